What follows belongs to an exercise in optimizing a design on an open flow for small area; a production flow would make more cautious choices. RTL that was checked went through simulation tests only; none was proved equivalent to the original. Order is by start time. A run may have started before the one above it ended, and the first run may already hold edits. The series may have gaps, and a smaller design here may also do less where the tests do not look. For runs 5, 17 and 18, only the layout was checked, not whether the RTL still works. The flow treats the clock pin as an ideal source, which a real chip does not have. Power is estimated from default activity; no workload was simulated.

==> flow/design.v <==
`timescale 1ns/100ps
module core_fsm(
    input                    clk,  
    input                    rst,
    input                    mode,
    input[4-1:0]     elec_idle_break,
    output[4-1:0]    rx_det_seq_req,
    input[4-1:0]     rx_det_seq_ack,
    input[4-1:0]     rx_det_valid,
    output[7:0]              ts_info,  
    output                   ts_update,
    input[3:0]               ts_update_ack,
    output                   ts_stop,
    output[5:0]              curr_speed,
    output                   linkup,
    input[4-1:0]     tsa_p2c,     
    input[4-1:0]     tsa_p_a2c,    
    input[4-1:0]     tsa_c_ws2wa,
    input[4-1:0]     tsa_c_wa2nw,
    input[4-1:0]     tsa_c_nw2na,
    input[4-1:0]     tsa_c_na2c,
    input[4-1:0]     tsa_c_c2i
);
reg[31:0]                    cnt;
reg[31:0]                    timeout_val_reg, timeout_val_nxt;
reg                          cnt_start_reg, cnt_start_nxt;
reg                          pulse_set_reg, pulse_set_nxt;
reg[3:0]                     state_nxt, state_reg;
reg[1:0]                     detect_subst_nxt, detect_subst_reg;
reg[1:0]                     poll_subst_nxt, poll_subst_reg;
reg[3:0]                     cfg_subst_nxt, cfg_subst_reg;
reg[31:0]                    lane0_info_reg, lane1_info_reg, lane2_info_reg, lane3_info_reg;
reg[31:0]                    lane0_info_nxt, lane1_info_nxt, lane2_info_nxt, lane3_info_nxt;
reg[4-1:0]           rx_det_seq_req_nxt, rx_det_seq_req_reg;
assign                       rx_det_seq_req = rx_det_seq_req_reg;
reg                          ts_update_nxt, ts_update_reg;
assign                       ts_update = ts_update_reg;
reg[7:0]                     ts_info_nxt, ts_info_reg;
assign                       ts_info = ts_info_reg;
always@(posedge clk) begin
    if(rst) begin
        state_reg <= 4'h0;
        detect_subst_reg <= 2'b00;
        poll_subst_reg <= 4'b0000;
        cfg_subst_reg <= 4'b0000;
    end else begin
        state_reg <= state_nxt;
        detect_subst_reg <= detect_subst_nxt;
        poll_subst_reg <= poll_subst_nxt;
        cfg_subst_reg <= cfg_subst_nxt;        
    end
end
always@(posedge clk) begin
    if(rst) begin
        pulse_set_reg <= 4'h0;
        cnt_start_reg <= 1'b0;
        timeout_val_reg <= 0;
        ts_info_reg <= 0;
        ts_update_reg <= 0;
        rx_det_seq_req_reg <= 0;
    end else begin
        pulse_set_reg <= pulse_set_nxt;
        cnt_start_reg <= cnt_start_nxt;
        timeout_val_reg <= timeout_val_nxt;
        ts_info_reg <= ts_info_nxt;
        ts_update_reg <= ts_update_nxt;
        rx_det_seq_req_reg <= rx_det_seq_req_nxt;
    end
end
always@(posedge clk) begin
    if(rst) begin
        cnt <= 32'hffffffff;
    end else begin
        if(cnt_start_reg) begin
            cnt <= timeout_val_reg;
        end 
  else begin
            cnt <= cnt - 1;
        end
    end
end
wire timeout = ~|cnt & ~cnt_start_reg ;
always@* begin
    default_val_init;
    case(state_reg)
        4'h0: begin
            case(detect_subst_reg)
                2'b00: begin
                    if(~pulse_set_reg) begin  
                        pulse_set_nxt = 1'b1;
                        cnt_start_nxt = 1'b1;
                        timeout_val_nxt = 'd12000000;  
                    end else begin
                        cnt_start_nxt = 1'b0;
                    end
                    if(|elec_idle_break || timeout) begin  
                        detect_subst_nxt = 2'b01;
                        pulse_set_nxt = 1'b0;
                        rx_det_seq_req_nxt = 4'hF;
                    end
                end
                2'b01: begin
                    if(~pulse_set_reg) begin  
                        pulse_set_nxt = 1'b1;
                        cnt_start_nxt = 1'b1;
                        timeout_val_nxt = 'd12000;  
                    end else begin
                        cnt_start_nxt = 1'b0;
                    end
                    rx_det_seq_req_nxt = &rx_det_seq_ack ?  4'h0: rx_det_seq_req_reg ;
                    if(&rx_det_valid) begin  
                        state_nxt = 4'h1;
                        detect_subst_nxt = 2'b00;  
                        pulse_set_nxt = 1'b0;
                        rx_det_seq_req_nxt = 1'b0;
                    end
                    if(timeout) begin
                        detect_subst_nxt = 2'b00;
                    end
                end
            endcase
        end
        4'h1: begin
            case(poll_subst_reg)
                4'b0000: begin
                    if(~pulse_set_reg) begin  
                        pulse_set_nxt = 1'b1;
                        cnt_start_nxt = 1'b1;
                        timeout_val_nxt = 'd24000;  
                        ts_info_nxt = {4'h1,4'b0000}; 
                        ts_update_nxt = 1'b1;
                    end else begin
                        cnt_start_nxt = 1'b0;
                        ts_update_nxt = &ts_update_ack? 1'b0 :ts_update_reg ;
                    end
                    if(&tsa_p_a2c) begin
                        poll_subst_nxt = 4'b0001;
                        pulse_set_nxt = 1'b0;                        
                    end
                    if(timeout) begin
                        state_nxt = 4'h0;
                    end                    
                end
                4'b0001: begin
                    if(~pulse_set_reg) begin  
                        pulse_set_nxt = 1'b1;
                        cnt_start_nxt = 1'b1;
                        timeout_val_nxt = 'd24000;  
                        ts_info_nxt = {4'h1,4'b0001};
                        ts_update_nxt = 1'b1;
                    end else begin
                        cnt_start_nxt = 1'b0;
                        ts_update_nxt = &ts_update_ack? 1'b0 :ts_update_reg ;
                    end
                    if(&tsa_p2c) begin
                        state_nxt = 4'h2;
                        poll_subst_nxt = 4'b0000;
                        pulse_set_nxt = 1'b0;
                    end
                    if(timeout) begin
                        state_nxt = 4'h0;
                    end
                end
            endcase
        end
        4'h2: begin
            case(cfg_subst_reg)
                4'b0000: begin
                    init_proc({4'h2,4'b0000},32'd24000);
                    if(&tsa_c_ws2wa) begin
                        cfg_subst_nxt = 4'b0001;
                        pulse_set_nxt = 1'b0;
                    end
                    if(timeout) begin 
                        state_nxt = 4'h0;
                    end
                end
                4'b0001: begin
                    init_proc({4'h2,4'b0001},32'd24000);
                    if(&tsa_c_wa2nw) begin
                        cfg_subst_nxt = 4'b0111;
                        pulse_set_nxt = 1'b0;
                    end
                    if(timeout) begin 
                        state_nxt = 4'h0;
                    end
                end
                4'b0111: begin
                    init_proc({4'h2,4'b0111},32'd24000);
                    if(&tsa_c_nw2na) begin
                        cfg_subst_nxt = 4'b0011;
                        pulse_set_nxt = 1'b0;
                    end
                    if(timeout) begin 
                        state_nxt = 4'h0;
                    end
                end
                4'b0011: begin
                    init_proc({4'h2,4'b0011},32'd24000);
                    if(&tsa_c_na2c) begin
                        cfg_subst_nxt = 4'b1110;
                        pulse_set_nxt = 1'b0;
                    end
                    if(timeout) begin 
                        state_nxt = 4'h0;
                    end
                end
                4'b1110: begin
                    init_proc({4'h2,4'b1110},32'd24000);
                    if(&tsa_c_c2i) begin
                        cfg_subst_nxt = 4'b1100;
                        pulse_set_nxt = 1'b0;
                    end
                    if(timeout) begin 
                        state_nxt = 4'h0;
                    end
                end
                4'b1100: begin
                    init_proc({4'h2,4'b1100},32'd24000);
                    if(timeout) begin 
                        state_nxt = 4'h0;
                    end
                end
            endcase
        end
    endcase
end
assign curr_speed = 6'h01;
assign ts_stop = 1'b0;
assign linkup = (state_reg == 4'h2) && (cfg_subst_reg == 4'b1100);
task init_proc;
input[7:0] ts_info;
input[31:0] timeout;
begin
    if(~pulse_set_reg) begin  
        pulse_set_nxt = 1'b1;
        cnt_start_nxt = 1'b1;
        timeout_val_nxt = timeout;  
        ts_info_nxt = ts_info;
        ts_update_nxt = 1'b1;
    end else begin
        cnt_start_nxt = 1'b0;
        ts_update_nxt = &ts_update_ack? 1'b0 :ts_update_reg ;
    end
end
endtask
task default_val_init;
begin
    state_nxt = state_reg;
    detect_subst_nxt = detect_subst_reg;
    poll_subst_nxt = poll_subst_reg;
    cfg_subst_nxt = cfg_subst_reg;
    cnt_start_nxt = cnt_start_reg;
    timeout_val_nxt = timeout_val_reg;
    pulse_set_nxt = pulse_set_reg;
    ts_update_nxt = ts_update_reg;
    ts_info_nxt = ts_info_reg;
    rx_det_seq_req_nxt = rx_det_seq_req_reg;
end   
endtask
endmodule                  
`timescale 1ns/100ps
module ts_gen(
    input                clk,  
    input                rst,
    input[7:0]           ts_info,  
    input                ts_update,
    output               ts_update_ack,
    input                ts_stop,    
    input                speed,
    input                mode,
    input[3:0]           lane_num,
    output               to_tsa_ts_sent_enough,
    input[7:0]           from_tsa_rcv_link_num,  
    input                from_tsa_rcv_link_num_vld,
    input[7:0]           from_tsa_rcv_lane_num,  
    input                from_tsa_rcv_lane_num_vld,
    output               to_tsa_update_ack,
    output               ts_valid,
    output[127:0]        ts,
    input                ts_tx_fifo_full
);
wire[3:0] curr_state = ts_info[7:4];
wire[3:0] curr_sub_st = ts_info[3:0];
reg[15:0] cnt_nxt, cnt_reg;
reg[15:0] target_nxt, target_reg;
integer i;
reg[1:0] state_nxt, state_reg;
reg[7:0] symbol_nxt[0:15];
reg[7:0] symbol_reg[0:15];
reg to_tsa_ts_sent_enough_nxt, to_tsa_ts_sent_enough_reg;
assign to_tsa_ts_sent_enough = to_tsa_ts_sent_enough_reg;
reg to_tsa_update_ack_nxt, to_tsa_update_ack_reg;
assign to_tsa_update_ack = to_tsa_update_ack_reg;
reg link_num_acquired_nxt, link_num_acquired_reg;
reg lane_num_acquired_nxt, lane_num_acquired_reg;
reg ts_valid_nxt, ts_valid_reg;
reg ts_update_ack_nxt, ts_update_ack_reg;
assign ts_update_ack = ts_update_ack_reg;
assign ts = ts_reg;
assign ts_valid = ts_valid_reg;
wire tsa_update = from_tsa_rcv_link_num_vld | from_tsa_rcv_lane_num_vld;
wire[127:0] ts_reg = {
        symbol_reg[0],
        symbol_reg[1],
        symbol_reg[2],
        symbol_reg[3],
        symbol_reg[4],
        symbol_reg[5],
        symbol_reg[6],
        symbol_reg[7],
        symbol_reg[8],
        symbol_reg[9],
        symbol_reg[10],
        symbol_reg[11],
        symbol_reg[12],
        symbol_reg[13],
        symbol_reg[14],
        symbol_reg[15]};
wire[5:0]   rate_support = 6'h3E;
wire[7:0]   w_lane_num = {4'h0,lane_num};
always@(posedge clk) begin
    if(rst) begin
        for(i=0;i<16;i=i+1) begin
            symbol_reg[i] <= 0;
        end
    end else begin
        for(i=0;i<16;i=i+1) begin
            symbol_reg[i] <= symbol_nxt[i]; 
        end
    end
end
always@(posedge clk) begin
    if(rst) begin
        state_reg <= 2'b00;
        cnt_reg <= 0;
        target_reg <= 0;
        to_tsa_update_ack_reg <= 0;
        to_tsa_ts_sent_enough_reg <= 0;        
        ts_valid_reg <= 1'b0;
        ts_update_ack_reg <= 1'b0;
        link_num_acquired_reg <= 0;
        lane_num_acquired_reg <= 0;           
    end else begin
        state_reg <= state_nxt;
        cnt_reg <= cnt_nxt;
        target_reg <= target_nxt;
        to_tsa_update_ack_reg <= to_tsa_update_ack_nxt;
        to_tsa_ts_sent_enough_reg <= to_tsa_ts_sent_enough_nxt;        
        ts_valid_reg <= ts_valid_nxt ;
        ts_update_ack_reg <= ts_update_ack_nxt;
        link_num_acquired_reg <= link_num_acquired_nxt;
        lane_num_acquired_reg <= lane_num_acquired_nxt;        
    end
end
always@* begin
    state_nxt = state_reg;
    target_nxt = target_reg;
    ts_valid_nxt = ts_valid_reg; 
    to_tsa_ts_sent_enough_nxt = to_tsa_ts_sent_enough_reg;
    to_tsa_update_ack_nxt = to_tsa_update_ack_reg;    
    ts_update_ack_nxt = ts_update_ack_reg;
    link_num_acquired_nxt = link_num_acquired_reg;
    lane_num_acquired_nxt = lane_num_acquired_reg;
    for(i=0;i<16;i=i+1) begin
        symbol_nxt[i] = symbol_reg[i]; 
    end
    cnt_nxt = cnt_reg;
    case(state_reg)
        2'b00: begin  
            if(ts_update || tsa_update) begin
                state_nxt = 2'b01;  
                ts_update_ack_nxt = ts_update;
                to_tsa_update_ack_nxt = tsa_update;  
                to_tsa_ts_sent_enough_nxt = 1'b0;
                if(curr_state == 4'h1 ) begin
                    symbol_nxt[0]  = 8'hBC;
                    symbol_nxt[1]  = 8'hF7;
                    symbol_nxt[2]  = 8'hF7;
                    symbol_nxt[3]  = 8'hFF;
                    symbol_nxt[4]  = {2'b00,rate_support};
                    symbol_nxt[5]  = 8'h00;
                    symbol_nxt[6]  = curr_sub_st == 4'b0000 ? 8'h4A : 8'h45;
                    symbol_nxt[7]  = curr_sub_st == 4'b0000 ? 8'h4A : 8'h45;
                    symbol_nxt[8]  = curr_sub_st == 4'b0000 ? 8'h4A : 8'h45;
                    symbol_nxt[9]  = curr_sub_st == 4'b0000 ? 8'h4A : 8'h45;
                    symbol_nxt[10] = curr_sub_st == 4'b0000 ? 8'h4A : 8'h45;
                    symbol_nxt[11] = curr_sub_st == 4'b0000 ? 8'h4A : 8'h45;
                    symbol_nxt[12] = curr_sub_st == 4'b0000 ? 8'h4A : 8'h45;
                    symbol_nxt[13] = curr_sub_st == 4'b0000 ? 8'h4A : 8'h45;
                    symbol_nxt[14] = curr_sub_st == 4'b0000 ? 8'h4A : 8'h45;
                    symbol_nxt[15] = curr_sub_st == 4'b0000 ? 8'h4A : 8'h45;
                    target_nxt     = curr_sub_st == 4'b0000 ? 16'd1024: 16'd16 ;
                end else if(curr_state == 4'h2 ) begin
                    symbol_nxt[0]  = 8'hBC;
                    symbol_nxt[3]  = 8'hFF;
                    symbol_nxt[4]  = {2'b00,rate_support};
                    symbol_nxt[5]  = 8'h00;
                    symbol_nxt[6]  = curr_sub_st == 4'b1110 ? 8'h45 : 8'h4A;
                    symbol_nxt[7]  = curr_sub_st == 4'b1110 ? 8'h45 : 8'h4A;
                    symbol_nxt[8]  = curr_sub_st == 4'b1110 ? 8'h45 : 8'h4A;
                    symbol_nxt[9]  = curr_sub_st == 4'b1110 ? 8'h45 : 8'h4A;
                    symbol_nxt[10] = curr_sub_st == 4'b1110 ? 8'h45 : 8'h4A;
                    symbol_nxt[11] = curr_sub_st == 4'b1110 ? 8'h45 : 8'h4A;
                    symbol_nxt[12] = curr_sub_st == 4'b1110 ? 8'h45 : 8'h4A;
                    symbol_nxt[13] = curr_sub_st == 4'b1110 ? 8'h45 : 8'h4A;
                    symbol_nxt[14] = curr_sub_st == 4'b1110 ? 8'h45 : 8'h4A;
                    symbol_nxt[15] = curr_sub_st == 4'b1110 ? 8'h45 : 8'h4A;
                    target_nxt     = curr_sub_st == 4'b1110 ? 16'd16 : 16'd2;
                    case(curr_sub_st)
                        4'b0000: begin
                            if(mode==1'b0) begin  
                                symbol_nxt[1]  = 8'h00;
                                symbol_nxt[2]  = 8'hF7;
                            end else begin  
                                symbol_nxt[1]  = 8'hF7;
                                symbol_nxt[2]  = 8'hF7;
                            end
                        end
                        4'b0001: begin
                            if(mode==1'b0) begin  
                                symbol_nxt[1]  = 8'h00;
                                symbol_nxt[2]  = w_lane_num;  
                            end else begin
                                symbol_nxt[1]  =  link_num_acquired_reg? from_tsa_rcv_link_num: 8'hF7;   
                                symbol_nxt[2]  =  lane_num_acquired_reg? from_tsa_rcv_lane_num: 8'hF7;   
                            end
                        end
                        4'b0111: begin
                            if(mode==1'b1) begin
                                symbol_nxt[1]  = 8'h00;                                
                                symbol_nxt[2]  = lane_num_acquired_reg? from_tsa_rcv_lane_num: 8'hF7;
                            end
                        end
                        4'b0011: begin
                            to_tsa_update_ack_nxt = 0;
                        end
                        4'b1110: begin
                            to_tsa_update_ack_nxt = 0;
                        end
                        4'b1100: begin
                        end
                    endcase
                end
            end
        end
        2'b01: begin  
            ts_update_ack_nxt = 1'b0;
            to_tsa_update_ack_nxt = 1'b0;
            if(cnt_reg >= target_reg) begin  
                to_tsa_ts_sent_enough_nxt = 1'b1;
            end
            if(~ts_tx_fifo_full) begin
                ts_valid_nxt = 1'b1;
                cnt_nxt = cnt_reg + 1;
            end else begin
                ts_valid_nxt = 1'b0;
            end
            if(ts_update & ~ts_update_ack_reg  ) begin  
                state_nxt = 2'b00;
                ts_update_ack_nxt = 1'b1;
                cnt_nxt = 0;
                to_tsa_ts_sent_enough_nxt = 1'b0;
            end
            if( tsa_update & ~to_tsa_update_ack_reg ) begin
                state_nxt = 2'b00;
                to_tsa_update_ack_nxt = 1'b1;  
                cnt_nxt = 0;
                to_tsa_ts_sent_enough_nxt = 1'b0;
                link_num_acquired_nxt = from_tsa_rcv_link_num_vld ? 1'b1: link_num_acquired_reg ;
                lane_num_acquired_nxt = from_tsa_rcv_lane_num_vld ? 1'b1: lane_num_acquired_reg ;
            end
        end
    endcase
end
endmodule
`timescale 1ns/100ps
module tsa(
    input                clk,  
    input                rst,
    input[7:0]           ts_info,  
    input                ts_update,
    output               ts_update_ack,
    input                ts_stop,    
    input                speed,
    input                mode,
    input[3:0]           lane_num,
    input                to_tsa_ts_sent_enough,  
    output[7:0]          to_tsg_rcv_link_num,  
    output               to_tsg_rcv_link_num_vld,
    output[7:0]          to_tsg_rcv_lane_num,  
    output               to_tsg_rcv_lane_num_vld,
    input                from_tsg_update_ack,
    input                remote_ts_valid,
    input[127:0]         remote_ts,
    output               tsa_p_a2c,
    output               tsa_p2c,
    output               tsa_c_ws2wa,
    output               tsa_c_wa2nw,
    output               tsa_c_nw2na,
    output               tsa_c_na2c,
    output               tsa_c_c2i
);
reg[7:0] symbol_nxt[0:15];
reg[7:0] symbol_reg[0:15];
wire[7:0] w_lane_num = {4'h0,lane_num};
reg[1:0] state_nxt, state_reg;
wire[3:0] curr_state = ts_info[7:4];
wire[3:0] curr_sub_st = ts_info[3:0];
reg[15:0] cnt_nxt, cnt_reg;
reg[15:0] target_nxt, target_reg;
reg[127:0] symbol_mask_nxt, symbol_mask_reg;
reg[127:0] ts2_symbol_mask_nxt, ts2_symbol_mask_reg;
reg tsa_p_a2c_nxt, tsa_p_a2c_reg;
assign tsa_p_a2c = tsa_p_a2c_reg;
reg tsa_p2c_nxt, tsa_p2c_reg;
assign tsa_p2c = tsa_p2c_reg;
reg tsa_c_ws2wa_nxt, tsa_c_ws2wa_reg;
assign tsa_c_ws2wa = tsa_c_ws2wa_reg;
reg tsa_c_wa2nw_nxt, tsa_c_wa2nw_reg;
assign tsa_c_wa2nw = tsa_c_wa2nw_reg;
reg tsa_c_nw2na_nxt, tsa_c_nw2na_reg;
assign tsa_c_nw2na = tsa_c_nw2na_reg;
reg tsa_c_na2c_nxt, tsa_c_na2c_reg;
assign tsa_c_na2c = tsa_c_na2c_reg;
reg tsa_c_c2i_nxt, tsa_c_c2i_reg;
assign tsa_c_c2i = tsa_c_c2i_reg;
reg [7:0] to_tsg_rcv_link_num_nxt, to_tsg_rcv_link_num_reg;
reg [7:0] to_tsg_rcv_lane_num_nxt, to_tsg_rcv_lane_num_reg;
reg to_tsg_rcv_link_num_vld_nxt, to_tsg_rcv_link_num_vld_reg;
reg to_tsg_rcv_lane_num_vld_nxt, to_tsg_rcv_lane_num_vld_reg;
reg link_num_acquired_nxt, link_num_acquired_reg;
reg lane_num_acquired_nxt, lane_num_acquired_reg;
wire [127:0] remote_ts_masked = remote_ts&symbol_mask_reg;
wire [127:0] ts_reg_masked = ts_reg&symbol_mask_reg;
reg ts_update_ack_nxt, ts_update_ack_reg;
assign ts_update_ack = ts_update_ack_reg;
integer i;
wire[5:0]   rate_support = 6'h3E;
wire [7:0] symbol0  = remote_ts[127:120];
wire [7:0] symbol1  = remote_ts[119:112];
wire [7:0] symbol2  = remote_ts[111:104];
wire [7:0] symbol3  = remote_ts[103:96];
wire [7:0] symbol4  = remote_ts[95:88];
wire [7:0] symbol5  = remote_ts[87:80];
wire [7:0] symbol6  = remote_ts[79:72];
wire [7:0] symbol7  = remote_ts[71:64];
wire [7:0] symbol8  = remote_ts[63:56];
wire [7:0] symbol9  = remote_ts[55:48];
wire [7:0] symbol10 = remote_ts[47:40];
wire [7:0] symbol11 = remote_ts[39:32];
wire [7:0] symbol12 = remote_ts[31:24];
wire [7:0] symbol13 = remote_ts[23:16];
wire [7:0] symbol14 = remote_ts[15:8];
wire [7:0] symbol15 = remote_ts[7:0];
wire[127:0] ts_reg = {
        symbol_reg[0],
        symbol_reg[1],
        symbol_reg[2],
        symbol_reg[3],
        symbol_reg[4],
        symbol_reg[5],
        symbol_reg[6],
        symbol_reg[7],
        symbol_reg[8],
        symbol_reg[9],
        symbol_reg[10],
        symbol_reg[11],
        symbol_reg[12],
        symbol_reg[13],
        symbol_reg[14],
        symbol_reg[15]};
always@(posedge clk) begin
    if(rst) begin
        state_reg <= 2'b00;
        cnt_reg <= 0;
        target_reg <= 0;
        ts_update_ack_reg <= 1'b0;     
        tsa_p_a2c_reg <= 0; 
        tsa_p2c_reg <= 0; 
        tsa_c_ws2wa_reg <= 0;
        tsa_c_wa2nw_reg <= 0;
        tsa_c_nw2na_reg <= 0;
        tsa_c_na2c_reg <= 0;
        tsa_c_c2i_reg <= 0;
        symbol_mask_reg <= 0;
        ts2_symbol_mask_reg <= 0;
        to_tsg_rcv_link_num_vld_reg <= 0;
        to_tsg_rcv_link_num_reg <= 0;
        to_tsg_rcv_lane_num_vld_reg <= 0;
        to_tsg_rcv_lane_num_reg <= 0;
        link_num_acquired_reg <= 0;
        lane_num_acquired_reg <= 0;      
    end else begin
        state_reg <= state_nxt;
        cnt_reg <= cnt_nxt;
        target_reg <= target_nxt;
        ts_update_ack_reg <= ts_update_ack_nxt;  
        tsa_p_a2c_reg <= tsa_p_a2c_nxt; 
        tsa_p2c_reg <= tsa_p2c_nxt; 
        tsa_c_ws2wa_reg <= tsa_c_ws2wa_nxt;
        tsa_c_wa2nw_reg <= tsa_c_wa2nw_nxt;
        tsa_c_nw2na_reg <= tsa_c_nw2na_nxt;
        tsa_c_na2c_reg <= tsa_c_na2c_nxt;
        tsa_c_c2i_reg <= tsa_c_c2i_nxt;
        symbol_mask_reg <= symbol_mask_nxt;
        ts2_symbol_mask_reg <= ts2_symbol_mask_nxt;
        to_tsg_rcv_link_num_vld_reg <= to_tsg_rcv_link_num_vld_nxt;
        to_tsg_rcv_link_num_reg <= to_tsg_rcv_link_num_nxt;
        to_tsg_rcv_lane_num_vld_reg <= to_tsg_rcv_lane_num_vld_nxt;
        to_tsg_rcv_lane_num_reg <= to_tsg_rcv_lane_num_nxt;      
        link_num_acquired_reg <= link_num_acquired_nxt;
        lane_num_acquired_reg <= lane_num_acquired_nxt;
    end
end
always@(posedge clk) begin
    if(rst) begin
        for(i=0;i<16;i=i+1) begin
            symbol_reg[i] <= 0;
        end
    end else begin
        for(i=0;i<16;i=i+1) begin
            symbol_reg[i] <= symbol_nxt[i]; 
        end
    end
end
always@* begin
    default_val_init;
    case(state_reg)
        2'b00: begin  
            if(ts_update) begin
                state_nxt = 2'b01;  
                ts_update_ack_nxt = 1'b1;
                cnt_nxt = 0;
                if(curr_state == 4'h1 ) begin
                    target_nxt     = curr_sub_st == 4'b0000 ? 16'd8: 16'd8 ;
                    symbol_nxt[0]  = 8'hBC;
                    symbol_nxt[1]  = 8'hF7;
                    symbol_nxt[2]  = 8'hF7;
                    symbol_nxt[3]  = 8'hFF;
                    symbol_nxt[4]  = {2'b00,rate_support};
                    symbol_nxt[5]  = 8'h00;
                    symbol_nxt[6]  = curr_sub_st == 4'b0000 ? 8'h4A : 8'h45;
                    symbol_nxt[7]  = curr_sub_st == 4'b0000 ? 8'h4A : 8'h45;
                    symbol_nxt[8]  = curr_sub_st == 4'b0000 ? 8'h4A : 8'h45;
                    symbol_nxt[9]  = curr_sub_st == 4'b0000 ? 8'h4A : 8'h45;
                    symbol_nxt[10] = curr_sub_st == 4'b0000 ? 8'h4A : 8'h45;
                    symbol_nxt[11] = curr_sub_st == 4'b0000 ? 8'h4A : 8'h45;
                    symbol_nxt[12] = curr_sub_st == 4'b0000 ? 8'h4A : 8'h45;
                    symbol_nxt[13] = curr_sub_st == 4'b0000 ? 8'h4A : 8'h45;
                    symbol_nxt[14] = curr_sub_st == 4'b0000 ? 8'h4A : 8'h45;
                    symbol_nxt[15] = curr_sub_st == 4'b0000 ? 8'h4A : 8'h45;
                    symbol_mask_nxt = 128'hFF_FF_FF_FF_FF_FF_FF_FF_FF_FF_FF_FF_FF_FF_FF_FF;
                end  else if(curr_state == 4'h2 ) begin  
                    symbol_nxt[0]  = 8'hBC;
                    symbol_nxt[3]  = 8'hFF;
                    symbol_nxt[4]  = {2'b00,rate_support};
                    symbol_nxt[5]  = 8'h00;
                    symbol_nxt[6]  = curr_sub_st == 4'b1110 ? 8'h45 : 8'h4A;
                    symbol_nxt[7]  = curr_sub_st == 4'b1110 ? 8'h45 : 8'h4A;
                    symbol_nxt[8]  = curr_sub_st == 4'b1110 ? 8'h45 : 8'h4A;
                    symbol_nxt[9]  = curr_sub_st == 4'b1110 ? 8'h45 : 8'h4A;
                    symbol_nxt[10] = curr_sub_st == 4'b1110 ? 8'h45 : 8'h4A;
                    symbol_nxt[11] = curr_sub_st == 4'b1110 ? 8'h45 : 8'h4A;
                    symbol_nxt[12] = curr_sub_st == 4'b1110 ? 8'h45 : 8'h4A;
                    symbol_nxt[13] = curr_sub_st == 4'b1110 ? 8'h45 : 8'h4A;
                    symbol_nxt[14] = curr_sub_st == 4'b1110 ? 8'h45 : 8'h4A;
                    symbol_nxt[15] = curr_sub_st == 4'b1110 ? 8'h45 : 8'h4A;
                    target_nxt     = curr_sub_st == 4'b0000 ? 16'd8: curr_sub_st == 4'b1110 ? 16'd8 : 16'd2;
                    case(curr_sub_st)
                        4'b0000: begin
                            symbol_mask_nxt = 128'hFF_00_FF_FF_FF_FF_FF_FF_FF_FF_FF_FF_FF_FF_FF_FF;  
                            symbol_nxt[2]  = 8'hF7;  
                        end
                        4'b0001: begin
                            symbol_nxt[1]  = to_tsg_rcv_link_num_reg;  
                            symbol_mask_nxt = 128'hFF_FF_00_FF_FF_FF_FF_FF_FF_FF_FF_FF_FF_FF_FF_FF;  
                        end
                        4'b0111: begin
                            symbol_mask_nxt = 128'hFF_FF_00_FF_FF_FF_FF_FF_FF_FF_FF_FF_FF_FF_FF_FF;  
                            ts2_symbol_mask_nxt = 128'hFF_FF_00_FF_FF_FF_00_00_00_00_00_00_00_00_00_00;
                        end
                        4'b1110: begin
                            if(mode==1'b1) begin
                                symbol_nxt[1]  = to_tsg_rcv_link_num_reg;  
                                symbol_nxt[2]  = to_tsg_rcv_lane_num_reg;
                            end else begin
                                symbol_nxt[1]  = 8'h00;  
                                symbol_nxt[2]  = w_lane_num;
                            end
                            symbol_mask_nxt = 128'hFF_FF_FF_FF_FF_FF_FF_FF_FF_FF_FF_FF_FF_FF_FF_FF;  
                        end
                    endcase
                end 
            end
        end
        2'b01: begin  
            ts_update_ack_nxt = 1'b0;            
            if(curr_state==4'h1) begin
                if(remote_ts_valid) begin
                    cnt_nxt = remote_ts == ts_reg ? cnt_reg + 1: cnt_reg;
                end
                if(ts_update & ~ts_update_ack_reg ) begin  
                    state_nxt = 2'b00;
                    ts_update_ack_nxt = 1'b1;  
                    cnt_nxt = 0;
                end else if(cnt_reg >= target_reg && to_tsa_ts_sent_enough || cnt_reg >= target_reg && target_reg <= 16'd2) begin 
                    tsa_p_a2c_nxt = {curr_state,curr_sub_st}=={4'h1,4'b0000} ;
                    tsa_p2c_nxt = {curr_state,curr_sub_st}=={4'h1,4'b0001} ;
                    cnt_nxt = 0;
                end
            end
            if(curr_state==4'h2) begin
                case(curr_sub_st)
                    4'b0000: begin
                        if(mode==1'b0) begin  
                            if(remote_ts_valid) begin  
                                if (ts_reg_masked == remote_ts_masked) begin
                                    cnt_nxt = symbol1 ==8'h00 ? cnt_reg + 1 : cnt_reg;  
                                end
                            end
                            if(cnt_reg >= target_reg) begin  
                                tsa_c_ws2wa_nxt = 1'b1;
                                cnt_nxt = 0;
                            end
                        end else begin  
                            if(~link_num_acquired_reg) begin 
                                if(remote_ts_valid) begin  
                                    if (ts_reg_masked == remote_ts_masked) begin 
                                        cnt_nxt = cnt_reg + 1;
                                        to_tsg_rcv_link_num_nxt = symbol1;
                                        to_tsg_rcv_link_num_vld_nxt = 1'b1;  
                                        link_num_acquired_nxt = 1'b1;
                                    end                                     
                                end
                            end else begin
                                to_tsg_rcv_link_num_vld_nxt = from_tsg_update_ack? 1'b0: to_tsg_rcv_link_num_vld_reg;  
                                if(remote_ts_valid) begin  
                                    if (ts_reg_masked == remote_ts_masked) begin 
                                        cnt_nxt = cnt_reg + 1;
                                    end                                     
                                end
                            end
                            if(cnt_reg >= target_reg) begin  
                                tsa_c_ws2wa_nxt = 1'b1;
                                cnt_nxt = 0;
                            end
                        end
                    end
                    4'b0001: begin
                        if(mode==1'b0) begin 
                            tsa_c_wa2nw_nxt = 1'b1;
                            cnt_nxt = 0;
                        end else begin  
                            if(~lane_num_acquired_reg) begin 
                                if(remote_ts_valid) begin
                                    if (ts_reg_masked == remote_ts_masked) begin
                                        cnt_nxt = symbol2==w_lane_num? cnt_reg + 1 : cnt_nxt;
                                        to_tsg_rcv_lane_num_nxt = symbol2;
                                        to_tsg_rcv_lane_num_vld_nxt = symbol2==w_lane_num? 1'b1 : 1'b0;  
                                        lane_num_acquired_nxt = symbol2==w_lane_num? 1'b1 : lane_num_acquired_reg;
                                    end
                                end
                            end else begin
                                to_tsg_rcv_lane_num_vld_nxt = from_tsg_update_ack? 1'b0: to_tsg_rcv_lane_num_vld_reg;  
                                if(remote_ts_valid) begin  
                                    if (ts_reg_masked == remote_ts_masked) begin 
                                        cnt_nxt = cnt_reg + 1;
                                    end                                     
                                end
                            end
                            if(cnt_reg >= target_reg) begin  
                                tsa_c_wa2nw_nxt = 1'b1;
                                cnt_nxt = 0;
                            end
                        end
                    end
                    4'b0111: begin
                        if(mode==1'b0) begin  
                            if(remote_ts_valid) begin  
                                if (ts_reg_masked == remote_ts_masked) begin
                                    cnt_nxt = symbol2 != 8'hF7 ? cnt_reg + 1 : cnt_reg;  
                                end
                            end
                            if(cnt_reg >= target_reg) begin  
                                tsa_c_nw2na_nxt = 1'b1;
                                cnt_nxt = 0;
                            end
                        end else begin  
                            if(remote_ts_valid) begin  
                                if (ts_reg_masked == remote_ts_masked) begin  
                                    if (symbol2 != to_tsg_rcv_lane_num_reg) begin
                                        cnt_nxt = cnt_reg + 1;  
                                    end 
                                end else begin  
                                    if (symbol2 == to_tsg_rcv_lane_num_reg) begin  
                                        if((ts2_symbol_mask_reg & remote_ts) == (ts2_symbol_mask_reg & ts_reg) && symbol6 == 8'h45 && symbol7 == 8'h45 &&
                                            symbol8 == 8'h45 &&symbol9 == 8'h45 &&symbol10 == 8'h45 &&symbol11 == 8'h45 && symbol12 == 8'h45 &&
                                            symbol13 == 8'h45 && symbol14 == 8'h45 && symbol15 == 8'h45) begin
                                            cnt_nxt = cnt_reg + 1;
                                        end
                                    end
                                end
                            end
                            if(cnt_reg >= target_reg) begin  
                                tsa_c_nw2na_nxt = 1'b1;
                                cnt_nxt = 0;
                            end
                        end
                    end  
                    4'b0011: begin
                        if(mode==1'b0) begin  
                            if(remote_ts_valid) begin 
                                if (ts_reg_masked == remote_ts_masked) begin
                                    cnt_nxt = symbol2 == w_lane_num ? cnt_reg + 1 : cnt_reg;  
                                end  
                            end
                            if(cnt_reg >= target_reg ) begin  
                                tsa_c_na2c_nxt = 1'b1;  
                                cnt_nxt = 0;
                            end
                        end else begin  
                            if(remote_ts_valid) begin 
                                if (ts_reg_masked == remote_ts_masked) begin  
                                       if (symbol2 != to_tsg_rcv_lane_num_reg) begin
                                           cnt_nxt = cnt_reg + 1;  
                                       end 
                                end else begin  
                                    if (symbol2 == to_tsg_rcv_lane_num_reg) begin  
                                        if((ts2_symbol_mask_reg & remote_ts) == (ts2_symbol_mask_reg & ts_reg) && symbol6 == 8'h45 && symbol7 == 8'h45 &&
                                            symbol8 == 8'h45 &&symbol9 == 8'h45 &&symbol10 == 8'h45 &&symbol11 == 8'h45 && symbol12 == 8'h45 &&
                                            symbol13 == 8'h45 && symbol14 == 8'h45 && symbol15 == 8'h45) begin
                                            cnt_nxt = cnt_reg + 1;
                                        end
                                    end
                                end
                            end
                            if(cnt_reg >= target_reg) begin  
                                tsa_c_na2c_nxt = 1'b1;
                                cnt_nxt = 0;
                            end
                        end
                    end  
                    4'b1110: begin
                        if(mode==1'b0) begin  
                            if(remote_ts_valid) begin 
                                if (ts_reg_masked == remote_ts_masked) begin
                                    cnt_nxt = cnt_reg + 1;  
                                end  
                            end
                            if(cnt_reg >= target_reg && to_tsa_ts_sent_enough) begin  
                                tsa_c_c2i_nxt = 1'b1;  
                                cnt_nxt = 0;
                            end
                        end else begin  
                            if(remote_ts_valid) begin 
                                if (ts_reg_masked == remote_ts_masked) begin
                                    cnt_nxt = cnt_reg + 1;  
                                end  
                            end
                            if(cnt_reg >= target_reg && to_tsa_ts_sent_enough ) begin  
                                tsa_c_c2i_nxt = 1'b1;  
                                cnt_nxt = 0;
                            end
                        end
                    end  
                endcase
                if(ts_update & ~ts_update_ack_reg ) begin  
                    state_nxt = 2'b00;
                    ts_update_ack_nxt = 1'b1;  
                    cnt_nxt = 0;
                end 
            end  
        end
    endcase
end
assign to_tsg_rcv_link_num_vld = to_tsg_rcv_link_num_vld_reg;
assign to_tsg_rcv_link_num = to_tsg_rcv_link_num_reg;
assign to_tsg_rcv_lane_num_vld = to_tsg_rcv_lane_num_vld_reg;
assign to_tsg_rcv_lane_num = to_tsg_rcv_lane_num_reg;
task default_val_init;
begin
    state_nxt = state_reg;
    target_nxt = target_reg;
    cnt_nxt = cnt_reg;
    ts_update_ack_nxt = ts_update_ack_reg;   
    tsa_p_a2c_nxt = tsa_p_a2c_reg;
    tsa_p2c_nxt = tsa_p2c_reg;
    tsa_c_ws2wa_nxt = tsa_c_ws2wa_reg;
    tsa_c_wa2nw_nxt = tsa_c_wa2nw_reg;
    tsa_c_nw2na_nxt = tsa_c_nw2na_reg;
    tsa_c_na2c_nxt = tsa_c_na2c_reg;   
    tsa_c_c2i_nxt = tsa_c_c2i_reg;   
    symbol_mask_nxt = symbol_mask_reg;
    ts2_symbol_mask_nxt = ts2_symbol_mask_reg;
    to_tsg_rcv_link_num_vld_nxt = to_tsg_rcv_link_num_vld_reg;
    to_tsg_rcv_link_num_nxt = to_tsg_rcv_link_num_reg;
    to_tsg_rcv_lane_num_vld_nxt = to_tsg_rcv_lane_num_vld_reg;
    to_tsg_rcv_lane_num_nxt = to_tsg_rcv_lane_num_reg;
    link_num_acquired_nxt = link_num_acquired_reg;
    lane_num_acquired_nxt = lane_num_acquired_reg;
    for(i=0;i<16;i=i+1) begin
        symbol_nxt[i] = symbol_reg[i]; 
    end
end
endtask
endmodule
`timescale 1ns/100ps
module LTSSM(
    input            clk,  
    input            rst,
    input            mode,  
    input            lane0_rx_det,
    input            lane1_rx_det,
    input            lane2_rx_det,
    input            lane3_rx_det,
    input            lane0_idle_break,
    input            lane1_idle_break,
    input            lane2_idle_break,
    input            lane3_idle_break,
    output           lane0_rx_det_seq_req,
    output           lane1_rx_det_seq_req,
    output           lane2_rx_det_seq_req,
    output           lane3_rx_det_seq_req,
    input            lane0_rx_det_seq_ack,
    input            lane1_rx_det_seq_ack,
    input            lane2_rx_det_seq_ack,
    input            lane3_rx_det_seq_ack,
    input[127:0]     lane0_ts_i,
    input            lane0_ts_i_vld,
    output[127:0]    lane0_ts_o,
    output           lane0_ts_o_vld,
    input[127:0]     lane1_ts_i,
    input            lane1_ts_i_vld,
    output[127:0]    lane1_ts_o,
    output           lane1_ts_o_vld,
    input[127:0]     lane2_ts_i,
    input            lane2_ts_i_vld,
    output[127:0]    lane2_ts_o,
    output           lane2_ts_o_vld,
    input[127:0]     lane3_ts_i,
    input            lane3_ts_i_vld,
    output[127:0]    lane3_ts_o,
    output           lane3_ts_o_vld,
    input            lane0_tx_fifo_full,
    input            lane1_tx_fifo_full,
    input            lane2_tx_fifo_full,
    input            lane3_tx_fifo_full,
    output[5:0]      curr_speed,
    output           linkup
);
wire        ts_stop;
wire        w_ts_stop;
wire        speed = 1'b0;
wire        w_linkup;
assign      ts_stop = w_ts_stop;
assign      linkup = w_linkup;
wire[3:0]   w_elec_idle_brk     =   {lane3_idle_break,lane2_idle_break,lane1_idle_break,lane0_idle_break};
wire[3:0]   w_rx_det_seq_ack    =   {lane3_rx_det_seq_ack,lane2_rx_det_seq_ack,lane1_rx_det_seq_ack,lane0_rx_det_seq_ack};
wire[3:0]   w_rx_det_seq_req;
assign      {lane3_rx_det_seq_req,lane2_rx_det_seq_req,lane1_rx_det_seq_req,lane0_rx_det_seq_req} = w_rx_det_seq_req;
wire[3:0]   w_lanes_rx_det; 
assign      w_lanes_rx_det = {lane3_rx_det, lane2_rx_det, lane1_rx_det, lane0_rx_det} ;
wire[7:0]   w_ts_info;
wire        w_ts_update;
wire[3:0]   w_ts_update_ack_tx;
wire[3:0]   w_ts_update_ack_rx;
wire    lane0_sent_enough;
wire    lane1_sent_enough;
wire    lane2_sent_enough;
wire    lane3_sent_enough;
wire    lane0_tsa_p_a2c;
wire    lane1_tsa_p_a2c;
wire    lane2_tsa_p_a2c;
wire    lane3_tsa_p_a2c;
wire    lane0_tsa_p2c;
wire    lane1_tsa_p2c;
wire    lane2_tsa_p2c;
wire    lane3_tsa_p2c;
wire    lane3_tsa_c_ws2wa;
wire    lane2_tsa_c_ws2wa;
wire    lane1_tsa_c_ws2wa;
wire    lane0_tsa_c_ws2wa;
wire    lane3_tsa_c_wa2nw;
wire    lane2_tsa_c_wa2nw;
wire    lane1_tsa_c_wa2nw;
wire    lane0_tsa_c_wa2nw;
wire    lane3_tsa_c_nw2na;
wire    lane2_tsa_c_nw2na;
wire    lane1_tsa_c_nw2na;
wire    lane0_tsa_c_nw2na;
wire    lane3_tsa_c_na2c;
wire    lane2_tsa_c_na2c;
wire    lane1_tsa_c_na2c;
wire    lane0_tsa_c_na2c;
wire    lane3_tsa_c_c2i;
wire    lane2_tsa_c_c2i;
wire    lane1_tsa_c_c2i;
wire    lane0_tsa_c_c2i;
wire [7:0] lane0_rcv_link_num;   
wire       lane0_rcv_link_num_vld;
wire [7:0] lane0_rcv_lane_num;    
wire       lane0_rcv_lane_num_vld;
wire [7:0] lane1_rcv_link_num;   
wire       lane1_rcv_link_num_vld;
wire [7:0] lane1_rcv_lane_num;    
wire       lane1_rcv_lane_num_vld;
wire [7:0] lane2_rcv_link_num;   
wire       lane2_rcv_link_num_vld;
wire [7:0] lane2_rcv_lane_num;    
wire       lane2_rcv_lane_num_vld;
wire [7:0] lane3_rcv_link_num;   
wire       lane3_rcv_link_num_vld;
wire [7:0] lane3_rcv_lane_num;    
wire       lane3_rcv_lane_num_vld;
wire       lane_0_update_ack;
wire       lane_1_update_ack;
wire       lane_2_update_ack;
wire       lane_3_update_ack;
ts_gen ts_gen_u0(
   .clk                             (clk),  
   .rst                             (rst),
   .ts_info                         (w_ts_info),  
   .ts_update                       (w_ts_update),
   .ts_update_ack                   (w_ts_update_ack_tx[0]),   
   .ts_stop                         (ts_stop),
   .lane_num                        (4'b0001),
   .mode                            (mode),
   .to_tsa_ts_sent_enough           (lane0_sent_enough),
   .from_tsa_rcv_link_num           (lane0_rcv_link_num),
   .from_tsa_rcv_link_num_vld       (lane0_rcv_link_num_vld),
   .from_tsa_rcv_lane_num           (lane0_rcv_lane_num),
   .from_tsa_rcv_lane_num_vld       (lane0_rcv_lane_num_vld),
   .to_tsa_update_ack               (lane0_update_ack),
   .ts_valid                        (lane0_ts_o_vld),
   .ts                              (lane0_ts_o),
   .ts_tx_fifo_full                 (lane0_tx_fifo_full)
);
tsa u_tsa_u0 (
    .clk                            (clk),                   
    .rst                            (rst),
    .ts_info                        (w_ts_info),               
    .ts_update                      (w_ts_update),
    .ts_update_ack                  (w_ts_update_ack_rx[0]),
    .ts_stop                        (ts_stop),
    .speed                          (speed),
    .lane_num                       (4'b0001),
    .mode                           (mode),
    .to_tsa_ts_sent_enough          (lane0_sent_enough),  
    .to_tsg_rcv_link_num            (lane0_rcv_link_num),
    .to_tsg_rcv_link_num_vld        (lane0_rcv_link_num_vld),
    .to_tsg_rcv_lane_num            (lane0_rcv_lane_num),
    .to_tsg_rcv_lane_num_vld        (lane0_rcv_lane_num_vld),
    .from_tsg_update_ack            (lane0_update_ack),
    .remote_ts_valid                (lane0_ts_i_vld), 
    .remote_ts                      (lane0_ts_i),             
    .tsa_p_a2c                      (lane0_tsa_p_a2c),
    .tsa_c_ws2wa                    (lane0_tsa_c_ws2wa),
    .tsa_c_nw2na                    (lane0_tsa_c_nw2na),    
    .tsa_c_wa2nw                    (lane0_tsa_c_wa2nw),
    .tsa_c_na2c                     (lane0_tsa_c_na2c),
    .tsa_c_c2i                      (lane0_tsa_c_c2i),        
    .tsa_p2c                        (lane0_tsa_p2c)
);
ts_gen ts_gen_u1(
   .clk                             (clk),  
   .rst                             (rst),
   .ts_info                         (w_ts_info),  
   .ts_update                       (w_ts_update),
   .ts_update_ack                   (w_ts_update_ack_tx[1]), 
   .ts_stop                         (ts_stop),    
   .lane_num                        (4'b0010), 
   .mode                            (mode),  
   .to_tsa_ts_sent_enough           (lane1_sent_enough),
   .from_tsa_rcv_link_num           (lane1_rcv_link_num),
   .from_tsa_rcv_link_num_vld       (lane1_rcv_link_num_vld),
   .from_tsa_rcv_lane_num           (lane1_rcv_lane_num),
   .from_tsa_rcv_lane_num_vld       (lane1_rcv_lane_num_vld),
   .to_tsa_update_ack               (lane1_update_ack),
   .ts_valid                        (lane1_ts_o_vld),
   .ts                              (lane1_ts_o),
   .ts_tx_fifo_full                 (lane1_tx_fifo_full)
);
tsa u_tsa_u1 (
    .clk                            (clk),                   
    .rst                            (rst),
    .ts_info                        (w_ts_info),               
    .ts_update                      (w_ts_update),
    .ts_update_ack                  (w_ts_update_ack_rx[1]),
    .ts_stop                        (ts_stop),
    .lane_num                       (4'b0010),
    .mode                           (mode),   
    .speed                          (speed),
    .to_tsa_ts_sent_enough          (lane1_sent_enough),  
    .to_tsg_rcv_link_num            (lane1_rcv_link_num),
    .to_tsg_rcv_link_num_vld        (lane1_rcv_link_num_vld),
    .to_tsg_rcv_lane_num            (lane1_rcv_lane_num),
    .to_tsg_rcv_lane_num_vld        (lane1_rcv_lane_num_vld),
    .from_tsg_update_ack            (lane1_update_ack),    
    .remote_ts_valid                (lane1_ts_i_vld),
    .remote_ts                      (lane1_ts_i),             
    .tsa_p_a2c                      (lane1_tsa_p_a2c),
    .tsa_c_ws2wa                    (lane1_tsa_c_ws2wa),
    .tsa_c_nw2na                    (lane1_tsa_c_nw2na),    
    .tsa_c_wa2nw                    (lane1_tsa_c_wa2nw),
    .tsa_c_na2c                     (lane1_tsa_c_na2c),   
    .tsa_c_c2i                      (lane1_tsa_c_c2i),        
    .tsa_p2c                        (lane1_tsa_p2c)
);
ts_gen ts_gen_u2(
   .clk                             (clk),  
   .rst                             (rst),
   .ts_info                         (w_ts_info),  
   .ts_update                       (w_ts_update),
   .ts_update_ack                   (w_ts_update_ack_tx[2]),
   .ts_stop                         (ts_stop),    
   .lane_num                        (4'b0100),   
   .mode                            (mode),
   .to_tsa_ts_sent_enough           (lane2_sent_enough),
   .from_tsa_rcv_link_num           (lane2_rcv_link_num),
   .from_tsa_rcv_link_num_vld       (lane2_rcv_link_num_vld),
   .from_tsa_rcv_lane_num           (lane2_rcv_lane_num),
   .from_tsa_rcv_lane_num_vld       (lane2_rcv_lane_num_vld),
   .to_tsa_update_ack               (lane2_update_ack),
   .ts_valid                        (lane2_ts_o_vld),
   .ts                              (lane2_ts_o),
   .ts_tx_fifo_full                 (lane2_tx_fifo_full)
);
tsa u_tsa_u2 (
    .clk                            (clk),                   
    .rst                            (rst),
    .ts_info                        (w_ts_info),               
    .ts_update                      (w_ts_update),
    .ts_update_ack                  (w_ts_update_ack_rx[2]),
    .ts_stop                        (ts_stop),
    .lane_num                       (4'b0100),
    .mode                           (mode),
    .speed                          (speed),
    .to_tsa_ts_sent_enough          (lane2_sent_enough),  
    .to_tsg_rcv_link_num            (lane2_rcv_link_num),
    .to_tsg_rcv_link_num_vld        (lane2_rcv_link_num_vld),
    .to_tsg_rcv_lane_num            (lane2_rcv_lane_num),
    .to_tsg_rcv_lane_num_vld        (lane2_rcv_lane_num_vld),
    .from_tsg_update_ack            (lane2_update_ack),    
    .remote_ts_valid                (lane2_ts_i_vld),
    .remote_ts                      (lane2_ts_i),             
    .tsa_p_a2c                      (lane2_tsa_p_a2c),
    .tsa_c_ws2wa                    (lane2_tsa_c_ws2wa),
    .tsa_c_nw2na                    (lane2_tsa_c_nw2na),    
    .tsa_c_wa2nw                    (lane2_tsa_c_wa2nw), 
    .tsa_c_na2c                     (lane2_tsa_c_na2c),  
    .tsa_c_c2i                      (lane2_tsa_c_c2i),        
    .tsa_p2c                        (lane2_tsa_p2c)
);
ts_gen ts_gen_u3(
   .clk                             (clk),  
   .rst                             (rst),
   .ts_info                         (w_ts_info),  
   .ts_update                       (w_ts_update),
   .ts_update_ack                   (w_ts_update_ack_tx[3]),
   .ts_stop                         (ts_stop),
   .lane_num                        (4'b1000),
   .mode                            (mode),
   .from_tsa_rcv_link_num           (lane3_rcv_link_num),
   .from_tsa_rcv_link_num_vld       (lane3_rcv_link_num_vld),
   .from_tsa_rcv_lane_num           (lane3_rcv_lane_num),
   .from_tsa_rcv_lane_num_vld       (lane3_rcv_lane_num_vld),
   .to_tsa_update_ack               (lane3_update_ack),
   .to_tsa_ts_sent_enough           (lane3_sent_enough),
   .ts_valid                        (lane3_ts_o_vld),
   .ts                              (lane3_ts_o),
   .ts_tx_fifo_full                 (lane3_tx_fifo_full)
);
tsa u_tsa_u3 (
    .clk                            (clk),                   
    .rst                            (rst),
    .ts_info                        (w_ts_info),               
    .ts_update                      (w_ts_update),
    .ts_update_ack                  (w_ts_update_ack_rx[3]),
    .ts_stop                        (ts_stop),
    .speed                          (speed),
    .lane_num                       (4'b1000),
    .mode                           (mode),
    .to_tsa_ts_sent_enough          (lane3_sent_enough),  
    .to_tsg_rcv_link_num            (lane3_rcv_link_num),
    .to_tsg_rcv_link_num_vld        (lane3_rcv_link_num_vld),
    .to_tsg_rcv_lane_num            (lane3_rcv_lane_num),
    .to_tsg_rcv_lane_num_vld        (lane3_rcv_lane_num_vld),
    .from_tsg_update_ack            (lane3_update_ack),    
    .remote_ts_valid                (lane3_ts_i_vld),
    .remote_ts                      (lane3_ts_i),             
    .tsa_p_a2c                      (lane3_tsa_p_a2c),
    .tsa_c_ws2wa                    (lane3_tsa_c_ws2wa),
    .tsa_c_nw2na                    (lane3_tsa_c_nw2na),
    .tsa_c_wa2nw                    (lane3_tsa_c_wa2nw),
    .tsa_c_na2c                     (lane3_tsa_c_na2c),
    .tsa_c_c2i                      (lane3_tsa_c_c2i),    
    .tsa_p2c                        (lane3_tsa_p2c)
);
core_fsm core_fsm_u(
    .clk                            (clk),  
    .rst                            (rst),
    .mode                           (mode),
    .elec_idle_break                (w_elec_idle_brk),
    .rx_det_seq_req                 (w_rx_det_seq_req),
    .rx_det_seq_ack                 (w_rx_det_seq_ack),
    .rx_det_valid                   (w_lanes_rx_det),
    .ts_info                        (w_ts_info),  
    .ts_update                      (w_ts_update),
    .ts_update_ack                  (w_ts_update_ack_tx&w_ts_update_ack_rx),  
    .ts_stop                        (w_ts_stop),
    .curr_speed                     (curr_speed),
    .linkup                         (w_linkup),
    .tsa_p2c                        ({lane3_tsa_p2c , lane2_tsa_p2c , lane1_tsa_p2c , lane0_tsa_p2c}),
    .tsa_c_nw2na                    ({lane3_tsa_c_nw2na , lane2_tsa_c_nw2na , lane1_tsa_c_nw2na , lane0_tsa_c_nw2na}),
    .tsa_c_ws2wa                    ({lane3_tsa_c_ws2wa , lane2_tsa_c_ws2wa , lane1_tsa_c_ws2wa , lane0_tsa_c_ws2wa}),
    .tsa_c_wa2nw                    ({lane3_tsa_c_wa2nw , lane2_tsa_c_wa2nw , lane1_tsa_c_wa2nw , lane0_tsa_c_wa2nw}),
    .tsa_c_na2c                     ({lane3_tsa_c_na2c , lane2_tsa_c_na2c , lane1_tsa_c_na2c , lane0_tsa_c_na2c}),
    .tsa_c_c2i                      ({lane3_tsa_c_c2i , lane2_tsa_c_c2i , lane1_tsa_c_c2i , lane0_tsa_c_c2i}),        
    .tsa_p_a2c                      ({lane3_tsa_p_a2c , lane2_tsa_p_a2c , lane1_tsa_p_a2c , lane0_tsa_p_a2c})
);
endmodule
==> flow/run.sh <==
#!/bin/bash
# synth_recipe.tcl (not shown) runs the flow's synth.tcl, then flattens the netlist and writes it again
# the make line also repeats each setting of config.mk as NAME=value (left out here)
make -C /OpenROAD-flow-scripts/flow DESIGN_CONFIG=/design/flow/config.mk WORK_HOME=/design/flow/orfs CLKGATE_MAP_FILE= SYNTH_SCRIPT=/design/flow/synth_recipe.tcl finish
==> flow/config.mk <==
export PLATFORM = sky130hd
export DESIGN_NAME = LTSSM
export DESIGN_NICKNAME = LTSSM
export VERILOG_FILES = /design/flow/design.v
export SDC_FILE = /design/flow/constraint.sdc
export NUM_CORES = 4
export LEC_CHECK = 0
export CAP_MARGIN = 20
export CORE_AREA = 10 10 390 390
export DIE_AREA = 0 0 400 400
export SLEW_MARGIN = 20
==> flow/constraint.sdc <==
create_clock -name core_clock -period 8.0 [get_ports {clk}]
set_input_delay 1.6000 -clock core_clock [delete_from_list [all_inputs] [get_ports {clk}]]
set_output_delay 1.6000 -clock core_clock [all_outputs]
set_load 0.01 [all_outputs]
==> summary.txt, run 1 <==
DRT
-----------------------------------------------------------------------------------------------------
Number of nets with antenna violations after detailed routing ..........................            0
Final routed wire length divided by cell count .........................................      21.3 um
DRT Wirelength .........................................................................   145,000 um
Via-per-instance ratio .................................................................         4.99
Pre-Repair DR Iteration Count ..........................................................            6
Number of DRC violations after detailed routing ........................................            0
Number of violations reported at the end of detailed-routing iteration 0 ...............        2,876
Number of vias after detailed routing ..................................................       34,000

SETUP PATH
-----------------------------------------------------------------------------------------------------
Stage delay of the slowest cell on the critical path ...................................       630 ps
Slowest library cell on the worst path ................................................. sky130_fd_sc_hd__o31ai_4
CP Data Required Time ..................................................................      8520 ps
Arrival time reported for the critical path endpoint ...................................      6100 ps
Category of the worst setup path launch point ..........................................   input port
Cells along the critical path .......................................................... clkdlybuf4s50_1 > or4_1 > o22a_1 > a211oi_1 > nand4_1 > o31ai_4 > and2_1 > a41oi_1 > nor2_1 > a21oi_1 > o31ai_1
Largest fanout on the critical path ....................................................           11
Kind of critical path .................................................................. input port to flop
Kind of capture point of the worst setup path ..........................................         flop

FLOORPLAN
-----------------------------------------------------------------------------------------------------
Cell row count .........................................................................          139
Die area ...............................................................................  160,000 um2
Die extent in y ........................................................................       400 um
# IOs ..................................................................................        1,062
Placeable core area ....................................................................  143,000 um2
Effective utilization at floorplan .....................................................        23.0%
Die W ..................................................................................       400 um

LAYOUT
-----------------------------------------------------------------------------------------------------
Ratio of cells with drive above 1 in the final layout ..................................        4.56%
Core Util, Final .......................................................................        30.1%
Final std cell area, no fill ...........................................................   43,200 um2
Number of filler cells placed in the layout ............................................       15,400
Syn-to-layout area delta ...............................................................        30.9%
Area occupied by multi-input gates .....................................................   18,900 um2
Number of flip-flops in the largest register ...........................................           32
Sequential cell area in the final layout ...............................................   10,400 um2
Non-filler cells in the finished layout ................................................        6,825
Final-stage net count ..................................................................        5,434

CLOCK TREE
-----------------------------------------------------------------------------------------------------
CTS tree ...............................................................................        built
CTS Sinks ..............................................................................          519
Clock-pin slew of the registers on the worst-case setup and hold paths .................        60 ps
Longest Clk Path Bufs ..................................................................            3
Htree depth ............................................................................            2
Number of buffers inserted during clock tree synthesis .................................           58
Count of hold buffers inserted by post-cts repair ......................................            0
Count of cells resized by post-cts repair ..............................................            0
Worst-Skew Late Latency ................................................................       660 ps
CTS root buffer ........................................................................ sky130_fd_sc_hd__clkbuf_16
# Post-CTS Setup Buffers ...............................................................            0

POWER
-----------------------------------------------------------------------------------------------------
Internal power consumption .............................................................      4800 uW
Pwr dens ...............................................................................   156 nW/um2
Switching share of power ...............................................................        28.7%
Static Leak ............................................................................    0.0145 uW
Sw Pwr .................................................................................      1930 uW
Clock share of power ...................................................................        42.7%
Gate power share .......................................................................        16.6%
VDD IR-drop max ........................................................................       184 uV
Relative contribution of sequential cells to total power ...............................        40.7%

STATUS
-----------------------------------------------------------------------------------------------------
Outcome ................................................................................  no timing/DRC/antenna violations

SYNTH
-----------------------------------------------------------------------------------------------------
Combinational family with the most area after synthesis ................................ simple AND/OR/NAND/NOR gates
Netlist Area Pre-Place .................................................................   33,000 um2
Post-synthesis simple-gate area fraction ...............................................        25.4%
Synth Register Bits ....................................................................          519
Top cell type by total area after synthesis ............................................ sky130_fd_sc_hd__dfxtp_1
XOR/XNOR Fraction of Synth Area ........................................................        5.04%
Cell types occupying the most area after synthesis ..................................... sky130_fd_sc_hd__dfxtp_1 31%, sky130_fd_sc_hd__buf_4 10%, sky130_fd_sc_hd__nor2_1 6.5%, sky130_fd_sc_hd__o21ai_0 4.8%, sky130_fd_sc_hd__a21oi_1 4.7%
Most frequently used flop master after synthesis ....................................... sky130_fd_sc_hd__dfxtp_1
Count leader, synth .................................................................... sky130_fd_sc_hd__nor2_1
Most common library cells after synthesis .............................................. 573 x sky130_fd_sc_hd__nor2_1, 519 x sky130_fd_sc_hd__dfxtp_1, 449 x sky130_fd_sc_hd__buf_4
Post-synthesis area per instance .......................................................     7.58 um2
Post-synth EDFFs .......................................................................            0
Post-Syn Instances .....................................................................        4,353
Async set-or-reset flop fraction in the synthesized netlist ............................           0%
Fraction of the mapped netlist area in compound gates ..................................        20.5%
Post-synthesis share of cell area spent on full adders, half adders and majority gates .        1.18%
Sequential cell area fraction in the yosys report ......................................        31.5%
Synth cell types .......................................................................           93
Area share of the leading cell type in the synthesized netlist .........................        31.5%
Number of warnings reported in the yosys synthesis log .................................           11
Multiplexer area fraction after synthesis ..............................................        2.81%

WORST HOLD PATH
-----------------------------------------------------------------------------------------------------
HP Class ............................................................................... flop to flop

TIMING
-----------------------------------------------------------------------------------------------------
FMAX ...................................................................................      179 MHz
Worst-case clock skew ..................................................................      61.8 ps
Final-report max-slew violation count ..................................................            0
Slack of the critical path .............................................................      2420 ps
Setup-violating endpoint count in the final report .....................................            0
Hold Fails Final Rpt ...................................................................            0
Post-route clock period utilization ....................................................        69.8%
Max-Slew Margin vs Limit ...............................................................        28.1%
Setup repair after global routing missed its margin ....................................        false
Setup TNS Final ........................................................................         0 ps
Worst Max-Slew Pin Slew ................................................................      1080 ps
Shortest period the worst path allows ..................................................      5580 ps

GLOBAL ROUTING
-----------------------------------------------------------------------------------------------------
Antenna violations before repair .......................................................           16
Fraction of met3 tracks used by global routing .........................................        3.63%
GR Overflow Total ......................................................................            0
Met2 Resource Use GR ...................................................................        28.7%
Most heavily used metal layer in global routing ........................................         met2
Largest net degree at the start of global routing ......................................          135
Vias in the first global route .........................................................       32,300
Total track usage ......................................................................        16.8%
Met1 Use GR ............................................................................        21.5%
Wire length of the first global-routing pass ...........................................   211,000 um

PLACEMENT
-----------------------------------------------------------------------------------------------------
Gpl congestion .........................................................................        0.904
Placed cell count ......................................................................        6,710
Setup Slack @ Placement ................................................................      1900 ps
Sum of net half-perimeters after detailed placement ....................................   115,000 um
Post-detailed-placement cell area ......................................................   41,100 um2
Quantity of I/O buffers inserted on ports ..............................................          879

RUN
-----------------------------------------------------------------------------------------------------
Number of maximum-capacitance violations ...............................................            0

==> layout by cell type (no fill, tap or decap), types with 30 or more instances in the layout <==
master / netlist / routed
sky130_fd_sc_hd__or4_1: 50 / 50
sky130_fd_sc_hd__xnor2_1: 93 / 93
sky130_fd_sc_hd__mux2i_1: 88 / 88
sky130_fd_sc_hd__a22oi_1: 38 / 38
sky130_fd_sc_hd__and3_1: 51 / 51
sky130_fd_sc_hd__nor3_1: 98 / 97
sky130_fd_sc_hd__o21ai_0: 318 / 317
sky130_fd_sc_hd__inv_1: 82 / 81
sky130_fd_sc_hd__nand2_1: 318 / 318
sky130_fd_sc_hd__nand3_1: 138 / 138
sky130_fd_sc_hd__clkbuf_16: 0 / 58
sky130_fd_sc_hd__conb_1: 2 / 182
sky130_fd_sc_hd__a21oi_1: 308 / 306
sky130_fd_sc_hd__ha_1: 31 / 30
sky130_fd_sc_hd__clkdlybuf4s50_1: 0 / 877
sky130_fd_sc_hd__nor2_1: 573 / 568
sky130_fd_sc_hd__nand2b_1: 32 / 32
sky130_fd_sc_hd__a211oi_1: 89 / 88
sky130_fd_sc_hd__nand4_1: 115 / 115
sky130_fd_sc_hd__nor4_1: 127 / 126
sky130_fd_sc_hd__and4_1: 33 / 33
sky130_fd_sc_hd__xor2_1: 97 / 97
sky130_fd_sc_hd__buf_4: 449 / 48
sky130_fd_sc_hd__a31oi_1: 92 / 91
sky130_fd_sc_hd__dfxtp_1: 519 / 518
==> metal layers <==
layer / wire, um / vias to the layer above
met1: 60300 / 16200
met3: 12300 / 203
met2: 69500 / 1476
met5: 102 / -
met4: 3090 / 14
li1: - / 16200
==> power groups by stage <==
stage	Combinational, uW	Clock (uW)	Sequential, uW
after detailed placement	1100	0	2790
after global placement	1100	0	2790
after global routing	1200	3030	2750
final	1120	2880	2740
after floorplan	584	0	2760
after CTS	1110	2920	2740
==> final timing paths <==
path                                               start  slack (ps)  cells past startpoint                               endpoint
hold / removal     ts_gen_u1.target_reg[10]$_SDFFE_PP0P_         450                      2  ts_gen_u1.target_reg[10]$_SDFFE_PP0P_
setup reg to reg  u_tsa_u1.symbol_reg[3][6]$_SDFFE_PP0P_        3570                     10       u_tsa_u1.cnt_reg[0]$_SDFFE_PP0P_
setup / recovery                           lane1_ts_i[1]        2420                     11       u_tsa_u1.cnt_reg[0]$_SDFFE_PP0P_
hold reg to reg    ts_gen_u1.target_reg[10]$_SDFFE_PP0P_         450                      2  ts_gen_u1.target_reg[10]$_SDFFE_PP0P_
==> stage by stage <==
stage | hold WS (ps) | total power [uW]
CTS | 457 | 6770
finish | 453 | 6740
detailed placement | 449 | 3900
global route | 486 | 6980
floorplan | 429 | 3340
global placement | 445 | 3890
==> layout make-up <==
cell class | count | share of cell area, %
Tap cell | 1903 | 5.51
Clock buffer | 83 | 3.88
Timing Repair Buffer | 929 | 21.3
Sequential cell | 519 | 24.1
Antenna cell | 6 | 0.0348
Inverter | 84 | 0.733
Clock inverter | 25 | 0.814
Multi-Input combinational cell | 3276 | 43.7
==> worst max-delay path, delay by kind of cell <==
| family | cells | cell delay [ps] |
|---|---|---|
| AO/OA/AOI/OAI | 6 | 1880 |
| buffers and inverters | 1 | 410 |
| AND/OR/NAND/NOR | 4 | 2190 |
==> logic make-up (layout without fill, tap and decap cells) <==
logic type,Yosys count,after routing
other,2,188
AOI/OAI and AO/OA,1095,1095
adders and majority gates,31,31
and+or+nand+nor,1686,1686
muxes,92,92
buffers and inverters,738,1121
DFF,519,519
xor gates and xnor gates,190,190
==> run 2: changes to the inputs <==
==> flow/design.v (replaced) <==
module core_fsm(
    input            clk,
    input            rst,
    input  [3:0]     elec_idle_break,
    output           rx_det_seq_req,    
    input  [3:0]     rx_det_seq_ack,
    input  [3:0]     rx_det_valid,
    output [3:0]     ts_info,
    output           ts_update,
    input            ts_update_ack,     
    output           linkup,
    input            tsa_p2c,           
    input            tsa_p_a2c,
    input            tsa_c_ws2wa,
    input            tsa_c_wa2nw,
    input            tsa_c_nw2na,
    input            tsa_c_na2c,
    input            tsa_c_c2i
);
localparam DQ = 2'd0, DA = 2'd1, POLL = 2'd2, CFG = 2'd3;
localparam LD_NONE = 2'd0, LD_12M = 2'd1, LD_12K = 2'd2, LD_24K = 2'd3;
reg [1:0]  st, st_n;
reg        ps, ps_n;
reg [2:0]  cs, cs_n;
reg        pulse, pulse_n;
reg [1:0]  ld, ld_n;
reg [31:0] cnt;
reg [3:0]  ti, ti_n;
reg        upd, upd_n;
reg        req, req_n;
assign rx_det_seq_req = req;
assign ts_info = ti;
assign ts_update = upd;
assign linkup = (st == CFG) && (cs == 3'd5);
wire timeout = ~|cnt & ~|ld;
always @(posedge clk) begin
    if (rst) begin
        st <= DQ; ps <= 1'b0; cs <= 3'd0; pulse <= 1'b0; ld <= LD_NONE;
        ti <= 4'd0; upd <= 1'b0; req <= 1'b0;
    end else begin
        st <= st_n; ps <= ps_n; cs <= cs_n; pulse <= pulse_n; ld <= ld_n;
        ti <= ti_n; upd <= upd_n; req <= req_n;
    end
end
always @(posedge clk) begin
    if (rst)
        cnt <= 32'hffffffff;
    else case (ld)
        LD_12M: cnt <= 32'd12000000;
        LD_12K: cnt <= 32'd12000;
        LD_24K: cnt <= 32'd24000;
        default: cnt <= cnt - 32'd1;
    endcase
end
always @* begin
    st_n = st; ps_n = ps; cs_n = cs; pulse_n = pulse; ti_n = ti; upd_n = upd; req_n = req;
    ld_n = LD_NONE;
    if (~pulse) begin
        pulse_n = 1'b1;
        ld_n = (st == DQ) ? LD_12M : (st == DA) ? LD_12K : LD_24K;
        if (st[1]) begin
            ti_n = st[0] ? {1'b1, cs} : {3'b001, ps};
            upd_n = 1'b1;
        end
    end else if (st[1]) begin
        upd_n = upd & ~ts_update_ack;
    end
    case (st)
        DQ: if (|elec_idle_break || timeout) begin
                st_n = DA; pulse_n = 1'b0; req_n = 1'b1;
            end
        DA: begin
                if (&rx_det_seq_ack) req_n = 1'b0;
                if (&rx_det_valid) begin
                    st_n = POLL; pulse_n = 1'b0; req_n = 1'b0;
                end else if (timeout) begin
                    st_n = DQ;
                end
            end
        POLL: begin
                if (~ps) begin
                    if (tsa_p_a2c) begin ps_n = 1'b1; pulse_n = 1'b0; end
                end else if (tsa_p2c) begin
                    st_n = CFG; ps_n = 1'b0; pulse_n = 1'b0;
                end
                if (timeout) st_n = DQ;
            end
        CFG: begin
                case (cs)
                    3'd0: if (tsa_c_ws2wa) begin cs_n = 3'd1;   pulse_n = 1'b0; end
                    3'd1:   if (tsa_c_wa2nw) begin cs_n = 3'd2;  pulse_n = 1'b0; end
                    3'd2:  if (tsa_c_nw2na) begin cs_n = 3'd3;   pulse_n = 1'b0; end
                    3'd3:   if (tsa_c_na2c)  begin cs_n = 3'd4; pulse_n = 1'b0; end
                    3'd4: if (tsa_c_c2i)   begin cs_n = 3'd5;     pulse_n = 1'b0; end
                    default: ;
                endcase
                if (timeout) st_n = DQ;
            end
    endcase
end
endmodule
module ts_gen #(parameter [7:0] LANE = 8'h01) (
    input                clk,
    input                rst,
    input  [3:0]         ts_info,
    input                ts_update,
    output               ts_update_ack,
    input                mode,
    output               to_tsa_ts_sent_enough,
    input  [7:0]         from_tsa_rcv_link_num,
    input                from_tsa_rcv_link_num_vld,
    input                from_tsa_rcv_lane_num_vld,
    output               to_tsa_update_ack,
    output               ts_valid,
    output [127:0]       ts,
    input                ts_tx_fifo_full
);
wire       is_poll = ~ts_info[3] & ts_info[1];
wire       is_cfg  = ts_info[3];
wire [2:0] sub     = ts_info[2:0];
wire       complete = (sub == 3'd4);
reg        gs, gs_n;
reg        tack, tack_n;
reg        uack, uack_n;
reg        se, se_n;
reg        vld, vld_n;
reg        lka, lka_n;
reg        lna, lna_n;
reg        t1, t1_n;           
reg        t2, t2_n;           
reg        p1, p1_n;           
reg        k1, k1_n;           
reg        p2, p2_n;           
reg        n2, n2_n;           
reg [10:0] cnt, cnt_n;
reg [1:0]  tg, tg_n;
assign ts_update_ack = tack;
assign to_tsa_update_ack = uack;
assign to_tsa_ts_sent_enough = se;
assign ts_valid = vld;
wire tsa_update = from_tsa_rcv_link_num_vld | from_tsa_rcv_lane_num_vld;
wire ge = (tg == 2'd0) | ((tg == 2'd1) & |cnt[10:1]) | ((tg == 2'd2) & |cnt[10:4]) | ((tg == 2'd3) & cnt[10]);
always @(posedge clk) begin
    if (rst) begin
        gs <= 1'b0; tack <= 1'b0; uack <= 1'b0; se <= 1'b0; vld <= 1'b0;
        lka <= 1'b0; lna <= 1'b0; t1 <= 1'b0; t2 <= 1'b0;
        p1 <= 1'b0; k1 <= 1'b0; p2 <= 1'b0; n2 <= 1'b0; cnt <= 11'd0; tg <= 2'd0;
    end else begin
        gs <= gs_n; tack <= tack_n; uack <= uack_n; se <= se_n; vld <= vld_n;
        lka <= lka_n; lna <= lna_n; t1 <= t1_n; t2 <= t2_n;
        p1 <= p1_n; k1 <= k1_n; p2 <= p2_n; n2 <= n2_n; cnt <= cnt_n; tg <= tg_n;
    end
end
always @* begin
    gs_n = gs; tack_n = tack; uack_n = uack; se_n = se; vld_n = vld;
    lka_n = lka; lna_n = lna; t1_n = t1; t2_n = t2;
    p1_n = p1; k1_n = k1; p2_n = p2; n2_n = n2; cnt_n = cnt; tg_n = tg;
    if (~gs) begin
        if (ts_update | tsa_update) begin
            gs_n = 1'b1;
            tack_n = ts_update;
            uack_n = tsa_update;
            se_n = 1'b0;
            if (is_poll) begin
                t1_n = ~ts_info[0]; t2_n = ts_info[0];
                p1_n = 1'b1; k1_n = 1'b0; p2_n = 1'b1; n2_n = 1'b0;
                tg_n = ts_info[0] ? 2'd2 : 2'd3;
            end else if (is_cfg) begin
                t1_n = ~complete; t2_n = complete;
                tg_n = complete ? 2'd2 : 2'd1;
                case (sub)
                    3'd0: begin
                        p1_n = mode; k1_n = 1'b0; p2_n = 1'b1; n2_n = 1'b0;
                    end
                    3'd1: begin
                        if (~mode) begin
                            p1_n = 1'b0; k1_n = 1'b0; p2_n = 1'b0; n2_n = 1'b1;
                        end else begin
                            p1_n = ~lka; k1_n = lka; p2_n = ~lna; n2_n = lna;
                        end
                    end
                    3'd2: begin
                        if (mode) begin
                            p1_n = 1'b0; k1_n = 1'b0; p2_n = ~lna; n2_n = lna;
                        end
                    end
                    3'd3, 3'd4: uack_n = 1'b0;
                    default: ;
                endcase
            end
        end
    end else begin
        tack_n = 1'b0;
        uack_n = 1'b0;
        if (ge) se_n = 1'b1;
        vld_n = ~ts_tx_fifo_full;
        if (~ts_tx_fifo_full) cnt_n = cnt + 11'd1;
        if (ts_update & ~tack) begin
            gs_n = 1'b0; tack_n = 1'b1; cnt_n = 11'd0; se_n = 1'b0;
        end
        if (tsa_update & ~uack) begin
            gs_n = 1'b0; uack_n = 1'b1; cnt_n = 11'd0; se_n = 1'b0;
            if (from_tsa_rcv_link_num_vld) lka_n = 1'b1;
            if (from_tsa_rcv_lane_num_vld) lna_n = 1'b1;
        end
    end
end
wire       L  = t1 | t2;
wire [7:0] s0 = {L, 1'b0, L, L, L, L, 1'b0, 1'b0};            
wire [7:0] s1 = ({8{p1}} & 8'hF7) | ({8{k1}} & from_tsa_rcv_link_num);
wire [7:0] s2 = ({8{p2}} & 8'hF7) | ({8{n2}} & LANE);
wire [7:0] s3 = {8{L}};                                       
wire [7:0] s4 = {2'b00, L, L, L, L, L, 1'b0};                 
wire [7:0] s5 = 8'h00;
wire [7:0] sid = {1'b0, L, 2'b00, t1, t2, t1, t2};           
assign ts = {s0, s1, s2, s3, s4, s5, {10{sid}}};
endmodule
module tsa_ctl(
    input        clk,
    input        rst,
    input  [3:0] ts_info,
    input        ts_update,
    output       ts_update_ack,
    output       active,      
    output       upd_new,     
    output       t8,          
    output       et2,         
    output       e1_link,     
    output       e2_num,      
    output       m1,          
    output       m2,          
    output       ts2m         
);
wire       is_poll = ~ts_info[3] & ts_info[1];
wire       is_cfg  = ts_info[3];
wire [2:0] sub     = ts_info[2:0];
reg as, tack, rt8, ret2, re1, re2, rm1, rm2, rts2m;
assign ts_update_ack = tack;
assign active = as;
assign upd_new = ts_update & ~tack;
assign t8 = rt8; assign et2 = ret2; assign e1_link = re1; assign e2_num = re2;
assign m1 = rm1; assign m2 = rm2; assign ts2m = rts2m;
always @(posedge clk) begin
    if (rst) begin
        as <= 1'b0; tack <= 1'b0; rt8 <= 1'b0; ret2 <= 1'b0; re1 <= 1'b0; re2 <= 1'b0;
        rm1 <= 1'b0; rm2 <= 1'b0; rts2m <= 1'b0;
    end else if (~as) begin
        if (ts_update) begin
            as <= 1'b1;
            tack <= 1'b1;
            if (is_poll) begin
                rt8 <= 1'b1; ret2 <= ts_info[0]; re1 <= 1'b0; re2 <= 1'b0;
                rm1 <= 1'b0; rm2 <= 1'b0;
            end else if (is_cfg) begin
                rt8 <= (sub == 3'd0) | (sub == 3'd4);
                ret2 <= (sub == 3'd4);
                case (sub)
                    3'd0: begin rm1 <= 1'b1; rm2 <= 1'b0; re2 <= 1'b0; end
                    3'd1:   begin rm1 <= 1'b0; rm2 <= 1'b1; re1 <= 1'b1; end
                    3'd2:  begin rm1 <= 1'b0; rm2 <= 1'b1; rts2m <= 1'b1; end
                    3'd4: begin rm1 <= 1'b0; rm2 <= 1'b0; re1 <= 1'b1; re2 <= 1'b1; end
                    default: ;
                endcase
            end
        end
    end else begin
        tack <= 1'b0;
        if (ts_update & ~tack) begin
            as <= 1'b0;
            tack <= 1'b1;
        end
    end
end
endmodule
module tsa #(parameter [7:0] LANE = 8'h01) (
    input                clk,
    input                rst,
    input  [3:0]         ts_info,
    input                mode,
    input                active,
    input                upd_new,
    input                t8,
    input                et2,
    input                e1_link,
    input                e2_num,
    input                m1,
    input                m2,
    input                ts2m,
    input                to_tsa_ts_sent_enough,
    output [7:0]         to_tsg_rcv_link_num,
    output               to_tsg_rcv_link_num_vld,
    output               to_tsg_rcv_lane_num_vld,
    input                from_tsg_update_ack,
    input                remote_ts_valid,
    input  [127:0]       remote_ts,
    output               tsa_p_a2c,
    output               tsa_p2c,
    output               tsa_c_ws2wa,
    output               tsa_c_wa2nw,
    output               tsa_c_nw2na,
    output               tsa_c_na2c,
    output               tsa_c_c2i
);
wire       is_poll = ~ts_info[3] & ts_info[1];
wire       is_cfg  = ts_info[3];
wire [2:0] sub     = ts_info[2:0];
reg [15:0] cnt;
reg        f_pa2c, f_p2c, f_ws2wa, f_wa2nw, f_nw2na, f_na2c, f_c2i;
reg [7:0]  link_num, lane_num;
reg        link_vld, lane_vld, link_acq, lane_acq;
assign tsa_p_a2c = f_pa2c;
assign tsa_p2c = f_p2c;
assign tsa_c_ws2wa = f_ws2wa;
assign tsa_c_wa2nw = f_wa2nw;
assign tsa_c_nw2na = f_nw2na;
assign tsa_c_na2c = f_na2c;
assign tsa_c_c2i = f_c2i;
assign to_tsg_rcv_link_num = link_num;
assign to_tsg_rcv_link_num_vld = link_vld;
assign to_tsg_rcv_lane_num_vld = lane_vld;
wire [7:0] r0 = remote_ts[127:120];
wire [7:0] r1 = remote_ts[119:112];
wire [7:0] r2 = remote_ts[111:104];
wire [7:0] r3 = remote_ts[103:96];
wire [7:0] r4 = remote_ts[95:88];
wire [7:0] r5 = remote_ts[87:80];
reg all_ts1, all_ts2;
integer i;
always @* begin
    all_ts1 = 1'b1; all_ts2 = 1'b1;
    for (i = 0; i < 10; i = i + 1) begin
        all_ts1 = all_ts1 & (remote_ts[8*i +: 8] == 8'h4A);
        all_ts2 = all_ts2 & (remote_ts[8*i +: 8] == 8'h45);
    end
end
wire       r1_link = (r1 == link_num);
wire       r2_lane = (r2 == lane_num);
wire       r2_wl   = (r2 == LANE);
wire       r2_pad  = (r2 == 8'hF7);
wire       eq_c    = (r0 == 8'hBC) & (r3 == 8'hFF) & (r4 == 8'h3E) & (r5 == 8'h00);
wire       eq1     = e1_link ? r1_link : (r1 == 8'hF7);
wire       eq2     = e2_num ? (mode ? r2_lane : r2_wl) : r2_pad;
wire       eq_id   = et2 ? all_ts2 : all_ts1;
wire       base    = eq_c & eq_id;
wire       full    = base & eq1 & eq2;
wire       mm      = base & (m1 | eq1) & (m2 | eq2);
wire       ts2ok   = (~ts2m | (eq_c & eq1)) & all_ts2;
wire       ge      = t8 ? |cnt[15:3] : |cnt[15:1];
wire       v       = remote_ts_valid;
wire       vm      = v & mm;
wire       usp_ln  = v & (mm ? ~r2_lane : (r2_lane & ts2ok));
reg inc, clr;
always @* begin
    inc = 1'b0; clr = 1'b0;
    if (is_poll) begin
        inc = v & full;
        if (upd_new) clr = 1'b1;
        else if (ge & (to_tsa_ts_sent_enough | ~t8)) clr = 1'b1;
    end
    if (is_cfg) begin
        case (sub)
            3'd0: begin
                inc = vm & (mode | (r1 == 8'h00));
                if (ge) clr = 1'b1;
            end
            3'd1: begin
                if (~mode) clr = 1'b1;
                else begin
                    inc = vm & (lane_acq | r2_wl);
                    if (ge) clr = 1'b1;
                end
            end
            3'd2, 3'd3: begin
                if (~mode) inc = vm & ((sub == 3'd2) ? ~r2_pad : r2_wl);
                else inc = usp_ln;
                if (ge) clr = 1'b1;
            end
            3'd4: begin
                inc = vm;
                if (ge & to_tsa_ts_sent_enough) clr = 1'b1;
            end
            default: ;
        endcase
        if (upd_new) clr = 1'b1;
    end
end
always @(posedge clk) begin
    if (active) begin
        if (clr) cnt <= 16'd0;
        else if (inc) cnt <= cnt + 16'd1;
    end else begin
        cnt <= 16'd0;
    end
end
always @(posedge clk) begin
    if (rst) begin
        f_pa2c <= 1'b0; f_p2c <= 1'b0; f_ws2wa <= 1'b0; f_wa2nw <= 1'b0;
        f_nw2na <= 1'b0; f_na2c <= 1'b0; f_c2i <= 1'b0;
        link_num <= 8'd0; lane_num <= 8'd0;
        link_vld <= 1'b0; lane_vld <= 1'b0; link_acq <= 1'b0; lane_acq <= 1'b0;
    end else if (active) begin
        if (is_poll & ~upd_new & ge & (to_tsa_ts_sent_enough | ~t8)) begin
            f_pa2c <= ~ts_info[0];
            f_p2c <= ts_info[0];
        end
        if (is_cfg) begin
            case (sub)
                3'd0: begin
                    if (ge) f_ws2wa <= 1'b1;
                    if (mode) begin
                        if (~link_acq) begin
                            if (vm) begin
                                link_num <= r1; link_vld <= 1'b1; link_acq <= 1'b1;
                            end
                        end else if (from_tsg_update_ack) begin
                            link_vld <= 1'b0;
                        end
                    end
                end
                3'd1: begin
                    if (~mode | ge) f_wa2nw <= 1'b1;
                    if (mode) begin
                        if (~lane_acq) begin
                            if (vm) begin
                                lane_num <= r2; lane_vld <= r2_wl; lane_acq <= r2_wl;
                            end
                        end else if (from_tsg_update_ack) begin
                            lane_vld <= 1'b0;
                        end
                    end
                end
                3'd2: if (ge) f_nw2na <= 1'b1;
                3'd3:  if (ge) f_na2c <= 1'b1;
                3'd4: if (ge & to_tsa_ts_sent_enough) f_c2i <= 1'b1;
                default: ;
            endcase
        end
    end
end
endmodule
module LTSSM(
    input            clk,  
    input            rst,
    input            mode,  
    input            lane0_rx_det,
    input            lane1_rx_det,
    input            lane2_rx_det,
    input            lane3_rx_det,
    input            lane0_idle_break,
    input            lane1_idle_break,
    input            lane2_idle_break,
    input            lane3_idle_break,
    output           lane0_rx_det_seq_req,
    output           lane1_rx_det_seq_req,
    output           lane2_rx_det_seq_req,
    output           lane3_rx_det_seq_req,
    input            lane0_rx_det_seq_ack,
    input            lane1_rx_det_seq_ack,
    input            lane2_rx_det_seq_ack,
    input            lane3_rx_det_seq_ack,
    input[127:0]     lane0_ts_i,
    input            lane0_ts_i_vld,
    output[127:0]    lane0_ts_o,
    output           lane0_ts_o_vld,
    input[127:0]     lane1_ts_i,
    input            lane1_ts_i_vld,
    output[127:0]    lane1_ts_o,
    output           lane1_ts_o_vld,
    input[127:0]     lane2_ts_i,
    input            lane2_ts_i_vld,
    output[127:0]    lane2_ts_o,
    output           lane2_ts_o_vld,
    input[127:0]     lane3_ts_i,
    input            lane3_ts_i_vld,
    output[127:0]    lane3_ts_o,
    output           lane3_ts_o_vld,
    input            lane0_tx_fifo_full,
    input            lane1_tx_fifo_full,
    input            lane2_tx_fifo_full,
    input            lane3_tx_fifo_full,
    output[5:0]      curr_speed,
    output           linkup
);
wire [3:0]  ts_info;
wire        ts_update;
wire        req;
wire [3:0]  gen_ack;
wire        rx_ack;
wire        active, upd_new, t8, et2, e1_link, e2_num, m1, m2, ts2m;
wire [3:0]  p_a2c, p2c, ws2wa, wa2nw, nw2na, na2c, c2i;
assign curr_speed = 6'h01;
assign {lane3_rx_det_seq_req, lane2_rx_det_seq_req, lane1_rx_det_seq_req, lane0_rx_det_seq_req} = {4{req}};
core_fsm core_fsm_u(
    .clk             (clk),
    .rst             (rst),
    .elec_idle_break ({lane3_idle_break, lane2_idle_break, lane1_idle_break, lane0_idle_break}),
    .rx_det_seq_req  (req),
    .rx_det_seq_ack  ({lane3_rx_det_seq_ack, lane2_rx_det_seq_ack, lane1_rx_det_seq_ack, lane0_rx_det_seq_ack}),
    .rx_det_valid    ({lane3_rx_det, lane2_rx_det, lane1_rx_det, lane0_rx_det}),
    .ts_info         (ts_info),
    .ts_update       (ts_update),
    .ts_update_ack   (&gen_ack & rx_ack),
    .linkup          (linkup),
    .tsa_p2c         (&p2c),
    .tsa_p_a2c       (&p_a2c),
    .tsa_c_ws2wa     (&ws2wa),
    .tsa_c_wa2nw     (&wa2nw),
    .tsa_c_nw2na     (&nw2na),
    .tsa_c_na2c      (&na2c),
    .tsa_c_c2i       (&c2i)
);
tsa_ctl tsa_ctl_u(
    .clk           (clk),
    .rst           (rst),
    .ts_info       (ts_info),
    .ts_update     (ts_update),
    .ts_update_ack (rx_ack),
    .active        (active),
    .upd_new       (upd_new),
    .t8            (t8),
    .et2           (et2),
    .e1_link       (e1_link),
    .e2_num        (e2_num),
    .m1            (m1),
    .m2            (m2),
    .ts2m          (ts2m)
);
wire [7:0] lane0_link_num;
wire       lane0_link_vld, lane0_lane_vld, lane0_sent_enough, lane0_uack;
ts_gen #(.LANE(8'h01)) ts_gen_u0(
    .clk                       (clk),
    .rst                       (rst),
    .ts_info                   (ts_info),
    .ts_update                 (ts_update),
    .ts_update_ack             (gen_ack[0]),
    .mode                      (mode),
    .to_tsa_ts_sent_enough     (lane0_sent_enough),
    .from_tsa_rcv_link_num     (lane0_link_num),
    .from_tsa_rcv_link_num_vld (lane0_link_vld),
    .from_tsa_rcv_lane_num_vld (lane0_lane_vld),
    .to_tsa_update_ack         (lane0_uack),
    .ts_valid                  (lane0_ts_o_vld),
    .ts                        (lane0_ts_o),
    .ts_tx_fifo_full           (lane0_tx_fifo_full)
);
tsa #(.LANE(8'h01)) u_tsa_u0(
    .clk                     (clk),
    .rst                     (rst),
    .ts_info                 (ts_info),
    .mode                    (mode),
    .active                  (active),
    .upd_new                 (upd_new),
    .t8                      (t8),
    .et2                     (et2),
    .e1_link                 (e1_link),
    .e2_num                  (e2_num),
    .m1                      (m1),
    .m2                      (m2),
    .ts2m                    (ts2m),
    .to_tsa_ts_sent_enough   (lane0_sent_enough),
    .to_tsg_rcv_link_num     (lane0_link_num),
    .to_tsg_rcv_link_num_vld (lane0_link_vld),
    .to_tsg_rcv_lane_num_vld (lane0_lane_vld),
    .from_tsg_update_ack     (lane0_uack),
    .remote_ts_valid         (lane0_ts_i_vld),
    .remote_ts               (lane0_ts_i),
    .tsa_p_a2c               (p_a2c[0]),
    .tsa_p2c                 (p2c[0]),
    .tsa_c_ws2wa             (ws2wa[0]),
    .tsa_c_wa2nw             (wa2nw[0]),
    .tsa_c_nw2na             (nw2na[0]),
    .tsa_c_na2c              (na2c[0]),
    .tsa_c_c2i               (c2i[0])
);
wire [7:0] lane1_link_num;
wire       lane1_link_vld, lane1_lane_vld, lane1_sent_enough, lane1_uack;
ts_gen #(.LANE(8'h02)) ts_gen_u1(
    .clk                       (clk),
    .rst                       (rst),
    .ts_info                   (ts_info),
    .ts_update                 (ts_update),
    .ts_update_ack             (gen_ack[1]),
    .mode                      (mode),
    .to_tsa_ts_sent_enough     (lane1_sent_enough),
    .from_tsa_rcv_link_num     (lane1_link_num),
    .from_tsa_rcv_link_num_vld (lane1_link_vld),
    .from_tsa_rcv_lane_num_vld (lane1_lane_vld),
    .to_tsa_update_ack         (lane1_uack),
    .ts_valid                  (lane1_ts_o_vld),
    .ts                        (lane1_ts_o),
    .ts_tx_fifo_full           (lane1_tx_fifo_full)
);
tsa #(.LANE(8'h02)) u_tsa_u1(
    .clk                     (clk),
    .rst                     (rst),
    .ts_info                 (ts_info),
    .mode                    (mode),
    .active                  (active),
    .upd_new                 (upd_new),
    .t8                      (t8),
    .et2                     (et2),
    .e1_link                 (e1_link),
    .e2_num                  (e2_num),
    .m1                      (m1),
    .m2                      (m2),
    .ts2m                    (ts2m),
    .to_tsa_ts_sent_enough   (lane1_sent_enough),
    .to_tsg_rcv_link_num     (lane1_link_num),
    .to_tsg_rcv_link_num_vld (lane1_link_vld),
    .to_tsg_rcv_lane_num_vld (lane1_lane_vld),
    .from_tsg_update_ack     (lane1_uack),
    .remote_ts_valid         (lane1_ts_i_vld),
    .remote_ts               (lane1_ts_i),
    .tsa_p_a2c               (p_a2c[1]),
    .tsa_p2c                 (p2c[1]),
    .tsa_c_ws2wa             (ws2wa[1]),
    .tsa_c_wa2nw             (wa2nw[1]),
    .tsa_c_nw2na             (nw2na[1]),
    .tsa_c_na2c              (na2c[1]),
    .tsa_c_c2i               (c2i[1])
);
wire [7:0] lane2_link_num;
wire       lane2_link_vld, lane2_lane_vld, lane2_sent_enough, lane2_uack;
ts_gen #(.LANE(8'h04)) ts_gen_u2(
    .clk                       (clk),
    .rst                       (rst),
    .ts_info                   (ts_info),
    .ts_update                 (ts_update),
    .ts_update_ack             (gen_ack[2]),
    .mode                      (mode),
    .to_tsa_ts_sent_enough     (lane2_sent_enough),
    .from_tsa_rcv_link_num     (lane2_link_num),
    .from_tsa_rcv_link_num_vld (lane2_link_vld),
    .from_tsa_rcv_lane_num_vld (lane2_lane_vld),
    .to_tsa_update_ack         (lane2_uack),
    .ts_valid                  (lane2_ts_o_vld),
    .ts                        (lane2_ts_o),
    .ts_tx_fifo_full           (lane2_tx_fifo_full)
);
tsa #(.LANE(8'h04)) u_tsa_u2(
    .clk                     (clk),
    .rst                     (rst),
    .ts_info                 (ts_info),
    .mode                    (mode),
    .active                  (active),
    .upd_new                 (upd_new),
    .t8                      (t8),
    .et2                     (et2),
    .e1_link                 (e1_link),
    .e2_num                  (e2_num),
    .m1                      (m1),
    .m2                      (m2),
    .ts2m                    (ts2m),
    .to_tsa_ts_sent_enough   (lane2_sent_enough),
    .to_tsg_rcv_link_num     (lane2_link_num),
    .to_tsg_rcv_link_num_vld (lane2_link_vld),
    .to_tsg_rcv_lane_num_vld (lane2_lane_vld),
    .from_tsg_update_ack     (lane2_uack),
    .remote_ts_valid         (lane2_ts_i_vld),
    .remote_ts               (lane2_ts_i),
    .tsa_p_a2c               (p_a2c[2]),
    .tsa_p2c                 (p2c[2]),
    .tsa_c_ws2wa             (ws2wa[2]),
    .tsa_c_wa2nw             (wa2nw[2]),
    .tsa_c_nw2na             (nw2na[2]),
    .tsa_c_na2c              (na2c[2]),
    .tsa_c_c2i               (c2i[2])
);
wire [7:0] lane3_link_num;
wire       lane3_link_vld, lane3_lane_vld, lane3_sent_enough, lane3_uack;
ts_gen #(.LANE(8'h08)) ts_gen_u3(
    .clk                       (clk),
    .rst                       (rst),
    .ts_info                   (ts_info),
    .ts_update                 (ts_update),
    .ts_update_ack             (gen_ack[3]),
    .mode                      (mode),
    .to_tsa_ts_sent_enough     (lane3_sent_enough),
    .from_tsa_rcv_link_num     (lane3_link_num),
    .from_tsa_rcv_link_num_vld (lane3_link_vld),
    .from_tsa_rcv_lane_num_vld (lane3_lane_vld),
    .to_tsa_update_ack         (lane3_uack),
    .ts_valid                  (lane3_ts_o_vld),
    .ts                        (lane3_ts_o),
    .ts_tx_fifo_full           (lane3_tx_fifo_full)
);
tsa #(.LANE(8'h08)) u_tsa_u3(
    .clk                     (clk),
    .rst                     (rst),
    .ts_info                 (ts_info),
    .mode                    (mode),
    .active                  (active),
    .upd_new                 (upd_new),
    .t8                      (t8),
    .et2                     (et2),
    .e1_link                 (e1_link),
    .e2_num                  (e2_num),
    .m1                      (m1),
    .m2                      (m2),
    .ts2m                    (ts2m),
    .to_tsa_ts_sent_enough   (lane3_sent_enough),
    .to_tsg_rcv_link_num     (lane3_link_num),
    .to_tsg_rcv_link_num_vld (lane3_link_vld),
    .to_tsg_rcv_lane_num_vld (lane3_lane_vld),
    .from_tsg_update_ack     (lane3_uack),
    .remote_ts_valid         (lane3_ts_i_vld),
    .remote_ts               (lane3_ts_i),
    .tsa_p_a2c               (p_a2c[3]),
    .tsa_p2c                 (p2c[3]),
    .tsa_c_ws2wa             (ws2wa[3]),
    .tsa_c_wa2nw             (wa2nw[3]),
    .tsa_c_nw2na             (nw2na[3]),
    .tsa_c_na2c              (na2c[3]),
    .tsa_c_c2i               (c2i[3])
);
endmodule
==> run 2 against run 1 <==
  * Setup slack improved by 150 ps
  * Sequential power is 38% lower
  * Highest routed layer unchanged
  * Die area did not move
  * Via count decreased by 37%
  * Synthesized area shrank 33%
  * Final cell count down 23%
  * Register-to-register slack got worse by 30 ps
  * Still clean
  * Maximum frequency up 2.8%
  * Clock-buffer cell count is 39 lower
  * Clock power is 42% lower
  * Non-clock buffer count decreased by 20
==> summary.txt, run 2 <==
STATUS
---------------------------------------------------------------------------------------
Outcome ..................................................................  no timing/DRC/antenna violations

SYNTH
---------------------------------------------------------------------------------------
Area share of the leading cell type in the synthesized netlist ...........        29.9%
Cell types occupying the most area after synthesis ....................... sky130_fd_sc_hd__dfxtp_1 30%, sky130_fd_sc_hd__buf_4 17%, sky130_fd_sc_hd__nor2_1 5.9%, sky130_fd_sc_hd__mux2i_1 3.7%, sky130_fd_sc_hd__a21oi_1 3.4%
Async set-or-reset flop fraction in the synthesized netlist ..............           0%
Post-synth EDFFs .........................................................            0
Netlist Area Pre-Place ...................................................   22,000 um2
Post-synthesis area per instance .........................................     7.98 um2
Post-Syn Instances .......................................................        2,752
Most frequently used flop master after synthesis ......................... sky130_fd_sc_hd__dfxtp_1
Number of warnings reported in the yosys synthesis log ...................           10
Top cell type by total area after synthesis .............................. sky130_fd_sc_hd__dfxtp_1
Sequential cell area fraction in the yosys report ........................        29.9%
Synth Register Bits ......................................................          328
Synth cell types .........................................................           82
Count leader, synth ...................................................... sky130_fd_sc_hd__buf_4
Most common library cells after synthesis ................................ 487 x sky130_fd_sc_hd__buf_4, 345 x sky130_fd_sc_hd__nor2_1, 328 x sky130_fd_sc_hd__dfxtp_1

GLOBAL ROUTING
---------------------------------------------------------------------------------------
Total track usage ........................................................        12.1%
Met2 Resource Use GR .....................................................        18.5%
Wire length of the first global-routing pass .............................   145,000 um
GR Overflow Total ........................................................            0
Met1 Use GR ..............................................................        17.2%
Antenna violations before repair .........................................           26
Fraction of met3 tracks used by global routing ...........................        3.44%
Largest net degree at the start of global routing ........................          150
Vias in the first global route ...........................................       20,500
Most heavily used metal layer in global routing ..........................         met2

DRT
---------------------------------------------------------------------------------------
Number of DRC violations after detailed routing ..........................            0
DRT Wirelength ...........................................................   106,000 um
Via-per-instance ratio ...................................................         4.12
Number of nets with antenna violations after detailed routing ............            0
Final routed wire length divided by cell count ...........................      20.3 um
Pre-Repair DR Iteration Count ............................................            8
Number of violations reported at the end of detailed-routing iteration 0 .        1,746
Number of vias after detailed routing ....................................       21,600

LAYOUT
---------------------------------------------------------------------------------------
Top library cells by usage in the layout, fill and taps aside ............ 875 x sky130_fd_sc_hd__clkdlybuf4s50_1, 345 x sky130_fd_sc_hd__nor2_1, 328 x sky130_fd_sc_hd__dfxtp_1
Number of filler cells placed in the layout ..............................       15,800
Ratio of cells with drive above 1 in the final layout ....................        4.47%
Syn-to-layout area delta .................................................        42.2%
Number of flip-flops in the largest register .............................           32
Top reg by flops ......................................................... core_fsm_u.cnt
Final-stage net count ....................................................        3,855
Leading cell type in the layout, fill and taps excluded .................. sky130_fd_sc_hd__clkdlybuf4s50_1

FLOORPLAN
---------------------------------------------------------------------------------------
Cell row count ...........................................................          139
Die area .................................................................  160,000 um2
Placeable core area ......................................................  143,000 um2
Die extent in y ..........................................................       400 um
# IOs ....................................................................        1,062
Effective utilization at floorplan .......................................        15.3%
Die W ....................................................................       400 um

POWER
---------------------------------------------------------------------------------------
Final total power ........................................................      3920 uW
VDD IR-drop max ..........................................................       115 uV
Pwr dens .................................................................   125 nW/um2
Static Leak ..............................................................    0.0106 uW

SETUP PATH
---------------------------------------------------------------------------------------
Arrival time reported for the critical path endpoint .....................      5850 ps
Cells along the critical path ............................................ clkdlybuf4s50_1 > nor4bb_1 > nand4_1 > nor4_1 > a22o_1 > o2111a_1 > nand2_1 > nor3_2 > mux2i_1 > nor2_1
CP Data Required Time ....................................................      8420 ps
Flop2flop setup slack ....................................................      3540 ps
Largest fanout on the critical path ......................................            8
Number of buffer and inverter instances along the worst setup path .......            1
Stage delay of the slowest cell on the critical path .....................       930 ps
Kind of capture point of the worst setup path ............................         flop
Slowest library cell on the worst path ................................... sky130_fd_sc_hd__nor3_2
Kind of critical path .................................................... input port to flop
Category of the worst setup path launch point ............................   input port
Family with the most delay on the worst path ............................. simple AND/OR/NAND/NOR gates

PLACEMENT
---------------------------------------------------------------------------------------
Sum of net half-perimeters after detailed placement ......................    90,100 um
Gpl congestion ...........................................................        0.935
Quantity of I/O buffers inserted on ports ................................          876

CLOCK TREE
---------------------------------------------------------------------------------------
CTS Sinks ................................................................          328
CTS tree .................................................................        built
Worst-Skew Late Latency ..................................................       570 ps
Number of buffers inserted during clock tree synthesis ...................           34
Clock-pin slew of the registers on the worst-case setup and hold paths ...        70 ps
CTS root buffer .......................................................... sky130_fd_sc_hd__clkbuf_16
Count of cells resized by post-cts repair ................................            0
# Post-CTS Setup Buffers .................................................            0
Htree depth ..............................................................            2
Longest Clk Path Bufs ....................................................            3
Count of hold buffers inserted by post-cts repair ........................            0

TIMING
---------------------------------------------------------------------------------------
Setup TNS Final ..........................................................         0 ps
Max-Slew Margin vs Limit .................................................        16.0%
Setup-violating endpoint count in the final report .......................            0
Final-report max-slew violation count ....................................            0
Shortest period the worst path allows ....................................      5430 ps
Setup repair after global routing missed its margin ......................        false
Post-route clock period utilization ......................................        67.9%
FMAX .....................................................................      184 MHz
Worst-case clock skew ....................................................      47.6 ps
Hold Fails Final Rpt .....................................................            0
Worst Max-Slew Pin Slew ..................................................      1250 ps

WORST HOLD PATH
---------------------------------------------------------------------------------------
HP Class ................................................................. flop to flop

RUN
---------------------------------------------------------------------------------------
Number of maximum-capacitance violations .................................            0

-- run 2: changes by cell type in the layout (fill, tap and decap cells not counted), sizes merged, moves of 61 or more --
cell    change
a211oi     -66
a21oi     -160
a31oi      -73
dfxtp     -191
nand2     -170
nand3      -76
nor2      -230
nor4       -65
nor4bb     +61
o21ai     -221
-- run 2: final cells by class --
class / count / area [um2] / share of cell area (%)
clock inverters: 16 / 174 / 0.557
multi-input cells: 1991 / 12000 / 38.3
flip-flops and latches: 328 / 6570 / 21.0
repair buffers: 909 / 9030 / 28.9
clock buffers: 44 / 960 / 3.07
diodes: 5 / 12.5 / 0.0400
well taps: 1903 / 2380 / 7.62
inverters: 42 / 158 / 0.505
-- run 2: metal layers --
metal / wire length, um / part of all wire, %
met5: 128 / 0.12
met3: 10100 / 9.5
met2: 46300 / 44
met4: 904 / 0.85
met1: 48800 / 46
-- run 2: worst paths after layout --
path                                       endpoint  cells past startpoint                     startpoint
setup / recovery  u_tsa_u1.link_num[2]$_SDFFE_PP0P_                     10                 lane1_ts_i[34]
hold reg to reg       u_tsa_u2.f_wa2nw$_SDFFE_PP0P_                      2  u_tsa_u2.f_wa2nw$_SDFFE_PP0P_
hold / removal        u_tsa_u2.f_wa2nw$_SDFFE_PP0P_                      2  u_tsa_u2.f_wa2nw$_SDFFE_PP0P_
setup reg to reg  u_tsa_u1.link_num[2]$_SDFFE_PP0P_                     10     tsa_ctl_u.re1$_SDFFE_PP0P_
-- run 2: report_power, final --
part | internal (uW) | switching, uW | leakage (uW)
registers | 1660 | 29.1 | 0.00265
logic | 315 | 253 | 0.00743
clock network | 922 | 742 | 0.000535
-- run 2: cell families (layout without fill, tap and decap cells) --
group,count (synthesis),after routing,share of synthesized area (%)
compound gates,459,459,13.1
xor+xnor,124,124,4.94
fa+ha+maj,14,14,0.797
buf+inv,616,1011,19.0
flops,328,328,29.9
mux,82,82,3.74
other cells,2,190,0.0342
simple gates,1127,1127,28.5
-- run 2: worst min-delay path, stage by stage, from the launching register on --
cell	delay, ps
sky130_fd_sc_hd__dfxtp_1	310
sky130_fd_sc_hd__inv_1	50
sky130_fd_sc_hd__a21oi_1	50
-- run 2: per-stage QoR --
stage / util, % / std cells / instance area (um2) / hold slack (ps) / setup WS, ps
2_1_floorplan: - / 2935 / 22700 / 426 / 4000
4_1_cts: 21.8 / 5233 / 31200 / 454 / 2780
3_3_place_gp: 20.9 / 5172 / 30100 / 433 / 1910
3_5_place_dp: 21.0 / 5173 / 30100 / 438 / 2190
5_1_grt: 21.8 / 5233 / 31200 / 485 / 2380
6_report: 21.8 / 5238 / 31200 / 451 / 2570
==> run 3: changes to the inputs <==
--- a/flow/config.mk
+++ b/flow/config.mk
@@ -7,2 +7,3 @@
 export LEC_CHECK = 0
+export ABC_AREA = 1
 export CAP_MARGIN = 20
==> run 3 against run 2 <==
  * Hold slack got worse by 1.2 ps
  * Maximum frequency increased by 9.7%
  * Die area did not move
  * Critical path depth up 2
  * Setup slack improved by 480 ps
  * First-iteration DRC count decreased by 7.9%
  * Core utilization is 1.0 points higher
  * Synthesized area up 5.9%
  * Sequential power barely moved
  * Via count up 13%
  * Clock skew shrank 0.86 ps
  * Clock power is 22% higher
  * Critical endpoint is now u_tsa_u2.lane_num[1]$_SDFFE_PP0P_
  * Largest cell class unchanged
==> summary.txt, run 3 <==
SYNTH
---------------------------------------------------------------------------------------
Cell types occupying the most area after synthesis ....................... sky130_fd_sc_hd__dfxtp_1 28%, sky130_fd_sc_hd__buf_4 16%, sky130_fd_sc_hd__nand2_1 8.9%, sky130_fd_sc_hd__nor2_1 7.7%, sky130_fd_sc_hd__inv_1 7.6%
Sequential cell area fraction in the yosys report ........................        28.2%
Count leader, synth ...................................................... sky130_fd_sc_hd__nand2_1
Post-Syn Instances .......................................................        3,563
Most common library cells after synthesis ................................ 551 x sky130_fd_sc_hd__nand2_1, 487 x sky130_fd_sc_hd__buf_4, 479 x sky130_fd_sc_hd__nor2_1
Number of warnings reported in the yosys synthesis log ...................           10
Area share of the leading cell type in the synthesized netlist ...........        28.2%
Post-synth EDFFs .........................................................            0
Synth cell types .........................................................           57
Netlist Area Pre-Place ...................................................   23,300 um2
Most frequently used flop master after synthesis ......................... sky130_fd_sc_hd__dfxtp_1
Top cell type by total area after synthesis .............................. sky130_fd_sc_hd__dfxtp_1
Post-synthesis area per instance .........................................     6.53 um2
Async set-or-reset flop fraction in the synthesized netlist ..............           0%
Synth Register Bits ......................................................          328

GLOBAL ROUTING
---------------------------------------------------------------------------------------
Antenna violations before repair .........................................           16
Vias in the first global route ...........................................       22,600
Largest net degree at the start of global routing ........................           89
GR Overflow Total ........................................................            0
Total track usage ........................................................        12.5%
Wire length of the first global-routing pass .............................   151,000 um

DRT
---------------------------------------------------------------------------------------
Via-per-instance ratio ...................................................         4.00
Number of vias after detailed routing ....................................       24,300
DRT Wirelength ...........................................................   109,000 um
Number of DRC violations after detailed routing ..........................            0
Number of nets with antenna violations after detailed routing ............            0
Number of violations reported at the end of detailed-routing iteration 0 .        1,608
Final routed wire length divided by cell count ...........................      18.0 um
Pre-Repair DR Iteration Count ............................................            6

CLOCK TREE
---------------------------------------------------------------------------------------
Number of buffers inserted during clock tree synthesis ...................           42
CTS Sinks ................................................................          328
Htree depth ..............................................................            2
CTS tree .................................................................        built
Count of cells resized by post-cts repair ................................            0
Longest Clk Path Bufs ....................................................            3
Clock-pin slew of the registers on the worst-case setup and hold paths ...        60 ps
Count of hold buffers inserted by post-cts repair ........................            0
Worst-Skew Late Latency ..................................................       610 ps
CTS root buffer .......................................................... sky130_fd_sc_hd__clkbuf_16
# Post-CTS Setup Buffers .................................................            0

WORST HOLD PATH
---------------------------------------------------------------------------------------
HP Class ................................................................. flop to flop

TIMING
---------------------------------------------------------------------------------------
FMAX .....................................................................      202 MHz
Setup repair after global routing missed its margin ......................        false
Worst Max-Slew Pin Slew ..................................................      1100 ps
Max-Slew Margin vs Limit .................................................        26.4%
Post-route clock period utilization ......................................        61.9%
Setup TNS Final ..........................................................         0 ps
Hold Fails Final Rpt .....................................................            0
Slack of the critical path ...............................................      3050 ps
Final-report max-slew violation count ....................................            0
Shortest period the worst path allows ....................................      4950 ps
Smallest hold slack ......................................................       450 ps
Worst-case clock skew ....................................................      46.7 ps
Setup-violating endpoint count in the final report .......................            0

POWER
---------------------------------------------------------------------------------------
Pwr dens .................................................................   131 nW/um2
Static Leak ..............................................................    0.0119 uW
Sw Pwr ...................................................................      1130 uW
Relative contribution of sequential cells to total power .................        39.4%
Internal power consumption ...............................................      3160 uW
Switching share of power .................................................        26.4%
Gate power share .........................................................        13.5%
VDD IR-drop max ..........................................................       139 uV
Clock share of power .....................................................        47.1%

PLACEMENT
---------------------------------------------------------------------------------------
Setup Slack @ Placement ..................................................      2430 ps
Gpl congestion ...........................................................        0.930
Quantity of I/O buffers inserted on ports ................................          876
Post-detailed-placement cell area ........................................   31,300 um2
Sum of net half-perimeters after detailed placement ......................    93,100 um

LAYOUT
---------------------------------------------------------------------------------------
Final std cell area, no fill .............................................   32,700 um2
Sequential cell area in the final layout .................................     6570 um2
Final-stage net count ....................................................        4,682
Number of flip-flops in the largest register .............................           32
Syn-to-layout area delta .................................................        40.7%
Area occupied by multi-input gates .......................................   11,700 um2
Top library cells by usage in the layout, fill and taps aside ............ 875 x sky130_fd_sc_hd__clkdlybuf4s50_1, 551 x sky130_fd_sc_hd__nand2_1, 479 x sky130_fd_sc_hd__nor2_1
Number of filler cells placed in the layout ..............................       16,000
Ratio of cells with drive above 1 in the final layout ....................        3.24%
Top reg by flops ......................................................... core_fsm_u.cnt
Leading cell type in the layout, fill and taps excluded .................. sky130_fd_sc_hd__clkdlybuf4s50_1

SETUP PATH
---------------------------------------------------------------------------------------
Kind of capture point of the worst setup path ............................         flop
Category of the worst setup path launch point ............................   input port
Largest fanout on the critical path ......................................           14
CP Data Required Time ....................................................      8470 ps
Kind of critical path .................................................... input port to flop
Arrival time reported for the critical path endpoint .....................      5420 ps

FLOORPLAN
---------------------------------------------------------------------------------------
# IOs ....................................................................        1,062
Die extent in y ..........................................................       400 um
Die W ....................................................................       400 um
Effective utilization at floorplan .......................................        16.2%
Die area .................................................................  160,000 um2
Placeable core area ......................................................  143,000 um2
Cell row count ...........................................................          139

STATUS
---------------------------------------------------------------------------------------
Outcome ..................................................................  no timing/DRC/antenna violations

RUN
---------------------------------------------------------------------------------------
Number of maximum-capacitance violations .................................            0

-- run 3: kinds of logic (layout without fill, tap and decap cells) --
logic type | after synthesis | count (layout) | share of synthesized area, %
adders and majority gates | 14 | 14 | 0.753
and+or+nand+nor | 1567 | 1567 | 30.0
other | 2 | 194 | 0.0323
DFF | 328 | 328 | 28.2
AOI/OAI and AO/OA | 532 | 532 | 12.6
xor gates and xnor gates | 97 | 97 | 3.65
buffers and inverters | 1023 | 1442 | 24.7
-- run 3: worst paths after layout --
kind	cells past startpoint	end	start	slack, ps
worst max register to register	11	u_tsa_u1.cnt[14]$_SDFFE_PP0P_	tsa_ctl_u.re1$_SDFFE_PP0P_	4070
worst min-delay path	2	u_tsa_u3.f_wa2nw$_SDFFE_PP0P_	u_tsa_u3.f_wa2nw$_SDFFE_PP0P_	450
worst max-delay path	12	u_tsa_u2.lane_num[1]$_SDFFE_PP0P_	mode	3050
worst min register to register	2	u_tsa_u3.f_wa2nw$_SDFFE_PP0P_	u_tsa_u3.f_wa2nw$_SDFFE_PP0P_	450
-- run 3: routing by layer --
layer  share of wire, %  up-vias  track usage (%)
li1                   -    12100                -
met1                 43    11200             16.6
met2                 46      941             20.6
met3                9.0       98             2.45
met4                2.0        4             3.02
met5              0.025        -                0
-- run 3: power by group through the flow --
stage               registers [uW]  clock network, uW  logic (uW)
CTS                           1690               2080         574
global placement              1720                  0         564
floorplan                     1720                  0         275
global route                  1690               2130         630
finish                        1690               2020         580
detailed placement            1720                  0         570
-- run 3: critical path, stage by stage --
cell and delay [ps]:
sky130_fd_sc_hd__clkdlybuf4s50_1 880, sky130_fd_sc_hd__clkinv_1 490, sky130_fd_sc_hd__nor2_1 260, sky130_fd_sc_hd__inv_1 160, sky130_fd_sc_hd__nor2_2 350, sky130_fd_sc_hd__inv_1 160
sky130_fd_sc_hd__nor2_1 180, sky130_fd_sc_hd__inv_1 70, sky130_fd_sc_hd__nor2_1 550, sky130_fd_sc_hd__inv_1 370, sky130_fd_sc_hd__o21ai_0 250, sky130_fd_sc_hd__a21oi_1 60
-- run 3: cell type report --
cell class                      instances  area share (%)
Inverter                              477            5.47
Antenna cell                            9          0.0688
Clock inverter                         18           0.837
Timing Repair Buffer                  889            27.1
Multi-Input combinational cell       2395            35.6
Tap cell                             1903            7.27
Clock buffer                           58            3.64
Sequential cell                       328            20.1
-- run 3: through the flow --
step                utilization (%)  std cells  total power [uW]
floorplan                         -       3746              1990
global placement               21.8       5992              2290
detailed placement             21.8       5992              2290
CTS                            22.8       6068              4340
finish                         22.8       6077              4290
global route                   22.8       6068              4460
==> run 4: changes to the inputs <==
==> flow/flow/run.sh (new file) <==
#!/bin/bash
# Standard layout, but the port buffers are the smallest buffer cell.
cp standard.sh standard_sh_copy.txt
export BUFFER_PORTS_ARGS="-buffer_cell sky130_fd_sc_hd__buf_1"
bash standard.sh > standard.log 2>&1
==> flow/standard.sh (new file) <==
#!/bin/bash
# synth_recipe.tcl (not shown) runs the flow's synth.tcl, then flattens the netlist and writes it again
# the make line also repeats each setting of config.mk as NAME=value (left out here)
make -C /OpenROAD-flow-scripts/flow DESIGN_CONFIG=/design/flow/config.mk WORK_HOME=/design/flow/orfs CLKGATE_MAP_FILE= SYNTH_SCRIPT=/design/flow/synth_recipe.tcl "${@:-finish}"
--- a/flow/config.mk
+++ b/flow/config.mk
@@ -7,3 +7,2 @@
 export LEC_CHECK = 0
-export ABC_AREA = 1
 export CAP_MARGIN = 20
removed: flow/run.sh
==> run 4 against run 3 <==
  * Still clean
  * Sequential power barely moved
  * Final cell count fell by 14%
  * Critical path type unchanged
  * Sequential share of layout area up 5.4 points
  * Clock skew shrank 20 ps
  * Die area unchanged
  * Setup slack got worse by 75 ps
  * Total power is 13% lower
  * Via count down 11%
  * Global-route usage is 0.90 points lower
==> summary.txt, run 4 <==
STATUS
---------------------------------------------------------------------------------------
Outcome ..................................................................  no timing/DRC/antenna violations

SYNTH
---------------------------------------------------------------------------------------
Post-Syn Instances .......................................................        2,752
Most frequently used flop master after synthesis ......................... sky130_fd_sc_hd__dfxtp_1
Synth Register Bits ......................................................          328
Top cell type by total area after synthesis .............................. sky130_fd_sc_hd__dfxtp_1
Post-synthesis area per instance .........................................     7.98 um2
Sequential cell area fraction in the yosys report ........................        29.9%
Post-synth EDFFs .........................................................            0
Async set-or-reset flop fraction in the synthesized netlist ..............           0%
Count leader, synth ...................................................... sky130_fd_sc_hd__buf_4
Netlist Area Pre-Place ...................................................   22,000 um2
Cell types occupying the most area after synthesis ....................... sky130_fd_sc_hd__dfxtp_1 30%, sky130_fd_sc_hd__buf_4 17%, sky130_fd_sc_hd__nor2_1 5.9%, sky130_fd_sc_hd__mux2i_1 3.7%, sky130_fd_sc_hd__a21oi_1 3.4%
Most common library cells after synthesis ................................ 487 x sky130_fd_sc_hd__buf_4, 345 x sky130_fd_sc_hd__nor2_1, 328 x sky130_fd_sc_hd__dfxtp_1
Area share of the leading cell type in the synthesized netlist ...........        29.9%
Number of warnings reported in the yosys synthesis log ...................           10
Synth cell types .........................................................           82

CLOCK TREE
---------------------------------------------------------------------------------------
Number of buffers inserted during clock tree synthesis ...................           36
Worst-Skew Late Latency ..................................................       550 ps
Htree depth ..............................................................            2
Clock-pin slew of the registers on the worst-case setup and hold paths ...        60 ps
CTS Sinks ................................................................          328
# Post-CTS Setup Buffers .................................................            0
Count of cells resized by post-cts repair ................................            0
CTS root buffer .......................................................... sky130_fd_sc_hd__clkbuf_16
CTS tree .................................................................        built
Longest Clk Path Bufs ....................................................            3
Count of hold buffers inserted by post-cts repair ........................            0

WORST HOLD PATH
---------------------------------------------------------------------------------------
HP Class ................................................................. flop to flop

TIMING
---------------------------------------------------------------------------------------
Worst-case clock skew ....................................................      26.7 ps
Final-report max-slew violation count ....................................            0
Smallest hold slack ......................................................       456 ps
Shortest period the worst path allows ....................................      5020 ps
Setup TNS Final ..........................................................         0 ps
FMAX .....................................................................      199 MHz
Setup-violating endpoint count in the final report .......................            0
Hold Fails Final Rpt .....................................................            0
Max-Slew Margin vs Limit .................................................        18.5%
Worst Max-Slew Pin Slew ..................................................      1210 ps
Setup repair after global routing missed its margin ......................        false
Post-route clock period utilization ......................................        62.8%

GLOBAL ROUTING
---------------------------------------------------------------------------------------
Total track usage ........................................................        11.6%
Antenna violations before repair .........................................           26
Vias in the first global route ...........................................       20,000
GR Overflow Total ........................................................            0
Wire length of the first global-routing pass .............................   139,000 um
Largest net degree at the start of global routing ........................          183

LAYOUT
---------------------------------------------------------------------------------------
Sequential cell area in the final layout .................................     6570 um2
Final-stage net count ....................................................        3,856
Syn-to-layout area delta .................................................        17.3%
Top reg by flops ......................................................... core_fsm_u.cnt
Final std cell area, no fill .............................................   25,800 um2
Area occupied by multi-input gates .......................................   12,000 um2
Number of filler cells placed in the layout ..............................       16,200
Top library cells by usage in the layout, fill and taps aside ............ 875 x sky130_fd_sc_hd__buf_1, 345 x sky130_fd_sc_hd__nor2_1, 328 x sky130_fd_sc_hd__dfxtp_1
Leading cell type in the layout, fill and taps excluded .................. sky130_fd_sc_hd__buf_1
Ratio of cells with drive above 1 in the final layout ....................        4.47%
Number of flip-flops in the largest register .............................           32

PLACEMENT
---------------------------------------------------------------------------------------
Quantity of I/O buffers inserted on ports ................................          876
Sum of net half-perimeters after detailed placement ......................    87,100 um
Gpl congestion ...........................................................         1.01
Post-detailed-placement cell area ........................................   24,600 um2

SETUP PATH
---------------------------------------------------------------------------------------
Kind of critical path .................................................... input port to flop
CP Data Required Time ....................................................      8400 ps
Category of the worst setup path launch point ............................   input port
Largest fanout on the critical path ......................................            8
Kind of capture point of the worst setup path ............................         flop
Arrival time reported for the critical path endpoint .....................      5420 ps

FLOORPLAN
---------------------------------------------------------------------------------------
# IOs ....................................................................        1,062
Placeable core area ......................................................  143,000 um2
Die W ....................................................................       400 um
Cell row count ...........................................................          139
Die area .................................................................  160,000 um2
Die extent in y ..........................................................       400 um
Effective utilization at floorplan .......................................        15.3%

RUN
---------------------------------------------------------------------------------------
Number of maximum-capacitance violations .................................            0

DRT
---------------------------------------------------------------------------------------
Final routed wire length divided by cell count ...........................      19.5 um
Pre-Repair DR Iteration Count ............................................            5
DRT Wirelength ...........................................................   102,000 um
Number of vias after detailed routing ....................................       21,700
Number of DRC violations after detailed routing ..........................            0
Number of violations reported at the end of detailed-routing iteration 0 .        1,816
Number of nets with antenna violations after detailed routing ............            0
Via-per-instance ratio ...................................................         4.14

POWER
---------------------------------------------------------------------------------------
Final total power ........................................................      3720 uW
Static Leak ..............................................................   0.00841 uW
VDD IR-drop max ..........................................................       114 uV
Pwr dens .................................................................   144 nW/um2

run 4: metal layers:
| layer | part of all wire, % | GRT usage (%) | wire length, um | vias up |
|---|---|---|---|---|
| li1 | - | - | - | 10300 |
| met1 | 46 | 17.0 | 47500 | 10300 |
| met2 | 43 | 17.0 | 43400 | 993 |
| met3 | 9.9 | 3.19 | 10100 | 81 |
| met4 | 1.0 | 1.42 | 1050 | 12 |
| met5 | 0.074 | 0 | 76 | - |
run 4: per-stage QoR:
stage                     setup WS, ps  cells  utilization, %
after floorplan                   4000   2935               -
after global placement            1960   5171            17.1
after detailed placement          2590   5172            17.1
after CTS                         3170   5235            17.9
after global routing              2880   5236            17.9
final                             2980   5244            18.0
run 4: kinds of logic after synthesis:
logic type	synth area share, %
other cells	0.0342
mux	3.74
flops	29.9
xor+xnor	4.94
simple gates	28.5
buf+inv	19.0
fa+ha+maj	0.797
compound gates	13.1
run 4: final cells by class:
class	count	share of cell area (%)
inverters	42	0.612
flip-flops and latches	328	25.5
clock inverters	16	0.563
multi-input cells	1991	46.4
diodes	9	0.0874
well taps	1903	9.24
repair buffers	908	13.8
clock buffers	47	3.81
run 4: worst max-delay path: stages:
cell	delay (ps)
sky130_fd_sc_hd__buf_1	100
sky130_fd_sc_hd__nor4bb_1	800
sky130_fd_sc_hd__nand4_1	380
sky130_fd_sc_hd__or4_1	610
sky130_fd_sc_hd__a21boi_0	550
sky130_fd_sc_hd__nand3_1	410
sky130_fd_sc_hd__or3_1	670
sky130_fd_sc_hd__mux2i_1	240
sky130_fd_sc_hd__nor2_1	60
run 4: worst paths after layout:
check | start | end | slack, ps | cells after the start
min reg2reg | ts_gen_u1.n2$_SDFFE_PP0P_ | ts_gen_u1.n2$_SDFFE_PP0P_ | 460 | 2
max | lane2_ts_i[3] | u_tsa_u2.lane_num[3]$_SDFFE_PP0P_ | 2980 | 9
max reg2reg | tsa_ctl_u.re1$_SDFFE_PP0P_ | u_tsa_u1.link_num[0]$_SDFFE_PP0P_ | 3900 | 10
min | ts_gen_u1.n2$_SDFFE_PP0P_ | ts_gen_u1.n2$_SDFFE_PP0P_ | 460 | 2
run 4: report_power, final:
part	total [uW]	internal [uW]	switching [uW]
Combinational	389	138	251
Clock	1640	910	735
Sequential	1690	1660	30.0
Total	3720	2700	1020
==> run 5: changes to the inputs <==
--- a/flow/design.v
+++ b/flow/design.v
@@ -141,3 +141,3 @@
 wire tsa_update = from_tsa_rcv_link_num_vld | from_tsa_rcv_lane_num_vld;
-wire ge = (tg == 2'd0) | ((tg == 2'd1) & |cnt[10:1]) | ((tg == 2'd2) & |cnt[10:4]) | ((tg == 2'd3) & cnt[10]);
+wire ge = (tg == 2'd0) | ((tg == 2'd1) & |cnt[10:1]) | ((tg == 2'd2) & |cnt[10:4]) | ((tg == 2'd3) & (cnt >= 11'd1024));
 always @(posedge clk) begin
--- a/flow/config.mk
+++ b/flow/config.mk
@@ -9,2 +9,4 @@
 export CORE_AREA = 10 10 390 390
+export CTS_BUF_LIST = sky130_fd_sc_hd__clkbuf_4
+export CTS_CLUSTER_SIZE = 30
 export DIE_AREA = 0 0 400 400
==> run 5 against run 4 <==
  * Global-route usage is 0.39 points lower
  * Combinational power hardly changed
  * Sequential power hardly changed
  * Setup slack better by 340 ps
  * Non-clock buffer count is 4 lower
  * Hold slack worse by 7.1 ps
  * Total power is 1.8% lower
  * Largest power group unchanged
==> summary.txt, run 5 <==
CLOCK TREE
---------------------------------------------------------------------------------------
Number of buffers inserted during clock tree synthesis ...................           87
# Post-CTS Setup Buffers .................................................            0
CTS tree .................................................................        built
Count of hold buffers inserted by post-cts repair ........................            0
Worst-Skew Late Latency ..................................................       900 ps
CTS Sinks ................................................................          328
Count of cells resized by post-cts repair ................................            0
Clock-pin slew of the registers on the worst-case setup and hold paths ...        60 ps
CTS root buffer .......................................................... sky130_fd_sc_hd__clkbuf_4
Htree depth ..............................................................            3
Longest Clk Path Bufs ....................................................            3

SYNTH
---------------------------------------------------------------------------------------
Netlist Area Pre-Place ...................................................   22,400 um2
Cell types occupying the most area after synthesis ....................... sky130_fd_sc_hd__dfxtp_1 29%, sky130_fd_sc_hd__buf_4 16%, sky130_fd_sc_hd__nor2_1 5.3%, sky130_fd_sc_hd__mux2i_1 3.8%, sky130_fd_sc_hd__nor4bb_1 3.8%
Number of warnings reported in the yosys synthesis log ...................           10
Top cell type by total area after synthesis .............................. sky130_fd_sc_hd__dfxtp_1
Synth cell types .........................................................           85
Post-Syn Instances .......................................................        2,822
Post-synth EDFFs .........................................................            0
Sequential cell area fraction in the yosys report ........................        29.3%
Most common library cells after synthesis ................................ 488 x sky130_fd_sc_hd__buf_4, 328 x sky130_fd_sc_hd__dfxtp_1, 318 x sky130_fd_sc_hd__nor2_1
Most frequently used flop master after synthesis ......................... sky130_fd_sc_hd__dfxtp_1
Async set-or-reset flop fraction in the synthesized netlist ..............           0%
Count leader, synth ...................................................... sky130_fd_sc_hd__buf_4
Post-synthesis area per instance .........................................     7.95 um2
Area share of the leading cell type in the synthesized netlist ...........        29.3%
Synth Register Bits ......................................................          328

DRT
---------------------------------------------------------------------------------------
Number of nets with antenna violations after detailed routing ............            0
Pre-Repair DR Iteration Count ............................................            5
Number of DRC violations after detailed routing ..........................            0
Via-per-instance ratio ...................................................         4.14
Number of vias after detailed routing ....................................       22,400
Number of violations reported at the end of detailed-routing iteration 0 .        1,523
DRT Wirelength ...........................................................    99,100 um
Final routed wire length divided by cell count ...........................      18.3 um

WORST HOLD PATH
---------------------------------------------------------------------------------------
HP Class ................................................................. flop to flop
Worst Hold Endpoint ...................................................... u_tsa_u3.f_wa2nw$_SDFFE_PP0P_
Start point of the worst min-delay path .................................. u_tsa_u3.f_wa2nw$_SDFFE_PP0P_
Hold path cells ..........................................................            2

SETUP PATH
---------------------------------------------------------------------------------------
Stage delay of the slowest cell on the critical path .....................       740 ps
Largest fanout on the critical path ......................................           19
Flop2flop setup slack ....................................................      3570 ps
Cells along the critical path ............................................ buf_1 > inv_1 > nor3_1 > nand3_1 > a2111o_1 > and2_1 > nor4_1 > mux2_2
CP Data Required Time ....................................................      8760 ps
Kind of capture point of the worst setup path ............................         flop
Arrival time reported for the critical path endpoint .....................      5440 ps
Kind of critical path .................................................... input port to flop
Reg-to-reg critical path endpoint ........................................ u_tsa_u3.lane_num[1]$_SDFFE_PP0P_
Reg2reg path depth .......................................................            8
Reg2Reg Launch Point ..................................................... tsa_ctl_u.ret2$_SDFFE_PP0P_
Slowest library cell on the worst path ................................... sky130_fd_sc_hd__nor3_1
Category of the worst setup path launch point ............................   input port

LAYOUT
---------------------------------------------------------------------------------------
Top library cells by usage in the layout, fill and taps aside ............ 875 x sky130_fd_sc_hd__buf_1, 328 x sky130_fd_sc_hd__dfxtp_1, 318 x sky130_fd_sc_hd__nor2_1
Leading cell type in the layout, fill and taps excluded .................. sky130_fd_sc_hd__buf_1
Core Util, Final .........................................................        18.3%
Area occupied by multi-input gates .......................................   12,400 um2
Syn-to-layout area delta .................................................        16.9%
Non-filler cells in the finished layout ..................................        5,404
Number of filler cells placed in the layout ..............................       16,300
Ratio of cells with drive above 1 in the final layout ....................        6.42%
Sequential cell area in the final layout .................................     6570 um2
Number of flip-flops in the largest register .............................           32
Final-stage net count ....................................................        3,977
Top reg by flops ......................................................... core_fsm_u.cnt

GLOBAL ROUTING
---------------------------------------------------------------------------------------
Antenna violations before repair .........................................           34
Wire length of the first global-routing pass .............................   136,000 um
Vias in the first global route ...........................................       21,500
Total track usage ........................................................        11.2%
GR Overflow Total ........................................................            0
Largest net degree at the start of global routing ........................           94

POWER
---------------------------------------------------------------------------------------
Static Leak ..............................................................   0.00881 uW
Gate power share .........................................................        10.7%
Sw Pwr ...................................................................      1050 uW
Relative contribution of sequential cells to total power .................        46.4%
Clock share of power .....................................................        42.9%
Final total power ........................................................      3650 uW
VDD IR-drop max ..........................................................      96.0 uV
Switching share of power .................................................        28.7%
Pwr dens .................................................................   139 nW/um2
Internal power consumption ...............................................      2600 uW

TIMING
---------------------------------------------------------------------------------------
Shortest period the worst path allows ....................................      4680 ps
Hold Fails Final Rpt .....................................................            0
Worst Max-Slew Pin Slew ..................................................      1060 ps
FMAX .....................................................................      214 MHz
Setup-violating endpoint count in the final report .......................            0
Max-Slew Margin vs Limit .................................................        29.0%
Setup repair after global routing missed its margin ......................        false
Worst-case clock skew ....................................................      92.6 ps
Post-route clock period utilization ......................................        58.5%
Setup TNS Final ..........................................................         0 ps
Slack of the critical path ...............................................      3320 ps
Final-report max-slew violation count ....................................            0

PLACEMENT
---------------------------------------------------------------------------------------
Sum of net half-perimeters after detailed placement ......................    83,000 um
Placed cell count ........................................................        5,238
Quantity of I/O buffers inserted on ports ................................          876
Setup Slack @ Placement ..................................................      2540 ps
Gpl congestion ...........................................................        0.890

FLOORPLAN
---------------------------------------------------------------------------------------
Die extent in y ..........................................................       400 um
Cell row count ...........................................................          139
Effective utilization at floorplan .......................................        15.6%
# IOs ....................................................................        1,062
Die area .................................................................  160,000 um2
Die W ....................................................................       400 um
Placeable core area ......................................................  143,000 um2

STATUS
---------------------------------------------------------------------------------------
Outcome ..................................................................  no timing/DRC/antenna violations

RUN
---------------------------------------------------------------------------------------
Number of maximum-capacitance violations .................................            0

-- run 5: changes by cell type in the layout (fill, tap and decap cells not counted), moves of 17 or more --
| cell | before | now |
|---|---|---|
| sky130_fd_sc_hd__nor2_1 | 345 | 318 |
| sky130_fd_sc_hd__inv_1 | 41 | 58 |
| sky130_fd_sc_hd__nor4bb_1 | 63 | 86 |
| sky130_fd_sc_hd__clkbuf_16 | 36 | 0 |
| sky130_fd_sc_hd__clkbuf_4 | 1 | 122 |
| sky130_fd_sc_hd__clkinv_1 | 0 | 20 |
| sky130_fd_sc_hd__nand2_1 | 149 | 178 |
-- run 5: cell type report --
class,count,area share (%)
Antenna cell,13,0.124
Clock buffer,121,3.46
Clock inverter,32,0.835
Inverter,59,0.844
Multi-Input combinational cell,2044,47.3
Sequential cell,328,25.0
Tap cell,1903,9.08
Timing Repair Buffer,904,13.3
-- run 5: layer usage --
metal / global-route usage [%] / up-vias / routed length (um) / part of all wire (%)
met2: 21.3 / 954 / 53000 / 53
met4: 4.88 / 18 / 3370 / 3.4
met5: 0 / - / 126 / 0.13
met3: 2.71 / 176 / 8070 / 8.1
li1: - / 10800 / - / -
met1: 11.5 / 10500 / 34500 / 35
-- run 5: through the flow --
stage | hold slack [ps] | area, um2
4_1_cts | 451 | 26200
5_1_grt | 487 | 26200
3_3_place_gp | 436 | 25000
3_5_place_dp | 440 | 25100
6_report | 449 | 26200
2_1_floorplan | 425 | 23100
-- run 5: cells by family after synthesis --
logic type / share of synthesized area (%)
adders and majority gates: 1.00
DFF: 29.3
and+or+nand+nor: 28.8
xor gates and xnor gates: 4.53
buffers and inverters: 18.9
other: 0.0335
muxes: 3.89
AOI/OAI and AO/OA: 13.6
-- run 5: power groups by stage --
| stage | registers, uW | clock network, uW | logic [uW] |
|---|---|---|---|
| after floorplan | 1720 | 0 | 273 |
| after global placement | 1730 | 0 | 379 |
| after detailed placement | 1730 | 0 | 385 |
| after CTS | 1690 | 1640 | 388 |
| after global routing | 1700 | 1710 | 434 |
| final | 1700 | 1570 | 392 |
-- run 5: worst max-delay path, delay by kind of cell --
family | cells | cell delay, ps
mux | 1 | 370
compound gates | 1 | 510
buf+inv | 2 | 1100
simple gates | 4 | 1850
-- run 5: worst max-delay path by stage --
stage	startpoint	slack, ps	end
3_5_place_dp	mode	2540	u_tsa_u3.cnt[15]$_SDFFE_PP0P_
3_3_place_gp	lane3_ts_i[56]	2140	u_tsa_u3.cnt[15]$_SDFFE_PP0P_
6_report	mode	3320	u_tsa_u3.cnt[15]$_SDFFE_PP0P_
2_1_floorplan	lane3_ts_i[88]	3810	u_tsa_u3.cnt[15]$_SDFFE_PP0P_
4_1_cts	tsa_ctl_u.ret2$_SDFFE_PP0P_	3330	u_tsa_u3.lane_num[1]$_SDFFE_PP0P_
5_1_grt	mode	3280	u_tsa_u3.cnt[15]$_SDFFE_PP0P_
==> run 6: changes to the inputs <==
--- a/flow/design.v
+++ b/flow/design.v
@@ -13,10 +13,6 @@
     input            tsa_p_a2c,
-    input            tsa_c_ws2wa,
-    input            tsa_c_wa2nw,
-    input            tsa_c_nw2na,
-    input            tsa_c_na2c,
-    input            tsa_c_c2i
+    output           cfg_new,           
+    input            tsa_cfg            
 );
 localparam DQ = 2'd0, DA = 2'd1, POLL = 2'd2, CFG = 2'd3;
-localparam LD_NONE = 2'd0, LD_12M = 2'd1, LD_12K = 2'd2, LD_24K = 2'd3;
 reg [1:0]  st, st_n;
@@ -25,4 +21,2 @@
 reg        pulse, pulse_n;
-reg [1:0]  ld, ld_n;
-reg [31:0] cnt;
 reg [3:0]  ti, ti_n;
@@ -30,2 +24,8 @@
 reg        req, req_n;
+reg [2:0]  lcfg;                      
+assign cfg_new = ts_info[3] & (ts_info[2:0] != lcfg);
+always @(posedge clk) begin
+    if (rst) lcfg <= 3'd0;
+    else if (ts_info[3]) lcfg <= ts_info[2:0];
+end
 assign rx_det_seq_req = req;
@@ -34,9 +34,25 @@
 assign linkup = (st == CFG) && (cs == 3'd5);
-wire timeout = ~|cnt & ~|ld;
+reg  [31:0] q;
+wire [32:0] c;
+assign c[0] = 1'b1;
+genvar gi;
+generate for (gi = 0; gi < 32; gi = gi + 1) begin : g_inc
+    assign c[gi+1] = c[gi] & q[gi];
+end endgenerate
+wire timeout = c[32];
+wire [31:0] load_val = (st == DQ) ? ~(32'd12000000 + 32'd1) : (st == DA) ? ~(32'd12000 + 32'd1) : ~(32'd24000 + 32'd1);
+always @(posedge clk) begin
+    if (rst)
+        q <= 32'd0;
+    else if (~pulse)
+        q <= load_val;
+    else
+        q <= q ^ c[31:0];
+end
 always @(posedge clk) begin
     if (rst) begin
-        st <= DQ; ps <= 1'b0; cs <= 3'd0; pulse <= 1'b0; ld <= LD_NONE;
+        st <= DQ; ps <= 1'b0; cs <= 3'd0; pulse <= 1'b0;
         ti <= 4'd0; upd <= 1'b0; req <= 1'b0;
     end else begin
-        st <= st_n; ps <= ps_n; cs <= cs_n; pulse <= pulse_n; ld <= ld_n;
+        st <= st_n; ps <= ps_n; cs <= cs_n; pulse <= pulse_n;
         ti <= ti_n; upd <= upd_n; req <= req_n;
@@ -44,18 +60,6 @@
 end
-always @(posedge clk) begin
-    if (rst)
-        cnt <= 32'hffffffff;
-    else case (ld)
-        LD_12M: cnt <= 32'd12000000;
-        LD_12K: cnt <= 32'd12000;
-        LD_24K: cnt <= 32'd24000;
-        default: cnt <= cnt - 32'd1;
-    endcase
-end
 always @* begin
     st_n = st; ps_n = ps; cs_n = cs; pulse_n = pulse; ti_n = ti; upd_n = upd; req_n = req;
-    ld_n = LD_NONE;
     if (~pulse) begin
         pulse_n = 1'b1;
-        ld_n = (st == DQ) ? LD_12M : (st == DA) ? LD_12K : LD_24K;
         if (st[1]) begin
@@ -88,10 +92,5 @@
         CFG: begin
-                case (cs)
-                    3'd0: if (tsa_c_ws2wa) begin cs_n = 3'd1;   pulse_n = 1'b0; end
-                    3'd1:   if (tsa_c_wa2nw) begin cs_n = 3'd2;  pulse_n = 1'b0; end
-                    3'd2:  if (tsa_c_nw2na) begin cs_n = 3'd3;   pulse_n = 1'b0; end
-                    3'd3:   if (tsa_c_na2c)  begin cs_n = 3'd4; pulse_n = 1'b0; end
-                    3'd4: if (tsa_c_c2i)   begin cs_n = 3'd5;     pulse_n = 1'b0; end
-                    default: ;
-                endcase
+                if (tsa_cfg && cs == lcfg && cs != 3'd5) begin
+                    cs_n = cs + 3'd1; pulse_n = 1'b0;
+                end
                 if (timeout) st_n = DQ;
@@ -134,4 +133,2 @@
 reg        n2, n2_n;           
-reg [10:0] cnt, cnt_n;
-reg [1:0]  tg, tg_n;
 assign ts_update_ack = tack;
@@ -141,3 +138,15 @@
 wire tsa_update = from_tsa_rcv_link_num_vld | from_tsa_rcv_lane_num_vld;
-wire ge = (tg == 2'd0) | ((tg == 2'd1) & |cnt[10:1]) | ((tg == 2'd2) & |cnt[10:4]) | ((tg == 2'd3) & (cnt >= 11'd1024));
+reg  [10:0] left;
+wire [11:0] b;
+assign b[0] = ~ts_tx_fifo_full;
+genvar gi;
+generate for (gi = 0; gi < 11; gi = gi + 1) begin : g_dec
+    assign b[gi+1] = b[gi] & ~left[gi];
+end endgenerate
+wire [10:0] target = is_poll ? (ts_info[0] ? 11'd16 : 11'd1024) : (complete ? 11'd16 : 11'd2);
+wire ge = ~|left;
+always @(posedge clk) begin
+    if (~gs) left <= target;
+    else     left <= left ^ b[10:0];
+end
 always @(posedge clk) begin
@@ -146,3 +155,3 @@
         lka <= 1'b0; lna <= 1'b0; t1 <= 1'b0; t2 <= 1'b0;
-        p1 <= 1'b0; k1 <= 1'b0; p2 <= 1'b0; n2 <= 1'b0; cnt <= 11'd0; tg <= 2'd0;
+        p1 <= 1'b0; k1 <= 1'b0; p2 <= 1'b0; n2 <= 1'b0;
     end else begin
@@ -150,3 +159,3 @@
         lka <= lka_n; lna <= lna_n; t1 <= t1_n; t2 <= t2_n;
-        p1 <= p1_n; k1 <= k1_n; p2 <= p2_n; n2 <= n2_n; cnt <= cnt_n; tg <= tg_n;
+        p1 <= p1_n; k1 <= k1_n; p2 <= p2_n; n2 <= n2_n;
     end
@@ -156,3 +165,3 @@
     lka_n = lka; lna_n = lna; t1_n = t1; t2_n = t2;
-    p1_n = p1; k1_n = k1; p2_n = p2; n2_n = n2; cnt_n = cnt; tg_n = tg;
+    p1_n = p1; k1_n = k1; p2_n = p2; n2_n = n2;
     if (~gs) begin
@@ -166,6 +175,4 @@
                 p1_n = 1'b1; k1_n = 1'b0; p2_n = 1'b1; n2_n = 1'b0;
-                tg_n = ts_info[0] ? 2'd2 : 2'd3;
             end else if (is_cfg) begin
                 t1_n = ~complete; t2_n = complete;
-                tg_n = complete ? 2'd2 : 2'd1;
                 case (sub)
@@ -196,8 +203,7 @@
         vld_n = ~ts_tx_fifo_full;
-        if (~ts_tx_fifo_full) cnt_n = cnt + 11'd1;
         if (ts_update & ~tack) begin
-            gs_n = 1'b0; tack_n = 1'b1; cnt_n = 11'd0; se_n = 1'b0;
+            gs_n = 1'b0; tack_n = 1'b1; se_n = 1'b0;
         end
         if (tsa_update & ~uack) begin
-            gs_n = 1'b0; uack_n = 1'b1; cnt_n = 11'd0; se_n = 1'b0;
+            gs_n = 1'b0; uack_n = 1'b1; se_n = 1'b0;
             if (from_tsa_rcv_link_num_vld) lka_n = 1'b1;
@@ -297,7 +303,4 @@
     output               tsa_p2c,
-    output               tsa_c_ws2wa,
-    output               tsa_c_wa2nw,
-    output               tsa_c_nw2na,
-    output               tsa_c_na2c,
-    output               tsa_c_c2i
+    input                cfg_new,           
+    output               tsa_cfg            
 );
@@ -307,3 +310,4 @@
 reg [15:0] cnt;
-reg        f_pa2c, f_p2c, f_ws2wa, f_wa2nw, f_nw2na, f_na2c, f_c2i;
+reg        f_pa2c, f_p2c;
+reg        f_cfg;
 reg [7:0]  link_num, lane_num;
@@ -312,7 +316,3 @@
 assign tsa_p2c = f_p2c;
-assign tsa_c_ws2wa = f_ws2wa;
-assign tsa_c_wa2nw = f_wa2nw;
-assign tsa_c_nw2na = f_nw2na;
-assign tsa_c_na2c = f_na2c;
-assign tsa_c_c2i = f_c2i;
+assign tsa_cfg = f_cfg;
 assign to_tsg_rcv_link_num = link_num;
@@ -386,9 +386,10 @@
 end
+wire [16:0] cc;
+assign cc[0] = inc;
+genvar gi;
+generate for (gi = 0; gi < 16; gi = gi + 1) begin : g_inc
+    assign cc[gi+1] = cc[gi] & cnt[gi];
+end endgenerate
 always @(posedge clk) begin
-    if (active) begin
-        if (clr) cnt <= 16'd0;
-        else if (inc) cnt <= cnt + 16'd1;
-    end else begin
-        cnt <= 16'd0;
-    end
+    cnt <= (cnt ^ cc[15:0]) & {16{active & ~clr}};
 end
@@ -396,7 +397,8 @@
     if (rst) begin
-        f_pa2c <= 1'b0; f_p2c <= 1'b0; f_ws2wa <= 1'b0; f_wa2nw <= 1'b0;
-        f_nw2na <= 1'b0; f_na2c <= 1'b0; f_c2i <= 1'b0;
+        f_pa2c <= 1'b0; f_p2c <= 1'b0; f_cfg <= 1'b0;
         link_num <= 8'd0; lane_num <= 8'd0;
         link_vld <= 1'b0; lane_vld <= 1'b0; link_acq <= 1'b0; lane_acq <= 1'b0;
-    end else if (active) begin
+    end else begin
+        if (cfg_new) f_cfg <= 1'b0;
+        if (active) begin
         if (is_poll & ~upd_new & ge & (to_tsa_ts_sent_enough | ~t8)) begin
@@ -408,3 +410,3 @@
                 3'd0: begin
-                    if (ge) f_ws2wa <= 1'b1;
+                    if (ge) f_cfg <= 1'b1;
                     if (mode) begin
@@ -420,3 +422,3 @@
                 3'd1: begin
-                    if (~mode | ge) f_wa2nw <= 1'b1;
+                    if (~mode | ge) f_cfg <= 1'b1;
                     if (mode) begin
@@ -431,5 +433,4 @@
                 end
-                3'd2: if (ge) f_nw2na <= 1'b1;
-                3'd3:  if (ge) f_na2c <= 1'b1;
-                3'd4: if (ge & to_tsa_ts_sent_enough) f_c2i <= 1'b1;
+                3'd2, 3'd3: if (ge) f_cfg <= 1'b1;
+                3'd4: if (ge & to_tsa_ts_sent_enough) f_cfg <= 1'b1;
                 default: ;
@@ -437,2 +438,3 @@
         end
+        end
     end
@@ -489,3 +491,4 @@
 wire        active, upd_new, t8, et2, e1_link, e2_num, m1, m2, ts2m;
-wire [3:0]  p_a2c, p2c, ws2wa, wa2nw, nw2na, na2c, c2i;
+wire [3:0]  p_a2c, p2c, fcfg;
+wire        cfg_new;
 assign curr_speed = 6'h01;
@@ -505,7 +508,4 @@
     .tsa_p_a2c       (&p_a2c),
-    .tsa_c_ws2wa     (&ws2wa),
-    .tsa_c_wa2nw     (&wa2nw),
-    .tsa_c_nw2na     (&nw2na),
-    .tsa_c_na2c      (&na2c),
-    .tsa_c_c2i       (&c2i)
+    .cfg_new         (cfg_new),
+    .tsa_cfg         (&fcfg)
 );
@@ -568,7 +568,4 @@
     .tsa_p2c                 (p2c[0]),
-    .tsa_c_ws2wa             (ws2wa[0]),
-    .tsa_c_wa2nw             (wa2nw[0]),
-    .tsa_c_nw2na             (nw2na[0]),
-    .tsa_c_na2c              (na2c[0]),
-    .tsa_c_c2i               (c2i[0])
+    .cfg_new                 (cfg_new),
+    .tsa_cfg                 (fcfg[0])
 );
@@ -615,7 +612,4 @@
     .tsa_p2c                 (p2c[1]),
-    .tsa_c_ws2wa             (ws2wa[1]),
-    .tsa_c_wa2nw             (wa2nw[1]),
-    .tsa_c_nw2na             (nw2na[1]),
-    .tsa_c_na2c              (na2c[1]),
-    .tsa_c_c2i               (c2i[1])
+    .cfg_new                 (cfg_new),
+    .tsa_cfg                 (fcfg[1])
 );
@@ -662,7 +656,4 @@
     .tsa_p2c                 (p2c[2]),
-    .tsa_c_ws2wa             (ws2wa[2]),
-    .tsa_c_wa2nw             (wa2nw[2]),
-    .tsa_c_nw2na             (nw2na[2]),
-    .tsa_c_na2c              (na2c[2]),
-    .tsa_c_c2i               (c2i[2])
+    .cfg_new                 (cfg_new),
+    .tsa_cfg                 (fcfg[2])
 );
@@ -709,7 +700,4 @@
     .tsa_p2c                 (p2c[3]),
-    .tsa_c_ws2wa             (ws2wa[3]),
-    .tsa_c_wa2nw             (wa2nw[3]),
-    .tsa_c_nw2na             (nw2na[3]),
-    .tsa_c_na2c              (na2c[3]),
-    .tsa_c_c2i               (c2i[3])
+    .cfg_new                 (cfg_new),
+    .tsa_cfg                 (fcfg[3])
 );
--- a/flow/config.mk
+++ b/flow/config.mk
@@ -9,4 +9,2 @@
 export CORE_AREA = 10 10 390 390
-export CTS_BUF_LIST = sky130_fd_sc_hd__clkbuf_4
-export CTS_CLUSTER_SIZE = 30
 export DIE_AREA = 0 0 400 400
==> run 6 against run 5 <==
  * Synthesized area decreased by 6.4%
  * First-iteration DRC count decreased by 27%
  * Clock power increased by 18%
  * Wire length decreased by 3.5%
  * Non-clock buffer count unchanged
  * Still clean
  * Via count decreased by 13%
  * Largest cell class unchanged
  * Design area decreased by 4.6%
  * Clock-buffer cell count decreased by 70
  * Flip-flop and latch count decreased by 19
  * Synthesized cell count decreased by 12%
  * Final cell count decreased by 7.9%
  * Core utilization decreased by 0.84 points
==> summary.txt, run 6 <==
TIMING
---------------------------------------------------------------------------------------
Setup repair after global routing missed its margin ......................        false
Max-Slew Margin vs Limit .................................................        32.3%
Hold Fails Final Rpt .....................................................            0
Setup-violating endpoint count in the final report .......................            0
Shortest period the worst path allows ....................................      6870 ps
FMAX .....................................................................      146 MHz
Setup TNS Final ..........................................................         0 ps
Worst Max-Slew Pin Slew ..................................................      1010 ps
Final-report max-slew violation count ....................................            0
Post-route clock period utilization ......................................        85.9%
Worst-case clock skew ....................................................      38.5 ps

GLOBAL ROUTING
---------------------------------------------------------------------------------------
Antenna violations before repair .........................................           33
GR Overflow Total ........................................................            0
Vias in the first global route ...........................................       18,800
Total track usage ........................................................        10.9%
Largest net degree at the start of global routing ........................          166
Wire length of the first global-routing pass .............................   128,000 um

DRT
---------------------------------------------------------------------------------------
Number of vias after detailed routing ....................................       19,400
DRT Wirelength ...........................................................    95,600 um
Number of DRC violations after detailed routing ..........................            0
Number of violations reported at the end of detailed-routing iteration 0 .        1,109
Via-per-instance ratio ...................................................         3.89
Pre-Repair DR Iteration Count ............................................            6
Final routed wire length divided by cell count ...........................      19.2 um
Number of nets with antenna violations after detailed routing ............            0

SETUP PATH
---------------------------------------------------------------------------------------
Kind of capture point of the worst setup path ............................         flop
Arrival time reported for the critical path endpoint .....................      7350 ps
CP Data Required Time ....................................................      8480 ps
Category of the worst setup path launch point ............................   input port
Flop2flop setup slack ....................................................      1230 ps
Reg2Reg Launch Point ..................................................... core_fsm_u.q[0]$_SDFF_PP0_
Largest fanout on the critical path ......................................            3
Reg2reg path depth .......................................................           35
Kind of critical path .................................................... input port to flop
Reg-to-reg critical path endpoint ........................................ core_fsm_u.req$_SDFFE_PP0P_

FLOORPLAN
---------------------------------------------------------------------------------------
Die area .................................................................  160,000 um2
Die extent in y ..........................................................       400 um
Placeable core area ......................................................  143,000 um2
Cell row count ...........................................................          139
Effective utilization at floorplan .......................................        14.6%
Die W ....................................................................       400 um
# IOs ....................................................................        1,062

WORST HOLD PATH
---------------------------------------------------------------------------------------
Hold path cells ..........................................................            1
HP Class ................................................................. flop to flop
Start point of the worst min-delay path .................................. core_fsm_u.q[0]$_SDFF_PP0_
Worst Hold Endpoint ...................................................... core_fsm_u.q[0]$_SDFF_PP0_

CLOCK TREE
---------------------------------------------------------------------------------------
CTS Sinks ................................................................          309
CTS root buffer .......................................................... sky130_fd_sc_hd__clkbuf_16
Count of cells resized by post-cts repair ................................            0
Worst-Skew Late Latency ..................................................       600 ps
# Post-CTS Setup Buffers .................................................            0
Htree depth ..............................................................            2
CTS tree .................................................................        built
Number of buffers inserted during clock tree synthesis ...................           41
Clock-pin slew of the registers on the worst-case setup and hold paths ...        60 ps
Count of hold buffers inserted by post-cts repair ........................            0
Longest Clk Path Bufs ....................................................            3

POWER
---------------------------------------------------------------------------------------
Final total power ........................................................      3780 uW
VDD IR-drop max ..........................................................       130 uV
Static Leak ..............................................................   0.00930 uW
Pwr dens .................................................................   151 nW/um2

SYNTH
---------------------------------------------------------------------------------------
Number of warnings reported in the yosys synthesis log ...................           10
Most common library cells after synthesis ................................ 488 x sky130_fd_sc_hd__buf_4, 309 x sky130_fd_sc_hd__dfxtp_1, 191 x sky130_fd_sc_hd__nor2_1
Async set-or-reset flop fraction in the synthesized netlist ..............           0%
Synth cell types .........................................................           78
Synth Register Bits ......................................................          309
Post-Syn Instances .......................................................        2,480
Post-synth EDFFs .........................................................            0
Count leader, synth ...................................................... sky130_fd_sc_hd__buf_4
Top cell type by total area after synthesis .............................. sky130_fd_sc_hd__dfxtp_1
Sequential cell area fraction in the yosys report ........................        29.4%
Most frequently used flop master after synthesis ......................... sky130_fd_sc_hd__dfxtp_1
Post-synthesis area per instance .........................................     8.47 um2
Netlist Area Pre-Place ...................................................   21,000 um2
Cell types occupying the most area after synthesis ....................... sky130_fd_sc_hd__dfxtp_1 29%, sky130_fd_sc_hd__buf_4 17%, sky130_fd_sc_hd__ha_1 7.9%, sky130_fd_sc_hd__nor4bb_1 3.6%, sky130_fd_sc_hd__nor2_1 3.4%
Area share of the leading cell type in the synthesized netlist ...........        29.4%

PLACEMENT
---------------------------------------------------------------------------------------
Post-detailed-placement cell area ........................................   23,700 um2
Sum of net half-perimeters after detailed placement ......................    81,400 um
Quantity of I/O buffers inserted on ports ................................          876
Gpl congestion ...........................................................        0.886

LAYOUT
---------------------------------------------------------------------------------------
Final-stage net count ....................................................        3,708
Number of flip-flops in the largest register .............................           32
Syn-to-layout area delta .................................................        19.1%
Final std cell area, no fill .............................................   25,000 um2
Ratio of cells with drive above 1 in the final layout ....................        4.72%
Top reg by flops ......................................................... core_fsm_u.q
Leading cell type in the layout, fill and taps excluded .................. sky130_fd_sc_hd__buf_1
Top library cells by usage in the layout, fill and taps aside ............ 875 x sky130_fd_sc_hd__buf_1, 308 x sky130_fd_sc_hd__dfxtp_1, 189 x sky130_fd_sc_hd__nor2_1

STATUS
---------------------------------------------------------------------------------------
Outcome ..................................................................  no timing/DRC/antenna violations

RUN
---------------------------------------------------------------------------------------
Number of maximum-capacitance violations .................................            0

[run 6: logic make-up (layout without fill, tap and decap cells)]
family          Yosys count  after routing  share of synthesized area, %
simple gates            895            895                          25.3
buf+inv                 665           1071                          20.7
compound gates          340            340                          10.5
flops                   309            309                          29.4
fa+ha+maj               133            133                          7.92
mux                      71             71                          3.42
xor+xnor                 65             65                          2.71
other cells               2            191                        0.0357
[run 6: worst max path at each step]
stage | end | slack, ps | start
after floorplan | u_tsa_u0.cnt[15]$_DFF_P_ | 1360 | lane0_ts_i[109]
after global placement | u_tsa_u2.cnt[15]$_DFF_P_ | 370 | lane2_ts_i[66]
after detailed placement | u_tsa_u2.cnt[15]$_DFF_P_ | 410 | lane2_ts_i[66]
after CTS | u_tsa_u2.cnt[15]$_DFF_P_ | 1050 | lane2_ts_i[66]
after global routing | u_tsa_u2.cnt[15]$_DFF_P_ | 800 | lane2_ts_i[66]
final | u_tsa_u2.cnt[15]$_DFF_P_ | 1130 | lane2_ts_i[66]
[run 6: cell type report]
| type | instances | area (um2) |
|---|---|---|
| clock buffers | 51 | 1120 |
| repair buffers | 904 | 3530 |
| flip-flops and latches | 309 | 6190 |
| fillers | 16200 | 118000 |
| multi-input cells | 1689 | 11200 |
| diodes | 6 | 15.0 |
| well taps | 1903 | 2380 |
| inverters | 95 | 357 |
| clock inverters | 21 | 229 |
[run 6: metrics by stage]
stage	hold slack, ps	cells	utilization (%)	setup slack (ps)
6_report	428	4978	17.4	1130
5_1_grt	462	4974	17.4	801
4_1_cts	430	4972	17.4	1050
3_5_place_dp	422	4900	16.5	407
3_3_place_gp	417	4900	16.5	375
2_1_floorplan	403	2663	-	1360
[run 6: metal layers]
metal	vias up	GRT usage, %	part of all wire [%]
met5	-	0	0.22
li1	9261	-	-
met3	150	4.03	11
met4	32	3.34	3.0
met2	936	20.1	51
met1	8986	11.4	35
[run 6: power breakdown]
group / internal [uW] / switching, uW
clock: 1070 / 791
combinational: 130 / 214
sequential: 1560 / 18.6
total: 2760 / 1020
[run 6: critical path, stage by stage]
cell and delay (ps):
sky130_fd_sc_hd__buf_1 130, sky130_fd_sc_hd__nor4bb_1 490, sky130_fd_sc_hd__nand4_1 190, sky130_fd_sc_hd__nor4_1 700
sky130_fd_sc_hd__o21ai_0 400, sky130_fd_sc_hd__nor3_1 210, sky130_fd_sc_hd__or3_1 130, sky130_fd_sc_hd__o311ai_0 140
sky130_fd_sc_hd__ha_1 250, sky130_fd_sc_hd__ha_1 190, sky130_fd_sc_hd__ha_1 190, sky130_fd_sc_hd__ha_1 200
sky130_fd_sc_hd__ha_1 210, sky130_fd_sc_hd__ha_1 200, sky130_fd_sc_hd__ha_1 200, sky130_fd_sc_hd__ha_1 200
sky130_fd_sc_hd__ha_1 200, sky130_fd_sc_hd__ha_1 200, sky130_fd_sc_hd__ha_1 200, sky130_fd_sc_hd__ha_1 200
sky130_fd_sc_hd__ha_1 210, sky130_fd_sc_hd__ha_1 200, sky130_fd_sc_hd__ha_1 200, sky130_fd_sc_hd__xor2_1 160
sky130_fd_sc_hd__and2_1 150
==> run 7: changes to the inputs <==
==> flow/flow/run.sh (replaced) <==
#!/bin/bash
# Standard layout with two changes: the port buffers are the smallest buffer
# cell, and after clock tree synthesis the cells on paths with timing slack
# are downsized (OpenROAD's power recovery), which also saves area.
cp standard.sh standard_sh_copy.txt
export BUFFER_PORTS_ARGS="-buffer_cell sky130_fd_sc_hd__buf_1"
export POST_CTS_TCL="$PWD/flow/post_cts.tcl"
bash standard.sh > standard.log 2>&1
==> flow/flow/post_cts.tcl (new file) <==
# downsize cells where the slack allows it
report_design_area
repair_timing -recover_power 100
report_design_area
--- a/flow/config.mk
+++ b/flow/config.mk
@@ -9,2 +9,4 @@
 export CORE_AREA = 10 10 390 390
+export CTS_BUF_LIST = sky130_fd_sc_hd__clkbuf_8
+export CTS_CLUSTER_SIZE = 40
 export DIE_AREA = 0 0 400 400
==> run 7 against run 6 <==
  * Largest cell class unchanged
  * Synthesized cell count stayed put
  * Hold slack better by 3.8 ps
  * First-iteration DRC count is 2.3% lower
  * Highest routed layer unchanged
  * Clock-buffer cell count is 25 higher
  * Register-to-register slack hardly changed
  * Sequential share of layout area is 0.052 points lower
  * Synthesized area stayed put
  * Flip-flop and latch count stayed put
  * Wire length is 0.16% higher
==> summary.txt, run 7 <==
CLOCK TREE
---------------------------------------------------------------------------------------
Worst-Skew Late Latency ..................................................       730 ps
CTS tree .................................................................        built
CTS Sinks ................................................................          309
Clock-pin slew of the registers on the worst-case setup and hold paths ...        60 ps

DRT
---------------------------------------------------------------------------------------
DRT Wirelength ...........................................................    95,700 um
Number of vias after detailed routing ....................................       19,500
Pre-Repair DR Iteration Count ............................................            5
Number of violations reported at the end of detailed-routing iteration 0 .        1,083
Number of DRC violations after detailed routing ..........................            0
Via-per-instance ratio ...................................................         3.89
Number of nets with antenna violations after detailed routing ............            0
Final routed wire length divided by cell count ...........................      19.1 um

WORST HOLD PATH
---------------------------------------------------------------------------------------
Hold path cells ..........................................................            1
Start point of the worst min-delay path .................................. core_fsm_u.q[0]$_SDFF_PP0_
HP Class ................................................................. flop to flop
Worst Hold Endpoint ...................................................... core_fsm_u.q[0]$_SDFF_PP0_

SETUP PATH
---------------------------------------------------------------------------------------
Arrival time reported for the critical path endpoint .....................      7790 ps
Flop2flop setup slack ....................................................      1220 ps
CP Data Required Time ....................................................      8650 ps
Kind of critical path .................................................... input port to flop
Reg2Reg Launch Point ..................................................... core_fsm_u.q[0]$_SDFF_PP0_
Kind of capture point of the worst setup path ............................         flop
Largest fanout on the critical path ......................................           20
Reg2reg path depth .......................................................           35
Category of the worst setup path launch point ............................   input port
Reg-to-reg critical path endpoint ........................................ core_fsm_u.req$_SDFFE_PP0P_

FLOORPLAN
---------------------------------------------------------------------------------------
Cell row count ...........................................................          139
Effective utilization at floorplan .......................................        14.6%
Placeable core area ......................................................  143,000 um2
Die extent in y ..........................................................       400 um
Die W ....................................................................       400 um
# IOs ....................................................................        1,062
Die area .................................................................  160,000 um2

SYNTH
---------------------------------------------------------------------------------------
Cell types occupying the most area after synthesis ....................... sky130_fd_sc_hd__dfxtp_1 29%, sky130_fd_sc_hd__buf_4 17%, sky130_fd_sc_hd__ha_1 7.9%, sky130_fd_sc_hd__nor4bb_1 3.6%, sky130_fd_sc_hd__nor2_1 3.4%
Number of warnings reported in the yosys synthesis log ...................           10
Synth Register Bits ......................................................          309
Netlist Area Pre-Place ...................................................   21,000 um2
Most frequently used flop master after synthesis ......................... sky130_fd_sc_hd__dfxtp_1
Top cell type by total area after synthesis .............................. sky130_fd_sc_hd__dfxtp_1
Async set-or-reset flop fraction in the synthesized netlist ..............           0%
Post-synthesis area per instance .........................................     8.47 um2
Most common library cells after synthesis ................................ 488 x sky130_fd_sc_hd__buf_4, 309 x sky130_fd_sc_hd__dfxtp_1, 191 x sky130_fd_sc_hd__nor2_1
Post-Syn Instances .......................................................        2,480
Post-synth EDFFs .........................................................            0
Count leader, synth ...................................................... sky130_fd_sc_hd__buf_4
Synth cell types .........................................................           78
Area share of the leading cell type in the synthesized netlist ...........        29.4%
Sequential cell area fraction in the yosys report ........................        29.4%

LAYOUT
---------------------------------------------------------------------------------------
Number of filler cells placed in the layout ..............................       16,300
Syn-to-layout area delta .................................................        19.4%
Top reg by flops ......................................................... core_fsm_u.q
Leading cell type in the layout, fill and taps excluded .................. sky130_fd_sc_hd__buf_1
Ratio of cells with drive above 1 in the final layout ....................        5.49%
Number of flip-flops in the largest register .............................           32
Core Util, Final .........................................................        17.5%
Top library cells by usage in the layout, fill and taps aside ............ 864 x sky130_fd_sc_hd__buf_1, 308 x sky130_fd_sc_hd__dfxtp_1, 189 x sky130_fd_sc_hd__nor2_1
Final-stage net count ....................................................        3,732
Final std cell area, no fill .............................................   25,100 um2

GLOBAL ROUTING
---------------------------------------------------------------------------------------
GR Overflow Total ........................................................            0
Wire length of the first global-routing pass .............................   129,000 um
Vias in the first global route ...........................................       19,000
Largest net degree at the start of global routing ........................          166
Total track usage ........................................................        10.9%
Antenna violations before repair .........................................           34

TIMING
---------------------------------------------------------------------------------------
Worst-case clock skew ....................................................      74.8 ps
Setup TNS Final ..........................................................         0 ps
Setup repair after global routing missed its margin ......................        false
Setup-violating endpoint count in the final report .......................            0
Post-route clock period utilization ......................................        89.2%
Hold Fails Final Rpt .....................................................            0
Shortest period the worst path allows ....................................      7140 ps
Final-report max-slew violation count ....................................            0
Max-Slew Margin vs Limit .................................................        26.5%
FMAX .....................................................................      140 MHz
Worst Max-Slew Pin Slew ..................................................      1090 ps

POWER
---------------------------------------------------------------------------------------
Static Leak ..............................................................   0.00936 uW
Internal power consumption ...............................................      2680 uW
Relative contribution of sequential cells to total power .................        42.7%
Gate power share .........................................................         9.4%
Clock share of power .....................................................        47.9%
VDD IR-drop max ..........................................................       119 uV
Switching share of power .................................................        27.4%
Pwr dens .................................................................   147 nW/um2
Sw Pwr ...................................................................      1010 uW

PLACEMENT
---------------------------------------------------------------------------------------
Post-detailed-placement cell area ........................................   23,700 um2
Gpl congestion ...........................................................        0.886
Quantity of I/O buffers inserted on ports ................................          876
Sum of net half-perimeters after detailed placement ......................    81,400 um

RUN
---------------------------------------------------------------------------------------
Number of maximum-capacitance violations .................................            0

STATUS
---------------------------------------------------------------------------------------
Outcome ..................................................................  no timing/DRC/antenna violations

==> run 7: cell counts after synthesis <==
Identical to the previous run, type by type.
==> run 7: kinds of logic (layout without fill, tap and decap cells) <==
logic type,Yosys count,after routing,synth area share [%]
muxes,71,71,3.42
and+or+nand+nor,895,895,25.3
other,2,193,0.0357
adders and majority gates,133,133,7.92
xor gates and xnor gates,65,65,2.71
buffers and inverters,665,1115,20.7
AOI/OAI and AO/OA,340,340,10.5
DFF,309,309,29.4
==> run 7: metal layers <==
| layer | share of wire [%] | vias to the layer above | track usage, % | wire length (um) |
|---|---|---|---|---|
| met5 | 0.24 | - | 0 | 230 |
| met4 | 2.9 | 34 | 3.27 | 2750 |
| met3 | 11 | 158 | 3.73 | 10400 |
| met2 | 51 | 916 | 20.1 | 48600 |
| met1 | 35 | 9112 | 11.6 | 33700 |
| li1 | - | 9314 | - | - |
==> run 7: cell type report <==
type	count	area [um2]	area share, %
clock inverters	34	300	1.20
multi-input cells	1689	11200	44.6
clock buffers	76	1050	4.17
repair buffers	910	3590	14.3
well taps	1903	2380	9.49
diodes	8	20.0	0.0798
flip-flops and latches	309	6190	24.7
inverters	95	357	1.42
==> run 7: worst max-delay path, cell delays in order <==
cell	delay, ps
sky130_fd_sc_hd__buf_1	100
sky130_fd_sc_hd__nor4b_1	570
sky130_fd_sc_hd__nand4_1	350
sky130_fd_sc_hd__nor4b_1	660
sky130_fd_sc_hd__o211ai_1	400
sky130_fd_sc_hd__nor3_2	250
sky130_fd_sc_hd__clkbuf_1	820
sky130_fd_sc_hd__o21ai_0	230
sky130_fd_sc_hd__o311ai_0	170
sky130_fd_sc_hd__ha_1	220
sky130_fd_sc_hd__ha_1	150
sky130_fd_sc_hd__ha_1	140
sky130_fd_sc_hd__ha_1	160
sky130_fd_sc_hd__ha_1	160
sky130_fd_sc_hd__ha_1	160
sky130_fd_sc_hd__ha_1	150
sky130_fd_sc_hd__ha_1	150
sky130_fd_sc_hd__ha_1	150
sky130_fd_sc_hd__ha_1	150
sky130_fd_sc_hd__ha_1	150
sky130_fd_sc_hd__ha_1	150
sky130_fd_sc_hd__ha_1	160
sky130_fd_sc_hd__ha_1	150
sky130_fd_sc_hd__ha_1	160
sky130_fd_sc_hd__xor2_1	130
sky130_fd_sc_hd__and2_1	130
==> run 7: metrics by stage <==
step | setup slack (ps) | hold slack (ps) | cells | total power [uW]
final | 862 | 432 | 5024 | 3690
after global routing | 413 | 463 | 5020 | 3880
after detailed placement | 407 | 422 | 4900 | 1950
after global placement | 375 | 417 | 4900 | 1940
after floorplan | 1360 | 403 | 2663 | 1840
==> run 7: worst max-delay path by stage <==
stage	cells past startpoint	start	slack [ps]	endpoint
2_1_floorplan	24	lane0_ts_i[109]	1360	u_tsa_u0.cnt[15]$_DFF_P_
3_3_place_gp	25	lane2_ts_i[66]	370	u_tsa_u2.cnt[15]$_DFF_P_
3_5_place_dp	25	lane2_ts_i[66]	410	u_tsa_u2.cnt[15]$_DFF_P_
5_1_grt	26	lane2_ts_i[29]	410	u_tsa_u2.cnt[15]$_DFF_P_
6_report	26	lane2_ts_i[29]	860	u_tsa_u2.cnt[15]$_DFF_P_
==> run 7: power by group through the flow <==
stage	Sequential (uW)	Combinational [uW]	Clock, uW
after floorplan	1600	237	0
after global placement	1610	332	0
after detailed placement	1610	338	0
after global routing	1580	384	1920
final	1580	347	1770
==> run 8: changes to the inputs <==
==> flow/flow/run.sh (replaced) <==
#!/bin/bash
# Standard layout with two changes:
#  - synthesis maps the logic with an area-oriented ABC script (flow/abc_area.script);
#    the registers and every other synthesis step are the standard ones;
#  - the port buffers are the smallest buffer cell.
set -euo pipefail
{ head -n 1 synth_recipe.tcl; cat flow/abc_wrap.tcl; tail -n +2 synth_recipe.tcl; } > area_synth.tcl
export FLOW_ABC_SCRIPT="$PWD/flow/abc_area.script"
export BUFFER_PORTS_ARGS="-buffer_cell sky130_fd_sc_hd__buf_1"
bash standard.sh SYNTH_SCRIPT="$PWD/area_synth.tcl" finish > standard.log 2>&1
==> flow/flow/abc_area.script (new file) <==
&get -n
&st
&syn2
&dch -f
&nf -a -R 1000
&st
&dch -f
&nf -a -R 1000
&put
topo
stime -c
dnsize -c
==> flow/flow/abc_wrap.tcl (new file) <==
# Run ABC with the area-oriented script given in FLOW_ABC_SCRIPT instead of
# the one the standard synthesis picks; everything else stays as it is.
proc abc {args} {
  set i [lsearch -exact $args -script]
  if { $i >= 0 } {
    lset args [expr { $i + 1 }] $::env(FLOW_ABC_SCRIPT)
  }
  puts "abc (area script): $args"
  yosys abc {*}$args
}
--- a/flow/config.mk
+++ b/flow/config.mk
@@ -9,4 +9,2 @@
 export CORE_AREA = 10 10 390 390
-export CTS_BUF_LIST = sky130_fd_sc_hd__clkbuf_8
-export CTS_CLUSTER_SIZE = 40
 export DIE_AREA = 0 0 400 400
removed: flow/flow/post_cts.tcl
==> run 8 against run 7 <==
  * Still clean on timing, DRC and antenna
  * First-iteration DRC count up 12%
  * Register-to-register slack got worse by 90 ps
  * Clock power about the same
  * Setup slack got worse by 140 ps
  * Sequential share of layout area increased by 1.2 points
  * Hold slack lost 5.0 ps
  * Combinational power shrank 4%
  * Flip-flop and latch count is the same
  * Critical path type unchanged
  * Critical endpoint is now u_tsa_u1.cnt[15]$_DFF_P_
  * Largest power group unchanged
==> summary.txt, run 8 <==
STATUS
-----------------------------------------------------------------------------------------------------
Outcome ................................................................................  no timing/DRC/antenna violations

LAYOUT
-----------------------------------------------------------------------------------------------------
Leading cell type in the layout, fill and taps excluded ................................ sky130_fd_sc_hd__buf_1
Final-stage net count ..................................................................        3,682
Syn-to-layout area delta ...............................................................        21.9%
Ratio of cells with drive above 1 in the final layout ..................................        3.46%
Number of flip-flops in the largest register ...........................................           32
Top reg by flops ....................................................................... core_fsm_u.q
Top library cells by usage in the layout, fill and taps aside .......................... 875 x sky130_fd_sc_hd__buf_1, 308 x sky130_fd_sc_hd__dfxtp_1, 287 x sky130_fd_sc_hd__nor2_1

SETUP PATH
-----------------------------------------------------------------------------------------------------
CP Data Required Time ..................................................................      8470 ps
Slowest library cell on the worst path ................................................. sky130_fd_sc_hd__nor3_1
Crit path to ........................................................................... u_tsa_u1.cnt[15]$_DFF_P_
Category of the worst setup path launch point ..........................................   input port
Arrival time reported for the critical path endpoint ...................................      7750 ps
Reg2Reg Launch Point ................................................................... core_fsm_u.q[0]$_SDFF_PP0_
Reg-to-reg critical path endpoint ...................................................... core_fsm_u.st[0]$_SDFFE_PP0P_
Flop2flop setup slack ..................................................................      1130 ps
Kind of critical path .................................................................. input port to flop
Largest fanout on the critical path ....................................................            2
Reg2reg path depth .....................................................................           35
Kind of capture point of the worst setup path ..........................................         flop
Most repeated library cell on the critical path ........................................ sky130_fd_sc_hd__ha_1
Stage delay of the slowest cell on the critical path ...................................       860 ps
Crit. Startpoint ....................................................................... lane1_ts_i[53]

TIMING
-----------------------------------------------------------------------------------------------------
Worst Max-Slew Pin Slew ................................................................      1050 ps
Setup repair after global routing missed its margin ....................................        false
Setup TNS Final ........................................................................         0 ps
Post-route clock period utilization ....................................................        91.0%
FMAX ...................................................................................      137 MHz
Slack of the critical path .............................................................       724 ps
Max-Slew Margin vs Limit ...............................................................        30.0%
Hold Fails Final Rpt ...................................................................            0
Worst-case clock skew ..................................................................      31.4 ps
Shortest period the worst path allows ..................................................      7280 ps
Final-report max-slew violation count ..................................................            0
Setup-violating endpoint count in the final report .....................................            0

SYNTH
-----------------------------------------------------------------------------------------------------
Top cell type by total area after synthesis ............................................ sky130_fd_sc_hd__dfxtp_1
Async set-or-reset flop fraction in the synthesized netlist ............................           0%
Post-synth EDFFs .......................................................................            0
Post-synthesis area per instance .......................................................     8.30 um2
Post-synthesis simple-gate area fraction ...............................................        25.0%
Sequential cell area fraction in the yosys report ......................................        31.5%
Combinational family with the most area after synthesis ................................ simple AND/OR/NAND/NOR gates
Most frequently used flop master after synthesis ....................................... sky130_fd_sc_hd__dfxtp_1
Post-synthesis share of cell area spent on full adders, half adders and majority gates .        8.48%
Synth Register Bits ....................................................................          309
Fraction of the mapped netlist area in compound gates ..................................        10.3%
XOR/XNOR Fraction of Synth Area ........................................................        2.28%
Count leader, synth .................................................................... sky130_fd_sc_hd__buf_4
Number of warnings reported in the yosys synthesis log .................................           10
Most common library cells after synthesis .............................................. 486 x sky130_fd_sc_hd__buf_4, 309 x sky130_fd_sc_hd__dfxtp_1, 287 x sky130_fd_sc_hd__nor2_1
Netlist Area Pre-Place .................................................................   19,600 um2
Multiplexer area fraction after synthesis ..............................................        2.09%
Post-Syn Instances .....................................................................        2,363
Cell types occupying the most area after synthesis ..................................... sky130_fd_sc_hd__dfxtp_1 32%, sky130_fd_sc_hd__buf_4 19%, sky130_fd_sc_hd__ha_1 8.5%, sky130_fd_sc_hd__nor2_1 5.5%, sky130_fd_sc_hd__a21oi_1 3.1%
Synth cell types .......................................................................           55
Area share of the leading cell type in the synthesized netlist .........................        31.5%

POWER
-----------------------------------------------------------------------------------------------------
Sw Pwr .................................................................................       961 uW
Relative contribution of sequential cells to total power ...............................        43.1%
Switching share of power ...............................................................        26.3%
Pwr dens ...............................................................................   153 nW/um2
Clock share of power ...................................................................        47.9%
VDD IR-drop max ........................................................................       129 uV
Internal power consumption .............................................................      2700 uW
Static Leak ............................................................................   0.00890 uW
Gate power share .......................................................................         9.1%

GLOBAL ROUTING
-----------------------------------------------------------------------------------------------------
Wire length of the first global-routing pass ...........................................   121,000 um
GR Overflow Total ......................................................................            0
Total track usage ......................................................................        10.1%
Antenna violations before repair .......................................................           25
Largest net degree at the start of global routing ......................................          190
Vias in the first global route .........................................................       17,700

CLOCK TREE
-----------------------------------------------------------------------------------------------------
Clock-pin slew of the registers on the worst-case setup and hold paths .................        60 ps
Worst-Skew Late Latency ................................................................       580 ps
Longest Clk Path Bufs ..................................................................            3
CTS root buffer ........................................................................ sky130_fd_sc_hd__clkbuf_16
CTS Sinks ..............................................................................          309
CTS tree ...............................................................................        built
Htree depth ............................................................................            2
Count of hold buffers inserted by post-cts repair ......................................            0
# Post-CTS Setup Buffers ...............................................................            0
Count of cells resized by post-cts repair ..............................................            0
Number of buffers inserted during clock tree synthesis .................................           36

DRT
-----------------------------------------------------------------------------------------------------
Number of DRC violations after detailed routing ........................................            0
Final routed wire length divided by cell count .........................................      17.9 um
DRT Wirelength .........................................................................    88,700 um
Via-per-instance ratio .................................................................         3.79
Pre-Repair DR Iteration Count ..........................................................            6
Number of vias after detailed routing ..................................................       18,700
Number of violations reported at the end of detailed-routing iteration 0 ...............        1,216
Number of nets with antenna violations after detailed routing ..........................            0

FLOORPLAN
-----------------------------------------------------------------------------------------------------
Die W ..................................................................................       400 um
Die extent in y ........................................................................       400 um
Cell row count .........................................................................          139
Placeable core area ....................................................................  143,000 um2
Die area ...............................................................................  160,000 um2
# IOs ..................................................................................        1,062
Effective utilization at floorplan .....................................................        13.7%

PLACEMENT
-----------------------------------------------------------------------------------------------------
Sum of net half-perimeters after detailed placement ....................................    76,200 um
Setup Slack @ Placement ................................................................       125 ps
Quantity of I/O buffers inserted on ports ..............................................          876
Gpl congestion .........................................................................        0.934

WORST HOLD PATH
-----------------------------------------------------------------------------------------------------
HP Class ............................................................................... flop to flop

RUN
-----------------------------------------------------------------------------------------------------
Number of maximum-capacitance violations ...............................................            0

-- run 8: cell count changes after synthesis, moves of 27 or more --
cell,previous run,this run
sky130_fd_sc_hd__and2_1,75,0
sky130_fd_sc_hd__and3_1,12,53
sky130_fd_sc_hd__clkbuf_1,72,0
sky130_fd_sc_hd__clkinv_1,2,87
sky130_fd_sc_hd__inv_1,92,0
sky130_fd_sc_hd__mux2i_1,68,41
sky130_fd_sc_hd__nor2_1,191,287
sky130_fd_sc_hd__nor2b_1,46,74
sky130_fd_sc_hd__nor3_1,52,107
sky130_fd_sc_hd__nor4bb_1,76,12
-- run 8: cell families (layout without fill, tap and decap cells) --
group / count (synthesis) / in the layout
compound gates: 315 / 315
xor+xnor: 51 / 51
fa+ha+maj: 133 / 133
buf+inv: 573 / 1066
flops: 309 / 309
mux: 41 / 41
other cells: 2 / 188
simple gates: 939 / 939
-- run 8: layer usage --
metal  part of all wire [%]  GRT usage (%)  up-vias
met5                  0.090              0        -
met4                    1.6           2.15       12
met3                    9.8           2.58      101
met2                     46           16.4      866
met1                     43           13.3     8786
li1                       -              -     8975
-- run 8: power groups by stage --
| stage | combinational [uW] | clock (uW) | sequential, uW |
|---|---|---|---|
| after global placement | 320 | 0 | 1610 |
| after global routing | 367 | 1880 | 1580 |
| after floorplan | 201 | 0 | 1610 |
| after detailed placement | 324 | 0 | 1610 |
| final | 332 | 1750 | 1580 |
| after CTS | 326 | 1810 | 1580 |
-- run 8: stage by stage --
step / power (uW) / utilization [%] / hold slack [ps] / cell area (um2) / std cells
detailed placement: 1930 / 15.8 / 418 / 22600 / 4879
finish: 3660 / 16.7 / 427 / 23900 / 4945
floorplan: 1810 / - / 398 / 20300 / 2546
CTS: 3710 / 16.6 / 426 / 23900 / 4942
global placement: 1930 / 15.8 / 410 / 22600 / 4879
global route: 3820 / 16.7 / 448 / 23900 / 4943
-- run 8: critical path, delay by kind of cell --
family / cells / cell delay (ps)
XOR/XNOR: 1 / 130
AO/OA/AOI/OAI: 2 / 240
adder cells (fa/ha/maj): 15 / 2700
buffers and inverters: 3 / 410
AND/OR/NAND/NOR: 10 / 2660
-- run 8: how the worst min path moves through the flow --
stage                                    start                    endpoint  slack (ps)  depth (start not counted)
finish              core_fsm_u.q[0]$_SDFF_PP0_  core_fsm_u.q[0]$_SDFF_PP0_         430                          1
detailed placement  core_fsm_u.q[0]$_SDFF_PP0_  core_fsm_u.q[0]$_SDFF_PP0_         420                          1
global placement    core_fsm_u.q[0]$_SDFF_PP0_  core_fsm_u.q[0]$_SDFF_PP0_         410                          1
global route        core_fsm_u.q[0]$_SDFF_PP0_  core_fsm_u.q[0]$_SDFF_PP0_         450                          1
CTS                 core_fsm_u.q[0]$_SDFF_PP0_  core_fsm_u.q[0]$_SDFF_PP0_         430                          1
floorplan           core_fsm_u.q[0]$_SDFF_PP0_  core_fsm_u.q[0]$_SDFF_PP0_         400                          1
-- run 8: final cells by class --
type | count | area, um2
diodes | 3 | 7.51
clock buffers | 47 | 1000
clock inverters | 16 | 233
fillers | 16300 | 120000
inverters | 87 | 327
multi-input cells | 1664 | 10200
flip-flops and latches | 309 | 6190
well taps | 1903 | 2380
repair buffers | 916 | 3600
==> run 9: changes to the inputs <==
--- a/flow/config.mk
+++ b/flow/config.mk
@@ -8,4 +8,4 @@
 export CAP_MARGIN = 20
-export CORE_AREA = 10 10 390 390
-export DIE_AREA = 0 0 400 400
+export CORE_AREA = 10 10 250 250
+export DIE_AREA = 0 0 260 260
 export SLEW_MARGIN = 20
==> run 9 against run 8 <==
  * The flow now stops in I/O pin placement (3_2_place_iop)
  * Synthesized area unchanged
  * Synthesized cell count unchanged
==> summary.txt, run 9 <==
SYNTH
-----------------------------------------------------------------------------
Most common library cells after synthesis ...................... 486 x sky130_fd_sc_hd__buf_4, 309 x sky130_fd_sc_hd__dfxtp_1, 287 x sky130_fd_sc_hd__nor2_1
Top cell type by total area after synthesis .................... sky130_fd_sc_hd__dfxtp_1
Post-Syn Instances .............................................        2,363
Sequential cell area fraction in the yosys report ..............        31.5%
Cell types occupying the most area after synthesis ............. sky130_fd_sc_hd__dfxtp_1 32%, sky130_fd_sc_hd__buf_4 19%, sky130_fd_sc_hd__ha_1 8.5%, sky130_fd_sc_hd__nor2_1 5.5%, sky130_fd_sc_hd__a21oi_1 3.1%
Netlist Area Pre-Place .........................................   19,600 um2
Count leader, synth ............................................ sky130_fd_sc_hd__buf_4
Async set-or-reset flop fraction in the synthesized netlist ....           0%
Synth cell types ...............................................           55
Synth Register Bits ............................................          309
Post-synthesis area per instance ...............................     8.30 um2
Area share of the leading cell type in the synthesized netlist .        31.5%
Number of warnings reported in the yosys synthesis log .........           10
Post-synth EDFFs ...............................................            0
Most frequently used flop master after synthesis ............... sky130_fd_sc_hd__dfxtp_1

STATUS
-----------------------------------------------------------------------------
Last stage ..................................................... I/O pin placement (3_2_place_iop)
Outcome ........................................................ aborted with a tool error
Error .......................................................... [ERROR PPL-0024] Number of IO pins (1062) exceeds maximum number of available positions (936). Increase the die perimeter from 1040.00um to 1444.32um.

FLOORPLAN
-----------------------------------------------------------------------------
Die W ..........................................................       260 um
Die extent in y ................................................       260 um
Effective utilization at floorplan .............................        34.6%
Cell row count .................................................           87

-- run 9: cell counts after synthesis --
Identical to the previous run, type by type.
-- run 9: cell families after synthesis --
group                    Yosys count  share of synthesized area, %
AO/OA/AOI/OAI                    315                          10.3
XOR/XNOR                          51                          2.28
AND/OR/NAND/NOR                  939                          25.0
flip-flops                       309                          31.5
multiplexers                      41                          2.09
adder cells (fa/ha/maj)          133                          8.48
buffers and inverters            573                          20.3
other                              2                        0.0383
==> run 10: changes to the inputs <==
--- a/flow/config.mk
+++ b/flow/config.mk
@@ -8,4 +8,6 @@
 export CAP_MARGIN = 20
-export CORE_AREA = 10 10 250 250
-export DIE_AREA = 0 0 260 260
+export CORE_AREA = 10 10 390 390
+export CTS_CLUSTER_DIAMETER = 60
+export CTS_CLUSTER_SIZE = 24
+export DIE_AREA = 0 0 400 400
 export SLEW_MARGIN = 20
==> run 10 against run 9 <==
  * Now clean on timing, DRC and antenna
  * Synthesized cell count stayed put
  * Synthesized area is the same
==> summary.txt, run 10 <==
LAYOUT
---------------------------------------------------------------------------------------
Number of flip-flops in the largest register .............................           32
Final-stage net count ....................................................        3,672
Final std cell area, no fill .............................................   23,600 um2
Top library cells by usage in the layout, fill and taps aside ............ 875 x sky130_fd_sc_hd__buf_1, 308 x sky130_fd_sc_hd__dfxtp_1, 287 x sky130_fd_sc_hd__nor2_1
Top reg by flops ......................................................... core_fsm_u.q
Non-filler cells in the finished layout ..................................        4,928
Syn-to-layout area delta .................................................        20.6%
Leading cell type in the layout, fill and taps excluded .................. sky130_fd_sc_hd__buf_1
Ratio of cells with drive above 1 in the final layout ....................        3.11%
Number of filler cells placed in the layout ..............................       16,300

SETUP PATH
---------------------------------------------------------------------------------------
Kind of critical path .................................................... input port to flop
Flop2flop setup slack ....................................................      1140 ps
Slowest library cell on the worst path ................................... sky130_fd_sc_hd__nor3_1
Kind of capture point of the worst setup path ............................         flop
Category of the worst setup path launch point ............................   input port
CP Data Required Time ....................................................      8500 ps
Most repeated library cell on the critical path .......................... sky130_fd_sc_hd__ha_1
Arrival time reported for the critical path endpoint .....................      7680 ps
Stage delay of the slowest cell on the critical path .....................       800 ps
Largest fanout on the critical path ......................................            2

SYNTH
---------------------------------------------------------------------------------------
Area share of the leading cell type in the synthesized netlist ...........        31.5%
Most common library cells after synthesis ................................ 486 x sky130_fd_sc_hd__buf_4, 309 x sky130_fd_sc_hd__dfxtp_1, 287 x sky130_fd_sc_hd__nor2_1
Number of warnings reported in the yosys synthesis log ...................           10
Count leader, synth ...................................................... sky130_fd_sc_hd__buf_4
Post-synthesis area per instance .........................................     8.30 um2
Netlist Area Pre-Place ...................................................   19,600 um2
Cell types occupying the most area after synthesis ....................... sky130_fd_sc_hd__dfxtp_1 32%, sky130_fd_sc_hd__buf_4 19%, sky130_fd_sc_hd__ha_1 8.5%, sky130_fd_sc_hd__nor2_1 5.5%, sky130_fd_sc_hd__a21oi_1 3.1%
Sequential cell area fraction in the yosys report ........................        31.5%
Post-Syn Instances .......................................................        2,363
Post-synth EDFFs .........................................................            0
Synth Register Bits ......................................................          309
Async set-or-reset flop fraction in the synthesized netlist ..............           0%
Synth cell types .........................................................           55
Top cell type by total area after synthesis .............................. sky130_fd_sc_hd__dfxtp_1
Most frequently used flop master after synthesis ......................... sky130_fd_sc_hd__dfxtp_1

TIMING
---------------------------------------------------------------------------------------
Worst Max-Slew Pin Slew ..................................................      1110 ps
Smallest hold slack ......................................................       431 ps
Hold Fails Final Rpt .....................................................            0
Final-report max-slew violation count ....................................            0
Shortest period the worst path allows ....................................      7180 ps
Post-route clock period utilization ......................................        89.8%
FMAX .....................................................................      139 MHz
Max-Slew Margin vs Limit .................................................        25.1%
Worst-case clock skew ....................................................      29.0 ps
Setup TNS Final ..........................................................         0 ps
Setup-violating endpoint count in the final report .......................            0
Setup repair after global routing missed its margin ......................        false

CLOCK TREE
---------------------------------------------------------------------------------------
Number of buffers inserted during clock tree synthesis ...................           26
Clock-pin slew of the registers on the worst-case setup and hold paths ...        90 ps
Longest Clk Path Bufs ....................................................            3
Count of hold buffers inserted by post-cts repair ........................            0
Worst-Skew Late Latency ..................................................       610 ps
CTS root buffer .......................................................... sky130_fd_sc_hd__clkbuf_16
CTS Sinks ................................................................          309
CTS tree .................................................................        built
Htree depth ..............................................................            1
# Post-CTS Setup Buffers .................................................            0
Count of cells resized by post-cts repair ................................            0

DRT
---------------------------------------------------------------------------------------
Number of vias after detailed routing ....................................       18,700
Pre-Repair DR Iteration Count ............................................            5
Via-per-instance ratio ...................................................         3.80
Number of DRC violations after detailed routing ..........................            0
DRT Wirelength ...........................................................    88,300 um
Number of violations reported at the end of detailed-routing iteration 0 .        1,344
Number of nets with antenna violations after detailed routing ............            0
Final routed wire length divided by cell count ...........................      17.9 um

FLOORPLAN
---------------------------------------------------------------------------------------
Cell row count ...........................................................          139
# IOs ....................................................................        1,062
Die extent in y ..........................................................       400 um
Die W ....................................................................       400 um
Effective utilization at floorplan .......................................        13.7%
Placeable core area ......................................................  143,000 um2
Die area .................................................................  160,000 um2

GLOBAL ROUTING
---------------------------------------------------------------------------------------
Wire length of the first global-routing pass .............................   120,000 um
Vias in the first global route ...........................................       17,600
Largest net degree at the start of global routing ........................          190
Antenna violations before repair .........................................           24
Total track usage ........................................................        9.99%
GR Overflow Total ........................................................            0

PLACEMENT
---------------------------------------------------------------------------------------
Placed cell count ........................................................        4,879
Post-detailed-placement cell area ........................................   22,600 um2
Sum of net half-perimeters after detailed placement ......................    76,200 um
Gpl congestion ...........................................................        0.934
Quantity of I/O buffers inserted on ports ................................          876

POWER
---------------------------------------------------------------------------------------
Static Leak ..............................................................   0.00877 uW
Final total power ........................................................      3360 uW
Pwr dens .................................................................   142 nW/um2
VDD IR-drop max ..........................................................       145 uV

WORST HOLD PATH
---------------------------------------------------------------------------------------
HP Class ................................................................. flop to flop

STATUS
---------------------------------------------------------------------------------------
Outcome ..................................................................  no timing/DRC/antenna violations

RUN
---------------------------------------------------------------------------------------
Number of maximum-capacitance violations .................................            0

-- run 10: cell counts after synthesis --
No cell type changed its count.
-- run 10: final cells by class --
type / count / area, um2 / area share, %
Clock inverter: 19 / 297 / 1.25
Inverter: 87 / 327 / 1.38
Sequential cell: 309 / 6190 / 26.2
Tap cell: 1903 / 2380 / 10.1
Antenna cell: 2 / 5.00 / 0.0212
Timing Repair Buffer: 916 / 3600 / 15.2
Multi-Input combinational cell: 1664 / 10200 / 43.0
Clock buffer: 28 / 678 / 2.87
-- run 10: critical path, delay by kind of cell --
family / cells / cell delay (ps)
AND/OR/NAND/NOR: 10 / 2600
adder cells (fa/ha/maj): 15 / 2700
XOR/XNOR: 1 / 130
AO/OA/AOI/OAI: 2 / 250
buffers and inverters: 3 / 400
-- run 10: logic make-up (layout without fill, tap and decap cells) --
| kind of cell | after synthesis | in the layout | synth area share, % |
|---|---|---|---|
| muxes | 41 | 41 | 2.09 |
| AOI/OAI and AO/OA | 315 | 315 | 10.3 |
| buffers and inverters | 573 | 1050 | 20.3 |
| adders and majority gates | 133 | 133 | 8.48 |
| and+or+nand+nor | 939 | 939 | 25.0 |
| DFF | 309 | 309 | 31.5 |
| xor gates and xnor gates | 51 | 51 | 2.28 |
| other | 2 | 187 | 0.0383 |
-- run 10: path summary, 6_finish.rpt --
check                             startpoint                             to  depth (start not counted)
setup / recovery              lane1_ts_i[52]       u_tsa_u1.cnt[15]$_DFF_P_                         31
hold / removal    core_fsm_u.q[0]$_SDFF_PP0_     core_fsm_u.q[0]$_SDFF_PP0_                          1
setup reg to reg  core_fsm_u.q[0]$_SDFF_PP0_  core_fsm_u.st[0]$_SDFFE_PP0P_                         35
hold reg to reg   core_fsm_u.q[0]$_SDFF_PP0_     core_fsm_u.q[0]$_SDFF_PP0_                          1
-- run 10: power by group --
part | internal (uW) | switching (uW) | total [uW] | leakage, uW
combinational | 118 | 214 | 332 | 0.00581
sequential | 1560 | 18.2 | 1570 | 0.00250
clock | 686 | 766 | 1450 | 0.000465
-- run 10: per-stage QoR --
stage	worst slack, ps	util, %
3_3_place_gp	-24.4	15.8
5_1_grt	420	16.5
3_5_place_dp	125	15.8
2_1_floorplan	1400	-
4_1_cts	779	16.5
6_report	819	16.5
-- run 10: metal layers --
layer	wire length [um]	track usage (%)
met1	37800	13.4
met2	40500	16.4
met3	8580	2.37
met4	1310	1.71
met5	80	0
==> run 11: changes to the inputs <==
--- a/flow/config.mk
+++ b/flow/config.mk
@@ -9,4 +9,4 @@
 export CORE_AREA = 10 10 390 390
-export CTS_CLUSTER_DIAMETER = 60
-export CTS_CLUSTER_SIZE = 24
+export CTS_CLUSTER_DIAMETER = 80
+export CTS_CLUSTER_SIZE = 28
 export DIE_AREA = 0 0 400 400
==> run 11 against run 10 <==
  * Register-to-register slack hardly changed
  * Synthesized cell count unchanged
  * Clock skew rose by 17 ps
  * Critical endpoint unchanged
  * Largest power group unchanged
==> summary.txt, run 11 <==
DRT
---------------------------------------------------------------------------------------
Final routed wire length divided by cell count ...........................      17.9 um
Number of nets with antenna violations after detailed routing ............            0
Number of violations reported at the end of detailed-routing iteration 0 .        1,349
Number of vias after detailed routing ....................................       18,700
DRT Wirelength ...........................................................    87,900 um
Pre-Repair DR Iteration Count ............................................            6
Number of DRC violations after detailed routing ..........................            0
Via-per-instance ratio ...................................................         3.80

SETUP PATH
---------------------------------------------------------------------------------------
CP Data Required Time ....................................................      8460 ps
Category of the worst setup path launch point ............................   input port
Flop2flop setup slack ....................................................      1130 ps
Largest fanout on the critical path ......................................            2
Most repeated library cell on the critical path .......................... sky130_fd_sc_hd__ha_1
Kind of capture point of the worst setup path ............................         flop
Arrival time reported for the critical path endpoint .....................      7750 ps
Slowest library cell on the worst path ................................... sky130_fd_sc_hd__nor3_1
Stage delay of the slowest cell on the critical path .....................       860 ps
Crit. Startpoint ......................................................... lane1_ts_i[53]
Reg2Reg Launch Point ..................................................... core_fsm_u.q[0]$_SDFF_PP0_
Kind of critical path .................................................... input port to flop

LAYOUT
---------------------------------------------------------------------------------------
Ratio of cells with drive above 1 in the final layout ....................        2.53%
Number of filler cells placed in the layout ..............................       16,400
Leading cell type in the layout, fill and taps excluded .................. sky130_fd_sc_hd__buf_1
Final-stage net count ....................................................        3,665
Number of flip-flops in the largest register .............................           32
Syn-to-layout area delta .................................................        18.9%
Top library cells by usage in the layout, fill and taps aside ............ 875 x sky130_fd_sc_hd__buf_1, 308 x sky130_fd_sc_hd__dfxtp_1, 287 x sky130_fd_sc_hd__nor2_1
Core Util, Final .........................................................        16.3%
Top reg by flops ......................................................... core_fsm_u.q

FLOORPLAN
---------------------------------------------------------------------------------------
Effective utilization at floorplan .......................................        13.7%
Die area .................................................................  160,000 um2
Die W ....................................................................       400 um
Die extent in y ..........................................................       400 um
# IOs ....................................................................        1,062
Cell row count ...........................................................          139
Placeable core area ......................................................  143,000 um2

SYNTH
---------------------------------------------------------------------------------------
Number of warnings reported in the yosys synthesis log ...................           10
Synth Register Bits ......................................................          309
Synth cell types .........................................................           55
Top cell type by total area after synthesis .............................. sky130_fd_sc_hd__dfxtp_1
Post-synth EDFFs .........................................................            0
Area share of the leading cell type in the synthesized netlist ...........        31.5%
Sequential cell area fraction in the yosys report ........................        31.5%
Count leader, synth ...................................................... sky130_fd_sc_hd__buf_4
Most common library cells after synthesis ................................ 486 x sky130_fd_sc_hd__buf_4, 309 x sky130_fd_sc_hd__dfxtp_1, 287 x sky130_fd_sc_hd__nor2_1
Netlist Area Pre-Place ...................................................   19,600 um2
Most frequently used flop master after synthesis ......................... sky130_fd_sc_hd__dfxtp_1
Cell types occupying the most area after synthesis ....................... sky130_fd_sc_hd__dfxtp_1 32%, sky130_fd_sc_hd__buf_4 19%, sky130_fd_sc_hd__ha_1 8.5%, sky130_fd_sc_hd__nor2_1 5.5%, sky130_fd_sc_hd__a21oi_1 3.1%
Post-synthesis area per instance .........................................     8.30 um2
Async set-or-reset flop fraction in the synthesized netlist ..............           0%
Post-Syn Instances .......................................................        2,363

CLOCK TREE
---------------------------------------------------------------------------------------
Htree depth ..............................................................            1
Clock-pin slew of the registers on the worst-case setup and hold paths ...       110 ps
Number of buffers inserted during clock tree synthesis ...................           19
# Post-CTS Setup Buffers .................................................            0
Count of cells resized by post-cts repair ................................            0
Count of hold buffers inserted by post-cts repair ........................            0
CTS Sinks ................................................................          309
CTS tree .................................................................        built
CTS root buffer .......................................................... sky130_fd_sc_hd__clkbuf_16
Worst-Skew Late Latency ..................................................       570 ps
Longest Clk Path Bufs ....................................................            3

GLOBAL ROUTING
---------------------------------------------------------------------------------------
Antenna violations before repair .........................................           25
Largest net degree at the start of global routing ........................          190
GR Overflow Total ........................................................            0
Total track usage ........................................................        9.96%
Wire length of the first global-routing pass .............................   120,000 um
Vias in the first global route ...........................................       17,500

PLACEMENT
---------------------------------------------------------------------------------------
Quantity of I/O buffers inserted on ports ................................          876
Gpl congestion ...........................................................        0.934
Sum of net half-perimeters after detailed placement ......................    76,200 um

RUN
---------------------------------------------------------------------------------------
Number of maximum-capacitance violations .................................            0

TIMING
---------------------------------------------------------------------------------------
Final-report max-slew violation count ....................................            0
Setup repair after global routing missed its margin ......................        false
Setup-violating endpoint count in the final report .......................            0
Shortest period the worst path allows ....................................      7290 ps
Max-Slew Margin vs Limit .................................................        25.5%
Hold Fails Final Rpt .....................................................            0
Post-route clock period utilization ......................................        91.2%
FMAX .....................................................................      137 MHz
Worst Max-Slew Pin Slew ..................................................      1110 ps
Worst-case clock skew ....................................................      46.2 ps

POWER
---------------------------------------------------------------------------------------
Static Leak ..............................................................   0.00861 uW
Final total power ........................................................      3020 uW
Pwr dens .................................................................   130 nW/um2
VDD IR-drop max ..........................................................       129 uV

STATUS
---------------------------------------------------------------------------------------
Outcome ..................................................................  no timing/DRC/antenna violations

WORST HOLD PATH
---------------------------------------------------------------------------------------
HP Class ................................................................. flop to flop
Start point of the worst min-delay path .................................. core_fsm_u.q[0]$_SDFF_PP0_

-- run 11: cell counts after synthesis --
No cell type changed its count.
-- run 11: worst max-delay path: cells and delay by family --
kind            cells  cell delay (ps)
fa+ha+maj          15             2700
xor+xnor            1              130
simple gates       10             2660
buf+inv             3              410
compound gates      2              240
-- run 11: cell type report --
class / count / area, um2 / area share [%]
tap: 1903 / 2380 / 10.2
timing repair buffer: 916 / 3600 / 15.5
antenna: 2 / 5.00 / 0.0215
sequential: 309 / 6190 / 26.5
clock inverter: 10 / 178 / 0.762
inverter: 87 / 327 / 1.40
multi-input combinational: 1664 / 10200 / 43.6
clock buffer: 19 / 475 / 2.04
-- run 11: path summary, 6_finish.rpt --
check | end | cells past startpoint
min reg2reg | core_fsm_u.q[0]$_SDFF_PP0_ | 1
max reg2reg | core_fsm_u.st[0]$_SDFFE_PP0P_ | 35
min | core_fsm_u.q[0]$_SDFF_PP0_ | 1
max | u_tsa_u1.cnt[15]$_DFF_P_ | 31
-- run 11: metrics by stage --
stage	cells	setup TNS [ps]	setup slack [ps]	cell area [um2]	hold WS (ps)
5_1_grt	4909	0	395	23300	456
6_report	4910	0	707	23300	434
3_3_place_gp	4879	-24.4	-24.4	22600	410
3_5_place_dp	4879	0	125	22600	418
2_1_floorplan	2546	0	1400	20300	398
4_1_cts	4908	0	737	23300	434
-- run 11: layer usage --
layer | GRT usage, % | vias to the layer above | routed length [um]
li1 | - | 8927 | -
met3 | 2.33 | 78 | 8430
met1 | 13.3 | 8773 | 37500
met2 | 16.4 | 883 | 40500
met4 | 1.66 | 12 | 1270
met5 | 0 | - | 87
-- run 11: cells by family (layout without fill, tap and decap cells) --
family                     Yosys count  after routing  share of synthesized area [%]
and+or+nand+nor                    939            939                           25.0
buffers and inverters              573           1032                           20.3
other                                2            187                         0.0383
DFF                                309            309                           31.5
muxes                               41             41                           2.09
AOI/OAI and AO/OA                  315            315                           10.3
xor gates and xnor gates            51             51                           2.28
adders and majority gates          133            133                           8.48
-- run 11: power breakdown --
group / total, uW / switching (uW) / internal, uW
clock: 1120 / 641 / 478
sequential: 1570 / 18.0 / 1560
combinational: 332 / 214 / 118
total: 3020 / 873 / 2150
==> run 12: changes to the inputs <==
--- a/flow/flow/run.sh
+++ b/flow/flow/run.sh
@@ -9,2 +9,3 @@
 export BUFFER_PORTS_ARGS="-buffer_cell sky130_fd_sc_hd__buf_1"
+export SKIP_REPAIR_TIE_FANOUT=1
 bash standard.sh SYNTH_SCRIPT="$PWD/area_synth.tcl" finish > standard.log 2>&1
--- a/flow/config.mk
+++ b/flow/config.mk
@@ -9,4 +9,4 @@
 export CORE_AREA = 10 10 390 390
-export CTS_CLUSTER_DIAMETER = 80
-export CTS_CLUSTER_SIZE = 28
+export CTS_CLUSTER_DIAMETER = 60
+export CTS_CLUSTER_SIZE = 24
 export DIE_AREA = 0 0 400 400
==> run 12 against run 11 <==
  * Highest routed layer unchanged
  * Critical path type unchanged
  * Clock skew shrank 3.1 ps
  * Total power grew 16%
  * Global-route usage about the same
==> summary.txt, run 12 <==
STATUS
---------------------------------------------------------------------------------------
Outcome ..................................................................  no timing/DRC/antenna violations

CLOCK TREE
---------------------------------------------------------------------------------------
Worst-Skew Late Latency ..................................................       640 ps
Count of cells resized by post-cts repair ................................            0
Htree depth ..............................................................            1
CTS tree .................................................................        built
Clock-pin slew of the registers on the worst-case setup and hold paths ...        90 ps
CTS root buffer .......................................................... sky130_fd_sc_hd__clkbuf_16
CTS Sinks ................................................................          309
# Post-CTS Setup Buffers .................................................            0
Count of hold buffers inserted by post-cts repair ........................            0
Number of buffers inserted during clock tree synthesis ...................           29
Longest Clk Path Bufs ....................................................            3

LAYOUT
---------------------------------------------------------------------------------------
Top library cells by usage in the layout, fill and taps aside ............ 875 x sky130_fd_sc_hd__buf_1, 309 x sky130_fd_sc_hd__dfxtp_1, 287 x sky130_fd_sc_hd__nor2_1
Number of flip-flops in the largest register .............................           32
Ratio of cells with drive above 1 in the final layout ....................        3.21%
Number of filler cells placed in the layout ..............................       16,400
Final-stage net count ....................................................        3,484
Top reg by flops ......................................................... core_fsm_u.q
Leading cell type in the layout, fill and taps excluded .................. sky130_fd_sc_hd__buf_1
Syn-to-layout area delta .................................................        17.8%
Core Util, Final .........................................................        16.1%

FLOORPLAN
---------------------------------------------------------------------------------------
Die area .................................................................  160,000 um2
# IOs ....................................................................        1,062
Die extent in y ..........................................................       400 um
Die W ....................................................................       400 um
Effective utilization at floorplan .......................................        13.7%
Cell row count ...........................................................          139
Placeable core area ......................................................  143,000 um2

TIMING
---------------------------------------------------------------------------------------
Max-Slew Margin vs Limit .................................................        23.2%
Setup TNS Final ..........................................................         0 ps
Hold Fails Final Rpt .....................................................            0
Post-route clock period utilization ......................................        89.9%
Worst-case clock skew ....................................................      43.1 ps
Worst Max-Slew Pin Slew ..................................................      1150 ps
Setup repair after global routing missed its margin ......................        false
Setup-violating endpoint count in the final report .......................            0
Shortest period the worst path allows ....................................      7190 ps
Final-report max-slew violation count ....................................            0
FMAX .....................................................................      139 MHz
Slack of the critical path ...............................................       810 ps

POWER
---------------------------------------------------------------------------------------
Pwr dens .................................................................   152 nW/um2
VDD IR-drop max ..........................................................       148 uV
Static Leak ..............................................................   0.00822 uW

DRT
---------------------------------------------------------------------------------------
Number of vias after detailed routing ....................................       17,900
DRT Wirelength ...........................................................    86,300 um
Number of DRC violations after detailed routing ..........................            0
Pre-Repair DR Iteration Count ............................................            5
Number of violations reported at the end of detailed-routing iteration 0 .        1,158
Final routed wire length divided by cell count ...........................      18.1 um
Via-per-instance ratio ...................................................         3.77
Number of nets with antenna violations after detailed routing ............            0

GLOBAL ROUTING
---------------------------------------------------------------------------------------
GR Overflow Total ........................................................            0
Vias in the first global route ...........................................       17,600
Antenna violations before repair .........................................           35
Total track usage ........................................................        9.94%
Largest net degree at the start of global routing ........................          185
Wire length of the first global-routing pass .............................   119,000 um

SETUP PATH
---------------------------------------------------------------------------------------
Reg-to-reg critical path endpoint ........................................ core_fsm_u.st[0]$_SDFFE_PP0P_
Arrival time reported for the critical path endpoint .....................      7690 ps
CP Data Required Time ....................................................      8500 ps
Reg2reg path depth .......................................................           35
Stage delay of the slowest cell on the critical path .....................       570 ps
Reg2Reg Launch Point ..................................................... core_fsm_u.q[0]$_SDFF_PP0_
Kind of critical path .................................................... input port to flop
Category of the worst setup path launch point ............................   input port
Slowest library cell on the worst path ................................... sky130_fd_sc_hd__nor4b_1
Largest fanout on the critical path ......................................            2
Flop2flop setup slack ....................................................      1120 ps
Kind of capture point of the worst setup path ............................         flop
Most repeated library cell on the critical path .......................... sky130_fd_sc_hd__ha_1

SYNTH
---------------------------------------------------------------------------------------
Synth cell types .........................................................           55
Netlist Area Pre-Place ...................................................   19,600 um2
Synth Register Bits ......................................................          309
Sequential cell area fraction in the yosys report ........................        31.5%
Top cell type by total area after synthesis .............................. sky130_fd_sc_hd__dfxtp_1
Cell types occupying the most area after synthesis ....................... sky130_fd_sc_hd__dfxtp_1 32%, sky130_fd_sc_hd__buf_4 19%, sky130_fd_sc_hd__ha_1 8.5%, sky130_fd_sc_hd__nor2_1 5.5%, sky130_fd_sc_hd__a21oi_1 3.1%
Area share of the leading cell type in the synthesized netlist ...........        31.5%
Most common library cells after synthesis ................................ 486 x sky130_fd_sc_hd__buf_4, 309 x sky130_fd_sc_hd__dfxtp_1, 287 x sky130_fd_sc_hd__nor2_1
Count leader, synth ...................................................... sky130_fd_sc_hd__buf_4
Post-synth EDFFs .........................................................            0
Number of warnings reported in the yosys synthesis log ...................           10
Async set-or-reset flop fraction in the synthesized netlist ..............           0%
Most frequently used flop master after synthesis ......................... sky130_fd_sc_hd__dfxtp_1
Post-synthesis area per instance .........................................     8.30 um2
Post-Syn Instances .......................................................        2,363

WORST HOLD PATH
---------------------------------------------------------------------------------------
Start point of the worst min-delay path .................................. core_fsm_u.q[0]$_SDFF_PP0_
HP Class ................................................................. flop to flop
Worst Hold Endpoint ...................................................... core_fsm_u.q[0]$_SDFF_PP0_
Hold path cells ..........................................................            1

PLACEMENT
---------------------------------------------------------------------------------------
Gpl congestion ...........................................................        0.949
Quantity of I/O buffers inserted on ports ................................          876
Setup Slack @ Placement ..................................................     -25.9 ps
Sum of net half-perimeters after detailed placement ......................    74,500 um

RUN
---------------------------------------------------------------------------------------
Number of maximum-capacitance violations .................................            0

run 12: cell types whose count changed in the layout (fill, tap and decap cells not counted), sizes merged:
cell and delta:
conb -183, diode +16, inv +12, clkbuf +10
buf -8, bufinv +1, clkinv +1
run 12: worst max path at each step:
stage,start,endpoint,slack (ps),depth (start not counted)
3_3_place_gp,lane1_ts_i[20],u_tsa_u1.cnt[15]$_DFF_P_,70,31
5_1_grt,lane1_ts_i[12],u_tsa_u1.cnt[15]$_DFF_P_,290,31
3_5_place_dp,lane1_ts_i[20],u_tsa_u1.cnt[15]$_DFF_P_,-30,31
6_report,lane1_ts_i[20],u_tsa_u1.cnt[15]$_DFF_P_,810,31
4_1_cts,lane1_ts_i[20],u_tsa_u1.cnt[15]$_DFF_P_,620,31
2_1_floorplan,lane3_ts_i[25],u_tsa_u3.cnt[15]$_DFF_P_,1400,30
run 12: cell type report:
cell class              count  area (um2)  area share [%]
diodes                     18        45.0           0.195
repair buffers            908        3540            15.3
well taps                1903        2380            10.3
clock inverters            24         419            1.81
inverters                  87         327            1.41
multi-input cells        1481        9490            41.0
flip-flops and latches    309        6190            26.8
clock buffers              29         726            3.14
run 12: cells by family after synthesis:
family / Yosys count / synth area share [%]
adders and majority gates: 133 / 8.48
DFF: 309 / 31.5
buffers and inverters: 573 / 20.3
xor gates and xnor gates: 51 / 2.28
and+or+nand+nor: 939 / 25.0
AOI/OAI and AO/OA: 315 / 10.3
muxes: 41 / 2.09
other: 2 / 0.0383
run 12: through the flow:
stage / total power, uW / instances / hold slack (ps) / cell area, um2
CTS: 3590 / 4741 / 437 / 23100
detailed placement: 1930 / 4688 / 417 / 21900
finish: 3520 / 4759 / 428 / 23100
floorplan: 1810 / 2363 / 398 / 19600
global placement: 1930 / 4688 / 409 / 21900
global route: 3680 / 4757 / 465 / 23100
run 12: worst max-delay path: cells and delay by family:
family	cells	cell delay, ps
simple gates	10	2380
xor+xnor	1	130
buf+inv	3	420
fa+ha+maj	15	2710
compound gates	2	430
run 12: layer usage:
metal  vias up  global-route usage, %  part of all wire [%]
met5         -                  0.696                  0.10
met4        16                   2.68                   1.8
met3        89                   2.97                   8.3
met2       686                   16.8                    48
met1      8343                   12.1                    42
li1       8802                      -                     -
run 12: power by group:
| group | internal [uW] | leakage, uW | switching (uW) |
|---|---|---|---|
| Combinational | 117 | 0.00517 | 208 |
| Clock | 794 | 0.000547 | 831 |
| Sequential | 1560 | 0.00250 | 17.7 |
| Total | 2470 | 0.00822 | 1060 |
==> run 13: changes to the inputs <==
--- a/flow/flow/run.sh
+++ b/flow/flow/run.sh
@@ -10,2 +10,3 @@
 export SKIP_REPAIR_TIE_FANOUT=1
+export CTS_ARGS="-sink_clustering_enable -repair_clock_nets -sink_clustering_size 24 -sink_clustering_max_diameter 60 -dont_use_dummy_load"
 bash standard.sh SYNTH_SCRIPT="$PWD/area_synth.tcl" finish > standard.log 2>&1
--- a/flow/config.mk
+++ b/flow/config.mk
@@ -9,4 +9,2 @@
 export CORE_AREA = 10 10 390 390
-export CTS_CLUSTER_DIAMETER = 60
-export CTS_CLUSTER_SIZE = 24
 export DIE_AREA = 0 0 400 400
==> run 13 against run 12 <==
  * Maximum frequency fell by 1.0%
  * Register-to-register slack got worse by 50 ps
  * Setup slack got worse by 74 ps
  * Core utilization decreased by 0.29 points
  * Combinational power barely moved
  * Critical path depth is the same
  * Sequential power about the same
  * Clock power fell by 26%
  * Largest power group is now sequential cells
  * Total power fell by 12%
==> summary.txt, run 13 <==
TIMING
---------------------------------------------------------------------------------------
Post-route clock period utilization ......................................        90.8%
Hold Fails Final Rpt .....................................................            0
FMAX .....................................................................      138 MHz
Max-Slew Margin vs Limit .................................................        19.1%
Setup repair after global routing missed its margin ......................        false
Setup-violating endpoint count in the final report .......................            0
Worst Max-Slew Pin Slew ..................................................      1210 ps
Final-report max-slew violation count ....................................            0
Setup TNS Final ..........................................................         0 ps
Shortest period the worst path allows ....................................      7260 ps
Worst-case clock skew ....................................................       104 ps

CLOCK TREE
---------------------------------------------------------------------------------------
Count of hold buffers inserted by post-cts repair ........................            0
Number of buffers inserted during clock tree synthesis ...................           29
Htree depth ..............................................................            1
CTS root buffer .......................................................... sky130_fd_sc_hd__clkbuf_16
Longest Clk Path Bufs ....................................................            3
Clock-pin slew of the registers on the worst-case setup and hold paths ...       100 ps
CTS tree .................................................................        built
# Post-CTS Setup Buffers .................................................            0
CTS Sinks ................................................................          309
Worst-Skew Late Latency ..................................................       630 ps
Count of cells resized by post-cts repair ................................            0

SYNTH
---------------------------------------------------------------------------------------
Top cell type by total area after synthesis .............................. sky130_fd_sc_hd__dfxtp_1
Count leader, synth ...................................................... sky130_fd_sc_hd__buf_4
Most common library cells after synthesis ................................ 486 x sky130_fd_sc_hd__buf_4, 309 x sky130_fd_sc_hd__dfxtp_1, 287 x sky130_fd_sc_hd__nor2_1
Post-synth EDFFs .........................................................            0
Async set-or-reset flop fraction in the synthesized netlist ..............           0%
Synth Register Bits ......................................................          309
Synth cell types .........................................................           55
Netlist Area Pre-Place ...................................................   19,600 um2
Cell types occupying the most area after synthesis ....................... sky130_fd_sc_hd__dfxtp_1 32%, sky130_fd_sc_hd__buf_4 19%, sky130_fd_sc_hd__ha_1 8.5%, sky130_fd_sc_hd__nor2_1 5.5%, sky130_fd_sc_hd__a21oi_1 3.1%
Post-synthesis area per instance .........................................     8.30 um2
Sequential cell area fraction in the yosys report ........................        31.5%
Area share of the leading cell type in the synthesized netlist ...........        31.5%
Most frequently used flop master after synthesis ......................... sky130_fd_sc_hd__dfxtp_1
Post-Syn Instances .......................................................        2,363
Number of warnings reported in the yosys synthesis log ...................           10

DRT
---------------------------------------------------------------------------------------
Number of violations reported at the end of detailed-routing iteration 0 .        1,150
Final routed wire length divided by cell count ...........................      18.2 um
Number of vias after detailed routing ....................................       17,900
Number of DRC violations after detailed routing ..........................            0
Pre-Repair DR Iteration Count ............................................            5
DRT Wirelength ...........................................................    86,300 um
Number of nets with antenna violations after detailed routing ............            0
Via-per-instance ratio ...................................................         3.79

SETUP PATH
---------------------------------------------------------------------------------------
Flop2flop setup slack ....................................................      1070 ps
Slowest library cell on the worst path ................................... sky130_fd_sc_hd__nor4b_1
Arrival time reported for the critical path endpoint .....................      7710 ps
Stage delay of the slowest cell on the critical path .....................       570 ps
CP Data Required Time ....................................................      8450 ps
Category of the worst setup path launch point ............................   input port
Kind of critical path .................................................... input port to flop
Most repeated library cell on the critical path .......................... sky130_fd_sc_hd__ha_1
Kind of capture point of the worst setup path ............................         flop
Largest fanout on the critical path ......................................            2

FLOORPLAN
---------------------------------------------------------------------------------------
Die W ....................................................................       400 um
Placeable core area ......................................................  143,000 um2
# IOs ....................................................................        1,062
Die area .................................................................  160,000 um2
Die extent in y ..........................................................       400 um
Effective utilization at floorplan .......................................        13.7%
Cell row count ...........................................................          139

LAYOUT
---------------------------------------------------------------------------------------
Top library cells by usage in the layout, fill and taps aside ............ 875 x sky130_fd_sc_hd__buf_1, 309 x sky130_fd_sc_hd__dfxtp_1, 287 x sky130_fd_sc_hd__nor2_1
Core Util, Final .........................................................        15.8%
Ratio of cells with drive above 1 in the final layout ....................        2.38%
Top reg by flops ......................................................... core_fsm_u.q
Final std cell area, no fill .............................................   22,700 um2
Number of flip-flops in the largest register .............................           32
Leading cell type in the layout, fill and taps excluded .................. sky130_fd_sc_hd__buf_1
Final-stage net count ....................................................        3,484
Syn-to-layout area delta .................................................        15.7%

PLACEMENT
---------------------------------------------------------------------------------------
Sum of net half-perimeters after detailed placement ......................    74,500 um
Post-detailed-placement cell area ........................................   21,900 um2
Quantity of I/O buffers inserted on ports ................................          876
Gpl congestion ...........................................................        0.949

RUN
---------------------------------------------------------------------------------------
Number of maximum-capacitance violations .................................            0

POWER
---------------------------------------------------------------------------------------
Final total power ........................................................      3110 uW
Pwr dens .................................................................   137 nW/um2
Static Leak ..............................................................   0.00803 uW
VDD IR-drop max ..........................................................       146 uV

WORST HOLD PATH
---------------------------------------------------------------------------------------
HP Class ................................................................. flop to flop

GLOBAL ROUTING
---------------------------------------------------------------------------------------
Largest net degree at the start of global routing ........................          185
Vias in the first global route ...........................................       17,600
Wire length of the first global-routing pass .............................   118,000 um
GR Overflow Total ........................................................            0
Total track usage ........................................................        9.93%
Antenna violations before repair .........................................           35

STATUS
---------------------------------------------------------------------------------------
Outcome ..................................................................  no timing/DRC/antenna violations

-- run 13: cell counts after synthesis --
Identical to the previous run, type by type.
-- run 13: routing by layer --
layer | share of wire (%) | wire [um] | global-route usage (%)
met5 | 0.10 | 90 | 0.696
met4 | 1.8 | 1530 | 2.66
met3 | 8.4 | 7210 | 2.97
met2 | 48 | 41500 | 16.8
met1 | 42 | 36000 | 12.1
-- run 13: kinds of logic (layout without fill, tap and decap cells) --
kind of cell | after synthesis | after routing | share of synthesized area [%]
simple gates | 939 | 939 | 25.0
buf+inv | 573 | 1024 | 20.3
compound gates | 315 | 315 | 10.3
flops | 309 | 309 | 31.5
fa+ha+maj | 133 | 133 | 8.48
xor+xnor | 51 | 51 | 2.28
mux | 41 | 41 | 2.09
other cells | 2 | 20 | 0.0383
-- run 13: final timing paths --
path,startpoint,endpoint,depth (start not counted)
setup reg to reg,core_fsm_u.q[0]$_SDFF_PP0_,core_fsm_u.st[0]$_SDFFE_PP0P_,35
hold reg to reg,core_fsm_u.q[0]$_SDFF_PP0_,core_fsm_u.q[0]$_SDFF_PP0_,1
setup / recovery,lane1_ts_i[20],u_tsa_u1.cnt[15]$_DFF_P_,31
hold / removal,core_fsm_u.q[0]$_SDFF_PP0_,core_fsm_u.q[0]$_SDFF_PP0_,1
-- run 13: cell type report --
class                      count  area (um2)
timing repair buffer         908        3540
sequential                   309        6190
inverter                      87         327
clock buffer                  29         726
antenna                       18        45.0
fill                       16400      121000
tap                         1903        2380
multi-input combinational   1481        9490
-- run 13: worst max-delay path, delay by kind of cell --
family	cells	cell delay, ps
and+or+nand+nor	10	2400
AOI/OAI and AO/OA	2	450
xor gates and xnor gates	1	130
buffers and inverters	3	420
adders and majority gates	15	2710
-- run 13: through the flow --
step	worst slack (ps)	hold WS [ps]	cells
after floorplan	1400	398	2363
after global placement	69.8	409	4688
after detailed placement	-25.9	417	4688
after CTS	563	432	4717
after global routing	232	462	4733
final	736	431	4735
-- run 13: power breakdown --
group / switching [uW] / internal [uW] / total, uW
clock network: 576 / 630 / 1210
logic: 208 / 117 / 325
registers: 17.7 / 1560 / 1580
total: 801 / 2300 / 3110
==> run 14: changes to the inputs <==
==> flow/flow/run.sh (replaced) <==
#!/bin/bash
# Standard layout (standard.sh) with these changes:
#  - synthesis maps the logic with an area-oriented ABC script (flow/abc_area.script);
#    the registers and every other synthesis step are the standard ones;
#  - the port buffers are the smallest buffer cell (every port still gets one);
#  - one tie cell drives all constant outputs instead of one tie cell each;
#  - clock tree: larger sink clusters and no dummy loads.
set -euo pipefail
{ head -n 1 synth_recipe.tcl; cat flow/abc_wrap.tcl; tail -n +2 synth_recipe.tcl; } > area_synth.tcl
export FLOW_ABC_SCRIPT="$PWD/flow/abc_area.script"
export BUFFER_PORTS_ARGS="-buffer_cell sky130_fd_sc_hd__buf_1"
export SKIP_REPAIR_TIE_FANOUT=1
export CTS_ARGS="-sink_clustering_enable -repair_clock_nets -sink_clustering_size 28 -sink_clustering_max_diameter 80 -dont_use_dummy_load"
bash standard.sh SYNTH_SCRIPT="$PWD/area_synth.tcl" finish > standard.log 2>&1
==> run 14 against run 13 <==
  * Global-route usage barely moved
  * Setup slack better by 40 ps
  * Clock power shrank 15%
  * Clock-buffer cell count decreased by 7
  * Synthesized cell count unchanged
  * Sequential share of layout area up 0.22 points
  * Via count fell by 0.26%
  * First-iteration DRC count down 4.4%
  * Final cell count fell by 0.17%
  * Wire length decreased by 0.26%
  * Non-clock buffer count unchanged
  * Die area is the same
==> summary.txt, run 14 <==
SYNTH
-----------------------------------------------------------------------------------------------------
Async set-or-reset flop fraction in the synthesized netlist ............................           0%
Most frequently used flop master after synthesis ....................................... sky130_fd_sc_hd__dfxtp_1
Netlist Area Pre-Place .................................................................   19,600 um2
Post-synthesis share of cell area spent on full adders, half adders and majority gates .        8.48%
Count leader, synth .................................................................... sky130_fd_sc_hd__buf_4
Synth Register Bits ....................................................................          309
Post-synth EDFFs .......................................................................            0
Top cell type by total area after synthesis ............................................ sky130_fd_sc_hd__dfxtp_1
Post-Syn Instances .....................................................................        2,363
Synth cell types .......................................................................           55
Cell types occupying the most area after synthesis ..................................... sky130_fd_sc_hd__dfxtp_1 32%, sky130_fd_sc_hd__buf_4 19%, sky130_fd_sc_hd__ha_1 8.5%, sky130_fd_sc_hd__nor2_1 5.5%, sky130_fd_sc_hd__a21oi_1 3.1%
Multiplexer area fraction after synthesis ..............................................        2.09%
Post-synthesis area per instance .......................................................     8.30 um2
Area share of the leading cell type in the synthesized netlist .........................        31.5%
XOR/XNOR Fraction of Synth Area ........................................................        2.28%
Combinational family with the most area after synthesis ................................ simple AND/OR/NAND/NOR gates
Number of warnings reported in the yosys synthesis log .................................           10
Fraction of the mapped netlist area in compound gates ..................................        10.3%
Sequential cell area fraction in the yosys report ......................................        31.5%
Most common library cells after synthesis .............................................. 486 x sky130_fd_sc_hd__buf_4, 309 x sky130_fd_sc_hd__dfxtp_1, 287 x sky130_fd_sc_hd__nor2_1
Post-synthesis simple-gate area fraction ...............................................        25.0%

TIMING
-----------------------------------------------------------------------------------------------------
Worst-case clock skew ..................................................................       106 ps
Post-route clock period utilization ....................................................        90.3%
Hold Fails Final Rpt ...................................................................            0
Setup-violating endpoint count in the final report .....................................            0
Final-report max-slew violation count ..................................................            0
Max-Slew Margin vs Limit ...............................................................        22.2%
Worst Max-Slew Pin Slew ................................................................      1160 ps
Setup repair after global routing missed its margin ....................................        false
Shortest period the worst path allows ..................................................      7220 ps
FMAX ...................................................................................      138 MHz

LAYOUT
-----------------------------------------------------------------------------------------------------
Syn-to-layout area delta ...............................................................        14.8%
Top reg by flops ....................................................................... core_fsm_u.q
Final-stage net count ..................................................................        3,477
Area occupied by multi-input gates .....................................................     9490 um2
Non-filler cells in the finished layout ................................................        4,727
Top library cells by usage in the layout, fill and taps aside .......................... 875 x sky130_fd_sc_hd__buf_1, 309 x sky130_fd_sc_hd__dfxtp_1, 287 x sky130_fd_sc_hd__nor2_1
Number of filler cells placed in the layout ............................................       16,400
Leading cell type in the layout, fill and taps excluded ................................ sky130_fd_sc_hd__buf_1
Final std cell area, no fill ...........................................................   22,500 um2
Ratio of cells with drive above 1 in the final layout ..................................        2.14%
Number of flip-flops in the largest register ...........................................           32
Sequential cell area in the final layout ...............................................     6190 um2

PLACEMENT
-----------------------------------------------------------------------------------------------------
Gpl congestion .........................................................................        0.949
Quantity of I/O buffers inserted on ports ..............................................          876
Post-detailed-placement cell area ......................................................   21,900 um2
Placed cell count ......................................................................        4,688
Sum of net half-perimeters after detailed placement ....................................    74,500 um

DRT
-----------------------------------------------------------------------------------------------------
Number of vias after detailed routing ..................................................       17,900
Met2 layer wire length in the routed design ............................................    41,400 um
Number of DRC violations after detailed routing ........................................            0
Met3 wire len ..........................................................................      7090 um
Number of nets with antenna violations after detailed routing ..........................            0
Uppermost layer routed .................................................................         met5
Final routed wire length divided by cell count .........................................      18.2 um
Pre-Repair DR Iteration Count ..........................................................            5
DRT Wirelength .........................................................................    86,100 um
Routed met1 length .....................................................................    36,000 um
Via-per-instance ratio .................................................................         3.78
Number of violations reported at the end of detailed-routing iteration 0 ...............        1,099

SETUP PATH
-----------------------------------------------------------------------------------------------------
Category of the worst setup path launch point ..........................................   input port
Largest fanout on the critical path ....................................................            2
Arrival time reported for the critical path endpoint ...................................      7680 ps
Stage delay of the slowest cell on the critical path ...................................       570 ps
Slowest library cell on the worst path ................................................. sky130_fd_sc_hd__nor4b_1
Kind of capture point of the worst setup path ..........................................         flop
Most repeated library cell on the critical path ........................................ sky130_fd_sc_hd__ha_1
Kind of critical path .................................................................. input port to flop
CP Data Required Time ..................................................................      8450 ps

FLOORPLAN
-----------------------------------------------------------------------------------------------------
Die W ..................................................................................       400 um
Die area ...............................................................................  160,000 um2
# IOs ..................................................................................        1,062
Effective utilization at floorplan .....................................................        13.7%
Die extent in y ........................................................................       400 um
Cell row count .........................................................................          139
Placeable core area ....................................................................  143,000 um2

POWER
-----------------------------------------------------------------------------------------------------
VDD IR-drop max ........................................................................       154 uV
Internal power consumption .............................................................      2160 uW
Pwr dens ...............................................................................   130 nW/um2
Gate power share .......................................................................        11.1%
Final total power ......................................................................      2930 uW
Clock share of power ...................................................................        35.3%
Static Leak ............................................................................   0.00794 uW
Sw Pwr .................................................................................       774 uW
Relative contribution of sequential cells to total power ...............................        53.7%
Switching share of power ...............................................................        26.4%

CLOCK TREE
-----------------------------------------------------------------------------------------------------
Count of hold buffers inserted by post-cts repair ......................................            0
Longest Clk Path Bufs ..................................................................            3
Clock-pin slew of the registers on the worst-case setup and hold paths .................       110 ps
Number of buffers inserted during clock tree synthesis .................................           22
CTS root buffer ........................................................................ sky130_fd_sc_hd__clkbuf_16
CTS tree ...............................................................................        built
CTS Sinks ..............................................................................          309
Htree depth ............................................................................            1
Count of cells resized by post-cts repair ..............................................            0
Worst-Skew Late Latency ................................................................       600 ps
# Post-CTS Setup Buffers ...............................................................            0

GLOBAL ROUTING
-----------------------------------------------------------------------------------------------------
Largest net degree at the start of global routing ......................................          185
Antenna violations before repair .......................................................           35
Wire length of the first global-routing pass ...........................................   118,000 um
Vias in the first global route .........................................................       17,500
GR Overflow Total ......................................................................            0
Total track usage ......................................................................        9.90%

WORST HOLD PATH
-----------------------------------------------------------------------------------------------------
HP Class ............................................................................... flop to flop

RUN
-----------------------------------------------------------------------------------------------------
Number of maximum-capacitance violations ...............................................            0

STATUS
-----------------------------------------------------------------------------------------------------
Outcome ................................................................................  no timing/DRC/antenna violations

-- run 14: cell count changes in the layout (fill, tap and decap cells not counted), sizes merged --
cell,previous run,this run
clkbuf,30,23
diode,18,17
-- run 14: logic make-up (layout without fill, tap and decap cells) --
| group | after synthesis | after routing |
|---|---|---|
| XOR/XNOR | 51 | 51 |
| flip-flops | 309 | 309 |
| multiplexers | 41 | 41 |
| adder cells (fa/ha/maj) | 133 | 133 |
| other | 2 | 19 |
| AO/OA/AOI/OAI | 315 | 315 |
| AND/OR/NAND/NOR | 939 | 939 |
| buffers and inverters | 573 | 1017 |
-- run 14: critical path: cells and delay by family --
kind	cells	cell delay (ps)
compound gates	2	430
xor+xnor	1	130
buf+inv	3	420
fa+ha+maj	15	2710
simple gates	10	2380
-- run 14: metal layers --
layer  up-vias  GRT usage, %
li1       8767             -
met1      8346          12.1
met4        16          2.50
met3        82          2.97
met2       670          16.8
met5         -         0.696
-- run 14: final timing paths --
path | slack, ps | depth (start not counted) | from | to
max | 780 | 31 | lane1_ts_i[20] | u_tsa_u1.cnt[15]$_DFF_P_
min | 430 | 1 | core_fsm_u.q[0]$_SDFF_PP0_ | core_fsm_u.q[0]$_SDFF_PP0_
max reg2reg | 1060 | 35 | core_fsm_u.q[0]$_SDFF_PP0_ | core_fsm_u.st[0]$_SDFFE_PP0P_
min reg2reg | 430 | 1 | core_fsm_u.q[0]$_SDFF_PP0_ | core_fsm_u.q[0]$_SDFF_PP0_
-- run 14: layout make-up --
type                            count  share of cell area (%)
Inverter                           87                    1.45
Tap cell                         1903                    10.6
Timing Repair Buffer              908                    15.7
Clock buffer                       22                    2.44
Antenna cell                       17                   0.189
Sequential cell                   309                    27.5
Multi-Input combinational cell   1481                    42.1
-- run 14: per-stage QoR --
stage / hold WS (ps) / TNS (ps) / setup WS (ps) / utilization [%]
floorplan: 398 / 0 / 1400 / -
global placement: 409 / 0 / 69.8 / 15.3
detailed placement: 417 / -25.9 / -25.9 / 15.3
CTS: 434 / 0 / 571 / 15.7
global route: 464 / 0 / 242 / 15.7
finish: 433 / 0 / 776 / 15.7
-- run 14: power by group through the flow --
stage          clock, uW  combinational [uW]  sequential [uW]
2_1_floorplan          0                 201             1610
3_3_place_gp           0                 322             1610
3_5_place_dp           0                 324             1610
4_1_cts             1090                 326             1580
5_1_grt             1130                 363             1580
6_report            1030                 325             1570
==> run 15: changes to the inputs <==
--- a/flow/config.mk
+++ b/flow/config.mk
@@ -7,5 +7,5 @@
 export LEC_CHECK = 0
-export CAP_MARGIN = 20
+export CAP_MARGIN = 0
 export CORE_AREA = 10 10 390 390
 export DIE_AREA = 0 0 400 400
-export SLEW_MARGIN = 20
+export SLEW_MARGIN = 0
==> run 15 against run 14 <==
  * Via count is 0.14% lower
  * Flip-flop and latch count did not move
  * Setup slack lost 2.9 ps
  * Clock skew up 1.9 ps
  * Still clean on timing, DRC and antenna
  * Register-to-register slack barely moved
  * Global-route usage did not move
  * Synthesized cell count unchanged
  * Critical endpoint unchanged
  * Core utilization hardly changed
  * Combinational power barely moved
  * Critical path type unchanged
  * Non-clock buffer count stayed put
  * Design area is essentially flat
==> summary.txt, run 15 <==
SYNTH
-----------------------------------------------------------------------------------------------------
Area share of the leading cell type in the synthesized netlist .........................        31.5%
Combinational family with the most area after synthesis ................................ simple AND/OR/NAND/NOR gates
Post-synth EDFFs .......................................................................            0
Async set-or-reset flop fraction in the synthesized netlist ............................           0%
Fraction of the mapped netlist area in compound gates ..................................        10.3%
Top cell type by total area after synthesis ............................................ sky130_fd_sc_hd__dfxtp_1
Count leader, synth .................................................................... sky130_fd_sc_hd__buf_4
Multiplexer area fraction after synthesis ..............................................        2.09%
Post-synthesis share of cell area spent on full adders, half adders and majority gates .        8.48%
XOR/XNOR Fraction of Synth Area ........................................................        2.28%
Cell types occupying the most area after synthesis ..................................... sky130_fd_sc_hd__dfxtp_1 32%, sky130_fd_sc_hd__buf_4 19%, sky130_fd_sc_hd__ha_1 8.5%, sky130_fd_sc_hd__nor2_1 5.5%, sky130_fd_sc_hd__a21oi_1 3.1%
Number of warnings reported in the yosys synthesis log .................................           10
Sequential cell area fraction in the yosys report ......................................        31.5%
Netlist Area Pre-Place .................................................................   19,600 um2
Most common library cells after synthesis .............................................. 486 x sky130_fd_sc_hd__buf_4, 309 x sky130_fd_sc_hd__dfxtp_1, 287 x sky130_fd_sc_hd__nor2_1
Synth cell types .......................................................................           55
Post-Syn Instances .....................................................................        2,363
Post-synthesis simple-gate area fraction ...............................................        25.0%
Most frequently used flop master after synthesis ....................................... sky130_fd_sc_hd__dfxtp_1
Synth Register Bits ....................................................................          309
Post-synthesis area per instance .......................................................     8.30 um2

SETUP PATH
-----------------------------------------------------------------------------------------------------
CP Data Required Time ..................................................................      8450 ps
Largest fanout on the critical path ....................................................            2
Stage delay of the slowest cell on the critical path ...................................       570 ps
Reg2Reg Launch Point ................................................................... core_fsm_u.q[0]$_SDFF_PP0_
Reg2reg path depth .....................................................................           35
Flop2flop setup slack ..................................................................      1060 ps
Slowest library cell on the worst path ................................................. sky130_fd_sc_hd__nor4b_1
Kind of critical path .................................................................. input port to flop
Most repeated library cell on the critical path ........................................ sky130_fd_sc_hd__ha_1
Kind of capture point of the worst setup path ..........................................         flop
Category of the worst setup path launch point ..........................................   input port
Reg-to-reg critical path endpoint ...................................................... core_fsm_u.st[0]$_SDFFE_PP0P_
Arrival time reported for the critical path endpoint ...................................      7680 ps

DRT
-----------------------------------------------------------------------------------------------------
Pre-Repair DR Iteration Count ..........................................................            5
Number of violations reported at the end of detailed-routing iteration 0 ...............        1,079
Final routed wire length divided by cell count .........................................      18.2 um
Via-per-instance ratio .................................................................         3.78
Number of DRC violations after detailed routing ........................................            0
Number of nets with antenna violations after detailed routing ..........................            0
Number of vias after detailed routing ..................................................       17,900
DRT Wirelength .........................................................................    86,100 um

POWER
-----------------------------------------------------------------------------------------------------
Static Leak ............................................................................   0.00794 uW
Pwr dens ...............................................................................   130 nW/um2
VDD IR-drop max ........................................................................       154 uV

TIMING
-----------------------------------------------------------------------------------------------------
Shortest period the worst path allows ..................................................      7230 ps
Worst Max-Slew Pin Slew ................................................................      1220 ps
Hold Fails Final Rpt ...................................................................            0
Setup repair after global routing missed its margin ....................................        false
Max-Slew Margin vs Limit ...............................................................        18.1%
Setup-violating endpoint count in the final report .....................................            0
Post-route clock period utilization ....................................................        90.3%
Final-report max-slew violation count ..................................................            0
Worst-case clock skew ..................................................................       108 ps
Smallest hold slack ....................................................................       440 ps
FMAX ...................................................................................      138 MHz

PLACEMENT
-----------------------------------------------------------------------------------------------------
Quantity of I/O buffers inserted on ports ..............................................          876
Gpl congestion .........................................................................        0.949
Sum of net half-perimeters after detailed placement ....................................    74,500 um
Placed cell count ......................................................................        4,688

CLOCK TREE
-----------------------------------------------------------------------------------------------------
Htree depth ............................................................................            1
Clock-pin slew of the registers on the worst-case setup and hold paths .................       100 ps
Number of buffers inserted during clock tree synthesis .................................           22
CTS tree ...............................................................................        built
Worst-Skew Late Latency ................................................................       600 ps
Count of cells resized by post-cts repair ..............................................            0
# Post-CTS Setup Buffers ...............................................................            0
Longest Clk Path Bufs ..................................................................            3
Count of hold buffers inserted by post-cts repair ......................................            0
CTS root buffer ........................................................................ sky130_fd_sc_hd__clkbuf_16
CTS Sinks ..............................................................................          309

WORST HOLD PATH
-----------------------------------------------------------------------------------------------------
Hold path cells ........................................................................            1
HP Class ............................................................................... flop to flop
Start point of the worst min-delay path ................................................ core_fsm_u.q[0]$_SDFF_PP0_
Worst Hold Endpoint .................................................................... core_fsm_u.q[0]$_SDFF_PP0_

LAYOUT
-----------------------------------------------------------------------------------------------------
Top reg by flops ....................................................................... core_fsm_u.q
Ratio of cells with drive above 1 in the final layout ..................................        2.07%
Number of flip-flops in the largest register ...........................................           32
Core Util, Final .......................................................................        15.7%
Top library cells by usage in the layout, fill and taps aside .......................... 875 x sky130_fd_sc_hd__buf_1, 309 x sky130_fd_sc_hd__dfxtp_1, 287 x sky130_fd_sc_hd__nor2_1
Non-filler cells in the finished layout ................................................        4,728
Syn-to-layout area delta ...............................................................        14.7%
Final-stage net count ..................................................................        3,477
Leading cell type in the layout, fill and taps excluded ................................ sky130_fd_sc_hd__buf_1

FLOORPLAN
-----------------------------------------------------------------------------------------------------
Effective utilization at floorplan .....................................................        13.7%
Die area ...............................................................................  160,000 um2
Cell row count .........................................................................          139
Die extent in y ........................................................................       400 um
# IOs ..................................................................................        1,062
Die W ..................................................................................       400 um
Placeable core area ....................................................................  143,000 um2

GLOBAL ROUTING
-----------------------------------------------------------------------------------------------------
Antenna violations before repair .......................................................           35
Fraction of met3 tracks used by global routing .........................................        2.97%
Met2 Resource Use GR ...................................................................        16.8%
Largest net degree at the start of global routing ......................................          185
Most heavily used metal layer in global routing ........................................         met2
GR Overflow Total ......................................................................            0
Total track usage ......................................................................        9.90%
Met1 Use GR ............................................................................        12.1%
Wire length of the first global-routing pass ...........................................   118,000 um
Vias in the first global route .........................................................       17,500

RUN
-----------------------------------------------------------------------------------------------------
Number of maximum-capacitance violations ...............................................            0

STATUS
-----------------------------------------------------------------------------------------------------
Outcome ................................................................................  no timing/DRC/antenna violations

==> run 15: changes by cell type in the layout (fill, tap and decap cells not counted) <==
cell / delta
sky130_fd_sc_hd__diode_2: +1
sky130_fd_sc_hd__nor3_1: +1
sky130_fd_sc_hd__nor3_4: -1
sky130_fd_sc_hd__o22ai_1: +1
sky130_fd_sc_hd__o22ai_2: -1
==> run 15: how the worst max path moves through the flow <==
| stage | end | startpoint |
|---|---|---|
| finish | u_tsa_u1.cnt[15]$_DFF_P_ | lane1_ts_i[20] |
| CTS | u_tsa_u1.cnt[15]$_DFF_P_ | lane1_ts_i[20] |
| detailed placement | u_tsa_u1.cnt[15]$_DFF_P_ | lane1_ts_i[20] |
| global route | u_tsa_u1.cnt[15]$_DFF_P_ | lane1_ts_i[12] |
| floorplan | u_tsa_u3.cnt[15]$_DFF_P_ | lane3_ts_i[25] |
| global placement | u_tsa_u1.cnt[15]$_DFF_P_ | lane1_ts_i[20] |
==> run 15: cell type report <==
class | instances | area [um2]
antenna | 18 | 45.0
clock buffer | 22 | 551
fill | 16400 | 121000
inverter | 87 | 327
multi-input combinational | 1481 | 9470
sequential | 309 | 6190
tap | 1903 | 2380
timing repair buffer | 908 | 3540
==> run 15: critical path: cells and delay by family <==
family                     cells  cell delay, ps
buffers and inverters          3             420
adders and majority gates     15            2710
AOI/OAI and AO/OA              2             430
xor gates and xnor gates       1             130
and+or+nand+nor               10            2380
==> run 15: metrics by stage <==
stage	cell area, um2	setup slack [ps]	TNS (ps)	total power, uW
CTS	22500	571	0	2990
global placement	21900	69.8	0	1930
finish	22500	773	0	2930
detailed placement	21900	-25.9	-25.9	1930
floorplan	19600	1400	0	1810
global route	22500	241	0	3070
==> run 15: routing by layer <==
metal | vias to the layer above | share of wire (%)
met5 | - | 0.11
met4 | 16 | 1.8
li1 | 8764 | -
met2 | 682 | 48
met3 | 88 | 8.2
met1 | 8306 | 42
==> run 15: kinds of logic after synthesis <==
group	count (synthesis)
other	2
multiplexers	41
AO/OA/AOI/OAI	315
XOR/XNOR	51
AND/OR/NAND/NOR	939
flip-flops	309
adder cells (fa/ha/maj)	133
buffers and inverters	573
==> run 15: power by group <==
group	switching, uW	leakage, uW	internal, uW
combinational	207	0.00517	117
clock	547	0.000271	485
sequential	17.7	0.00250	1560
total	772	0.00794	2160
==> run 16: changes to the inputs <==
--- a/flow/design.v
+++ b/flow/design.v
@@ -24,8 +24,5 @@
 reg        req, req_n;
-reg [2:0]  lcfg;                      
-assign cfg_new = ts_info[3] & (ts_info[2:0] != lcfg);
-always @(posedge clk) begin
-    if (rst) lcfg <= 3'd0;
-    else if (ts_info[3]) lcfg <= ts_info[2:0];
-end
+reg        shown;
+wire       show_cs = ts_info[3] & (ts_info[2:0] == cs);
+assign cfg_new = show_cs & ~shown;
 assign rx_det_seq_req = req;
@@ -60,2 +57,7 @@
 end
+always @(posedge clk) begin
+    if (rst) shown <= 1'b1;
+    else if (cs_n != cs) shown <= 1'b0;
+    else if (show_cs) shown <= 1'b1;
+end
 always @* begin
@@ -92,3 +94,3 @@
         CFG: begin
-                if (tsa_cfg && cs == lcfg && cs != 3'd5) begin
+                if (tsa_cfg && shown && cs != 3'd5) begin
                     cs_n = cs + 3'd1; pulse_n = 1'b0;
@@ -116,3 +118,3 @@
 );
-wire       is_poll = ~ts_info[3] & ts_info[1];
+wire       is_poll = ~ts_info[3];    
 wire       is_cfg  = ts_info[3];
@@ -239,4 +241,2 @@
 );
-wire       is_poll = ~ts_info[3] & ts_info[1];
-wire       is_cfg  = ts_info[3];
 wire [2:0] sub     = ts_info[2:0];
@@ -248,6 +248,6 @@
 assign m1 = rm1; assign m2 = rm2; assign ts2m = rts2m;
+wire load = ~as & ts_update;
 always @(posedge clk) begin
     if (rst) begin
-        as <= 1'b0; tack <= 1'b0; rt8 <= 1'b0; ret2 <= 1'b0; re1 <= 1'b0; re2 <= 1'b0;
-        rm1 <= 1'b0; rm2 <= 1'b0; rts2m <= 1'b0;
+        as <= 1'b0; tack <= 1'b0; rts2m <= 1'b0;
     end else if (~as) begin
@@ -256,15 +256,5 @@
             tack <= 1'b1;
-            if (is_poll) begin
-                rt8 <= 1'b1; ret2 <= ts_info[0]; re1 <= 1'b0; re2 <= 1'b0;
-                rm1 <= 1'b0; rm2 <= 1'b0;
-            end else if (is_cfg) begin
-                rt8 <= (sub == 3'd0) | (sub == 3'd4);
-                ret2 <= (sub == 3'd4);
-                case (sub)
-                    3'd0: begin rm1 <= 1'b1; rm2 <= 1'b0; re2 <= 1'b0; end
-                    3'd1:   begin rm1 <= 1'b0; rm2 <= 1'b1; re1 <= 1'b1; end
-                    3'd2:  begin rm1 <= 1'b0; rm2 <= 1'b1; rts2m <= 1'b1; end
-                    3'd4: begin rm1 <= 1'b0; rm2 <= 1'b0; re1 <= 1'b1; re2 <= 1'b1; end
-                    default: ;
-                endcase
+            if (~ts_info[3]) begin
+            end else if (sub == 3'd2) begin
+                rts2m <= 1'b1;
             end
@@ -279,2 +269,20 @@
 end
+always @(posedge clk) begin
+    if (load) begin
+        if (~ts_info[3]) begin
+            rt8 <= 1'b1; ret2 <= ts_info[0]; re1 <= 1'b0; re2 <= 1'b0;
+            rm1 <= 1'b0; rm2 <= 1'b0;
+        end else begin
+            rt8 <= (sub == 3'd0) | (sub == 3'd4);
+            ret2 <= (sub == 3'd4);
+            case (sub)
+                3'd0: begin rm1 <= 1'b1; rm2 <= 1'b0; re2 <= 1'b0; end
+                3'd1:   begin rm1 <= 1'b0; rm2 <= 1'b1; re1 <= 1'b1; end
+                3'd2:  begin rm1 <= 1'b0; rm2 <= 1'b1; end
+                3'd4: begin rm1 <= 1'b0; rm2 <= 1'b0; re1 <= 1'b1; re2 <= 1'b1; end
+                default: ;
+            endcase
+        end
+    end
+end
 endmodule
@@ -306,3 +314,3 @@
 );
-wire       is_poll = ~ts_info[3] & ts_info[1];
+wire       is_poll = ~ts_info[3];    
 wire       is_cfg  = ts_info[3];
==> run 16 against run 15 <==
  * Still clean on timing, DRC and antenna
  * Global-route usage grew 0.97 points
  * Register-to-register slack got worse by 230 ps
  * Design area decreased by 1.6%
  * Clock skew fell by 39 ps
  * Maximum frequency is 0.81% higher
  * Total power down 1.2%
  * Core utilization is 0.24 points lower
  * Setup slack better by 58 ps
  * Critical path depth rose by 4
==> summary.txt, run 16 <==
DRT
---------------------------------------------------------------------------------------
DRT Wirelength ...........................................................    94,100 um
Pre-Repair DR Iteration Count ............................................            5
Number of vias after detailed routing ....................................       17,300
Number of nets with antenna violations after detailed routing ............            0
Number of DRC violations after detailed routing ..........................            0
Via-per-instance ratio ...................................................         3.73
Final routed wire length divided by cell count ...........................      20.3 um
Number of violations reported at the end of detailed-routing iteration 0 .        1,142

SYNTH
---------------------------------------------------------------------------------------
Async set-or-reset flop fraction in the synthesized netlist ..............           0%
Area share of the leading cell type in the synthesized netlist ...........        31.0%
Netlist Area Pre-Place ...................................................   19,500 um2
Number of warnings reported in the yosys synthesis log ...................           10
Synth Register Bits ......................................................          307
Post-synth EDFFs .........................................................            6
Top cell type by total area after synthesis .............................. sky130_fd_sc_hd__dfxtp_1
Synth cell types .........................................................           55
Count leader, synth ...................................................... sky130_fd_sc_hd__buf_4
Most common library cells after synthesis ................................ 486 x sky130_fd_sc_hd__buf_4, 301 x sky130_fd_sc_hd__dfxtp_1, 267 x sky130_fd_sc_hd__nor2_1
Post-Syn Instances .......................................................        2,298
Cell types occupying the most area after synthesis ....................... sky130_fd_sc_hd__dfxtp_1 31%, sky130_fd_sc_hd__buf_4 19%, sky130_fd_sc_hd__ha_1 8.6%, sky130_fd_sc_hd__nor2_1 5.2%, sky130_fd_sc_hd__mux2i_1 3.5%
Post-synthesis area per instance .........................................     8.46 um2
Most frequently used flop master after synthesis ......................... sky130_fd_sc_hd__dfxtp_1
Sequential cell area fraction in the yosys report ........................        31.9%

WORST HOLD PATH
---------------------------------------------------------------------------------------
Start point of the worst min-delay path .................................. core_fsm_u.q[0]$_SDFF_PP0_
Worst Hold Endpoint ...................................................... core_fsm_u.q[0]$_SDFF_PP0_
Hold path cells ..........................................................            1
HP Class ................................................................. flop to flop

SETUP PATH
---------------------------------------------------------------------------------------
Kind of capture point of the worst setup path ............................         flop
Flop2flop setup slack ....................................................       830 ps
Kind of critical path .................................................... flop to flop
Arrival time reported for the critical path endpoint .....................      7650 ps
Reg2Reg Launch Point ..................................................... core_fsm_u.q[0]$_SDFF_PP0_
Reg2reg path depth .......................................................           35
Most repeated library cell on the critical path .......................... sky130_fd_sc_hd__ha_1
Stage delay of the slowest cell on the critical path .....................       600 ps
CP Data Required Time ....................................................      8480 ps
Largest fanout on the critical path ......................................            4
Category of the worst setup path launch point ............................         flop
Slowest library cell on the worst path ................................... sky130_fd_sc_hd__nor4_1
Reg-to-reg critical path endpoint ........................................ core_fsm_u.req$_SDFFE_PP0P_

TIMING
---------------------------------------------------------------------------------------
Final-report max-slew violation count ....................................            0
Hold Fails Final Rpt .....................................................            0
Worst Max-Slew Pin Slew ..................................................      1220 ps
Shortest period the worst path allows ....................................      7170 ps
Setup repair after global routing missed its margin ......................        false
FMAX .....................................................................      140 MHz
Setup-violating endpoint count in the final report .......................            0
Max-Slew Margin vs Limit .................................................        18.4%
Setup TNS Final ..........................................................         0 ps
Post-route clock period utilization ......................................        89.6%
Slack of the critical path ...............................................       832 ps
Worst-case clock skew ....................................................      69.6 ps

LAYOUT
---------------------------------------------------------------------------------------
Core Util, Final .........................................................        15.4%
Syn-to-layout area delta .................................................        13.9%
Top reg by flops ......................................................... core_fsm_u.q
Final-stage net count ....................................................        3,406
Number of flip-flops in the largest register .............................           32
Top library cells by usage in the layout, fill and taps aside ............ 875 x sky130_fd_sc_hd__buf_1, 301 x sky130_fd_sc_hd__dfxtp_1, 267 x sky130_fd_sc_hd__nor2_1
Leading cell type in the layout, fill and taps excluded .................. sky130_fd_sc_hd__buf_1
Ratio of cells with drive above 1 in the final layout ....................        1.90%
Non-filler cells in the finished layout ..................................        4,647

PLACEMENT
---------------------------------------------------------------------------------------
Gpl congestion ...........................................................        0.955
Quantity of I/O buffers inserted on ports ................................          876
Setup Slack @ Placement ..................................................       455 ps
Sum of net half-perimeters after detailed placement ......................    82,600 um
Placed cell count ........................................................        4,623

FLOORPLAN
---------------------------------------------------------------------------------------
Effective utilization at floorplan .......................................        13.6%
Die W ....................................................................       400 um
Placeable core area ......................................................  143,000 um2
Cell row count ...........................................................          139
Die area .................................................................  160,000 um2
# IOs ....................................................................        1,062
Die extent in y ..........................................................       400 um

CLOCK TREE
---------------------------------------------------------------------------------------
CTS Sinks ................................................................          307
Count of cells resized by post-cts repair ................................            0
Clock-pin slew of the registers on the worst-case setup and hold paths ...       100 ps
Htree depth ..............................................................            1
Longest Clk Path Bufs ....................................................            3
CTS tree .................................................................        built
# Post-CTS Setup Buffers .................................................            0
Worst-Skew Late Latency ..................................................       570 ps
Number of buffers inserted during clock tree synthesis ...................           16
Count of hold buffers inserted by post-cts repair ........................            0
CTS root buffer .......................................................... sky130_fd_sc_hd__clkbuf_16

GLOBAL ROUTING
---------------------------------------------------------------------------------------
Vias in the first global route ...........................................       16,700
GR Overflow Total ........................................................            0
Antenna violations before repair .........................................           15
Largest net degree at the start of global routing ........................          185
Wire length of the first global-routing pass .............................   127,000 um
Total track usage ........................................................        10.9%

POWER
---------------------------------------------------------------------------------------
Final total power ........................................................      2900 uW
Static Leak ..............................................................   0.00777 uW
VDD IR-drop max ..........................................................       121 uV
Pwr dens .................................................................   131 nW/um2

RUN
---------------------------------------------------------------------------------------
Number of maximum-capacitance violations .................................            0

STATUS
---------------------------------------------------------------------------------------
Outcome ..................................................................  no timing/DRC/antenna violations

run 16: worst max-delay path by stage:
stage | startpoint | end | slack, ps | cells after the start
detailed placement | lane0_ts_i[66] | u_tsa_u0.cnt[15]$_DFF_P_ | 460 | 30
global placement | lane0_ts_i[66] | u_tsa_u0.cnt[15]$_DFF_P_ | 340 | 30
finish | core_fsm_u.q[0]$_SDFF_PP0_ | core_fsm_u.req$_SDFFE_PP0P_ | 830 | 35
CTS | core_fsm_u.q[0]$_SDFF_PP0_ | core_fsm_u.req$_SDFFE_PP0P_ | 790 | 35
global route | core_fsm_u.q[0]$_SDFF_PP0_ | core_fsm_u.req$_SDFFE_PP0P_ | 320 | 35
floorplan | core_fsm_u.q[0]$_SDFF_PP0_ | core_fsm_u.req$_SDFFE_PP0P_ | 1400 | 35
run 16: power breakdown:
part           total, uW  internal, uW  leakage (uW)  switching [uW]
clock network        883           361      0.000197             522
logic                430           150       0.00509             280
registers           1580          1560       0.00249            26.6
run 16: critical path, delay by kind of cell, from the launching register on:
family,cells,cell delay (ps)
AO/OA/AOI/OAI,1,240
buffers and inverters,1,70
adder cells (fa/ha/maj),31,5680
flip-flops,1,320
AND/OR/NAND/NOR,2,800
run 16: cells by family (layout without fill, tap and decap cells):
kind of cell             Yosys count  count (layout)  synth area share [%]
AND/OR/NAND/NOR                  829             829                  22.7
buffers and inverters            595            1033                  20.9
AO/OA/AOI/OAI                    317             317                  10.3
flip-flops                       307             307                  31.9
adder cells (fa/ha/maj)          133             133                  8.56
multiplexers                      68              68                  3.50
XOR/XNOR                          47              47                  2.12
other                              2              10                0.0386
run 16: per-layer routing:
metal | vias to the layer above | GRT usage, % | share of wire (%)
li1 | 8445 | - | -
met1 | 8270 | 15.3 | 46
met2 | 566 | 18.4 | 48
met3 | 35 | 1.05 | 5.4
met4 | 2 | 1.28 | 0.78
met5 | - | 0 | 0.014
run 16: cell type report:
| cell class | instances | area (um2) |
|---|---|---|
| antenna | 8 | 20.0 |
| fill | 16500 | 121000 |
| multi-input combinational | 1396 | 9200 |
| inverter | 109 | 409 |
| clock buffer | 16 | 400 |
| tap | 1903 | 2380 |
| sequential | 307 | 6210 |
| timing repair buffer | 908 | 3530 |
run 16: stage by stage:
stage	instance area [um2]	hold slack, ps
detailed placement	21700	420
finish	22200	431
CTS	22100	437
global route	22100	480
global placement	21700	419
floorplan	19500	396
==> run 17: changes to the inputs <==
--- a/flow/design.v
+++ b/flow/design.v
@@ -140,3 +140,3 @@
 wire tsa_update = from_tsa_rcv_link_num_vld | from_tsa_rcv_lane_num_vld;
-reg  [10:0] left;
+reg  [10:0] nleft;
 wire [11:0] b;
@@ -144,10 +144,10 @@
 genvar gi;
-generate for (gi = 0; gi < 11; gi = gi + 1) begin : g_dec
-    assign b[gi+1] = b[gi] & ~left[gi];
+generate for (gi = 0; gi < 11; gi = gi + 1) begin : g_cnt
+    assign b[gi+1] = b[gi] & nleft[gi];
 end endgenerate
 wire [10:0] target = is_poll ? (ts_info[0] ? 11'd16 : 11'd1024) : (complete ? 11'd16 : 11'd2);
-wire ge = ~|left;
+wire ge = &nleft;
 always @(posedge clk) begin
-    if (~gs) left <= target;
-    else     left <= left ^ b[10:0];
+    if (~gs) nleft <= ~target;
+    else     nleft <= nleft ^ b[10:0];
 end
==> run 17 against run 16 <==
  * Still clean on timing, DRC and antenna
  * Sequential share of layout area shrank 0.29 points
  * Core utilization grew 0.16 points
  * Sequential power is essentially flat
  * Combinational power shrank 2%
  * Maximum frequency grew 4.0%
  * First-iteration DRC count shrank 2.5%
  * Global-route usage grew 0.25 points
  * Critical path depth is the same
  * Final cell count shrank 0.52%
  * Register-to-register slack gained 280 ps
  * Clock-buffer cell count grew 10
==> summary.txt, run 17 <==
STATUS
---------------------------------------------------------------------------------------
Outcome ..................................................................  no timing/DRC/antenna violations

CLOCK TREE
---------------------------------------------------------------------------------------
Count of cells resized by post-cts repair ................................            0
Number of buffers inserted during clock tree synthesis ...................           26
Htree depth ..............................................................            1
CTS root buffer .......................................................... sky130_fd_sc_hd__clkbuf_16
Worst-Skew Late Latency ..................................................       660 ps
# Post-CTS Setup Buffers .................................................            0
Clock-pin slew of the registers on the worst-case setup and hold paths ...        70 ps
Longest Clk Path Bufs ....................................................            3
CTS Sinks ................................................................          307
CTS tree .................................................................        built
Count of hold buffers inserted by post-cts repair ........................            0

SETUP PATH
---------------------------------------------------------------------------------------
Most repeated library cell on the critical path .......................... sky130_fd_sc_hd__ha_1
Reg-to-reg critical path endpoint ........................................ core_fsm_u.req$_SDFFE_PP0P_
Number of buffer and inverter instances along the worst setup path .......            0
Reg2reg path depth .......................................................           35
Total stage count of the critical path ...................................           35
Family with the most delay on the worst path .............................  adder cells
Largest fanout on the critical path ......................................            3
CP Data Required Time ....................................................      8430 ps
Kind of capture point of the worst setup path ............................         flop
Kind of critical path .................................................... flop to flop
Crit. Startpoint ......................................................... core_fsm_u.q[0]$_SDFF_PP0_
Arrival time reported for the critical path endpoint .....................      7330 ps
Reg2Reg Launch Point ..................................................... core_fsm_u.q[0]$_SDFF_PP0_
Category of the worst setup path launch point ............................         flop
Slowest library cell on the worst path ................................... sky130_fd_sc_hd__dfxtp_1
Flop2flop setup slack ....................................................      1110 ps
Crit path to ............................................................. core_fsm_u.req$_SDFFE_PP0P_
Stage delay of the slowest cell on the critical path .....................       320 ps

TIMING
---------------------------------------------------------------------------------------
Post-route clock period utilization ......................................        86.2%
Setup TNS Final ..........................................................         0 ps
Hold Fails Final Rpt .....................................................            0
FMAX .....................................................................      145 MHz
Smallest hold slack ......................................................       430 ps
Worst-case clock skew ....................................................       172 ps
Setup repair after global routing missed its margin ......................        false
Max-Slew Margin vs Limit .................................................        21.1%
Shortest period the worst path allows ....................................      6890 ps
Final-report max-slew violation count ....................................            0
Setup-violating endpoint count in the final report .......................            0
Worst Max-Slew Pin Slew ..................................................      1180 ps

GLOBAL ROUTING
---------------------------------------------------------------------------------------
Antenna violations before repair .........................................           23
GR Overflow Total ........................................................            0
Largest net degree at the start of global routing ........................          185
Vias in the first global route ...........................................       16,900
Wire length of the first global-routing pass .............................   128,000 um
Total track usage ........................................................        11.1%

PLACEMENT
---------------------------------------------------------------------------------------
Post-detailed-placement cell area ........................................   21,700 um2
Placed cell count ........................................................        4,582
Quantity of I/O buffers inserted on ports ................................          876
Gpl congestion ...........................................................        0.927
Sum of net half-perimeters after detailed placement ......................    85,000 um

WORST HOLD PATH
---------------------------------------------------------------------------------------
HP Class ................................................................. flop to flop

DRT
---------------------------------------------------------------------------------------
Number of violations reported at the end of detailed-routing iteration 0 .        1,114
Final routed wire length divided by cell count ...........................      20.9 um
DRT Wirelength ...........................................................    96,500 um
Number of vias after detailed routing ....................................       17,300
Pre-Repair DR Iteration Count ............................................            5
Number of DRC violations after detailed routing ..........................            0
Via-per-instance ratio ...................................................         3.74
Number of nets with antenna violations after detailed routing ............            0

FLOORPLAN
---------------------------------------------------------------------------------------
Effective utilization at floorplan .......................................        13.5%
Die extent in y ..........................................................       400 um
Die area .................................................................  160,000 um2
Cell row count ...........................................................          139
# IOs ....................................................................        1,062
Die W ....................................................................       400 um
Placeable core area ......................................................  143,000 um2

SYNTH
---------------------------------------------------------------------------------------
Cell types occupying the most area after synthesis ....................... sky130_fd_sc_hd__dfxtp_1 31%, sky130_fd_sc_hd__buf_4 19%, sky130_fd_sc_hd__ha_1 8.6%, sky130_fd_sc_hd__nor2_1 4.8%, sky130_fd_sc_hd__mux2i_1 3.7%
Post-Syn Instances .......................................................        2,255
Async set-or-reset flop fraction in the synthesized netlist ..............           0%
Number of warnings reported in the yosys synthesis log ...................           10
Synth Register Bits ......................................................          307
Top cell type by total area after synthesis .............................. sky130_fd_sc_hd__dfxtp_1
Sequential cell area fraction in the yosys report ........................        32.0%
Netlist Area Pre-Place ...................................................   19,400 um2
Count leader, synth ...................................................... sky130_fd_sc_hd__buf_4
Post-synth EDFFs .........................................................            6
Post-synthesis area per instance .........................................     8.60 um2
Synth cell types .........................................................           57
Most common library cells after synthesis ................................ 486 x sky130_fd_sc_hd__buf_4, 301 x sky130_fd_sc_hd__dfxtp_1, 250 x sky130_fd_sc_hd__nor2_1
Area share of the leading cell type in the synthesized netlist ...........        31.1%
Most frequently used flop master after synthesis ......................... sky130_fd_sc_hd__dfxtp_1

LAYOUT
---------------------------------------------------------------------------------------
Syn-to-layout area delta .................................................        15.4%
Area occupied by multi-input gates .......................................     9360 um2
Ratio of cells with drive above 1 in the final layout ....................        2.44%
Final-stage net count ....................................................        3,375
Final std cell area, no fill .............................................   22,400 um2
Sequential cell area in the final layout .................................     6210 um2
Top reg by flops ......................................................... core_fsm_u.q
Leading cell type in the layout, fill and taps excluded .................. sky130_fd_sc_hd__buf_1
Non-filler cells in the finished layout ..................................        4,623
Number of filler cells placed in the layout ..............................       16,400
Top library cells by usage in the layout, fill and taps aside ............ 875 x sky130_fd_sc_hd__buf_1, 300 x sky130_fd_sc_hd__dfxtp_1, 250 x sky130_fd_sc_hd__nor2_1
Number of flip-flops in the largest register .............................           32

POWER
---------------------------------------------------------------------------------------
VDD IR-drop max ..........................................................       178 uV
Pwr dens .................................................................   140 nW/um2
Static Leak ..............................................................   0.00786 uW

RUN
---------------------------------------------------------------------------------------
Number of maximum-capacitance violations .................................            0

[run 17: worst min path at each step]
stage / from / end / depth (start not counted)
final: core_fsm_u.q[0]$_SDFF_PP0_ / core_fsm_u.q[0]$_SDFF_PP0_ / 1
after global routing: core_fsm_u.q[0]$_SDFF_PP0_ / core_fsm_u.q[0]$_SDFF_PP0_ / 1
after CTS: core_fsm_u.q[0]$_SDFF_PP0_ / core_fsm_u.q[0]$_SDFF_PP0_ / 1
after detailed placement: core_fsm_u.q[0]$_SDFF_PP0_ / core_fsm_u.q[0]$_SDFF_PP0_ / 1
after global placement: core_fsm_u.q[0]$_SDFF_PP0_ / core_fsm_u.q[0]$_SDFF_PP0_ / 1
after floorplan: core_fsm_u.q[0]$_SDFF_PP0_ / core_fsm_u.q[0]$_SDFF_PP0_ / 1
[run 17: cell families after synthesis]
logic type | count (synthesis) | synth area share, %
other cells | 2 | 0.0387
compound gates | 307 | 9.93
mux | 76 | 3.95
flops | 307 | 32.0
simple gates | 845 | 23.7
fa+ha+maj | 133 | 8.58
xor+xnor | 43 | 1.94
buf+inv | 542 | 19.9
[run 17: worst register-to-register path, delay by kind of cell, from the launching register on]
family,cells,cell delay [ps]
fa+ha+maj,31,5700
simple gates,3,570
compound gates,1,240
flops,1,320
[run 17: report_power, final]
group | switching [uW] | leakage, uW | internal (uW)
clock | 564 | 0.000320 | 566
sequential | 30.4 | 0.00250 | 1560
combinational | 270 | 0.00504 | 150
total | 865 | 0.00786 | 2270
[run 17: layout make-up]
type                    instances  area share (%)
clock buffers                  26            2.91
flip-flops and latches        307            27.7
multi-input cells            1406            41.8
repair buffers                910            15.8
inverters                      56           0.939
diodes                         15           0.168
well taps                    1903            10.6
[run 17: metal layers]
metal  track usage (%)  part of all wire (%)  up-vias
met1              14.3                    43     8181
met3              2.52                   7.3       80
met4              2.56                   1.6        8
li1                  -                     -     8421
met5                 0                 0.053        -
met2              18.8                    48      598
[run 17: stage by stage]
stage | utilization (%) | power [uW] | setup WS (ps)
6_report | 15.6 | 3140 | 1110
3_5_place_dp | 15.1 | 2040 | 445
5_1_grt | 15.6 | 3300 | 674
2_1_floorplan | - | 1900 | 1340
3_3_place_gp | 15.1 | 2040 | 357
4_1_cts | 15.6 | 3210 | 985
==> run 18: changes to the inputs <==
--- a/flow/design.v
+++ b/flow/design.v
@@ -348,3 +348,4 @@
 wire       eq_c    = (r0 == 8'hBC) & (r3 == 8'hFF) & (r4 == 8'h3E) & (r5 == 8'h00);
-wire       eq1     = e1_link ? r1_link : (r1 == 8'hF7);
+wire       r1_00   = (r1 == 8'h00);
+wire       eq1     = e1_link ? (link_acq ? r1_link : r1_00) : (r1 == 8'hF7);
 wire       eq2     = e2_num ? (mode ? r2_lane : r2_wl) : r2_pad;
@@ -370,3 +371,3 @@
             3'd0: begin
-                inc = vm & (mode | (r1 == 8'h00));
+                inc = vm & (mode | r1_00);
                 if (ge) clr = 1'b1;
@@ -394,2 +395,6 @@
 end
+always @(posedge clk) begin
+    if (active & is_cfg & (sub == 3'd0) & mode & ~link_acq & vm)
+        link_num <= r1;
+end
 wire [16:0] cc;
@@ -406,3 +411,3 @@
         f_pa2c <= 1'b0; f_p2c <= 1'b0; f_cfg <= 1'b0;
-        link_num <= 8'd0; lane_num <= 8'd0;
+        lane_num <= 8'd0;
         link_vld <= 1'b0; lane_vld <= 1'b0; link_acq <= 1'b0; lane_acq <= 1'b0;
@@ -422,3 +427,3 @@
                             if (vm) begin
-                                link_num <= r1; link_vld <= 1'b1; link_acq <= 1'b1;
+                                link_vld <= 1'b1; link_acq <= 1'b1;
                             end
==> run 18 against run 17 <==
  * Still clean
  * Global-route usage decreased by 0.66 points
  * Hold slack improved by 3.2 ps
  * Design area decreased by 1.3%
  * Wire length decreased by 5.3%
  * Clock-buffer cell count decreased by 6
  * Final cell count decreased by 1.9%
  * Maximum frequency decreased by 4.9%
  * First-iteration DRC count decreased by 7.0%
  * Clock skew decreased by 51 ps
  * Non-clock buffer count decreased by 2
  * Sequential power about the same
  * Core utilization decreased by 0.20 points
==> summary.txt, run 18 <==
POWER
---------------------------------------------------------------------------------------
Pwr dens .................................................................   136 nW/um2
Final total power ........................................................      3000 uW
Static Leak ..............................................................   0.00743 uW
VDD IR-drop max ..........................................................       137 uV

SETUP PATH
---------------------------------------------------------------------------------------
Arrival time reported for the critical path endpoint .....................      7740 ps
Stage delay of the slowest cell on the critical path .....................       620 ps
Most repeated library cell on the critical path .......................... sky130_fd_sc_hd__ha_1
Category of the worst setup path launch point ............................   input port
Reg2reg path depth .......................................................           36
Reg-to-reg critical path endpoint ........................................ core_fsm_u.req$_SDFFE_PP0P_
Kind of critical path .................................................... input port to flop
Flop2flop setup slack ....................................................      1050 ps
Slowest library cell on the worst path ................................... sky130_fd_sc_hd__nor4b_1
CP Data Required Time ....................................................      8490 ps
Reg2Reg Launch Point ..................................................... core_fsm_u.q[0]$_SDFF_PP0_
Kind of capture point of the worst setup path ............................         flop
Largest fanout on the critical path ......................................            2

GLOBAL ROUTING
---------------------------------------------------------------------------------------
Wire length of the first global-routing pass .............................   122,000 um
Antenna violations before repair .........................................           34
Vias in the first global route ...........................................       16,700
GR Overflow Total ........................................................            0
Largest net degree at the start of global routing ........................          185
Total track usage ........................................................        10.5%

LAYOUT
---------------------------------------------------------------------------------------
Syn-to-layout area delta .................................................        14.6%
Number of filler cells placed in the layout ..............................       16,500
Leading cell type in the layout, fill and taps excluded .................. sky130_fd_sc_hd__buf_1
Number of flip-flops in the largest register .............................           32
Final-stage net count ....................................................        3,293
Non-filler cells in the finished layout ..................................        4,536
Top reg by flops ......................................................... core_fsm_u.q
Top library cells by usage in the layout, fill and taps aside ............ 873 x sky130_fd_sc_hd__buf_1, 268 x sky130_fd_sc_hd__dfxtp_1, 181 x sky130_fd_sc_hd__nor2_1
Ratio of cells with drive above 1 in the final layout ....................        2.25%

CLOCK TREE
---------------------------------------------------------------------------------------
Longest Clk Path Bufs ....................................................            3
CTS Sinks ................................................................          307
# Post-CTS Setup Buffers .................................................            0
Worst-Skew Late Latency ..................................................       610 ps
Count of hold buffers inserted by post-cts repair ........................            0
Htree depth ..............................................................            1
Count of cells resized by post-cts repair ................................            0
CTS tree .................................................................        built
CTS root buffer .......................................................... sky130_fd_sc_hd__clkbuf_16
Clock-pin slew of the registers on the worst-case setup and hold paths ...       100 ps
Number of buffers inserted during clock tree synthesis ...................           20

FLOORPLAN
---------------------------------------------------------------------------------------
Placeable core area ......................................................  143,000 um2
# IOs ....................................................................        1,062
Cell row count ...........................................................          139
Die W ....................................................................       400 um
Die extent in y ..........................................................       400 um
Effective utilization at floorplan .......................................        13.4%
Die area .................................................................  160,000 um2

TIMING
---------------------------------------------------------------------------------------
Worst Max-Slew Pin Slew ..................................................      1450 ps
Shortest period the worst path allows ....................................      7250 ps
Max-Slew Margin vs Limit .................................................        3.61%
Setup repair after global routing missed its margin ......................        false
Final-report max-slew violation count ....................................            0
Post-route clock period utilization ......................................        90.6%
Hold Fails Final Rpt .....................................................            0
Smallest hold slack ......................................................       433 ps
Setup-violating endpoint count in the final report .......................            0
FMAX .....................................................................      138 MHz
Worst-case clock skew ....................................................       121 ps

DRT
---------------------------------------------------------------------------------------
Number of DRC violations after detailed routing ..........................            0
Final routed wire length divided by cell count ...........................      20.2 um
Via-per-instance ratio ...................................................         3.77
Pre-Repair DR Iteration Count ............................................            5
Number of nets with antenna violations after detailed routing ............            0
Number of violations reported at the end of detailed-routing iteration 0 .        1,036
DRT Wirelength ...........................................................    91,400 um
Number of vias after detailed routing ....................................       17,100

SYNTH
---------------------------------------------------------------------------------------
Count leader, synth ...................................................... sky130_fd_sc_hd__buf_4
Post-synthesis area per instance .........................................     8.84 um2
Cell types occupying the most area after synthesis ....................... sky130_fd_sc_hd__dfxtp_1 28%, sky130_fd_sc_hd__buf_4 19%, sky130_fd_sc_hd__ha_1 8.6%, sky130_fd_sc_hd__edfxtp_1 5.9%, sky130_fd_sc_hd__nor2_1 3.5%
Sequential cell area fraction in the yosys report ........................        33.8%
Netlist Area Pre-Place ...................................................   19,300 um2
Synth Register Bits ......................................................          307
Synth cell types .........................................................           56
Async set-or-reset flop fraction in the synthesized netlist ..............           0%
Area share of the leading cell type in the synthesized netlist ...........        27.9%
Most frequently used flop master after synthesis ......................... sky130_fd_sc_hd__dfxtp_1
Post-synth EDFFs .........................................................           38
Number of warnings reported in the yosys synthesis log ...................           10
Most common library cells after synthesis ................................ 486 x sky130_fd_sc_hd__buf_4, 269 x sky130_fd_sc_hd__dfxtp_1, 181 x sky130_fd_sc_hd__nor2_1
Top cell type by total area after synthesis .............................. sky130_fd_sc_hd__dfxtp_1
Post-Syn Instances .......................................................        2,181

STATUS
---------------------------------------------------------------------------------------
Outcome ..................................................................  no timing/DRC/antenna violations

PLACEMENT
---------------------------------------------------------------------------------------
Sum of net half-perimeters after detailed placement ......................    79,900 um
Gpl congestion ...........................................................        0.963
Quantity of I/O buffers inserted on ports ................................          876
Placed cell count ........................................................        4,505

WORST HOLD PATH
---------------------------------------------------------------------------------------
HP Class ................................................................. flop to flop
Hold path cells ..........................................................            1
Start point of the worst min-delay path .................................. core_fsm_u.q[0]$_SDFF_PP0_
Worst Hold Endpoint ...................................................... core_fsm_u.q[0]$_SDFF_PP0_

RUN
---------------------------------------------------------------------------------------
Number of maximum-capacitance violations .................................            0

-- run 18: changes by cell type after synthesis, moves of 8 or more --
cell | previous run | this run
sky130_fd_sc_hd__nor2_1 | 250 | 181
sky130_fd_sc_hd__mux2i_1 | 72 | 33
sky130_fd_sc_hd__dfxtp_1 | 301 | 269
sky130_fd_sc_hd__edfxtp_1 | 6 | 38
sky130_fd_sc_hd__o21a_1 | 5 | 37
sky130_fd_sc_hd__nand2_1 | 94 | 118
sky130_fd_sc_hd__nor2b_1 | 35 | 15
sky130_fd_sc_hd__a211oi_1 | 29 | 16
sky130_fd_sc_hd__nand3_1 | 14 | 22
sky130_fd_sc_hd__nor4_1 | 49 | 57
sky130_fd_sc_hd__o22ai_1 | 16 | 8
-- run 18: stage by stage --
| stage | util (%) | area (um2) | setup TNS (ps) | setup WS, ps |
|---|---|---|---|---|
| 2_1_floorplan | - | 19300 | 0 | 1440 |
| 3_3_place_gp | 15.0 | 21600 | 0 | 157 |
| 3_5_place_dp | 15.0 | 21600 | -42.7 | -42.7 |
| 4_1_cts | 15.4 | 22100 | 0 | 596 |
| 5_1_grt | 15.4 | 22100 | 0 | 201 |
| 6_report | 15.4 | 22100 | 0 | 754 |
-- run 18: worst max path at each step --
stage          slack [ps]            from                  endpoint  cells past startpoint
2_1_floorplan        1440  lane2_ts_i[85]  u_tsa_u2.cnt[15]$_DFF_P_                     27
3_3_place_gp          160  lane1_ts_i[21]  u_tsa_u1.cnt[15]$_DFF_P_                     32
3_5_place_dp          -40  lane1_ts_i[21]  u_tsa_u1.cnt[15]$_DFF_P_                     32
4_1_cts               600  lane1_ts_i[21]  u_tsa_u1.cnt[15]$_DFF_P_                     32
5_1_grt               200  lane1_ts_i[21]  u_tsa_u1.cnt[15]$_DFF_P_                     32
6_report              750  lane1_ts_i[21]  u_tsa_u1.cnt[15]$_DFF_P_                     32
-- run 18: cells by family (layout without fill, tap and decap cells) --
| family | Yosys count | in the layout | synth area share, % |
|---|---|---|---|
| and+or+nand+nor | 782 | 782 | 22.2 |
| adders and majority gates | 133 | 133 | 8.63 |
| other | 2 | 12 | 0.0389 |
| buffers and inverters | 541 | 983 | 20.0 |
| DFF | 307 | 307 | 33.8 |
| muxes | 37 | 37 | 1.95 |
| xor gates and xnor gates | 50 | 50 | 2.27 |
| AOI/OAI and AO/OA | 329 | 329 | 11.1 |
-- run 18: area by class of cell --
class                   count  area, um2  area share (%)
clock buffers              20        500            2.26
diodes                     10       25.0           0.113
inverters                  55        206           0.934
flip-flops and latches    307       6530            29.5
multi-input cells        1333       8920            40.3
well taps                1903       2380            10.8
repair buffers            908       3540            16.0
-- run 18: routing by layer --
layer / share of wire [%] / vias to the layer above / track usage (%)
met5: 0.14 / - / 0
met4: 2.8 / 22 / 2.84
met3: 8.0 / 117 / 2.91
met2: 49 / 615 / 18.2
met1: 40 / 8139 / 12.5
li1: - / 8187 / -
-- run 18: worst max-delay path: cells and delay by family --
family / cells / cell delay, ps
AND/OR/NAND/NOR: 8 / 2250
adder cells (fa/ha/maj): 15 / 2800
buffers and inverters: 3 / 260
AO/OA/AOI/OAI: 5 / 680
XOR/XNOR: 1 / 140
-- run 18: where the power goes --
group / internal (uW) / leakage, uW / switching, uW
registers: 1580 / 0.00252 / 26.3
logic: 151 / 0.00466 / 264
clock network: 444 / 0.000247 / 530
==> run 19: changes to the inputs <==
--- a/flow/design.v
+++ b/flow/design.v
@@ -416,37 +416,37 @@
         if (active) begin
-        if (is_poll & ~upd_new & ge & (to_tsa_ts_sent_enough | ~t8)) begin
-            f_pa2c <= ~ts_info[0];
-            f_p2c <= ts_info[0];
-        end
-        if (is_cfg) begin
-            case (sub)
-                3'd0: begin
-                    if (ge) f_cfg <= 1'b1;
-                    if (mode) begin
-                        if (~link_acq) begin
-                            if (vm) begin
-                                link_vld <= 1'b1; link_acq <= 1'b1;
+            if (is_poll & ~upd_new & ge & (to_tsa_ts_sent_enough | ~t8)) begin
+                f_pa2c <= ~ts_info[0];
+                f_p2c <= ts_info[0];
+            end
+            if (is_cfg) begin
+                case (sub)
+                    3'd0: begin
+                        if (ge) f_cfg <= 1'b1;
+                        if (mode) begin
+                            if (~link_acq) begin
+                                if (vm) begin
+                                    link_vld <= 1'b1; link_acq <= 1'b1;
+                                end
+                            end else if (from_tsg_update_ack) begin
+                                link_vld <= 1'b0;
                             end
-                        end else if (from_tsg_update_ack) begin
-                            link_vld <= 1'b0;
                         end
                     end
-                end
-                3'd1: begin
-                    if (~mode | ge) f_cfg <= 1'b1;
-                    if (mode) begin
-                        if (~lane_acq) begin
-                            if (vm) begin
-                                lane_num <= r2; lane_vld <= r2_wl; lane_acq <= r2_wl;
+                    3'd1: begin
+                        if (~mode | ge) f_cfg <= 1'b1;
+                        if (mode) begin
+                            if (~lane_acq) begin
+                                if (vm) begin
+                                    lane_num <= r2; lane_vld <= r2_wl; lane_acq <= r2_wl;
+                                end
+                            end else if (from_tsg_update_ack) begin
+                                lane_vld <= 1'b0;
                             end
-                        end else if (from_tsg_update_ack) begin
-                            lane_vld <= 1'b0;
                         end
                     end
-                end
-                3'd2, 3'd3: if (ge) f_cfg <= 1'b1;
-                3'd4: if (ge & to_tsa_ts_sent_enough) f_cfg <= 1'b1;
-                default: ;
-            endcase
-        end
+                    3'd2, 3'd3: if (ge) f_cfg <= 1'b1;
+                    3'd4: if (ge & to_tsa_ts_sent_enough) f_cfg <= 1'b1;
+                    default: ;
+                endcase
+            end
         end
--- a/flow/flow/run.sh
+++ b/flow/flow/run.sh
@@ -12,3 +12,3 @@
 export SKIP_REPAIR_TIE_FANOUT=1
-export CTS_ARGS="-sink_clustering_enable -repair_clock_nets -sink_clustering_size 28 -sink_clustering_max_diameter 80 -dont_use_dummy_load"
+export CTS_ARGS="-sink_clustering_enable -repair_clock_nets -sink_clustering_size 30 -sink_clustering_max_diameter 120 -dont_use_dummy_load"
 bash standard.sh SYNTH_SCRIPT="$PWD/area_synth.tcl" finish > standard.log 2>&1
==> run 19 against run 18 <==
  * Clock skew down 53 ps
  * Global-route usage about the same
  * Flip-flop and latch count unchanged
  * Critical path depth unchanged
  * Combinational power about the same
  * Core utilization about the same
  * Register-to-register slack worse by 70 ps
  * Wire length about the same
  * Clock-buffer cell count down 3
  * Sequential power about the same
  * Design area down 0.32%
  * Highest routed layer unchanged
==> summary.txt, run 19 <==
CLOCK TREE
---------------------------------------------------------------------------------------
Count of hold buffers inserted by post-cts repair ........................            0
Number of buffers inserted during clock tree synthesis ...................           17
CTS root buffer .......................................................... sky130_fd_sc_hd__clkbuf_16
Longest Clk Path Bufs ....................................................            3
Worst-Skew Late Latency ..................................................       560 ps
CTS Sinks ................................................................          307
# Post-CTS Setup Buffers .................................................            0
Count of cells resized by post-cts repair ................................            0
Clock-pin slew of the registers on the worst-case setup and hold paths ...       120 ps
Htree depth ..............................................................            1
CTS tree .................................................................        built

LAYOUT
---------------------------------------------------------------------------------------
Top reg by flops ......................................................... core_fsm_u.q
Syn-to-layout area delta .................................................        14.2%
Number of flip-flops in the largest register .............................           32
Top library cells by usage in the layout, fill and taps aside ............ 873 x sky130_fd_sc_hd__buf_1, 268 x sky130_fd_sc_hd__dfxtp_1, 181 x sky130_fd_sc_hd__nor2_1
Final-stage net count ....................................................        3,290
Final std cell area, no fill .............................................   22,000 um2
Ratio of cells with drive above 1 in the final layout ....................        2.14%
Area occupied by multi-input gates .......................................     8920 um2
Number of filler cells placed in the layout ..............................       16,500
Sequential cell area in the final layout .................................     6530 um2
Leading cell type in the layout, fill and taps excluded .................. sky130_fd_sc_hd__buf_1

FLOORPLAN
---------------------------------------------------------------------------------------
Cell row count ...........................................................          139
Die extent in y ..........................................................       400 um
Die W ....................................................................       400 um
Placeable core area ......................................................  143,000 um2
# IOs ....................................................................        1,062
Die area .................................................................  160,000 um2
Effective utilization at floorplan .......................................        13.4%

SETUP PATH
---------------------------------------------------------------------------------------
Reg-to-reg critical path endpoint ........................................ core_fsm_u.req$_SDFFE_PP0P_
Reg2reg path depth .......................................................           36
Largest fanout on the critical path ......................................            2
Flop2flop setup slack ....................................................       980 ps
Kind of critical path .................................................... input port to flop
CP Data Required Time ....................................................      8450 ps
Reg2Reg Launch Point ..................................................... core_fsm_u.q[0]$_SDFF_PP0_
Stage delay of the slowest cell on the critical path .....................       610 ps
Most repeated library cell on the critical path .......................... sky130_fd_sc_hd__ha_1
Category of the worst setup path launch point ............................   input port
Arrival time reported for the critical path endpoint .....................      7700 ps
Slowest library cell on the worst path ................................... sky130_fd_sc_hd__nor4b_1
Kind of capture point of the worst setup path ............................         flop

TIMING
---------------------------------------------------------------------------------------
Final-report max-slew violation count ....................................            0
FMAX .....................................................................      138 MHz
Worst-case clock skew ....................................................      68.6 ps
Worst Max-Slew Pin Slew ..................................................      1450 ps
Max-Slew Margin vs Limit .................................................        3.21%
Setup TNS Final ..........................................................         0 ps
Hold Fails Final Rpt .....................................................            0
Post-route clock period utilization ......................................        90.6%
Setup repair after global routing missed its margin ......................        false
Setup-violating endpoint count in the final report .......................            0
Shortest period the worst path allows ....................................      7250 ps

POWER
---------------------------------------------------------------------------------------
Static Leak ..............................................................   0.00739 uW
Final total power ........................................................      2930 uW
VDD IR-drop max ..........................................................       124 uV
Pwr dens .................................................................   133 nW/um2

SYNTH
---------------------------------------------------------------------------------------
Most common library cells after synthesis ................................ 486 x sky130_fd_sc_hd__buf_4, 269 x sky130_fd_sc_hd__dfxtp_1, 181 x sky130_fd_sc_hd__nor2_1
Post-synthesis area per instance .........................................     8.84 um2
Area share of the leading cell type in the synthesized netlist ...........        27.9%
Synth cell types .........................................................           56
Count leader, synth ...................................................... sky130_fd_sc_hd__buf_4
Netlist Area Pre-Place ...................................................   19,300 um2
Post-Syn Instances .......................................................        2,181
Number of warnings reported in the yosys synthesis log ...................           10
Post-synth EDFFs .........................................................           38
Most frequently used flop master after synthesis ......................... sky130_fd_sc_hd__dfxtp_1
Synth Register Bits ......................................................          307
Sequential cell area fraction in the yosys report ........................        33.8%
Cell types occupying the most area after synthesis ....................... sky130_fd_sc_hd__dfxtp_1 28%, sky130_fd_sc_hd__buf_4 19%, sky130_fd_sc_hd__ha_1 8.6%, sky130_fd_sc_hd__edfxtp_1 5.9%, sky130_fd_sc_hd__nor2_1 3.5%
Top cell type by total area after synthesis .............................. sky130_fd_sc_hd__dfxtp_1
Async set-or-reset flop fraction in the synthesized netlist ..............           0%

DRT
---------------------------------------------------------------------------------------
DRT Wirelength ...........................................................    91,400 um
Number of nets with antenna violations after detailed routing ............            0
Number of vias after detailed routing ....................................       17,100
Final routed wire length divided by cell count ...........................      20.1 um
Number of violations reported at the end of detailed-routing iteration 0 .          987
Pre-Repair DR Iteration Count ............................................            5
Via-per-instance ratio ...................................................         3.77
Number of DRC violations after detailed routing ..........................            0

PLACEMENT
---------------------------------------------------------------------------------------
Post-detailed-placement cell area ........................................   21,600 um2
Quantity of I/O buffers inserted on ports ................................          876
Gpl congestion ...........................................................        0.963
Sum of net half-perimeters after detailed placement ......................    79,900 um

GLOBAL ROUTING
---------------------------------------------------------------------------------------
Total track usage ........................................................        10.5%
Largest net degree at the start of global routing ........................          185
Wire length of the first global-routing pass .............................   122,000 um
Antenna violations before repair .........................................           32
Vias in the first global route ...........................................       16,700
GR Overflow Total ........................................................            0

WORST HOLD PATH
---------------------------------------------------------------------------------------
Hold path cells ..........................................................            1
Worst Hold Endpoint ...................................................... core_fsm_u.q[0]$_SDFF_PP0_
HP Class ................................................................. flop to flop
Start point of the worst min-delay path .................................. core_fsm_u.q[0]$_SDFF_PP0_

RUN
---------------------------------------------------------------------------------------
Number of maximum-capacitance violations .................................            0

STATUS
---------------------------------------------------------------------------------------
Outcome ..................................................................  no timing/DRC/antenna violations

[run 19: worst max-delay path: cells and delay by family]
family	cells	cell delay [ps]
compound gates	5	660
xor+xnor	1	140
fa+ha+maj	15	2800
buf+inv	3	270
simple gates	8	2240
[run 19: layout make-up]
type	instances	area share (%)
multi-input cells	1333	40.5
flip-flops and latches	307	29.6
repair buffers	908	16.1
well taps	1903	10.8
clock buffers	17	1.93
inverters	55	0.937
diodes	12	0.136
[run 19: stage by stage]
step | setup WS (ps) | util (%) | cells | hold slack, ps
2_1_floorplan | 1440 | - | 2181 | 396
3_3_place_gp | 157 | 15.0 | 4505 | 408
3_5_place_dp | -42.7 | 15.0 | 4505 | 416
4_1_cts | 543 | 15.3 | 4522 | 429
5_1_grt | 162 | 15.3 | 4528 | 470
6_report | 752 | 15.4 | 4535 | 434
[run 19: how the worst max path moves through the flow]
stage,from,end,cells past startpoint
5_1_grt,lane1_ts_i[21],u_tsa_u1.cnt[15]$_DFF_P_,32
3_5_place_dp,lane1_ts_i[21],u_tsa_u1.cnt[15]$_DFF_P_,32
4_1_cts,lane1_ts_i[21],u_tsa_u1.cnt[15]$_DFF_P_,32
2_1_floorplan,lane2_ts_i[85],u_tsa_u2.cnt[15]$_DFF_P_,27
6_report,lane1_ts_i[21],u_tsa_u1.cnt[15]$_DFF_P_,32
3_3_place_gp,lane1_ts_i[21],u_tsa_u1.cnt[15]$_DFF_P_,32
[run 19: power breakdown]
group	switching, uW	internal, uW
registers	26.3	1580
clock network	524	382
logic	264	151
[run 19: per-layer routing]
metal,GRT usage (%),vias up,routed length (um)
met5,0,-,129
met4,2.73,22,2470
met3,2.79,108,7250
met2,18.2,626,44700
met1,12.6,8149,36900
li1,-,8190,-
[run 19: logic make-up after synthesis]
logic type / share of synthesized area [%]
AOI/OAI and AO/OA: 11.1
and+or+nand+nor: 22.2
DFF: 33.8
other: 0.0389
adders and majority gates: 8.63
buffers and inverters: 20.0
muxes: 1.95
xor gates and xnor gates: 2.27
==> run 20: changes to the inputs <==
--- a/flow/flow/run.sh
+++ b/flow/flow/run.sh
@@ -12,3 +12,3 @@
 export SKIP_REPAIR_TIE_FANOUT=1
-export CTS_ARGS="-sink_clustering_enable -repair_clock_nets -sink_clustering_size 30 -sink_clustering_max_diameter 120 -dont_use_dummy_load"
+export CTS_ARGS="-sink_clustering_enable -repair_clock_nets -sink_clustering_size 28 -sink_clustering_max_diameter 80 -dont_use_dummy_load"
 bash standard.sh SYNTH_SCRIPT="$PWD/area_synth.tcl" finish > standard.log 2>&1
--- a/flow/flow/abc_area.script
+++ b/flow/flow/abc_area.script
@@ -9,2 +9,3 @@
 &put
+mfs3 -ae
 topo
==> run 20 against run 19 <==
  * Via count fell by 0.81%
  * Die area unchanged
  * Synthesized cell count up 1.2%
  * Largest cell class unchanged
  * Highest routed layer unchanged
==> summary.txt, run 20 <==
SYNTH
-----------------------------------------------------------------------------------------------------
Number of warnings reported in the yosys synthesis log .................................           10
Top cell type by total area after synthesis ............................................ sky130_fd_sc_hd__dfxtp_1
Multiplexer area fraction after synthesis ..............................................        2.19%
Count leader, synth .................................................................... sky130_fd_sc_hd__buf_4
Post-synth EDFFs .......................................................................           38
Netlist Area Pre-Place .................................................................   19,200 um2
Fraction of the mapped netlist area in compound gates ..................................        10.2%
Combinational family with the most area after synthesis ................................ simple AND/OR/NAND/NOR gates
Synth Register Bits ....................................................................          307
Most common library cells after synthesis .............................................. 486 x sky130_fd_sc_hd__buf_4, 269 x sky130_fd_sc_hd__dfxtp_1, 210 x sky130_fd_sc_hd__nor2_1
Post-Syn Instances .....................................................................        2,208
Area share of the leading cell type in the synthesized netlist .........................        28.0%
Post-synthesis area per instance .......................................................     8.70 um2
Post-synthesis simple-gate area fraction ...............................................        22.5%
Sequential cell area fraction in the yosys report ......................................        34.0%
Cell types occupying the most area after synthesis ..................................... sky130_fd_sc_hd__dfxtp_1 28%, sky130_fd_sc_hd__buf_4 19%, sky130_fd_sc_hd__ha_1 8.7%, sky130_fd_sc_hd__edfxtp_1 5.9%, sky130_fd_sc_hd__nor2_1 4.1%
XOR/XNOR Fraction of Synth Area ........................................................        2.28%
Post-synthesis share of cell area spent on full adders, half adders and majority gates .        8.66%
Async set-or-reset flop fraction in the synthesized netlist ............................           0%
Synth cell types .......................................................................           53
Most frequently used flop master after synthesis ....................................... sky130_fd_sc_hd__dfxtp_1

DRT
-----------------------------------------------------------------------------------------------------
Number of DRC violations after detailed routing ........................................            0
Pre-Repair DR Iteration Count ..........................................................            7
DRT Wirelength .........................................................................    90,100 um
Met3 wire len ..........................................................................      7420 um
Routed met1 length .....................................................................    35,600 um
Via-per-instance ratio .................................................................         3.70
Number of violations reported at the end of detailed-routing iteration 0 ...............        1,195
Number of nets with antenna violations after detailed routing ..........................            0
Met2 layer wire length in the routed design ............................................    44,700 um
Uppermost layer routed .................................................................         met5
Number of vias after detailed routing ..................................................       17,000
Final routed wire length divided by cell count .........................................      19.7 um

CLOCK TREE
-----------------------------------------------------------------------------------------------------
Count of cells resized by post-cts repair ..............................................            0
Count of hold buffers inserted by post-cts repair ......................................            0
Worst-Skew Late Latency ................................................................       560 ps
CTS root buffer ........................................................................ sky130_fd_sc_hd__clkbuf_16
Number of buffers inserted during clock tree synthesis .................................           18
# Post-CTS Setup Buffers ...............................................................            0
Htree depth ............................................................................            1
Longest Clk Path Bufs ..................................................................            3
Clock-pin slew of the registers on the worst-case setup and hold paths .................       100 ps
CTS Sinks ..............................................................................          307
CTS tree ...............................................................................        built

TIMING
-----------------------------------------------------------------------------------------------------
Max-Slew Margin vs Limit ...............................................................        22.0%
Setup repair after global routing missed its margin ....................................        false
Shortest period the worst path allows ..................................................      7330 ps
Final-report max-slew violation count ..................................................            0
Setup-violating endpoint count in the final report .....................................            0
Hold Fails Final Rpt ...................................................................            0
Worst Max-Slew Pin Slew ................................................................      1170 ps
Smallest hold slack ....................................................................       430 ps
Post-route clock period utilization ....................................................        91.6%
FMAX ...................................................................................      136 MHz
Worst-case clock skew ..................................................................      53.4 ps

LAYOUT
-----------------------------------------------------------------------------------------------------
Syn-to-layout area delta ...............................................................        15.2%
Top library cells by usage in the layout, fill and taps aside .......................... 875 x sky130_fd_sc_hd__buf_1, 269 x sky130_fd_sc_hd__dfxtp_1, 210 x sky130_fd_sc_hd__nor2_1
Final-stage net count ..................................................................        3,336
Top reg by flops ....................................................................... core_fsm_u.q
Number of filler cells placed in the layout ............................................       16,500
Ratio of cells with drive above 1 in the final layout ..................................        2.89%
Number of flip-flops in the largest register ...........................................           32
Leading cell type in the layout, fill and taps excluded ................................ sky130_fd_sc_hd__buf_1

STATUS
-----------------------------------------------------------------------------------------------------
Outcome ................................................................................  no timing/DRC/antenna violations

GLOBAL ROUTING
-----------------------------------------------------------------------------------------------------
Largest net degree at the start of global routing ......................................          185
GR Overflow Total ......................................................................            0
Wire length of the first global-routing pass ...........................................   120,000 um
Total track usage ......................................................................        10.3%
Antenna violations before repair .......................................................           24
Vias in the first global route .........................................................       16,400

SETUP PATH
-----------------------------------------------------------------------------------------------------
Most repeated library cell on the critical path ........................................ sky130_fd_sc_hd__ha_1
Reg2reg path depth .....................................................................           36
Category of the worst setup path launch point ..........................................   input port
Largest fanout on the critical path ....................................................            2
Arrival time reported for the critical path endpoint ...................................      7750 ps
Kind of capture point of the worst setup path ..........................................         flop
Kind of critical path .................................................................. input port to flop
CP Data Required Time ..................................................................      8430 ps
Slowest library cell on the worst path ................................................. sky130_fd_sc_hd__buf_1
Stage delay of the slowest cell on the critical path ...................................       430 ps

FLOORPLAN
-----------------------------------------------------------------------------------------------------
# IOs ..................................................................................        1,062
Placeable core area ....................................................................  143,000 um2
Die area ...............................................................................  160,000 um2
Die W ..................................................................................       400 um
Effective utilization at floorplan .....................................................        13.4%
Cell row count .........................................................................          139
Die extent in y ........................................................................       400 um

PLACEMENT
-----------------------------------------------------------------------------------------------------
Sum of net half-perimeters after detailed placement ....................................    79,200 um
Gpl congestion .........................................................................        0.908
Quantity of I/O buffers inserted on ports ..............................................          876

POWER
-----------------------------------------------------------------------------------------------------
Final total power ......................................................................      2940 uW
Static Leak ............................................................................   0.00742 uW
Pwr dens ...............................................................................   133 nW/um2
VDD IR-drop max ........................................................................       107 uV

RUN
-----------------------------------------------------------------------------------------------------
Number of maximum-capacitance violations ...............................................            0

WORST HOLD PATH
-----------------------------------------------------------------------------------------------------
Hold path cells ........................................................................            1
HP Class ............................................................................... flop to flop

[run 20: final cells by class]
class / count / area (um2) / share of cell area, %
Multi-Input combinational cell: 1355 / 8860 / 40.0
Clock buffer: 18 / 450 / 2.03
Tap cell: 1903 / 2380 / 10.8
Antenna cell: 10 / 25.0 / 0.113
Sequential cell: 307 / 6530 / 29.5
Inverter: 60 / 225 / 1.02
Timing Repair Buffer: 926 / 3670 / 16.6
[run 20: metrics by stage]
stage	util, %	cell area [um2]	setup slack [ps]	setup TNS (ps)	std cells
6_report	15.4	22100	670	0	4579
5_1_grt	15.4	22100	237	0	4572
4_1_cts	15.4	22100	576	0	4569
3_5_place_dp	15.1	21700	-7.56	-7.56	4551
3_3_place_gp	15.1	21700	-40.4	-40.4	4551
2_1_floorplan	-	19200	1250	0	2208
[run 20: where the power goes]
group	total (uW)	switching, uW	leakage, uW	internal [uW]
clock	920	518	0.000222	403
combinational	415	268	0.00468	148
sequential	1610	27.6	0.00252	1580
[run 20: cells by family after synthesis]
| family | Yosys count |
|---|---|
| mux | 41 |
| xor+xnor | 50 |
| other cells | 2 |
| simple gates | 821 |
| buf+inv | 546 |
| flops | 307 |
| compound gates | 308 |
| fa+ha+maj | 133 |
[run 20: routing by layer]
metal / vias up / global-route usage [%]
met2: 590 / 17.9
met4: 10 / 2.76
met3: 80 / 2.71
li1: 8258 / -
met1: 8018 / 12.5
met5: - / 0
[run 20: final timing paths]
| check | start | end | slack, ps |
|---|---|---|---|
| hold reg to reg | core_fsm_u.q[0]$_SDFF_PP0_ | core_fsm_u.q[0]$_SDFF_PP0_ | 430 |
| hold / removal | core_fsm_u.q[0]$_SDFF_PP0_ | core_fsm_u.q[0]$_SDFF_PP0_ | 430 |
| setup reg to reg | core_fsm_u.q[0]$_SDFF_PP0_ | core_fsm_u.req$_SDFFE_PP0P_ | 1000 |
| setup / recovery | lane2_ts_i[3] | u_tsa_u2.cnt[15]$_DFF_P_ | 670 |
[run 20: critical path, delay by kind of cell]
family                     cells  cell delay, ps
AOI/OAI and AO/OA              4             510
xor gates and xnor gates       1             140
adders and majority gates     15            2970
buffers and inverters          2             620
muxes                          1             310
and+or+nand+nor                7            1580
==> run 21: changes to the inputs <==
==> flow/flow/abc_area.script (replaced) <==
&get -n
&st
&syn2
&dch -f
&nf -a -R 1000
&st
&dch -f
&nf -a -R 1000
&put
topo
stime -c
dnsize -c
--- a/flow/config.mk
+++ b/flow/config.mk
@@ -10,2 +10,3 @@
 export DIE_AREA = 0 0 400 400
+export PLACE_DENSITY = 0.8
 export SLEW_MARGIN = 0
==> run 21 against run 20 <==
  * Clock-buffer cell count is 3 higher
  * Largest power group unchanged
  * Design area is essentially flat
  * Non-clock buffer count decreased by 12
  * Global-route usage is 1.1 points lower
==> summary.txt, run 21 <==
STATUS
---------------------------------------------------------------------------------------
Outcome ..................................................................  no timing/DRC/antenna violations

LAYOUT
---------------------------------------------------------------------------------------
Number of flip-flops in the largest register .............................           32
Final-stage net count ....................................................        3,300
Top reg by flops ......................................................... core_fsm_u.q
Ratio of cells with drive above 1 in the final layout ....................        2.28%
Top library cells by usage in the layout, fill and taps aside ............ 875 x sky130_fd_sc_hd__buf_1, 269 x sky130_fd_sc_hd__dfxtp_1, 181 x sky130_fd_sc_hd__nor2_1
Syn-to-layout area delta .................................................        14.8%
Leading cell type in the layout, fill and taps excluded .................. sky130_fd_sc_hd__buf_1
Core Util, Final .........................................................        15.4%

TIMING
---------------------------------------------------------------------------------------
Shortest period the worst path allows ....................................      7350 ps
Post-route clock period utilization ......................................        91.9%
FMAX .....................................................................      136 MHz
Setup-violating endpoint count in the final report .......................            0
Slack of the critical path ...............................................       647 ps
Setup TNS Final ..........................................................         0 ps
Hold Fails Final Rpt .....................................................            0
Final-report max-slew violation count ....................................            0
Max-Slew Margin vs Limit .................................................        23.4%
Smallest hold slack ......................................................       423 ps
Worst-case clock skew ....................................................      86.9 ps
Setup repair after global routing missed its margin ......................        false
Worst Max-Slew Pin Slew ..................................................      1150 ps

CLOCK TREE
---------------------------------------------------------------------------------------
Longest Clk Path Bufs ....................................................            3
Count of cells resized by post-cts repair ................................            0
CTS root buffer .......................................................... sky130_fd_sc_hd__clkbuf_16
CTS Sinks ................................................................          307
CTS tree .................................................................        built
# Post-CTS Setup Buffers .................................................            0
Count of hold buffers inserted by post-cts repair ........................            0
Number of buffers inserted during clock tree synthesis ...................           21
Worst-Skew Late Latency ..................................................       600 ps
Htree depth ..............................................................            1
Clock-pin slew of the registers on the worst-case setup and hold paths ...       100 ps

FLOORPLAN
---------------------------------------------------------------------------------------
# IOs ....................................................................        1,062
Die area .................................................................  160,000 um2
Die extent in y ..........................................................       400 um
Placeable core area ......................................................  143,000 um2
Effective utilization at floorplan .......................................        13.4%
Cell row count ...........................................................          139
Die W ....................................................................       400 um

WORST HOLD PATH
---------------------------------------------------------------------------------------
HP Class ................................................................. flop to flop
Hold path cells ..........................................................            1
Start point of the worst min-delay path .................................. core_fsm_u.q[0]$_SDFF_PP0_
Worst Hold Endpoint ...................................................... core_fsm_u.q[0]$_SDFF_PP0_

SETUP PATH
---------------------------------------------------------------------------------------
Arrival time reported for the critical path endpoint .....................      7860 ps
Stage delay of the slowest cell on the critical path .....................       850 ps
Kind of capture point of the worst setup path ............................         flop
Reg2Reg Launch Point ..................................................... core_fsm_u.q[0]$_SDFF_PP0_
Most repeated library cell on the critical path .......................... sky130_fd_sc_hd__ha_1
Slowest library cell on the worst path ................................... sky130_fd_sc_hd__nor4_1
Kind of critical path .................................................... input port to flop
Reg2reg path depth .......................................................           36
CP Data Required Time ....................................................      8500 ps
Largest fanout on the critical path ......................................            2
Reg-to-reg critical path endpoint ........................................ core_fsm_u.req$_SDFFE_PP0P_
Flop2flop setup slack ....................................................      1010 ps
Category of the worst setup path launch point ............................   input port

PLACEMENT
---------------------------------------------------------------------------------------
Setup Slack @ Placement ..................................................       130 ps
Quantity of I/O buffers inserted on ports ................................          876
Sum of net half-perimeters after detailed placement ......................    71,500 um
Gpl congestion ...........................................................        0.926

GLOBAL ROUTING
---------------------------------------------------------------------------------------
Wire length of the first global-routing pass .............................   111,000 um
GR Overflow Total ........................................................            0
Total track usage ........................................................        9.26%
Vias in the first global route ...........................................       16,800
Largest net degree at the start of global routing ........................          185
Antenna violations before repair .........................................           16

SYNTH
---------------------------------------------------------------------------------------
Post-Syn Instances .......................................................        2,181
Count leader, synth ...................................................... sky130_fd_sc_hd__buf_4
Post-synthesis area per instance .........................................     8.84 um2
Area share of the leading cell type in the synthesized netlist ...........        27.9%
Most frequently used flop master after synthesis ......................... sky130_fd_sc_hd__dfxtp_1
Sequential cell area fraction in the yosys report ........................        33.8%
Async set-or-reset flop fraction in the synthesized netlist ..............           0%
Cell types occupying the most area after synthesis ....................... sky130_fd_sc_hd__dfxtp_1 28%, sky130_fd_sc_hd__buf_4 19%, sky130_fd_sc_hd__ha_1 8.6%, sky130_fd_sc_hd__edfxtp_1 5.9%, sky130_fd_sc_hd__nor2_1 3.5%
Number of warnings reported in the yosys synthesis log ...................           10
Netlist Area Pre-Place ...................................................   19,300 um2
Synth cell types .........................................................           56
Synth Register Bits ......................................................          307
Top cell type by total area after synthesis .............................. sky130_fd_sc_hd__dfxtp_1
Most common library cells after synthesis ................................ 486 x sky130_fd_sc_hd__buf_4, 269 x sky130_fd_sc_hd__dfxtp_1, 181 x sky130_fd_sc_hd__nor2_1
Post-synth EDFFs .........................................................           38

DRT
---------------------------------------------------------------------------------------
Number of DRC violations after detailed routing ..........................            0
Final routed wire length divided by cell count ...........................      18.1 um
Via-per-instance ratio ...................................................         3.79
Number of violations reported at the end of detailed-routing iteration 0 .        1,297
DRT Wirelength ...........................................................    82,400 um
Pre-Repair DR Iteration Count ............................................            5
Number of nets with antenna violations after detailed routing ............            0
Number of vias after detailed routing ....................................       17,200

POWER
---------------------------------------------------------------------------------------
Static Leak ..............................................................   0.00747 uW
VDD IR-drop max ..........................................................       113 uV
Pwr dens .................................................................   136 nW/um2

RUN
---------------------------------------------------------------------------------------
Number of maximum-capacitance violations .................................            0

run 21: worst max-delay path by stage:
stage                        start                        to  slack, ps  depth (start not counted)
finish              lane2_ts_i[25]  u_tsa_u2.cnt[15]$_DFF_P_        650                         30
global route        lane3_ts_i[50]  u_tsa_u3.cnt[15]$_DFF_P_        340                         32
detailed placement  lane3_ts_i[50]  u_tsa_u3.cnt[15]$_DFF_P_        130                         32
global placement    lane3_ts_i[50]  u_tsa_u3.cnt[15]$_DFF_P_        240                         32
floorplan           lane2_ts_i[85]  u_tsa_u2.cnt[15]$_DFF_P_       1440                         27
CTS                 lane2_ts_i[25]  u_tsa_u2.cnt[15]$_DFF_P_        780                         30
run 21: where the power goes:
group	switching [uW]	internal, uW	total [uW]
clock	536	464	1000
combinational	253	152	405
sequential	28.2	1580	1610
total	818	2200	3020
run 21: per-stage QoR:
stage | cell area, um2 | cells | total power, uW
6_report | 22100 | 4543 | 3020
4_1_cts | 22100 | 4533 | 3060
5_1_grt | 22100 | 4534 | 3160
3_3_place_gp | 21600 | 4512 | 2030
2_1_floorplan | 19300 | 2181 | 1930
3_5_place_dp | 21600 | 4512 | 2050
run 21: cell families (layout without fill, tap and decap cells):
logic type	Yosys count	count (layout)	share of synthesized area, %
AO/OA/AOI/OAI	329	329	11.1
buffers and inverters	541	990	20.0
adder cells (fa/ha/maj)	133	133	8.63
XOR/XNOR	50	50	2.27
other	2	12	0.0389
multiplexers	37	37	1.95
flip-flops	307	307	33.8
AND/OR/NAND/NOR	782	782	22.2
run 21: critical path, delay by kind of cell:
family	cells	cell delay, ps
adder cells (fa/ha/maj)	15	3060
AND/OR/NAND/NOR	7	2040
AO/OA/AOI/OAI	5	760
buffers and inverters	2	250
XOR/XNOR	1	140
run 21: metal layers:
metal	wire length, um	GRT usage, %
met5	89	0
met4	2490	2.79
met3	8320	2.84
met2	38800	15.4
met1	32800	11.4
run 21: cell type report:
type | count | area [um2]
antenna | 10 | 25.0
clock buffer | 21 | 526
fill | 16300 | 121000
inverter | 55 | 206
multi-input combinational | 1333 | 8900
sequential | 307 | 6530
tap | 1903 | 2380
timing repair buffer | 914 | 3580
==> run 22: changes to the inputs <==
--- a/flow/config.mk
+++ b/flow/config.mk
@@ -10,3 +10,2 @@
 export DIE_AREA = 0 0 400 400
-export PLACE_DENSITY = 0.8
 export SLEW_MARGIN = 0
==> run 22 against run 21 <==
  * Still clean on timing, DRC and antenna
  * Final cell count shrank 0.15%
  * Sequential power is essentially flat
  * Clock-buffer cell count down 1
  * First-iteration DRC count down 20%
  * Flip-flop and latch count unchanged
  * Die area stayed put
  * Design area decreased by 0.19%
  * Register-to-register slack improved by 40 ps
  * Via count down 0.89%
  * Total power decreased by 0.64%
  * Critical path type unchanged
  * Largest cell class unchanged
==> summary.txt, run 22 <==
SETUP PATH
---------------------------------------------------------------------------------------
Most repeated library cell on the critical path .......................... sky130_fd_sc_hd__ha_1
Category of the worst setup path launch point ............................   input port
Largest fanout on the critical path ......................................            2
Stage delay of the slowest cell on the critical path .....................       620 ps
Number of buffer and inverter instances along the worst setup path .......            3
Reg2Reg Launch Point ..................................................... core_fsm_u.q[0]$_SDFF_PP0_
Kind of capture point of the worst setup path ............................         flop
Kind of critical path .................................................... input port to flop
Arrival time reported for the critical path endpoint .....................      7740 ps
CP Data Required Time ....................................................      8490 ps
Crit. Startpoint ......................................................... lane1_ts_i[21]
Slowest library cell on the worst path ................................... sky130_fd_sc_hd__nor4b_1
Family with the most delay on the worst path .............................  adder cells

DRT
---------------------------------------------------------------------------------------
Number of nets with antenna violations after detailed routing ............            0
DRT Wirelength ...........................................................    91,400 um
Number of vias after detailed routing ....................................       17,100
Via-per-instance ratio ...................................................         3.77
Number of violations reported at the end of detailed-routing iteration 0 .        1,036
Number of DRC violations after detailed routing ..........................            0
Pre-Repair DR Iteration Count ............................................            5
Final routed wire length divided by cell count ...........................      20.2 um

GLOBAL ROUTING
---------------------------------------------------------------------------------------
Fraction of met3 tracks used by global routing ...........................        2.91%
Most heavily used metal layer in global routing ..........................         met2
Met1 Use GR ..............................................................        12.5%
Largest net degree at the start of global routing ........................          185
Vias in the first global route ...........................................       16,700
Total track usage ........................................................        10.5%
GR Overflow Total ........................................................            0
Antenna violations before repair .........................................           34
Wire length of the first global-routing pass .............................   122,000 um
Met2 Resource Use GR .....................................................        18.2%

TIMING
---------------------------------------------------------------------------------------
Smallest hold slack ......................................................       433 ps
Setup-violating endpoint count in the final report .......................            0
Post-route clock period utilization ......................................        90.6%
Worst Max-Slew Pin Slew ..................................................      1450 ps
Hold Fails Final Rpt .....................................................            0
Setup repair after global routing missed its margin ......................        false
Shortest period the worst path allows ....................................      7250 ps
Max-Slew Margin vs Limit .................................................        3.61%
Worst-case clock skew ....................................................       121 ps
FMAX .....................................................................      138 MHz
Slack of the critical path ...............................................       754 ps
Final-report max-slew violation count ....................................            0

CLOCK TREE
---------------------------------------------------------------------------------------
CTS tree .................................................................        built
Count of hold buffers inserted by post-cts repair ........................            0
Count of cells resized by post-cts repair ................................            0
Htree depth ..............................................................            1
CTS Sinks ................................................................          307
Worst-Skew Late Latency ..................................................       610 ps
Number of buffers inserted during clock tree synthesis ...................           20
CTS root buffer .......................................................... sky130_fd_sc_hd__clkbuf_16
Longest Clk Path Bufs ....................................................            3
# Post-CTS Setup Buffers .................................................            0
Clock-pin slew of the registers on the worst-case setup and hold paths ...       100 ps

PLACEMENT
---------------------------------------------------------------------------------------
Sum of net half-perimeters after detailed placement ......................    79,900 um
Gpl congestion ...........................................................        0.963
Quantity of I/O buffers inserted on ports ................................          876
Setup Slack @ Placement ..................................................     -42.7 ps

FLOORPLAN
---------------------------------------------------------------------------------------
Effective utilization at floorplan .......................................        13.4%
Die area .................................................................  160,000 um2
Cell row count ...........................................................          139
Die extent in y ..........................................................       400 um
# IOs ....................................................................        1,062
Placeable core area ......................................................  143,000 um2
Die W ....................................................................       400 um

LAYOUT
---------------------------------------------------------------------------------------
Top reg by flops ......................................................... core_fsm_u.q
Ratio of cells with drive above 1 in the final layout ....................        2.25%
Leading cell type in the layout, fill and taps excluded .................. sky130_fd_sc_hd__buf_1
Top library cells by usage in the layout, fill and taps aside ............ 873 x sky130_fd_sc_hd__buf_1, 268 x sky130_fd_sc_hd__dfxtp_1, 181 x sky130_fd_sc_hd__nor2_1
Number of flip-flops in the largest register .............................           32
Syn-to-layout area delta .................................................        14.6%
Final-stage net count ....................................................        3,293

SYNTH
---------------------------------------------------------------------------------------
Synth cell types .........................................................           56
Sequential cell area fraction in the yosys report ........................        33.8%
Post-synth EDFFs .........................................................           38
Post-Syn Instances .......................................................        2,181
Post-synthesis area per instance .........................................     8.84 um2
Count leader, synth ...................................................... sky130_fd_sc_hd__buf_4
Synth Register Bits ......................................................          307
Area share of the leading cell type in the synthesized netlist ...........        27.9%
Number of warnings reported in the yosys synthesis log ...................           10
Most common library cells after synthesis ................................ 486 x sky130_fd_sc_hd__buf_4, 269 x sky130_fd_sc_hd__dfxtp_1, 181 x sky130_fd_sc_hd__nor2_1
Most frequently used flop master after synthesis ......................... sky130_fd_sc_hd__dfxtp_1
Async set-or-reset flop fraction in the synthesized netlist ..............           0%
Netlist Area Pre-Place ...................................................   19,300 um2
Top cell type by total area after synthesis .............................. sky130_fd_sc_hd__dfxtp_1
Cell types occupying the most area after synthesis ....................... sky130_fd_sc_hd__dfxtp_1 28%, sky130_fd_sc_hd__buf_4 19%, sky130_fd_sc_hd__ha_1 8.6%, sky130_fd_sc_hd__edfxtp_1 5.9%, sky130_fd_sc_hd__nor2_1 3.5%

POWER
---------------------------------------------------------------------------------------
Static Leak ..............................................................   0.00743 uW
Final total power ........................................................      3000 uW
VDD IR-drop max ..........................................................       137 uV
Pwr dens .................................................................   136 nW/um2

STATUS
---------------------------------------------------------------------------------------
Outcome ..................................................................  no timing/DRC/antenna violations

RUN
---------------------------------------------------------------------------------------
Number of maximum-capacitance violations .................................            0

WORST HOLD PATH
---------------------------------------------------------------------------------------
Start point of the worst min-delay path .................................. core_fsm_u.q[0]$_SDFF_PP0_
HP Class ................................................................. flop to flop

-- run 22: power by group --
part	internal [uW]	total, uW	switching (uW)
combinational	151	415	264
sequential	1580	1610	26.3
clock	444	973	530
-- run 22: cells by family after synthesis --
logic type	share of synthesized area [%]
compound gates	11.1
xor+xnor	2.27
fa+ha+maj	8.63
buf+inv	20.0
flops	33.8
mux	1.95
other cells	0.0389
simple gates	22.2
-- run 22: final cells by class --
class | instances | area [um2]
fill | 16500 | 121000
timing repair buffer | 908 | 3540
multi-input combinational | 1333 | 8920
clock buffer | 20 | 500
antenna | 10 | 25.0
tap | 1903 | 2380
sequential | 307 | 6530
inverter | 55 | 206
-- run 22: final timing paths --
kind	endpoint	slack (ps)	depth (start not counted)
min	core_fsm_u.q[0]$_SDFF_PP0_	430	1
max	u_tsa_u1.cnt[15]$_DFF_P_	750	32
min reg2reg	core_fsm_u.q[0]$_SDFF_PP0_	430	1
max reg2reg	core_fsm_u.req$_SDFFE_PP0P_	1050	36
-- run 22: worst register-to-register path: cells and delay by family, from the launching register on --
kind	cells	cell delay, ps
compound gates	2	230
fa+ha+maj	31	5710
flops	1	330
simple gates	3	620
-- run 22: stage by stage --
| step | TNS, ps | area (um2) | instances | util, % |
|---|---|---|---|---|
| 2_1_floorplan | 0 | 19300 | 2181 | - |
| 3_3_place_gp | 0 | 21600 | 4505 | 15.0 |
| 3_5_place_dp | -42.7 | 21600 | 4505 | 15.0 |
| 4_1_cts | 0 | 22100 | 4525 | 15.4 |
| 5_1_grt | 0 | 22100 | 4531 | 15.4 |
| 6_report | 0 | 22100 | 4536 | 15.4 |
-- run 22: per-layer routing --
metal	share of wire [%]	routed length, um
met1	40	36800
met3	8.0	7350
met2	49	44600
met5	0.14	129
met4	2.8	2560
==> run 23: changes to the inputs <==
--- a/flow/flow/run.sh
+++ b/flow/flow/run.sh
@@ -12,2 +12,4 @@
 export SKIP_REPAIR_TIE_FANOUT=1
+export REMOVE_ABC_BUFFERS=1
+export GPL_TIMING_DRIVEN=0
 export CTS_ARGS="-sink_clustering_enable -repair_clock_nets -sink_clustering_size 28 -sink_clustering_max_diameter 80 -dont_use_dummy_load"
==> run 23 against run 22 <==
  * Setup slack got worse by 170 ps
  * Register-to-register slack improved by 80 ps
  * Die area did not move
  * Wire length fell by 13%
  * Sequential share of layout area rose by 0.070 points
  * Clock skew fell by 25 ps
  * Via count fell by 1.7%
  * Design area fell by 0.25%
  * Final cell count fell by 0.49%
==> summary.txt, run 23 <==
PLACEMENT
---------------------------------------------------------------------------------------
Gpl congestion ...........................................................        0.931
Setup Slack @ Placement ..................................................      -130 ps
Quantity of I/O buffers inserted on ports ................................          876
Sum of net half-perimeters after detailed placement ......................    68,000 um

LAYOUT
---------------------------------------------------------------------------------------
Core Util, Final .........................................................        15.4%
Top library cells by usage in the layout, fill and taps aside ............ 875 x sky130_fd_sc_hd__buf_1, 269 x sky130_fd_sc_hd__dfxtp_1, 181 x sky130_fd_sc_hd__nor2_1
Leading cell type in the layout, fill and taps excluded .................. sky130_fd_sc_hd__buf_1
Top reg by flops ......................................................... core_fsm_u.q
Number of filler cells placed in the layout ..............................       16,400
Number of flip-flops in the largest register .............................           32
Ratio of cells with drive above 1 in the final layout ....................        1.50%
Syn-to-layout area delta .................................................        14.3%
Final-stage net count ....................................................        3,271

SYNTH
---------------------------------------------------------------------------------------
Area share of the leading cell type in the synthesized netlist ...........        27.9%
Most frequently used flop master after synthesis ......................... sky130_fd_sc_hd__dfxtp_1
Post-synthesis area per instance .........................................     8.84 um2
Post-Syn Instances .......................................................        2,181
Count leader, synth ...................................................... sky130_fd_sc_hd__buf_4
Sequential cell area fraction in the yosys report ........................        33.8%
Netlist Area Pre-Place ...................................................   19,300 um2
Number of warnings reported in the yosys synthesis log ...................           10
Async set-or-reset flop fraction in the synthesized netlist ..............           0%
Synth cell types .........................................................           56
Synth Register Bits ......................................................          307
Cell types occupying the most area after synthesis ....................... sky130_fd_sc_hd__dfxtp_1 28%, sky130_fd_sc_hd__buf_4 19%, sky130_fd_sc_hd__ha_1 8.6%, sky130_fd_sc_hd__edfxtp_1 5.9%, sky130_fd_sc_hd__nor2_1 3.5%
Most common library cells after synthesis ................................ 486 x sky130_fd_sc_hd__buf_4, 269 x sky130_fd_sc_hd__dfxtp_1, 181 x sky130_fd_sc_hd__nor2_1
Top cell type by total area after synthesis .............................. sky130_fd_sc_hd__dfxtp_1
Post-synth EDFFs .........................................................           38

POWER
---------------------------------------------------------------------------------------
Gate power share .........................................................        13.0%
Clock share of power .....................................................        33.8%
Internal power consumption ...............................................      2220 uW
Switching share of power .................................................        26.9%
Sw Pwr ...................................................................       816 uW
Relative contribution of sequential cells to total power .................        53.1%
VDD IR-drop max ..........................................................       143 uV
Static Leak ..............................................................   0.00735 uW
Final total power ........................................................      3030 uW
Pwr dens .................................................................   138 nW/um2

CLOCK TREE
---------------------------------------------------------------------------------------
Count of cells resized by post-cts repair ................................            0
Longest Clk Path Bufs ....................................................            3
Count of hold buffers inserted by post-cts repair ........................            0
Clock-pin slew of the registers on the worst-case setup and hold paths ...       100 ps
CTS Sinks ................................................................          307
CTS root buffer .......................................................... sky130_fd_sc_hd__clkbuf_16
Htree depth ..............................................................            1
Number of buffers inserted during clock tree synthesis ...................           22
# Post-CTS Setup Buffers .................................................            0
Worst-Skew Late Latency ..................................................       600 ps
CTS tree .................................................................        built

DRT
---------------------------------------------------------------------------------------
Final routed wire length divided by cell count ...........................      17.5 um
Via-per-instance ratio ...................................................         3.72
Pre-Repair DR Iteration Count ............................................            5
Number of violations reported at the end of detailed-routing iteration 0 .          829
Number of nets with antenna violations after detailed routing ............            0
Number of DRC violations after detailed routing ..........................            0
Number of vias after detailed routing ....................................       16,800
DRT Wirelength ...........................................................    79,200 um

SETUP PATH
---------------------------------------------------------------------------------------
Kind of critical path .................................................... input port to flop
Kind of capture point of the worst setup path ............................         flop
Stage delay of the slowest cell on the critical path .....................       730 ps
CP Data Required Time ....................................................      8500 ps
Flop2flop setup slack ....................................................      1130 ps
Reg2reg path depth .......................................................           36
Largest fanout on the critical path ......................................            5
Slowest library cell on the worst path ................................... sky130_fd_sc_hd__nor3_1
Category of the worst setup path launch point ............................   input port
Reg-to-reg critical path endpoint ........................................ core_fsm_u.req$_SDFFE_PP0P_
Reg2Reg Launch Point ..................................................... core_fsm_u.q[0]$_SDFF_PP0_
Arrival time reported for the critical path endpoint .....................      7920 ps
Most repeated library cell on the critical path .......................... sky130_fd_sc_hd__ha_1

FLOORPLAN
---------------------------------------------------------------------------------------
Cell row count ...........................................................          139
Effective utilization at floorplan .......................................        13.4%
Die W ....................................................................       400 um
Die area .................................................................  160,000 um2
# IOs ....................................................................        1,062
Placeable core area ......................................................  143,000 um2
Die extent in y ..........................................................       400 um

TIMING
---------------------------------------------------------------------------------------
Setup TNS Final ..........................................................         0 ps
Post-route clock period utilization ......................................        92.7%
Hold Fails Final Rpt .....................................................            0
Setup-violating endpoint count in the final report .......................            0
Worst Max-Slew Pin Slew ..................................................      1350 ps
FMAX .....................................................................      135 MHz
Setup repair after global routing missed its margin ......................        false
Smallest hold slack ......................................................       415 ps
Worst-case clock skew ....................................................      96.0 ps
Final-report max-slew violation count ....................................            0
Max-Slew Margin vs Limit .................................................        9.86%
Slack of the critical path ...............................................       582 ps
Shortest period the worst path allows ....................................      7420 ps

RUN
---------------------------------------------------------------------------------------
Number of maximum-capacitance violations .................................            0

GLOBAL ROUTING
---------------------------------------------------------------------------------------
Vias in the first global route ...........................................       17,400
Antenna violations before repair .........................................           19
GR Overflow Total ........................................................            0
Total track usage ........................................................        9.00%
Wire length of the first global-routing pass .............................   109,000 um
Largest net degree at the start of global routing ........................          185

STATUS
---------------------------------------------------------------------------------------
Outcome ..................................................................  no timing/DRC/antenna violations

WORST HOLD PATH
---------------------------------------------------------------------------------------
Hold path cells ..........................................................            1
HP Class ................................................................. flop to flop
Worst Hold Endpoint ...................................................... core_fsm_u.q[0]$_SDFF_PP0_
Start point of the worst min-delay path .................................. core_fsm_u.q[0]$_SDFF_PP0_

==> run 23: layout make-up <==
cell class / count / area, um2 / area share [%]
multi-input combinational: 1333 / 8940 / 40.6
inverter: 55 / 206 / 0.937
timing repair buffer: 884 / 3410 / 15.5
sequential: 307 / 6530 / 29.6
tap: 1903 / 2380 / 10.8
antenna: 10 / 25.0 / 0.114
clock buffer: 22 / 551 / 2.50
==> run 23: worst max-delay path, delay by kind of cell <==
| family | cells | cell delay (ps) |
|---|---|---|
| adder cells (fa/ha/maj) | 15 | 3010 |
| AO/OA/AOI/OAI | 5 | 1240 |
| AND/OR/NAND/NOR | 7 | 1830 |
| buffers and inverters | 1 | 90 |
| XOR/XNOR | 1 | 130 |
==> run 23: through the flow <==
| stage | instances | area [um2] |
|---|---|---|
| after floorplan | 1695 | 15600 |
| after global placement | 4474 | 21300 |
| after detailed placement | 4482 | 21500 |
| after CTS | 4504 | 22000 |
| after global routing | 4506 | 22000 |
| final | 4514 | 22000 |
==> run 23: worst max-delay path by stage <==
stage,startpoint,end,slack [ps],depth (start not counted)
6_report,lane2_ts_i[52],u_tsa_u2.cnt[15]$_DFF_P_,580,29
3_5_place_dp,lane2_ts_i[52],u_tsa_u2.cnt[15]$_DFF_P_,-130,29
3_3_place_gp,rst,core_fsm_u.q[23]$_SDFF_PP0_,-1780,4
4_1_cts,lane2_ts_i[52],u_tsa_u2.cnt[15]$_DFF_P_,520,29
5_1_grt,lane2_ts_i[52],u_tsa_u2.cnt[15]$_DFF_P_,250,29
2_1_floorplan,lane2_ts_i[85],u_tsa_u2.cnt[15]$_DFF_P_,1440,27
==> run 23: power groups by stage <==
stage / logic, uW / clock network (uW) / registers, uW
3_3_place_gp: 390 / 0 / 1650
4_1_cts: 400 / 1080 / 1610
6_report: 396 / 1030 / 1610
5_1_grt: 447 / 1120 / 1620
2_1_floorplan: 171 / 0 / 1640
3_5_place_dp: 397 / 0 / 1650
==> run 23: logic make-up (layout without fill, tap and decap cells) <==
group | after synthesis | after routing | synth area share, %
DFF | 307 | 307 | 33.8
adders and majority gates | 133 | 133 | 8.63
AOI/OAI and AO/OA | 329 | 329 | 11.1
xor gates and xnor gates | 50 | 50 | 2.27
and+or+nand+nor | 782 | 782 | 22.2
buffers and inverters | 541 | 961 | 20.0
other | 2 | 12 | 0.0389
muxes | 37 | 37 | 1.95
==> run 23: per-layer routing <==
| layer | routed length [um] | GRT usage [%] | up-vias |
|---|---|---|---|
| met4 | 3540 | 4.08 | 10 |
| met5 | 73 | 0 | - |
| met1 | 30200 | 9.84 | 7810 |
| met3 | 6080 | 1.92 | 120 |
| met2 | 39300 | 16.5 | 696 |
| li1 | - | - | 8147 |
==> run 24: changes to the inputs <==
--- a/flow/flow/run.sh
+++ b/flow/flow/run.sh
@@ -12,4 +12,2 @@
 export SKIP_REPAIR_TIE_FANOUT=1
-export REMOVE_ABC_BUFFERS=1
-export GPL_TIMING_DRIVEN=0
 export CTS_ARGS="-sink_clustering_enable -repair_clock_nets -sink_clustering_size 28 -sink_clustering_max_diameter 80 -dont_use_dummy_load"
--- a/flow/flow/abc_area.script
+++ b/flow/flow/abc_area.script
@@ -2,2 +2,3 @@
 &st
+&dc2
 &syn2
==> run 24 against run 23 <==
  * Design area rose by 0.18%
  * Critical path type unchanged
  * Sequential share of layout area fell by 0.052 points
  * Largest cell class unchanged
  * Critical endpoint is now u_tsa_u0.cnt[15]$_DFF_P_
  * Wire length rose by 15%
  * Hold slack improved by 23 ps
  * Total power fell by 2.4%
  * Non-clock buffer count rose by 28
  * Die area did not move
  * Still clean on timing, DRC and antenna
  * Sequential power barely moved
==> summary.txt, run 24 <==
TIMING
---------------------------------------------------------------------------------------
Final-report max-slew violation count ....................................            0
FMAX .....................................................................      142 MHz
Shortest period the worst path allows ....................................      7070 ps
Setup repair after global routing missed its margin ......................        false
Smallest hold slack ......................................................       438 ps
Setup-violating endpoint count in the final report .......................            0
Post-route clock period utilization ......................................        88.3%
Worst-case clock skew ....................................................      79.3 ps
Max-Slew Margin vs Limit .................................................        13.9%
Worst Max-Slew Pin Slew ..................................................      1280 ps
Hold Fails Final Rpt .....................................................            0
Setup TNS Final ..........................................................         0 ps

SYNTH
---------------------------------------------------------------------------------------
Most frequently used flop master after synthesis ......................... sky130_fd_sc_hd__dfxtp_1
Sequential cell area fraction in the yosys report ........................        33.9%
Post-Syn Instances .......................................................        2,202
Synth cell types .........................................................           55
Post-synth EDFFs .........................................................           38
Most common library cells after synthesis ................................ 486 x sky130_fd_sc_hd__buf_4, 269 x sky130_fd_sc_hd__dfxtp_1, 202 x sky130_fd_sc_hd__nor2_1
Post-synthesis area per instance .........................................     8.73 um2
Area share of the leading cell type in the synthesized netlist ...........        28.0%
Cell types occupying the most area after synthesis ....................... sky130_fd_sc_hd__dfxtp_1 28%, sky130_fd_sc_hd__buf_4 19%, sky130_fd_sc_hd__ha_1 8.7%, sky130_fd_sc_hd__edfxtp_1 5.9%, sky130_fd_sc_hd__nor2_1 3.9%
Synth Register Bits ......................................................          307
Top cell type by total area after synthesis .............................. sky130_fd_sc_hd__dfxtp_1
Count leader, synth ...................................................... sky130_fd_sc_hd__buf_4
Async set-or-reset flop fraction in the synthesized netlist ..............           0%
Number of warnings reported in the yosys synthesis log ...................           10
Netlist Area Pre-Place ...................................................   19,200 um2

LAYOUT
---------------------------------------------------------------------------------------
Syn-to-layout area delta .................................................        14.8%
Top reg by flops ......................................................... core_fsm_u.q
Core Util, Final .........................................................        15.4%
Final-stage net count ....................................................        3,317
Ratio of cells with drive above 1 in the final layout ....................        2.53%
Top library cells by usage in the layout, fill and taps aside ............ 875 x sky130_fd_sc_hd__buf_1, 269 x sky130_fd_sc_hd__dfxtp_1, 200 x sky130_fd_sc_hd__nor2_1
Leading cell type in the layout, fill and taps excluded .................. sky130_fd_sc_hd__buf_1
Number of flip-flops in the largest register .............................           32
Number of filler cells placed in the layout ..............................       16,400

POWER
---------------------------------------------------------------------------------------
Gate power share .........................................................        13.7%
Relative contribution of sequential cells to total power .................        54.3%
Clock share of power .....................................................        31.9%
VDD IR-drop max ..........................................................       122 uV
Final total power ........................................................      2960 uW
Sw Pwr ...................................................................       810 uW
Static Leak ..............................................................   0.00744 uW
Switching share of power .................................................        27.4%
Internal power consumption ...............................................      2150 uW
Pwr dens .................................................................   134 nW/um2

FLOORPLAN
---------------------------------------------------------------------------------------
Die area .................................................................  160,000 um2
Effective utilization at floorplan .......................................        13.4%
Placeable core area ......................................................  143,000 um2
Die W ....................................................................       400 um
Cell row count ...........................................................          139
Die extent in y ..........................................................       400 um
# IOs ....................................................................        1,062

CLOCK TREE
---------------------------------------------------------------------------------------
CTS Sinks ................................................................          307
CTS tree .................................................................        built
Number of buffers inserted during clock tree synthesis ...................           19
Htree depth ..............................................................            1
CTS root buffer .......................................................... sky130_fd_sc_hd__clkbuf_16
Count of cells resized by post-cts repair ................................            0
Clock-pin slew of the registers on the worst-case setup and hold paths ...       110 ps
Worst-Skew Late Latency ..................................................       570 ps
# Post-CTS Setup Buffers .................................................            0
Longest Clk Path Bufs ....................................................            3
Count of hold buffers inserted by post-cts repair ........................            0

SETUP PATH
---------------------------------------------------------------------------------------
Flop2flop setup slack ....................................................      1030 ps
Stage delay of the slowest cell on the critical path .....................       730 ps
Reg-to-reg critical path endpoint ........................................ core_fsm_u.req$_SDFFE_PP0P_
Kind of capture point of the worst setup path ............................         flop
Category of the worst setup path launch point ............................   input port
Largest fanout on the critical path ......................................            4
Kind of critical path .................................................... input port to flop
CP Data Required Time ....................................................      8470 ps
Crit. Startpoint ......................................................... lane0_ts_i[116]
Crit path to ............................................................. u_tsa_u0.cnt[15]$_DFF_P_
Reg2Reg Launch Point ..................................................... core_fsm_u.q[0]$_SDFF_PP0_
Most repeated library cell on the critical path .......................... sky130_fd_sc_hd__ha_1
Reg2reg path depth .......................................................           36
Slowest library cell on the worst path ................................... sky130_fd_sc_hd__nor3_1
Arrival time reported for the critical path endpoint .....................      7540 ps

WORST HOLD PATH
---------------------------------------------------------------------------------------
HP Class ................................................................. flop to flop

GLOBAL ROUTING
---------------------------------------------------------------------------------------
Largest net degree at the start of global routing ........................          185
Wire length of the first global-routing pass .............................   123,000 um
Total track usage ........................................................        10.5%
GR Overflow Total ........................................................            0
Antenna violations before repair .........................................           33
Vias in the first global route ...........................................       17,000

DRT
---------------------------------------------------------------------------------------
Number of vias after detailed routing ....................................       17,200
Via-per-instance ratio ...................................................         3.78
Number of nets with antenna violations after detailed routing ............            0
Number of DRC violations after detailed routing ..........................            0
Pre-Repair DR Iteration Count ............................................            5
DRT Wirelength ...........................................................    91,100 um
Number of violations reported at the end of detailed-routing iteration 0 .        1,029
Final routed wire length divided by cell count ...........................      20.0 um

PLACEMENT
---------------------------------------------------------------------------------------
Sum of net half-perimeters after detailed placement ......................    80,100 um
Quantity of I/O buffers inserted on ports ................................          876
Gpl congestion ...........................................................        0.972

STATUS
---------------------------------------------------------------------------------------
Outcome ..................................................................  no timing/DRC/antenna violations

RUN
---------------------------------------------------------------------------------------
Number of maximum-capacitance violations .................................            0

run 24: layer usage:
layer  track usage [%]  up-vias  share of wire [%]
met4              2.00       14                1.7
met3              3.45       92                9.6
met2              17.1      715                 46
met5                 0        -               0.10
li1                  -     8271                  -
met1              13.7     8138                 43
run 24: cells by family after synthesis:
logic type,synth area share [%]
simple gates,22.5
buf+inv,20.8
compound gates,10.8
flops,33.9
fa+ha+maj,8.65
xor+xnor,1.55
mux,1.78
other cells,0.0391
run 24: worst min-delay path by stage:
| stage | start | cells after the start | slack [ps] | endpoint |
|---|---|---|---|---|
| after floorplan | core_fsm_u.q[0]$_SDFF_PP0_ | 1 | 400 | core_fsm_u.q[0]$_SDFF_PP0_ |
| after global placement | core_fsm_u.q[0]$_SDFF_PP0_ | 1 | 420 | core_fsm_u.q[0]$_SDFF_PP0_ |
| after detailed placement | core_fsm_u.q[0]$_SDFF_PP0_ | 1 | 420 | core_fsm_u.q[0]$_SDFF_PP0_ |
| after CTS | core_fsm_u.q[0]$_SDFF_PP0_ | 1 | 440 | core_fsm_u.q[0]$_SDFF_PP0_ |
| after global routing | core_fsm_u.q[0]$_SDFF_PP0_ | 1 | 480 | core_fsm_u.q[0]$_SDFF_PP0_ |
| final | core_fsm_u.q[0]$_SDFF_PP0_ | 1 | 440 | core_fsm_u.q[0]$_SDFF_PP0_ |
run 24: power groups by stage:
stage               combinational [uW]  sequential (uW)  clock (uW)
CTS                                406             1610         995
global placement                   400             1640           0
global route                       458             1610        1040
finish                             407             1610         946
detailed placement                 403             1650           0
floorplan                          279             1630           0
run 24: through the flow:
| step | setup WS, ps | cell area [um2] | instances |
|---|---|---|---|
| 6_report | 933 | 22100 | 4560 |
| 5_1_grt | 482 | 22100 | 4554 |
| 4_1_cts | 923 | 22000 | 4550 |
| 3_5_place_dp | 326 | 21600 | 4531 |
| 3_3_place_gp | -93.7 | 21600 | 4530 |
| 2_1_floorplan | 1350 | 19200 | 2202 |
run 24: area by class of cell:
cell class              instances  area (um2)  share of cell area [%]
inverters                      93         349                    1.58
clock buffers                  19         475                    2.15
repair buffers                912        3560                    16.1
diodes                         10        25.0                   0.113
flip-flops and latches        307        6530                    29.6
well taps                    1903        2380                    10.8
multi-input cells            1316        8760                    39.7
run 24: worst max-delay path: cells and delay by family:
kind	cells	cell delay, ps
fa+ha+maj	15	3000
compound gates	8	1170
buf+inv	2	330
xor+xnor	1	120
simple gates	5	1320
==> run 25: changes to the inputs <==
--- a/flow/flow/run.sh
+++ b/flow/flow/run.sh
@@ -12,2 +12,3 @@
 export SKIP_REPAIR_TIE_FANOUT=1
+export GPL_KEEP_OVERFLOW=0
 export CTS_ARGS="-sink_clustering_enable -repair_clock_nets -sink_clustering_size 28 -sink_clustering_max_diameter 80 -dont_use_dummy_load"
==> flow/flow/abc_area.script (replaced) <==
&get -n
&st
&syn2
&dch -f
&nf -a -R 1000
&st
&dch -f
&nf -a -R 1000
&put
topo
stime -c
dnsize -c
==> run 25 against run 24 <==
  * Non-clock buffer count down 29
  * Hold slack worse by 6.3 ps
  * Critical path type unchanged
  * Largest power group unchanged
  * Die area unchanged
  * First-iteration DRC count down 6.4%
  * Final cell count down 0.94%
  * Setup slack worse by 560 ps
  * Highest routed layer unchanged
  * Global-route usage down 0.17 points
  * Sequential power about the same
  * Synthesized area up 0.27%
  * Still clean
  * Maximum frequency down 7.3%
  * Largest cell class unchanged
  * Wire length down 0.26%
==> summary.txt, run 25 <==
SYNTH
-----------------------------------------------------------------------------------------------------
Top cell type by total area after synthesis ............................................ sky130_fd_sc_hd__dfxtp_1
Post-Syn Instances .....................................................................        2,181
Cell types occupying the most area after synthesis ..................................... sky130_fd_sc_hd__dfxtp_1 28%, sky130_fd_sc_hd__buf_4 19%, sky130_fd_sc_hd__ha_1 8.6%, sky130_fd_sc_hd__edfxtp_1 5.9%, sky130_fd_sc_hd__nor2_1 3.5%
Number of warnings reported in the yosys synthesis log .................................           10
Synth Register Bits ....................................................................          307
XOR/XNOR Fraction of Synth Area ........................................................        2.27%
Multiplexer area fraction after synthesis ..............................................        1.95%
Post-synthesis simple-gate area fraction ...............................................        22.2%
Most frequently used flop master after synthesis ....................................... sky130_fd_sc_hd__dfxtp_1
Area share of the leading cell type in the synthesized netlist .........................        27.9%
Synth cell types .......................................................................           56
Sequential cell area fraction in the yosys report ......................................        33.8%
Post-synthesis area per instance .......................................................     8.84 um2
Count leader, synth .................................................................... sky130_fd_sc_hd__buf_4
Most common library cells after synthesis .............................................. 486 x sky130_fd_sc_hd__buf_4, 269 x sky130_fd_sc_hd__dfxtp_1, 181 x sky130_fd_sc_hd__nor2_1
Async set-or-reset flop fraction in the synthesized netlist ............................           0%
Post-synthesis share of cell area spent on full adders, half adders and majority gates .        8.63%
Fraction of the mapped netlist area in compound gates ..................................        11.1%
Post-synth EDFFs .......................................................................           38
Combinational family with the most area after synthesis ................................ simple AND/OR/NAND/NOR gates
Netlist Area Pre-Place .................................................................   19,300 um2

FLOORPLAN
-----------------------------------------------------------------------------------------------------
Die area ...............................................................................  160,000 um2
Cell row count .........................................................................          139
Die extent in y ........................................................................       400 um
# IOs ..................................................................................        1,062
Die W ..................................................................................       400 um
Effective utilization at floorplan .....................................................        13.4%
Placeable core area ....................................................................  143,000 um2

LAYOUT
-----------------------------------------------------------------------------------------------------
Final-stage net count ..................................................................        3,271
Leading cell type in the layout, fill and taps excluded ................................ sky130_fd_sc_hd__buf_1
Number of flip-flops in the largest register ...........................................           32
Core Util, Final .......................................................................        15.4%
Top reg by flops ....................................................................... core_fsm_u.q
Syn-to-layout area delta ...............................................................        14.5%
Sequential cell area in the final layout ...............................................     6530 um2
Top library cells by usage in the layout, fill and taps aside .......................... 875 x sky130_fd_sc_hd__buf_1, 268 x sky130_fd_sc_hd__dfxtp_1, 181 x sky130_fd_sc_hd__nor2_1
Non-filler cells in the finished layout ................................................        4,517
Ratio of cells with drive above 1 in the final layout ..................................        1.58%
Area occupied by multi-input gates .....................................................     8950 um2
Number of filler cells placed in the layout ............................................       16,400

DRT
-----------------------------------------------------------------------------------------------------
Via-per-instance ratio .................................................................         3.75
Number of vias after detailed routing ..................................................       17,000
Final routed wire length divided by cell count .........................................      20.1 um
Number of violations reported at the end of detailed-routing iteration 0 ...............          963
Pre-Repair DR Iteration Count ..........................................................            5
Number of nets with antenna violations after detailed routing ..........................            0
DRT Wirelength .........................................................................    90,900 um
Number of DRC violations after detailed routing ........................................            0

GLOBAL ROUTING
-----------------------------------------------------------------------------------------------------
Wire length of the first global-routing pass ...........................................   121,000 um
Largest net degree at the start of global routing ......................................          185
Total track usage ......................................................................        10.4%
Antenna violations before repair .......................................................           34
GR Overflow Total ......................................................................            0
Vias in the first global route .........................................................       16,500

SETUP PATH
-----------------------------------------------------------------------------------------------------
Kind of critical path .................................................................. input port to flop
Slowest library cell on the worst path ................................................. sky130_fd_sc_hd__nor4b_1
Most repeated library cell on the critical path ........................................ sky130_fd_sc_hd__ha_1
Reg2reg path depth .....................................................................           36
Flop2flop setup slack ..................................................................       980 ps
Category of the worst setup path launch point ..........................................   input port
Stage delay of the slowest cell on the critical path ...................................      1000 ps
CP Data Required Time ..................................................................      8450 ps
Arrival time reported for the critical path endpoint ...................................      8070 ps
Largest fanout on the critical path ....................................................            5
Kind of capture point of the worst setup path ..........................................         flop

POWER
-----------------------------------------------------------------------------------------------------
Switching share of power ...............................................................        27.3%
Sw Pwr .................................................................................       841 uW
Internal power consumption .............................................................      2240 uW
Gate power share .......................................................................        13.3%
Clock share of power ...................................................................        34.3%
VDD IR-drop max ........................................................................       133 uV
Relative contribution of sequential cells to total power ...............................        52.4%
Pwr dens ...............................................................................   140 nW/um2
Static Leak ............................................................................   0.00735 uW

TIMING
-----------------------------------------------------------------------------------------------------
Post-route clock period utilization ....................................................        95.3%
Smallest hold slack ....................................................................       432 ps
Slack of the critical path .............................................................       373 ps
Setup-violating endpoint count in the final report .....................................            0
Final-report max-slew violation count ..................................................            0
Setup TNS Final ........................................................................         0 ps
FMAX ...................................................................................      131 MHz
Hold Fails Final Rpt ...................................................................            0
Shortest period the worst path allows ..................................................      7630 ps
Worst-case clock skew ..................................................................      98.5 ps
Setup repair after global routing missed its margin ....................................        false
Worst Max-Slew Pin Slew ................................................................      1420 ps
Max-Slew Margin vs Limit ...............................................................        5.51%

CLOCK TREE
-----------------------------------------------------------------------------------------------------
Clock-pin slew of the registers on the worst-case setup and hold paths .................       100 ps
Worst-Skew Late Latency ................................................................       610 ps
Number of buffers inserted during clock tree synthesis .................................           23
Count of hold buffers inserted by post-cts repair ......................................            0
# Post-CTS Setup Buffers ...............................................................            0
Htree depth ............................................................................            1
CTS root buffer ........................................................................ sky130_fd_sc_hd__clkbuf_16
CTS Sinks ..............................................................................          307
Longest Clk Path Bufs ..................................................................            3
CTS tree ...............................................................................        built

STATUS
-----------------------------------------------------------------------------------------------------
Outcome ................................................................................  no timing/DRC/antenna violations

WORST HOLD PATH
-----------------------------------------------------------------------------------------------------
Hold path cells ........................................................................            1
HP Class ............................................................................... flop to flop

PLACEMENT
-----------------------------------------------------------------------------------------------------
Quantity of I/O buffers inserted on ports ..............................................          876
Placed cell count ......................................................................        4,481
Setup Slack @ Placement ................................................................      -229 ps
Sum of net half-perimeters after detailed placement ....................................    79,300 um
Gpl congestion .........................................................................        0.959

RUN
-----------------------------------------------------------------------------------------------------
Number of maximum-capacitance violations ...............................................            0

[run 25: per-stage QoR]
step,instance area [um2],total power [uW]
2_1_floorplan,19300,1930
3_3_place_gp,21300,2050
3_5_place_dp,21500,2050
4_1_cts,22000,3130
5_1_grt,22100,3230
6_report,22100,3080
[run 25: worst max-delay path: cells and delay by family]
family / cells / cell delay, ps
buffers and inverters: 1 / 70
XOR/XNOR: 1 / 130
AO/OA/AOI/OAI: 5 / 1140
adder cells (fa/ha/maj): 15 / 3010
AND/OR/NAND/NOR: 7 / 2110
[run 25: what timing repair did]
action	CTS	global route
setup endpoints to repair	0	1
endpoints found under the hold margin	0	0
gates resized for setup	0	1
[run 25: logic make-up (layout without fill, tap and decap cells)]
family | count (synthesis) | count (layout)
AND/OR/NAND/NOR | 782 | 782
buffers and inverters | 541 | 961
AO/OA/AOI/OAI | 329 | 329
flip-flops | 307 | 307
adder cells (fa/ha/maj) | 133 | 133
XOR/XNOR | 50 | 50
multiplexers | 37 | 37
other | 2 | 15
[run 25: cell type report]
cell class | count | area share, %
Timing Repair Buffer | 883 | 15.4
Clock buffer | 23 | 2.61
Antenna cell | 13 | 0.147
Inverter | 55 | 0.935
Tap cell | 1903 | 10.8
Sequential cell | 307 | 29.6
Multi-Input combinational cell | 1333 | 40.5
[run 25: layer usage]
metal	up-vias	wire length, um	track usage [%]
met2	669	44700	17.6
met4	20	2160	3.46
met3	115	6580	2.35
met5	-	150	0
li1	8155	-	-
met1	7993	37300	12.8
[run 25: path summary, 6_finish.rpt]
path | to | from
setup / recovery | u_tsa_u2.cnt[15]$_DFF_P_ | lane2_ts_i[61]
setup reg to reg | core_fsm_u.req$_SDFFE_PP0P_ | core_fsm_u.q[0]$_SDFF_PP0_
hold / removal | core_fsm_u.q[0]$_SDFF_PP0_ | core_fsm_u.q[0]$_SDFF_PP0_
hold reg to reg | core_fsm_u.q[0]$_SDFF_PP0_ | core_fsm_u.q[0]$_SDFF_PP0_
[run 25: power groups by stage]
| stage | logic (uW) | registers, uW | clock network, uW |
|---|---|---|---|
| final | 409 | 1610 | 1060 |
| after global routing | 460 | 1620 | 1150 |
| after CTS | 410 | 1610 | 1110 |
| after detailed placement | 407 | 1650 | 0 |
| after global placement | 399 | 1650 | 0 |
| after floorplan | 292 | 1630 | 0 |

what the ideal ports hide:
Ports are ideal in the flow. The routed layouts listed here were re-timed in OpenROAD. Step 1: set_driving_cell puts a clkbuf_16 on clk and a buf_2 on each other input, an assumption about the parent block. Step 2 times the ports against the registers' clock, not the clock port: input delays grow and output delays shrink by t, the midpoint of the rising clock arrivals with the driver on. a / b / c = ideal ports / drivers / drivers and shift; a / b = the first two.
| run | t, ns | setup slack, ns | hold WS [ns] | slew at the worst register clock pin (ns) |
|---|---|---|---|---|
| run 1 | 0.687 | 2.418 / 2.446 / 1.759 | 0.453 / 0.453 / 0.453 | 0.06 / 0.06 |
| run 2 | 0.620 | 2.568 / 2.592 / 1.972 | 0.451 / 0.451 / 0.451 | 0.07 / 0.07 |
| run 3 | 0.635 | 3.051 / 2.954 / 2.320 | 0.450 / 0.450 / 0.450 | 0.07 / 0.07 |
| run 4 | 0.611 | 2.976 / 2.984 / 2.373 | 0.456 / 0.456 / 0.456 | 0.07 / 0.07 |
| run 5 | 0.900 | 3.320 / 3.242 / 2.342 | 0.449 / 0.449 / 0.449 | 0.08 / 0.08 |
| run 6 | 0.663 | 1.130 / 1.179 / 0.515 | 0.428 / 0.428 / 0.428 | 0.08 / 0.08 |
| run 7 | 0.770 | 0.862 / 0.905 / 0.136 | 0.432 / 0.432 / 0.432 | 0.07 / 0.07 |
| run 8 | 0.633 | 0.724 / 0.762 / 0.129 | 0.427 / 0.427 / 0.427 | 0.06 / 0.06 |
| run 10 | 0.665 | 0.819 / 0.862 / 0.197 | 0.431 / 0.431 / 0.431 | 0.10 / 0.10 |
| run 11 | 0.621 | 0.707 / 0.746 / 0.125 | 0.434 / 0.434 / 0.434 | 0.11 / 0.11 |
| run 12 | 0.678 | 0.810 / 0.847 / 0.168 | 0.428 / 0.428 / 0.428 | 0.10 / 0.10 |
| run 13 | 0.641 | 0.736 / 0.773 / 0.132 | 0.431 / 0.431 / 0.431 | 0.10 / 0.10 |
| run 14 | 0.611 | 0.776 / 0.813 / 0.202 | 0.433 / 0.433 / 0.433 | 0.11 / 0.11 |
| run 15 | 0.612 | 0.773 / 0.810 / 0.198 | 0.440 / 0.440 / 0.440 | 0.11 / 0.11 |
| run 16 | 0.596 | 0.832 / 0.832 / 0.391 | 0.431 / 0.431 / 0.431 | 0.11 / 0.11 |
| run 17 | 0.627 | 1.107 / 1.107 / 0.548 | 0.430 / 0.430 / 0.430 | 0.11 / 0.11 |
| run 18 | 0.620 | 0.754 / 0.760 / 0.140 | 0.433 / 0.433 / 0.433 | 0.10 / 0.10 |
| run 19 | 0.607 | 0.752 / 0.766 / 0.158 | 0.434 / 0.434 / 0.434 | 0.12 / 0.12 |
| run 20 | 0.609 | 0.670 / 0.667 / 0.058 | 0.430 / 0.430 / 0.430 | 0.11 / 0.11 |
| run 21 | 0.625 | 0.647 / 0.665 / 0.039 | 0.423 / 0.423 / 0.423 | 0.11 / 0.11 |
| run 22 | 0.620 | 0.754 / 0.760 / 0.140 | 0.433 / 0.433 / 0.433 | 0.10 / 0.10 |
| run 23 | 0.627 | 0.582 / 0.622 / -0.005 | 0.415 / 0.415 / 0.415 | 0.12 / 0.12 |
| run 24 | 0.603 | 0.933 / 0.959 / 0.356 | 0.438 / 0.438 / 0.438 | 0.11 / 0.11 |
| run 25 | 0.623 | 0.373 / 0.412 / -0.212 | 0.432 / 0.432 / 0.432 | 0.11 / 0.11 |
Met with ideal ports but missed after step 2: setup timing in run 23 and run 25. The setup slack of run 5, which loses most, moves by -0.078 ns with the drivers and by -0.978 ns with both steps.
